This design comes from an exercise in tuning for small area on the open sky130 flow, not from production work.
At most, simulation tests tie the RTL to the original design; equivalence was not proved.
Runs are listed by start time; runs that overlapped did not see each other's results, and the first one shown may already differ from the original design.
Some runs may be left out. An edit can pass the tests and still lose a function that they never use.
For runs 2, 3, 9, 11, 12 and 17, only the layout was checked, not whether the RTL still works.
Power and IR drop assume default switching activity.

--- flow/run.sh ---
#!/bin/bash
# synth_recipe.tcl (not shown) runs the flow's synth.tcl, then flattens the netlist and writes it again
# the make line also repeats each setting of config.mk as NAME=value (left out here)
make -C /OpenROAD-flow-scripts/flow DESIGN_CONFIG=/design/flow/config.mk WORK_HOME=/design/flow/orfs CLKGATE_MAP_FILE= SYNTH_SCRIPT=/design/flow/synth_recipe.tcl finish
--- flow/config.mk ---
export PLATFORM = sky130hd
export DESIGN_NAME = main
export DESIGN_NICKNAME = main
export VERILOG_FILES = /design/flow/design.v
export SDC_FILE = /design/flow/constraint.sdc
export NUM_CORES = 4
export LEC_CHECK = 0
export CAP_MARGIN = 20
export CORE_MARGIN = 2
export CORE_UTILIZATION = 40
export SLEW_MARGIN = 20
--- flow/constraint.sdc ---
create_clock -name core_clock -period 10.0 [get_ports {clock}]
set_input_delay 2.0000 -clock core_clock [delete_from_list [all_inputs] [get_ports {clock}]]
set_output_delay 2.0000 -clock core_clock [all_outputs]
set_load 0.01 [all_outputs]
--- flow/design.v ---
`timescale 1ns / 1ps
module BCD_to7_hexadecimal(
    input [3:0] in,
    output reg [6:0] out
    );
	 always@(in) begin
		case(in)
			4'd0: out <= 7'b1111110;
			4'd1: out <= 7'b0110000;
			4'd2: out <= 7'b1101101;
			4'd3: out <= 7'b1111001;
			4'd4: out <= 7'b0110011;
			4'd5: out <= 7'b1011011;
			4'd6: out <= 7'b1011111;
			4'd7: out <= 7'b1110000;
			4'd8: out <= 7'b1111111;
			4'd9: out <= 7'b1111011;
			4'd10: out <= 7'b1110111;  
			4'd11: out <= 7'b0011111;  
			4'd12: out <= 7'b1001110; 
			4'd13: out <= 7'b0111101;  
			4'd14: out <= 7'b1001111; 
			4'd15: out <= 7'b1000111; 
		endcase
	end
endmodule
`timescale 1ns / 1ps
module MUX_2bit(
    input [1:0] In1,
    input [1:0] In2,
    input signal,
    output [1:0] out1
    );
	 assign out1 = (signal == 1'b0) ? In1 :
						In2;		
endmodule
`timescale 1ns / 1ps
module MUX_8bit(
    input [7:0] In1,
    input [7:0] In2,
    input signal,
    output [7:0] out1
    );
	 reg[7:0] out_reg;
	 assign out1 = out_reg;
	 always@(In1 or In2 or signal)
		begin
			if(signal == 0) begin
				out_reg = In1;
			end else begin
				out_reg = In2;
			end
		end
endmodule
`timescale 1ns / 1ps
module ALU(
    input [7:0] A,
    input [7:0] B,
    output [7:0] F,
    input ALUop
    );
	 assign F = A+B;
endmodule
`timescale 1ns / 1ps
module Control(
    input [7:6] Instruction,
    output reg RegDst,
    output reg RegWrite,
    output reg ALUsrc,
    output reg Branch,
    output reg MemRead,
    output reg MemWrite,
    output reg MemtoReg,
    output reg ALUOp  
    );
	 reg [7:0] out;
	 always @(Instruction)
	 begin
		case(Instruction)
			2'b00 : out = 8'b11000001; 
			2'b01 : out = 8'b01101011; 
			2'b10 : out = 8'b00100101; 
			2'b11 : out = 8'b00010000; 
			default : out = 8'b00000000;
		endcase
		RegDst = out[7];
		RegWrite = out[6];
		ALUsrc = out[5];
		Branch = out[4];
		MemRead = out[3];
		MemWrite = out[2];
		MemtoReg = out[1];
		ALUOp = out[0];
	end		
endmodule
`timescale 1ns / 1ps
module counter(
    input clk,
    input reset,
	 input [7:0] value,
	 output [7:0] read_address
    );
	 reg [7:0] address;
	 assign read_address = address;
	 always@(posedge clk or posedge reset)
		begin
			if (reset == 1'b1)
				begin
					address <= 0;
				end
			else
				begin
					address <= value;
				end
		end
endmodule
`timescale 1ns / 1ps
module Registers(
    input clk,
    input [1:0] Read_Register1,
    input [1:0] Read_Register2,
    input [1:0] Write_Register,
	 input RegWrite,
	 input reset,
    output [7:0] Read_Data1,
    output [7:0] Read_Data2,
    input [7:0] Write_Data_in,
	 output [7:0] Write_Data_out,  
	 output [7:0] reg1,  
	 output [7:0] reg2,
	 output [7:0] reg3,
	 output [7:0] reg4
    );
	 reg [7:0] r1,
					r2,
					r3,
					r4;  
	 reg [7:0] rd1,  
					rd2,  
					wdo;  
	 assign reg1 = r1;
	 assign reg2 = r2;
	 assign reg3 = r3;
	 assign reg4 = r4;
	 always @(posedge clk or posedge reset)
		begin
			if (reset) begin
				r1 = 8'b00000000;
				r2 = 8'b00000000;
				r3 = 8'b00000000;
				r4 = 8'b00000000;
				rd1 = 8'b00000000;
				rd2 = 8'b00000000;
				wdo = 8'b00000000;
			end
			else begin
				if(RegWrite) begin
						case(Write_Register)
							2'b00 : r1 = Write_Data_in;
							2'b01 : r2 = Write_Data_in;
							2'b10 : r3 = Write_Data_in;
							2'b11 : r4 = Write_Data_in;
						endcase
				end
			end
		end
		assign Read_Data1 = (Read_Register1 == 2'b00) ? r1 : 
								  (Read_Register1 == 2'b01) ? r2 :
								  (Read_Register1 == 2'b10) ? r3 :
								  r4;
		assign Read_Data2 = (Read_Register2 == 2'b00) ? r1 : 
								  (Read_Register2 == 2'b01) ? r2 :
								  (Read_Register2 == 2'b10) ? r3 :
								  r4;
		assign Write_Data_out = Write_Data_in;  
endmodule
`timescale 1ns / 1ps
module DataMemory(
	 input clk,
    input [7:0] Address,
    input [7:0] WriteData,
    input MemRead,
    input MemWrite,
	 input reset,
    output [7:0] ReadData,
	 output [7:0] DataMemory0,  
	 output [7:0] DataMemory1,
	 output [7:0] DataMemory2,
	 output [7:0] DataMemory3
    );
	 reg[7:0] Data[31:0];
	 integer i;
	 assign ReadData = (MemRead == 1'b1 && Address < 8'd32) ? Data[Address[4:0]] : 8'd0;
	 assign DataMemory0 = Data[0];  
	 assign DataMemory1 = Data[1]; 
	 assign DataMemory2 = Data[2]; 
	 assign DataMemory3 = Data[3]; 
	 always@ (posedge clk or posedge reset)  
		begin
			if(reset) begin
				for(i = 0; i < 16; i = i + 1) begin
					Data[i] = i;  
				end
				for(i = 0; i < 16; i = i + 1) begin
					Data[i+16] = -1 * i;
				end
			end
			else if (MemWrite && Address < 8'd32) begin
				Data[Address[4:0]] = WriteData;
			end
		end
endmodule
`timescale 1ns / 1ps
module main(
	 input clock,
	 input [7:0] Instruction,  
	 input reset,
	 output [7:0] read_address,  
	 output [6:0] BCD_output1,
	 output [6:0] BCD_output2,
	 output [6:0] BCD_output3,
	 output [6:0] BCD_output4
    );
	 wire [7:0] PC_out;
	 assign read_address = PC_out;
	 wire clkout;  
	 wire [7:0] PC_in;  
	 wire RegDst;  
	 wire RegWrite;
	 wire ALUsrc;
	 wire Branch;
	 wire MemRead;
	 wire MemWrite;
	 wire MemtoReg;
	 wire ALUOp;  
	 wire [1:0] write_register;  
	 wire [7:0] read_reg_data1;  
	 wire [7:0] read_reg_data2;  
	 wire [7:0] read_reg_data2_toALU;  
	 wire [7:0] write_reg_data;  
	 wire [7:0] reg_out;  
	 wire [7:0] ALU_out;
	 wire [7:0] data_memory_out;  
	 wire [7:0] Add1_out;  
	 wire [7:0] Add2_out;  
	 wire [7:0] sign_extended;
	 wire [1:0] instruction_control;
	 wire [1:0] instruction_reg_address1;
	 wire [1:0] instruction_reg_address2;
	 wire [1:0] instruction_1_0;
	 assign sign_extended = $signed(Instruction[1:0]);	 
	 assign instruction_control = Instruction[7:6];	 
	 assign instruction_reg_address1 = Instruction[5:4];
	 assign instruction_reg_address2 = Instruction[3:2];
	 assign instruction_1_0 = Instruction[1:0];
	 assign clkout = clock;  
	 counter Counter(.clk(clkout), .reset(reset), .value(PC_in), .read_address(PC_out));
	 Control Control(.Instruction(instruction_control), .RegDst(RegDst), .RegWrite(RegWrite), .ALUsrc(ALUsrc), .Branch(Branch), .MemRead(MemRead), .MemWrite(MemWrite), .MemtoReg(MemtoReg), .ALUOp(ALUOp));
	 Registers Registers(.clk(clkout), .Read_Register1(instruction_reg_address1), .Read_Register2(instruction_reg_address2), .Write_Register(write_register), .RegWrite(RegWrite), .reset(reset), .Read_Data1(read_reg_data1), .Read_Data2(read_reg_data2), .Write_Data_in(write_reg_data), .Write_Data_out(reg_out), .reg1(), .reg2(), .reg3(), .reg4());
	 MUX_2bit Mux1(.In1(instruction_reg_address2), .In2(instruction_1_0), .signal(RegDst), .out1(write_register));
	 MUX_8bit Mux2(.In1(read_reg_data2), .In2(sign_extended), .signal(ALUsrc), .out1(read_reg_data2_toALU));
	 ALU ALU(.A(read_reg_data1), .B(read_reg_data2_toALU), .F(ALU_out), .ALUop(ALUOp));
	 DataMemory DataMemory(.clk(clkout), .Address(ALU_out), .WriteData(read_reg_data2), .MemRead(MemRead), .MemWrite(MemWrite), .reset(reset), .ReadData(data_memory_out), .DataMemory0(), .DataMemory1(), .DataMemory2(), .DataMemory3());
	 MUX_8bit Mux3(.In1(ALU_out), .In2(data_memory_out), .signal(MemtoReg), .out1(write_reg_data));
	 ALU Add1(.A(PC_out), .B(8'd1), .F(Add1_out), .ALUop(1'b1));
	 ALU Add2(.A(Add1_out), .B(sign_extended), .F(Add2_out), .ALUop(1'b1));
	 MUX_8bit Mux4(.In1(Add1_out), .In2(Add2_out), .signal(Branch), .out1(PC_in));
	 BCD_to7_hexadecimal BCD_1(.in(reg_out[3:0]), .out(BCD_output1));
	 BCD_to7_hexadecimal BCD_2(.in(reg_out[7:4]), .out(BCD_output2));
	 BCD_to7_hexadecimal BCD_3(.in(PC_out[3:0]), .out(BCD_output3));
	 BCD_to7_hexadecimal BCD_4(.in(PC_out[7:4]), .out(BCD_output4));
endmodule
==> summary.txt, run 1 <==
Outcome
The run finished with no timing, DRC or antenna violations.

Global route
The first global-routing pass estimated ~86,000 um of wire. For this run, the total global-route usage over all layers was measured as 0.2668. Entering global routing, the biggest net connects approximately 200 pins.

After global routing the overflow that remains totals 0. The initial antenna violation count came to 1. The number of global-route vias before repair is approximately 13,000.

Floorplanning
The initialized floorplan defines 74 standard-cell rows. The initial core utilization is 0.4060. In this run the count of I/O pins placed on the die edge is between 40 and 50. The total core area is around 41,000 um^2.

The die boundary width is 207.6 um. The floorplan die area is between 40,000 and 50,000 um^2. The die is 207.6 um tall.

Yosys
When the netlist entered floorplanning its net count stood at ~1,500. In the synthesized netlist the dominant register cell turns out to be dfrtp_1. The share of synthesized area in the top cell type comes to 0.2596. The number of synthesis warnings is 7. In the synthesized netlist the async set-or-reset flop fraction comes to 1.000. The mapped netlist covers 16,580 um^2. Synthesis instantiated 87 different standard cells from the library.

The share of the yosys chip area belonging to registers is 0.4561. In this run, synthesis inferred 0 flip-flops with an integrated enable. The synthesized instance count is roughly 1,500. The number of storage elements in the synthesis netlist is ~300.

mux2_2 is the most common cell in the netlist. In the synthesized netlist, the cells that appear most often are mux2_2, dfrtp_1, dfstp_2. The mean cell area of the mapped netlist is between 10 and 15 um^2.

The cell type with the largest total area after synthesis is dfrtp_1. Yosys attributes the largest share of cell area to dfrtp_1, dfstp_2, mux2_2.

Clock network
Buffers inserted to repair hold after CTS numbered 0. The clock latency on the worst-skew pair is 0.55 ns. TritonCTS built the clock tree. Buffers inserted during clock tree synthesis total 36. The maximum clock path buffer count is 3. The clock transition at the registers of the reported paths is 0.06 ns. The number of H-tree levels is 2. For this design, the sink count on the clock tree is 296.

The tree is rooted in a clkbuf_16.

Routing
The number of routed nets with antenna violations is 0. The first-pass detailed-route iteration total is 6. The total wirelength of the detailed-routed design is approximately 57,000 um. In the routed design, unresolved DRC markers number 0. The detailed router finished its first iteration with between 1,000 and 1,500 violations. The overall via count from detail_route is 12,950. In the routed layout, each cell is associated on average with a via count of roughly 6. The detail-routed net length per standard cell is around 27 um.

Timing
The minimum clock period after layout is 9.860 ns. The summed negative setup slack over all endpoints is 0 ns. The ratio of final minimum period to clock period is 0.9860. Setup violations remaining at the end of the flow were counted as 0. Setup repair after global routing left no endpoint under its margin. The actual transition at the worst max-transition pin is approximately 1.0 ns. The worst clock skew is approximately 0.024 ns.

After layout, the worst setup slack is 0.1399 ns. The tightest slew margin relative to the limit is 0.3103. The max-slew violation total from the final report is 0. The count of final hold-check violations is 0. Timing would allow up to 101.4 MHz.

Placed design
The number of buffer cells added on primary ports is between 40 and 50. The HPWL after detailed placement is around 40,000 um. The placer congestion estimate is just under 1.

The count of placed standard cells including taps is 2,050. The setup slack after placement is -0.2457 ns.

Worst setup path
The critical path is of the input pin to output pin type. The peak fanout along the critical path is 10. For the worst setup path, the data required time is ~8.0 ns. The sort of element at the end of the critical path is an output pin. The signal arrival time at the worst endpoint is just under 8 ns.

Setup slack on the worst reg-to-reg path comes out at roughly 4.6 ns. The kind of launch point of the worst setup path is an input pin.

Layout
For this run, the share of the core covered by cells in the final layout is 0.4782. The area added between synthesis and finish is 17.76%. The net count reported at finish is between 1,500 and 2,000. The repair_antennas step left the layout with diodes totalling 0.

The post-route non-filler standard cell count is ~2,100. In the final layout, the share of cells above drive strength 1 is 0.3866.

Flow run
The reported max-cap violation count is 0.

Min path
The worst hold path belongs to the class flop to flop.
-- cell families (layout without fill, tap and decap cells) --
| family | count (synthesis) | after routing | share of synthesized area |
|---|---|---|---|
| XOR/XNOR | 22 | 22 | 0.01328 |
| adder cells (fa/ha/maj) | 47 | 47 | 0.03637 |
| multiplexers | 309 | 309 | 0.2190 |
| flip-flops | 296 | 296 | 0.4561 |
| AO/OA/AOI/OAI | 329 | 329 | 0.1386 |
| buffers and inverters | 148 | 252 | 0.03637 |
| AND/OR/NAND/NOR | 328 | 328 | 0.1002 |
-- state kept, by name (all words and copies together), names as in the netlist --
| name | flops |
|---|---|
| Registers.r4 | 8 |
| DataMemory.Data | 256 |
| Registers.r3 | 8 |
| Registers.r2 | 8 |
| Registers.r1 | 8 |
| Counter.address | 8 |
-- metal layers --
layer	up-vias	share of wire	track usage
li1	5640	-	-
met1	6671	0.44	0.3696
met2	512	0.46	0.4137
met3	122	0.072	0.05068
met4	2	0.036	0.1044
met5	-	0.00023	0
-- layout make-up --
class / count / area [um^2]
well taps: 532 / 665.6
flip-flops and latches: 296 / 7562
multi-input cells: 1035 / 8551
inverters: 35 / 138.9
clock buffers: 50 / 1005
fillers: 3711 / 21310
repair buffers: 153 / 1373
clock inverters: 14 / 229.0
-- worst max-delay path, stage by stage --
cell	delay [ns]
clkdlybuf4s50_1	0.52
mux4_2	0.52
mux2_2	0.28
ha_1	0.25
fa_2	0.64
nand2b_1	0.40
nor2_1	0.10
a2111oi_0	0.64
o21ai_0	0.21
a221o_1	0.48
o32ai_1	0.34
buf_4	0.18
o21ai_4	0.10
buf_4	0.21
a311oi_1	0.37
clkdlybuf4s50_1	0.61
-- worst paths after layout --
path | from | end | cells after the start
min in group asynchronous | reset | Counter.address[7] | 2
max in group asynchronous | reset | DataMemory.Data[21][2] | 4
max reg2reg | Registers.r4[0] | DataMemory.Data[2][0] | 13
min reg2reg | DataMemory.Data[5][3] | DataMemory.Data[5][3] | 2
max | Instruction[2] | BCD_output2[1] | 16
min | DataMemory.Data[5][3] | DataMemory.Data[5][3] | 2
-- per-stage QoR --
step           cell area, um^2  hold slack (ns)
2_1_floorplan            16580           0.4418
3_3_place_gp             18180           0.4588
3_5_place_dp             18180           0.4617
4_1_cts                  19440           0.4743
5_1_grt                  19520           0.5044
6_report                 19520           0.4750
-- layout by cell type (no fill, tap or decap), types with 14 or more instances in the layout --
cell type,netlist,routed
xnor2_1,16,15
clkdlybuf4s50_1,0,45
nor2_1,65,61
clkbuf_16,0,37
a22oi_1,32,32
nand3_1,37,37
a21oi_1,66,66
nand2b_1,14,14
nand2_1,108,108
a211oi_1,22,20
o21ai_0,65,65
inv_1,34,33
mux2_2,258,258
mux2i_1,32,31
buf_4,1,99
dfrtp_1,172,172
and3_1,17,17
ha_1,45,44
dfstp_2,124,124
mux4_2,17,17
-- timing repair --
action	CTS	global route
gates resized for setup	5	11
endpoints found under the setup margin	6	14
buffers inserted	0	0
cloned	0	0
pin swaps	0	1
Power of run 1 is not shown: the default activity estimate is doubtful for this run.
==> inputs of run 2 (changes only) <==
==> flow/design.v (replaced) <==
module main(
    input clock,
    input [7:0] Instruction,
    input reset,
    output [7:0] read_address,
    output [6:0] BCD_output1,
    output [6:0] BCD_output2,
    output [6:0] BCD_output3,
    output [6:0] BCD_output4
    );
    function [6:0] seg;
        input [3:0] v;
        case (v)
            4'h0: seg = 7'b1111110;
            4'h1: seg = 7'b0110000;
            4'h2: seg = 7'b1101101;
            4'h3: seg = 7'b1111001;
            4'h4: seg = 7'b0110011;
            4'h5: seg = 7'b1011011;
            4'h6: seg = 7'b1011111;
            4'h7: seg = 7'b1110000;
            4'h8: seg = 7'b1111111;
            4'h9: seg = 7'b1111011;
            4'hA: seg = 7'b1110111;
            4'hB: seg = 7'b0011111;
            4'hC: seg = 7'b1001110;
            4'hD: seg = 7'b0111101;
            4'hE: seg = 7'b1001111;
            default: seg = 7'b1000111;
        endcase
    endfunction
    function [7:0] mem_init;
        input [4:0] a;
        mem_init = a[4] ? (8'd0 - {4'd0, a[3:0]}) : {4'd0, a[3:0]};
    endfunction
    reg  [7:0] pc;
    reg  [7:0] r0, r1, r2, r3;
    reg        ready;
    reg  [7:0] mem [0:31];
    reg        m1b0;             
    wire [1:0] op = Instruction[7:6];
    wire [1:0] rs = Instruction[5:4];
    wire [1:0] rt = Instruction[3:2];
    wire [1:0] lo = Instruction[1:0];
    wire [7:0] sx = {{6{lo[1]}}, lo};
    wire is_add = (op == 2'b00);
    wire is_lw  = (op == 2'b01);
    wire is_sw  = (op == 2'b10);
    wire is_j   = (op == 2'b11);
    reg [7:0] a_val, b_val;
    always @* begin
        case (rs)
            2'd0: a_val = r0;
            2'd1: a_val = r1;
            2'd2: a_val = r2;
            default: a_val = r3;
        endcase
        case (rt)
            2'd0: b_val = r0;
            2'd1: b_val = r1;
            2'd2: b_val = r2;
            default: b_val = r3;
        endcase
    end
    wire [7:0] alu = a_val + ((is_lw | is_sw) ? sx : b_val);
    wire       inrange = (alu[7:5] == 3'd0);
    reg  [7:0] mem_rd;
    integer i;
    always @* begin
        mem_rd = 8'd0;
        for (i = 0; i < 32; i = i + 1)
            if (ready && inrange && alu[4:0] == i)
                mem_rd = mem_rd | (i == 1 ? {mem[i][7:1], m1b0} : mem[i]);
    end
    wire [7:0] rd = {mem_rd[7:1], mem_rd[0] | (!ready && alu == 8'd1 && m1b0)};
    wire [7:0] wd = is_lw ? rd : alu;
    wire        mem_we = is_sw && inrange;
    wire [7:0]  wdata0 = ready ? b_val : 8'h00;    
    wire [7:0]  wdata1 = ready ? b_val : 8'hFF;    
    integer w, b;
    always @(posedge clock) begin
        for (w = 0; w < 32; w = w + 1)
            if (!ready || (mem_we && alu[4:0] == w))
                for (b = 0; b < 8; b = b + 1)
                    mem[w][b] <= mem_init(w) >> b & 1 ? wdata1[b] : wdata0[b];
    end
    always @(posedge clock or posedge reset) begin
        if (reset) begin
            ready <= 1'b0;
            m1b0 <= 1'b1;
            pc <= 8'd0;
            r0 <= 8'd0; r1 <= 8'd0; r2 <= 8'd0; r3 <= 8'd0;
        end else begin
            ready <= 1'b1;
            if (mem_we && alu[4:0] == 5'd1)
                m1b0 <= b_val[0];
            pc <= pc + 8'd1 + (is_j ? sx : 8'd0);
            if (is_add)
                case (lo)
                    2'd0: r0 <= alu;
                    2'd1: r1 <= alu;
                    2'd2: r2 <= alu;
                    default: r3 <= alu;
                endcase
            else if (is_lw)
                case (rt)
                    2'd0: r0 <= rd;
                    2'd1: r1 <= rd;
                    2'd2: r2 <= rd;
                    default: r3 <= rd;
                endcase
        end
    end
    assign read_address = pc;
    assign BCD_output1 = seg(wd[3:0]);
    assign BCD_output2 = seg(wd[7:4]);
    assign BCD_output3 = seg(pc[3:0]);
    assign BCD_output4 = seg(pc[7:4]);
endmodule
==> run 2 against run 1 <==
Via count fell by 20%; count of clock-buffer cells in the layout fell by 10; first-iteration DRC count rose by 11%; area after synthesis fell by 13%; critical path type unchanged; largest cell class is now sequential cells.
==> summary.txt, run 2 <==
Yosys
After synthesis, the netlist uses a little over 80 different library cells. Among all flip-flop cells after synthesis, the most frequent one is edfxtp_1. The adder and majority gate portion of the synthesized area is 0.04255. Synthesis handed over a netlist of 1,106 instances. The number of storage elements in the synthesis netlist is between 200 and 300. The library cell with the highest instance count after synthesis is edfxtp_1. By count the netlist is led by edfxtp_1, o21ai_0, nand2_1. The cell type with the largest total area after synthesis is edfxtp_1. The number of synthesis warnings is 2. Each instance of the synthesized netlist takes up on average 13.08 um^2.

The mapped netlist covers 14,470 um^2. Of the total synthesized cell area, the portion taken by AND, OR, NAND and NOR gates is 0.08501. Measured against the total synthesized area, the mux share comes to 0.1026.

The post-synthesis xor/xnor area fraction is 0.01193. By area, the combinational part of the netlist is dominated by compound AO/OA/AOI/OAI gates. Of the post-synthesis cell area, the dominant cell type holds 0.5293.

The share of the Yosys chip area taken by registers is 0.6020. After synthesis, the share of flip-flops with an asynchronous set or reset is 0.1414. The share of the synthesized area in compound gates (AO/OA/AOI/OAI) is 0.1257. The total nets after synthesis is roughly 1,200.

In the post-synthesis netlist, the biggest area contributors are edfxtp_1, dfrtp_1, ha_1. The count of flip-flops with a built-in enable after synthesis is roughly 260.

Global route
The global router's overall resource usage is 0.2364. The number of global-route vias before repair is 10,280. The first global-routing pass estimated 66,880 um of wire. The total global routing overflow is 0. The initial antenna violation count came to 0. Entering global routing, the biggest net connects 44 pins.

Worst setup path
The cell with the biggest individual delay on the critical path is or4_1. The critical path ends at BCD_output1[3]. For the worst setup path, the data required time is around 8.0 ns. The number of buffers and inverters on the critical path is 8. The signal arrival time at the worst endpoint is 7.80 ns. The cell count along the critical path is 22. In this run the critical register-to-register path is launched from r3[3]. STA classifies the critical path startpoint as an input pin. In this design, the stage delay of the slowest critical-path cell is about 0.55 ns.

Broken down by cell family, the worst path's largest delay share belongs to buffers and inverters. The startpoint-to-endpoint class of the critical path is input pin to output pin. The worst setup path is captured at an output pin.

The cell occurring most often along the worst timing path is inv_1. In this run the worst path has a maximum fanout of 18. The logic depth of the worst register-to-register path is 12. The worst register-to-register path has a setup slack of between 4 and 5 ns. The worst register-to-register path ends at mem[8][5]. Walking the worst path, the cells encountered are clkdlybuf4s50_1 -> inv_1 -> ha_1 -> mux2_2 -> ha_2 -> inv_1 -> fa_2 -> buf_4 -> xnor2_4 -> buf_12 -> mux2i_2 -> o2bb2ai_1 -> nand3_1 -> o21ai_0 -> or4_1 -> o21bai_1 -> a31oi_2 -> inv_1 -> ha_1 -> mux4_2 -> inv_1 -> clkdlybuf4s50_1. The startpoint of the worst setup timing path is Instruction[6].

Placed design
The placer congestion estimate is between 0.9 and 1. The HPWL after detailed placement is ~31,000 um. The count of placed standard cells including taps is roughly 1,700. During placement, the flow inserted port buffers numbering between 40 and 50.

Clock network
After clock tree synthesis, the clock-pin slew on the worst setup and hold paths is around 0.06 ns. The clock tree from TritonCTS is yes. The number of clock sinks seen by CTS is roughly 300. The maximum clock path buffer count is 3. The tree is rooted in a clkbuf_16. In this run, CTS created clock tree buffers numbering 31.

The number of H-tree levels is 1. The post-cts hold buffer count is 0. At the later pin of the worst-skew pair, clock insertion delay measures around 0.57 ns.

Routing
The violation count after the first detailed-routing iteration is ~1,400. In the routed design, unresolved DRC markers number 0. After detailed routing, the average wire length per cell comes to between 20 and 30 um. After detailed routing, the number of vias per cell comes to ~6. The total wirelength of the detailed-routed design is about 45,000 um. The pre-antenna-repair detailed-routing pass consisted of 6 iterations. The number of routed nets with antenna violations is 0. The final route contains just over 10,000 vias.

Timing
The count of final hold-check violations was 0. Setup repair after global routing could not meet its margin everywhere. At the pin with the least slew margin, the transition time is between 1 and 1.5 ns. The minimum clock period after layout is between 9 and 10 ns. In the finished design, the share of the clock period the worst path needs comes to 0.9802.

Headroom to the max-slew limit came out at 0.2150. Setup violations remaining at the end of the flow were counted as 0. The max-slew violation total from the final report is 0.

The worst clock skew is between 0.01 and 0.015 ns. For this run, the top clock speed supported by timing is ~100 MHz.

Flow run
The reported max-cap violation count is 0.

Layout
The layout has about 3,100 filler cells. The top cell types in the final layout, fill and taps aside, are edfxtp_1, buf_4, nand2_1. For this run, the post-layout net count is ~1,300.

The area added between synthesis and finish is 19.02%. Leaving out fill and tap cells, the most frequent cell in the layout is edfxtp_1. The post-route non-filler standard cell count is approximately 1,700. The register with the most flip-flops in the layout has ~260 of them. Of the cells placed in the final design, the portion with a size suffix greater than 1 is 0.2132.

Floorplanning
The floorplan die area is around 38,000 um^2. The die outline height is between 150 and 200 um. Measured along the x axis, the die boundary spans 194.2 um.

The initial core utilization is 0.4067. The count of boundary I/O pins is 46. The total core area is around 36,000 um^2. The initialized floorplan defines 69 standard-cell rows.

Outcome
The flow ran to the end and the layout has no timing, DRC or antenna violations.

Min path
The worst hold path belongs to the class flop to flop.
## run 2: cell count changes after synthesis, sizes merged, moves of 13 or more
cell / before / now
nand2: 116 / 84
nor2: 71 / 47
o21ai: 66 / 89
a211oi: 23 / 10
dfstp: 124 / 1
mux2: 260 / 48
a21oi: 66 / 43
clkbuf: 78 / 40
edfxtp: 0 / 255
dfrtp: 172 / 41
## run 2: routing by layer
| metal | GRT usage | part of all wire | vias to the layer above |
|---|---|---|---|
| met5 | 0 | 0 | - |
| met4 | 0.08081 | 0.038 | 0 |
| met3 | 0.06784 | 0.092 | 112 |
| met2 | 0.3749 | 0.46 | 533 |
| met1 | 0.3119 | 0.41 | 5191 |
| li1 | - | - | 4522 |
## run 2: layout make-up
class / instances / area, um^2 / area share
Multi-Input combinational cell: 703 / 5434 / 0.3156
Timing Repair Buffer: 157 / 1380 / 0.08015
Inverter: 42 / 157.7 / 0.009156
Clock buffer: 40 / 809.5 / 0.04701
Clock inverter: 18 / 148.9 / 0.008647
Sequential cell: 297 / 8710 / 0.5058
Tap cell: 461 / 576.8 / 0.03350
Antenna cell: 1 / 2.502 / 0.0001453
## run 2: through the flow
stage | hold WS [ns] | TNS, ns | setup WS, ns | area, um^2 | util
2_1_floorplan | 0.4924 | 0 | 1.113 | 14470 | -
6_report | 0.5285 | 0 | 0.1977 | 17220 | 0.4841
4_1_cts | 0.5293 | 0 | 0.04126 | 17110 | 0.4810
5_1_grt | 0.5518 | -0.006169 | -0.004690 | 17220 | 0.4840
3_3_place_gp | 0.5017 | -0.1606 | -0.08266 | 16140 | 0.4538
3_5_place_dp | 0.5170 | -0.2693 | -0.1215 | 16150 | 0.4540
## run 2: worst min-delay path by stage
stage / startpoint / to / slack [ns] / depth (start not counted)
3_3_place_gp: r0[5] / r0[5] / 0.50 / 1
3_5_place_dp: r2[5] / r2[5] / 0.52 / 1
6_report: r0[5] / r0[5] / 0.53 / 1
4_1_cts: r2[5] / r2[5] / 0.53 / 1
2_1_floorplan: r1[7] / r1[7] / 0.49 / 1
5_1_grt: r0[6] / r0[6] / 0.55 / 1
## run 2: cell families (layout without fill, tap and decap cells)
| logic type | after synthesis | count (layout) |
|---|---|---|
| other | 1 | 2 |
| AND/OR/NAND/NOR | 254 | 254 |
| XOR/XNOR | 18 | 18 |
| buffers and inverters | 106 | 257 |
| AO/OA/AOI/OAI | 271 | 271 |
| adder cells (fa/ha/maj) | 48 | 48 |
| flip-flops | 297 | 297 |
| multiplexers | 111 | 111 |
## run 2: repair_timing
action / in CTS / in global routing
pin swaps: 0 / 3
endpoints found under the setup margin: 4 / 12
resized for setup: 2 / 13
buffers inserted: 0 / 3
Power of run 2 is not shown: the default activity estimate is doubtful for this run.
==> inputs of run 3 (changes only) <==
--- a/flow/config.mk
+++ b/flow/config.mk
@@ -10,2 +10,3 @@
 export CORE_UTILIZATION = 40
+export GPL_TIMING_DRIVEN = 0
 export SLEW_MARGIN = 20
==> run 3 against run 2 <==
Global-route usage is 1.8 points higher; worst setup slack worse by 0.050 ns; area after synthesis stayed put; clock skew is 0.016 ns higher; still clean; highest routed layer unchanged; maximum frequency is 0.51% lower; final area is 0.92% higher.
==> summary.txt, run 3 <==
Floorplanning
The count of boundary I/O pins is between 40 and 50. The floorplan step defined a die boundary enclosing approximately 38,000 um^2. The die boundary width is 194.2 um. In this run the vertical extent of the chip is slightly below 200 um. The floorplan has a little under 70 rows. The initial core utilization is 0.4067. The total core area is between 30,000 and 40,000 um^2.

Clock network
The clock transition at the registers of the reported paths is around 0.060 ns. TritonCTS built the clock tree. The clock passes through at most 3 buffers.

The number of buffers added by the clock tree synthesis step is 31. The clock latency on the worst-skew pair is about 0.6 ns. The number of clock sinks seen by CTS is ~300. CTS built an H-tree with a depth of 1. In this run, post-CTS hold repair placed 0 buffers. The CTS root buffer is clkbuf_16.

Yosys
The async set or reset register ratio after synthesis is 0.1414. The number of storage elements in the synthesis netlist is roughly 300. The synthesized instance count is ~1,100.

The mean cell area of the mapped netlist is between 10 and 15 um^2. The share of synthesized area in the top cell type comes to 0.5293. After synthesis, the cell types taking the most area are edfxtp_1, dfrtp_1, ha_1. Yosys mapped a number of flops with a built-in enable equal to 255. The share of the Yosys chip area taken by registers is 0.6020. The library cell with the highest instance count after synthesis is edfxtp_1. Ranked by instance count, the synthesized netlist is headed by edfxtp_1, o21ai_0, nand2_1. The flip-flop cell with the highest count after synthesis is edfxtp_1.

The netlist uses 82 different library cells. The total nets after synthesis is 1,164. edfxtp_1 takes more of the synthesized area than any other cell. The number of synthesis warnings is 2. Summing every instance area after synthesis gives ~14,000 um^2.

Global route
The total global routing overflow is 0. The maximum number of pins on one net before global-route repair is 35. The initial antenna violation count is 0. The number of global-route vias before repair is 10,190. In the global route stage, met3 resource usage came out at 0.05357. In the global route stage, overall resource usage came out at 0.2542.

The wire length of the first global-routing pass is about 70,000 um. For met1 alone, demand over resource in global routing was 0.3524. After global routing, the most crowded layer is met2.

For this run, global-route usage on met2 was measured as 0.3978.

Routing
The residual DRC count is 0. The first detailed-routing pass took 8 iterations. In the final routed layout, each cell accounts on average for between 20 and 30 um.

The overall via count from detail_route is ~11,000. The number of routed nets with antenna violations is 0. The via count normalized by instance count is ~6.2. For this block, the initial DRC count from the detailed router was 1,452.

The total wirelength of the detailed-routed design is 49,110 um.

Timing
Derived from the worst setup path, the maximum achievable clock frequency is 101.5 MHz. The worst-case setup margin in the final layout is about 0.15 ns. At the pin with the least slew margin, the transition time is between 1 and 1.5 ns. Setup violations remaining at the end of the flow were counted as 0. The smallest clock period supported by the final layout is computed as just under 10 ns. The count of final hold-check violations is 0. Adding up every negative setup slack in the final design gives 0 ns.

The max-slew violation total from the final report is 0. The worst clock skew is between 0.02 and 0.03 ns. The ratio of final minimum period to clock period is 0.9853. Measured against its own limit, the worst slew margin works out to 0.3316.

Worst setup path
The peak fanout along the critical path is 10. The most critical setup path has its endpoint at BCD_output1[3]. In this run the critical register-to-register path is launched from r3[0]. STA puts the critical path data required time at approximately 8 ns. The internal reg-to-reg setup slack is slightly below 5 ns. The startpoint of the worst setup timing path is Instruction[3]. Counting cells, the worst reg-to-reg path comes to 14. The largest individual stage delay along the critical path comes from the cell clkdlybuf4s50_1. The sort of element at the end of the critical path is an output pin. The endpoint identified for the worst register-to-register timing path is mem[23][4]. The startpoint-to-endpoint class of the critical path is input pin to output pin. STA puts the critical path data arrival time at 7.85 ns. The kind of launch point of the worst setup path is an input pin. On the worst path, the slowest cell contributes a delay of approximately 0.53 ns. Walking the worst path, the cells encountered are clkdlybuf4s50_1 -> clkbuf_8 -> mux4_2 -> mux2_2 -> ha_2 -> buf_2 -> buf_4 -> buf_4 -> clkbuf_2 -> clkbuf_4 -> a31oi_1 -> o21ai_0 -> a211oi_1 -> a21oi_1 -> o21ai_2 -> mux2_4 -> ha_1 -> mux4_2 -> inv_1 -> clkdlybuf4s50_1.

Layout
The ratio of cells with drive above 1 in the final layout is 0.2298. The register with the most flip-flops in the layout has between 200 and 300 of them. Leaving out filler cells and counting taps, the final layout contains around 1,700. The library cells used most frequently in the layout, excluding fill and tap cells, are edfxtp_1, nand2_1, o21ai_0. From synthesis to final layout, the design area changed by 20.12%. The commonest non-fill, non-tap cell in the layout is edfxtp_1. The final layout contains about 1,300 nets.

Flow run
The reported max-cap violation count is 0.

Placed design
After legalization and detailed placement, the total HPWL measured about 34,000 um. The number of buffer cells added on primary ports is 42. The setup slack after placement is -2.176 ns. At the end of routability-driven placement, the weighted congestion stood at slightly below 1. Including well taps, the total number of placed cells is 1,639.

Outcome
The run finished with no timing, DRC or antenna violations.

Min path
The type of the tightest min-delay check is flop to flop.
-- run 3: cell types whose count changed in the layout (fill, tap and decap cells not counted), moves of 6 or more --
| cell | previous run | this run |
|---|---|---|
| buf_6 | 4 | 15 |
| buf_4 | 101 | 43 |
| buf_2 | 1 | 8 |
| o21ai_0 | 77 | 50 |
| clkbuf_1 | 9 | 26 |
| clkinv_1 | 9 | 3 |
| o21ai_1 | 9 | 26 |
| clkbuf_2 | 0 | 7 |
| clkbuf_4 | 0 | 8 |
| o21ai_2 | 3 | 12 |
| clkbuf_8 | 0 | 6 |
| nor2_1 | 42 | 35 |
-- run 3: stage by stage --
step	area [um^2]	util	hold WS, ns
floorplan	14470	-	0.4924
global placement	15460	0.4348	0.5027
detailed placement	15810	0.4445	0.5100
CTS	17190	0.4833	0.5272
global route	17380	0.4885	0.5453
finish	17380	0.4886	0.5249
-- run 3: worst min-delay path by stage --
stage	depth (start not counted)	start	slack, ns	end
finish	1	r3[2]	0.52	r3[2]
global route	1	r2[2]	0.55	r2[2]
CTS	1	r3[2]	0.53	r3[2]
detailed placement	1	r2[5]	0.51	r2[5]
global placement	1	r1[7]	0.50	r1[7]
floorplan	1	r1[7]	0.49	r1[7]
-- run 3: metal layers --
layer / part of all wire / wire length, um / vias up
met5: 0 / 0 / -
met4: 0.040 / 1973 / 0
met3: 0.11 / 5422 / 130
met2: 0.46 / 22440 / 684
met1: 0.39 / 19270 / 5343
li1: - / - / 4515
-- run 3: area by class of cell --
type | count | area (um^2)
Tap cell | 461 | 576.8
Fill cell | 3172 | 18190
Timing Repair Buffer | 88 | 822.0
Sequential cell | 297 | 8710
Buffer | 61 | 429.2
Inverter | 42 | 157.7
Clock buffer | 43 | 840.8
Antenna cell | 1 | 2.502
Multi-Input combinational cell | 703 | 5672
Clock inverter | 15 | 167.7
-- run 3: critical path: cells and delay by family --
| family | cells | cell delay (ns) |
|---|---|---|
| AOI/OAI and AO/OA | 5 | 0.79 |
| buffers and inverters | 9 | 3.00 |
| adders and majority gates | 2 | 0.65 |
| muxes | 4 | 1.41 |
-- run 3: timing repair --
action,CTS,global route
pin swaps,6,5
setup buffers,8,8
endpoints found under the hold margin,0,0
endpoints found under the setup margin,14,13
resized for setup,107,32
-- run 3: cell families after synthesis --
group,synth area share
xor+xnor,0.01193
buf+inv,0.02992
flops,0.6020
mux,0.1026
other cells,0.0002592
fa+ha+maj,0.04255
compound gates,0.1257
simple gates,0.08501
Power of run 3 is not shown: the default activity estimate is doubtful for this run.
==> inputs of run 4 (changes only) <==
--- a/flow/design.v
+++ b/flow/design.v
@@ -31,6 +31,2 @@
     endfunction
-    function [7:0] mem_init;
-        input [4:0] a;
-        mem_init = a[4] ? (8'd0 - {4'd0, a[3:0]}) : {4'd0, a[3:0]};
-    endfunction
     reg  [7:0] pc;
@@ -38,3 +34,2 @@
     reg        ready;
-    reg  [7:0] mem [0:31];
     reg        m1b0;             
@@ -66,22 +61,67 @@
     wire       inrange = (alu[7:5] == 3'd0);
-    reg  [7:0] mem_rd;
-    integer i;
-    always @* begin
-        mem_rd = 8'd0;
-        for (i = 0; i < 32; i = i + 1)
-            if (ready && inrange && alu[4:0] == i)
-                mem_rd = mem_rd | (i == 1 ? {mem[i][7:1], m1b0} : mem[i]);
-    end
-    wire [7:0] rd = {mem_rd[7:1], mem_rd[0] | (!ready && alu == 8'd1 && m1b0)};
-    wire [7:0] wd = is_lw ? rd : alu;
-    wire        mem_we = is_sw && inrange;
-    wire [7:0]  wdata0 = ready ? b_val : 8'h00;    
-    wire [7:0]  wdata1 = ready ? b_val : 8'hFF;    
-    integer w, b;
-    always @(posedge clock) begin
-        for (w = 0; w < 32; w = w + 1)
-            if (!ready || (mem_we && alu[4:0] == w))
-                for (b = 0; b < 8; b = b + 1)
-                    mem[w][b] <= mem_init(w) >> b & 1 ? wdata1[b] : wdata0[b];
-    end
+    wire [3:0] dlo;              
+    wire [7:0] dhi;              
+    genvar j, k, w, b;
+    generate
+        for (j = 0; j < 4; j = j + 1) begin : g_dlo
+            assign dlo[j] = (alu[1:0] == j);
+        end
+        for (k = 0; k < 8; k = k + 1) begin : g_dhi
+            assign dhi[k] = (alu[4:2] == k) && inrange;
+        end
+    endgenerate
+    wire [3:0] n_rlo = ~dlo;
+    wire [7:0] n_rhi = ~(dhi & {8{is_lw & ready}});
+    wire       n_rhi0x = ~(dhi[0] & is_lw);              
+    wire [3:0] n_wlo = ~dlo & {4{ready}};
+    wire [7:0] n_whi = ~(dhi & {8{is_sw}}) & {8{ready}};
+    wire       we_m1 = dlo[1] & dhi[0] & is_sw;
+    wire [31:0] rsel, wsel;
+    wire        rsel1x;
+    generate
+        for (w = 0; w < 32; w = w + 1) begin : g_sel
+            c_nor2 u_r (.a(n_rlo[w % 4]), .b(n_rhi[w / 4]), .y(rsel[w]));
+            c_nor2 u_w (.a(n_wlo[w % 4]), .b(n_whi[w / 4]), .y(wsel[w]));
+        end
+    endgenerate
+    c_nor2 u_r1x (.a(n_rlo[1]), .b(n_rhi0x), .y(rsel1x));
+    wire [7:0] d0 = b_val & {8{ready}};
+    wire [7:0] d1 = b_val | {8{~ready}};
+    wire [7:0] mq [0:31];
+    generate
+        for (w = 0; w < 32; w = w + 1) begin : g_mem
+            localparam [7:0] INIT = (w < 16) ? w : ((256 - (w - 16)) % 256);
+            reg [7:0] m;
+            for (b = 0; b < 8; b = b + 1) begin : g_bit
+                if (w == 1 && b == 0) begin : g_x
+                    assign mq[w][b] = m1b0;
+                end else begin : g_f
+                    always @(posedge clock)
+                        if (wsel[w])
+                            m[b] <= INIT[b] ? d1[b] : d0[b];
+                    assign mq[w][b] = m[b];
+                end
+            end
+        end
+    endgenerate
+    wire nlw = ~is_lw;
+    wire [7:0] wd;
+    generate
+        for (b = 0; b < 8; b = b + 1) begin : g_rd
+            wire [10:0] t;
+            wire [31:0] sl = (b == 0) ? {rsel[31:2], rsel1x, rsel[0]} : rsel;
+            for (k = 0; k < 10; k = k + 1) begin : g_t
+                c_aoi222 u (.a1(sl[3*k]), .a2(mq[3*k][b]),
+                            .b1(sl[3*k+1]), .b2(mq[3*k+1][b]),
+                            .c1(sl[3*k+2]), .c2(mq[3*k+2][b]), .y(t[k]));
+            end
+            c_aoi222 u_last (.a1(sl[30]), .a2(mq[30][b]), .b1(sl[31]), .b2(mq[31][b]),
+                             .c1(nlw), .c2(alu[b]), .y(t[10]));
+            wire p0, p1, p2;
+            c_nand4 u_p0 (.a(t[0]), .b(t[1]), .c(t[2]), .d(t[3]), .y(p0));
+            c_nand4 u_p1 (.a(t[4]), .b(t[5]), .c(t[6]), .d(t[7]), .y(p1));
+            c_nand3 u_p2 (.a(t[8]), .b(t[9]), .c(t[10]), .y(p2));
+            c_or3   u_o  (.a(p0), .b(p1), .c(p2), .y(wd[b]));
+        end
+    endgenerate
     always @(posedge clock or posedge reset) begin
@@ -94,3 +134,3 @@
             ready <= 1'b1;
-            if (mem_we && alu[4:0] == 5'd1)
+            if (we_m1)
                 m1b0 <= b_val[0];
@@ -99,6 +139,6 @@
                 case (lo)
-                    2'd0: r0 <= alu;
-                    2'd1: r1 <= alu;
-                    2'd2: r2 <= alu;
-                    default: r3 <= alu;
+                    2'd0: r0 <= wd;
+                    2'd1: r1 <= wd;
+                    2'd2: r2 <= wd;
+                    default: r3 <= wd;
                 endcase
@@ -106,6 +146,6 @@
                 case (rt)
-                    2'd0: r0 <= rd;
-                    2'd1: r1 <= rd;
-                    2'd2: r2 <= rd;
-                    default: r3 <= rd;
+                    2'd0: r0 <= wd;
+                    2'd1: r1 <= wd;
+                    2'd2: r2 <= wd;
+                    default: r3 <= wd;
                 endcase
@@ -119 +159,16 @@
 endmodule
+module c_nor2(input a, input b, output y);
+    assign y = ~(a | b);
+endmodule
+module c_nand3(input a, input b, input c, output y);
+    assign y = ~(a & b & c);
+endmodule
+module c_nand4(input a, input b, input c, input d, output y);
+    assign y = ~(a & b & c & d);
+endmodule
+module c_or3(input a, input b, input c, output y);
+    assign y = a | b | c;
+endmodule
+module c_aoi222(input a1, input a2, input b1, input b2, input c1, input c2, output y);
+    assign y = ~((a1 & a2) | (b1 & b2) | (c1 & c2));
+endmodule
--- a/flow/config.mk
+++ b/flow/config.mk
@@ -10,3 +10,4 @@
 export CORE_UTILIZATION = 40
-export GPL_TIMING_DRIVEN = 0
 export SLEW_MARGIN = 20
+export SYNTH_HIERARCHICAL = 1
+export SYNTH_MINIMUM_KEEP_SIZE = 0
==> run 4 against run 3 <==
Routed wire length shrank 36%; critical path depth grew 4; count of clock-buffer cells in the layout shrank 1; worst hold slack lost 0.016 ns; register-to-register slack lost 0.08 ns; non-clock buffer count shrank 39; still clean; cell count shrank 18%.
==> summary.txt, run 4 <==
Yosys
The synthesized instance count is roughly 860. Counting every net in the synthesized netlist gives 920. Counting flops with an async set or reset pin after synthesis yields a share of 0.1414. The share of the Yosys chip area taken by registers is 0.6777.

The number of synthesis warnings is 7. A synthesized cell averages roughly 15 um^2. The flip-flop cell with the highest count after synthesis is edfxtp_1. The top-area cell type share of the netlist area is 0.5958. The synthesized design contains 297 register bits. Synthesis instantiated 48 different standard cells from the library.

Ranked by total cell area, the synthesized netlist is headed by edfxtp_1, dfrtp_1, a222oi_1. The netlist area before placement is around 13,000 um^2. The count of flip-flops with a built-in enable after synthesis is between 200 and 300. In the synthesized netlist, the cells that appear most often are edfxtp_1, nor2_1, a222oi_1. Yosys instantiated no cell more often than edfxtp_1. The cell type with the largest total area after synthesis is edfxtp_1.

Min path
In this run the worst hold path is classified as flop to flop. The launch instance of the worst min-delay path is r2[1]. The worst hold path stage count is 2. The terminating pin of the worst hold path is r2[1].

Clock network
In this run the number of H-tree levels came out at 1. TritonCTS built the clock tree. The CTS root buffer is clkbuf_16. The number of hold buffers added after CTS was 0. The maximum clock path buffer count is 3. The number of buffers added by the clock tree synthesis step is 30. At the later pin of the worst-skew pair, clock insertion delay measures around 0.55 ns. Clock-pin slew was measured on the worst setup and hold paths at 0.06 ns.

The number of clock sinks seen by CTS is approximately 300.

Pwr
The total power per unit cell area is about 340 nW/um^2. In this run the static leakage power is between 5 and 6 nW. The post-route total power is about 0.0052 W.

The worst ir drop on vdd is roughly 0.00030 V.

Routing
The violation count after the first detailed-routing iteration is between 1,000 and 1,500. The count of nets left with antenna violations once routing finished came out at 0. The residual DRC count is 0. The overall via count from detail_route is ~8,300. Dividing the detail-routed wire length by the instance count gives 22.33 um. The via count normalized by instance count is 5.901. Wires add up to 31,480 um.

The first-pass detailed-route iteration total is 8.

Placed design
Once placement completed, the tool counted placed cells totaling ~1,400. The number of buffer cells added on primary ports is 45. The HPWL after detailed placement is 21,980 um. The placer congestion estimate is roughly 0.85. The setup slack after placement is -0.1835 ns.

Worst setup path
The signal arrival time at the worst endpoint is around 7.8 ns. The critical register-to-register path startpoint is r3[0]. The peak fanout along the critical path is 5. The kind of launch point of the worst setup path is an input pin. STA classifies the critical path endpoint as an output pin. Across all register-to-register paths, the minimum setup slack is about 4.8 ns. In this run the critical register-to-register path is captured at r3[2]. The critical path required time is roughly 8.0 ns. The critical path in this run is classified as input pin to output pin. The worst register-to-register path has a depth of 19.

Global route
The wire length of the first global-routing pass is approximately 48,000 um. The initial antenna violation count is 1. The global router's overall resource usage is 0.1873. The number of global-route vias before repair is 8,150. The total global routing overflow is 0.

The maximum number of pins on one net before global-route repair is 43.

Layout
The total inserted antenna cells is 0. In the final layout, the share of cells above drive strength 1 is 0.2024. The number of flip-flops under the largest register name is 255.

In the layout the commonest cells are edfxtp_1, a222oi_1, nor2_1. For this run, the post-layout net count is approximately 1,000. Once layout is complete, the cells apart from fillers number roughly 1,400. Relative to the synthesized area, the layout overhead comes to 20.25%. Measured on the finished design, the core utilization comes to 0.4885. Counting the fill cells in the layout gives around 2,600. The commonest non-fill, non-tap cell in the layout is edfxtp_1.

Timing
The maximum clock rate is a little over 100 MHz. The max-slew violation total from the final report is 0. The worst clock skew is roughly 0.0087 ns. The final hold slack is ~0.51 ns. The ratio of final minimum period to clock period is 0.9801. Across all setup checks in the final design, the least slack found is 0.1989 ns. The actual transition at the worst max-transition pin is 0.9991 ns. The count of final hold-check violations is 0. Setup repair after global routing could not meet its margin everywhere.

After layout, the minimum clock period comes to approximately 9.8 ns. The tightest slew margin relative to the limit is 0.3339. Setup violations remaining at the end of the flow were counted as 0.

Floorplanning
The placement row count is 65. In this run the horizontal extent of the chip is 183.3 um. The total core area is approximately 32,000 um^2. The die outline height is between 150 and 200 um. The floorplan step defined a die boundary enclosing 33,580 um^2.

The count of boundary I/O pins is 46. The initial core utilization is 0.4062.

Flow run
The tool flagged a number of max-cap violations equal to 0.

Outcome
The run finished with no timing, DRC or antenna violations.
==> run 4: cell count changes in the layout (fill, tap and decap cells not counted), sizes merged, moves of 32 or more <==
cell | before | now
mux2i | 38 | 6
nor2 | 47 | 95
nand2 | 84 | 43
a222oi | 3 | 88
clkbuf | 78 | 42
nand3 | 43 | 11
o21ai | 89 | 32
==> run 4: worst max-delay path by stage <==
stage | start | slack, ns | cells after the start | endpoint
after floorplan | Instruction[3] | 1.27 | 22 | BCD_output1[3]
after global placement | Instruction[3] | -0.07 | 23 | BCD_output2[3]
after detailed placement | Instruction[3] | -0.18 | 24 | BCD_output2[3]
after CTS | Instruction[2] | -0.002 | 24 | BCD_output2[3]
after global routing | Instruction[2] | -0.05 | 25 | BCD_output1[3]
final | Instruction[2] | 0.20 | 24 | BCD_output2[3]
==> run 4: area by class of cell <==
cell class              instances  area (um^2)  area share
inverters                      46        172.7     0.01117
multi-input cells             499         4106      0.2657
well taps                     402        503.0     0.03255
clock inverters                14        125.1    0.008096
flip-flops and latches        297         8710      0.5636
clock buffers                  42        889.6     0.05756
repair buffers                110        948.4     0.06137
==> run 4: cell families after synthesis <==
family,synth area share
AOI/OAI and AO/OA,0.1118
other,0.0002918
adders and majority gates,0.04790
DFF,0.6777
and+or+nand+nor,0.07379
muxes,0.05987
buffers and inverters,0.02054
xor gates and xnor gates,0.008178
==> run 4: critical path, stage by stage <==
cell and delay [ns]:
clkdlybuf4s50_1 0.53, mux4_2 0.53, mux2_2 0.28, ha_1 0.21
inv_1 0.07, fa_1 0.20, nor2b_1 0.07, o31a_1 0.28
o21ai_1 0.16, o31ai_2 0.10, or4_4 0.54, nor4_4 0.29
buf_6 0.18, nand2_2 0.15, nor2_4 0.23, a222oi_1 0.14
nand4_1 0.18, or3_4 0.20, inv_1 0.09, ha_1 0.29
inv_1 0.04, mux4_2 0.45, inv_1 0.07, clkdlybuf4s50_1 0.53
==> run 4: what timing repair did <==
| action | CTS | global route |
|---|---|---|
| endpoints found under the setup margin | 5 | 14 |
| pin swaps | 0 | 11 |
| resized for setup | 24 | 42 |
| setup buffers | 0 | 3 |
==> run 4: stage by stage <==
step | TNS [ns] | instance area (um^2)
final | 0 | 15450
after global routing | -0.07433 | 15450
after CTS | -0.002363 | 15280
after detailed placement | -0.4125 | 14190
after global placement | -0.1043 | 14180
after floorplan | 0 | 12850
==> run 4: power breakdown <==
group	switching (W)	total, W	leakage (nW)	internal (W)
Clock	0.000458	0.00113	0.494	0.000671
Sequential	0.000172	0.00202	2.94	0.00185
Combinational	0.00122	0.00209	2.17	0.000862
==> run 4: layer usage <==
metal	share of wire	GRT usage	wire length (um)	vias to the layer above
met5	0	0	0	-
met4	0.018	0.05088	581	0
met3	0.069	0.02482	2178	38
met2	0.48	0.3079	15220	325
met1	0.43	0.2637	13500	4225
li1	-	-	-	3733
==> run 4: per-module statistics from Yosys (local to each module, per instance) <==
module / times used / flip-flops and latches
c_nor2: 65 / 0
c_or3: 8 / 0
c_aoi222: 88 / 0
c_nand4: 16 / 0
main: 1 / 297
c_nand3: 8 / 0
==> inputs of run 5 (changes only) <==
--- a/flow/config.mk
+++ b/flow/config.mk
@@ -9,3 +9,6 @@
 export CORE_MARGIN = 2
-export CORE_UTILIZATION = 40
+export CORE_UTILIZATION = 60
+export CTS_BUF_LIST = sky130_fd_sc_hd__clkbuf_8 sky130_fd_sc_hd__clkbuf_16
+export CTS_CLUSTER_DIAMETER = 60
+export CTS_CLUSTER_SIZE = 30
 export SLEW_MARGIN = 20
==> run 5 against run 4 <==
Core utilization is 23 points higher; worst setup slack improved by 0.045 ns; sequential power about the same; still clean; non-clock buffer count is 17 higher; combinational power grew 3%.
==> summary.txt, run 5 <==
Outcome
The flow ran to the end and the layout has no timing, DRC or antenna violations.

Yosys
After synthesis, the cell types taking the most area are edfxtp_1, dfrtp_1, a222oi_1. The library cell with the highest instance count after synthesis is edfxtp_1. Of the post-synthesis cell area, the dominant cell type holds 0.5958. The count of unique library cells instantiated by Yosys is 48.

The mean cell area of the mapped netlist is approximately 15 um^2. Counting flops with a built-in enable in the synthesized netlist gives between 200 and 300. The cell type with the largest total area after synthesis is edfxtp_1.

Counting flops with an async set or reset pin after synthesis yields a share of 0.1414. The most used flip-flop cell after synthesis is edfxtp_1. The share of the yosys chip area belonging to registers is 0.6777. Yosys printed 7 warnings. Summing every instance area after synthesis gives ~13,000 um^2. The synthesized instance count is ~860. After synthesis, the most frequently instantiated cells are edfxtp_1, nor2_1, a222oi_1.

The number of nets in the synthesized netlist is just over 900. The number of storage elements in the synthesis netlist is 297.

Layout
The filler cells instantiated in the layout total roughly 1,300. For this run, the share of the core covered by cells in the final layout is 0.7198. The register with the most flip-flops in the layout has roughly 260 of them.

Relative to the synthesized area, the layout overhead comes to 17.74%. In the layout the commonest cells are edfxtp_1, a222oi_1, nor2_1. The library cell used most frequently in the layout, excluding fill and tap cells, is edfxtp_1. The ratio of cells with drive above 1 in the final layout is 0.1966. The net count reported at finish is between 1,000 and 1,500. The repair_antennas step left the layout with diodes totalling 0.

Clock network
The CTS root buffer is clkbuf_16. TritonCTS created 21 clock buffers. The clock transition at the registers of the reported paths is around 0.090 ns. TritonCTS built the clock tree. The clock net in this run drives a total of 297 sinks. CTS built an H-tree with a depth of 1. The clock reaches the later pin of the worst-skew pair after 0.55 ns. The maximum clock path buffer count is 3.

Pwr
The logic gate share of total power is 0.420. The leakage power is 5.591 nW. The total net switching power is about 0.0019 W. The fraction of power consumed by the clock network is 0.185. The worst ir drop on vdd is 0.0002864 V. Of the total power, the share spent switching nets is 0.3739. In this run the power density over the cells is 340.0 nW/um^2. The internal power of the cells totals approximately 0.0032 W. The part of the total power dissipated in sequential elements is 0.395.

Timing
For the final routed database, the setup TNS stands at 0 ns. The tightest slew margin relative to the limit is 0.2717. The worst clock skew is roughly 0.037 ns. Setup repair after global routing left no endpoint under its margin. For the pin with the worst max-slew slack, the measured transition is around 1.1 ns. Dividing the final minimum period by the clock period gives 0.9756. The maximum clock rate is 102.5 MHz. The count of final hold-check violations came to 0. The max-slew violation total from the final report is 0.

Setup violations remaining at the end of the flow were counted as 0. The clock period could shrink to slightly below 10 ns.

Routing
The pre-antenna-repair detailed-routing pass consisted of 8 iterations. The violation count after the first detailed-routing iteration is 1,057. The via count normalized by instance count is roughly 6.7. The total wirelength of the detailed-routed design is between 30,000 and 40,000 um. After detailed routing, the number of remaining DRC violations is 0. The overall via count from detail_route is between 8,000 and 9,000. The detail-routed net length per standard cell is 25.67 um. The number of routed nets with antenna violations is 0.

Placed design
Port buffering added 45 buffers. Routability-driven placement finished with a final weighted congestion of just under 0.9. Summed over all nets, the half-perimeter wirelength after detailed placement is approximately 23,000 um.

Worst setup path
In this run the register-to-register setup slack is between 4 and 5 ns. The kind of launch point of the worst setup path is an input pin. The critical register-to-register path startpoint is r3[0].

The peak fanout along the critical path is 8. The cell with the biggest individual delay on the critical path is clkdlybuf4s50_1. For the worst setup path, the data required time is 8.00 ns. The longest individual stage delay on the worst path is between 0.5 and 0.6 ns. Data arrives at the worst endpoint at 7.76 ns. The critical path goes through clkdlybuf4s50_1 -> inv_1 -> ha_4 -> mux2_2 -> ha_1 -> buf_4 -> a211oi_1 -> o21bai_1 -> a41oi_2 -> xnor2_2 -> or4_4 -> nor4_4 -> buf_4 -> nand2_2 -> nor2_1 -> buf_4 -> a222oi_1 -> nand4_1 -> or3_4 -> buf_4 -> ha_1 -> mux4_2 -> inv_1 -> clkdlybuf4s50_1. The critical path is of the input pin to output pin type. The sort of element at the end of the critical path is an output pin.

The cell occurring most often along the worst timing path is buf_4. The startpoint of the worst setup timing path is Instruction[7].

Global route
The global router's overall resource usage is 0.2967. The initial antenna violation count came to 0. Entering global routing, the biggest net connects 43 pins. The total overflow left after global routing is 0. The wire length of the first global-routing pass is approximately 49,000 um. The number of global-route vias before repair is about 8,400.

Floorplanning
The placement row count is 53. The floorplan die area is between 20,000 and 25,000 um^2. After floorplanning, the core was sized to cover around 21,000 um^2. The count of boundary I/O pins is 46. The die boundary width is 150.4 um. The initial core utilization is 0.6114.

The die outline height is between 150 and 200 um.

Flow run
The tool flagged a number of max-cap violations equal to 0.

Min path
In this run the worst hold path is classified as flop to flop. The startpoint identified for the worst hold timing path is r1[1].
[run 5: repair_timing]
item,in CTS,in global routing
buffers inserted,0,10
hold buffers,0,0
setup endpoints to repair,11,14
pin swaps,1,17
resized for setup,8,29
endpoints found under the hold margin,0,0
[run 5: worst paths after layout]
check | to | cells past startpoint
worst min-delay path | r1[1] | 2
worst max-delay path | BCD_output2[3] | 24
min in group asynchronous | pc[1] | 3
worst max register to register | r1[3] | 19
worst min register to register | r1[1] | 2
max in group asynchronous | r2[7] | 3
[run 5: metal layers]
metal	global-route usage	up-vias	routed length, um
li1	-	3737	-
met2	0.4852	449	16250
met4	0.1061	0	1040
met1	0.4041	4333	12740
met3	0.05394	64	2877
met5	0	-	0
[run 5: per-module statistics from Yosys (local to each module, per instance)]
| module | times used | cell area, um^2 |
|---|---|---|
| c_nor2 | 65 | 3.754 |
| c_nand4 | 16 | 6.256 |
| c_nand3 | 8 | 5.005 |
| c_aoi222 | 88 | 10.01 |
| c_or3 | 8 | 6.256 |
| main | 1 | 11540 |
[run 5: kinds of logic after synthesis]
group                    share of synthesized area
XOR/XNOR                                  0.008178
adder cells (fa/ha/maj)                    0.04790
multiplexers                               0.05987
buffers and inverters                      0.02054
flip-flops                                  0.6777
AND/OR/NAND/NOR                            0.07379
other                                    0.0002918
AO/OA/AOI/OAI                               0.1118
[run 5: final cells by class]
| type | instances | area, um^2 | area share |
|---|---|---|---|
| sequential | 297 | 8710 | 0.5756 |
| multi-input combinational | 499 | 4036 | 0.2667 |
| inverter | 46 | 172.7 | 0.01141 |
| clock buffer | 21 | 525.5 | 0.03473 |
| clock inverter | 17 | 266.5 | 0.01761 |
| tap | 275 | 344.1 | 0.02274 |
| timing repair buffer | 127 | 1077 | 0.07119 |
[run 5: power by group through the flow]
stage	combinational [W]	sequential, W	clock, W
2_1_floorplan	0.00117	0.00198	0
3_3_place_gp	0.00198	0.00203	0
3_5_place_dp	0.00204	0.00206	0
4_1_cts	0.00206	0.00203	0.000959
5_1_grt	0.00232	0.00207	0.00101
6_report	0.00216	0.00203	0.000949
[run 5: worst max-delay path, delay by kind of cell]
family                     cells  cell delay, ns
buffers and inverters          8            1.82
AOI/OAI and AO/OA              4            1.10
xor gates and xnor gates       1            0.15
muxes                          2            0.81
adders and majority gates      3            0.74
and+or+nand+nor                6            1.12
[run 5: through the flow]
step	std cells	area, um^2	setup WS [ns]	hold WS, ns	power (W)
2_1_floorplan	862	12850	1.272	0.4609	0.003148
3_3_place_gp	1233	14100	-0.02769	0.4908	0.004006
4_1_cts	1272	14930	0.001492	0.5284	0.005053
3_5_place_dp	1234	14110	-0.2447	0.5086	0.004091
6_report	1282	15130	0.2441	0.5250	0.005145
5_1_grt	1282	15130	0.05365	0.5586	0.005397
==> inputs of run 6 (changes only) <==
--- a/flow/config.mk
+++ b/flow/config.mk
@@ -9,6 +9,6 @@
 export CORE_MARGIN = 2
-export CORE_UTILIZATION = 60
-export CTS_BUF_LIST = sky130_fd_sc_hd__clkbuf_8 sky130_fd_sc_hd__clkbuf_16
-export CTS_CLUSTER_DIAMETER = 60
-export CTS_CLUSTER_SIZE = 30
+export CORE_UTILIZATION = 40
+export CTS_BUF_LIST = sky130_fd_sc_hd__clkbuf_8
+export CTS_CLUSTER_DIAMETER = 80
+export CTS_CLUSTER_SIZE = 20
 export SLEW_MARGIN = 20
==> run 6 against run 5 <==
Still clean; cell count increased by 7.7%; worst setup slack got worse by 0.055 ns; combinational power decreased by 4%; global-route usage decreased by 11 points; clock power decreased by 43%; worst hold slack got worse by 0.013 ns; register-to-register slack improved by 0.05 ns; count of clock-buffer cells in the layout decreased by 2; synthesized cell count unchanged; non-clock buffer count decreased by 18; die area increased by 49%; routed wire length decreased by 6.0%.
==> summary.txt, run 6 <==
Pwr
The leakage power is approximately 5.3 nW. The total power per unit cell area is around 310 nW/um^2. VDD sags by at most just over 0.0003 V.

Floorplanning
The total core area is around 32,000 um^2. The floorplan die area is around 34,000 um^2. During I/O placement, the number of pins put on the boundary was 46. The die is 183.3 um tall. The initial utilization of the core area, before any placement, comes to 0.4062.

The floorplan step set the die width to approximately 180 um. The placement row count is 65.

Yosys
The async set or reset register ratio after synthesis is 0.1414. By count the netlist is led by edfxtp_1, nor2_1, a222oi_1. The mean cell area of the mapped netlist is approximately 15 um^2. The number of storage elements in the synthesis netlist is approximately 300.

The synthesized instance count is 862. The cell type with the largest total area after synthesis is edfxtp_1. During synthesis, Yosys emitted a total of 7 warnings.

Among all flip-flop cells after synthesis, the most frequent one is edfxtp_1. The count of flip-flops with a built-in enable after synthesis is between 200 and 300. The count of unique library cells instantiated by Yosys is 48. The share of the Yosys chip area taken by registers is 0.6777. edfxtp_1 is the most common cell in the netlist. The total nets after synthesis is 920. Sorting the synthesized cells by area gives the leading types as edfxtp_1, dfrtp_1, a222oi_1.

In this run the cell area of the synthesized design comes to ~13,000 um^2. Of the post-synthesis cell area, the dominant cell type holds 0.5958.

Timing
For the pin with the worst max-slew slack, the measured transition is just under 1 ns. The max-slew violation total from the final report is 0. Setup repair after global routing could not meet its margin everywhere. The number of endpoints failing setup at the final stage is 0. Clock skew on the completed layout was measured at 0.02986 ns. Of the available clock period, the critical path in the final layout requires 0.9811. On the final layout, the worst hold slack is between 0.5 and 0.6 ns.

The minimum clock period after layout is just under 10 ns. For this run, the top clock speed supported by timing is a little over 100 MHz. The tightest slew margin relative to the limit is 0.3509.

The count of final hold-check violations is 0. The summed negative setup slack over all endpoints is 0 ns.

Clock network
The maximum clock path buffer count is 3. Counting the buffers created by CTS gives 19. The clock tree from TritonCTS is yes.

The later pin in the worst-skew pair is clocked with a latency of 0.56 ns. The number of clock sinks seen by CTS is between 200 and 300. The clock transition at the registers of the reported paths is 0.11 ns. The number of H-tree levels is 1. The post-cts hold buffer count is 0. In this run the clock root is driven by a clkbuf_8.

Worst setup path
The peak fanout along the critical path is 5. STA classifies the critical path startpoint as an input pin. In this run the register-to-register setup slack is 4.93 ns. At the worst endpoint, the arrival time is ~7.8 ns. The logic depth of the worst register-to-register path is 19. The critical register-to-register path startpoint is r3[0]. The critical path required time is about 8.0 ns. The worst setup path is captured at an output pin. The destination of the worst register-to-register timing path is r2[2]. The startpoint-to-endpoint class of the critical path is input pin to output pin.

Layout
The total inserted antenna cells is 0. The final layout contains 1,030 nets. In the final layout, the share of cells above drive strength 1 is 0.1859. The post-route core utilization is 0.4658. The area added between synthesis and finish is 14.67%. The number of flip-flops under the largest register name is approximately 260. In the final layout, the multi-input gates occupy a little over 4000 um^2.

The post-route standard cell area excluding fillers is about 15,000 um^2. The sequential cells in the finished layout cover a total of approximately 8700 um^2. In the layout the commonest cells are edfxtp_1, a222oi_1, nor2_1.

The commonest non-fill, non-tap cell in the layout is edfxtp_1. Leaving out filler cells and counting taps, the final layout contains 1,381. Fill cells in the final layout number roughly 2,700.

Global route
The maximum number of pins on one net before global-route repair is 43. The total global routing overflow is 0. The number of global-route vias before repair came to between 8,000 and 9,000. The first global-routing pass estimated between 40,000 and 50,000 um of wire. Across every metal layer, demand over resource in global routing totals 0.1843.

The initial antenna violation count came to 1.

Flow run
The tool flagged a number of max-cap violations equal to 0.

Routing
The detailed-route wire length on metal 1 is 13,250 um. The residual DRC count is 0. In the final routed layout, each cell accounts on average for 22.41 um. The via count normalized by instance count is between 5 and 6.

The top metal layer carrying routed signals is met4. Before antenna repair, the detailed router went through 5 iterations. Summed over all layers, the routed wires come to ~31,000 um.

The violation count after the first detailed-routing iteration is about 980. Once detail routing completed, the nets flagged for antenna violations numbered 0. The overall via count from detail_route is slightly above 8,000. The routed wire length on met2 is roughly 15,000 um. The length of routed met3 wiring is 2196 um.

Outcome
The run finished with no timing, DRC or antenna violations.

Min path
The worst hold path passes through 2 cells. The path class of the tightest hold or removal check is flop to flop. The launch instance of the worst min-delay path is r1[1]. The terminating pin of the worst hold path is r1[1].

Placed design
During placement, the flow inserted port buffers numbering 45. After legalization and detailed placement, the total HPWL measured ~22,000 um. At the end of routability-driven placement, the weighted congestion stood at 0.8531. Summing all placed instances gives a cell area of between 10,000 and 15,000 um^2. Counting tap cells, the placed design contains a total of 1,351 instances.
-- run 6: cell counts after synthesis --
No cell type changed its count.
-- run 6: critical path, stage by stage --
cell             delay, ns
clkdlybuf4s50_1       0.51
mux4_2                0.53
mux2_2                0.28
ha_1                  0.21
inv_1                 0.07
fa_1                  0.20
nor2b_1               0.07
o31a_1                0.27
o21ai_0               0.15
o31ai_1               0.11
or4_4                 0.54
nor4_4                0.31
buf_6                 0.19
nand2_2               0.15
nor2_4                0.23
a222oi_1              0.15
nand4_1               0.18
or3_4                 0.20
inv_1                 0.09
ha_1                  0.28
inv_1                 0.04
mux4_2                0.45
inv_1                 0.07
clkdlybuf4s50_1       0.53
-- run 6: per-stage QoR --
stage / worst slack (ns) / total power [W]
after floorplan: 1.272 / 0.003148
after global placement: -0.07008 / 0.004022
after detailed placement: -0.1835 / 0.004036
after CTS: -0.002450 / 0.004606
after global routing: -0.06416 / 0.004920
final: 0.1892 / 0.004642
-- run 6: worst max-delay path by stage --
stage	startpoint	end	slack [ns]
finish	Instruction[2]	BCD_output2[3]	0.19
global route	Instruction[2]	BCD_output2[3]	-0.06
CTS	Instruction[2]	BCD_output2[3]	-0.002
detailed placement	Instruction[3]	BCD_output2[3]	-0.18
global placement	Instruction[3]	BCD_output2[3]	-0.07
floorplan	Instruction[3]	BCD_output1[3]	1.27
-- run 6: modules after synthesis (local to each module, per instance) --
module    cells inside  area (um^2)
c_nand3              1        5.005
c_nand4              1        6.256
c_aoi222             1        10.01
c_nor2               1        3.754
c_or3                1        6.256
main               677        11540
-- run 6: cell type report --
class	instances	share of cell area
sequential	297	0.5910
multi-input combinational	499	0.2785
timing repair buffer	109	0.06333
tap	402	0.03413
clock buffer	19	0.01774
inverter	46	0.01172
clock inverter	9	0.003566
-- run 6: kinds of logic after synthesis --
family | synth area share
DFF | 0.6777
and+or+nand+nor | 0.07379
other | 0.0002918
AOI/OAI and AO/OA | 0.1118
adders and majority gates | 0.04790
muxes | 0.05987
buffers and inverters | 0.02054
xor gates and xnor gates | 0.008178
-- run 6: timing repair --
| item | 4_1_cts | 5_1_grt |
|---|---|---|
| buffers inserted | 0 | 2 |
| resized for setup | 25 | 38 |
| gates cloned | 0 | 0 |
| endpoints found under the setup margin | 4 | 14 |
| pin swaps | 0 | 10 |
-- run 6: power breakdown --
| group | internal, W | switching, W | total [W] |
|---|---|---|---|
| Clock | 0.000182 | 0.000363 | 0.000545 |
| Combinational | 0.000863 | 0.00121 | 0.00208 |
| Sequential | 0.00185 | 0.000173 | 0.00202 |
| Total | 0.00289 | 0.00175 | 0.00464 |
-- run 6: routing by layer --
layer	GRT usage	up-vias
li1	-	3673
met1	0.2594	4179
met2	0.3039	324
met3	0.02720	39
met4	0.04352	0
met5	0	-
==> inputs of run 7 (changes only) <==
==> flow/design.v (replaced) <==
module main(
    input clock,
    input [7:0] Instruction,
    input reset,
    output [7:0] read_address,
    output [6:0] BCD_output1,
    output [6:0] BCD_output2,
    output [6:0] BCD_output3,
    output [6:0] BCD_output4
    );
    reg  [7:0] pc;
    reg  [7:0] r0, r1, r2, r3;
    reg        ready;
    reg        m1b0;             
    wire is_lw, is_sw, is_addj;
    wire [3:0] sa, sb, we;
    blk_dec u_dec (.I(Instruction), .is_lw(is_lw), .is_sw(is_sw), .is_addj(is_addj),
                   .sa(sa), .sb(sb), .we(we));
    wire [7:0] a, b;
    genvar w, k, i;
    generate
        for (i = 0; i < 8; i = i + 1) begin : g_rp
            wire a012, a3, b012, b3;
            c_a222oi_1 u_a012 (.A1(sa[0]), .A2(r0[i]), .B1(sa[1]), .B2(r1[i]), .C1(sa[2]), .C2(r2[i]), .Y(a012));
            c_nand2_1  u_a3   (.A(sa[3]), .B(r3[i]), .Y(a3));
            c_nand2_1  u_a    (.A(a012), .B(a3), .Y(a[i]));
            c_a222oi_1 u_b012 (.A1(sb[0]), .A2(r0[i]), .B1(sb[1]), .B2(r1[i]), .C1(sb[2]), .C2(r2[i]), .Y(b012));
            c_nand2_1  u_b3   (.A(sb[3]), .B(r3[i]), .Y(b3));
            c_nand2_1  u_b    (.A(b012), .B(b3), .Y(b[i]));
        end
    endgenerate
    wire [7:0] addr, sum;
    wire [3:0] n_rlo, n_wlo;
    wire [7:0] n_rhi, n_whi;
    wire n_rhi0x, we_m1;
    blk_addr u_addr (.a(a), .I(Instruction), .ready(ready), .addr(addr),
                     .n_rlo(n_rlo), .n_rhi(n_rhi), .n_rhi0x(n_rhi0x),
                     .n_wlo(n_wlo), .n_whi(n_whi), .we_m1(we_m1));
    wire [7:0] cs;
    wire x7;
    c_ha_1 u_s0 (.A(a[0]), .B(b[0]), .SUM(sum[0]), .COUT(cs[1]));
    generate
        for (i = 1; i < 7; i = i + 1) begin : g_sum
            c_fa_1 u (.A(a[i]), .B(b[i]), .CIN(cs[i]), .SUM(sum[i]), .COUT(cs[i+1]));
        end
    endgenerate
    c_xnor2_1 u_s7a (.A(a[7]), .B(b[7]), .Y(x7));
    c_xnor2_1 u_s7  (.A(x7), .B(cs[7]), .Y(sum[7]));
    wire [31:0] rsel, wsel;
    wire        rsel1x;          
    generate
        for (w = 0; w < 32; w = w + 1) begin : g_sel
            c_nor2_1 u_r (.A(n_rlo[w % 4]), .B(n_rhi[w / 4]), .Y(rsel[w]));
            c_nor2_1 u_w (.A(n_wlo[w % 4]), .B(n_whi[w / 4]), .Y(wsel[w]));
        end
    endgenerate
    c_nor2_1 u_r1x (.A(n_rlo[1]), .B(n_rhi0x), .Y(rsel1x));
    wire [7:0] d0, d1;
    generate
        for (i = 0; i < 8; i = i + 1) begin : g_d
            c_and2_1   u_d0 (.A(b[i]), .B(ready), .X(d0[i]));
            c_nand2b_1 u_d1 (.A_N(b[i]), .B(ready), .Y(d1[i]));
        end
    endgenerate
    wire [7:0] mq [0:31];
    generate
        for (w = 0; w < 32; w = w + 1) begin : g_mem
            localparam [7:0] INIT = (w < 16) ? w : ((256 - (w - 16)) % 256);
            reg [7:0] m;
            for (i = 0; i < 8; i = i + 1) begin : g_bit
                if (w == 1 && i == 0) begin : g_x
                    assign mq[w][i] = m1b0;
                end else begin : g_f
                    always @(posedge clock)
                        if (wsel[w])
                            m[i] <= INIT[i] ? d1[i] : d0[i];
                    assign mq[w][i] = m[i];
                end
            end
        end
    endgenerate
    wire [7:0] wd;
    generate
        for (i = 0; i < 8; i = i + 1) begin : g_wd
            wire [31:0] sl = (i == 0) ? {rsel[31:2], rsel1x, rsel[0]} : rsel;
            wire [10:0] t;
            for (k = 0; k < 10; k = k + 1) begin : g_t
                c_a222oi_1 u (.A1(sl[3*k]), .A2(mq[3*k][i]), .B1(sl[3*k+1]), .B2(mq[3*k+1][i]),
                              .C1(sl[3*k+2]), .C2(mq[3*k+2][i]), .Y(t[k]));
            end
            c_a222oi_1 u_t10 (.A1(sl[30]), .A2(mq[30][i]), .B1(sl[31]), .B2(mq[31][i]),
                              .C1(is_sw), .C2(addr[i]), .Y(t[10]));
            wire p0, p1, p2;
            c_nand4_1  u_p0 (.A(t[0]), .B(t[1]), .C(t[2]), .D(t[3]), .Y(p0));
            c_nand4_1  u_p1 (.A(t[4]), .B(t[5]), .C(t[6]), .D(t[7]), .Y(p1));
            c_nand3_1  u_p2 (.A(t[8]), .B(t[9]), .C(t[10]), .Y(p2));
            c_a2111o_1 u_o  (.A1(is_addj), .A2(sum[i]), .B1(p0), .C1(p1), .D1(p2), .X(wd[i]));
        end
    endgenerate
    wire [3:0] nwe;
    wire [7:0] r0n, r1n, r2n, r3n;
    generate
        for (k = 0; k < 4; k = k + 1) begin : g_nwe
            c_inv_1 u (.A(we[k]), .Y(nwe[k]));
        end
        for (i = 0; i < 8; i = i + 1) begin : g_rw
            c_a22o_1 u_0 (.A1(we[0]), .A2(wd[i]), .B1(nwe[0]), .B2(r0[i]), .X(r0n[i]));
            c_a22o_1 u_1 (.A1(we[1]), .A2(wd[i]), .B1(nwe[1]), .B2(r1[i]), .X(r1n[i]));
            c_a22o_1 u_2 (.A1(we[2]), .A2(wd[i]), .B1(nwe[2]), .B2(r2[i]), .X(r2n[i]));
            c_a22o_1 u_3 (.A1(we[3]), .A2(wd[i]), .B1(nwe[3]), .B2(r3[i]), .X(r3n[i]));
        end
    endgenerate
    wire [7:0] pcn;
    wire [7:0] cp;
    wire isj, lox, i0, i1, sgn, y7;
    c_and2_1   u_j   (.A(Instruction[7]), .B(Instruction[6]), .X(isj));
    c_nand2_1  u_i0  (.A(isj), .B(Instruction[0]), .Y(i0));
    c_xor2_1   u_lox (.A(Instruction[1]), .B(Instruction[0]), .X(lox));
    c_and2_1   u_i1  (.A(isj), .B(lox), .X(i1));
    c_and3b_1  u_sg  (.A_N(Instruction[0]), .B(Instruction[1]), .C(isj), .X(sgn));
    c_ha_1     u_p0  (.A(pc[0]), .B(i0), .SUM(pcn[0]), .COUT(cp[1]));
    c_fa_1     u_p1  (.A(pc[1]), .B(i1), .CIN(cp[1]), .SUM(pcn[1]), .COUT(cp[2]));
    generate
        for (i = 2; i < 7; i = i + 1) begin : g_pc
            c_fa_1 u (.A(pc[i]), .B(sgn), .CIN(cp[i]), .SUM(pcn[i]), .COUT(cp[i+1]));
        end
    endgenerate
    c_xnor2_1 u_p7a (.A(pc[7]), .B(sgn), .Y(y7));
    c_xnor2_1 u_p7  (.A(y7), .B(cp[7]), .Y(pcn[7]));
    always @(posedge clock or posedge reset) begin
        if (reset) begin
            ready <= 1'b0;
            m1b0 <= 1'b1;
            pc <= 8'd0;
            r0 <= 8'd0; r1 <= 8'd0; r2 <= 8'd0; r3 <= 8'd0;
        end else begin
            ready <= 1'b1;
            if (we_m1) m1b0 <= b[0];
            pc <= pcn;
            r0 <= r0n; r1 <= r1n; r2 <= r2n; r3 <= r3n;
        end
    end
    assign read_address = pc;
    blk_seg_fast  u_s1 (.v(wd[3:0]), .seg(BCD_output1));
    blk_seg_fast  u_s2 (.v(wd[7:4]), .seg(BCD_output2));
    blk_seg_small u_s3 (.v(pc[3:0]), .seg(BCD_output3));
    blk_seg_small u_s4 (.v(pc[7:4]), .seg(BCD_output4));
endmodule
module blk_seg_small(input [3:0] v, output [6:0] seg);
    wire n13;
    wire n14;
    wire n15;
    wire n16;
    wire n17;
    wire n18;
    wire n19;
    wire n20;
    wire n21;
    wire n22;
    wire n23;
    wire n24;
    wire n25;
    wire n26;
    wire n27;
    wire n28;
    wire n29;
    wire n30;
    wire n31;
    c_inv_1 u0 (.A(v[0]), .Y(n13));
    c_inv_1 u1 (.A(v[2]), .Y(n14));
    c_nor2_1 u2 (.A(n13), .B(n14), .Y(n15));
    c_nor2_1 u3 (.A(v[0]), .B(v[2]), .Y(n16));
    c_nor2_1 u4 (.A(n16), .B(n15), .Y(n17));
    c_inv_1 u5 (.A(v[3]), .Y(n18));
    c_nand3_1 u6 (.A(n14), .B(n18), .C(v[1]), .Y(n19));
    c_nand3_1 u7 (.A(n17), .B(v[1]), .C(n19), .Y(n20));
    c_nor2_1 u8 (.A(n14), .B(n18), .Y(n21));
    c_inv_1 u9 (.A(v[1]), .Y(n22));
    c_nand2_1 u10 (.A(n21), .B(n22), .Y(n23));
    c_nand2_1 u11 (.A(n20), .B(n23), .Y(n24));
    c_o21ai_1 u12 (.A1(v[1]), .A2(n14), .B1(n18), .Y(n25));
    c_nand2_1 u13 (.A(n23), .B(n25), .Y(n26));
    c_o21ai_1 u14 (.A1(v[2]), .A2(n22), .B1(n13), .Y(n27));
    c_nand2_1 u15 (.A(n26), .B(n27), .Y(seg[1]));
    c_o21ai_1 u16 (.A1(n15), .A2(n24), .B1(seg[1]), .Y(seg[5]));
    c_nand2_1 u17 (.A(seg[5]), .B(n19), .Y(n28));
    c_o21ai_1 u18 (.A1(n21), .A2(n16), .B1(n28), .Y(seg[4]));
    c_nand2_1 u19 (.A(n19), .B(v[1]), .Y(n29));
    c_nor2_1 u20 (.A(n29), .B(n17), .Y(n30));
    c_a31oi_1 u21 (.A1(n22), .A2(n18), .A3(n17), .B1(n30), .Y(seg[3]));
    c_nor2_1 u22 (.A(n16), .B(n21), .Y(n31));
    c_nand2_1 u23 (.A(n20), .B(n31), .Y(seg[2]));
    c_o22a_1 u24 (.A1(v[0]), .A2(n23), .B1(n25), .B2(n28), .X(seg[0]));
    c_a32oi_1 u25 (.A1(n22), .A2(n18), .A3(n17), .B1(n24), .B2(v[0]), .Y(seg[6]));
endmodule
module blk_seg_fast(input [3:0] v, output [6:0] seg);
    wire n13;
    wire n14;
    wire n15;
    wire n16;
    wire n17;
    wire n18;
    wire n19;
    wire n20;
    wire n21;
    wire n22;
    wire n23;
    wire n24;
    wire n25;
    wire n26;
    wire n27;
    wire n28;
    wire n29;
    wire n30;
    wire n31;
    wire n32;
    wire n33;
    c_inv_1 u0 (.A(v[0]), .Y(n13));
    c_inv_1 u1 (.A(v[2]), .Y(n14));
    c_inv_1 u2 (.A(v[3]), .Y(n15));
    c_and2_1 u3 (.A(v[1]), .B(v[0]), .X(n16));
    c_nor2_1 u4 (.A(v[2]), .B(n16), .Y(n17));
    c_nor2_1 u5 (.A(v[1]), .B(n14), .Y(n18));
    c_nand3b_1 u6 (.A_N(v[1]), .B(v[0]), .C(v[2]), .Y(n19));
    c_nand2_1 u7 (.A(v[3]), .B(n19), .Y(n20));
    c_nor2_1 u8 (.A(v[1]), .B(v[0]), .Y(n21));
    c_a21bo_1 u9 (.A1(v[1]), .A2(v[0]), .B1_N(v[2]), .X(n22));
    c_nor2_1 u10 (.A(n14), .B(n21), .Y(n23));
    c_nor2_1 u11 (.A(n21), .B(n22), .Y(n24));
    c_o32a_1 u12 (.A1(v[3]), .A2(n21), .A3(n22), .B1(n17), .B2(n20), .X(seg[5]));
    c_nand2b_1 u13 (.A_N(v[1]), .B(v[0]), .Y(n25));
    c_a21o_1 u14 (.A1(v[2]), .A2(n25), .B1(n15), .X(n26));
    c_nand2b_1 u15 (.A_N(v[2]), .B(v[1]), .Y(n27));
    c_nor2_1 u16 (.A(v[0]), .B(n27), .Y(n28));
    c_o21ai_1 u17 (.A1(v[3]), .A2(n28), .B1(n26), .Y(seg[4]));
    c_a21o_1 u18 (.A1(n14), .A2(n25), .B1(v[3]), .X(n29));
    c_nor2_1 u19 (.A(n14), .B(n15), .Y(n30));
    c_o21ai_1 u20 (.A1(v[1]), .A2(v[2]), .B1(v[3]), .Y(n31));
    c_o21ai_1 u21 (.A1(n13), .A2(v[2]), .B1(n22), .Y(n32));
    c_o22a_1 u22 (.A1(n24), .A2(n29), .B1(n31), .B2(n32), .X(seg[3]));
    c_o21ai_1 u23 (.A1(v[0]), .A2(n18), .B1(n31), .Y(seg[2]));
    c_o21a_1 u24 (.A1(v[1]), .A2(v[0]), .B1(n22), .X(n33));
    c_o21ai_1 u25 (.A1(v[3]), .A2(n33), .B1(n20), .Y(seg[1]));
    c_a32oi_1 u26 (.A1(n15), .A2(n22), .A3(n27), .B1(n30), .B2(n21), .Y(seg[0]));
    c_o22a_1 u27 (.A1(n17), .A2(n26), .B1(n29), .B2(n23), .X(seg[6]));
endmodule
module blk_dec(input [7:0] I, output is_lw, output is_sw, output is_addj, output [3:0] sa, output [3:0] sb, output [3:0] we);
    wire n25;
    wire n26;
    wire n27;
    wire n28;
    wire n29;
    wire n30;
    wire n31;
    wire n32;
    wire n33;
    wire n34;
    wire n35;
    wire n36;
    wire n37;
    c_inv_1 u0 (.A(I[7]), .Y(n25));
    c_inv_1 u1 (.A(I[4]), .Y(n26));
    c_inv_1 u2 (.A(I[5]), .Y(n27));
    c_nand2b_1 u3 (.A_N(I[2]), .B(I[3]), .Y(n28));
    c_inv_1 u4 (.A(n28), .Y(sb[2]));
    c_nand2b_1 u5 (.A_N(I[7]), .B(I[6]), .Y(n29));
    c_inv_1 u6 (.A(n29), .Y(is_lw));
    c_nand2_1 u7 (.A(I[2]), .B(I[3]), .Y(n30));
    c_inv_1 u8 (.A(n30), .Y(sb[3]));
    c_nor2_1 u9 (.A(I[4]), .B(n27), .Y(sa[2]));
    c_nand2b_1 u10 (.A_N(I[3]), .B(I[2]), .Y(n31));
    c_inv_1 u11 (.A(n31), .Y(sb[1]));
    c_or2_1 u12 (.A(I[6]), .B(I[7]), .X(n32));
    c_nand2b_1 u13 (.A_N(I[1]), .B(I[0]), .Y(n33));
    c_o22ai_1 u14 (.A1(n29), .A2(n31), .B1(n32), .B2(n33), .Y(we[1]));
    c_nor2_1 u15 (.A(n26), .B(I[5]), .Y(sa[1]));
    c_or2_1 u16 (.A(I[2]), .B(I[3]), .X(n34));
    c_inv_1 u17 (.A(n34), .Y(sb[0]));
    c_or4_1 u18 (.A(I[0]), .B(I[1]), .C(I[6]), .D(I[7]), .X(n35));
    c_o21ai_1 u19 (.A1(n29), .A2(n34), .B1(n35), .Y(we[0]));
    c_nand2_1 u20 (.A(I[0]), .B(I[1]), .Y(n36));
    c_o22ai_1 u21 (.A1(n29), .A2(n30), .B1(n32), .B2(n36), .Y(we[3]));
    c_nor2_1 u22 (.A(n26), .B(n27), .Y(sa[3]));
    c_nand2b_1 u23 (.A_N(I[0]), .B(I[1]), .Y(n37));
    c_o22ai_1 u24 (.A1(n28), .A2(n29), .B1(n32), .B2(n37), .Y(we[2]));
    c_nor2_1 u25 (.A(I[4]), .B(I[5]), .Y(sa[0]));
    c_nor2_1 u26 (.A(I[6]), .B(n25), .Y(is_sw));
    c_xnor2_1 u27 (.A(I[6]), .B(I[7]), .Y(is_addj));
endmodule
module blk_addr(input [7:0] a, input [7:0] I, input ready, output [7:0] addr, output [3:0] n_rlo, output [7:0] n_rhi, output n_rhi0x, output [3:0] n_wlo, output [7:0] n_whi, output we_m1);
    wire n53;
    wire n54;
    wire n55;
    wire n56;
    wire n57;
    wire n58;
    wire n59;
    wire n60;
    wire n61;
    wire n62;
    wire n63;
    wire n64;
    wire n65;
    wire n66;
    wire n67;
    wire n68;
    wire n69;
    wire n70;
    wire n71;
    wire n72;
    wire n73;
    wire n74;
    wire n75;
    wire n76;
    wire n77;
    wire n78;
    wire n79;
    wire n80;
    wire n81;
    wire n82;
    wire n83;
    wire n84;
    wire n85;
    wire n86;
    wire n87;
    wire n88;
    wire n89;
    wire n90;
    wire n91;
    c_inv_1 u0 (.A(ready), .Y(n53));
    c_inv_1 u1 (.A(I[7]), .Y(n54));
    c_nand2_1 u2 (.A(I[1]), .B(a[2]), .Y(n55));
    c_nand2_1 u3 (.A(I[1]), .B(a[1]), .Y(n56));
    c_nand2_1 u4 (.A(I[0]), .B(a[0]), .Y(n57));
    c_nor2_1 u5 (.A(I[1]), .B(a[1]), .Y(n58));
    c_xor2_1 u6 (.A(I[1]), .B(a[1]), .X(n59));
    c_o21ai_1 u7 (.A1(n57), .A2(n58), .B1(n56), .Y(n60));
    c_xor2_1 u8 (.A(I[1]), .B(a[2]), .X(n61));
    c_nand2_1 u9 (.A(n60), .B(n61), .Y(n62));
    c_nand2_1 u10 (.A(n55), .B(n62), .Y(n63));
    c_nand2_1 u11 (.A(I[1]), .B(a[3]), .Y(n64));
    c_xor2_1 u12 (.A(I[1]), .B(a[3]), .X(n65));
    c_xnor2_1 u13 (.A(n63), .B(n65), .Y(n66));
    c_inv_1 u14 (.A(n66), .Y(addr[3]));
    c_xnor2_1 u15 (.A(n60), .B(n61), .Y(n67));
    c_inv_1 u16 (.A(n67), .Y(addr[2]));
    c_nand2_1 u17 (.A(n55), .B(n64), .Y(n68));
    c_a31oi_1 u18 (.A1(n60), .A2(n61), .A3(n65), .B1(n68), .Y(n69));
    c_nand2_1 u19 (.A(I[1]), .B(a[4]), .Y(n70));
    c_nor2_1 u20 (.A(I[1]), .B(a[4]), .Y(n71));
    c_xor2_1 u21 (.A(I[1]), .B(a[4]), .X(n72));
    c_xnor2_1 u22 (.A(n69), .B(n72), .Y(addr[4]));
    c_nand2b_1 u23 (.A_N(I[1]), .B(a[6]), .Y(n73));
    c_nand2b_1 u24 (.A_N(a[6]), .B(I[1]), .Y(n74));
    c_nand2_1 u25 (.A(n73), .B(n74), .Y(n75));
    c_nand2_1 u26 (.A(I[1]), .B(a[5]), .Y(n76));
    c_xnor2_1 u27 (.A(I[1]), .B(a[5]), .Y(n77));
    c_o311a_1 u28 (.A1(n69), .A2(n71), .A3(n77), .B1(n76), .C1(n70), .X(n78));
    c_xnor2_1 u29 (.A(n75), .B(n78), .Y(addr[6]));
    c_o21ai_1 u30 (.A1(n69), .A2(n71), .B1(n70), .Y(n79));
    c_xnor2_1 u31 (.A(n77), .B(n79), .Y(addr[5]));
    c_xnor2_1 u32 (.A(n57), .B(n59), .Y(addr[1]));
    c_xnor2_1 u33 (.A(I[0]), .B(a[0]), .Y(n80));
    c_inv_1 u34 (.A(n80), .Y(addr[0]));
    c_nand2_1 u35 (.A(n59), .B(addr[0]), .Y(n_rlo[3]));
    c_nand2_1 u36 (.A(addr[1]), .B(n80), .Y(n_rlo[2]));
    c_nand2b_1 u37 (.A_N(n59), .B(addr[0]), .Y(n_rlo[1]));
    c_nand2b_1 u38 (.A_N(addr[1]), .B(n80), .Y(n_rlo[0]));
    c_nor2_1 u39 (.A(n66), .B(addr[2]), .Y(n81));
    c_mux2i_1 u40 (.A0(n73), .A1(n74), .S(n78), .Y(n82));
    c_xnor2_1 u41 (.A(a[7]), .B(n82), .Y(n83));
    c_inv_1 u42 (.A(n83), .Y(addr[7]));
    c_nor2_1 u43 (.A(addr[6]), .B(addr[5]), .Y(n84));
    c_and3_1 u44 (.A(addr[4]), .B(n83), .C(n84), .X(n85));
    c_nor2_1 u45 (.A(I[6]), .B(n54), .Y(n86));
    c_a31oi_1 u46 (.A1(n81), .A2(n85), .A3(n86), .B1(n53), .Y(n_whi[6]));
    c_nor2_1 u47 (.A(addr[3]), .B(n67), .Y(n87));
    c_a31oi_1 u48 (.A1(n85), .A2(n86), .A3(n87), .B1(n53), .Y(n_whi[5]));
    c_nor2_1 u49 (.A(addr[3]), .B(addr[2]), .Y(n88));
    c_a31oi_1 u50 (.A1(n85), .A2(n86), .A3(n88), .B1(n53), .Y(n_whi[4]));
    c_nor2_1 u51 (.A(n66), .B(n67), .Y(n89));
    c_and3b_1 u52 (.A_N(addr[4]), .B(n83), .C(n84), .X(n90));
    c_a31oi_1 u53 (.A1(n86), .A2(n89), .A3(n90), .B1(n53), .Y(n_whi[3]));
    c_a31oi_1 u54 (.A1(n81), .A2(n86), .A3(n90), .B1(n53), .Y(n_whi[2]));
    c_a31oi_1 u55 (.A1(n86), .A2(n87), .A3(n90), .B1(n53), .Y(n_whi[1]));
    c_a31oi_1 u56 (.A1(n86), .A2(n88), .A3(n90), .B1(n53), .Y(n_whi[0]));
    c_and2_1 u57 (.A(ready), .B(n_rlo[2]), .X(n_wlo[2]));
    c_and2_1 u58 (.A(ready), .B(n_rlo[1]), .X(n_wlo[1]));
    c_and2_1 u59 (.A(ready), .B(n_rlo[0]), .X(n_wlo[0]));
    c_and3_1 u60 (.A(ready), .B(I[6]), .C(n54), .X(n91));
    c_nand3_1 u61 (.A(n81), .B(n85), .C(n91), .Y(n_rhi[6]));
    c_nand3_1 u62 (.A(n85), .B(n87), .C(n91), .Y(n_rhi[5]));
    c_nand3_1 u63 (.A(n85), .B(n88), .C(n91), .Y(n_rhi[4]));
    c_nand3_1 u64 (.A(n89), .B(n90), .C(n91), .Y(n_rhi[3]));
    c_nand3_1 u65 (.A(n81), .B(n90), .C(n91), .Y(n_rhi[2]));
    c_nand3_1 u66 (.A(n87), .B(n90), .C(n91), .Y(n_rhi[1]));
    c_nand3_1 u67 (.A(n88), .B(n90), .C(n91), .Y(n_rhi[0]));
    c_and4b_1 u68 (.A_N(n_rlo[1]), .B(n86), .C(n88), .D(n90), .X(we_m1));
    c_a31oi_1 u69 (.A1(n85), .A2(n86), .A3(n89), .B1(n53), .Y(n_whi[7]));
    c_and2_1 u70 (.A(ready), .B(n_rlo[3]), .X(n_wlo[3]));
    c_nand4_1 u71 (.A(I[6]), .B(n54), .C(n88), .D(n90), .Y(n_rhi0x));
    c_nand3_1 u72 (.A(n85), .B(n89), .C(n91), .Y(n_rhi[7]));
endmodule
module c_a2111o_1(input A1, input A2, input B1, input C1, input D1, output X);
    assign X = (A1&A2) | (B1) | (C1) | (D1);
endmodule
module c_a21bo_1(input A1, input A2, input B1_N, output X);
    assign X = (A1&A2) | (~B1_N);
endmodule
module c_a21o_1(input A1, input A2, input B1, output X);
    assign X = (A1&A2) | (B1);
endmodule
module c_a222oi_1(input A1, input A2, input B1, input B2, input C1, input C2, output Y);
    assign Y = (~A1&~B1&~C1) | (~A1&~B1&~C2) | (~A1&~B2&~C1) | (~A2&~B1&~C1) | (~A1&~B2&~C2) | (~A2&~B1&~C2) | (~A2&~B2&~C1) | (~A2&~B2&~C2);
endmodule
module c_a22o_1(input A1, input A2, input B1, input B2, output X);
    assign X = (B1&B2) | (A1&A2);
endmodule
module c_a31oi_1(input A1, input A2, input A3, input B1, output Y);
    assign Y = (~A1&~B1) | (~A2&~B1) | (~A3&~B1);
endmodule
module c_a32oi_1(input A1, input A2, input A3, input B1, input B2, output Y);
    assign Y = (~A1&~B1) | (~A1&~B2) | (~A2&~B1) | (~A3&~B1) | (~A2&~B2) | (~A3&~B2);
endmodule
module c_and2_1(input A, input B, output X);
    assign X = (A&B);
endmodule
module c_and3_1(input A, input B, input C, output X);
    assign X = (A&B&C);
endmodule
module c_and3b_1(input A_N, input B, input C, output X);
    assign X = (~A_N&B&C);
endmodule
module c_and4b_1(input A_N, input B, input C, input D, output X);
    assign X = (~A_N&B&C&D);
endmodule
module c_fa_1(input A, input B, input CIN, output COUT, output SUM);
    assign COUT = (A&B) | (A&CIN) | (B&CIN);
    assign SUM = (A&~B&~CIN) | (~A&B&~CIN) | (~A&~B&CIN) | (A&B&CIN);
endmodule
module c_ha_1(input A, input B, output COUT, output SUM);
    assign COUT = (A&B);
    assign SUM = (A&~B) | (~A&B);
endmodule
module c_inv_1(input A, output Y);
    assign Y = (~A);
endmodule
module c_mux2i_1(input A0, input A1, input S, output Y);
    assign Y = (~A0&~S) | (~A1&S);
endmodule
module c_nand2_1(input A, input B, output Y);
    assign Y = (~A) | (~B);
endmodule
module c_nand2b_1(input A_N, input B, output Y);
    assign Y = (A_N) | (~B);
endmodule
module c_nand3_1(input A, input B, input C, output Y);
    assign Y = (~A) | (~B) | (~C);
endmodule
module c_nand3b_1(input A_N, input B, input C, output Y);
    assign Y = (A_N) | (~B) | (~C);
endmodule
module c_nand4_1(input A, input B, input C, input D, output Y);
    assign Y = (~A) | (~B) | (~C) | (~D);
endmodule
module c_nor2_1(input A, input B, output Y);
    assign Y = (~A&~B);
endmodule
module c_o21a_1(input A1, input A2, input B1, output X);
    assign X = (A1&B1) | (A2&B1);
endmodule
module c_o21ai_1(input A1, input A2, input B1, output Y);
    assign Y = (~A1&~A2) | (~B1);
endmodule
module c_o22a_1(input A1, input A2, input B1, input B2, output X);
    assign X = (A1&B1) | (A2&B1) | (A1&B2) | (A2&B2);
endmodule
module c_o22ai_1(input A1, input A2, input B1, input B2, output Y);
    assign Y = (~B1&~B2) | (~A1&~A2);
endmodule
module c_o311a_1(input A1, input A2, input A3, input B1, input C1, output X);
    assign X = (A1&B1&C1) | (A2&B1&C1) | (A3&B1&C1);
endmodule
module c_o32a_1(input A1, input A2, input A3, input B1, input B2, output X);
    assign X = (A1&B1) | (A1&B2) | (A2&B1) | (A3&B1) | (A2&B2) | (A3&B2);
endmodule
module c_or2_1(input A, input B, output X);
    assign X = (A) | (B);
endmodule
module c_or4_1(input A, input B, input C, input D, output X);
    assign X = (A) | (B) | (C) | (D);
endmodule
module c_xnor2_1(input A, input B, output Y);
    assign Y = (~A&~B) | (A&B);
endmodule
module c_xor2_1(input A, input B, output X);
    assign X = (A&~B) | (~A&B);
endmodule
--- a/flow/config.mk
+++ b/flow/config.mk
@@ -11,4 +11,4 @@
 export CTS_BUF_LIST = sky130_fd_sc_hd__clkbuf_8
-export CTS_CLUSTER_DIAMETER = 80
-export CTS_CLUSTER_SIZE = 20
+export CTS_CLUSTER_DIAMETER = 60
+export CTS_CLUSTER_SIZE = 16
 export SLEW_MARGIN = 20
==> run 7 against run 6 <==
Non-clock buffer count shrank 31; power decreased by 12%; count of clock-buffer cells in the layout increased by 6; highest routed layer unchanged; critical path type unchanged; synthesized cell count fell by 5.3%; global-route usage grew 1.9 points; largest cell class unchanged.
==> summary.txt, run 7 <==
Outcome
The flow ran to the end and the layout has no timing, DRC or antenna violations.

Worst setup path
The critical register-to-register path startpoint is r2[2]. Across all register-to-register paths, the minimum setup slack is 5.07 ns. The signal arrival time at the worst endpoint is just under 8 ns. The worst setup path is launched from an input pin.

The cell class contributing the biggest share of worst-path delay is compound AO/OA/AOI/OAI gates. The largest individual stage delay along the critical path comes from the cell a2111o_1. In this run the worst setup path begins at Instruction[5]. The startpoint-to-endpoint class of the critical path is input pin to output pin. The cell that appears most often on the critical path is nor2_1.

Along the worst path, the maximum fanout reaches 8. The critical path required time is around 8 ns. The sort of element at the end of the critical path is an output pin.

The signal on the critical path passes through clkdlybuf4s50_1 -> inv_1 -> nor2_1 -> buf_4 -> a222oi_1 -> nand2_1 -> nand2_1 -> o21ai_1 -> a31oi_2 -> o311a_1 -> xnor2_1 -> nor2_1 -> and3b_1 -> buf_4 -> nand3_1 -> nor2_1 -> a222oi_1 -> nand4_1 -> a2111o_1 -> a21bo_1 -> o21a_1 -> o21ai_1 -> clkdlybuf4s50_1. Measured in cells, the most critical reg-to-reg path has a length of 16. The critical path runs through a total of 23 cells. The largest single stage delay on the critical path is about 0.6 ns. The number of buffers and inverters on the critical path is 5.

Clock network
The clock latency on the worst-skew pair is around 0.58 ns. The number of buffers added by the clock tree synthesis step is 25. The number of H-tree levels is 1. The CTS root buffer is clkbuf_8. TritonCTS built the clock tree.

The number of clock sinks seen by CTS is slightly below 300. The clock passes through at most 3 buffers. Clock-pin slew was measured on the worst setup and hold paths at approximately 0.09 ns.

Min path
In this run the most critical hold path is launched from r0[6]. Counting instances, the worst hold path has a depth of 1. The type of the tightest min-delay check is flop to flop.

Global route
The initial antenna violation count came to 0. The number of global-route vias before repair came to between 7,000 and 8,000. The total global routing overflow is 0. The wire length of the first global-routing pass is around 48,000 um.

Entering global routing, the biggest net connects 43 pins. The global router's overall resource usage is 0.2030.

Routing
The violation count after the first detailed-routing iteration is roughly 1,300. After detailed routing, the number of vias per cell comes to ~6.2. After detailed routing, the number of remaining DRC violations is 0.

The first-pass detailed-route iteration total is 10. The overall via count from detail_route is slightly above 8,000. The routed design has roughly 33,000 um of wire.

The detail-routed net length per standard cell is approximately 25 um. The count of nets left with antenna violations once routing finished came out at 0.

Yosys
The netlist area before placement is ~12,000 um^2. The number of synthesis warnings is 7. The number of nets in the synthesized netlist is 840.

A synthesized cell averages 14.97 um^2. Counting every instance in the synthesized netlist gives 816.

Timing
The summed negative setup slack over all endpoints is 0 ns. The max-slew violation total from the final report is 0. Measured against its own limit, the worst slew margin works out to 0.2813.

Setup violations remaining at the end of the flow were counted as 0. Setup repair after global routing left no endpoint under its margin. The maximum clock rate is between 100 and 150 MHz. In the finished design, the share of the clock period the worst path needs comes to 0.9772. The worst-case setup margin in the final layout is around 0.23 ns.

The worst clock skew is between 0.02 and 0.03 ns. The minimum clock period after layout is between 9 and 10 ns. The final hold slack is between 0.5 and 0.6 ns. The actual transition at the worst max-transition pin is roughly 1.1 ns. The count of final hold-check violations is 0.

Placed design
The HPWL after detailed placement is 22,190 um. The number of buffer cells added on primary ports is 45. The setup slack after placement is 0.3203 ns. The count of placed standard cells including taps is between 1,000 and 1,500.

The placer congestion estimate is about 0.92.

Floorplanning
Measured along the x axis, the die boundary spans between 150 and 200 um. The placement row count is 63. The count of boundary I/O pins is 46. The die covers approximately 32,000 um^2. The initial core utilization is 0.4089. The floorplan step defined a core boundary enclosing ~30,000 um^2.

The die outline height is about 180 um.

Layout
The layout has ~2,600 filler cells. The commonest non-fill, non-tap cell in the layout is edfxtp_1. The post-route core utilization is 0.4658. Compared with the post-synthesis result, the final layout area differs by 13.92%. The ratio of cells with drive above 1 in the final layout is 0.08030. The final layout contains about 950 nets. The finished layout holds approximately 1,300 standard cells, fillers aside. The multi-input gate area in the final layout is about 3400 um^2. Registers take about 8700 um^2. The number of flip-flops under the largest register name is ~260.

In the layout the commonest cells are edfxtp_1, a222oi_1, nor2_1. The number of antenna diodes in the final layout is 0.

Flow run
The reported max-cap violation count is 0.

Pwr
The worst-case IR drop observed on VDD is 0.0001831 V. For this design the static power due to leakage is approximately 5.0 nW. The total power per unit cell area is between 200 and 300 nW/um^2.
## run 7: worst paths after layout
kind	to
min in group asynchronous	pc[7]
worst min-delay path	r0[6]
worst min register to register	r0[6]
max in group asynchronous	r3[3]
worst max register to register	r0[7]
worst max-delay path	BCD_output1[1]
## run 7: cell type report
type / count / share of cell area
sequential: 297 / 0.6258
timing repair buffer: 78 / 0.05017
multi-input combinational: 488 / 0.2458
inverter: 32 / 0.008631
clock buffer: 25 / 0.02472
clock inverter: 14 / 0.009800
tap: 390 / 0.03506
## run 7: where the power goes
| group | internal, W | leakage (nW) | switching [W] |
|---|---|---|---|
| Clock | 0.000292 | 0.261 | 0.000402 |
| Sequential | 0.00172 | 2.97 | 0.000142 |
| Combinational | 0.000633 | 1.78 | 0.000906 |
| Total | 0.00265 | 5.01 | 0.00145 |
## run 7: metal layers
metal	wire length (um)	GRT usage
met1	14010	0.2865
met2	15210	0.3214
met3	2859	0.04220
met4	780	0.05386
met5	0	0
## run 7: worst reg2reg max path: stages, from the launching register on
cell,delay (ns)
dfrtp_1,0.42
a222oi_1,0.37
nand2_1,0.19
xor2_1,0.28
a31oi_2,0.14
o311a_1,0.41
xnor2_1,0.24
nor2_1,0.09
and3b_1,0.23
buf_4,0.16
nand3_1,0.17
nor2_1,0.21
a222oi_1,0.56
nand4_1,0.33
a2111o_1,0.64
buf_4,0.23
a22o_1,0.18
## run 7: what timing repair did
item                                    CTS  global route
gates resized for setup                   0             5
hold endpoints to repair                  0             0
hold buffers                              0             0
endpoints found under the setup margin    0            10
setup buffers                             0             3
## run 7: metrics by stage
stage                     instance area (um^2)  total power [W]
after floorplan                          12220         0.002670
after global placement                   13380         0.003378
after detailed placement                 13380         0.003393
after CTS                                13860         0.004077
after global routing                     13920         0.004289
final                                    13920         0.004098
==> inputs of run 8 (changes only) <==
--- a/flow/config.mk
+++ b/flow/config.mk
@@ -10,5 +10,5 @@
 export CORE_UTILIZATION = 40
-export CTS_BUF_LIST = sky130_fd_sc_hd__clkbuf_8
-export CTS_CLUSTER_DIAMETER = 60
-export CTS_CLUSTER_SIZE = 16
+export CTS_BUF_LIST = sky130_fd_sc_hd__clkbuf_8 sky130_fd_sc_hd__clkbuf_16
+export CTS_CLUSTER_DIAMETER = 80
+export CTS_CLUSTER_SIZE = 20
 export SLEW_MARGIN = 20
==> run 8 against run 7 <==
Worst setup slack worse by 0.045 ns; maximum frequency is 0.45% lower; clock power is 5.5% higher; synthesized cell count stayed put; sequential share of layout area is 0.19 points lower; non-clock buffer count stayed put; final area is 0.30% higher; worst hold slack better by 0.00099 ns; still clean on timing, DRC and antenna; routed wire length is 0.85% lower.
==> summary.txt, run 8 <==
Pwr
The total power per unit cell area is 295.9 nW/um^2. In this run the static leakage power is ~5.0 nW. IR analysis of the VDD net gives a maximum drop of 0.0001831 V.

Layout
Leaving out filler cells and counting taps, the final layout contains 1,312. The total inserted antenna cells is 0. The commonest non-fill, non-tap cell in the layout is edfxtp_1. In the layout the commonest cells are edfxtp_1, a222oi_1, nor2_1. For this run, the post-layout net count is 940.

The area growth from synthesis to layout is 14.26%. Of the cells placed in the final design, the portion with a size suffix greater than 1 is 0.06725. At the end of the flow the core is filled with cells to 0.4672. The number of flip-flops under the largest register name is between 200 and 300.

Global route
The maximum number of pins on one net before global-route repair is 43. The initial antenna violation count came to 0. The number of global-route vias before repair is ~7,800. The wire length of the first global-routing pass is just under 50,000 um. The total global routing overflow is 0. Across every metal layer, demand over resource in global routing totals 0.2031.

Floorplanning
The floorplan step defined a core boundary enclosing 29,870 um^2. From left edge to right edge, the die measures 178.8 um. The floorplan die area is 31,960 um^2. The die outline height is around 180 um. In this run the core area contains 63 standard-cell rows. The initial utilization of the core area, before any placement, comes to 0.4089. For this design the top-level I/O count stands at 46.

Timing
The minimum clock period after layout is about 10 ns. The tightest slew margin relative to the limit is 0.3005. Once routing completed, OpenROAD measured the worst setup slack at ~0.18 ns.

Static timing analysis puts the maximum clock frequency at roughly 100 MHz. The number of endpoints failing setup at the final stage is 0. At the pin with the least slew margin, the transition time is about 1.0 ns. Across the routed clock network, the largest skew measured is 0.01779 ns. The max-slew violation total from the final report is 0.

The summed negative setup slack over all endpoints is 0 ns. The count of final hold-check violations is 0. The ratio of final minimum period to clock period is 0.9816.

Setup repair after global routing left no endpoint under its margin.

Yosys
Synthesis produced a netlist with a net count of 840. During synthesis, Yosys emitted a total of 7 warnings. The synthesized instance count is 816. In this run the cell area of the synthesized design comes to ~12,000 um^2. After synthesis, the mean cell area works out to about 15 um^2.

Worst setup path
The sort of element at the end of the critical path is an output pin. The critical path required time is ~8.0 ns. The worst register-to-register path begins at r2[2]. The startpoint-to-endpoint class of the critical path is input pin to output pin. The internal reg-to-reg setup slack is 5.09 ns. Measured in cells, the most critical reg-to-reg path has a length of 16. The kind of launch point of the worst setup path is an input pin. The destination of the worst register-to-register timing path is r1[7]. The peak fanout along the critical path is 8. At the worst endpoint, the arrival time is 7.82 ns.

Routing
The detail route stage leaves a number of antenna-violating nets equal to 0. The routed layout has slightly above 8,000 vias. The violation count after the first detailed-routing iteration is between 1,000 and 1,500. The via count normalized by instance count is 6.234. The first detailed-routing pass took 9 iterations. For this run, design rule violations remaining after detail routing come to 0. The final layout contains routed wiring with a total length of roughly 33,000 um. The detail-routed net length per standard cell is 24.82 um.

Clock network
In this run the number of H-tree levels came out at 1. The number of buffers added by the clock tree synthesis step is 19. The number of clock sinks seen by CTS is roughly 300. The maximum clock path buffer count is 3. For the worst-skew pair, the clock arrives at the later sink with an insertion delay of ~0.5 ns. The CTS root buffer is clkbuf_16. Clock-pin slew was measured on the worst setup and hold paths at approximately 0.070 ns. TritonCTS built the clock tree.

Min path
The launch instance of the worst min-delay path is r1[5]. The worst hold path belongs to the class flop to flop. For hold timing, the worst endpoint is r1[5]. The worst hold path stage count is 1.

Placed design
The HPWL after detailed placement is roughly 22,000 um. Timing analysis after detailed placement gives a worst setup slack of between 0.3 and 0.4 ns. At the end of routability-driven placement, the weighted congestion stood at approximately 0.92. The number of buffer cells added on primary ports is 45. The count of placed standard cells including taps is around 1,300.

Flow run
The tool flagged a number of max-cap violations equal to 0.

Outcome
The run finished with no timing, DRC or antenna violations.
run 8: stage by stage:
stage | hold slack (ns) | total power (W) | instance area [um^2]
after floorplan | 0.4952 | 0.002670 | 12220
after global placement | 0.5152 | 0.003378 | 13380
after detailed placement | 0.5187 | 0.003393 | 13380
after CTS | 0.5413 | 0.004121 | 13900
after global routing | 0.5709 | 0.004333 | 13960
final | 0.5449 | 0.004130 | 13960
run 8: layout make-up:
type	instances	area [um^2]
fill	2577	15920
sequential	297	8710
multi-input combinational	488	3421
timing repair buffer	78	698.2
tap	390	488.0
clock buffer	19	475.5
inverter	32	120.1
clock inverter	8	46.29
run 8: how the worst max path moves through the flow:
stage	from	end	slack, ns	cells after the start
3_5_place_dp	Instruction[5]	BCD_output1[1]	0.32	21
2_1_floorplan	Instruction[2]	BCD_output2[3]	1.81	15
6_report	Instruction[5]	BCD_output1[1]	0.18	23
4_1_cts	Instruction[5]	BCD_output1[1]	0.30	21
5_1_grt	Instruction[5]	BCD_output2[6]	0.02	22
3_3_place_gp	Instruction[5]	BCD_output1[5]	0.35	21
run 8: power breakdown:
| part | internal, W | switching (W) | total, W | leakage [nW] |
|---|---|---|---|---|
| sequential | 0.00172 | 0.000142 | 0.00187 | 2.97 |
| clock | 0.000347 | 0.000384 | 0.000732 | 0.271 |
| combinational | 0.000633 | 0.000901 | 0.00153 | 1.78 |
| total | 0.00270 | 0.00143 | 0.00413 | 5.02 |
run 8: timing repair:
| action | in CTS | in global routing |
|---|---|---|
| setup buffers | 0 | 3 |
| hold buffers | 0 | 0 |
| resized for setup | 0 | 5 |
| hold endpoints to repair | 0 | 0 |
| setup endpoints to repair | 0 | 10 |
run 8: worst max-delay path: stages:
cell and delay [ns]:
clkdlybuf4s50_1 0.52, inv_1 0.07, nor2_1 0.10, buf_4 0.17
a222oi_1 0.11, nand2_1 0.18, nand2_1 0.13, o21ai_1 0.31
a31oi_2 0.15, o311a_1 0.41, xnor2_1 0.24, nor2_1 0.09
and3b_1 0.23, buf_4 0.16, nand3_1 0.18, nor2_1 0.20
a222oi_1 0.43, nand4_1 0.40, a2111o_1 0.61, a21bo_1 0.28
o21a_1 0.12, o21ai_1 0.13, clkdlybuf4s50_1 0.57
run 8: routing by layer:
metal | track usage | vias up | wire (um)
met5 | 0 | - | 0
met4 | 0.05251 | 0 | 782
met3 | 0.03732 | 54 | 2985
met2 | 0.3234 | 409 | 15430
met1 | 0.2888 | 4148 | 13370
li1 | - | 3568 | -
==> inputs of run 9 (changes only) <==
--- a/flow/design.v
+++ b/flow/design.v
@@ -60,3 +60,3 @@
         for (i = 0; i < 8; i = i + 1) begin : g_d
-            c_and2_1   u_d0 (.A(b[i]), .B(ready), .X(d0[i]));
+            assign d0[i] = b[i];     
             c_nand2b_1 u_d1 (.A_N(b[i]), .B(ready), .Y(d1[i]));
@@ -255,35 +255,25 @@
     wire n32;
-    wire n33;
-    wire n34;
-    wire n35;
-    wire n36;
-    wire n37;
-    c_inv_1 u0 (.A(I[7]), .Y(n25));
-    c_inv_1 u1 (.A(I[4]), .Y(n26));
-    c_inv_1 u2 (.A(I[5]), .Y(n27));
-    c_nand2b_1 u3 (.A_N(I[2]), .B(I[3]), .Y(n28));
-    c_inv_1 u4 (.A(n28), .Y(sb[2]));
-    c_nand2b_1 u5 (.A_N(I[7]), .B(I[6]), .Y(n29));
-    c_inv_1 u6 (.A(n29), .Y(is_lw));
-    c_nand2_1 u7 (.A(I[2]), .B(I[3]), .Y(n30));
-    c_inv_1 u8 (.A(n30), .Y(sb[3]));
-    c_nor2_1 u9 (.A(I[4]), .B(n27), .Y(sa[2]));
-    c_nand2b_1 u10 (.A_N(I[3]), .B(I[2]), .Y(n31));
-    c_inv_1 u11 (.A(n31), .Y(sb[1]));
-    c_or2_1 u12 (.A(I[6]), .B(I[7]), .X(n32));
-    c_nand2b_1 u13 (.A_N(I[1]), .B(I[0]), .Y(n33));
-    c_o22ai_1 u14 (.A1(n29), .A2(n31), .B1(n32), .B2(n33), .Y(we[1]));
-    c_nor2_1 u15 (.A(n26), .B(I[5]), .Y(sa[1]));
-    c_or2_1 u16 (.A(I[2]), .B(I[3]), .X(n34));
-    c_inv_1 u17 (.A(n34), .Y(sb[0]));
-    c_or4_1 u18 (.A(I[0]), .B(I[1]), .C(I[6]), .D(I[7]), .X(n35));
-    c_o21ai_1 u19 (.A1(n29), .A2(n34), .B1(n35), .Y(we[0]));
-    c_nand2_1 u20 (.A(I[0]), .B(I[1]), .Y(n36));
-    c_o22ai_1 u21 (.A1(n29), .A2(n30), .B1(n32), .B2(n36), .Y(we[3]));
-    c_nor2_1 u22 (.A(n26), .B(n27), .Y(sa[3]));
-    c_nand2b_1 u23 (.A_N(I[0]), .B(I[1]), .Y(n37));
-    c_o22ai_1 u24 (.A1(n28), .A2(n29), .B1(n32), .B2(n37), .Y(we[2]));
-    c_nor2_1 u25 (.A(I[4]), .B(I[5]), .Y(sa[0]));
-    c_nor2_1 u26 (.A(I[6]), .B(n25), .Y(is_sw));
-    c_xnor2_1 u27 (.A(I[6]), .B(I[7]), .Y(is_addj));
+    c_inv_1 u0 (.A(I[3]), .Y(n25));
+    c_nor2_1 u1 (.A(I[2]), .B(n25), .Y(sb[2]));
+    c_inv_1 u2 (.A(I[7]), .Y(n26));
+    c_and2_1 u3 (.A(n26), .B(I[6]), .X(is_lw));
+    c_inv_1 u4 (.A(I[2]), .Y(n27));
+    c_nor2_1 u5 (.A(n27), .B(n25), .Y(sb[3]));
+    c_inv_1 u6 (.A(I[5]), .Y(n28));
+    c_nor2_1 u7 (.A(I[4]), .B(n28), .Y(sa[2]));
+    c_inv_1 u8 (.A(I[1]), .Y(n29));
+    c_nor2_1 u9 (.A(I[6]), .B(I[7]), .Y(n30));
+    c_nor2_1 u10 (.A(I[3]), .B(n27), .Y(sb[1]));
+    c_a32o_1 u11 (.A1(I[0]), .A2(n29), .A3(n30), .B1(is_lw), .B2(sb[1]), .X(we[1]));
+    c_inv_1 u12 (.A(I[4]), .Y(n31));
+    c_nor2_1 u13 (.A(I[5]), .B(n31), .Y(sa[1]));
+    c_inv_1 u14 (.A(I[0]), .Y(n32));
+    c_nor2_1 u15 (.A(I[2]), .B(I[3]), .Y(sb[0]));
+    c_a32o_1 u16 (.A1(n32), .A2(n29), .A3(n30), .B1(is_lw), .B2(sb[0]), .X(we[0]));
+    c_a32o_1 u17 (.A1(I[0]), .A2(I[1]), .A3(n30), .B1(is_lw), .B2(sb[3]), .X(we[3]));
+    c_nor2_1 u18 (.A(n31), .B(n28), .Y(sa[3]));
+    c_a32o_1 u19 (.A1(n32), .A2(I[1]), .A3(n30), .B1(is_lw), .B2(sb[2]), .X(we[2]));
+    c_nor2_1 u20 (.A(I[4]), .B(I[5]), .Y(sa[0]));
+    c_nor2_1 u21 (.A(I[6]), .B(n26), .Y(is_sw));
+    c_nor2_1 u22 (.A(is_sw), .B(is_lw), .Y(is_addj));
 endmodule
@@ -421,2 +411,5 @@
 endmodule
+module c_a32o_1(input A1, input A2, input A3, input B1, input B2, output X);
+    assign X = (A1&A2&A3) | (B1&B2);
+endmodule
 module c_a32oi_1(input A1, input A2, input A3, input B1, input B2, output Y);
@@ -477,5 +470,2 @@
 endmodule
-module c_o22ai_1(input A1, input A2, input B1, input B2, output Y);
-    assign Y = (~B1&~B2) | (~A1&~A2);
-endmodule
 module c_o311a_1(input A1, input A2, input A3, input B1, input C1, output X);
@@ -486,8 +476,2 @@
 endmodule
-module c_or2_1(input A, input B, output X);
-    assign X = (A) | (B);
-endmodule
-module c_or4_1(input A, input B, input C, input D, output X);
-    assign X = (A) | (B) | (C) | (D);
-endmodule
 module c_xnor2_1(input A, input B, output Y);
--- a/flow/config.mk
+++ b/flow/config.mk
@@ -10,4 +10,4 @@
 export CORE_UTILIZATION = 40
-export CTS_BUF_LIST = sky130_fd_sc_hd__clkbuf_8 sky130_fd_sc_hd__clkbuf_16
-export CTS_CLUSTER_DIAMETER = 80
+export CTS_BUF_LIST = sky130_fd_sc_hd__clkbuf_8
+export CTS_CLUSTER_DIAMETER = 60
 export CTS_CLUSTER_SIZE = 20
==> run 9 against run 8 <==
Maximum frequency rose by 0.66%; critical path type unchanged; critical endpoint is now BCD_output2[0]; critical path depth fell by 2; cell count rose by 0.69%; routed wire length fell by 2.3%.
==> summary.txt, run 9 <==
Yosys
The async set or reset register ratio after synthesis is 0.1414. Each instance of the synthesized netlist takes up on average around 15 um^2. The synthesized instance count is ~800. The synthesized design spends more area on one cell type than any other, namely edfxtp_1. The most common cell in the synthesized netlist is edfxtp_1. The netlist area before placement is between 10,000 and 15,000 um^2.

The top-area cell type share of the netlist area is 0.6305. Sorting the synthesized cells by how often they occur yields edfxtp_1, nor2_1, a222oi_1. The netlist uses 34 different library cells. The synthesized design contains around 260 enable-type register cells. The number of storage elements in the synthesis netlist is ~300.

The number of nets in the synthesized netlist is a little over 800. The number of synthesis warnings is 7. Of the synthesized area, sequential elements account for 0.7172. In the post-synthesis netlist, the biggest area contributors are edfxtp_1, a222oi_1, dfrtp_1.

The flip-flop cell with the highest count after synthesis is edfxtp_1.

Timing
Setup violations remaining at the end of the flow were counted as 0. Summed over all failing endpoints, the final setup total negative slack is 0 ns. The tightest slew margin relative to the limit is 0.3324. For the pin with the worst max-slew slack, the measured transition is around 1 ns. The ratio of final minimum period to clock period is 0.9751. The final hold slack is around 0.55 ns. The worst-case setup margin in the final layout is between 0.2 and 0.25 ns. The count of final hold-check violations is 0. Clock skew on the completed layout was measured at slightly below 0.03 ns. The minimum clock period after layout is around 9.8 ns.

The max-slew violation total from the final report is 0. Timing would allow up to 102.5 MHz.

Layout
The post-route non-filler standard cell count is between 1,000 and 1,500. The finished cells cover ~14,000 um^2. At the end of the flow, the number of nets in the layout was between 900 and 1,000. The number of flip-flops under the largest register name is approximately 260.

Leaving out fill and tap cells, the most frequent cells in the layout are edfxtp_1, nor2_1, a222oi_1. 0 antenna diodes ended up in the layout. The number of filler cells placed in the layout is around 2,600. Of the cells placed in the final design, the portion with a size suffix greater than 1 is 0.09774. The area added between synthesis and finish is 14.90%. The commonest non-fill, non-tap cell in the layout is edfxtp_1.

Outcome
The run finished with no timing, DRC or antenna violations.

Clock network
The tree is rooted in a clkbuf_8. The clock tree from TritonCTS is yes. The clock latency on the worst-skew pair is around 0.6 ns. In this run, CTS created clock tree buffers numbering 25. The number of hold buffers added after CTS was 0. CTS built an H-tree with a depth of 1. The clock transition at the registers of the reported paths is 0.11 ns. The number of clock sinks seen by CTS is approximately 300. The maximum clock path buffer count is 3.

Global route
The initial antenna violation count is 0. The maximum number of pins on one net before global-route repair is 43. The number of global-route vias before repair is ~8,000. The global router's overall resource usage is 0.2032. The wire length of the first global-routing pass is between 40,000 and 50,000 um.

Summed over all layers, the global routing overflow is 0.

Worst setup path
The setup check on the worst reg-to-reg path leaves a slack of between 5 and 6 ns. The cell with the biggest individual delay on the critical path is clkdlybuf4s50_1. The combined buffer and inverter count along the critical path is 5. The kind of launch point of the worst setup path is an input pin. Traced cell by cell, the critical path runs through clkdlybuf4s50_1 -> inv_1 -> nor2_1 -> buf_4 -> a222oi_1 -> nand2_1 -> xor2_2 -> a31oi_4 -> o311a_1 -> mux2i_1 -> xnor2_1 -> and3b_1 -> buf_4 -> nand3_1 -> nor2_1 -> a222oi_1 -> nand4_1 -> a2111o_1 -> a21bo_1 -> a32oi_1 -> clkdlybuf4s50_1. The startpoint of the worst setup timing path is Instruction[5]. The most critical setup path has its endpoint at BCD_output2[0]. For the worst flop-to-flop path, the logic depth is 16.

The cell count along the critical path is 21. The startpoint-to-endpoint class of the critical path is input pin to output pin. For the worst setup path, the data required time is about 8 ns.

The peak fanout along the critical path is 8. The cell class contributing the biggest share of worst-path delay is compound AO/OA/AOI/OAI gates. The longest individual stage delay on the worst path is roughly 0.59 ns. STA classifies the critical path endpoint as an output pin. The critical register-to-register path startpoint is r2[3]. The endpoint identified for the worst register-to-register timing path is r0[7]. At the worst endpoint, the arrival time is approximately 7.8 ns.

Floorplanning
The placement row count is between 60 and 70. For this configuration, the core starts out at a cell density of 0.4076. The floorplan die area is around 32,000 um^2. The total core area is between 20,000 and 30,000 um^2. between 40 and 50 I/O pins were placed. The die boundary width is ~180 um. Measured along the y axis, the die boundary spans 178.2 um.

Routing
The residual DRC count is 0. The total wirelength of the detailed-routed design is around 32,000 um. The detail-routed net length per standard cell is 24.08 um. Detailed routing inserted a total of about 8,000 vias. The first-pass detailed-route iteration total is 10. The via count normalized by instance count is between 6 and 7. In this run the remaining antenna-violating nets after routing total 0. The violation count after the first detailed-routing iteration is roughly 1,100.

Placed design
The setup slack after placement is 0.2663 ns. Summed over all nets, the half-perimeter wirelength after detailed placement is about 21,000 um. In this run the cell area measured after placement is about 13,000 um^2. In this run, placement finished with an instance count of 1,277. The congestion estimate from routability-driven global placement came to 0.9024. The count of buffers added on input and output ports is 45.

Pwr
The worst ir drop on vdd is 0.0001861 V. In this run the power density over the cells is 300.8 nW/um^2. For this design the static power due to leakage is 5.005 nW.

Flow run
The reported max-cap violation count is 0.

Min path
The path class of the tightest hold or removal check is flop to flop.
-- run 9: worst min-delay path by stage --
| stage | cells past startpoint | slack, ns | start | to |
|---|---|---|---|---|
| final | 1 | 0.55 | r3[1] | r3[1] |
| after global routing | 1 | 0.56 | r2[1] | r2[1] |
| after CTS | 1 | 0.55 | r3[3] | r3[3] |
| after detailed placement | 1 | 0.52 | r3[7] | r3[7] |
| after global placement | 1 | 0.51 | r3[2] | r3[2] |
| after floorplan | 1 | 0.50 | r2[0] | r2[0] |
-- run 9: logic make-up after synthesis --
group | synth area share
compound gates | 0.1485
xor+xnor | 0.01298
fa+ha+maj | 0.02184
buf+inv | 0.009891
flops | 0.7172
mux | 0.002060
other cells | 0.0003088
simple gates | 0.08727
-- run 9: layout make-up --
type	instances	area [um^2]	share of cell area
clock buffers	25	344.1	0.02466
clock inverters	17	180.2	0.01291
inverters	32	120.1	0.008608
multi-input cells	475	3361	0.2409
flip-flops and latches	297	8710	0.6242
well taps	390	488.0	0.03497
repair buffers	85	750.7	0.05380
-- run 9: what timing repair did --
item,in CTS,in global routing
buffers inserted,0,2
setup endpoints to repair,0,13
resized for setup,0,10
endpoints found under the hold margin,0,0
-- run 9: per-module statistics from Yosys (local to each module, per instance), a selection --
| module | times used | area, um^2 | cells inside | flops+latches |
|---|---|---|---|---|
| c_fa_1 | 12 | 20.02 | 1 | 0 |
| c_a2111o_1 | 8 | 11.26 | 1 | 0 |
| c_and4b_1 | 1 | 10.01 | 1 | 0 |
| c_a222oi_1 | 104 | 10.01 | 1 | 0 |
| c_a22o_1 | 32 | 8.758 | 1 | 0 |
| c_xor2_1 | 5 | 8.758 | 1 | 0 |
| c_o22a_1 | 6 | 8.758 | 1 | 0 |
| c_nand3b_1 | 2 | 7.507 | 1 | 0 |
| c_and3_1 | 2 | 6.256 | 1 | 0 |
| c_and2_1 | 9 | 6.256 | 1 | 0 |
| c_a31oi_1 | 11 | 6.256 | 1 | 0 |
| c_nand2b_1 | 16 | 6.256 | 1 | 0 |
| c_nand3_1 | 20 | 5.005 | 1 | 0 |
| c_o21ai_1 | 20 | 5.005 | 1 | 0 |
| c_nand2_1 | 61 | 3.754 | 1 | 0 |
| c_inv_1 | 31 | 3.754 | 1 | 0 |
-- run 9: power breakdown --
group	internal, W	leakage [nW]	total, W	switching, W
combinational	0.000632	1.78	0.00156	0.000929
sequential	0.00178	2.96	0.00192	0.000144
clock	0.000266	0.266	0.000713	0.000446
-- run 9: routing by layer --
layer  GRT usage  up-vias  part of all wire
met5           0        -                 0
met4     0.06606        0             0.031
met3     0.03367       71             0.075
met2      0.3175      355              0.47
met1      0.2916     4060              0.43
li1            -     3569                 -
-- run 9: per-stage QoR --
stage	power (W)	utilization
3_5_place_dp	0.003481	0.4486
4_1_cts	0.004187	0.4662
6_report	0.004197	0.4683
2_1_floorplan	0.002728	-
5_1_grt	0.004407	0.4683
3_3_place_gp	0.003468	0.4486
==> inputs of run 10 (changes only) <==
==> flow/design.v: back to that of run 7 <==
==> flow/flow/run.sh (new file) <==
#!/bin/bash
set -uo pipefail
bash standard.sh 'BUFFER_PORTS_ARGS=-buffer_cell sky130_fd_sc_hd__buf_1' finish > standard_sh.log 2>&1
==> flow/standard.sh (new file) <==
#!/bin/bash
# synth_recipe.tcl (not shown) runs the flow's synth.tcl, then flattens the netlist and writes it again
# the make line also repeats each setting of config.mk as NAME=value (left out here)
make -C /OpenROAD-flow-scripts/flow DESIGN_CONFIG=/design/flow/config.mk WORK_HOME=/design/flow/orfs CLKGATE_MAP_FILE= SYNTH_SCRIPT=/design/flow/synth_recipe.tcl "${@:-finish}"
--- a/flow/config.mk
+++ b/flow/config.mk
@@ -12,3 +12,3 @@
 export CTS_CLUSTER_DIAMETER = 60
-export CTS_CLUSTER_SIZE = 20
+export CTS_CLUSTER_SIZE = 16
 export SLEW_MARGIN = 20
removed: flow/run.sh
==> run 10 against run 9 <==
Still clean; register-to-register slack worse by 0.15 ns; die area increased by 0.58%; clock skew up 0.0030 ns; sequential cell count did not move; cell count down 1.8%; final area fell by 4.2%; worst setup slack improved by 0.24 ns; synthesized cell count is 1.5% higher; clock power decreased by 6.3%; sequential power shrank 3%; maximum frequency increased by 2.5%.
==> summary.txt, run 10 <==
Timing
The maximum clock rate is between 100 and 150 MHz. The count of final hold-check violations is 0. The summed negative setup slack over all endpoints is 0 ns.

Setup repair after global routing left no endpoint under its margin. The worst clock skew is 0.03232 ns. The final hold slack is roughly 0.55 ns. The worst path in the final design needs a cycle of ~9.5 ns, including I/O delays and setup. Setup violations remaining at the end of the flow were counted as 0. The worst pin sits at a relative slew slack of 0.3117. The max-slew violation total from the final report is 0. Of the available clock period, the critical path in the final layout requires 0.9512.

For the pin with the worst max-slew slack, the measured transition is slightly above 1 ns.

Clock network
In this run, post-CTS repair resized a total of 0 instances. After clock tree synthesis, the clock-pin slew on the worst setup and hold paths is 0.09 ns. Clock tree synthesis selected as its root buffer the cell clkbuf_8.

The number of clock sinks seen by CTS is around 300. Once the clock tree was built, the setup fixing pass inserted 0 buffers. CTS built an H-tree with a depth of 1. The clock latency on the worst-skew pair is just under 0.6 ns. The post-cts hold buffer count is 0. The maximum clock path buffer count is 3.

The number of clock buffers added by TritonCTS is 25. TritonCTS built the clock tree.

Placed design
The HPWL after detailed placement is about 21,000 um. After detailed placement, the design holds a cell count of ~1,300. The number of buffer cells added on primary ports is 45. The placer congestion estimate is 0.8893.

Layout
The post-route non-filler standard cell count is ~1,300. The commonest non-fill, non-tap cell in the layout is edfxtp_1. The total inserted antenna cells is 0. The ratio of cells with drive above 1 in the final layout is 0.04190. The number of flip-flops under the largest register name is approximately 260. Compared with the post-synthesis result, the final layout area differs by 9.443%. In the layout the commonest cells are edfxtp_1, a222oi_1, nor2_1. The filler cells instantiated in the layout total 2,614.

After the last flow step, the layout net total stands at roughly 910.

Floorplanning
The die covers ~32,000 um^2. The die outline height is ~180 um. In this run the horizontal extent of the chip is between 150 and 200 um.

The total core area is approximately 30,000 um^2. The initial core utilization is 0.4089. The count of boundary I/O pins is 46.

The placement row count is 63.

Global route
The initial antenna violation count is 0. The global router's overall resource usage is 0.2013. The number of global-route vias before repair is ~7,700.

Entering global routing, the biggest net connects 43 pins. The wire length of the first global-routing pass is about 48,000 um. The total global routing overflow is 0.

Worst setup path
The startpoint identified for the worst register-to-register timing path is r2[3]. The worst setup path is launched from an input pin. The logic depth of the worst register-to-register path is 14. The sort of element at the end of the critical path is an output pin.

The critical path required time is approximately 8.0 ns. The startpoint-to-endpoint class of the critical path is input pin to output pin. The endpoint identified for the worst register-to-register timing path is r3[7]. Of all nets on the critical path, the largest fanout is 12. The internal reg-to-reg setup slack is slightly below 5 ns. The signal arrival time at the worst endpoint is 7.51 ns.

Outcome
The run finished with no timing, DRC or antenna violations.

Routing
The first-pass detailed-route iteration total is 8. The detail-routed net length per standard cell is around 25 um. The residual DRC count is 0.

The violation count after the first detailed-routing iteration is around 1,400. The number of routed nets with antenna violations is 0. The total wirelength of the detailed-routed design is 31,960 um.

The overall via count from detail_route is 8,099. Dividing the detail-routed via count by the number of cells gives ~6.2.

Pwr
The worst ir drop on vdd is about 0.00016 V. In this run the static leakage power is 4.723 nW. The total power per unit cell area is around 280 nW/um^2.

Min path
Counting instances, the worst hold path has a depth of 1. The startpoint identified for the worst hold timing path is r0[2]. The type of the tightest min-delay check is flop to flop. For hold timing, the worst endpoint is r0[2].

Yosys
The synthesized netlist occupies a cell area of approximately 12,000 um^2. The synthesized instance count is roughly 820. During synthesis, Yosys emitted a total of 7 warnings. The mean cell area of the mapped netlist is ~15 um^2.

The number of nets in the synthesized netlist is 840.

Flow run
The reported max-cap violation count is 0.
[run 10: routing by layer]
layer  global-route usage  up-vias  wire, um
met2               0.3058      446     14750
li1                     -     3519         -
met5                    0        -         0
met4              0.04844        0       728
met1               0.2967     4080     13420
met3              0.04283       54      3058
[run 10: area by class of cell]
class,count,area (um^2),share of cell area
tap,390,488.0,0.03650
sequential,297,8710,0.6514
clock inverter,19,137.6,0.01029
multi-input combinational,487,3387,0.2533
timing repair buffer,47,183.9,0.01376
clock buffer,25,344.1,0.02573
inverter,32,120.1,0.008984
[run 10: power breakdown]
| group | leakage [nW] | switching (W) | internal, W | total (W) |
|---|---|---|---|---|
| Combinational | 1.49 | 0.000870 | 0.000391 | 0.00126 |
| Clock | 0.265 | 0.000399 | 0.000269 | 0.000668 |
| Sequential | 2.97 | 0.000145 | 0.00172 | 0.00187 |
| Total | 4.72 | 0.00141 | 0.00238 | 0.00380 |
[run 10: worst max-delay path, stage by stage]
cell and delay (ns):
buf_1 0.12, inv_1 0.07, nor2_1 0.43, a222oi_1 0.22, nand2_1 0.21, nor2_1 0.07, o21ai_1 0.29, a31oi_1 0.21
o311a_1 0.43, mux2i_1 0.14, xnor2_1 0.24, and3_1 0.37, nand3_1 0.23, nor2_1 0.66, a222oi_1 0.31, nand4_1 0.26
a2111o_1 0.47, a21bo_1 0.32, o21a_1 0.12, o21ai_1 0.15, buf_1 0.18
[run 10: how the worst max path moves through the flow]
| stage | slack (ns) | to | cells past startpoint | from |
|---|---|---|---|---|
| floorplan | 1.81 | BCD_output2[3] | 15 | Instruction[2] |
| global placement | 0.73 | BCD_output1[1] | 21 | Instruction[5] |
| detailed placement | 0.68 | BCD_output1[1] | 21 | Instruction[5] |
| CTS | 0.66 | BCD_output1[1] | 21 | Instruction[5] |
| global route | 0.03 | BCD_output1[1] | 21 | Instruction[5] |
| finish | 0.49 | BCD_output1[1] | 21 | Instruction[5] |
[run 10: stage by stage]
stage / setup slack (ns) / util / power (W) / cell area [um^2]
global route: 0.03042 / 0.4475 / 0.004002 / 13370
CTS: 0.6614 / 0.4475 / 0.003804 / 13370
detailed placement: 0.6824 / 0.4314 / 0.003141 / 12890
finish: 0.4884 / 0.4475 / 0.003797 / 13370
global placement: 0.7295 / 0.4314 / 0.003133 / 12890
floorplan: 1.807 / - / 0.002670 / 12220
==> inputs of run 11 (changes only) <==
==> flow/design.v: back to that of run 9 <==
==> flow/flow/run.sh (replaced) <==
#!/bin/bash
set -uo pipefail
bash standard.sh 'BUFFER_PORTS_ARGS=-buffer_cell sky130_fd_sc_hd__buf_1' \
  'CTS_ARGS=-sink_clustering_enable -repair_clock_nets -sink_clustering_size 20 -sink_clustering_max_diameter 60 -buf_list sky130_fd_sc_hd__clkbuf_8 -dont_use_dummy_load' \
  finish > standard_sh.log 2>&1
--- a/flow/config.mk
+++ b/flow/config.mk
@@ -10,5 +10,2 @@
 export CORE_UTILIZATION = 40
-export CTS_BUF_LIST = sky130_fd_sc_hd__clkbuf_8
-export CTS_CLUSTER_DIAMETER = 60
-export CTS_CLUSTER_SIZE = 16
 export SLEW_MARGIN = 20
==> run 11 against run 10 <==
Critical endpoint is now BCD_output1[3]; highest routed layer unchanged; clock skew rose by 0.031 ns; sequential cell count did not move; sequential power rose by 3%; sequential share of layout area rose by 0.89 points; synthesized cell count fell by 1.5%; critical path depth did not move; via count fell by 2.0%; register-to-register slack improved by 0.18 ns; still clean on timing, DRC and antenna; routed wire length fell by 2.9%; worst hold slack got worse by 0.0077 ns; combinational power barely moved; cell count fell by 2.1%.
==> summary.txt, run 11 <==
Outcome
The run finished with no timing, DRC or antenna violations.

Timing
The maximum clock rate is ~110 MHz. The max-slew violation total from the final report was 0. The number of endpoints failing setup at the final stage is 0. In the finished design, the share of the clock period the worst path needs comes to 0.9388. The worst path in the final design needs a cycle of approximately 9.4 ns, including I/O delays and setup. The worst pin sits at a relative slew slack of 0.3327. The actual transition at the worst max-transition pin is 1.001 ns. Setup repair after global routing left no endpoint under its margin. For the final database, setup skew stands at roughly 0.063 ns. For the final routed database, the setup TNS stands at 0 ns. The count of final hold-check violations came to 0.

Pwr
The part of the total power dissipated in sequential elements is 0.509. IR analysis of the VDD net gives a maximum drop of 0.0001542 V. Of the total power, the clock network draws 0.154.

Of the total power, the share spent switching nets is 0.3673. The total power per unit cell area is approximately 290 nW/um^2. Of the total power, combinational logic draws 0.337. The leakage power is approximately 4.6 nW.

The cell-internal power is between 0.002 and 0.0025 W. The total net switching power is 0.001390 W.

Placed design
The placer congestion estimate is between 0.8 and 0.9. The count of placed standard cells including taps is about 1,200. The HPWL after detailed placement is 20,750 um. During placement, the flow inserted port buffers numbering 45.

Yosys
The total nets after synthesis is slightly above 800. Yosys attributes the largest share of cell area to edfxtp_1, a222oi_1, dfrtp_1. Sorting the synthesized cells by how often they occur yields edfxtp_1, nor2_1, a222oi_1. Of the post-synthesis cell area, the dominant cell type holds 0.6305.

The cell count after synthesis came out at about 800. For this run, the register share of the synthesized area comes to 0.7172. The number of different library cells used by synthesis comes to 34. Counting flops with a built-in enable in the synthesized netlist gives between 200 and 300. The most common cell in the synthesized netlist is edfxtp_1.

The most used flip-flop cell after synthesis is edfxtp_1. The mean cell area of the mapped netlist is ~15 um^2. The number of storage elements in the synthesis netlist is approximately 300. Yosys printed 7 warnings. After synthesis, the share of flip-flops with an asynchronous set or reset is 0.1414. The cell type with the largest total area after synthesis is edfxtp_1. The netlist area before placement is between 10,000 and 15,000 um^2.

Global route
The initial antenna violation count was 0. Across every metal layer, demand over resource in global routing totals 0.1974. The wire length of the first global-routing pass is between 40,000 and 50,000 um. The total overflow left after global routing is 0. The number of global-route vias before repair came to between 7,000 and 8,000. The maximum number of pins on one net before global-route repair is 43.

Clock network
Clock latency on the worst-skew pair, taken at its later pin, is 0.59 ns. The clock tree from TritonCTS is yes. Counting every sink on the clock net gives 297.

The number of buffers added by the clock tree synthesis step is 25. The post-cts hold buffer count is 0. The maximum clock path buffer count is 3. The CTS root buffer is clkbuf_8. The total of cells resized after clock tree synthesis is 0. The post-CTS setup buffer count is 0. Clock-pin slew was measured on the worst setup and hold paths at 0.05 ns. In this run the number of H-tree levels came out at 1.

Routing
The count of nets left with antenna violations once routing finished came out at 0. The residual DRC count is 0. In the routed layout, each cell is associated on average with a via count of approximately 6.3. The routed layout has between 7,000 and 8,000 vias.

The detail-routed net length per standard cell is about 24 um. For this block, the routed nets add up to 31,040 um of wire. The first routing iteration left approximately 1,300 violations. The first detailed-routing pass took 13 iterations.

Layout
The commonest non-fill, non-tap cell in the layout is edfxtp_1. The post-route non-filler standard cell count is between 1,000 and 1,500. For this run, the share of the core covered by cells in the final layout is 0.4427. From synthesis to final layout, the design area changed by 8.614%. The final layout contains between 900 and 1,000 nets.

The number of flip-flops under the largest register name is approximately 260. The library cells used most frequently in the layout, excluding fill and tap cells, are edfxtp_1, nor2_1, a222oi_1. In the final layout, the share of cells above drive strength 1 is 0.03750. 0 antenna diodes ended up in the layout.

Min path
The type of the tightest min-delay check is flop to flop.

Floorplanning
The die is ~180 um tall. During I/O placement, the number of pins put on the boundary was 46. The floorplan step set the die width to 178.2 um. The initial core utilization is 0.4076. The floorplan die area is about 32,000 um^2. Row generation in the floorplan step produced between 60 and 70 rows. The total core area is roughly 30,000 um^2.

Worst setup path
The slowest stage of the critical path belongs to the cell a2111o_1. On the worst path, the slowest cell contributes a delay of ~0.65 ns. The setup path with the least slack is of type input pin to output pin. By instance count, the cell type seen most on the critical path is nor2_1.

STA puts the critical path data arrival time at 7.39 ns. The critical path goes through buf_1 -> inv_1 -> nor2_1 -> a222oi_1 -> nand2_1 -> nor2_1 -> o21ai_1 -> a31oi_1 -> o311a_1 -> xnor2_1 -> nor2_1 -> and3_1 -> nand3_1 -> nor2_1 -> a222oi_1 -> nand4_1 -> a2111o_1 -> a21bo_1 -> o21ai_1 -> o22a_1 -> buf_1. At the worst endpoint, the required time is around 8 ns.

The kind of launch point of the worst setup path is an input pin. The worst setup path is captured at an output pin. The peak fanout along the critical path is 12.

Flow run
Across the run, the number of max-cap violations was 0.
[run 11: final cells by class]
cell class,count,area (um^2)
fill,2706,16610
inverter,32,120.1
clock buffer,25,344.1
timing repair buffer,51,214.0
sequential,297,8710
tap,390,488.0
multi-input combinational,475,3314
[run 11: final timing paths]
| check | startpoint | end | slack [ns] | cells past startpoint |
|---|---|---|---|---|
| min in group asynchronous | reset | r2[7] | 1.54 | 3 |
| max in group asynchronous | reset | m1b0 | 8.04 | 3 |
| max | Instruction[5] | BCD_output1[3] | 0.61 | 21 |
| min reg2reg | r3[5] | r3[5] | 0.54 | 1 |
| max reg2reg | r2[3] | r0[2] | 5.15 | 14 |
| min | r3[5] | r3[5] | 0.54 | 1 |
[run 11: through the flow]
step	area [um^2]	hold WS, ns	worst slack [ns]	power (W)
6_report	13190	0.5398	0.6123	0.003784
3_3_place_gp	12850	0.5147	0.8478	0.003205
2_1_floorplan	12140	0.4952	1.627	0.002728
4_1_cts	13190	0.5400	0.7806	0.003792
3_5_place_dp	12850	0.5177	0.7908	0.003218
5_1_grt	13190	0.5481	0.1911	0.003991
[run 11: Yosys stat by module, one instance, submodules excluded, excerpt]
module | flip-flops and latches | cells | area (um^2)
c_a22o_1 | 0 | 1 | 8.758
c_and3b_1 | 0 | 1 | 8.758
c_and4b_1 | 0 | 1 | 10.01
c_xor2_1 | 0 | 1 | 8.758
c_o21a_1 | 0 | 1 | 7.507
c_o21ai_1 | 0 | 1 | 5.005
c_nand3_1 | 0 | 1 | 5.005
[run 11: power by group through the flow]
stage | registers (W) | logic, W | clock network (W)
after global routing | 0.00196 | 0.00139 | 0.000641
after detailed placement | 0.00195 | 0.00127 | 0
final | 0.00192 | 0.00128 | 0.000584
after CTS | 0.00192 | 0.00127 | 0.000598
after global placement | 0.00195 | 0.00126 | 0
after floorplan | 0.00191 | 0.000823 | 0
[run 11: cell families after synthesis]
family,synth area share
flops,0.7172
simple gates,0.08727
compound gates,0.1485
buf+inv,0.009891
xor+xnor,0.01298
fa+ha+maj,0.02184
mux,0.002060
other cells,0.0003088
[run 11: critical path: cells and delay by family]
family / cells / cell delay [ns]
buffers and inverters: 3 / 0.31
xor gates and xnor gates: 1 / 0.23
and+or+nand+nor: 8 / 1.84
AOI/OAI and AO/OA: 9 / 3.00
[run 11: layer usage]
metal  routed length [um]  track usage  vias to the layer above
met5                    0            0                        -
met4                  718      0.05115                        0
met3                 2422      0.02302                       47
met2                14720       0.3127                      391
met1                13180       0.2915                     4028
li1                     -            -                     3475
==> inputs of run 12 (changes only) <==
==> flow/flow/run.sh (replaced) <==
#!/bin/bash
set -uo pipefail
bash standard.sh 'BUFFER_PORTS_ARGS=-buffer_cell sky130_fd_sc_hd__buf_1' \
  'CTS_ARGS=-sink_clustering_enable -repair_clock_nets -sink_clustering_size 30 -sink_clustering_max_diameter 80 -buf_list sky130_fd_sc_hd__clkbuf_16 -dont_use_dummy_load' \
  finish > standard_sh.log 2>&1
==> run 12 against run 11 <==
Largest power group unchanged; still clean; sequential cell count stayed put; global-route usage is 0.17 points lower; clock power is 7.5% higher; power is 1.2% higher; critical endpoint unchanged.
==> summary.txt, run 12 <==
Yosys
The flip-flop cell with the highest count after synthesis is edfxtp_1. Of the synthesized area, sequential elements account for 0.7172. After synthesis, the netlist uses 34 different library cells.

The async set or reset register ratio after synthesis is 0.1414. The commonest cells after synthesis are edfxtp_1, nor2_1, a222oi_1. The top-area cell type share of the netlist area is 0.6305. The mean cell area of the mapped netlist is between 15 and 20 um^2. The netlist area before placement is 12,140 um^2. After synthesis the netlist holds a flip-flop and latch count of between 200 and 300. After synthesis, the cell types taking the most area are edfxtp_1, a222oi_1, dfrtp_1. The number of synthesis warnings is 7. The total nets after synthesis is a little over 800. The cell type with the largest total area after synthesis is edfxtp_1. The count of flip-flops with a built-in enable after synthesis is 255. The synthesized instance count is between 800 and 900. The library cell with the highest instance count after synthesis is edfxtp_1.

Timing
The max-slew violation total from the final report is 0. Setup repair after global routing left no endpoint under its margin. Dividing the final minimum period by the clock period gives 0.9394. Adding up every negative setup slack in the final design gives 0 ns. The final hold slack is around 0.54 ns.

The count of final hold-check violations came to 0. The worst clock skew is slightly above 0.07 ns. The worst-case setup margin in the final layout is around 0.61 ns.

Measured against its own limit, the worst slew margin works out to 0.3393. The minimum clock period after layout is 9.394 ns. For the pin with the worst max-slew slack, the measured transition is approximately 0.99 ns. The maximum clock rate is roughly 110 MHz. Setup violations remaining at the end of the flow were counted as 0.

Placed design
The HPWL after detailed placement is 20,750 um. The placer congestion estimate is between 0.8 and 0.9. The number of buffer cells added on primary ports is 45. At the placement stage, the worst setup path has a slack of a little under 0.8 ns.

Global route
After global routing the overflow that remains totals 0. The first global-routing pass estimated approximately 46,000 um of wire. The number of global-route vias before repair is roughly 7,500. The initial antenna violation count was 0. The global router's overall resource usage is 0.1957. The maximum number of pins on one net before global-route repair is 43.

Worst setup path
The setup path with the least slack is of type input pin to output pin. The logic depth of the worst register-to-register path is 14. STA classifies the critical path endpoint as an output pin. The signal arrival time at the worst endpoint is between 7 and 8 ns. The critical register-to-register path startpoint is r2[3]. For this run, the slowest stage of the critical path takes ~0.65 ns. The cell with the biggest individual delay on the critical path is a2111o_1. Walking the worst path, the cells encountered are buf_1 -> inv_1 -> nor2_1 -> a222oi_1 -> nand2_1 -> nor2_1 -> o21ai_1 -> a31oi_1 -> o311a_1 -> mux2i_1 -> xnor2_1 -> and3_1 -> nand3_1 -> nor2_1 -> a222oi_1 -> nand4_1 -> a2111o_1 -> a21bo_1 -> o21ai_1 -> o22a_1 -> buf_1. The peak fanout along the critical path is 12. STA puts the critical path data required time at around 8.0 ns.

The critical path starts at Instruction[5]. STA classifies the critical path startpoint as an input pin. The most numerous cell type found on the critical path is nor2_1.

Routing
The number of routed nets with antenna violations is 0. In the routed layout, each cell is associated on average with a via count of 6.277. The final layout contains routed wiring with a total length of around 31,000 um. The detail-routed net length per standard cell is approximately 25 um. Across all layers, the routed design uses about 7,900 vias. The first-pass detailed-route iteration total is 10. After the first detailed-routing iteration, the DRC count stood at about 1,300. The residual DRC count is 0.

Layout
The number of antenna diodes in the final layout is 0. The number of flip-flops under the largest register name is 255. Leaving out fill and tap cells, the most frequent cells in the layout are edfxtp_1, nor2_1, a222oi_1. The area added between synthesis and finish is 8.871%. The commonest non-fill, non-tap cell in the layout is edfxtp_1. For this run, the post-layout net count is about 900. Of the cells placed in the final design, the portion with a size suffix greater than 1 is 0.02644.

Floorplanning
After floorplanning, the core was sized to cover roughly 30,000 um^2. The die is around 180 um wide. The initial core utilization is 0.4076. The die outline height is approximately 180 um. The die covers 31,770 um^2.

The count of boundary I/O pins is 46. The placement row count is 63.

Clock network
The total of cells resized after clock tree synthesis is 0. In this run the post-CTS setup repair buffer count came out at 0. In this run the clock root is driven by a clkbuf_16. Counting along the longest clock path gives a buffer depth of 3. The number of clock sinks seen by CTS is between 200 and 300. CTS built an H-tree with a depth of 1. For the worst-skew pair, the clock arrives at the later sink with an insertion delay of roughly 0.52 ns.

The clock tree from TritonCTS is yes. The number of hold buffers added after CTS was 0. The clock transition at the registers of the reported paths is 0.06 ns. The number of buffers added by the clock tree synthesis step is 15.

Min path
The type of the tightest min-delay check is flop to flop. In this run the most critical hold path is launched from r2[7]. Counting instances, the worst hold path has a depth of 1.

Pwr
In this run the power density over the cells is slightly below 300 nW/um^2. Across the VDD grid, the largest voltage drop is between 0.00015 and 0.0002 V. In this run the static leakage power is between 4 and 5 nW.

Outcome
The flow ran to the end and the layout has no timing, DRC or antenna violations.

Flow run
The reported max-cap violation count is 0.
## run 12: changes by cell type in the layout (fill, tap and decap cells not counted)
cell       before  now
clkbuf_8       25    0
clkbuf_16       0   15
## run 12: final timing paths
kind | end | slack [ns]
setup / recovery | BCD_output1[3] | 0.61
hold / removal | r2[7] | 0.54
setup reg to reg | r2[2] | 5.18
hold reg to reg | r2[7] | 0.54
max in group asynchronous | pc[1] | 7.99
min in group asynchronous | r3[5] | 1.59
## run 12: worst max-delay path: cells and delay by family
| family | cells | cell delay, ns |
|---|---|---|
| buf+inv | 3 | 0.31 |
| simple gates | 7 | 1.73 |
| xor+xnor | 1 | 0.13 |
| mux | 1 | 0.19 |
| compound gates | 9 | 3.03 |
## run 12: power breakdown
part | internal [W] | total, W | leakage (nW) | switching [W]
sequential | 0.00178 | 0.00192 | 2.96 | 0.000144
clock | 0.000270 | 0.000628 | 0.185 | 0.000357
combinational | 0.000390 | 0.00128 | 1.47 | 0.000887
total | 0.00244 | 0.00383 | 4.62 | 0.00139
## run 12: layer usage
layer	vias to the layer above	track usage	wire, um
li1	3457	-	-
met1	4038	0.2892	13380
met2	374	0.3161	14910
met3	40	0.01662	2057
met4	0	0.04709	707
met5	-	0	0
## run 12: metrics by stage
step / instances / instance area, um^2 / total power [W] / utilization
after floorplan: 804 / 12140 / 0.002728 / -
after global placement: 1245 / 12850 / 0.003205 / 0.4311
after detailed placement: 1245 / 12850 / 0.003218 / 0.4311
after CTS: 1260 / 13220 / 0.003836 / 0.4437
after global routing: 1260 / 13220 / 0.004031 / 0.4437
final: 1260 / 13220 / 0.003830 / 0.4437
## run 12: cells by family after synthesis
kind of cell,synth area share
mux,0.002060
simple gates,0.08727
fa+ha+maj,0.02184
compound gates,0.1485
other cells,0.0003088
buf+inv,0.009891
flops,0.7172
xor+xnor,0.01298
## run 12: Yosys stat by module, one instance, submodules excluded, a selection
module,area [um^2],cells
c_and2_1,6.256,1
c_a31oi_1,6.256,1
c_o21ai_1,5.005,1
c_and3_1,6.256,1
c_nor2_1,3.754,1
c_xor2_1,8.758,1
## run 12: layout make-up
cell class	instances	area, um^2
clock buffers	15	375.4
flip-flops and latches	297	8710
well taps	390	488.0
multi-input cells	475	3314
repair buffers	51	214.0
fillers	2691	16570
inverters	32	120.1
==> inputs of run 13 (changes only) <==
--- a/flow/design.v
+++ b/flow/design.v
@@ -143,4 +143,4 @@
     assign read_address = pc;
-    blk_seg_fast  u_s1 (.v(wd[3:0]), .seg(BCD_output1));
-    blk_seg_fast  u_s2 (.v(wd[7:4]), .seg(BCD_output2));
+    blk_seg_small u_s1 (.v(wd[3:0]), .seg(BCD_output1));
+    blk_seg_small u_s2 (.v(wd[7:4]), .seg(BCD_output2));
     blk_seg_small u_s3 (.v(pc[3:0]), .seg(BCD_output3));
@@ -195,53 +195,2 @@
 endmodule
-module blk_seg_fast(input [3:0] v, output [6:0] seg);
-    wire n13;
-    wire n14;
-    wire n15;
-    wire n16;
-    wire n17;
-    wire n18;
-    wire n19;
-    wire n20;
-    wire n21;
-    wire n22;
-    wire n23;
-    wire n24;
-    wire n25;
-    wire n26;
-    wire n27;
-    wire n28;
-    wire n29;
-    wire n30;
-    wire n31;
-    wire n32;
-    wire n33;
-    c_inv_1 u0 (.A(v[0]), .Y(n13));
-    c_inv_1 u1 (.A(v[2]), .Y(n14));
-    c_inv_1 u2 (.A(v[3]), .Y(n15));
-    c_and2_1 u3 (.A(v[1]), .B(v[0]), .X(n16));
-    c_nor2_1 u4 (.A(v[2]), .B(n16), .Y(n17));
-    c_nor2_1 u5 (.A(v[1]), .B(n14), .Y(n18));
-    c_nand3b_1 u6 (.A_N(v[1]), .B(v[0]), .C(v[2]), .Y(n19));
-    c_nand2_1 u7 (.A(v[3]), .B(n19), .Y(n20));
-    c_nor2_1 u8 (.A(v[1]), .B(v[0]), .Y(n21));
-    c_a21bo_1 u9 (.A1(v[1]), .A2(v[0]), .B1_N(v[2]), .X(n22));
-    c_nor2_1 u10 (.A(n14), .B(n21), .Y(n23));
-    c_nor2_1 u11 (.A(n21), .B(n22), .Y(n24));
-    c_o32a_1 u12 (.A1(v[3]), .A2(n21), .A3(n22), .B1(n17), .B2(n20), .X(seg[5]));
-    c_nand2b_1 u13 (.A_N(v[1]), .B(v[0]), .Y(n25));
-    c_a21o_1 u14 (.A1(v[2]), .A2(n25), .B1(n15), .X(n26));
-    c_nand2b_1 u15 (.A_N(v[2]), .B(v[1]), .Y(n27));
-    c_nor2_1 u16 (.A(v[0]), .B(n27), .Y(n28));
-    c_o21ai_1 u17 (.A1(v[3]), .A2(n28), .B1(n26), .Y(seg[4]));
-    c_a21o_1 u18 (.A1(n14), .A2(n25), .B1(v[3]), .X(n29));
-    c_nor2_1 u19 (.A(n14), .B(n15), .Y(n30));
-    c_o21ai_1 u20 (.A1(v[1]), .A2(v[2]), .B1(v[3]), .Y(n31));
-    c_o21ai_1 u21 (.A1(n13), .A2(v[2]), .B1(n22), .Y(n32));
-    c_o22a_1 u22 (.A1(n24), .A2(n29), .B1(n31), .B2(n32), .X(seg[3]));
-    c_o21ai_1 u23 (.A1(v[0]), .A2(n18), .B1(n31), .Y(seg[2]));
-    c_o21a_1 u24 (.A1(v[1]), .A2(v[0]), .B1(n22), .X(n33));
-    c_o21ai_1 u25 (.A1(v[3]), .A2(n33), .B1(n20), .Y(seg[1]));
-    c_a32oi_1 u26 (.A1(n15), .A2(n22), .A3(n27), .B1(n30), .B2(n21), .Y(seg[0]));
-    c_o22a_1 u27 (.A1(n17), .A2(n26), .B1(n29), .B2(n23), .X(seg[6]));
-endmodule
 module blk_dec(input [7:0] I, output is_lw, output is_sw, output is_addj, output [3:0] sa, output [3:0] sb, output [3:0] we);
@@ -396,8 +345,2 @@
 endmodule
-module c_a21bo_1(input A1, input A2, input B1_N, output X);
-    assign X = (A1&A2) | (~B1_N);
-endmodule
-module c_a21o_1(input A1, input A2, input B1, output X);
-    assign X = (A1&A2) | (B1);
-endmodule
 module c_a222oi_1(input A1, input A2, input B1, input B2, input C1, input C2, output Y);
@@ -452,5 +395,2 @@
 endmodule
-module c_nand3b_1(input A_N, input B, input C, output Y);
-    assign Y = (A_N) | (~B) | (~C);
-endmodule
 module c_nand4_1(input A, input B, input C, input D, output Y);
@@ -461,5 +401,2 @@
 endmodule
-module c_o21a_1(input A1, input A2, input B1, output X);
-    assign X = (A1&B1) | (A2&B1);
-endmodule
 module c_o21ai_1(input A1, input A2, input B1, output Y);
@@ -473,5 +410,2 @@
 endmodule
-module c_o32a_1(input A1, input A2, input A3, input B1, input B2, output X);
-    assign X = (A1&B1) | (A1&B2) | (A2&B1) | (A3&B1) | (A2&B2) | (A3&B2);
-endmodule
 module c_xnor2_1(input A, input B, output Y);
==> flow/flow/run.sh (replaced) <==
#!/bin/bash
set -uo pipefail
bash standard.sh 'BUFFER_PORTS_ARGS=-buffer_cell sky130_fd_sc_hd__buf_1' \
  'CTS_ARGS=-sink_clustering_enable -repair_clock_nets -sink_clustering_size 20 -sink_clustering_max_diameter 60 -buf_list sky130_fd_sc_hd__clkbuf_8 -dont_use_dummy_load' \
  finish > standard_sh.log 2>&1
==> run 13 against run 12 <==
Still clean; power decreased by 2.8%; die area fell by 0.71%; non-clock buffer count increased by 5; first-iteration DRC count grew 11%; routed wire length rose by 1.5%; critical endpoint is now BCD_output2[0]; sequential cell count unchanged; sequential share of layout area rose by 0.41 points; worst hold slack improved by 0.0045 ns.
==> summary.txt, run 13 <==
Routing
Once detail routing completed, the nets flagged for antenna violations numbered 0. The total wirelength of the detailed-routed design is between 30,000 and 40,000 um. The detail-routed net length per standard cell is roughly 25 um. After detailed routing, the number of remaining DRC violations is 0. The via count normalized by instance count is about 6.3. The first routing iteration left around 1,400 violations.

The overall via count from detail_route is between 8,000 and 9,000. The first detailed-routing pass ran for 9 iterations.

Floorplanning
The die boundary width is roughly 180 um. The placement row count is 63. The count of boundary I/O pins is 46. The initial utilization of the core area, before any placement, comes to 0.4068. The die outline height is between 150 and 200 um. The die covers around 32,000 um^2.

The total core area is about 30,000 um^2.

Outcome
The flow ran to the end and the layout has no timing, DRC or antenna violations.

Worst setup path
At the worst endpoint, the arrival time is 7.64 ns. The sort of element at the end of the critical path is an output pin. In this run the critical register-to-register path is captured at r1[5]. The combined buffer and inverter count along the critical path is 5. STA classifies the critical path startpoint as an input pin. Data on the critical path is required at its endpoint by roughly 8.0 ns. The cell family contributing the most delay on the critical path is compound AO/OA/AOI/OAI gates. The cell with the biggest individual delay on the critical path is a2111o_1. The number of cells on the worst reg-to-reg path is 15. The peak fanout along the critical path is 10. The worst setup path is of the input pin to output pin kind. The cell occurring most often along the worst timing path is nor2_1. In this run the register-to-register setup slack is approximately 5.1 ns. The critical register-to-register path startpoint is r2[3]. The largest single stage delay on the critical path is ~0.52 ns.

Yosys
edfxtp_1 takes more of the synthesized area than any other cell. After synthesis the netlist holds a flip-flop and latch count of 297. The most common cell in the synthesized netlist is edfxtp_1.

The count of unique library cells instantiated by Yosys is 29. The mean cell area of the mapped netlist is approximately 15 um^2. Ranked by total cell area, the synthesized netlist is headed by edfxtp_1, a222oi_1, dfrtp_1.

The cell area that synthesis handed to floorplanning was about 12,000 um^2. The share of the yosys chip area belonging to registers is 0.7224. Of all flip-flops after synthesis, the portion carrying an async set or reset was 0.1414. The number of nets in the synthesized netlist is about 820.

By count the netlist is led by edfxtp_1, nor2_1, a222oi_1. The Yosys step of the flow raised 7 warnings. The synthesized instance count is 800.

The share of synthesized area in the top cell type comes to 0.6351. The flip-flop cell with the highest count after synthesis is edfxtp_1. The count of flip-flops with a built-in enable after synthesis is 255.

Layout
Leaving out fill and tap cells, the most frequent cells in the layout are edfxtp_1, a222oi_1, nor2_1. 0 antenna diodes ended up in the layout. The ratio of cells with drive above 1 in the final layout is 0.05581. The library cell used most frequently in the layout, excluding fill and tap cells, is edfxtp_1.

The net count reported at finish is between 900 and 1,000. The number of flip-flops under the largest register name is approximately 260. The area growth from synthesis to layout is 8.977%.

Pwr
The logic gate share of total power is 0.335. IR analysis of the VDD net gives a maximum drop of around 0.00012 V. Power spread over the standard cell area amounts to 283.3 nW/um^2. The fraction of power spent switching nets is 0.3708. The leakage power is approximately 4.6 nW. The share of total power dissipated in sequential elements is 0.518. The fraction of power consumed by the clock network is 0.147.

For this design the total switching power over the nets is approximately 0.0014 W. Cell internal power was estimated by the tool at 0.002342 W. Overall power consumption after layout is estimated at about 0.0037 W.

Global route
The number of global-route vias before repair came to slightly below 8,000. The maximum number of pins on one net before global-route repair is 43. For this run, the total global-route usage over all layers was measured as 0.1998. The total global routing overflow is 0. The wire length of the first global-routing pass is approximately 47,000 um. The initial antenna violation count was 0.

Timing
For the pin with the worst max-slew slack, the measured transition is approximately 1.0 ns. The minimum clock period after layout is between 9 and 10 ns. The count of final hold-check violations was 0. Setup violations remaining at the end of the flow were counted as 0.

The tightest slew margin relative to the limit is 0.3077. Adding up every negative setup slack in the final design gives 0 ns. The worst clock skew is around 0.044 ns. The ratio of final minimum period to clock period is 0.9643.

The worst-case setup margin in the final layout is about 0.36 ns. The max-slew violation total from the final report is 0. Timing would allow up to around 100 MHz. Setup repair after global routing left no endpoint under its margin.

Clock network
The clock tree from TritonCTS is yes. The clock latency on the worst-skew pair is approximately 0.57 ns. Once the clock tree was built, the setup fixing pass inserted 0 buffers. The number of H-tree levels is 1. The number of buffers added by the clock tree synthesis step is 22. The maximum clock path buffer count is 3. The post-cts hold buffer count is 0. The tree is rooted in a clkbuf_8. The clock transition at the registers of the reported paths is ~0.07 ns. For this design, the sink count on the clock tree is about 300.

Placed design
Buffers placed on the I/O ports in this run total 45. At the placement stage, the worst setup path has a slack of roughly 0.42 ns. At the end of routability-driven placement, the weighted congestion stood at ~0.87. The wire-length estimate of the detail-placed layout is approximately 21,000 um.

Min path
The type of the tightest min-delay check is flop to flop. The launch instance of the worst min-delay path is r2[1]. The worst hold path stage count is 1. The terminating pin of the worst hold path is r2[1].

Flow run
The tool flagged a number of max-cap violations equal to 0.
==> run 13: layout make-up <==
type | count | area [um^2]
fill | 2648 | 16500
sequential | 297 | 8710
multi-input combinational | 469 | 3259
tap | 390 | 488.0
clock buffer | 22 | 302.8
timing repair buffer | 56 | 251.5
inverter | 34 | 127.6
==> run 13: per-module statistics from Yosys (local to each module, per instance), excerpt <==
module | cells inside | cell area, um^2 | copies in the design
c_xor2_1 | 1 | 8.758 | 5
c_and2_1 | 1 | 6.256 | 7
c_o311a_1 | 1 | 10.01 | 1
c_and4b_1 | 1 | 10.01 | 1
c_a22o_1 | 1 | 8.758 | 32
main | 300 | 8732 | 1
c_ha_1 | 1 | 12.51 | 2
c_and3_1 | 1 | 6.256 | 2
c_o21ai_1 | 1 | 5.005 | 18
c_a32oi_1 | 1 | 8.758 | 4
c_nand2b_1 | 1 | 6.256 | 12
c_nor2_1 | 1 | 3.754 | 108
c_xnor2_1 | 1 | 8.758 | 13
c_o22a_1 | 1 | 8.758 | 4
==> run 13: repair_timing <==
action | in CTS | in global routing
gates resized for setup | 0 | 15
endpoints found under the setup margin | 0 | 5
endpoints found under the hold margin | 0 | 0
==> run 13: per-layer routing <==
layer / up-vias / routed length (um) / global-route usage
met5: - / 0 / 0
met4: 0 / 655 / 0.04850
met3: 52 / 2663 / 0.02871
met2: 430 / 14570 / 0.3167
met1: 4073 / 13620 / 0.2917
li1: 3455 / - / -
==> run 13: cells by family (layout without fill, tap and decap cells) <==
kind of cell	after synthesis	after routing	synth area share
compound gates	188	188	0.1412
xor+xnor	18	18	0.01308
fa+ha+maj	14	14	0.02200
buf+inv	34	112	0.01059
flops	297	297	0.7224
mux	2	2	0.002075
other cells	1	1	0.0003110
simple gates	246	246	0.08831
==> run 13: worst max-delay path by stage <==
stage / startpoint / endpoint / slack (ns) / cells past startpoint
2_1_floorplan: Instruction[3] / BCD_output2[0] / 1.20 / 20
3_3_place_gp: Instruction[5] / BCD_output1[0] / 0.58 / 26
3_5_place_dp: Instruction[5] / BCD_output1[0] / 0.42 / 26
4_1_cts: Instruction[5] / BCD_output1[0] / 0.41 / 26
5_1_grt: Instruction[5] / BCD_output1[0] / 0.01 / 26
6_report: Instruction[5] / BCD_output2[0] / 0.36 / 27
==> run 13: power groups by stage <==
stage	clock network (W)	logic (W)	registers [W]
final	0.000547	0.00125	0.00193
after detailed placement	0	0.00123	0.00196
after CTS	0.000560	0.00123	0.00193
after global routing	0.000596	0.00136	0.00196
after floorplan	0	0.000783	0.00191
after global placement	0	0.00121	0.00195
==> run 13: per-stage QoR <==
step | hold slack, ns | instance area, um^2 | util | std cells
final | 0.5427 | 13140 | 0.4433 | 1268
after CTS | 0.5432 | 13100 | 0.4420 | 1268
after floorplan | 0.4952 | 12060 | - | 800
after global routing | 0.5639 | 13140 | 0.4433 | 1268
after detailed placement | 0.5236 | 12800 | 0.4317 | 1246
after global placement | 0.5176 | 12800 | 0.4317 | 1246
==> inputs of run 14 (changes only) <==
==> flow/flow/run.sh (replaced) <==
#!/bin/bash
set -uo pipefail
bash standard.sh 'BUFFER_PORTS_ARGS=-buffer_cell sky130_fd_sc_hd__buf_1' \
  'CTS_ARGS=-sink_clustering_enable -repair_clock_nets -sink_clustering_size 25 -sink_clustering_max_diameter 50 -buf_list sky130_fd_sc_hd__clkbuf_8 -dont_use_dummy_load' \
  finish > standard_sh.log 2>&1
--- a/flow/config.mk
+++ b/flow/config.mk
@@ -9,3 +9,3 @@
 export CORE_MARGIN = 2
-export CORE_UTILIZATION = 40
+export CORE_UTILIZATION = 60
 export SLEW_MARGIN = 20
==> run 14 against run 13 <==
Sequential power about the same; via count increased by 2.2%; area after synthesis unchanged; critical endpoint is now BCD_output1[0]; register-to-register slack improved by 0.03 ns; count of clock-buffer cells in the layout increased by 3; still clean on timing, DRC and antenna; maximum frequency decreased by 0.36%; core utilization increased by 22 points; worst hold slack got worse by 0.0056 ns; largest cell class unchanged.
==> summary.txt, run 14 <==
Outcome
The flow ran to the end and the layout has no timing, DRC or antenna violations.

Clock network
The CTS root buffer is clkbuf_8. In this run, CTS created clock tree buffers numbering 25. The clock latency on the worst-skew pair is roughly 0.59 ns. The maximum clock path buffer count is 3. The total of cells resized after clock tree synthesis is 0. The post-cts hold buffer count is 0. The tree built by TritonCTS fans out to ~300 sinks. The post-CTS setup buffer count is 0. TritonCTS built the clock tree. Clock-pin slew was measured on the worst setup and hold paths at ~0.07 ns. In this run the number of H-tree levels came out at 1.

Worst setup path
The cell occurring most often along the worst timing path is nor2_1. The signal arrival time at the worst endpoint is 7.68 ns. The peak fanout along the critical path is 10. The startpoint-to-endpoint class of the critical path is input pin to output pin.

The worst setup path is launched from an input pin. STA puts the critical path data required time at 8.00 ns. The critical path starts at Instruction[5].

The critical register-to-register path startpoint is r2[2]. The longest individual stage delay on the worst path is around 0.6 ns. STA classifies the critical path endpoint as an output pin.

The cell with the biggest individual delay on the critical path is nor2_1.

Layout
The number of flip-flops under the largest register name is approximately 260. The repair_antennas step left the layout with diodes totalling 0. After filler insertion, the fill cell instance count of the layout stands at ~1,400. The top cell types in the final layout, fill and taps aside, are edfxtp_1, a222oi_1, nor2_1.

Leaving out fill and tap cells, the most frequent cell in the layout is edfxtp_1. From synthesis to final layout, the design area changed by 7.524%. The net count reported at finish is about 900. Of the cells placed in the final design, the portion with a size suffix greater than 1 is 0.04333.

Yosys
Dividing the synthesized area by the synthesized cell count gives between 15 and 20 um^2. The commonest cells after synthesis are edfxtp_1, nor2_1, a222oi_1. After synthesis the cells add up to 12,060 um^2.

The number of storage elements in the synthesis netlist is 297. Synthesis produced a netlist whose cell count is 800. The flip-flop cell with the highest count after synthesis is edfxtp_1. The count of unique library cells instantiated by Yosys is 29. The top-area cell type share of the netlist area is 0.6351. For this run, the register share of the synthesized area comes to 0.7224.

Yosys attributes the largest share of cell area to edfxtp_1, a222oi_1, dfrtp_1. The total nets after synthesis is around 820. The cell type with the largest total area after synthesis is edfxtp_1. Among all cell types in the netlist, the one instantiated most often is edfxtp_1. Yosys mapped a number of flops with a built-in enable equal to 255. For this run, asynchronously set or reset flops after synthesis account for 0.1414. The number of synthesis warnings is 7.

Routing
The number of routed nets with antenna violations is 0. The total wirelength of the detailed-routed design is 31,430 um. For this run, the detailed router's first-pass iteration total came to 11. For this block, the via count after detailed routing is between 8,000 and 9,000.

The detail-routed net length per standard cell is between 20 and 30 um. In this run, the number of DRC markers left after iteration 0 of detailed routing was approximately 1,600. The residual DRC count is 0. After detailed routing, the number of vias per cell comes to roughly 7.

Floorplanning
The total core area is ~20,000 um^2. The floorplan step set the die height to between 100 and 150 um. Row generation in the floorplan step produced 51 rows.

The die boundary width is roughly 150 um. The initial core utilization is 0.6154. The floorplan die area is approximately 21,000 um^2.

Pin placement for this block handled 46 I/O pins.

Pwr
In this run the power density over the cells is between 200 and 300 nW/um^2. Summed over all cells, the static leakage comes to roughly 4.6 nW. Across the VDD grid, the largest voltage drop is about 0.00017 V.

Global route
The first global-routing pass estimated approximately 47,000 um of wire. The number of global-route vias before repair was just under 8,000. Across every metal layer, demand over resource in global routing totals 0.2926. The initial antenna violation count came to 1.

The total overflow left after global routing is 0. Entering global routing, the biggest net connects 43 pins.

Timing
The summed negative setup slack over all endpoints is 0 ns. The worst clock skew is approximately 0.084 ns. The count of final hold-check violations came to 0. The number of endpoints failing setup at the final stage is 0. The actual transition at the worst max-transition pin is around 0.96 ns. The ratio of final minimum period to clock period is 0.9678. On the final layout, the worst hold slack is 0.5371 ns. Setup repair after global routing left no endpoint under its margin. The maximum clock rate is approximately 100 MHz. The tightest slew margin relative to the limit is 0.3594.

The minimum clock period after layout is approximately 9.7 ns. The max-slew violation total from the final report is 0.

Placed design
The placer congestion estimate is between 0.9 and 1. Detailed placement ended at an HPWL of 21,400 um. The number of buffer cells added on primary ports is 45.

Min path
The type of the tightest min-delay check is flop to flop. In this run the most critical hold path is launched from r3[6].

Flow run
The tool flagged a number of max-cap violations equal to 0.
run 14: cell families (layout without fill, tap and decap cells):
group | after synthesis | count (layout) | synth area share
flip-flops | 297 | 297 | 0.7224
AND/OR/NAND/NOR | 246 | 246 | 0.08831
AO/OA/AOI/OAI | 188 | 188 | 0.1412
buffers and inverters | 34 | 111 | 0.01059
XOR/XNOR | 18 | 18 | 0.01308
adder cells (fa/ha/maj) | 14 | 14 | 0.02200
multiplexers | 2 | 2 | 0.002075
other | 1 | 1 | 0.0003110
run 14: final timing paths:
kind	endpoint	depth (start not counted)	slack, ns
setup reg to reg	r3[4]	14	5.09
hold / removal	r3[6]	1	0.54
min in group asynchronous	pc[7]	3	1.54
max in group asynchronous	r3[0]	3	8.02
setup / recovery	BCD_output1[0]	26	0.32
hold reg to reg	r3[6]	1	0.54
run 14: metal layers:
metal | global-route usage | share of wire | wire length, um | up-vias
met4 | 0.07892 | 0.029 | 903 | 2
met2 | 0.4623 | 0.47 | 14840 | 528
li1 | - | - | - | 3445
met5 | 0 | 0.0015 | 46 | -
met3 | 0.05298 | 0.10 | 3185 | 82
met1 | 0.4273 | 0.40 | 12460 | 4129
run 14: report_power, final:
part	internal [W]	switching [W]	leakage, nW
sequential	0.00178	0.000151	2.96
clock	0.000223	0.000347	0.180
combinational	0.000360	0.000899	1.47
total	0.00236	0.00140	4.61
run 14: per-stage QoR:
stage	total power (W)	setup WS [ns]	instance area, um^2	instances	utilization
2_1_floorplan	0.002689	1.202	12060	800	-
3_3_place_gp	0.003112	0.6675	12610	1117	0.6437
3_5_place_dp	0.003187	0.3825	12610	1117	0.6437
4_1_cts	0.003740	0.3519	12950	1142	0.6612
5_1_grt	0.003945	0.03453	12960	1142	0.6617
6_report	0.003762	0.3217	12960	1142	0.6617
run 14: per-module statistics from Yosys (local to each module, per instance), excerpt:
module	area, um^2	cells	flops+latches	copies in the design
c_nand2_1	3.754	1	0	73
c_inv_1	3.754	1	0	33
c_xor2_1	8.758	1	0	5
c_and3b_1	8.758	1	0	2
c_o21ai_1	5.005	1	0	18
c_a32o_1	10.01	1	0	4
c_fa_1	20.02	1	0	12
c_and3_1	6.256	1	0	2
c_a31oi_1	6.256	1	0	13
c_a2111o_1	11.26	1	0	8
c_mux2i_1	10.01	1	0	1
c_and2_1	6.256	1	0	7
c_xnor2_1	8.758	1	0	13
run 14: critical path: cells and delay by family:
family	cells	cell delay (ns)
buf+inv	4	0.53
simple gates	12	2.70
xor+xnor	1	0.23
mux	1	0.14
compound gates	8	2.06
run 14: cell type report:
cell class | instances | area, um^2 | share of cell area
clock buffer | 25 | 344.1 | 0.02654
inverter | 34 | 127.6 | 0.009845
multi-input combinational | 469 | 3229 | 0.2491
sequential | 297 | 8710 | 0.6718
tap | 265 | 331.6 | 0.02558
timing repair buffer | 52 | 221.5 | 0.01708
==> inputs of run 15 (changes only) <==
==> flow/flow/run.sh (replaced) <==
#!/bin/bash
set -uo pipefail
bash standard.sh 'BUFFER_PORTS_ARGS=-buffer_cell sky130_fd_sc_hd__buf_1' \
  'CTS_ARGS=-sink_clustering_enable -repair_clock_nets -sink_clustering_size 20 -sink_clustering_max_diameter 60 -buf_list sky130_fd_sc_hd__clkbuf_8 -dont_use_dummy_load' \
  finish > standard_sh.log 2>&1
==> run 15 against run 14 <==
Worst setup slack worse by 0.048 ns; still clean; area after synthesis stayed put; register-to-register slack better by 0.07 ns; critical endpoint unchanged.
==> summary.txt, run 15 <==
Routing
The overall via count from detail_route is 8,129. The residual DRC count is 0. The detail-routed net length per standard cell is between 20 and 30 um.

The total wirelength of the detailed-routed design is approximately 31,000 um. The first-pass detailed-route iteration total is 12. The via count normalized by instance count is ~7.

The number of routed nets with antenna violations is 0. The violation count after the first detailed-routing iteration is ~1,600.

Timing
The max-slew violation total from the final report came to 0. Timing would allow up to between 100 and 150 MHz. The minimum clock period after layout is a little under 10 ns.

Setup total negative slack on the finished layout was measured at 0 ns. The tightest slew margin relative to the limit is 0.3522. The actual transition at the worst max-transition pin is approximately 1 ns. Setup repair after global routing left no endpoint under its margin. The number of endpoints failing setup at the final stage is 0. The count of final hold-check violations is 0. Between clock sinks in the finished design, the worst skew comes to a little under 0.07 ns.

Dividing the final minimum period by the clock period gives 0.9726.

Min path
The min-delay analysis places its worst path in the category flop to flop. The worst hold path begins at r3[6].

Layout
The area added between synthesis and finish is 6.953%. The total inserted antenna cells is 0. The library cells used most frequently in the layout, excluding fill and tap cells, are edfxtp_1, a222oi_1, nor2_1. The number of flip-flops under the largest register name is approximately 260.

The ratio of cells with drive above 1 in the final layout is 0.03784. The register area is between 8000 and 9000 um^2. The net count reported at finish is between 800 and 900. In the final layout, the multi-input gates occupy ~3200 um^2. The library cell used most frequently in the layout, excluding fill and tap cells, is edfxtp_1. The filler cells instantiated in the layout total around 1,400.

Global route
The initial antenna violation count came to 0. The first global-routing pass estimated 46,870 um of wire. Across every metal layer, demand over resource in global routing totals 0.2937. Entering global routing, the biggest net connects between 40 and 50 pins. The met1 demand-to-capacity share in global routing is 0.4381.

The global-route met3 utilization is 0.04263. The number of global-route vias before repair is 7,660. The total global routing overflow is 0.

For this run, global-route usage on met2 was measured as 0.4646. The most congested layer reported by global routing is met2.

Yosys
The count of unique library cells instantiated by Yosys is 29. The share of the synthesized area in compound gates (AO/OA/AOI/OAI) is 0.1412. The largest family of logic cells by synthesized area is compound AO/OA/AOI/OAI gates. The number of synthesis warnings is 7.

The netlist area before placement is between 10,000 and 15,000 um^2. Counting every instance in the synthesized netlist gives 800. A synthesized cell averages 15.07 um^2. After synthesis, the cell types taking the most area are edfxtp_1, a222oi_1, dfrtp_1. The cell type with the largest total area after synthesis is edfxtp_1. Of the post-synthesis cell area, the dominant cell type holds 0.6351. The share of synthesized cell area in and, or, nand and nor gates is 0.08831. The number of nets handed over by synthesis was between 800 and 900. After synthesis the netlist holds a flip-flop and latch count of 297. Of the total synthesized cell area, the portion taken by XOR and XNOR cells is 0.01308. The share of synthesized area spent on multiplexers is 0.002076. For this run, asynchronously set or reset flops after synthesis account for 0.1414. The adder and majority gate portion of the synthesized area is 0.02200. The flip-flop cell with the highest count after synthesis is edfxtp_1.

The synthesized design contains approximately 260 enable-type register cells. The share of the yosys chip area belonging to registers is 0.7224. The commonest cells after synthesis are edfxtp_1, nor2_1, a222oi_1. The library cell with the highest instance count after synthesis is edfxtp_1.

Placed design
Summed over all nets, the half-perimeter wirelength after detailed placement is approximately 21,000 um. In this run the tool buffered the top-level ports with 45 buffer cells. The congestion estimate from routability-driven global placement came to about 0.99.

Floorplanning
From left edge to right edge, the die measures about 150 um. The initial core utilization is 0.6154. The count of boundary I/O pins is 46. In this run the standard cell core region covers between 15,000 and 20,000 um^2. The floorplan has 51 rows. The die covers 21,240 um^2. In this run the vertical extent of the chip is around 150 um.

Clock network
Clock latency on the worst-skew pair, taken at its later pin, is between 0.5 and 0.6 ns. The clock transition at the registers of the reported paths is roughly 0.09 ns. Counting along the longest clock path gives a buffer depth of 3. In this run, CTS created clock tree buffers numbering 20. The clock tree from TritonCTS is yes. The CTS root buffer is clkbuf_8. The number of clock sinks seen by CTS is between 200 and 300. The number of H-tree levels is 1.

The post-cts hold buffer count is 0.

Pwr
In this run the power density over the cells is between 200 and 300 nW/um^2. The leakage power is between 4 and 5 nW. The worst ir drop on vdd is roughly 0.00015 V. The post-route total power is between 0.003 and 0.004 W.

Worst setup path
The longest individual stage delay on the worst path is slightly above 0.7 ns. The startpoint of the worst setup timing path is Instruction[5]. The internal reg-to-reg setup slack is around 5.2 ns. Data arrives at the worst endpoint at ~7.7 ns. The most critical setup path has its endpoint at BCD_output1[0]. STA classifies the critical path startpoint as an input pin.

The sort of element at the end of the critical path is an output pin. The startpoint identified for the worst register-to-register timing path is r2[2]. At the worst endpoint, the required time is around 8 ns. Among the stages of the critical path, the cell type that occurs most often is nor2_1. In this run the critical register-to-register path is captured at r0[5]. The peak fanout along the critical path is 8. The critical path is of the input pin to output pin type. The cell with the biggest individual delay on the critical path is a222oi_1. The logic depth of the worst register-to-register path is 14.

Flow run
The tool flagged a number of max-cap violations equal to 0.

Outcome
The run finished with no timing, DRC or antenna violations.
## run 15: area by class of cell
cell class | count | area share
inverter | 34 | 0.009897
tap | 265 | 0.02571
multi-input combinational | 469 | 0.2504
timing repair buffer | 52 | 0.01717
clock buffer | 20 | 0.02135
sequential | 297 | 0.6754
## run 15: worst min path at each step
stage / to / slack, ns / depth (start not counted)
floorplan: r2[0] / 0.50 / 1
global placement: r0[5] / 0.52 / 1
detailed placement: r3[6] / 0.52 / 1
CTS: r3[6] / 0.55 / 1
global route: r0[3] / 0.57 / 1
finish: r3[6] / 0.55 / 1
## run 15: timing repair
item / CTS / global route
resized for setup: 0 / 4
setup buffers: 0 / 0
endpoints found under the setup margin: 0 / 4
## run 15: cell families (layout without fill, tap and decap cells)
kind of cell / Yosys count / after routing
adders and majority gates: 14 / 14
DFF: 297 / 297
muxes: 2 / 2
other: 1 / 1
AOI/OAI and AO/OA: 188 / 188
xor gates and xnor gates: 18 / 18
and+or+nand+nor: 246 / 246
buffers and inverters: 34 / 106
## run 15: where the power goes
part | total, W | internal, W | switching, W
Sequential | 0.00193 | 0.00178 | 0.000152
Combinational | 0.00126 | 0.000360 | 0.000904
Clock | 0.000518 | 0.000181 | 0.000337
## run 15: Yosys stat by module, one instance, submodules excluded, a selection
| module | cells inside | area, um^2 | flops+latches | times used |
|---|---|---|---|---|
| main | 300 | 8732 | 297 | 1 |
| c_and4b_1 | 1 | 10.01 | 0 | 1 |
| c_o21ai_1 | 1 | 5.005 | 0 | 18 |
| c_o22a_1 | 1 | 8.758 | 0 | 4 |
| c_nor2_1 | 1 | 3.754 | 0 | 108 |
| c_a22o_1 | 1 | 8.758 | 0 | 32 |
| c_nand2_1 | 1 | 3.754 | 0 | 73 |
| c_mux2i_1 | 1 | 10.01 | 0 | 1 |
| c_inv_1 | 1 | 3.754 | 0 | 33 |
| c_a32oi_1 | 1 | 8.758 | 0 | 4 |
| c_nand4_1 | 1 | 6.256 | 0 | 17 |
| c_ha_1 | 1 | 12.51 | 0 | 2 |
| c_xor2_1 | 1 | 8.758 | 0 | 5 |
| c_o311a_1 | 1 | 10.01 | 0 | 1 |
| c_and2_1 | 1 | 6.256 | 0 | 7 |
| c_a32o_1 | 1 | 10.01 | 0 | 4 |
## run 15: metal layers
| metal | routed length, um | vias to the layer above |
|---|---|---|
| met4 | 670 | 0 |
| met1 | 12680 | 4140 |
| met2 | 15020 | 491 |
| met3 | 3094 | 56 |
| met5 | 0 | - |
| li1 | - | 3442 |
## run 15: critical path, delay by kind of cell
kind	cells	cell delay, ns
and+or+nand+nor	13	2.32
AOI/OAI and AO/OA	8	2.79
buffers and inverters	3	0.40
xor gates and xnor gates	1	0.23
## run 15: stage by stage
step	cell area [um^2]	utilization	setup slack (ns)	hold slack, ns	std cells
final	12890	0.6582	0.2738	0.5471	1137
after global routing	12890	0.6582	0.03387	0.5684	1137
after CTS	12880	0.6577	0.3519	0.5480	1137
after detailed placement	12610	0.6437	0.3825	0.5208	1117
after global placement	12610	0.6437	0.6675	0.5182	1117
after floorplan	12060	-	1.202	0.4952	800
==> inputs of run 16 (changes only) <==
--- a/flow/config.mk
+++ b/flow/config.mk
@@ -9,3 +9,4 @@
 export CORE_MARGIN = 2
-export CORE_UTILIZATION = 60
+export CORE_UTILIZATION = 70
+export PLACE_DENSITY = 0.78
 export SLEW_MARGIN = 20
==> run 16 against run 15 <==
Non-clock buffer count up 2; worst hold slack worse by 0.0031 ns; sequential power is essentially flat; register-to-register slack lost 0.12 ns; combinational power barely moved; die area is 14% lower; via count is 1.2% higher; critical path type unchanged; largest power group unchanged; highest routed layer unchanged.
==> summary.txt, run 16 <==
Outcome
The run finished with no timing, DRC or antenna violations.

Placed design
Detailed placement finished with a half-perimeter wire length of 20,420 um. The count of placed standard cells including taps is approximately 1,100. At the end of routability-driven placement, the weighted congestion stood at around 0.92.

Input and output buffers added on the ports amount to 45.

Worst setup path
The combined buffer and inverter count along the critical path is 5. Of all nets on the critical path, the largest fanout is 10. The cell family contributing the most delay on the critical path is compound AO/OA/AOI/OAI gates. The cell count along the critical path is 26. The logic depth of the worst register-to-register path is 14. In this run the critical register-to-register path is launched from r2[3]. The startpoint of the worst setup timing path is Instruction[4]. In this design, the stage delay of the slowest critical-path cell is between 0.5 and 0.6 ns.

The worst setup path is of the input pin to output pin kind. The internal reg-to-reg setup slack is 5.04 ns. At the worst endpoint, the required time is ~8 ns.

In this run the critical register-to-register path is captured at r3[5]. The signal arrival time at the worst endpoint is between 7 and 8 ns. In this run the worst setup path terminates at BCD_output1[0]. The worst setup path is launched from an input pin. The worst setup path is captured at an output pin. For this design, the slowest cell found on the critical path is a2111o_1.

Global route
The initial antenna violation count came to 0. The total overflow left after global routing is 0. The number of global-route vias before repair came to a little under 8,000. The wire length of the first global-routing pass is approximately 46,000 um. The maximum number of pins on one net before global-route repair is 43.

In the global route stage, overall resource usage came out at 0.3372.

Floorplanning
The count of boundary I/O pins is 46. The initial core utilization is 0.7219. The placement row count is 47. The total core area is approximately 17,000 um^2. The die outline height is approximately 140 um. The floorplan step set the die width to 135.2 um. The floorplan die area is roughly 18,000 um^2.

Yosys
In the post-synthesis netlist, the biggest area contributors are edfxtp_1, a222oi_1, dfrtp_1. Synthesis produced a netlist with a net count of between 800 and 900. The synthesized instance count is 800. The count of unique library cells instantiated by Yosys is 29.

The flip-flop cell with the highest count after synthesis is edfxtp_1. Of the synthesized area, sequential elements account for 0.7224. The netlist area before placement is roughly 12,000 um^2.

Yosys printed 7 warnings. By instance count, the leading cell after synthesis is edfxtp_1. The cell type with the largest total area after synthesis is edfxtp_1. Each instance of the synthesized netlist takes up on average ~15 um^2. Counting flops with a built-in enable in the synthesized netlist gives about 260. Sorting the synthesized cells by how often they occur yields edfxtp_1, nor2_1, a222oi_1.

The number of storage elements in the synthesis netlist is ~300. After synthesis, the share of flip-flops with an asynchronous set or reset is 0.1414. The top-area cell type share of the netlist area is 0.6351.

Layout
In the layout the commonest cells are edfxtp_1, a222oi_1, nor2_1. After the flow finishes, the layout carries non-filler instances totaling around 1,100. The total inserted antenna cells is 0. The area added between synthesis and finish is 6.808%. The ratio of cells with drive above 1 in the final layout is 0.05155. The commonest non-fill, non-tap cell in the layout is edfxtp_1. For this run, the post-layout net count is roughly 900. The number of filler cells placed in the layout is about 990. The register with the most flip-flops in the layout has 255 of them.

Timing
The actual transition at the worst max-transition pin is about 0.9 ns. The worst clock skew is ~0.066 ns. The minimum clock period after layout is 9.703 ns. The ratio of final minimum period to clock period is 0.9703. The worst pin sits at a relative slew slack of 0.3944. The max-slew violation total from the final report is 0. Setup violations remaining at the end of the flow were counted as 0. For this run, the top clock speed supported by timing is 103.1 MHz. The count of final hold-check violations is 0.

Clock network
The post-cts hold buffer count is 0. TritonCTS built the clock tree. Clock tree synthesis inserted a total of 19 buffers. Clock tree synthesis found a total of 297 sinks. Clock tree synthesis selected as its root buffer the cell clkbuf_8.

The clock transition at the registers of the reported paths is 0.08 ns. Post-CTS timing repair inserted 0 buffers for setup. The total of cells resized after clock tree synthesis is 0. The maximum clock path buffer count is 3. CTS built an H-tree with a depth of 1. At the later pin of the worst-skew pair, clock insertion delay measures about 0.55 ns.

Routing
For this block, the via count after detailed routing is ~8,000. The number of routed nets with antenna violations is 0. The via count normalized by instance count is ~7.5.

In the final routed layout, each cell accounts on average for 27.50 um. The first-pass detailed-route iteration total is 8. The residual DRC count is 0. The detailed router finished its first iteration with between 1,500 and 2,000 violations. The total wirelength of the detailed-routed design is 30,060 um.

Flow run
The reported max-cap violation count is 0.

Min path
Along the worst hold path, the cell count comes to 1. The path class of the tightest hold or removal check is flop to flop.

Pwr
The leakage power is between 4 and 5 nW. Dividing total power by cell area gives a power density of 286.9 nW/um^2. The post-route total power is 0.003695 W.

The worst ir drop on vdd is 0.0002598 V.
run 16: per-stage QoR:
step	worst slack [ns]	setup TNS (ns)	area (um^2)	hold slack (ns)	utilization
floorplan	1.202	0	12060	0.4952	-
global placement	0.7314	0	12570	0.5161	0.7525
detailed placement	0.3443	0	12570	0.5220	0.7525
CTS	0.3189	0	12830	0.5419	0.7682
global route	-0.009494	-0.009494	12880	0.5591	0.7711
finish	0.2966	0	12880	0.5439	0.7711
run 16: routing by layer:
layer  vias up  GRT usage  part of all wire
met5         -          0                 0
met2       639     0.5479              0.48
met1      4064     0.4813              0.36
met4         0     0.1007             0.039
met3       100    0.05836              0.12
li1       3425          -                 -
run 16: power by group:
group / switching [W] / internal, W
clock: 0.000330 / 0.000173
sequential: 0.000153 / 0.00178
combinational: 0.000898 / 0.000360
run 16: worst min path at each step:
stage | slack [ns] | from | end
final | 0.54 | r3[0] | r3[0]
after global routing | 0.56 | r2[1] | r2[1]
after CTS | 0.54 | r3[0] | r3[0]
after detailed placement | 0.52 | r2[6] | r2[6]
after global placement | 0.52 | r3[7] | r3[7]
after floorplan | 0.50 | r2[0] | r2[0]
run 16: area by class of cell:
cell class,count,area (um^2),area share
Clock buffer,19,261.5,0.02031
Inverter,34,127.6,0.009911
Multi-Input combinational cell,469,3267,0.2537
Sequential cell,297,8710,0.6763
Tap cell,220,275.3,0.02138
Timing Repair Buffer,54,236.5,0.01836
run 16: kinds of logic (layout without fill, tap and decap cells):
logic type                 Yosys count  count (layout)  share of synthesized area
muxes                                2               2                   0.002075
adders and majority gates           14              14                    0.02200
and+or+nand+nor                    246             246                    0.08831
xor gates and xnor gates            18              18                    0.01308
AOI/OAI and AO/OA                  188             188                     0.1412
buffers and inverters               34             107                    0.01059
DFF                                297             297                     0.7224
other                                1               1                  0.0003110
run 16: modules after synthesis (local to each module, per instance), excerpt:
module	area [um^2]	cells inside	flops+latches
c_a32o_1	10.01	1	0
c_a222oi_1	10.01	1	0
c_and2_1	6.256	1	0
c_a31oi_1	6.256	1	0
c_nand4_1	6.256	1	0
c_and3_1	6.256	1	0
c_nand3_1	5.005	1	0
c_o21ai_1	5.005	1	0
c_inv_1	3.754	1	0
c_nor2_1	3.754	1	0
run 16: worst register-to-register path, delay by kind of cell, from the launching register on:
kind            cells  cell delay [ns]
compound gates      6             2.57
simple gates        5             1.21
flops               1             0.43
xor+xnor            2             0.38
mux                 1             0.26
==> inputs of run 17 (changes only) <==
--- a/flow/design.v
+++ b/flow/design.v
@@ -57,2 +57,8 @@
     c_nor2_1 u_r1x (.A(n_rlo[1]), .B(n_rhi0x), .Y(rsel1x));
+    wire [31:0] nwsel;
+    generate
+        for (w = 0; w < 32; w = w + 1) begin : g_nws
+            c_inv_1 u (.A(wsel[w]), .Y(nwsel[w]));
+        end
+    endgenerate
     wire [7:0] d0, d1;
@@ -73,5 +79,6 @@
                 end else begin : g_f
+                    wire nx;
+                    c_a22o_1 u_n (.A1(wsel[w]), .A2(INIT[i] ? d1[i] : d0[i]), .B1(nwsel[w]), .B2(m[i]), .X(nx));
                     always @(posedge clock)
-                        if (wsel[w])
-                            m[i] <= INIT[i] ? d1[i] : d0[i];
+                        m[i] <= nx;
                     assign mq[w][i] = m[i];
--- a/flow/config.mk
+++ b/flow/config.mk
@@ -9,4 +9,3 @@
 export CORE_MARGIN = 2
-export CORE_UTILIZATION = 70
-export PLACE_DENSITY = 0.78
+export CORE_UTILIZATION = 60
 export SLEW_MARGIN = 20
==> run 17 against run 16 <==
Clock skew decreased by 0.022 ns; global-route usage is 0.68 points lower; final area decreased by 1.0%; via count increased by 22%; power grew 21%; worst hold slack got worse by 0.056 ns; area after synthesis is 1.7% lower; non-clock buffer count rose by 4; sequential power up about 10%.
==> summary.txt, run 17 <==
Routing
Before antenna repair, the detailed router went through 12 iterations. Detailed routing placed a total of ~3400 um of wire on met3. For this block, the initial DRC count from the detailed router was 1,738.

Using the TritonRoute via totals, the vias-per-cell ratio works out to around 7.0. The highest metal layer carrying signal wires in the routed design is met4. For this block, the routed nets add up to between 30,000 and 40,000 um of wire. Detailed routing placed a total of ~15,000 um of wire on met2.

The detailed-route wire length on metal 1 is between 15,000 and 20,000 um. The number of routed nets with antenna violations is 0. After detailed routing, the average wire length per cell comes to around 24 um. The overall via count from detail_route is about 10,000. In the routed design, unresolved DRC markers number 0.

Yosys
The post-synthesis xor/xnor area fraction is 0.01330. The number of synthesis warnings is 7. The share of the synthesized area in compound gates (AO/OA/AOI/OAI) is 0.3320.

The share of the Yosys chip area taken by registers is 0.5193. The mean cell area of the mapped netlist is between 10 and 15 um^2. The number of nets handed over by synthesis was around 1,100. After synthesis, the largest family of logic cells by area is compound AO/OA/AOI/OAI gates. In the post-synthesis netlist, the biggest area contributors are dfxtp_1, a22o_1, a222oi_1. The library cell with the highest instance count after synthesis is a22o_1. The commonest cells after synthesis are a22o_1, dfxtp_1, nor2_1. In this run, distinct cell masters in the synthesized netlist total 29.

The async set or reset register ratio after synthesis is 0.1414. The synthesized design contains 0 enable-type register cells. The adder and majority gate portion of the synthesized area is 0.02237. The flip-flop cell with the highest count after synthesis is dfxtp_1. The share of synthesized area spent on multiplexers is 0.002110. The number of storage elements in the synthesis netlist is around 300. The top-area cell type share of the netlist area is 0.4305. The synthesized netlist occupies a cell area of about 12,000 um^2. The share of synthesized cell area in and, or, nand and nor gates is 0.08980. Summed over all instances, the cell type with the most area after synthesis is dfxtp_1. Synthesis produced 1,087 cells.

Timing
The count of final hold-check violations came to 0. At the pin with the least slew margin, the transition time is 1.137 ns. The summed negative setup slack over all endpoints is 0 ns. The maximum clock rate is 105.1 MHz. The number of endpoints failing setup at the final stage is 0. Setup repair after global routing left no endpoint under its margin. In this run the tightest slew margin relative to its limit is 0.2418.

On the final layout, the worst clock skew is roughly 0.044 ns. The ratio of final minimum period to clock period is 0.9514. The minimum clock period after layout is about 9.5 ns. The max-slew violation total from the final report is 0.

Global route
In the global route stage, overall resource usage came out at 0.3304. The initial antenna violation count is 0. Entering global routing, the biggest net connects 43 pins. The wire length of the first global-routing pass is 53,340 um. The number of global-route vias before repair is about 9,200. The total global routing overflow is 0.

Pwr
The fraction of power spent switching nets is 0.4008. The worst ir drop on vdd is a little over 0.0003 V. The share of total power dissipated in sequential elements is 0.478. Internal power comes to around 0.0027 W. The fraction of power consumed by the clock network is 0.122. The share of total power dissipated in combinational logic is 0.400. Summed over all nets, the switching power comes to 0.001790 W. The total power per unit cell area is 350.4 nW/um^2. The leakage power is ~5.3 nW.

Placed design
Once placement completed, the tool counted placed cells totaling ~1,400. In this run the cell area measured after placement is 12,460 um^2. The placer congestion estimate is 0.9373.

The HPWL after detailed placement is between 20,000 and 25,000 um. The number of buffer cells added on primary ports is between 40 and 50.

Floorplanning
The die boundary width is about 140 um. The die covers 20,900 um^2. The total core area is 19,400 um^2. The floorplan has 51 rows. The count of boundary I/O pins is 46. The initial core utilization is 0.6113. The die outline height is 144.6 um.

Clock network
The CTS root buffer is clkbuf_8. Counting every sink on the clock net gives between 200 and 300. TritonCTS built the clock tree. Counting the buffers created by CTS gives 21. CTS built an H-tree with a depth of 1. The clock transition at the registers of the reported paths is about 0.07 ns. Buffers added to address setup during post-CTS repair amount to 0.

The maximum clock path buffer count is 3. In this run, post-CTS repair resized a total of 0 instances. The number of hold buffers added after CTS was 0. The clock latency on the worst-skew pair is approximately 0.56 ns.

Flow run
The reported max-cap violation count is 0.

Layout
The post-route standard cell area excluding fillers is 12,740 um^2. The register with the most flip-flops in the layout has around 260 of them. For this run, the share of the core covered by cells in the final layout is 0.6570. The ratio of cells with drive above 1 in the final layout is 0.03087. The commonest non-fill, non-tap cell in the layout is a22o_1.

At the end of the flow, the number of nets in the layout was between 1,000 and 1,500. Excluding fillers, the count of instances in the completed layout stands at ~1,400. In the layout the commonest cells are a22o_1, dfxtp_1, nor2_1. The number of antenna diodes in the final layout is 0. From synthesis to final layout, the design area changed by 7.481%.

Worst setup path
The kind of launch point of the worst setup path is an input pin. At the worst endpoint, the arrival time is 7.51 ns. The logic depth of the worst register-to-register path is 14. The peak fanout along the critical path is 8. Data on the critical path is required at its endpoint by roughly 8 ns. The longest individual stage delay on the worst path is 0.59 ns. By startpoint and endpoint, the worst setup path is classified as input pin to output pin. The critical path ends at BCD_output1[0]. The startpoint of the worst setup timing path is Instruction[5]. The cell with the biggest individual delay on the critical path is a2111o_1. For flop-to-flop paths, the worst setup slack is 5.25 ns. The destination of the worst register-to-register timing path is r0[1]. The worst register-to-register path begins at r0[2]. The cell occurring most often along the worst timing path is nor2_1. The sort of element at the end of the critical path is an output pin.

Outcome
The flow ran to the end and the layout has no timing, DRC or antenna violations.

Min path
The type of the tightest min-delay check is flop to flop.
[run 17: area by class of cell]
cell class / instances / area (um^2)
Inverter: 66 / 247.7
Tap cell: 265 / 331.6
Timing Repair Buffer: 58 / 266.5
Multi-Input combinational cell: 724 / 5453
Sequential cell: 297 / 6157
Fill cell: 1609 / 6654
Clock buffer: 21 / 289.0
[run 17: per-layer routing]
layer	track usage	up-vias
met1	0.4843	4864
met2	0.4964	552
met5	0	-
met3	0.06159	93
li1	-	4553
met4	0.1032	0
[run 17: per-module statistics from Yosys (local to each module, per instance), excerpt]
module,flip-flops and latches,times used,cell area [um^2],cells
main,297,1,6180,300
c_ha_1,0,2,12.51,1
c_a2111o_1,0,8,11.26,1
c_and4b_1,0,1,10.01,1
c_a32o_1,0,4,10.01,1
c_o22a_1,0,4,8.758,1
c_a32oi_1,0,4,8.758,1
c_xor2_1,0,5,8.758,1
c_nand2b_1,0,12,6.256,1
c_o21ai_1,0,18,5.005,1
[run 17: worst min-delay path by stage]
stage / depth (start not counted) / end / startpoint / slack (ns)
after floorplan: 1 / g_mem[11].m[0] / g_mem[11].m[0] / 0.45
after global placement: 1 / g_mem[29].m[3] / g_mem[29].m[3] / 0.46
after detailed placement: 1 / g_mem[29].m[2] / g_mem[29].m[2] / 0.46
after CTS: 1 / g_mem[31].m[7] / g_mem[31].m[7] / 0.49
after global routing: 1 / g_mem[0].m[4] / g_mem[0].m[4] / 0.50
final: 1 / g_mem[31].m[7] / g_mem[31].m[7] / 0.49
[run 17: critical path, delay by kind of cell]
kind / cells / cell delay [ns]
AOI/OAI and AO/OA: 8 / 2.43
buffers and inverters: 3 / 0.39
xor gates and xnor gates: 1 / 0.23
and+or+nand+nor: 13 / 2.46
[run 17: cell families (layout without fill, tap and decap cells)]
| kind of cell | Yosys count | in the layout |
|---|---|---|
| buffers and inverters | 66 | 145 |
| other | 1 | 1 |
| AO/OA/AOI/OAI | 443 | 443 |
| flip-flops | 297 | 297 |
| XOR/XNOR | 18 | 18 |
| adder cells (fa/ha/maj) | 14 | 14 |
| multiplexers | 2 | 2 |
| AND/OR/NAND/NOR | 246 | 246 |
[run 17: per-stage QoR]
step	hold WS [ns]	total power (W)	worst slack, ns
2_1_floorplan	0.4489	0.003282	1.134
3_3_place_gp	0.4604	0.003863	0.7839
3_5_place_dp	0.4642	0.003890	0.6572
4_1_cts	0.4885	0.004441	0.6305
5_1_grt	0.4989	0.004727	0.01445
6_report	0.4881	0.004465	0.4862
[run 17: power by group through the flow]
stage | logic (W) | registers [W] | clock network, W
after CTS | 0.00176 | 0.00212 | 0.000561
after floorplan | 0.00126 | 0.00202 | 0
after detailed placement | 0.00176 | 0.00213 | 0
after global placement | 0.00172 | 0.00214 | 0
after global routing | 0.00194 | 0.00219 | 0.000599
final | 0.00178 | 0.00213 | 0.000546
==> inputs of run 18 (changes only) <==
--- a/flow/design.v
+++ b/flow/design.v
@@ -121,16 +121,13 @@
     wire [7:0] cp;
-    wire isj, lox, i0, i1, sgn, y7;
-    c_and2_1   u_j   (.A(Instruction[7]), .B(Instruction[6]), .X(isj));
-    c_nand2_1  u_i0  (.A(isj), .B(Instruction[0]), .Y(i0));
-    c_xor2_1   u_lox (.A(Instruction[1]), .B(Instruction[0]), .X(lox));
-    c_and2_1   u_i1  (.A(isj), .B(lox), .X(i1));
-    c_and3b_1  u_sg  (.A_N(Instruction[0]), .B(Instruction[1]), .C(isj), .X(sgn));
-    c_ha_1     u_p0  (.A(pc[0]), .B(i0), .SUM(pcn[0]), .COUT(cp[1]));
-    c_fa_1     u_p1  (.A(pc[1]), .B(i1), .CIN(cp[1]), .SUM(pcn[1]), .COUT(cp[2]));
+    wire s0, s1, y7;
+    c_and3_1   u_ps0 (.A(Instruction[7]), .B(Instruction[6]), .C(Instruction[0]), .X(s0));
+    c_and3_1   u_ps1 (.A(Instruction[7]), .B(Instruction[6]), .C(Instruction[1]), .X(s1));
+    c_xnor2_1  u_p0  (.A(pc[0]), .B(s0), .Y(pcn[0]));
+    c_or2_1    u_c1  (.A(pc[0]), .B(s0), .X(cp[1]));
     generate
-        for (i = 2; i < 7; i = i + 1) begin : g_pc
-            c_fa_1 u (.A(pc[i]), .B(sgn), .CIN(cp[i]), .SUM(pcn[i]), .COUT(cp[i+1]));
+        for (i = 1; i < 7; i = i + 1) begin : g_pc
+            c_fa_1 u (.A(pc[i]), .B(s1), .CIN(cp[i]), .SUM(pcn[i]), .COUT(cp[i+1]));
         end
     endgenerate
-    c_xnor2_1 u_p7a (.A(pc[7]), .B(sgn), .Y(y7));
+    c_xnor2_1 u_p7a (.A(pc[7]), .B(s1), .Y(y7));
     c_xnor2_1 u_p7  (.A(y7), .B(cp[7]), .Y(pcn[7]));
@@ -417,2 +414,5 @@
 endmodule
+module c_or2_1(input A, input B, output X);
+    assign X = (A) | (B);
+endmodule
 module c_xnor2_1(input A, input B, output Y);
==> flow/flow/run.sh (replaced) <==
#!/bin/bash
set -uo pipefail
bash standard.sh 'BUFFER_PORTS_ARGS=-buffer_cell sky130_fd_sc_hd__buf_1' \
  'CTS_ARGS=-sink_clustering_enable -repair_clock_nets -sink_clustering_size 22 -sink_clustering_max_diameter 60 -buf_list sky130_fd_sc_hd__clkbuf_8 -dont_use_dummy_load' \
  finish > standard_sh.log 2>&1
==> run 18 against run 17 <==
Still clean on timing, DRC and antenna; global-route usage grew 0.45 points; worst hold slack lost 0.0011 ns; cell count shrank 0.56%; maximum frequency decreased by 1.5%; synthesized cell count fell by 0.18%; clock power hardly changed; power grew 0.23%; sequential power about the same; worst setup slack got worse by 0.14 ns; critical path depth increased by 1; via count is 0.85% higher; count of clock-buffer cells in the layout did not move; critical path type unchanged; critical endpoint unchanged.
==> summary.txt, run 18 <==
Yosys
Synthesis produced a netlist whose cell count is 1,085. After synthesis, the most frequently instantiated cells are a22o_1, dfxtp_1, nor2_1. The number of storage elements in the synthesis netlist is 297. Yosys mapped a number of flops with a built-in enable equal to 0. Of the synthesized area, sequential elements account for 0.5201. After synthesis, the cell types taking the most area are dfxtp_1, a22o_1, a222oi_1. The netlist area before placement is between 10,000 and 15,000 um^2. Of the post-synthesis cell area, the dominant cell type holds 0.4312. The synthesized design spends more area on one cell type than any other, namely dfxtp_1. The average instance in the mapped netlist occupies about 11 um^2. The flip-flop cell with the highest count after synthesis is dfxtp_1. The library cell with the highest instance count after synthesis is a22o_1. The number of nets handed over by synthesis was roughly 1,100.

Counting flops with an async set or reset pin after synthesis yields a share of 0.1414. The count of unique library cells instantiated by Yosys is 30. The number of synthesis warnings is 7.

Clock network
The number of H-tree levels is 1. The number of clock sinks seen by CTS is a little under 300. For this design, the CTS-stage hold fixing added 0 buffers.

The clock latency on the worst-skew pair is 0.58 ns. The number of buffers added by the clock tree synthesis step is 21. The maximum clock path buffer count is 3. The clock transition at the registers of the reported paths is ~0.070 ns. The CTS root buffer is clkbuf_8. Post-CTS repair changed the size of 0 cells. The clock tree from TritonCTS is yes. The post-CTS setup buffer count is 0.

Timing
Measured against its own limit, the worst slew margin works out to 0.2612. On the final layout, the worst clock skew is around 0.083 ns. Setup violations remaining at the end of the flow were counted as 0. Setup repair after global routing left no endpoint under its margin. The ratio of final minimum period to clock period is 0.9658. Setup slack closes at 0.3420 ns.

The count of final hold-check violations is 0. The max-slew violation total from the final report is 0. The minimum clock period after layout is roughly 9.7 ns.

The maximum clock rate is ~100 MHz. For the pin with the worst max-slew slack, the measured transition is around 1.1 ns. In the final timing run, aggregate negative setup slack is 0 ns.

Global route
The maximum number of pins on one net before global-route repair is 43. The initial antenna violation count is 1. After global routing the overflow that remains totals 0. In the global route stage, overall resource usage came out at 0.3348. The wire length of the first global-routing pass is approximately 54,000 um.

The number of global-route vias before repair came to roughly 9,300.

Worst setup path
At the worst endpoint, the required time is approximately 8 ns. The startpoint-to-endpoint class of the critical path is input pin to output pin. STA classifies the critical path endpoint as an output pin. The signal arrival time at the worst endpoint is 7.66 ns. Of all nets on the critical path, the largest fanout is 10. STA classifies the critical path startpoint as an input pin.

Routing
The violation count after the first detailed-routing iteration is 1,499. Summed over all layers, the routed wires come to 35,360 um. The via count normalized by instance count is just over 7. The first-pass detailed-route iteration total is 12. After detailed routing, the average wire length per cell comes to about 25 um. In this run the remaining antenna-violating nets after routing total 0.

The routed layout has 10,150 vias. The residual DRC count is 0.

Layout
The area added between synthesis and finish is 7.134%. The total inserted antenna cells is 0. The register with the most flip-flops in the layout has ~260 of them. The net count reported at finish is between 1,000 and 1,500. Leaving out fill and tap cells, the most frequent cells in the layout are a22o_1, dfxtp_1, nor2_1. Leaving out fill and tap cells, the most frequent cell in the layout is a22o_1. Of the cells placed in the final design, the portion with a size suffix greater than 1 is 0.02677.

Outcome
The run finished with no timing, DRC or antenna violations.

Flow run
Across the run, the number of max-cap violations was 0.

Placed design
The number of buffer cells added on primary ports is 45. The HPWL after detailed placement is 23,740 um. Before CTS, the worst setup slack after placement is between 0.6 and 0.7 ns. At the end of routability-driven placement, the weighted congestion stood at 0.9426.

Min path
The type of the tightest min-delay check is flop to flop.

Floorplanning
The placement row count is a little over 50. The die outline height is 144.5 um. The total core area is a little under 20,000 um^2. From left edge to right edge, the die measures between 100 and 150 um.

The count of boundary I/O pins is between 40 and 50. For this configuration, the core starts out at a cell density of 0.6103. The floorplan die area is 20,870 um^2.

Pwr
The leakage power is 5.277 nW. The total power per unit cell area is 352.9 nW/um^2. The worst ir drop on vdd is 0.0003482 V.
==> run 18: metrics by stage <==
stage / hold WS (ns) / utilization / instance area (um^2) / cells / power (W)
2_1_floorplan: 0.4489 / - / 11840 / 1085 / 0.003287
3_3_place_gp: 0.4613 / 0.6388 / 12390 / 1402 / 0.003868
3_5_place_dp: 0.4632 / 0.6388 / 12390 / 1402 / 0.003889
4_1_cts: 0.4865 / 0.6537 / 12680 / 1423 / 0.004435
5_1_grt: 0.4967 / 0.6538 / 12680 / 1423 / 0.004729
6_report: 0.4870 / 0.6538 / 12680 / 1423 / 0.004475
==> run 18: critical path, stage by stage <==
cell and delay [ns]:
buf_1 0.13, inv_1 0.07, nor2_1 0.44, a222oi_1 0.22
nand2_1 0.22, nor2_1 0.08, o21ai_1 0.27, a31oi_1 0.19
o311a_1 0.43, mux2i_1 0.20, xnor2_1 0.12, and3b_1 0.30
nand3_1 0.21, nor2_1 0.18, a222oi_1 0.48, nand4_1 0.29
a2111o_1 0.60, inv_1 0.17, nor2_1 0.08, nor2_1 0.23
nand3_1 0.15, nand2_1 0.13, o21ai_1 0.09, nand2_1 0.09
o22a_1 0.13, buf_1 0.14
==> run 18: where the power goes <==
group,total (W),switching (W),internal [W]
Clock,0.000545,0.000356,0.000189
Combinational,0.00179,0.00107,0.000727
Sequential,0.00214,0.000383,0.00175
==> run 18: logic make-up (layout without fill, tap and decap cells) <==
group	Yosys count	count (layout)	share of synthesized area
multiplexers	2	2	0.002113
AO/OA/AOI/OAI	443	443	0.3325
flip-flops	297	297	0.5201
XOR/XNOR	18	18	0.01332
AND/OR/NAND/NOR	245	245	0.08941
buffers and inverters	66	139	0.02093
other	1	1	0.0003168
adder cells (fa/ha/maj)	13	13	0.02135
==> run 18: path summary, 6_finish.rpt <==
| kind | start | to | slack [ns] | depth (start not counted) |
|---|---|---|---|---|
| hold reg to reg | g_mem[28].m[0] | g_mem[28].m[0] | 0.49 | 1 |
| setup / recovery | Instruction[5] | BCD_output1[0] | 0.34 | 26 |
| max in group asynchronous | reset | r1[4] | 7.99 | 3 |
| min in group asynchronous | reset | pc[1] | 1.50 | 3 |
| setup reg to reg | r2[2] | r0[5] | 5.21 | 14 |
| hold / removal | g_mem[28].m[0] | g_mem[28].m[0] | 0.49 | 1 |
==> run 18: area by class of cell <==
| type | count | area (um^2) |
|---|---|---|
| Clock buffer | 21 | 289.0 |
| Fill cell | 1591 | 6715 |
| Inverter | 66 | 247.7 |
| Multi-Input combinational cell | 722 | 5436 |
| Sequential cell | 297 | 6157 |
| Tap cell | 265 | 331.6 |
| Timing Repair Buffer | 52 | 221.5 |
==> run 18: per-module statistics from Yosys, one instance, submodules excluded, excerpt <==
module,flip-flops and latches,copies in the design
c_a222oi_1,0,104
c_and2_1,0,5
c_xnor2_1,0,14
c_a32oi_1,0,4
c_fa_1,0,12
c_xor2_1,0,4
c_nand2_1,0,72
c_o21ai_1,0,18
c_o311a_1,0,1
==> run 18: routing by layer <==
metal | routed length [um] | global-route usage | share of wire
met5 | 0 | 0 | 0
met4 | 1061 | 0.09913 | 0.030
met3 | 3565 | 0.07550 | 0.10
met2 | 15520 | 0.5086 | 0.44
met1 | 15200 | 0.4796 | 0.43
==> inputs of run 19 (changes only) <==
==> flow/flow/run.sh (replaced) <==
#!/bin/bash
set -uo pipefail
bash standard.sh 'BUFFER_PORTS_ARGS=-buffer_cell sky130_fd_sc_hd__buf_1' \
  'CTS_ARGS=-sink_clustering_enable -repair_clock_nets -sink_clustering_size 20 -sink_clustering_max_diameter 60 -buf_list sky130_fd_sc_hd__clkbuf_8 -dont_use_dummy_load' \
  finish > standard_sh.log 2>&1
==> run 19 against run 18 <==
Register-to-register slack lost 0.06 ns; die area unchanged; via count down 0.41%; synthesized cell count unchanged; combinational power barely moved; clock skew grew 0.0067 ns; final area about the same; largest power group unchanged; critical path type unchanged; sequential cell count unchanged; area after synthesis stayed put; count of clock-buffer cells in the layout stayed put; sequential power is essentially flat; critical path depth down 1.
==> summary.txt, run 19 <==
Worst setup path
The signal arrival time at the worst endpoint is roughly 7.5 ns. The internal reg-to-reg setup slack is about 5.2 ns. The destination of the worst register-to-register timing path is r0[5]. The peak fanout along the critical path is 10.

The worst setup path is captured at an output pin. The critical path endpoint is BCD_output1[0]. Tracing the worst setup path back leads to its startpoint at Instruction[5]. For the worst flop-to-flop path, the logic depth is 14.

In this run the critical register-to-register path is launched from r2[2]. STA puts the critical path data required time at around 8.0 ns. The setup path with the least slack is of type input pin to output pin. STA classifies the critical path startpoint as an input pin.

Yosys
The flip-flop cell with the highest count after synthesis is dfxtp_1. Summed over all instances, the cell type with the most area after synthesis is dfxtp_1. The total nets after synthesis is 1,108.

The count of unique library cells instantiated by Yosys is 30. The share of the yosys chip area belonging to registers is 0.5201. Averaged over all synthesized cells, the footprint is between 10 and 15 um^2. Among all cell types in the netlist, the one instantiated most often is a22o_1. The count of flip-flops with a built-in enable after synthesis is 0. Of the post-synthesis cell area, the dominant cell type holds 0.4312. The async set or reset register ratio after synthesis is 0.1414.

The number of storage elements in the synthesis netlist is around 300. After technology mapping, the gate count stands at 1,085. The commonest cells after synthesis are a22o_1, dfxtp_1, nor2_1.

In the post-synthesis netlist, the biggest area contributors are dfxtp_1, a22o_1, a222oi_1. During synthesis, Yosys emitted a total of 7 warnings. The netlist area before placement is between 10,000 and 15,000 um^2.

Clock network
The post-CTS setup buffer count is 0. CTS built an H-tree with a depth of 1. The clock latency on the worst-skew pair is about 0.58 ns.

The CTS root buffer is clkbuf_8. The maximum clock path buffer count is 3. After clock tree synthesis, the clock-pin slew on the worst setup and hold paths is 0.07 ns. The clock tree from TritonCTS is yes. The number of clock buffers added by TritonCTS is 21.

The number of clock sinks seen by CTS is between 200 and 300.

Layout
The area added between synthesis and finish is 7.176%. Of the cells placed in the final design, the portion with a size suffix greater than 1 is 0.02850. The repair_antennas step left the layout with diodes totalling 0. In the layout the commonest cells are a22o_1, dfxtp_1, nor2_1.

The register with the most flip-flops in the layout has between 200 and 300 of them. The post-route non-filler standard cell count is ~1,400. The commonest non-fill, non-tap cell in the layout is a22o_1.

Measured on the finished design, the core utilization comes to 0.6541. The net count reported at finish is around 1,200.

Pwr
The total power per unit cell area is around 350 nW/um^2. Across the VDD grid, the largest voltage drop is approximately 0.00035 V. Overall power consumption after layout is estimated at 0.004482 W.

The leakage power is ~5.3 nW.

Timing
At the pin with the least slew margin, the transition time is ~1.1 ns. The minimum clock period after layout is about 9.5 ns. The ratio of final minimum period to clock period is 0.9511. The count of final hold-check violations is 0.

Static timing analysis puts the maximum clock frequency at around 110 MHz. The number of endpoints failing setup at the final stage is 0. Setup repair after global routing left no endpoint under its margin. Final hold analysis gives a worst-case slack of 0.4871 ns.

The max-slew violation total from the final report was 0. The worst clock skew is 0.08954 ns. In this run the tightest slew margin relative to its limit is 0.2626. Setup total negative slack on the finished layout was measured at 0 ns.

Floorplanning
The die is 144.5 um wide. The die covers between 20,000 and 25,000 um^2. The count of boundary I/O pins is 46. The die outline height is between 100 and 150 um. The initial utilization of the core area, before any placement, comes to 0.6103. Row generation in the floorplan step produced roughly 50 rows. The floorplan step defined a core boundary enclosing ~19,000 um^2.

Routing
Across all layers, the routed design uses around 10,000 vias. The top metal layer carrying routed signals is met4. The total wirelength of the detailed-routed design is roughly 35,000 um. After detailed routing, the number of remaining DRC violations is 0. The first-pass detailed-route iteration total is 13.

The detailed-route wire length on metal 1 is roughly 15,000 um. The via count normalized by instance count is between 7 and 8. The routed design uses approximately 16,000 um of met2 wire. The length of routed met3 wiring is 3578 um. The count of nets left with antenna violations once routing finished came out at 0. The violation count after the first detailed-routing iteration is roughly 1,500. Dividing the detail-routed wire length by the instance count gives between 20 and 25 um.

Global route
The number of global-route vias before repair is 9,293. The initial antenna violation count was 1. Global routing finished with a remaining overflow of 0.

The wire length of the first global-routing pass is ~54,000 um. Entering global routing, the biggest net connects 43 pins. For this run, the total global-route usage over all layers was measured as 0.3353.

Placed design
At the end of routability-driven placement, the weighted congestion stood at 0.9426. The number of placed instances, taps included, is about 1,400. The HPWL after detailed placement is between 20,000 and 25,000 um. The number of buffer cells added on primary ports is 45.

Min path
The type of the tightest min-delay check is flop to flop. The startpoint identified for the worst hold timing path is g_mem[8].m[0].

Flow run
The reported max-cap violation count is 0.

Outcome
The run finished with no timing, DRC or antenna violations.
[run 19: cell count changes in the layout (fill, tap and decap cells not counted)]
| cell | delta |
|---|---|
| nor2_2 | +2 |
| nor2_1 | -2 |
[run 19: critical path, stage by stage]
cell and delay, ns:
buf_1 0.11, nor2_1 0.45, a222oi_1 0.19, nand2_1 0.22, nor2_1 0.08, o21ai_1 0.27, a31oi_1 0.19, o311a_1 0.43
mux2i_1 0.20, xnor2_1 0.13, and3b_1 0.30, nand3_1 0.21, nor2_1 0.17, a222oi_1 0.47, nand4_1 0.28, a2111o_1 0.60
inv_1 0.17, nor2_1 0.08, nor2_1 0.23, nand3_1 0.15, nand2_1 0.13, o21ai_1 0.09, nand2_1 0.09, o22a_1 0.13
buf_1 0.14
[run 19: logic make-up after synthesis]
family                   synth area share
AO/OA/AOI/OAI                      0.3325
XOR/XNOR                          0.01332
adder cells (fa/ha/maj)           0.02135
buffers and inverters             0.02093
flip-flops                         0.5201
multiplexers                     0.002113
other                           0.0003168
AND/OR/NAND/NOR                   0.08941
[run 19: modules after synthesis (local to each module, per instance), a selection]
module	flops+latches	cell area, um^2	copies in the design	cells
c_a22o_1	0	8.758	287	1
c_nor2_1	0	3.754	108	1
c_and2_1	0	6.256	5	1
c_o311a_1	0	10.01	1	1
c_a32o_1	0	10.01	4	1
c_xor2_1	0	8.758	4	1
c_and3_1	0	6.256	4	1
c_and3b_1	0	8.758	1	1
c_mux2i_1	0	10.01	1	1
c_nand4_1	0	6.256	17	1
c_nand2_1	0	3.754	72	1
[run 19: report_power, final]
part | total [W] | switching (W) | leakage [nW] | internal (W)
clock | 0.000550 | 0.000361 | 0.151 | 0.000189
sequential | 0.00214 | 0.000384 | 2.66 | 0.00175
combinational | 0.00179 | 0.00107 | 2.47 | 0.000727
total | 0.00448 | 0.00181 | 5.28 | 0.00267
[run 19: layout make-up]
class / instances / area, um^2
fill: 1582 / 6710
sequential: 297 / 6157
multi-input combinational: 722 / 5441
tap: 265 / 331.6
clock buffer: 21 / 289.0
inverter: 66 / 247.7
timing repair buffer: 52 / 221.5
[run 19: per-stage QoR]
| stage | setup WS [ns] | area (um^2) |
|---|---|---|
| global placement | 0.7534 | 12390 |
| global route | 0.08059 | 12690 |
| CTS | 0.5946 | 12680 |
| detailed placement | 0.6231 | 12390 |
| finish | 0.4892 | 12690 |
| floorplan | 1.134 | 11840 |
[run 19: worst min-delay path by stage]
stage	slack [ns]	depth (start not counted)	end
after global routing	0.50	1	g_mem[28].m[2]
after detailed placement	0.46	1	g_mem[17].m[6]
after CTS	0.49	1	g_mem[2].m[0]
final	0.49	1	g_mem[8].m[0]
after global placement	0.46	1	g_mem[8].m[5]
after floorplan	0.45	1	g_mem[11].m[0]
[run 19: per-layer routing]
layer	vias to the layer above	track usage
met5	-	0
met4	0	0.09198
met3	92	0.07119
met2	597	0.5099
met1	4883	0.4856
li1	4534	-
[run 19: timing repair]
item,CTS,global route
hold buffers,0,0
endpoints found under the setup margin,0,2
hold endpoints to repair,0,0
gates resized for setup,0,3
==> inputs of run 20 (changes only) <==
--- a/flow/design.v
+++ b/flow/design.v
@@ -16,3 +16,3 @@
     wire [3:0] sa, sb, we;
-    blk_dec u_dec (.I(Instruction), .is_lw(is_lw), .is_sw(is_sw), .is_addj(is_addj),
+    blk_dec u_dec (.I(Instruction), .ready(ready), .is_lw(is_lw), .is_sw(is_sw), .is_addj(is_addj),
                    .sa(sa), .sb(sb), .we(we));
@@ -106,13 +106,31 @@
     endgenerate
-    wire [3:0] nwe;
-    wire [7:0] r0n, r1n, r2n, r3n;
+    wire [3:0] nwe, wr, nwr;
+    wire nready;
+    wire [7:0] wdg;
+    c_inv_1 u_nrdy (.A(ready), .Y(nready));
     generate
         for (k = 0; k < 4; k = k + 1) begin : g_nwe
-            c_inv_1 u (.A(we[k]), .Y(nwe[k]));
+            c_inv_1  u   (.A(we[k]), .Y(nwe[k]));
+            c_nor2_1 u_n (.A(we[k]), .B(nready), .Y(nwr[k]));
+            c_inv_1  u_w (.A(nwr[k]), .Y(wr[k]));
+        end
+        for (i = 1; i < 8; i = i + 1) begin : g_wdg
+            c_and2_1 u (.A(wd[i]), .B(ready), .X(wdg[i]));
         end
+    endgenerate
+    assign wdg[0] = wd[0];
+    wire [7:0] r0n, r1n, r2n, r3n;
+    generate
         for (i = 0; i < 8; i = i + 1) begin : g_rw
-            c_a22o_1 u_0 (.A1(we[0]), .A2(wd[i]), .B1(nwe[0]), .B2(r0[i]), .X(r0n[i]));
-            c_a22o_1 u_1 (.A1(we[1]), .A2(wd[i]), .B1(nwe[1]), .B2(r1[i]), .X(r1n[i]));
-            c_a22o_1 u_2 (.A1(we[2]), .A2(wd[i]), .B1(nwe[2]), .B2(r2[i]), .X(r2n[i]));
-            c_a22o_1 u_3 (.A1(we[3]), .A2(wd[i]), .B1(nwe[3]), .B2(r3[i]), .X(r3n[i]));
+            if (i == 0) begin : g_r
+                c_a22o_1 u_0 (.A1(we[0]), .A2(wd[i]), .B1(nwe[0]), .B2(r0[i]), .X(r0n[i]));
+                c_a22o_1 u_1 (.A1(we[1]), .A2(wd[i]), .B1(nwe[1]), .B2(r1[i]), .X(r1n[i]));
+                c_a22o_1 u_2 (.A1(we[2]), .A2(wd[i]), .B1(nwe[2]), .B2(r2[i]), .X(r2n[i]));
+                c_a22o_1 u_3 (.A1(we[3]), .A2(wd[i]), .B1(nwe[3]), .B2(r3[i]), .X(r3n[i]));
+            end else begin : g_x
+                c_a22o_1 u_0 (.A1(wr[0]), .A2(wdg[i]), .B1(nwr[0]), .B2(r0[i]), .X(r0n[i]));
+                c_a22o_1 u_1 (.A1(wr[1]), .A2(wdg[i]), .B1(nwr[1]), .B2(r1[i]), .X(r1n[i]));
+                c_a22o_1 u_2 (.A1(wr[2]), .A2(wdg[i]), .B1(nwr[2]), .B2(r2[i]), .X(r2n[i]));
+                c_a22o_1 u_3 (.A1(wr[3]), .A2(wdg[i]), .B1(nwr[3]), .B2(r3[i]), .X(r3n[i]));
+            end
         end
@@ -138,3 +156,3 @@
             pc <= 8'd0;
-            r0 <= 8'd0; r1 <= 8'd0; r2 <= 8'd0; r3 <= 8'd0;
+            r0[0] <= 1'b0; r1[0] <= 1'b0; r2[0] <= 1'b0; r3[0] <= 1'b0;
         end else begin
@@ -143,5 +161,8 @@
             pc <= pcn;
-            r0 <= r0n; r1 <= r1n; r2 <= r2n; r3 <= r3n;
+            r0[0] <= r0n[0]; r1[0] <= r1n[0]; r2[0] <= r2n[0]; r3[0] <= r3n[0];
         end
     end
+    always @(posedge clock) begin
+        r0[7:1] <= r0n[7:1]; r1[7:1] <= r1n[7:1]; r2[7:1] <= r2n[7:1]; r3[7:1] <= r3n[7:1];
+    end
     assign read_address = pc;
@@ -199,4 +220,3 @@
 endmodule
-module blk_dec(input [7:0] I, output is_lw, output is_sw, output is_addj, output [3:0] sa, output [3:0] sb, output [3:0] we);
-    wire n25;
+module blk_dec(input [7:0] I, input ready, output is_lw, output is_sw, output is_addj, output [3:0] sa, output [3:0] sb, output [3:0] we);
     wire n26;
@@ -208,25 +228,40 @@
     wire n32;
-    c_inv_1 u0 (.A(I[3]), .Y(n25));
-    c_nor2_1 u1 (.A(I[2]), .B(n25), .Y(sb[2]));
-    c_inv_1 u2 (.A(I[7]), .Y(n26));
-    c_and2_1 u3 (.A(n26), .B(I[6]), .X(is_lw));
-    c_inv_1 u4 (.A(I[2]), .Y(n27));
-    c_nor2_1 u5 (.A(n27), .B(n25), .Y(sb[3]));
-    c_inv_1 u6 (.A(I[5]), .Y(n28));
-    c_nor2_1 u7 (.A(I[4]), .B(n28), .Y(sa[2]));
-    c_inv_1 u8 (.A(I[1]), .Y(n29));
-    c_nor2_1 u9 (.A(I[6]), .B(I[7]), .Y(n30));
-    c_nor2_1 u10 (.A(I[3]), .B(n27), .Y(sb[1]));
-    c_a32o_1 u11 (.A1(I[0]), .A2(n29), .A3(n30), .B1(is_lw), .B2(sb[1]), .X(we[1]));
-    c_inv_1 u12 (.A(I[4]), .Y(n31));
-    c_nor2_1 u13 (.A(I[5]), .B(n31), .Y(sa[1]));
-    c_inv_1 u14 (.A(I[0]), .Y(n32));
-    c_nor2_1 u15 (.A(I[2]), .B(I[3]), .Y(sb[0]));
-    c_a32o_1 u16 (.A1(n32), .A2(n29), .A3(n30), .B1(is_lw), .B2(sb[0]), .X(we[0]));
-    c_a32o_1 u17 (.A1(I[0]), .A2(I[1]), .A3(n30), .B1(is_lw), .B2(sb[3]), .X(we[3]));
-    c_nor2_1 u18 (.A(n31), .B(n28), .Y(sa[3]));
-    c_a32o_1 u19 (.A1(n32), .A2(I[1]), .A3(n30), .B1(is_lw), .B2(sb[2]), .X(we[2]));
-    c_nor2_1 u20 (.A(I[4]), .B(I[5]), .Y(sa[0]));
-    c_nor2_1 u21 (.A(I[6]), .B(n26), .Y(is_sw));
-    c_nor2_1 u22 (.A(is_sw), .B(is_lw), .Y(is_addj));
+    wire n33;
+    wire n34;
+    wire n35;
+    wire n36;
+    wire n37;
+    wire n38;
+    wire n39;
+    wire n40;
+    c_inv_1 u0 (.A(I[1]), .Y(n26));
+    c_nand2_1 u1 (.A(I[3]), .B(I[6]), .Y(n27));
+    c_o21ai_1 u2 (.A1(I[6]), .A2(n26), .B1(n27), .Y(n28));
+    c_inv_1 u3 (.A(n28), .Y(n29));
+    c_inv_1 u4 (.A(I[2]), .Y(n30));
+    c_nand2_1 u5 (.A(n30), .B(I[6]), .Y(n31));
+    c_o21a_1 u6 (.A1(I[0]), .A2(I[6]), .B1(n31), .X(n32));
+    c_inv_1 u7 (.A(I[7]), .Y(n33));
+    c_nand2b_1 u8 (.A_N(n32), .B(n33), .Y(n34));
+    c_nor2_1 u9 (.A(n29), .B(n34), .Y(we[2]));
+    c_and2_1 u10 (.A(n33), .B(I[6]), .X(is_lw));
+    c_nand2_1 u11 (.A(I[3]), .B(ready), .Y(n35));
+    c_nor2_1 u12 (.A(I[2]), .B(n35), .Y(sb[2]));
+    c_nand2_1 u13 (.A(I[5]), .B(ready), .Y(n36));
+    c_nor2_1 u14 (.A(I[4]), .B(n36), .Y(sa[2]));
+    c_nand2_1 u15 (.A(n32), .B(n33), .Y(n37));
+    c_nor2_1 u16 (.A(n28), .B(n37), .Y(we[1]));
+    c_nand2b_1 u17 (.A_N(I[3]), .B(ready), .Y(n38));
+    c_nor2_1 u18 (.A(n30), .B(n38), .Y(sb[1]));
+    c_inv_1 u19 (.A(I[4]), .Y(n39));
+    c_nand2b_1 u20 (.A_N(I[5]), .B(ready), .Y(n40));
+    c_nor2_1 u21 (.A(n39), .B(n40), .Y(sa[1]));
+    c_nor2_1 u22 (.A(n28), .B(n34), .Y(we[0]));
+    c_nor2_1 u23 (.A(n30), .B(n35), .Y(sb[3]));
+    c_nor2_1 u24 (.A(n29), .B(n37), .Y(we[3]));
+    c_nor2_1 u25 (.A(I[2]), .B(n38), .Y(sb[0]));
+    c_nor2_1 u26 (.A(n39), .B(n36), .Y(sa[3]));
+    c_nor2_1 u27 (.A(I[4]), .B(n40), .Y(sa[0]));
+    c_nor2_1 u28 (.A(I[6]), .B(n33), .Y(is_sw));
+    c_nor2_1 u29 (.A(is_sw), .B(is_lw), .Y(is_addj));
 endmodule
@@ -358,5 +393,2 @@
 endmodule
-module c_a32o_1(input A1, input A2, input A3, input B1, input B2, output X);
-    assign X = (A1&A2&A3) | (B1&B2);
-endmodule
 module c_a32oi_1(input A1, input A2, input A3, input B1, input B2, output Y);
@@ -405,2 +437,5 @@
 endmodule
+module c_o21a_1(input A1, input A2, input B1, output X);
+    assign X = (A1&B1) | (A2&B1);
+endmodule
 module c_o21ai_1(input A1, input A2, input B1, output Y);
==> flow/flow/run.sh (replaced) <==
#!/bin/bash
set -uo pipefail
bash standard.sh 'BUFFER_PORTS_ARGS=-buffer_cell sky130_fd_sc_hd__buf_1' \
  'CTS_ARGS=-sink_clustering_enable -repair_clock_nets -sink_clustering_size 12 -sink_clustering_max_diameter 50 -buf_list "sky130_fd_sc_hd__clkbuf_4 sky130_fd_sc_hd__clkbuf_8" -dont_use_dummy_load' \
  finish > standard_sh.log 2>&1
==> run 20 against run 19 <==
The flow now stops in clock tree synthesis; area after synthesis decreased by 0.41%; synthesized cell count rose by 2.1%.
==> summary.txt, run 20 <==
Yosys
The commonest cells after synthesis are a22o_1, dfxtp_1, nor2_1. In the synthesized netlist the async set-or-reset flop fraction comes to 0.04714. The count of unique library cells instantiated by Yosys is 30. The most used flip-flop cell after synthesis is dfxtp_1. Sorting the synthesized cells by area gives the leading types as dfxtp_1, a22o_1, a222oi_1. The mean cell area of the mapped netlist is 10.64 um^2. The cell area that synthesis handed to floorplanning was ~12,000 um^2. The synthesized instance count is roughly 1,100. The biggest area contributor in the post-synthesis netlist is dfxtp_1. The total nets after synthesis is roughly 1,100.

For this run, the number of Yosys warnings is 7. For this run, the register share of the synthesized area comes to 0.5103. Of the post-synthesis cell area, the dominant cell type holds 0.4805. The library cell with the highest instance count after synthesis is a22o_1.

The number of storage elements in the synthesis netlist is a little under 300. Counting flops with a built-in enable in the synthesized netlist gives 0.

Floorplanning
The initial core utilization is 0.6078. The floorplan has 51 rows. The die boundary width is between 100 and 150 um. The die is ~140 um tall.

46 I/O pins were placed.

Placed design
The HPWL after detailed placement is approximately 24,000 um. The number of buffer cells added on primary ports is 45. Routability-driven placement finished with a final weighted congestion of about 0.96.

Outcome
The first error in the log reads "[ERROR STA-0564] clock_tree_synthesis positional arguments not supported". The stage where the run came to a stop is clock tree synthesis. The flow did not finish.
run 20: changes by cell type after synthesis, sizes merged:
cell,change
nand2b,+3
nor2,+7
o21ai,+1
dfrtp,-28
dfxtp,+28
a32o,-4
and2,+7
o21a,+1
inv,+3
nand2,+5
run 20: through the flow:
step,std cells,hold slack [ns],cell area [um^2],worst slack [ns]
after floorplan,1108,0.4489,11790,1.181
after global placement,1425,0.4603,12340,0.7497
after detailed placement,1425,0.4633,12340,0.5712
run 20: logic make-up after synthesis:
family	synth area share
AOI/OAI and AO/OA	0.3315
DFF	0.5103
and+or+nand+nor	0.09891
buffers and inverters	0.02197
xor gates and xnor gates	0.01337
adders and majority gates	0.02144
muxes	0.002122
other	0.0003181
run 20: how the worst max path moves through the flow:
stage,from,endpoint,slack (ns)
after detailed placement,Instruction[5],BCD_output1[0],0.57
after global placement,Instruction[5],BCD_output1[0],0.75
after floorplan,Instruction[3],BCD_output2[0],1.18
run 20: Yosys stat by module, one instance, submodules excluded, a selection:
module      flip-flops and latches  cell area (um^2)  copies in the design  cells
c_nand3_1                        0             5.005                    24      1
c_mux2i_1                        0             10.01                     1      1
c_and2_1                         0             6.256                    12      1
c_or2_1                          0             6.256                     1      1
c_o21a_1                         0             7.507                     1      1
c_a2111o_1                       0             11.26                     8      1
c_a22o_1                         0             8.758                   287      1
c_xor2_1                         0             8.758                     4      1
c_a32oi_1                        0             8.758                     4      1
c_and3_1                         0             6.256                     4      1
c_o311a_1                        0             10.01                     1      1
c_nand2b_1                       0             6.256                    15      1
c_a222oi_1                       0             10.01                   104      1
c_and4b_1                        0             10.01                     1      1
==> inputs of run 21 (changes only) <==
==> flow/flow/run.sh (replaced) <==
#!/bin/bash
set -uo pipefail
bash standard.sh 'BUFFER_PORTS_ARGS=-buffer_cell sky130_fd_sc_hd__buf_1' \
  'CTS_ARGS=-sink_clustering_enable -repair_clock_nets -sink_clustering_size 12 -sink_clustering_max_diameter 50 -buf_list {sky130_fd_sc_hd__clkbuf_4 sky130_fd_sc_hd__clkbuf_8} -dont_use_dummy_load' \
  finish > standard_sh.log 2>&1
==> run 21 against run 20 <==
Synthesized cell count is the same; area after synthesis is the same; now clean on timing, DRC and antenna.
==> summary.txt, run 21 <==
Pwr
In this run the power density over the cells is ~220 nW/um^2. The total net switching power is 0.0009083 W. The analysis attributes to cell leakage a power of about 5.2 nW. The logic gate share of total power is 0.231. IR analysis of the VDD net gives a maximum drop of 0.0001315 V. The cell-internal power is about 0.0019 W. Of the total power, the share spent switching nets is 0.3260. The share of total power dissipated in sequential elements is 0.535. The fraction of power consumed by the clock network is 0.234.

Timing
After routing, the total negative slack on setup checks comes to 0 ns. The max-slew violation total from the final report is 0. Across all setup checks in the final design, the least slack found is around 0.48 ns. The maximum clock rate is 105.0 MHz. The worst clock skew is between 0.06 and 0.07 ns. The final hold slack is ~0.48 ns. Setup violations remaining at the end of the flow were counted as 0.

For the pin with the worst max-slew slack, the measured transition is 1.120 ns. Setup repair after global routing left no endpoint under its margin. The tightest slew margin relative to the limit is 0.2534. The worst path needs about 9.5 ns of the cycle, external delays included.

Dividing the final minimum period by the clock period gives 0.9524. The count of final hold-check violations is 0.

Routing
The detailed router finished its first iteration with 1,819 violations. In the final routed layout, each cell accounts on average for between 20 and 25 um. After detailed routing, the number of remaining DRC violations is 0. The pre-antenna-repair detailed-routing pass consisted of 10 iterations.

The number of routed nets with antenna violations is 0. The total wirelength of the detailed-routed design is between 30,000 and 40,000 um. The routed layout has around 10,000 vias. The via count normalized by instance count is 7.137.

Clock network
The clock net in this run drives a total of between 200 and 300 sinks. The CTS root buffer is clkbuf_8. The maximum clock path buffer count is 3.

The number of buffers added by the clock tree synthesis step is 31. TritonCTS built the clock tree. The clock transition at the registers of the reported paths is approximately 0.070 ns. The post-cts hold buffer count is 0.

The clock latency on the worst-skew pair is between 0.5 and 0.6 ns. In this run the number of H-tree levels came out at 1.

Placed design
The placer congestion estimate is about 0.96. OpenSTA, run right after detailed placement, puts the worst setup slack at between 0.5 and 0.6 ns. The number of buffer cells added on primary ports is 45.

The HPWL after detailed placement is 24,250 um.

Worst setup path
The cell occurring most often along the worst timing path is nor2_1. Along the worst path, the maximum fanout reaches 10. The signal arrival time at the worst endpoint is around 7.5 ns.

The critical path required time is 8.00 ns. The kind of launch point of the worst setup path is an input pin. The cell with the biggest individual delay on the critical path is a2111o_1. The sort of element at the end of the critical path is an output pin. The worst setup path is of the input pin to output pin kind. On the worst path, the slowest cell contributes a delay of between 0.6 and 0.7 ns.

Global route
The initial antenna violation count is 0. The number of global-route vias before repair is a little under 10,000. In the global route stage, met3 resource usage came out at 0.06821. For this run the aggregate overflow at the end of global routing stands at 0. The first global-routing pass estimated 55,520 um of wire. For this run, global-route usage on met1 was measured as 0.4803.

The met2 layer usage reported by global route is 0.5338. Entering global routing, the biggest net connects 27 pins. For this run, the total global-route usage over all layers was measured as 0.3425. The global routing stage identified its most utilized layer as met2.

Yosys
a22o_1 is the most common cell in the netlist. The share of the yosys chip area belonging to registers is 0.5103. The synthesized instance count is ~1,100.

After synthesis, the most frequently instantiated cells are a22o_1, dfxtp_1, nor2_1. Synthesis instantiated 30 different standard cells from the library. The flip-flop cell with the highest count after synthesis is dfxtp_1. The number of storage elements in the synthesis netlist is 297.

The async set or reset register ratio after synthesis is 0.04714. The count of flip-flops with a built-in enable after synthesis is 0. The total nets after synthesis is around 1,100. The cell type with the largest total area after synthesis is dfxtp_1.

The netlist area before placement is roughly 12,000 um^2. The number of synthesis warnings is 7. Yosys attributes the largest share of cell area to dfxtp_1, a22o_1, a222oi_1. The mean cell area of the mapped netlist is between 10 and 15 um^2. The top-area cell type share of the netlist area is 0.4805.

Outcome
The flow ran to the end and the layout has no timing, DRC or antenna violations.

Flow run
The reported max-cap violation count is 0.

Layout
The net count reported at finish is around 1,200. In the final layout, the share of cells above drive strength 1 is 0.03610. The number of flip-flops under the largest register name is about 260. The area added between synthesis and finish is 8.374%. The filler cells instantiated in the layout total roughly 1,600. The commonest non-fill, non-tap cell in the layout is a22o_1.

The top cell types in the final layout, fill and taps aside, are a22o_1, dfxtp_1, nor2_1. The total inserted antenna cells is 0.

Floorplanning
The die is approximately 140 um wide. The total core area is ~19,000 um^2. The floorplan die area is 20,790 um^2. The die outline height is 144.2 um. For this configuration, the core starts out at a cell density of 0.6078. The count of boundary I/O pins is 46. The initialized floorplan defines 51 standard-cell rows.

Min path
The path class of the tightest hold or removal check is flop to flop.
run 21: cell counts after synthesis:
No cell type changed its count.
run 21: timing repair:
item | 4_1_cts | 5_1_grt
endpoints found under the setup margin | 0 | 2
setup buffers | 0 | 0
gates resized for setup | 0 | 3
run 21: area by class of cell:
type,count,area [um^2],share of cell area
inverters,69,259.0,0.02027
clock buffers,31,426.7,0.03339
flip-flops and latches,297,6017,0.4709
well taps,265,331.6,0.02595
repair buffers,52,221.5,0.01733
multi-input cells,742,5522,0.4321
run 21: metrics by stage:
stage,power (W),cell area (um^2),instances,utilization
after detailed placement,0.002140,12340,1425,0.6363
after global routing,0.002915,12780,1456,0.6587
after floorplan,0.001916,11790,1108,-
after CTS,0.002779,12770,1456,0.6583
after global placement,0.002128,12340,1425,0.6363
final,0.002786,12780,1456,0.6587
run 21: power by group through the flow:
stage / sequential (W) / clock [W] / combinational [W]
final: 0.00149 / 0.000653 / 0.000643
after floorplan: 0.00148 / 0 / 0.000440
after global placement: 0.00151 / 0 / 0.000616
after detailed placement: 0.00151 / 0 / 0.000633
after CTS: 0.00149 / 0.000660 / 0.000633
after global routing: 0.00151 / 0.000704 / 0.000701
run 21: cell families after synthesis:
group           count (synthesis)  share of synthesized area
other cells                     1                  0.0003181
buf+inv                        69                    0.02197
mux                             2                   0.002122
xor+xnor                       18                    0.01337
flops                         297                     0.5103
simple gates                  267                    0.09891
fa+ha+maj                      13                    0.02144
compound gates                441                     0.3315
run 21: worst max-delay path: cells and delay by family:
family / cells / cell delay (ns)
AOI/OAI and AO/OA: 7 / 2.40
buffers and inverters: 3 / 0.37
xor gates and xnor gates: 1 / 0.25
and+or+nand+nor: 14 / 2.49
run 21: Yosys stat by module, one instance, submodules excluded, excerpt:
module      flip-flops and latches  times used  cells inside  cell area [um^2]
c_nand4_1                        0          17             1             6.256
c_a222oi_1                       0         104             1             10.01
c_mux2i_1                        0           1             1             10.01
c_a2111o_1                       0           8             1             11.26
c_o21ai_1                        0          19             1             5.005
c_nand3_1                        0          24             1             5.005
c_and2_1                         0          12             1             6.256
c_a31oi_1                        0          13             1             6.256
c_nand2_1                        0          77             1             3.754
c_or2_1                          0           1             1             6.256
run 21: worst paths after layout:
check                      cells past startpoint  slack (ns)             end      startpoint
max                                           25        0.48  BCD_output1[0]  Instruction[4]
min reg2reg                                    1        0.48  g_mem[26].m[7]  g_mem[26].m[7]
min                                            1        0.48  g_mem[26].m[7]  g_mem[26].m[7]
min in group asynchronous                      2        1.45           pc[0]           reset
max reg2reg                                   19        4.55           r1[5]           ready
max in group asynchronous                      2        8.11           r0[0]           reset
run 21: routing by layer:
metal	part of all wire	up-vias
li1	-	4608
met2	0.44	618
met5	0	-
met1	0.43	5063
met4	0.034	0
met3	0.096	103
==> inputs of run 22 (changes only) <==
==> flow/flow/run.sh (replaced) <==
#!/bin/bash
set -uo pipefail
bash standard.sh 'BUFFER_PORTS_ARGS=-buffer_cell sky130_fd_sc_hd__buf_1' \
  'CTS_ARGS=-sink_clustering_enable -repair_clock_nets -sink_clustering_size 20 -sink_clustering_max_diameter 60 -buf_list sky130_fd_sc_hd__clkbuf_8 -dont_use_dummy_load' \
  finish > standard_sh.log 2>&1
--- a/flow/config.mk
+++ b/flow/config.mk
@@ -9,3 +9,3 @@
 export CORE_MARGIN = 2
-export CORE_UTILIZATION = 60
+export CORE_UTILIZATION = 65
 export SLEW_MARGIN = 20
==> run 22 against run 21 <==
Worst setup slack got worse by 0.047 ns; critical endpoint unchanged; worst hold slack got worse by 0.0018 ns; critical path type unchanged; non-clock buffer count did not move; clock skew rose by 0.00079 ns; clock power fell by 17%; cell count fell by 3.2%; largest cell class unchanged; power fell by 4.0%; core utilization rose by 4.4 points; routed wire length fell by 1.9%.
==> summary.txt, run 22 <==
Outcome
The flow ran to the end and the layout has no timing, DRC or antenna violations.

Worst setup path
The kind of launch point of the worst setup path is an input pin. Data on the critical path is required at its endpoint by approximately 8 ns. The endpoint identified for the worst register-to-register timing path is r0[5]. The critical path is of the input pin to output pin type.

The critical register-to-register path startpoint is ready. The cell with the biggest individual delay on the critical path is nor2_1. The critical path endpoint is BCD_output1[0]. Among the stages of the critical path, the cell type that occurs most often is nor2_1. The internal reg-to-reg setup slack is roughly 4.4 ns.

Tracing the worst setup path back leads to its startpoint at Instruction[5]. The sort of element at the end of the critical path is an output pin. The longest individual stage delay on the worst path is roughly 0.50 ns.

For the worst setup path, the data arrival time is 7.57 ns. The logic depth of the worst register-to-register path is 19. The peak fanout along the critical path is 10.

Pwr
The internal portion of the total power is approximately 0.0018 W. Of the total power, the clock network draws 0.202. The share of total power dissipated in sequential elements is 0.558.

The logic gate share of total power is 0.240. In this run the power density over the cells is ~210 nW/um^2. The analysis attributes to net switching a power of 0.0008822 W. Summing internal, switching and leakage power gives 0.002674 W. The leakage power is 5.145 nW. The fraction of power spent switching nets is 0.3299. Across the VDD grid, the largest voltage drop is 0.0002031 V.

Yosys
Yosys attributes the largest share of cell area to dfxtp_1, a22o_1, a222oi_1. The cell type with the largest total area after synthesis is dfxtp_1. The count of flip-flops with a built-in enable after synthesis is 0. Among all cell types in the netlist, the one instantiated most often is a22o_1. The count of unique library cells instantiated by Yosys is 30. The top-area cell type share of the netlist area is 0.4805. The synthesized instance count is around 1,100. The netlist area before placement is approximately 12,000 um^2. The number of synthesis warnings is 7. For this run, the register share of the synthesized area comes to 0.5103.

When the netlist entered floorplanning its net count stood at between 1,000 and 1,500. The flip-flop cell with the highest count after synthesis is dfxtp_1. Synthesis inferred 297 register bits. The mean cell area of the mapped netlist is 10.64 um^2. The commonest cells after synthesis are a22o_1, dfxtp_1, nor2_1. The async set or reset register ratio after synthesis is 0.04714.

Clock network
Clock tree synthesis inserted a total of 21 buffers. The clock tree from TritonCTS is yes. The post-cts hold buffer count is 0. In this run the number of H-tree levels came out at 1. The CTS root buffer is clkbuf_8.

Once the clock tree was built, the resizer swapped 0 gates to a different size. After clock tree synthesis, the clock-pin slew on the worst setup and hold paths is around 0.04 ns. The later pin in the worst-skew pair is clocked with a latency of 0.55 ns. The clock drives 297 sinks. The maximum clock path buffer count is 3. The post-CTS setup buffer count is 0.

Layout
The library cells used most frequently in the layout, excluding fill and tap cells, are a22o_1, dfxtp_1, nor2_1. At the end of the flow the core is filled with cells to 0.7031. The number of filler cells placed in the layout is between 1,000 and 1,500. The repair_antennas step left the layout with diodes totalling 0. In the final layout, the share of cells above drive strength 1 is 0.02540.

The area growth from synthesis to layout is 6.760%. The commonest non-fill, non-tap cell in the layout is a22o_1. The multi-input combinational cells in the finished layout cover a total of 5514 um^2.

The register with the most flip-flops in the layout has approximately 260 of them. In the final design database the tool counted between 1,000 and 1,500 nets. In the final layout, flip-flops and latches occupy between 6000 and 7000 um^2.

Placed design
After legalization and detailed placement, the total HPWL measured approximately 24,000 um. The placer congestion estimate is a little under 1. At the placement stage, the worst setup path has a slack of 0.6218 ns.

Buffers placed on the I/O ports in this run total 45.

Global route
The first global-routing pass estimated ~55,000 um of wire. The maximum number of pins on one net before global-route repair is 27. The number of global-route vias before repair came to approximately 10,000. The global router's overall resource usage is 0.3543. Summed over all layers, the global routing overflow is 0.

The initial antenna violation count is 0.

Timing
The ratio of final minimum period to clock period is 0.9570. The count of final hold-check violations was 0. Based on the critical path, the design can be clocked at up to 104.5 MHz. The number of endpoints failing setup at the final stage is 0. Across the routed clock network, the largest skew measured is between 0.06 and 0.07 ns. The worst pin sits at a relative slew slack of 0.1926. Setup repair after global routing left no endpoint under its margin. The minimum clock period after layout is roughly 9.6 ns. The summed negative setup slack over all endpoints is 0 ns.

The actual transition at the worst max-transition pin is between 1 and 1.5 ns. The worst-case setup margin in the final layout is around 0.43 ns. The max-slew violation total from the final report was 0.

Min path
The worst hold path stage count is 1. The type of the tightest min-delay check is flop to flop.

Routing
The number of routed nets with antenna violations is 0. The first-pass detailed-route iteration total is 17. The first routing iteration left 1,765 violations. Summed over all layers, the routed wires come to 35,490 um. Across all layers, the routed design uses 10,490 vias.

The detail-routed net length per standard cell is 25.17 um. In the routed layout, each cell is associated on average with a via count of about 7.4. After detailed routing, the number of remaining DRC violations is 0.

Floorplanning
The die is between 100 and 150 um wide. For this design the top-level I/O count stands at 46. The total core area is around 18,000 um^2. Row generation in the floorplan step produced ~50 rows. The initial utilization of the core area, before any placement, comes to 0.6586. The die covers 19,230 um^2. The floorplan step set the die height to 138.7 um.

Flow run
The reported max-cap violation count is 0.
-- run 22: modules after synthesis, one instance, submodules excluded, a selection --
module / cells inside / flops+latches / area (um^2)
c_a2111o_1: 1 / 0 / 11.26
c_a222oi_1: 1 / 0 / 10.01
c_a22o_1: 1 / 0 / 8.758
c_and2_1: 1 / 0 / 6.256
c_and3_1: 1 / 0 / 6.256
c_and4b_1: 1 / 0 / 10.01
c_inv_1: 1 / 0 / 3.754
c_nand3_1: 1 / 0 / 5.005
c_nand4_1: 1 / 0 / 6.256
c_nor2_1: 1 / 0 / 3.754
c_o22a_1: 1 / 0 / 8.758
c_o311a_1: 1 / 0 / 10.01
c_or2_1: 1 / 0 / 6.256
c_xnor2_1: 1 / 0 / 8.758
c_xor2_1: 1 / 0 / 8.758
main: 300 / 297 / 6040
-- run 22: worst min path at each step --
stage | start | end
after floorplan | g_mem[11].m[0] | g_mem[11].m[0]
after global placement | g_mem[2].m[5] | g_mem[2].m[5]
after detailed placement | g_mem[20].m[2] | g_mem[20].m[2]
after CTS | g_mem[2].m[4] | g_mem[2].m[4]
after global routing | g_mem[2].m[4] | g_mem[2].m[4]
final | g_mem[2].m[4] | g_mem[2].m[4]
-- run 22: power groups by stage --
stage / sequential (W) / clock [W] / combinational (W)
6_report: 0.00149 / 0.000540 / 0.000641
5_1_grt: 0.00151 / 0.000583 / 0.000702
4_1_cts: 0.00149 / 0.000550 / 0.000629
3_5_place_dp: 0.00151 / 0 / 0.000630
3_3_place_gp: 0.00152 / 0 / 0.000609
2_1_floorplan: 0.00148 / 0 / 0.000440
-- run 22: stage by stage --
stage	hold WS [ns]	cells	instance area, um^2
CTS	0.4780	1410	12590
detailed placement	0.4667	1389	12300
global placement	0.4607	1389	12300
floorplan	0.4489	1108	11790
global route	0.4996	1410	12590
finish	0.4817	1410	12590
-- run 22: final cells by class --
class	instances	share of cell area
multi-input combinational	742	0.4381
clock buffer	21	0.02296
tap	229	0.02276
inverter	69	0.02058
sequential	297	0.4780
timing repair buffer	52	0.01759
-- run 22: cells by family after synthesis --
| kind of cell | Yosys count | synth area share |
|---|---|---|
| AOI/OAI and AO/OA | 441 | 0.3315 |
| xor gates and xnor gates | 18 | 0.01337 |
| adders and majority gates | 13 | 0.02144 |
| buffers and inverters | 69 | 0.02197 |
| DFF | 297 | 0.5103 |
| muxes | 2 | 0.002122 |
| other | 1 | 0.0003181 |
| and+or+nand+nor | 267 | 0.09891 |
-- run 22: worst max-delay path, delay by kind of cell --
family | cells | cell delay, ns
buffers and inverters | 3 | 0.30
XOR/XNOR | 1 | 0.22
AND/OR/NAND/NOR | 13 | 2.88
multiplexers | 1 | 0.15
AO/OA/AOI/OAI | 8 | 2.01
-- run 22: routing by layer --
| metal | global-route usage | vias to the layer above | share of wire |
|---|---|---|---|
| met5 | 0 | - | 0 |
| met4 | 0.1095 | 0 | 0.036 |
| met3 | 0.06112 | 121 | 0.11 |
| met2 | 0.5555 | 703 | 0.45 |
| met1 | 0.5067 | 5074 | 0.41 |
| li1 | - | 4589 | - |
==> inputs of run 23 (changes only) <==
--- a/flow/config.mk
+++ b/flow/config.mk
@@ -9,3 +9,3 @@
 export CORE_MARGIN = 2
-export CORE_UTILIZATION = 65
+export CORE_UTILIZATION = 55
 export SLEW_MARGIN = 20
==> run 23 against run 22 <==
Global-route usage down 3.2 points; non-clock buffer count up 1; final area up 0.71%; via count down 2.3%; critical path type unchanged; largest cell class unchanged.
==> summary.txt, run 23 <==
Clock network
In this run, post-CTS hold repair placed 0 buffers. The post-CTS setup buffer count is 0. The number of clock sinks seen by CTS is between 200 and 300. The number of buffers added by the clock tree synthesis step is 22. At the later pin of the worst-skew pair, clock insertion delay measures about 0.6 ns. The maximum clock path buffer count is 3.

The clock tree from TritonCTS is yes. The number of H-tree levels is 1. Clock-pin slew was measured on the worst setup and hold paths at ~0.070 ns. The total of cells resized after clock tree synthesis is 0.

The tree is rooted in a clkbuf_8.

Worst setup path
At the worst endpoint, the required time is about 8 ns. The critical path in this run is classified as input pin to output pin. STA classifies the critical path endpoint as an output pin. Counting cells, the worst reg-to-reg path comes to 19. The critical register-to-register path startpoint is ready.

The internal reg-to-reg setup slack is 4.22 ns. The destination of the worst register-to-register timing path is r0[5]. The kind of launch point of the worst setup path is an input pin. The peak fanout along the critical path is 10.

The signal arrival time at the worst endpoint is between 7 and 8 ns. The startpoint of the worst setup timing path is Instruction[5].

Routing
The overall via count from detail_route is about 10,000. Wire segments on met2 add up to about 16,000 um in the final route. In this run, the number of DRC markers left after iteration 0 of detailed routing was 1,391. The detail route stage leaves a number of antenna-violating nets equal to 0. The via count normalized by instance count is about 7.0. Summed over all layers, the routed wires come to approximately 37,000 um. After detailed routing, the wire length on met1 is approximately 16,000 um. The top metal layer carrying routed signals is met4. The first-pass detailed-route iteration total is 14. Detailed routing placed a total of around 3300 um of wire on met3. The residual DRC count is 0. The detail-routed net length per standard cell is ~25 um.

Layout
The ratio of cells with drive above 1 in the final layout is 0.02790. In the final design database the tool counted roughly 1,200 nets. The number of flip-flops under the largest register name is between 200 and 300. The area growth from synthesis to layout is 7.513%. The post-route standard cell area excluding fillers is roughly 13,000 um^2. The commonest non-fill, non-tap cell in the layout is a22o_1. Leaving out fill and tap cells, the most frequent cells in the layout are a22o_1, dfxtp_1, nor2_1.

The total inserted antenna cells is 0.

Min path
The type of the tightest min-delay check is flop to flop. Along the worst hold path, the cell count comes to 1. The startpoint identified for the worst hold timing path is g_mem[10].m[0]. For hold timing, the worst endpoint is g_mem[10].m[0].

Timing
The maximum clock rate is ~100 MHz. Setup repair after global routing left no endpoint under its margin. The minimum clock period after layout is approximately 9.6 ns.

The count of final hold-check violations came to 0. Setup violations remaining at the end of the flow were counted as 0. The tightest slew margin relative to the limit is 0.2679. The max-slew violation total from the final report is 0.

Adding up every negative setup slack in the final design gives 0 ns. Final hold analysis gives a worst-case slack of 0.4866 ns. The worst clock skew is 0.09513 ns. At the pin with the least slew margin, the transition time is ~1.1 ns.

The ratio of final minimum period to clock period is 0.9645. The worst path meets setup with ~0.35 ns of slack.

Placed design
Routability-driven placement finished with a final weighted congestion of slightly below 1. Input and output buffers added on the ports amount to 45. The placed instance area is 12,360 um^2. Detailed placement finished with a half-perimeter wire length of 24,890 um. Prior to clock tree synthesis, the placed netlist has a worst setup slack of roughly 0.57 ns.

Global route
Global routing finished with a remaining overflow of 0. For this run, the total global-route usage over all layers was measured as 0.3221. The initial antenna violation count is 0.

The number of global-route vias before repair is around 9,300. The maximum number of pins on one net before global-route repair is 27. The first global-routing pass estimated 56,230 um of wire.

Flow run
Max-cap violations in this run came to 0.

Yosys
Of all cell types, the one taking the most synthesized area is dfxtp_1. The commonest cells after synthesis are a22o_1, dfxtp_1, nor2_1. The count of unique library cells instantiated by Yosys is 30. Yosys instantiated no cell more often than a22o_1. The top-area cell type share of the netlist area is 0.4805. The synthesized design contains ~300 register bits. In this run the cell area of the synthesized design comes to roughly 12,000 um^2.

When the netlist entered floorplanning its net count stood at 1,131. Of the synthesized area, sequential elements account for 0.5103. The cell count after synthesis came out at between 1,000 and 1,500. The synthesized design contains 0 enable-type register cells. Sorting the synthesized cells by area gives the leading types as dfxtp_1, a22o_1, a222oi_1. After synthesis, the share of flip-flops with an asynchronous set or reset is 0.04714.

For this run, the number of Yosys warnings is 7. Among all flip-flop cells after synthesis, the most frequent one is dfxtp_1. The mean cell area of the mapped netlist is about 11 um^2.

Floorplanning
The die outline height is roughly 150 um. The floorplan die area is around 23,000 um^2. The initial utilization of the core area, before any placement, comes to 0.5609. The total core area is between 20,000 and 25,000 um^2. The die boundary width is ~150 um. The count of boundary I/O pins is 46. The placement row count is between 50 and 60.

Pwr
The worst ir drop on vdd is ~0.00013 V. Summed over all cells, the static leakage comes to 5.159 nW. The total power per unit cell area is between 200 and 250 nW/um^2.

Outcome
The run finished with no timing, DRC or antenna violations.
## run 23: cell counts after synthesis
Identical to the previous run, type by type.
## run 23: per-module statistics from Yosys (local to each module, per instance), excerpt
module | cells | flops+latches | times used
c_nor2_1 | 1 | 0 | 115
c_nand2b_1 | 1 | 0 | 15
c_a2111o_1 | 1 | 0 | 8
c_or2_1 | 1 | 0 | 1
c_fa_1 | 1 | 0 | 12
c_and2_1 | 1 | 0 | 12
c_a222oi_1 | 1 | 0 | 104
c_a31oi_1 | 1 | 0 | 13
c_ha_1 | 1 | 0 | 1
c_and3b_1 | 1 | 0 | 1
c_o311a_1 | 1 | 0 | 1
c_and4b_1 | 1 | 0 | 1
c_mux2i_1 | 1 | 0 | 1
## run 23: cell families (layout without fill, tap and decap cells)
family | Yosys count | after routing | share of synthesized area
adder cells (fa/ha/maj) | 13 | 13 | 0.02144
AO/OA/AOI/OAI | 441 | 441 | 0.3315
multiplexers | 2 | 2 | 0.002122
XOR/XNOR | 18 | 18 | 0.01337
flip-flops | 297 | 297 | 0.5103
other | 1 | 1 | 0.0003181
AND/OR/NAND/NOR | 267 | 267 | 0.09891
buffers and inverters | 69 | 144 | 0.02197
## run 23: how the worst max path moves through the flow
stage / to / slack [ns]
after CTS: BCD_output1[0] / 0.58
final: BCD_output2[0] / 0.35
after detailed placement: BCD_output1[0] / 0.57
after global placement: BCD_output2[0] / 0.73
after global routing: BCD_output1[0] / 0.03
after floorplan: BCD_output2[0] / 1.18
## run 23: stage by stage
stage	total power, W	util	instances
floorplan	0.001916	-	1108
global route	0.002821	0.6030	1458
finish	0.002688	0.6030	1458
CTS	0.002688	0.6023	1457
detailed placement	0.002135	0.5879	1435
global placement	0.002131	0.5878	1435
## run 23: layer usage
metal,up-vias,global-route usage
met5,-,0
met4,0,0.1160
met3,108,0.03939
met2,590,0.4866
met1,4958,0.4741
li1,4585,-
## run 23: critical path, stage by stage
cell	delay (ns)
buf_1	0.08
nand2b_1	0.16
nor2_1	0.42
a222oi_1	0.19
nand2_1	0.22
nor2_1	0.08
o21ai_1	0.28
a31oi_1	0.20
o311a_1	0.43
mux2i_1	0.20
xnor2_1	0.13
and3b_1	0.31
nand3_1	0.22
nor2_1	0.18
a222oi_1	0.56
nand4_1	0.26
a2111o_1	0.50
inv_1	0.14
nor2_1	0.08
nor2_1	0.23
nand3_1	0.15
nand2_1	0.12
o21ai_1	0.10
nand2_1	0.10
o22a_1	0.16
buf_1	0.16
## run 23: final cells by class
cell class | instances | area, um^2
Clock buffer | 22 | 302.8
Fill cell | 1752 | 8346
Inverter | 69 | 259.0
Multi-Input combinational cell | 742 | 5517
Sequential cell | 297 | 6017
Tap cell | 275 | 344.1
Timing Repair Buffer | 53 | 236.5
## run 23: power by group
| group | switching (W) | internal, W |
|---|---|---|
| Combinational | 0.000392 | 0.000245 |
| Sequential | 0.000129 | 0.00136 |
| Clock | 0.000367 | 0.000198 |
==> inputs of run 24 (changes only) <==
--- a/flow/config.mk
+++ b/flow/config.mk
@@ -9,3 +9,3 @@
 export CORE_MARGIN = 2
-export CORE_UTILIZATION = 55
+export CORE_UTILIZATION = 60
 export SLEW_MARGIN = 20
==> run 24 against run 23 <==
Largest cell class unchanged; synthesized cell count is the same; clock skew decreased by 0.044 ns; sequential cell count is the same; combinational power barely moved; largest power group unchanged; area after synthesis unchanged.
==> summary.txt, run 24 <==
Outcome
The flow ran to the end and the layout has no timing, DRC or antenna violations.

Worst setup path
The critical path endpoint is BCD_output1[0]. STA classifies the critical path startpoint as an input pin. The worst register-to-register path has a depth of 19. The signal arrival time at the worst endpoint is roughly 7.5 ns.

The startpoint-to-endpoint class of the critical path is input pin to output pin. In this run the worst path has a maximum fanout of 10. The sort of element at the end of the critical path is an output pin. The destination of the worst register-to-register timing path is r1[5]. The startpoint of the worst setup timing path is Instruction[4]. The critical path required time is ~8 ns.

In this run the register-to-register setup slack is around 4.5 ns. The critical register-to-register path startpoint is ready.

Timing
The worst-case setup margin in the final layout is 0.5053 ns. The count of final hold-check violations is 0. The number of endpoints failing setup at the final stage is 0. Setup repair after global routing left no endpoint under its margin.

Adding up every negative setup slack in the final design gives 0 ns. The max-slew violation total from the final report was 0. The worst clock skew is 0.05094 ns. At the pin with the least slew margin, the transition time is 1.125 ns.

The minimum clock period after layout is 9.495 ns. The ratio of final minimum period to clock period is 0.9495. The maximum clock rate is 105.3 MHz. The tightest slew margin relative to the limit is 0.2502.

The final hold slack is 0.4895 ns.

Global route
The total global routing overflow is 0. The global router's overall resource usage is 0.3389. The number of global-route vias before repair is between 9,000 and 10,000. The initial antenna violation count came to 0.

The first global-routing pass estimated roughly 55,000 um of wire. The maximum number of pins on one net before global-route repair is 27.

Pwr
IR analysis of the VDD net gives a maximum drop of about 0.00013 V. The part of the total power dissipated in sequential elements is 0.554. In this run the power spent charging and discharging nets is 0.0008879 W. The fraction of power consumed by the clock network is 0.208. For this design the ratio of total power to cell area is 212.5 nW/um^2. The leakage power is between 5 and 6 nW.

The internal power of the cells totals about 0.0018 W. The share of total power dissipated in combinational logic is 0.238. The fraction of power spent switching nets is 0.3302.

Placed design
The HPWL after detailed placement is ~24,000 um. The number of buffer cells added on primary ports is 45. The placed instance area is ~12,000 um^2. The placer congestion estimate is 0.9554. Prior to clock tree synthesis, the placed netlist has a worst setup slack of about 0.57 ns.

Layout
The multi-input gate area in the final layout is about 5500 um^2. The number of filler cells placed in the layout is around 1,600. The top cell types in the final layout, fill and taps aside, are a22o_1, dfxtp_1, nor2_1. The commonest non-fill, non-tap cell in the layout is a22o_1. The net count reported at finish is between 1,000 and 1,500.

The ratio of cells with drive above 1 in the final layout is 0.02876. The register area is 6017 um^2. With fillers left out, the area of the finished cells amounts to between 10,000 and 15,000 um^2. The number of flip-flops under the largest register name is roughly 260. The total inserted antenna cells is 0. The area added between synthesis and finish is 7.323%.

Flow run
The reported max-cap violation count is 0.

Yosys
The flip-flop cell with the highest count after synthesis is dfxtp_1. The share of the yosys chip area belonging to registers is 0.5103. The mapped netlist covers between 10,000 and 15,000 um^2. After synthesis, the cell types taking the most area are dfxtp_1, a22o_1, a222oi_1. The mean cell area of the mapped netlist is 10.64 um^2. The number of nets in the synthesized netlist is around 1,100. The cell type with the largest total area after synthesis is dfxtp_1. Synthesis inferred about 300 register bits. The library cell with the highest instance count after synthesis is a22o_1. In this run, synthesis inferred 0 flip-flops with an integrated enable. After technology mapping, the gate count stands at between 1,000 and 1,500. During synthesis, Yosys emitted a total of 7 warnings. The async set or reset register ratio after synthesis is 0.04714.

In the synthesized netlist, the cells that appear most often are a22o_1, dfxtp_1, nor2_1. The synthesized netlist contains 30 unique library cells. The share of synthesized area in the top cell type comes to 0.4805.

Clock network
The clock tree from TritonCTS is yes. The number of clock sinks seen by CTS is just under 300. After clock tree synthesis, the clock-pin slew on the worst setup and hold paths is 0.07 ns. CTS built an H-tree with a depth of 1. The maximum clock path buffer count is 3. In this run the clock root is driven by a clkbuf_8.

The number of setup buffers added after CTS is 0. The clock latency on the worst-skew pair is between 0.5 and 0.6 ns. The number of buffers added by the clock tree synthesis step is 22.

Routing
The first detailed-routing pass ran for 10 iterations. In the routed design, unresolved DRC markers number 0. The total wirelength of the detailed-routed design is between 30,000 and 40,000 um. The first routing iteration left roughly 1,800 violations. Dividing the detail-routed via count by the number of cells gives 7.099. The number of routed nets with antenna violations is 0. The detail-routed net length per standard cell is roughly 25 um. The final route contains 10,270 vias.

Min path
The type of the tightest min-delay check is flop to flop.

Floorplanning
The floorplan step defined a die boundary enclosing between 20,000 and 25,000 um^2. The die outline height is 144.2 um. Row generation in the floorplan step produced 51 rows. The count of boundary I/O pins is 46. In this run the standard cell core region covers ~19,000 um^2. For this configuration, the core starts out at a cell density of 0.6078. The die boundary width is between 100 and 150 um.
## run 24: cell counts after synthesis
Identical to the previous run, type by type.
## run 24: metal layers
layer,routed length (um),share of wire,global-route usage
met5,0,0,0
met4,1128,0.032,0.09555
met3,3492,0.098,0.06954
met2,15890,0.44,0.5276
met1,15290,0.43,0.4812
## run 24: how the worst min path moves through the flow
stage	start	to	slack [ns]	cells after the start
3_3_place_gp	g_mem[29].m[0]	g_mem[29].m[0]	0.46	1
6_report	g_mem[2].m[0]	g_mem[2].m[0]	0.49	1
3_5_place_dp	g_mem[29].m[0]	g_mem[29].m[0]	0.46	1
5_1_grt	g_mem[19].m[4]	g_mem[19].m[4]	0.50	1
4_1_cts	g_mem[2].m[0]	g_mem[2].m[0]	0.49	1
2_1_floorplan	g_mem[11].m[0]	g_mem[11].m[0]	0.45	1
## run 24: area by class of cell
cell class / count / area share
Tap cell: 265 / 0.02620
Multi-Input combinational cell: 742 / 0.4364
Inverter: 69 / 0.02047
Sequential cell: 297 / 0.4755
Clock buffer: 22 / 0.02393
Timing Repair Buffer: 52 / 0.01750
## run 24: through the flow
step | utilization | power, W | cells
floorplan | - | 0.001916 | 1108
global placement | 0.6363 | 0.002128 | 1425
detailed placement | 0.6363 | 0.002140 | 1425
CTS | 0.6519 | 0.002681 | 1447
global route | 0.6523 | 0.002814 | 1447
finish | 0.6523 | 0.002689 | 1447
## run 24: what timing repair did
| action | 4_1_cts | 5_1_grt |
|---|---|---|
| gates resized for setup | 0 | 3 |
| hold buffers | 0 | 0 |
| endpoints found under the setup margin | 0 | 2 |
## run 24: power groups by stage
stage                     clock network, W  registers [W]  logic, W
after floorplan                          0        0.00148  0.000440
after global placement                   0        0.00151  0.000616
after detailed placement                 0        0.00151  0.000633
after CTS                         0.000563        0.00148  0.000634
after global routing              0.000604        0.00151  0.000701
final                             0.000559        0.00149  0.000641
## run 24: logic make-up after synthesis
family | Yosys count | synth area share
other | 1 | 0.0003181
AO/OA/AOI/OAI | 441 | 0.3315
multiplexers | 2 | 0.002122
buffers and inverters | 69 | 0.02197
XOR/XNOR | 18 | 0.01337
AND/OR/NAND/NOR | 267 | 0.09891
flip-flops | 297 | 0.5103
adder cells (fa/ha/maj) | 13 | 0.02144
## run 24: worst max-delay path: stages
cell and delay [ns]:
buf_1 0.16, inv_1 0.09, nor2_1 0.42, nand2_1 0.10
nand2_1 0.19, nor2_1 0.08, o21ai_1 0.27, a31oi_1 0.19
o311a_1 0.43, mux2i_1 0.20, xnor2_1 0.13, and3b_1 0.30
nand3_1 0.20, nor2_1 0.17, a222oi_1 0.53, nand4_1 0.28
a2111o_1 0.61, nor2_1 0.24, nor2_1 0.12, nand3_1 0.13
nand2_1 0.10, o21ai_1 0.17, nand2_1 0.09, o22a_1 0.19
buf_1 0.12
## run 24: modules after synthesis (local to each module, per instance), a selection
module / area (um^2) / cells inside / flip-flops and latches
c_a32oi_1: 8.758 / 1 / 0
c_and2_1: 6.256 / 1 / 0
c_a22o_1: 8.758 / 1 / 0
c_nand2b_1: 6.256 / 1 / 0
c_nand3_1: 5.005 / 1 / 0
c_a31oi_1: 6.256 / 1 / 0
c_o21a_1: 7.507 / 1 / 0
c_o311a_1: 10.01 / 1 / 0
c_nand4_1: 6.256 / 1 / 0
c_inv_1: 3.754 / 1 / 0
c_a222oi_1: 10.01 / 1 / 0
c_xor2_1: 8.758 / 1 / 0
c_xnor2_1: 8.758 / 1 / 0
c_a2111o_1: 11.26 / 1 / 0
==> inputs of run 25 (changes only) <==
--- a/flow/config.mk
+++ b/flow/config.mk
@@ -7,6 +7,6 @@
 export LEC_CHECK = 0
-export CAP_MARGIN = 20
+export CAP_MARGIN = 0
 export CORE_MARGIN = 2
 export CORE_UTILIZATION = 60
-export SLEW_MARGIN = 20
+export SLEW_MARGIN = 0
 export SYNTH_HIERARCHICAL = 1
==> run 25 against run 24 <==
Die area did not move; critical endpoint unchanged; power did not move; sequential cell count did not move; final area did not move; sequential power barely moved; critical path type unchanged.
==> summary.txt, run 25 <==
Yosys
The post-synthesis xor/xnor area fraction is 0.01337. The share of synthesized area spent on multiplexers is 0.002122. Of the total synthesized cell area, the portion taken by full adders, half adders and majority gates is 0.02144. The synthesized design contains 0 enable-type register cells. The netlist area before placement is approximately 12,000 um^2.

Of the post-synthesis cell area, the dominant cell type holds 0.4805. After synthesis, the share of flip-flops with an asynchronous set or reset is 0.04714. The Yosys step of the flow raised 7 warnings. The largest total area in the synthesized netlist belongs to dfxtp_1. The share of the yosys chip area belonging to registers is 0.5103. The number of nets in the synthesized netlist is 1,131.

In the synthesized netlist, the number of instances is about 1,100. The mean cell area of the mapped netlist is 10.64 um^2. The largest family of logic cells by synthesized area is compound AO/OA/AOI/OAI gates. The count of unique library cells instantiated by Yosys is 30. The share of the synthesized area in compound gates (AO/OA/AOI/OAI) is 0.3315. The number of storage elements in the synthesis netlist is around 300. In the synthesized netlist, the cells that appear most often are a22o_1, dfxtp_1, nor2_1. The library cell with the highest instance count after synthesis is a22o_1.

Ranked by total cell area, the synthesized netlist is headed by dfxtp_1, a22o_1, a222oi_1. The flip-flop cell with the highest count after synthesis is dfxtp_1. Of the total synthesized cell area, the portion taken by AND, OR, NAND and NOR gates is 0.09891.

Global route
After global routing the overflow that remains totals 0. The initial antenna violation count was 0. The number of global-route vias before repair is about 9,500. In the global route stage, overall resource usage came out at 0.3389.

The maximum number of pins on one net before global-route repair is 27. The first global-routing pass estimated around 55,000 um of wire.

Worst setup path
In this design, the stage delay of the slowest critical-path cell is roughly 0.6 ns. The startpoint-to-endpoint class of the critical path is input pin to output pin. The cell class contributing the biggest share of worst-path delay is simple AND/OR/NAND/NOR gates. STA classifies the critical path endpoint as an output pin. STA puts the critical path data arrival time at approximately 7.5 ns. The cell occurring most often along the worst timing path is nor2_1.

In this run the worst path has a maximum fanout of 10. The combined buffer and inverter count along the critical path is 3. The logic depth of the worst register-to-register path is 19.

The critical path runs through a total of 25 cells. The cell with the biggest individual delay on the critical path is a2111o_1. The critical path required time is roughly 8.0 ns.

The worst setup path is launched from an input pin.

Floorplanning
The die outline height is 144.2 um. The initial core utilization is 0.6078. The count of boundary I/O pins is 46. Measured along the x axis, the die boundary spans between 100 and 150 um.

The placement row count is 51. The die covers approximately 21,000 um^2. The total core area is about 19,000 um^2.

Placed design
The HPWL after detailed placement is roughly 24,000 um. The placer congestion estimate is 0.9554. Buffers placed on the I/O ports in this run total 45. Summing all placed instances gives a cell area of between 10,000 and 15,000 um^2.

Timing
The count of final hold-check violations came to 0. Setup repair after global routing left no endpoint under its margin. The tightest slew margin relative to the limit is 0.2502. At the pin with the least slew margin, the transition time is ~1.1 ns. The summed negative setup slack over all endpoints is 0 ns. The minimum clock period after layout is 9.495 ns. Setup violations remaining at the end of the flow were counted as 0. Of the available clock period, the critical path in the final layout requires 0.9495. The maximum clock rate is 105.3 MHz.

The worst clock skew is between 0.05 and 0.06 ns. The max-slew violation total from the final report is 0.

Layout
The number of flip-flops under the largest register name is between 200 and 300. Summing all non-filler instances in the final layout gives an area of around 13,000 um^2. Of the cells placed in the final design, the portion with a size suffix greater than 1 is 0.02876. The net count reported at finish is 1,207. In the layout the commonest cells are a22o_1, dfxtp_1, nor2_1.

The library cell used most frequently in the layout, excluding fill and tap cells, is a22o_1. The area added between synthesis and finish is 7.323%. The number of antenna diodes in the final layout is 0.

Routing
Wires add up to 35,790 um. Once detail routing completed, the nets flagged for antenna violations numbered 0. The first routing iteration left about 1,800 violations. The first-pass detailed-route iteration total is 10. After detailed routing, the average wire length per cell comes to 24.74 um. The detailed-route wire length on metal 1 is approximately 15,000 um. The via count normalized by instance count is 7.099. In the detailed route, the total length drawn on met3 is about 3500 um.

The routed layout has around 10,000 vias. The top metal layer carrying routed signals is met4. Detailed routing placed a total of 15,890 um of wire on met2. For this run, design rule violations remaining after detail routing come to 0.

Pwr
The worst ir drop on vdd is about 0.00013 V. For this design the static power due to leakage is 5.151 nW. For this design the ratio of total power to cell area is ~210 nW/um^2.

Outcome
The run finished with no timing, DRC or antenna violations.

Clock network
The number of H-tree levels is 1. Clock-pin slew was measured on the worst setup and hold paths at 0.07 ns. The CTS root buffer is clkbuf_8. The clock tree from TritonCTS is yes. The number of buffers added by the clock tree synthesis step is 22. The clock net in this run drives a total of around 300 sinks. The post-cts hold buffer count is 0. For the worst-skew pair, the clock arrives at the later sink with an insertion delay of between 0.5 and 0.6 ns. The maximum clock path buffer count is 3.

Min path
Counting instances, the worst hold path has a depth of 1. The tightest min-delay check is of the flop to flop type.

Flow run
The tool flagged a number of max-cap violations equal to 0.
-- run 25: cell counts after synthesis --
Identical to the previous run, type by type.
-- run 25: worst reg2reg max path, cell delays in order, from the launching register on --
cell and delay, ns:
dfrtp_1 0.35, buf_4 0.26, nand2_1 0.13, nor2_1 0.45, nand2_1 0.11, nand2_1 0.19, nor2_1 0.08, o21ai_1 0.27
a31oi_1 0.19, o311a_1 0.43, xnor2_1 0.24, nor2_1 0.07, and3_1 0.29, nand3_1 0.21, nor2_1 0.17, a222oi_1 0.56
nand4_1 0.30, a2111o_1 0.56, and2_1 0.30, a22o_1 0.21
-- run 25: timing repair --
item                                    in CTS  in global routing
endpoints found under the setup margin       0                  2
resized for setup                            0                  3
buffers inserted                             0                  0
-- run 25: worst paths after layout --
check / to / slack (ns) / start
max: BCD_output1[0] / 0.51 / Instruction[4]
min: g_mem[2].m[0] / 0.49 / g_mem[2].m[0]
max reg2reg: r1[5] / 4.50 / ready
min reg2reg: g_mem[2].m[0] / 0.49 / g_mem[2].m[0]
max in group asynchronous: m1b0 / 8.08 / reset
min in group asynchronous: pc[3] / 1.47 / reset
-- run 25: modules after synthesis, one instance, submodules excluded, excerpt --
| module | cells inside | copies in the design | area [um^2] | flops+latches |
|---|---|---|---|---|
| c_a31oi_1 | 1 | 13 | 6.256 | 0 |
| c_mux2i_1 | 1 | 1 | 10.01 | 0 |
| c_nand2_1 | 1 | 77 | 3.754 | 0 |
| c_nand2b_1 | 1 | 15 | 6.256 | 0 |
| c_nand4_1 | 1 | 17 | 6.256 | 0 |
| c_nor2_1 | 1 | 115 | 3.754 | 0 |
| c_o22a_1 | 1 | 4 | 8.758 | 0 |
-- run 25: layer usage --
layer	vias up	track usage
met5	-	0
met4	0	0.09555
met3	78	0.06954
met2	569	0.5276
met1	5034	0.4812
li1	4591	-
-- run 25: final cells by class --
class | count | area (um^2)
Fill cell | 1637 | 6745
Clock buffer | 22 | 302.8
Sequential cell | 297 | 6017
Inverter | 69 | 259.0
Timing Repair Buffer | 52 | 221.5
Tap cell | 265 | 331.6
Multi-Input combinational cell | 742 | 5522
-- run 25: cell families after synthesis --
family	count (synthesis)
buffers and inverters	69
adders and majority gates	13
xor gates and xnor gates	18
DFF	297
other	1
and+or+nand+nor	267
muxes	2
AOI/OAI and AO/OA	441
-- run 25: power by group --
part           switching (W)  internal (W)
logic               0.000395      0.000246
clock network       0.000361      0.000198
registers           0.000132       0.00136
total               0.000888       0.00180
-- run 25: through the flow --
step	std cells	total power [W]	hold slack [ns]	worst slack, ns	utilization
final	1447	0.002689	0.4895	0.5053	0.6523
after detailed placement	1425	0.002140	0.4633	0.5712	0.6363
after floorplan	1108	0.001916	0.4489	1.181	-
after global placement	1425	0.002128	0.4603	0.7497	0.6363
after CTS	1447	0.002681	0.4863	0.5628	0.6519
after global routing	1447	0.002814	0.4976	0.01389	0.6523
==> inputs of run 26 (changes only) <==
--- a/flow/config.mk
+++ b/flow/config.mk
@@ -7,6 +7,7 @@
 export LEC_CHECK = 0
-export CAP_MARGIN = 0
+export CAP_MARGIN = 20
 export CORE_MARGIN = 2
 export CORE_UTILIZATION = 60
-export SLEW_MARGIN = 0
+export GPL_TIMING_DRIVEN = 0
+export SLEW_MARGIN = 20
 export SYNTH_HIERARCHICAL = 1
==> run 26 against run 25 <==
Core utilization shrank 0.10 points; global-route usage is 1.5 points lower; still clean on timing, DRC and antenna; maximum frequency decreased by 1.2%; synthesized cell count stayed put; largest cell class unchanged.
==> summary.txt, run 26 <==
Timing
The actual transition at the worst max-transition pin is roughly 1 ns. In this run the tightest slew margin relative to its limit is 0.3305. After routing, the total negative slack on setup checks comes to 0 ns.

The count of final hold-check violations was 0. The ratio of final minimum period to clock period is 0.9610. For this run, the top clock speed supported by timing is ~100 MHz. The number of endpoints failing setup at the final stage is 0. The minimum clock period after layout is about 9.6 ns. The max-slew violation total from the final report is 0.

On the final layout, the worst clock skew is 0.05981 ns. Setup repair after global routing left no endpoint under its margin. The final hold slack is 0.4827 ns. After layout, the worst setup slack is around 0.4 ns.

Clock network
The CTS root buffer is clkbuf_8. The post-CTS setup buffer count is 0. The clock latency on the worst-skew pair is between 0.5 and 0.6 ns. The clock tree from TritonCTS is yes. Clock tree synthesis inserted a total of 21 buffers.

In this run the deepest clock path goes through 3 buffers. The clock transition at the registers of the reported paths is 0.06 ns. The number of clock sinks seen by CTS is 297. The number of H-tree levels is 1.

Routing
After detailed routing, the number of vias per cell comes to around 7.0. The overall via count from detail_route is 10,060. The detail-routed net length per standard cell is 23.72 um. The number of routed nets with antenna violations is 0.

The first routing iteration left between 1,000 and 1,500 violations. The total wirelength of the detailed-routed design is ~34,000 um. The residual DRC count is 0.

Before antenna repair, the detailed router went through 9 iterations.

Pwr
Of the total power, the share spent switching nets is 0.3250. The total power per unit cell area is between 200 and 250 nW/um^2. The total net switching power is between 0.0008 and 0.0009 W. The worst ir drop on vdd is between 0.0001 and 0.00015 V. The logic gate share of total power is 0.237.

The cell-internal power is 0.001790 W. The part of the total power dissipated in sequential elements is 0.557. Of the total power, the clock network draws 0.206. The leakage power is between 5 and 6 nW.

Layout
The area growth from synthesis to layout is 7.153%. The total inserted antenna cells is 0. The number of filler cells placed in the layout is ~1,700. With fillers left out, the area of the finished cells amounts to roughly 13,000 um^2. The number of flip-flops under the largest register name is about 260. For this run, the post-layout net count is 1,199. The commonest non-fill, non-tap cell in the layout is a22o_1.

The ratio of cells with drive above 1 in the final layout is 0.02981. The library cells used most frequently in the layout, excluding fill and tap cells, are a22o_1, dfxtp_1, nor2_1.

Global route
The wire length of the first global-routing pass is roughly 52,000 um. The number of global-route vias before repair is 8,997. The total global routing overflow is 0. Entering global routing, the biggest net connects 27 pins.

The initial antenna violation count was 0. The global router's overall resource usage is 0.3242.

Worst setup path
The critical path endpoint is BCD_output2[0]. Tracing the worst setup path back leads to its startpoint at Instruction[5]. The critical path is of the input pin to output pin type. For flop-to-flop paths, the worst setup slack is 3.96 ns. The sort of element at the end of the critical path is an output pin. The peak fanout along the critical path is 8. The worst register-to-register path begins at ready. The logic depth of the worst register-to-register path is 18. The endpoint identified for the worst register-to-register timing path is r1[5]. The critical path required time is about 8.0 ns. The signal arrival time at the worst endpoint is 7.61 ns.

The kind of launch point of the worst setup path is an input pin.

Floorplanning
The die outline height is roughly 140 um. From left edge to right edge, the die measures about 140 um. The placement row count is a little over 50. The count of boundary I/O pins is 46. The total core area is 19,400 um^2. The floorplan step defined a die boundary enclosing about 21,000 um^2.

The initial utilization of the core area, before any placement, comes to 0.6078.

Yosys
Of the post-synthesis cell area, the dominant cell type holds 0.4805. The netlist area before placement is 11,790 um^2. The synthesized design spends more area on one cell type than any other, namely dfxtp_1.

For this run, the register share of the synthesized area comes to 0.5103. The mean cell area of the mapped netlist is 10.64 um^2. Sorting the synthesized cells by area gives the leading types as dfxtp_1, a22o_1, a222oi_1. The total nets after synthesis is ~1,100. Counting flops with an async set or reset pin after synthesis yields a share of 0.04714.

Yosys printed 7 warnings. The synthesized instance count is 1,108. The flip-flop cell with the highest count after synthesis is dfxtp_1. In this run, synthesis produced a sequential element count of roughly 300. The count of flip-flops with a built-in enable after synthesis is 0. Ranked by instance count, the synthesized netlist is headed by a22o_1, dfxtp_1, nor2_1. The count of unique library cells instantiated by Yosys is 30. The library cell with the highest instance count after synthesis is a22o_1.

Placed design
Once detailed placement completed, the half-perimeter wirelength came to roughly 23,000 um. The placer congestion estimate is approximately 0.95. Prior to clock tree synthesis, the placed netlist has a worst setup slack of ~0.24 ns. Buffers placed on the I/O ports in this run total 45. The placed instances occupy a cell area of approximately 12,000 um^2.

Min path
The min-delay analysis places its worst path in the category flop to flop.

Outcome
The run finished with no timing, DRC or antenna violations.

Flow run
The reported max-cap violation count is 0.
run 26: routing by layer:
layer  vias up  GRT usage  part of all wire  wire, um
li1       4574          -                 -         -
met1      4940     0.4798              0.45     15420
met2       473     0.4882              0.44     14890
met3        71    0.04868             0.081      2755
met4         0     0.1063             0.031      1063
met5         -          0                 0         0
run 26: power by group through the flow:
stage / clock [W] / sequential (W) / combinational, W
2_1_floorplan: 0 / 0.00148 / 0.000440
3_3_place_gp: 0 / 0.00150 / 0.000604
3_5_place_dp: 0 / 0.00150 / 0.000618
4_1_cts: 0.000553 / 0.00148 / 0.000619
5_1_grt: 0.000595 / 0.00150 / 0.000690
6_report: 0.000545 / 0.00148 / 0.000629
run 26: cell families (layout without fill, tap and decap cells):
family | after synthesis | count (layout) | synth area share
AOI/OAI and AO/OA | 441 | 441 | 0.3315
DFF | 297 | 297 | 0.5103
muxes | 2 | 2 | 0.002122
buffers and inverters | 69 | 135 | 0.02197
xor gates and xnor gates | 18 | 18 | 0.01337
other | 1 | 1 | 0.0003181
adders and majority gates | 13 | 13 | 0.02144
and+or+nand+nor | 267 | 267 | 0.09891
run 26: what timing repair did:
item	CTS	global route
hold buffers	0	0
gates resized for setup	0	16
endpoints found under the setup margin	0	10
run 26: critical path: stages:
cell	delay, ns
buf_1	0.08
nand2b_1	0.22
nor2_4	0.11
a222oi_1	0.35
nand2_1	0.26
xor2_1	0.35
a31oi_2	0.17
o311a_1	0.42
xnor2_1	0.25
nor2_1	0.09
and3_1	0.28
nand3_1	0.26
nor2_1	0.21
a222oi_1	0.54
nand4_1	0.32
a2111o_1	0.54
inv_1	0.14
nor2_1	0.07
nor2_1	0.23
nand3_1	0.14
nand2_1	0.11
o21ai_1	0.09
nand2_1	0.09
o22a_1	0.13
buf_1	0.14
run 26: cell type report:
class / count / area [um^2] / share of cell area
Multi-Input combinational cell: 742 / 5568 / 0.4407
Inverter: 69 / 259.0 / 0.02050
Clock buffer: 21 / 289.0 / 0.02288
Sequential cell: 297 / 6017 / 0.4763
Tap cell: 265 / 331.6 / 0.02625
Timing Repair Buffer: 45 / 168.9 / 0.01337
run 26: worst min path at each step:
stage                    from              to  cells after the start  slack [ns]
2_1_floorplan  g_mem[11].m[0]  g_mem[11].m[0]                      1        0.45
3_3_place_gp    g_mem[5].m[3]   g_mem[5].m[3]                      1        0.46
3_5_place_dp    g_mem[8].m[4]   g_mem[8].m[4]                      1        0.46
4_1_cts        g_mem[31].m[3]  g_mem[31].m[3]                      1        0.49
5_1_grt        g_mem[31].m[2]  g_mem[31].m[2]                      1        0.50
6_report       g_mem[31].m[2]  g_mem[31].m[2]                      1        0.48
run 26: Yosys stat by module (local to each module, per instance), a selection:
module	cells inside	copies in the design
c_inv_1	1	68
c_xnor2_1	1	14
c_a2111o_1	1	8
c_and3b_1	1	1
c_and4b_1	1	1
c_a31oi_1	1	13
c_and2_1	1	12
c_a22o_1	1	287
c_a32oi_1	1	4
main	300	1
c_nand3_1	1	24
c_and3_1	1	4
c_o21a_1	1	1
c_nand2b_1	1	15
c_o22a_1	1	4
c_nand2_1	1	77
run 26: stage by stage:
| step | cells | total power, W | util |
|---|---|---|---|
| final | 1439 | 0.002652 | 0.6513 |
| after global routing | 1439 | 0.002786 | 0.6513 |
| after CTS | 1439 | 0.002648 | 0.6485 |
| after detailed placement | 1418 | 0.002116 | 0.6336 |
| after global placement | 1418 | 0.002104 | 0.6336 |
| after floorplan | 1108 | 0.001916 | - |
==> inputs of run 27 (changes only) <==
--- a/flow/config.mk
+++ b/flow/config.mk
@@ -9,3 +9,3 @@
 export CORE_MARGIN = 2
-export CORE_UTILIZATION = 60
+export CORE_UTILIZATION = 65
 export GPL_TIMING_DRIVEN = 0
==> run 27 against run 26 <==
Core utilization rose by 5.2 points; worst setup slack worse by 0.043 ns; die area down 7.5%; via count up 1.0%; sequential share of layout area up 0.18 points; critical endpoint unchanged; largest cell class unchanged; highest routed layer unchanged.
==> summary.txt, run 27 <==
Yosys
The largest family of logic cells by synthesized area is compound AO/OA/AOI/OAI gates. Of the total synthesized cell area, the portion taken by AND, OR, NAND and NOR gates is 0.09891. The share of synthesized area spent on multiplexers is 0.002122. The netlist area before placement is about 12,000 um^2. In the post-synthesis netlist, the biggest area contributors are dfxtp_1, a22o_1, a222oi_1.

The total nets after synthesis is ~1,100. Counting flops with an async set or reset pin after synthesis yields a share of 0.04714. Yosys printed 7 warnings. The mean cell area of the mapped netlist is 10.64 um^2.

The largest total area in the synthesized netlist belongs to dfxtp_1. The library cell with the highest instance count after synthesis is a22o_1. The top-area cell type share of the netlist area is 0.4805. The synthesized instance count is about 1,100. The count of unique library cells instantiated by Yosys is 30. Counting flops and latches in the post-synthesis netlist gives between 200 and 300.

The count of flip-flops with a built-in enable after synthesis is 0. The flip-flop cell with the highest count after synthesis is dfxtp_1. Of the total synthesized cell area, the portion taken by full adders, half adders and majority gates is 0.02144. After synthesis, the most frequently instantiated cells are a22o_1, dfxtp_1, nor2_1. Of the total synthesized cell area, the portion taken by XOR and XNOR cells is 0.01337. The share of the yosys chip area belonging to registers is 0.5103. The share of the synthesized area in compound gates (AO/OA/AOI/OAI) is 0.3315.

Routing
Using the TritonRoute via totals, the vias-per-cell ratio works out to between 7 and 8. The top metal layer carrying routed signals is met4. The total wirelength of the detailed-routed design is roughly 34,000 um. In the final routed layout, each cell accounts on average for roughly 24 um. Summing over every cut layer, the via total after detailed routing is between 10,000 and 15,000.

Wire segments on met3 add up to around 3400 um in the final route. The number of routed nets with antenna violations is 0. The first-pass detailed-route iteration total is 11. The detailed-route wire length on metal 1 is around 14,000 um. After detailed routing, the number of remaining DRC violations is 0. The routed wire length on met2 is 14,910 um. The violation count after the first detailed-routing iteration is ~1,400.

Layout
The register with the most flip-flops in the layout has between 200 and 300 of them. The post-route core utilization is 0.7030. Fill cells in the final layout number roughly 1,400. The net count of the finished layout is ~1,200. The area added between synthesis and finish is 6.739%. The ratio of cells with drive above 1 in the final layout is 0.03152. The finished cells cover around 13,000 um^2. In the layout the commonest cells are a22o_1, dfxtp_1, a222oi_1. The commonest non-fill, non-tap cell in the layout is a22o_1. The total inserted antenna cells is 0.

Floorplanning
The die covers a little under 20,000 um^2. The total core area is 17,900 um^2. The placement row count is around 50. For this design the top-level I/O count stands at 46. The die is around 140 um tall.

The die boundary width is 138.7 um. The initial core utilization is 0.6586.

Outcome
The flow ran to the end and the layout has no timing, DRC or antenna violations.

Global route
The initial antenna violation count is 0. Across every metal layer, demand over resource in global routing totals 0.3410. The maximum number of pins on one net before global-route repair is 27. The number of global-route vias before repair is 9,540. The wire length of the first global-routing pass is approximately 53,000 um.

Global routing finished with a remaining overflow of 0.

Worst setup path
The critical path required time is approximately 8.0 ns. The setup path with the least slack is of type input pin to output pin. The critical register-to-register path startpoint is ready.

STA classifies the critical path endpoint as an output pin. The worst register-to-register path ends at r2[5]. Of all nets on the critical path, the largest fanout is 19.

For the worst flop-to-flop path, the logic depth is 18. Setup slack on the worst reg-to-reg path comes out at roughly 4.2 ns. The kind of launch point of the worst setup path is an input pin. The signal arrival time at the worst endpoint is 7.65 ns.

Timing
Setup repair after global routing could not meet its margin everywhere. In the finished design, the share of the clock period the worst path needs comes to 0.9653. The clock arrives with between 0.04 and 0.05 ns of skew. The tightest slew margin relative to the limit is 0.3100. The max-slew violation total from the final report came to 0. For the pin with the worst max-slew slack, the measured transition is roughly 1.0 ns.

The count of final hold-check violations is 0. The number of endpoints failing setup at the final stage is 0. The worst path in the final design needs a cycle of 9.653 ns, including I/O delays and setup. The maximum clock rate is a little over 100 MHz.

Placed design
The congestion estimate from routability-driven global placement came to between 0.9 and 1. Summed over all nets, the half-perimeter wirelength after detailed placement is ~23,000 um. Buffers placed on the I/O ports in this run total 45. The placed instance area is roughly 12,000 um^2.

Min path
The tightest min-delay check is of the flop to flop type. In this run the most critical hold path is launched from g_mem[31].m[4]. The worst hold path stage count is 1.

For hold timing, the worst endpoint is g_mem[31].m[4].

Pwr
Of the total power, combinational logic draws 0.237. Of the total power, the clock network draws 0.204. The part of the total power dissipated in sequential elements is 0.559.

The leakage power is roughly 5.1 nW. The cell-internal power is ~0.0018 W. The worst ir drop on vdd is around 0.0002 V. In this run the power spent charging and discharging nets is 0.0008600 W. The fraction of power spent switching nets is 0.3245. In this run the power density over the cells is 210.6 nW/um^2.

Clock network
The post-cts hold buffer count is 0. The clock tree from TritonCTS is yes. After clock tree synthesis, the clock-pin slew on the worst setup and hold paths is 0.06 ns. The maximum clock path buffer count is 3.

In this run, CTS created clock tree buffers numbering 21. Counting every sink on the clock net gives just under 300. The root buffer cell chosen for the clock tree is clkbuf_8.

The clock latency on the worst-skew pair is ~0.55 ns. In this run the number of H-tree levels came out at 1.

Flow run
Max-cap violations in this run came to 0.
## run 27: changes by cell type in the layout (fill, tap and decap cells not counted)
cell and delta:
a31oi_2 -1, nor2_4 -1, nor2_2 +4, a31oi_1 +1, nor2_1 -3
## run 27: worst max-delay path, cell delays in order
cell	delay, ns
buf_1	0.13
nand2b_1	0.14
nor2_1	0.18
a222oi_1	0.41
nand2_2	0.42
ha_1	0.35
fa_1	0.38
fa_1	0.40
fa_1	0.39
fa_1	0.41
fa_1	0.41
fa_1	0.45
a2111o_1	0.44
inv_1	0.13
nor2_1	0.07
nor2_1	0.22
nand3_1	0.14
nand2_1	0.11
o21ai_1	0.10
nand2_1	0.09
o22a_1	0.12
buf_1	0.14
## run 27: modules after synthesis (local to each module, per instance), excerpt
module,cells,cell area [um^2],times used
c_a222oi_1,1,10.01,104
c_and2_1,1,6.256,12
main,300,6040,1
c_a31oi_1,1,6.256,13
c_o311a_1,1,10.01,1
c_and4b_1,1,10.01,1
c_nor2_1,1,3.754,115
c_o22a_1,1,8.758,4
## run 27: cell type report
| class | count | area [um^2] | share of cell area |
|---|---|---|---|
| well taps | 229 | 286.5 | 0.02277 |
| inverters | 69 | 259.0 | 0.02058 |
| flip-flops and latches | 297 | 6017 | 0.4781 |
| repair buffers | 45 | 168.9 | 0.01342 |
| multi-input cells | 742 | 5564 | 0.4421 |
| clock buffers | 21 | 289.0 | 0.02297 |
## run 27: repair_timing
action | CTS | global route
gates resized for setup | 0 | 17
setup buffers | 0 | 0
setup endpoints to repair | 0 | 8
## run 27: metal layers
layer / vias to the layer above / global-route usage
li1: 4587 / -
met4: 0 / 0.1372
met3: 82 / 0.06112
met5: - / 0
met2: 543 / 0.5224
met1: 4948 / 0.4836
## run 27: worst max-delay path by stage
stage | startpoint | end | slack [ns] | cells past startpoint
final | Instruction[3] | BCD_output2[0] | 0.35 | 22
after global routing | Instruction[4] | BCD_output1[0] | -0.03 | 25
after CTS | Instruction[3] | BCD_output2[0] | 0.20 | 22
after detailed placement | Instruction[3] | BCD_output2[0] | 0.22 | 22
after global placement | Instruction[3] | BCD_output2[0] | 0.28 | 22
after floorplan | Instruction[3] | BCD_output2[0] | 1.18 | 20
## run 27: stage by stage
stage               setup TNS (ns)  power, W  setup slack, ns  hold slack [ns]  std cells
floorplan                        0  0.001916            1.181           0.4489       1108
global placement                 0  0.002096           0.2800           0.4610       1382
detailed placement               0  0.002118           0.2220           0.4643       1382
CTS                              0  0.002643           0.2012           0.4843       1403
global route              -0.03262  0.002777         -0.03262           0.4948       1403
finish                           0  0.002650           0.3470           0.4841       1403
## run 27: cell families (layout without fill, tap and decap cells)
group | count (synthesis) | in the layout
AO/OA/AOI/OAI | 441 | 441
flip-flops | 297 | 297
AND/OR/NAND/NOR | 267 | 267
buffers and inverters | 69 | 135
XOR/XNOR | 18 | 18
adder cells (fa/ha/maj) | 13 | 13
multiplexers | 2 | 2
other | 1 | 1
## run 27: power by group through the flow
stage,Combinational [W],Sequential (W),Clock [W]
2_1_floorplan,0.000440,0.00148,0
3_5_place_dp,0.000618,0.00150,0
6_report,0.000629,0.00148,0.000541
3_3_place_gp,0.000599,0.00150,0
5_1_grt,0.000692,0.00150,0.000585
4_1_cts,0.000619,0.00148,0.000547

[afterwards: timing with drivers on the ports]
The results above use ideal ports. As a check the final layouts listed here were re-extracted and re-timed, cells and wires unchanged. Step 1 sets driving cells, clkbuf_16 on the clock port and buf_2 on the other inputs (assumed; they add their load-dependent delay and slew). Step 2 moves the port delays by t, midway between the first and last clock arrival at a register: inputs arrive t later, outputs are due t later. That takes back most of the time a late clock gives input paths. a / b / c = ideal ports / drivers / drivers and shift; a / b = the first two.
run	shift t [ns]	slack for setup (ns)	worst setup path at the end	slew at the worst register clock pin (ns)	worst data-port slew with drivers (ns)
run 1	0.588	0.140 / 0.116 / 0.116	input to output	0.06 / 0.06	0.03
run 2	0.619	0.198 / 0.176 / 0.176	input to output	0.07 / 0.07	0.03
run 3	0.649	0.147 / 0.119 / 0.119	input to output	0.07 / 0.07	0.03
run 4	0.600	0.199 / 0.175 / 0.175	input to output	0.06 / 0.06	0.03
run 5	0.579	0.244 / 0.221 / 0.221	input to output	0.11 / 0.11	0.03
run 6	0.595	0.189 / 0.165 / 0.165	input to output	0.12 / 0.12	0.03
run 7	0.608	0.228 / 0.205 / 0.205	input to output	0.10 / 0.10	0.03
run 8	0.548	0.184 / 0.160 / 0.160	input to output	0.08 / 0.08	0.03
run 9	0.616	0.249 / 0.226 / 0.226	input to output	0.12 / 0.12	0.04
run 10	0.603	0.488 / 0.462 / 0.462	input to output	0.11 / 0.11	0.03
run 11	0.597	0.612 / 0.588 / 0.588	input to output	0.11 / 0.11	0.03
run 12	0.534	0.606 / 0.582 / 0.582	input to output	0.11 / 0.11	0.03
run 13	0.585	0.357 / 0.335 / 0.335	input to output	0.12 / 0.12	0.04
run 14	0.591	0.322 / 0.297 / 0.297	input to output	0.12 / 0.12	0.05
run 15	0.579	0.274 / 0.249 / 0.249	input to output	0.11 / 0.11	0.04
run 16	0.558	0.297 / 0.276 / 0.276	input to output	0.12 / 0.12	0.03
run 17	0.584	0.486 / 0.465 / 0.465	input to output	0.12 / 0.12	0.04
run 18	0.577	0.342 / 0.318 / 0.318	input to output	0.12 / 0.12	0.04
run 19	0.580	0.489 / 0.467 / 0.467	input to output	0.12 / 0.12	0.04
run 21	0.601	0.476 / 0.455 / 0.455	input to output	0.08 / 0.08	0.03
run 22	0.562	0.430 / 0.410 / 0.410	input to output	0.12 / 0.12	0.03
run 23	0.583	0.355 / 0.335 / 0.335	input to output	0.12 / 0.12	0.03
run 24	0.585	0.505 / 0.484 / 0.484	input to output	0.12 / 0.12	0.03
run 25	0.585	0.505 / 0.484 / 0.484	input to output	0.12 / 0.12	0.03
run 26	0.577	0.390 / 0.366 / 0.366	input to output	0.12 / 0.12	0.03
run 27	0.574	0.347 / 0.326 / 0.326	input to output	0.11 / 0.11	0.04
After both steps every run listed still meets setup and hold. The setup slack of run 3, which loses most, moves by -0.028 ns with the drivers and by -0.028 ns with both steps.
